This design comes from an exercise in tuning for small area, a short achievable clock period and few clock cycles on the open sky130 flow, not from production work.
At most, simulation tests tie the RTL to the original design; equivalence was not proved.
Order is by start time. A run may have started before the one above it ended, and the first run may already hold edits.
Not every run is shown, and edits may drop behaviour that the tests do not exercise.
For runs 2 to 10, 16, 17, 25 to 29, 32 to 37, 40, 44, 45, 47, 50, 51, 56 and 65, only the layout was checked, not whether the RTL still works.
Power and IR drop assume default switching activity.

[design/flow/config.mk]
export PLATFORM = sky130hd
export DESIGN_NAME = lab9
export DESIGN_NICKNAME = lab9
export VERILOG_FILES = /design/flow/design.v
export SDC_FILE = /design/flow/constraint.sdc
export NUM_CORES = 4
export LEC_CHECK = 0
export CAP_MARGIN = 20
export CORE_MARGIN = 2
export CORE_UTILIZATION = 40
export SLEW_MARGIN = 20
[design/flow/constraint.sdc]
create_clock -name core_clock -period 5.0 [get_ports {clk}]
set_input_delay 1.0000 -clock core_clock [delete_from_list [all_inputs] [get_ports {clk}]]
set_output_delay 1.0000 -clock core_clock [all_outputs]
set_load 0.01 [all_outputs]
[design/flow/design.v]
module lab9(x,y,z,clk,reset,start,done);
input [7:0]x,y;
input clk,reset;
input start;
output reg [7:0]z;
output reg done;
reg [7:0]xr,yr,tmp;
reg busy;
always@(posedge clk)
begin
	if(reset)
	begin
		busy<=0;
		done<=0;
		z<=0; 
	end
	else if(start && !busy)
	begin
		xr<=x;
		yr<=y;
		busy<=1;
		done<=0;
	end
	else if(!busy)
	begin
		done<=0;
	end
	else 
	begin
		if(xr>0)
		begin
			if(yr==0)
			begin
				yr=xr;
				xr=0;
			end
			else
			begin
			if(xr<=yr)
			begin
				tmp=xr;
				xr = yr;
				yr=tmp;
			end
			xr = xr - yr;
			end
		end
		else
		begin
			z=yr;
			busy<=0;
			done<=1;
		end
	end
end
endmodule
[design/flow/run.sh]
#!/bin/bash
# synth_recipe.tcl (not shown) runs the flow's synth.tcl, then flattens the netlist and writes it again
# the make line also repeats each setting of config.mk as NAME=value (left out here)
make -C /OpenROAD-flow-scripts/flow DESIGN_CONFIG=/design/flow/config.mk WORK_HOME=/design/flow/orfs CLKGATE_MAP_FILE= SYNTH_SCRIPT=/design/flow/synth_recipe.tcl finish
==> reports/metrics.yaml, run 1 <==
status: "finished clean"
topRoutingLayerUsed: "met4"
power_density_nw_per_um2: 374
max_freq_mhz: 267
yosysSeqAreaShare_pct: 39.0
grt_overflow: 0
antennaDiodeCount: 0
area_delta_synth_final_pct: 20.1
worstMarginPinSlew_ps: 758
slowest_delay_ps: 460
rsz0062_at_grt: "no"
synthAdderAreaFrac_pct: 6.45
dieArea_um2: 4910
routed_via_density: 5.62
gp_congestion: 0.812
drive_gt1_share_pct: 3.98
post_synth_num_cell_types: 47
worstPathRequired_ps: 5050
grt_start_max_net_pins: 22
path_max_fanout: 7
maxSlewHeadroom_pct: 48.1
die_height_um: 70.1
switching_share_pct: 38.8
synth_edf_count: 16
muxShareOfSynthArea_pct: 2.29
cp_common_cell: "ha_1"
worst-path-buf-inv: 1
wl_per_cell_um: 15.2
pwr-share-comb_pct: 46.2
core_area_um2: 4290
cts.htree.levels: 1
cts_buffer_depth: 2
ctsHoldBuffers: 0
clk_pin_slew_ps: 90
grt_pass1_wl_mm: 7.32
synth_flop_cell: "edfxtp_1"
post-route-min-period_ps: 3750
power_leakage_nw: 0.838
crit_chain: "inv_1, ha_1, nand4_1, nor2_4, nor2_1, a2111o_1, nor3b_1, ha_1, or3_1, a211o_1, xor2_1, a22o_1"
hold_path_class: "reg -> reg"
tns_ps: 0
synth_top_family_by_area: "compound AO/OA/AOI/OAI gates"
routed_wl_mm: 4.24
synth_seq_cells: 26
rows: 24
via_count: 1562
synthArstFlopShare_pct: 0
clock_skew_ps: 7.88
ys_top_cells_by_count: "26 x nand2_1, 24 x nor2_1, 21 x a21oi_1, 16 x edfxtp_1, 12 x inv_1"
grt.total_usage_pct: 18.4
die_x_um: 70.1
finish.cell_count_without_fillers: 278
crit_slowest_cell: "ha_1"
postCtsResizedCells: 0
cp_top_family: "simple AND/OR/NAND/NOR gates"
antenna_found_initial: 0
remaining_drc_errors: 0
internal-power_mw: 0.480
cts.sinks: 26
cap_violations: 0
cts_tree: "yes"
cp-end-kind: "flip-flop"
io_pins: 28
startpoint_type: "flip-flop"
synthSimpleGateAreaFrac_pct: 21.8
p_seq_share_pct: 38.0
dp_cells: 275
route.met3.wl_um: 125
synth_top_area_share_pct: 27.5
ir_drop_mv: 0.177
netlist_top_cells_area: "edfxtp_1 28%, dfxtp_1 11%, ha_1 6.4%"
io_buffers: 27
p_switching_mw: 0.304
synth.avg_cell_area_um2: 8.60
finalCritPeriodShare_pct: 75.0
pwr-share-clk_pct: 15.8
ys_warn_count: 1
wl_met1_mm: 2.04
worstSetupPathType: "reg -> reg"
dr.pass1.iters: 4
synth_compound_area_share_pct: 24.4
initial_core_util_pct: 40.7
syn_inst: 203
synthXorXnorAreaFrac_pct: 1.50
grt_pass1_vias: 1546
cts_root_buf: "clkbuf_8"
synth_most_common_cell: "nand2_1"
cts_setup_buffers: 0
post-dp-hpwl_mm: 3.30
cts_buffers: 3
drtIter0Drc: 69
synth_area_leader_cell: "edfxtp_1"
ant_nets: 0
met2_wirelength_mm: 1.98
syn_nets: 231
crit_arrival_ps: 3800
nets: 256
fillCellCount: 452
clk_latency_ps: 280
hold_viol: 0
netlist_area_um2: 1750
finalSetupViolations: 0
drv_slew: 0
-- worst reg2reg max path: cells and delay by family, from the launching register on --
family | cells | cell delay, ps
and+or+nand+nor | 5 | 1150
AOI/OAI and AO/OA | 3 | 970
adders and majority gates | 2 | 670
DFF | 1 | 440
xor gates and xnor gates | 1 | 160
buffers and inverters | 1 | 150
-- worst paths after layout --
| check | startpoint | endpoint | slack (ps) | cells past startpoint |
|---|---|---|---|---|
| max reg2reg | yr[3] | xr[4] | 1250 | 12 |
| max | yr[3] | xr[4] | 1250 | 12 |
| min | z[4] | z[4] | 490 | 2 |
| min reg2reg | z[4] | z[4] | 490 | 2 |
-- flip-flops by register name, indices dropped and copies added, names as in the netlist, named ones only --
signal	flops
z	8
done	1
yr	7
busy	1
xr	8
-- logic make-up (layout without fill, tap and decap cells) --
group,Yosys count,in the layout
xor+xnor,3,3
simple gates,79,79
flops,26,26
compound gates,62,62
mux,4,4
fa+ha+maj,9,9
buf+inv,20,43
-- placed cells by master, fill, tap and decap left out, types with 3 or more instances in the layout --
cell             instances
nor2_1                  24
a22o_1                   3
a21oi_1                 21
edfxtp_1                16
dfxtp_1                 10
o211a_1                  3
nor3_1                   4
nand2b_1                 3
ha_1                     9
nor4_1                   5
clkbuf_8                 3
inv_1                   12
and2_1                   3
clkdlybuf4s50_1         27
o21ai_0                 11
nand2_1                 26
mux2i_1                  4
o21a_1                   4
a2111oi_0                5
or3_1                    3
-- final cells by class --
| type | count | area, um^2 | area share (%) |
|---|---|---|---|
| Clock buffer | 3 | 41.3 | 1.97 |
| Inverter | 12 | 45.0 | 2.15 |
| Sequential cell | 26 | 681 | 32.4 |
| Multi-Input combinational cell | 157 | 988 | 47.1 |
| Tap cell | 52 | 65.1 | 3.10 |
| Timing Repair Buffer | 28 | 278 | 13.2 |
-- through the flow --
step | instance area, um^2 | setup WS, ps | util (%) | hold slack (ps) | total power [mW]
3_5_place_dp | 2060 | 1310 | 47.9 | 482 | 0.660
4_1_cts | 2100 | 1300 | 48.9 | 501 | 0.781
5_1_grt | 2100 | 1070 | 48.9 | 531 | 0.838
6_report | 2100 | 1250 | 48.9 | 494 | 0.784
2_1_floorplan | 1750 | 1680 | - | 468 | 0.574
3_3_place_gp | 2060 | 1300 | 47.9 | 472 | 0.663
-- power by group through the flow --
stage	Sequential (mW)	Clock, mW	Combinational [mW]
5_1_grt	0.302	0.131	0.405
4_1_cts	0.297	0.124	0.359
6_report	0.298	0.124	0.362
3_3_place_gp	0.302	0	0.361
2_1_floorplan	0.291	0	0.283
3_5_place_dp	0.302	0	0.358
-- layer usage --
| metal | global-route usage, % | up-vias |
|---|---|---|
| li1 | - | 794 |
| met1 | 25.2 | 726 |
| met4 | 6.62 | 0 |
| met2 | 29.8 | 33 |
| met3 | 2.45 | 9 |
| met5 | 0 | - |
Testbench counts, summed over its fixed seeds: cycles 70,623.
==> run 2, diff against run 1 <==
==> design/flow/design.v (replaced) <==
module lab9(x,y,z,clk,reset,start,done);
input [7:0]x,y;
input clk,reset;
input start;
output [7:0]z;
output done;
reg [7:0] a, b;
reg busy;
wire [7:0] o = a | b;
wire [7:0] m = o & ~(o - 8'd1);           
wire a_even = ~|(a & m);
wire b_even = ~|(b & m);
wire fin = (a == b) | ~|a | ~|b;
wire [8:0] dab = {1'b0, a} - {1'b0, b};
wire [7:0] dba = b - a;
wire a_ge = ~dab[8];
assign done = busy & fin;
assign z = a | b;
always @(posedge clk) begin
	if (reset) begin
		busy <= 1'b0;
	end else if (start && (!busy || fin)) begin
		a <= x;
		b <= y;
		busy <= 1'b1;
	end else if (busy) begin
		if (fin) begin
			busy <= 1'b0;
		end else if (a_even) begin
			a <= a >> 1;
		end else if (b_even) begin
			b <= b >> 1;
		end else if (a_ge) begin
			a <= dab[7:1];
		end else begin
			a <= dba[7:1];
			b <= a;
		end
	end
end
endmodule
==> reports/metrics.yaml, run 2 <==
ant_nets: 0  # unchanged
cts.htree.levels: 1  # unchanged
initial_core_util_pct: 42.1  # was 40.7%
power_mw: 0.613  # was 0.784 mW
pwr-share-comb_pct: 50.6  # was 46.2%
clk_pin_slew_ps: 60  # was 90 ps
grt.total_usage_pct: 19.7  # was 18.4%
cts.sinks: 17  # was 26
cts_buffers: 3  # unchanged
dr.pass1.iters: 4  # unchanged
yosysSeqAreaShare_pct: 26.9  # was 39.0%
die_height_um: 72.2  # was 70.1 um
cts_buffer_depth: 2  # unchanged
routed_via_density: 5.53  # was 5.62
post-route-min-period_ps: 3590  # was 3750 ps
fin_ws_ps: 1410  # was 1250 ps
final_common_cell: "inv_1"  # was clkdlybuf4s50_1
synth_most_common_cell: "inv_1"  # was nand2_1
pwr-share-clk_pct: 16.4  # was 15.8%
synth_seq_cells: 17  # was 26
dieArea_um2: 5210  # was 4910 um^2
cts_tree: "yes"  # unchanged
grt_pass1_vias: 1635  # was 1546
synth_top_area_share_pct: 25.8  # was 27.5%
placed_cell_area_um2: 2170  # was 2060 um^2
drive_gt1_share_pct: 2.79  # was 3.98%
crit_slowest_cell: "clkdlybuf4s50_1"  # was ha_1
netlist_area_um2: 1860  # was 1750 um^2
cts_setup_buffers: 0  # unchanged
crit_arrival_ps: 2590  # was 3800 ps
die_x_um: 72.2  # was 70.1 um
hold_viol: 0  # unchanged
p_switching_mw: 0.245  # was 0.304 mW
status: "finished clean"  # unchanged
syn_inst: 224  # was 203
synth_flop_cell: "edfxtp_1"  # unchanged
finalCritPeriodShare_pct: 71.8  # was 75.0%
hold_path_class: "reg -> reg"  # unchanged
via_count: 1676  # was 1562
antennaDiodeCount: 0  # unchanged
nets: 296  # was 256
final_design_area_no_fill_um2: 2220  # was 2100 um^2
ys_warn_count: 1  # unchanged
cts_root_buf: "clkbuf_8"  # unchanged
antenna_found_initial: 0  # unchanged
ys_top_cells_by_count: "30 x inv_1, 23 x ha_1, 22 x nand2_1, 18 x a21oi_1, 17 x nor2_1"  # was 26 x nand2_1, 24 x nor2_1, 21 x a21oi_1, 16 x edfxtp_1, 12 x inv_1
core_area_um2: 4410  # was 4290 um^2
cp-end-kind: "output port"  # was flip-flop
drtIter0Drc: 100  # was 69
-- run 2: cell types whose count changed in the layout (fill, tap and decap cells not counted), moves of 5 or more --
| cell | delta |
|---|---|
| o21ai_0 | -6 |
| mux2i_1 | +6 |
| o21ai_1 | +5 |
| ha_1 | +14 |
| a2111oi_0 | -5 |
| inv_1 | +18 |
| dfxtp_1 | -9 |
| nor2_1 | -7 |
-- run 2: cells by family after synthesis --
family          share of synthesized area, %
mux                                     5.38
xor+xnor                                2.83
fa+ha+maj                               17.6
simple gates                            18.2
flops                                   26.9
buf+inv                                 7.94
compound gates                          21.1
-- run 2: path summary, 6_finish.rpt --
| check | from | to | slack (ps) | cells past startpoint |
|---|---|---|---|---|
| max | a[1] | done | 1410 | 6 |
| max reg2reg | a[1] | b[3] | 1620 | 9 |
| min reg2reg | busy | busy | 580 | 2 |
| min | busy | busy | 580 | 2 |
-- run 2: tightest hold or removal path, stage by stage (launching register included) --
cell and delay, ps:
dfxtp_1 340, a21oi_1 130, nor2_1 60
-- run 2: area by class of cell --
cell class / count / area [um^2] / share of cell area (%)
Tap cell: 52 / 65.1 / 2.93
Inverter: 30 / 113 / 5.07
Clock buffer: 4 / 45.0 / 2.03
Timing Repair Buffer: 29 / 285 / 12.9
Multi-Input combinational cell: 171 / 1210 / 54.6
Sequential cell: 17 / 500 / 22.5
-- run 2: metal layers --
| layer | wire length, um | vias up | track usage, % |
|---|---|---|---|
| met1 | 2340 | 776 | 27.8 |
| li1 | - | 853 | - |
| met3 | 177 | 4 | 0.833 |
| met5 | 0 | - | 0 |
| met4 | 26 | 0 | 3.77 |
| met2 | 2320 | 43 | 33.6 |
==> run 3, diff against run 2 <==
--- a/design/flow/config.mk
+++ b/design/flow/config.mk
@@ -8,4 +8,5 @@
 export CAP_MARGIN = 20
 export CORE_MARGIN = 2
 export CORE_UTILIZATION = 40
+export SETUP_SLACK_MARGIN = 1.5
 export SLEW_MARGIN = 20
==> reports/metrics.yaml, run 3 <==
status: "finished clean"  # unchanged
synth_area_leader_cell: "edfxtp_1"  # unchanged
tns_ps: 0  # unchanged
post_synth_num_cell_types: 45  # unchanged
area_delta_synth_final_pct: 23.1  # was 19.4%
rsz0062_at_grt: "no"  # unchanged
grt_pass1_wl_mm: 8.07  # was 7.99 mm
slowest_delay_ps: 540  # about the same
post-route-min-period_ps: 3370  # was 3590 ps
whs_path_depth: 2  # unchanged
die_x_um: 72.2  # unchanged
ir_drop_mv: 0.171  # was 0.170 mV
utilization_pct: 51.8  # was 50.3%
r2r-start: "a[0]"  # was a[1]
final_cell_mix: "30 x inv_1, 27 x clkdlybuf4s50_1, 22 x nand2_1, 22 x ha_1, 17 x a21oi_1"  # was 30 x inv_1, 27 x clkdlybuf4s50_1, 23 x ha_1, 22 x nand2_1, 18 x a21oi_1
r2r_slack_ps: 1940  # was 1620 ps
synth_edf_count: 16  # unchanged
clk_pin_slew_ps: 60  # about the same
netlist_area_um2: 1860  # unchanged
synth_flop_cell: "edfxtp_1"  # unchanged
core_area_um2: 4410  # unchanged
nets: 301  # was 296
power_mw: 0.625  # was 0.613 mW
p_seq_mw: 0.199  # was 0.203 mW
synth.avg_cell_area_um2: 8.30  # unchanged
clock_skew_ps: 1.44  # was 1.27 ps
routed_wl_mm: 5.00  # was 4.87 mm
dr.pass1.iters: 4  # unchanged
clk_latency_ps: 250  # about the same
dp_cells: 299  # unchanged
ys_top_cells_by_count: "30 x inv_1, 23 x ha_1, 22 x nand2_1, 18 x a21oi_1, 17 x nor2_1"  # unchanged
syn_inst: 224  # unchanged
pwr-share-comb_pct: 51.9  # was 50.6%
switching_share_pct: 40.1  # was 39.9%
crit_arrival_ps: 2370  # was 2590 ps
post-dp-hpwl_mm: 4.02  # unchanged
grt.total_usage_pct: 19.9  # was 19.7%
gp_congestion: 0.868  # unchanged
cts_root_buf: "clkbuf_8"  # unchanged
placed_cell_area_um2: 2170  # unchanged
r2r_end: "b[3]"  # unchanged
synth_seq_cells: 17  # unchanged
initial_core_util_pct: 42.1  # unchanged
place_ws_ps: 1590  # unchanged
remaining_drc_errors: 0  # unchanged
routed_via_density: 5.52  # was 5.53
pg_clk_mw: 0.102  # was 0.100 mW
worstMarginPinSlew_ps: 639  # was 871 ps
finalCritPeriodShare_pct: 67.3  # was 71.8%
finalSetupViolations: 0  # unchanged
netlist_top_cells_area: "edfxtp_1 26%, ha_1 15%, inv_1 6.1%"  # unchanged
cts_buffer_depth: 2  # unchanged
maxSlewHeadroom_pct: 57.4  # was 41.2%
fillCellCount: 414  # was 420
power_density_nw_per_um2: 273  # was 276 nW/um^2
synth_top_area_share_pct: 25.8  # unchanged
p_switching_mw: 0.251  # was 0.245 mW
max_freq_mhz: 297  # was 279 MHz
p_seq_share_pct: 31.9  # was 33.1%
grt_start_max_net_pins: 24  # unchanged
rows: 24  # unchanged
cts.sinks: 17  # unchanged
ant_nets: 0  # unchanged
ff2ff_path_depth: 9  # unchanged
cts_tree: "yes"  # unchanged
dieArea_um2: 5210  # unchanged
power_leader: "combinational cells"  # unchanged
cp-end-kind: "output port"  # unchanged
startpoint_type: "flip-flop"  # unchanged
hold_viol: 0  # unchanged
ys_warn_count: 1  # unchanged
==> run 3: cell counts after synthesis <==
No cell type changed its count.
==> run 3: layout make-up <==
| type | count | area (um^2) | area share (%) |
|---|---|---|---|
| Sequential cell | 17 | 500 | 21.9 |
| Inverter | 30 | 113 | 4.92 |
| Clock buffer | 4 | 45.0 | 1.97 |
| Multi-Input combinational cell | 171 | 1240 | 54.3 |
| Tap cell | 52 | 65.1 | 2.84 |
| Timing Repair Buffer | 34 | 323 | 14.1 |
==> run 3: routing by layer <==
metal  part of all wire [%]  vias up  GRT usage, %  wire length (um)
met5                      0        -             0                 0
met4                   0.68        0          3.77                34
met3                    4.2        5         0.833               209
met2                     48       40          34.1              2400
met1                     47      789          28.1              2350
li1                       -      865             -                 -
==> run 3: cells by family after synthesis <==
logic type / after synthesis / share of synthesized area [%]
and+or+nand+nor: 71 / 18.2
AOI/OAI and AO/OA: 59 / 21.1
buffers and inverters: 36 / 7.94
adders and majority gates: 25 / 17.6
DFF: 17 / 26.9
muxes: 10 / 5.38
xor gates and xnor gates: 6 / 2.83
==> run 3: repair_timing <==
action / CTS / global route
setup buffers: 2 / 3
resized for setup: 2 / 5
setup endpoints to repair: 1 / 9
pin swaps: 0 / 2
hold buffers: 0 / 0
==> run 3: critical path: cells and delay by family (launching register included) <==
family | cells | cell delay [ps]
adders and majority gates | 1 | 290
buffers and inverters | 2 | 710
AOI/OAI and AO/OA | 1 | 190
DFF | 1 | 490
and+or+nand+nor | 2 | 440
==> run 4, diff against run 3 <==
--- a/design/flow/config.mk
+++ b/design/flow/config.mk
@@ -8,5 +8,5 @@
 export CAP_MARGIN = 20
 export CORE_MARGIN = 2
 export CORE_UTILIZATION = 40
-export SETUP_SLACK_MARGIN = 1.5
+export SETUP_SLACK_MARGIN = 2.5
 export SLEW_MARGIN = 20
==> reports/metrics.yaml, run 4 <==
ys_top_cells_by_count: "30 x inv_1, 23 x ha_1, 22 x nand2_1, 18 x a21oi_1, 17 x nor2_1"  # unchanged
tns_ps: 0  # unchanged
power_mw: 0.708  # was 0.625 mW
finalCritPeriodShare_pct: 54.7  # was 67.3%
grt_overflow: 0  # unchanged
dp_cells: 299  # unchanged
antenna_found_initial: 0  # unchanged
ctsHoldBuffers: 0  # unchanged
synth_most_common_cell: "inv_1"  # unchanged
cp_top_family: "flip-flops"  # was buffers and inverters
p_seq_share_pct: 27.1  # was 31.9%
dieArea_um2: 5210  # unchanged
hold_path_class: "reg -> reg"  # unchanged
drtIter0Drc: 146  # was 124
ir_drop_mv: 0.187  # was 0.171 mV
routed_wl_mm: 5.73  # was 5.00 mm
area_delta_synth_final_pct: 40.8  # was 23.1%
cts.htree.levels: 1  # unchanged
worstMarginPinSlew_ps: 486  # was 639 ps
synth_flop_cell: "edfxtp_1"  # unchanged
cts_buffers: 3  # unchanged
ys_warn_count: 1  # unchanged
synth_area_leader_cell: "edfxtp_1"  # unchanged
post-route-min-period_ps: 2740  # was 3370 ps
final_common_cell: "buf_4"  # was inv_1
die_x_um: 72.2  # unchanged
seq_area_um2: 500  # unchanged
synth_edf_count: 16  # unchanged
netlist_area_um2: 1860  # unchanged
finish.cell_count_without_fillers: 330  # was 308
die_height_um: 72.2  # unchanged
hold_viol: 0  # unchanged
worst-path-buf-inv: 2  # unchanged
synth.avg_cell_area_um2: 8.30  # unchanged
clk_latency_ps: 240  # was 250 ps
ant_nets: 0  # unchanged
fillCellCount: 396  # was 414
cts.sinks: 17  # unchanged
cts_buffer_depth: 2  # unchanged
syn_inst: 224  # unchanged
place_ws_ps: 1800  # was 1590 ps
multi_input_comb_area_um2: 1400  # was 1240 um^2
rows: 24  # unchanged
post_synth_num_cell_types: 45  # unchanged
nets: 323  # was 301
final_cell_mix: "27 x buf_4, 22 x nand2_1, 21 x inv_1, 18 x clkdlybuf4s50_1"  # was 30 x inv_1, 27 x clkdlybuf4s50_1, 22 x nand2_1, 22 x ha_1, 17 x a21oi_1
status: "finished clean"  # unchanged
hold_ws_ps: 570  # was 578 ps
max_freq_mhz: 366  # was 297 MHz
placed_cell_area_um2: 2210  # was 2170 um^2
io_buffers: 27  # unchanged
synth_top_area_share_pct: 25.8  # unchanged
clock_skew_ps: 0.759  # was 1.44 ps
core_area_um2: 4410  # unchanged
synth_compound_area_share_pct: 21.1  # unchanged
p_switching_mw: 0.286  # was 0.251 mW
crit_slowest_cell: "edfxtp_1"  # was clkdlybuf4s50_1
pwr-share-comb_pct: 58.8  # was 51.9%
gp_congestion: 0.859  # was 0.868
cts_root_buf: "clkbuf_8"  # unchanged
drive_gt1_share_pct: 24.5  # was 7.42%
initial_core_util_pct: 42.1  # unchanged
finalSetupViolations: 0  # unchanged
netlist_top_cells_area: "edfxtp_1 26%, ha_1 15%, inv_1 6.1%"  # unchanged
worstSetupPathType: "reg -> out"  # unchanged
utilization_pct: 59.3  # was 51.8%
cts_tree: "yes"  # unchanged
muxShareOfSynthArea_pct: 5.38  # unchanged
cap_violations: 0  # unchanged
syn_nets: 268  # unchanged
io_pins: 28  # unchanged
## run 4: cell counts after synthesis
No cell type changed its count.
## run 4: routing by layer
metal	share of wire, %	GRT usage, %	vias up
met5	0	0	-
li1	-	-	910
met1	48	32.0	866
met4	1.4	7.34	0
met2	46	36.2	50
met3	4.6	3.33	6
## run 4: what timing repair did
action | CTS | global route
gates resized for setup | 42 | 8
hold endpoints to repair | 0 | 0
buffers inserted | 25 | 2
endpoints found under the setup margin | 36 | 24
pin swaps | 15 | 5
## run 4: worst paths after layout
path,start,to,slack (ps),cells past startpoint
worst max register to register,a[3],a[2],2310,10
worst min register to register,busy,busy,570,2
worst max-delay path,a[3],done,2260,6
worst min-delay path,busy,busy,570,2
## run 4: power by group through the flow
| stage | sequential [mW] | combinational [mW] | clock, mW |
|---|---|---|---|
| final | 0.192 | 0.417 | 0.0998 |
| after global routing | 0.194 | 0.452 | 0.105 |
| after CTS | 0.191 | 0.392 | 0.101 |
| after detailed placement | 0.206 | 0.313 | 0 |
| after global placement | 0.206 | 0.315 | 0 |
| after floorplan | 0.197 | 0.229 | 0 |
## run 4: worst min-delay path: stages (launching register included)
cell and delay, ps:
dfxtp_1 340, a21oi_1 130, nor2_1 60
## run 4: logic make-up after synthesis
| kind of cell | count (synthesis) |
|---|---|
| and+or+nand+nor | 71 |
| buffers and inverters | 36 |
| adders and majority gates | 25 |
| AOI/OAI and AO/OA | 59 |
| muxes | 10 |
| xor gates and xnor gates | 6 |
| DFF | 17 |
## run 4: layout make-up
cell class | count | area share, %
inverters | 30 | 4.40
well taps | 52 | 2.48
multi-input cells | 171 | 53.6
clock buffers | 4 | 1.72
flip-flops and latches | 17 | 19.1
repair buffers | 56 | 18.7
==> run 5, diff against run 4 <==
==> design/flow/design.v (replaced) <==
module lab9(x,y,z,clk,reset,start,done);
input [7:0]x,y;
input clk,reset;
input start;
output [7:0]z;
output done;
reg [7:0] a, b;
reg busy;
wire [7:0] o = a | b;
wire [7:0] lo = {|o[6:0], |o[5:0], |o[4:0], |o[3:0], |o[2:0], |o[1:0], o[0], 1'b0};
wire a_odd = |(a & ~lo);
wire b_odd = |(b & ~lo);
wire fin = (a == b) | ~|a | ~|b;
wire [7:0] pr = ~(a ^ b);                 
wire [7:0] gn = a & ~b;                   
wire [8:0] c;                             
wire [8:0] c1;                            
assign c[0] = 1'b0;
assign c1[0] = 1'b1;
genvar i;
generate for (i = 0; i < 8; i = i + 1) begin : add
	assign c[i+1] = gn[i] | (pr[i] & c[i]);
	assign c1[i+1] = c[i+1] | (&pr[i:0]);
end endgenerate
wire [7:0] s = pr ^ c[7:0];
wire [7:0] dab = pr ^ c1[7:0];            
wire [7:0] dba = ~s;                      
wire a_ge = c1[8];
assign done = busy & fin;
assign z = o;
always @(posedge clk) begin
	if (reset)
		busy <= 1'b0;
	else if (start)
		busy <= 1'b1;
	else if (fin)
		busy <= 1'b0;
end
always @(posedge clk) begin
	if (start) begin
		a <= x;
		b <= y;
	end else if (!a_odd) begin
		a <= a >> 1;
	end else if (!b_odd) begin
		b <= b >> 1;
	end else if (a_ge) begin
		a <= dab[7:1];
	end else begin
		a <= dba[7:1];
		b <= a;
	end
end
endmodule
==> reports/metrics.yaml, run 5 <==
status: "finished clean"  # unchanged
multi_input_comb_area_um2: 1160  # was 1400 um^2
clock_buffers: 3  # was 4
rsz0062_at_grt: "yes"  # unchanged
hold_ws_ps: 548  # was 570 ps
min-delay-start: "busy"  # unchanged
dp_cells: 247  # was 299
nMultiInputCombCells: 126  # was 171
initial_core_util_pct: 41.2  # was 42.1%
synthSimpleGateAreaFrac_pct: 14.5  # was 18.2%
yosysSeqAreaShare_pct: 30.8  # was 26.9%
dr.pass1.iters: 4  # unchanged
synth_flop_cell: "edfxtp_1"  # unchanged
utilization_pct: 60.2  # was 59.3%
tns_ps: 0  # unchanged
seq_area_um2: 500  # unchanged
whs_path_depth: 2  # unchanged
final_common_cell: "buf_4"  # unchanged
crit_arrival_ps: 4030  # was 1740 ps
cts.sinks: 17  # unchanged
via_count: 1593  # was 1832
fillCellCount: 319  # was 396
maxSlewHeadroom_pct: 37.9  # was 67.6%
synth_seq_cells: 17  # unchanged
final_cell_mix: "27 x buf_4, 22 x inv_1, 18 x clkdlybuf4s50_1, 16 x a21oi_1, 16 x edfxtp_1"  # was 27 x buf_4, 22 x nand2_1, 21 x inv_1, 18 x clkdlybuf4s50_1
cts_buffer_depth: 2  # unchanged
buffers: 56  # unchanged
post-route-min-period_ps: 4040  # was 2740 ps
taps: 50  # was 52
hold_path_class: "reg -> reg"  # unchanged
path_max_fanout: 6  # was 3
ctsHoldBuffers: 0  # unchanged
grt_pass1_wl_mm: 7.65  # was 9.04 mm
ff2ff_path_depth: 13  # was 10
synth_area_leader_cell: "edfxtp_1"  # unchanged
muxShareOfSynthArea_pct: 5.93  # was 5.38%
nonClkBufAreaFrac_pct: 20.8  # was 18.7%
grt_overflow: 0  # unchanged
cap_violations: 0  # unchanged
netlist_area_um2: 1630  # was 1860 um^2
syn_nets: 210  # was 268
startpoint_type: "flip-flop"  # unchanged
ys_warn_count: 1  # unchanged
max_freq_mhz: 248  # was 366 MHz
multi_input_area_share_pct: 48.9  # was 53.6%
cp-end-kind: "flip-flop"  # was output port
whs_endpoint: "busy"  # unchanged
top_regs: "a x8, b x8, busy x1"  # unchanged
synthArstFlopShare_pct: 0  # unchanged
antenna_found_initial: 0  # unchanged
worstPathRequired_ps: 5000  # was 4000 ps
dominant_cells: "multi-input gates"  # unchanged
post-dp-hpwl_mm: 3.41  # was 4.11 mm
gp_congestion: 0.873  # was 0.859
r2r-start: "b[0]"  # was a[3]
syn_inst: 174  # was 224
antennaDiodeCount: 0  # unchanged
ys_top_cells_by_count: "28 x inv_1, 17 x a21oi_1, 16 x edfxtp_1, 13 x nand2_1, 10 x ha_1"  # was 30 x inv_1, 23 x ha_1, 22 x nand2_1, 18 x a21oi_1, 17 x nor2_1
core_area_um2: 3940  # was 4410 um^2
post_synth_num_cell_types: 41  # was 45
grt_pass1_vias: 1616  # was 1786
finalCritPeriodShare_pct: 80.7  # was 54.7%
synth_top_family_by_area: "compound AO/OA/AOI/OAI gates"  # unchanged
drv_slew: 0  # unchanged
drtIter0Drc: 87  # was 146
io_buffers: 27  # unchanged
dieArea_um2: 4590  # was 5210 um^2
synth_edf_count: 16  # unchanged
cts.htree.levels: 1  # unchanged
cts_buffers: 3  # unchanged
r2r_slack_ps: 960  # was 2310 ps
## run 5: changes by cell type after synthesis, moves of 3 or more
cell,delta
ha_1,-13
nand2_1,-9
nor2_1,-8
mux2i_1,-6
o211ai_1,+6
o21ai_1,-6
fa_1,+5
mux2_2,+5
nor3_1,-4
o31ai_1,-3
xnor2_1,-3
## run 5: routing by layer
metal / up-vias / share of wire [%] / track usage, %
met1: 764 / 43 / 28.3
met2: 64 / 49 / 39.6
li1: 747 / - / -
met4: 0 / 2.9 / 10.5
met5: - / 0 / 0
met3: 18 / 5.2 / 4.17
## run 5: worst max path at each step
stage,to,depth (start not counted),start
floorplan,b[0],12,b[0]
global placement,b[4],12,b[0]
detailed placement,b[6],12,b[0]
CTS,a[0],12,a[0]
global route,a[0],13,b[0]
finish,a[0],13,b[0]
## run 5: timing repair
item | 4_1_cts | 5_1_grt
pin swaps | 10 | 12
setup endpoints to repair | 34 | 36
hold endpoints to repair | 0 | 0
gates cloned | 1 | 1
buffers inserted | 17 | 11
gates resized for setup | 31 | 19
## run 5: worst max-delay path: stages, from the launching register on
cell,delay [ps]
edfxtp_1,390
inv_2,70
ha_2,170
fa_2,350
fa_2,360
fa_2,360
fa_2,360
fa_2,370
fa_2,380
fa_2,440
a21oi_4,220
nand2_1,80
o211ai_1,90
o221ai_1,120
## run 5: cell families (layout without fill, tap and decap cells)
logic type	after synthesis	after routing
compound gates	46	48
flops	17	17
fa+ha+maj	17	17
xor+xnor	5	5
simple gates	47	47
mux	9	9
buf+inv	33	88
## run 5: through the flow
step	worst slack [ps]	instance area [um^2]
after detailed placement	537	1990
after floorplan	844	1690
after CTS	1000	2220
after global placement	651	1990
final	963	2370
after global routing	822	2370
Power of run 5 is not shown: the default activity estimate is doubtful for this run.
==> run 6, diff against run 5 <==
--- a/design/flow/config.mk
+++ b/design/flow/config.mk
@@ -8,5 +8,5 @@
 export CAP_MARGIN = 20
 export CORE_MARGIN = 2
 export CORE_UTILIZATION = 40
-export SETUP_SLACK_MARGIN = 2.5
+export SETUP_SLACK_MARGIN = 3.0
 export SLEW_MARGIN = 20
==> reports/metrics.yaml, run 6 <==
status: "finished clean"  # unchanged
finalSetupViolations: 0  # unchanged
core_area_um2: 3940  # unchanged
ys_top_cells_by_count: "28 x inv_1, 17 x a21oi_1, 16 x edfxtp_1, 13 x nand2_1, 10 x ha_1"  # unchanged
worstSetupPathType: "reg -> reg"  # unchanged
io_pins: 28  # unchanged
crit_start: "b[0]"  # unchanged
post_synth_num_cell_types: 41  # unchanged
synth_compound_area_share_pct: 20.6  # unchanged
crit_chain: "inv_2, ha_2, fa_2, fa_2, fa_2, fa_2, fa_2, fa_2, fa_2, buf_4, buf_4, a2111oi_2, a211o_1"  # was inv_2, ha_2, fa_2, fa_2, fa_2, fa_2, fa_2, fa_2, fa_2, a21oi_4, nand2_1, o211ai_1, o221ai_1
yosysSeqAreaShare_pct: 30.8  # unchanged
finish.cell_count_without_fillers: 307  # was 281
grt_overflow: 0  # unchanged
drv_slew: 0  # unchanged
via_count: 1733  # was 1593
wl_per_cell_um: 19.2  # was 18.5 um
grt_pass1_wl_mm: 8.63  # was 7.65 mm
ys_warn_count: 1  # unchanged
r2r_slack_ps: 860  # was 960 ps
antenna_found_initial: 0  # unchanged
cts_root_buf: "clkbuf_8"  # unchanged
worstMarginPinSlew_ps: 699  # was 921 ps
clk_pin_slew_ps: 70  # was 80 ps
io_buffers: 27  # unchanged
netlist_area_um2: 1630  # unchanged
gp_congestion: 0.947  # was 0.873
netlist_top_cells_area: "edfxtp_1 30%, fa_1 8.6%, ha_1 7.7%"  # unchanged
nets: 294  # was 268
final_cell_mix: "43 x buf_4, 18 x clkdlybuf4s50_1, 16 x edfxtp_1, 14 x a21oi_1"  # was 27 x buf_4, 22 x inv_1, 18 x clkdlybuf4s50_1, 16 x a21oi_1, 16 x edfxtp_1
finalCritPeriodShare_pct: 82.8  # was 80.7%
syn_nets: 210  # unchanged
ctsHoldBuffers: 0  # unchanged
cts_buffer_depth: 2  # unchanged
top_regs: "a x8, b x8, busy x1"  # unchanged
synth_edf_count: 16  # unchanged
post-dp-hpwl_mm: 3.44  # was 3.41 mm
cp-end-kind: "flip-flop"  # unchanged
rows: 23  # unchanged
cts_tree: "yes"  # unchanged
remaining_drc_errors: 0  # unchanged
synth_seq_cells: 17  # unchanged
synth_top_family_by_area: "compound AO/OA/AOI/OAI gates"  # unchanged
synthArstFlopShare_pct: 0  # unchanged
slowest_delay_ps: 420  # was 440 ps
max_freq_mhz: 241  # was 248 MHz
drtIter0Drc: 99  # was 87
dp_cells: 248  # was 247
clk_latency_ps: 260  # about the same
synthXorXnorAreaFrac_pct: 2.69  # unchanged
routed_via_density: 5.64  # was 5.67
grt_start_max_net_pins: 29  # was 21
routed_wl_mm: 5.88  # was 5.20 mm
cp_common_cell: "fa_2"  # unchanged
synth_flop_cell: "edfxtp_1"  # unchanged
cts_buffers: 3  # unchanged
cap_violations: 0  # unchanged
crit_arrival_ps: 4280  # was 4030 ps
r2r_end: "a[5]"  # was a[0]
tns_ps: 0  # unchanged
ff2ff_path_depth: 13  # unchanged
post-route-min-period_ps: 4140  # was 4040 ps
cp_top_family: "adder cells"  # unchanged
maxSlewHeadroom_pct: 53.1  # was 37.9%
synth_top_area_share_pct: 29.6  # unchanged
utilization_pct: 70.2  # was 60.2%
synthAdderAreaFrac_pct: 16.3  # unchanged
hold_viol: 0  # unchanged
initial_core_util_pct: 41.2  # unchanged
synthSimpleGateAreaFrac_pct: 14.5  # unchanged
worstPathRequired_ps: 5130  # was 5000 ps
ant_nets: 0  # unchanged
## run 6: changes by cell type in the layout (fill, tap and decap cells not counted), sizes merged
cell,delta
clkbuf,+1
a221o,+1
buf,+29
dlygate4sd2,-1
dlymetal6s2s,-3
a21oi,-1
## run 6: cell type report
class / instances / area (um^2)
Fill cell: 270 / 1170
Inverter: 28 / 120
Sequential cell: 17 / 500
Tap cell: 50 / 62.6
Timing Repair Buffer: 82 / 734
Multi-Input combinational cell: 126 / 1300
Clock buffer: 3 / 41.3
Clock inverter: 1 / 5.00
## run 6: stage by stage
step	setup slack [ps]	area, um^2
after detailed placement	531	2010
final	858	2770
after CTS	982	2550
after floorplan	844	1710
after global routing	740	2770
after global placement	638	2010
## run 6: what timing repair did
item                       CTS  global route
setup buffers               35            18
resized for setup           70            39
cloned                       2             0
setup endpoints to repair   41            41
pin swaps                   20             6
## run 6: worst min-delay path: stages, from the launching register on
cell and delay (ps):
dfxtp_1 320, a41oi_2 120, nor2_1 40
## run 6: worst min-delay path by stage
stage               depth (start not counted)  startpoint    to
finish                                      2        busy  busy
global route                                2        busy  busy
CTS                                         2        busy  busy
detailed placement                          2        busy  busy
global placement                            2        busy  busy
floorplan                                   2        busy  busy
## run 6: routing by layer
layer	wire length [um]	global-route usage (%)	vias to the layer above
met2	3190	44.5	64
met5	0	0	-
li1	-	-	808
met4	126	10.2	0
met3	247	3.50	11
met1	2320	33.4	850
## run 6: cells by family after synthesis
group | count (synthesis)
AND/OR/NAND/NOR | 47
AO/OA/AOI/OAI | 46
buffers and inverters | 33
adder cells (fa/ha/maj) | 17
flip-flops | 17
multiplexers | 9
XOR/XNOR | 5
Power of run 6 is not shown: the default activity estimate is doubtful for this run.
==> run 7, diff against run 6 <==
==> design/flow/design.v (replaced) <==
module lab9(x,y,z,clk,reset,start,done);
input [7:0]x,y;
input clk,reset;
input start;
output [7:0]z;
output done;
reg [7:0] a, b;
reg busy;
wire [7:0] o = a | b;
wire [7:0] lo = {|o[6:0], |o[5:0], |o[4:0], |o[3:0], |o[2:0], |o[1:0], o[0], 1'b0};
wire a_odd = |(a & ~lo);
wire b_odd = |(b & ~lo);
wire [7:0] pr = ~(a ^ b);                 
wire [7:0] g = a & ~b;
wire [7:0] t = a | ~b;
wire [7:0] G, T;
wire g10 = g[1] | (t[1] & g[0]),  t10 = t[1] & t[0];
wire g32 = g[3] | (t[3] & g[2]),  t32 = t[3] & t[2];
wire g54 = g[5] | (t[5] & g[4]),  t54 = t[5] & t[4];
wire g76 = g[7] | (t[7] & g[6]),  t76 = t[7] & t[6];
wire g20 = g[2] | (t[2] & g10),   t20 = t[2] & t10;
wire g30 = g32 | (t32 & g10),     t30 = t32 & t10;
wire g64 = g[6] | (t[6] & g54),   t64 = t[6] & t54;
wire g74 = g76 | (t76 & g54),     t74 = t76 & t54;
assign G[0] = g[0];              assign T[0] = t[0];
assign G[1] = g10;               assign T[1] = t10;
assign G[2] = g20;               assign T[2] = t20;
assign G[3] = g30;               assign T[3] = t30;
assign G[4] = g[4] | (t[4] & g30); assign T[4] = t[4] & t30;
assign G[5] = g54 | (t54 & g30);   assign T[5] = t54 & t30;
assign G[6] = g64 | (t64 & g30);   assign T[6] = t64 & t30;
assign G[7] = g74 | (t74 & g30);   assign T[7] = t74 & t30;
wire [7:0] c  = {G[6:0], 1'b0};           
wire [7:0] c1 = {G[6:0] | T[6:0], 1'b1};  
wire [7:0] dab = pr ^ c1;                 
wire [7:0] dba = ~(pr ^ c);               
wire a_ge = G[7] | T[7];                  
wire fin = &pr | ~|a | ~|b;
assign done = busy & fin;
assign z = o;
always @(posedge clk) begin
	if (reset)
		busy <= 1'b0;
	else if (start)
		busy <= 1'b1;
	else if (fin)
		busy <= 1'b0;
end
always @(posedge clk) begin
	if (start) begin
		a <= x;
		b <= y;
	end else if (!a_odd) begin
		a <= a >> 1;
	end else if (!b_odd) begin
		b <= b >> 1;
	end else if (a_ge) begin
		a <= dab[7:1];
	end else begin
		a <= dba[7:1];
		b <= a;
	end
end
endmodule
--- a/design/flow/config.mk
+++ b/design/flow/config.mk
@@ -8,5 +8,5 @@
 export CAP_MARGIN = 20
 export CORE_MARGIN = 2
 export CORE_UTILIZATION = 40
-export SETUP_SLACK_MARGIN = 3.0
+export SETUP_SLACK_MARGIN = 2.5
 export SLEW_MARGIN = 20
==> reports/metrics.yaml, run 7 <==
status: "finished clean"  # unchanged
cts.sinks: 17  # unchanged
remaining_drc_errors: 0  # unchanged
drtIter0Drc: 165  # was 99
netlist_area_um2: 1860  # was 1630 um^2
grt_pass1_wl_mm: 9.22  # was 8.63 mm
initial_core_util_pct: 42.1  # was 41.2%
worstPathRequired_ps: 4000  # was 5130 ps
crit_slowest_cell: "edfxtp_1"  # was fa_2
netlist_top_cells_area: "edfxtp_1 26%, ha_1 16%, inv_1 5.7%"  # was edfxtp_1 30%, fa_1 8.6%, ha_1 7.7%
top_regs: "a x8, b x8, busy x1"  # unchanged
cap_violations: 0  # unchanged
antennaDiodeCount: 0  # unchanged
fin_ws_ps: 2260  # was 858 ps
ant_nets: 0  # unchanged
grt_overflow: 0  # unchanged
io_buffers: 27  # unchanged
dieArea_um2: 5210  # was 4590 um^2
min-delay-start: "busy"  # unchanged
grt_start_max_net_pins: 25  # was 29
cts.htree.levels: 1  # unchanged
post-route-min-period_ps: 2740  # was 4140 ps
ff2ff_path_depth: 16  # was 13
synth_edf_count: 16  # unchanged
worstMarginPinSlew_ps: 663  # was 699 ps
syn_inst: 212  # was 174
area_delta_synth_final_pct: 54.1  # was 70.3%
drv_slew: 0  # unchanged
utilization_pct: 64.9  # was 70.2%
syn_nets: 258  # was 210
via_count: 1914  # was 1733
place_ws_ps: 1910  # was 531 ps
post-dp-hpwl_mm: 3.81  # was 3.44 mm
post_synth_num_cell_types: 44  # was 41
wl_per_cell_um: 17.8  # was 19.2 um
worstSetupPathType: "reg -> out"  # was reg -> reg
nets: 332  # was 294
slowest_delay_ps: 460  # was 420 ps
tns_ps: 0  # unchanged
die_height_um: 72.2  # was 67.7 um
rows: 24  # was 23
rsz0062_at_grt: "yes"  # unchanged
finalSetupViolations: 0  # unchanged
drive_gt1_share_pct: 36.1  # was 51.4%
path_max_fanout: 2  # was 5
path_depth: 6  # was 13
routed_via_density: 5.68  # was 5.64
core_area_um2: 4410  # was 3940 um^2
cts_tree: "yes"  # unchanged
grt.total_usage_pct: 22.9  # was 26.1%
worst-path-buf-inv: 2  # was 3
grt_pass1_vias: 1898  # was 1672
cts_buffers: 3  # unchanged
finalCritPeriodShare_pct: 54.8  # was 82.8%
final_common_cell: "buf_4"  # unchanged
final_cell_mix: "42 x buf_4, 18 x clkdlybuf4s50_1, 17 x ha_1, 16 x edfxtp_1, 15 x inv_1"  # was 43 x buf_4, 18 x clkdlybuf4s50_1, 16 x edfxtp_1, 14 x a21oi_1
ys_top_cells_by_count: "28 x inv_1, 24 x ha_1, 16 x a21oi_1, 16 x edfxtp_1, 14 x nand2_1"  # was 28 x inv_1, 17 x a21oi_1, 16 x edfxtp_1, 13 x nand2_1, 10 x ha_1
cp-end-kind: "output port"  # was flip-flop
routed_wl_mm: 6.00  # was 5.88 mm
synthArstFlopShare_pct: 0  # unchanged
crit_start: "a[2]"  # was b[0]
ctsHoldBuffers: 0  # unchanged
r2r_slack_ps: 2270  # was 860 ps
io_pins: 28  # unchanged
startpoint_type: "flip-flop"  # unchanged
synth_most_common_cell: "inv_1"  # unchanged
synth_flop_cell: "edfxtp_1"  # unchanged
clock_skew_ps: 4.82  # was 3.46 ps
hold_path_class: "reg -> reg"  # unchanged
r2r_end: "busy"  # was a[5]
gp_congestion: 0.885  # was 0.947
[run 7: changes by cell type in the layout (fill, tap and decap cells not counted), sizes merged, moves of 4 or more]
cell,previous run,this run
fa,7,3
nor3b,0,4
mux2,5,0
nor3,4,8
buf,60,48
ha,10,24
dlymetal6s2s,0,5
nand3,3,9
o21ai,5,12
[run 7: through the flow]
stage	area (um^2)	cells
after detailed placement	2190	287
after floorplan	1870	212
after global routing	2870	337
final	2870	337
after global placement	2190	287
after CTS	2690	330
[run 7: cell type report]
type,instances,area (um^2)
Timing Repair Buffer,74,654
Fill cell,351,1550
Clock buffer,3,41.3
Tap cell,52,65.1
Clock inverter,1,5.00
Inverter,28,105
Multi-Input combinational cell,162,1490
Sequential cell,17,500
[run 7: logic make-up (layout without fill, tap and decap cells)]
| group | Yosys count | in the layout | share of synthesized area, % |
|---|---|---|---|
| AND/OR/NAND/NOR | 73 | 73 | 21.3 |
| AO/OA/AOI/OAI | 52 | 52 | 20.5 |
| buffers and inverters | 33 | 106 | 6.73 |
| adder cells (fa/ha/maj) | 27 | 27 | 19.4 |
| flip-flops | 17 | 17 | 26.9 |
| multiplexers | 7 | 7 | 3.77 |
| XOR/XNOR | 3 | 3 | 1.41 |
[run 7: routing by layer]
layer / share of wire [%] / track usage [%]
met3: 6.0 / 1.53
met1: 44 / 32.0
met5: 0 / 0
met2: 49 / 38.4
met4: 1.1 / 6.29
[run 7: repair_timing]
| action | CTS | global route |
|---|---|---|
| gates resized for setup | 43 | 25 |
| endpoints found under the setup margin | 38 | 32 |
| buffers inserted | 39 | 7 |
| pin swaps | 19 | 16 |
| endpoints found under the hold margin | 0 | 0 |
Power of run 7 is not shown: the default activity estimate is doubtful for this run.
==> run 8, diff against run 7 <==
==> design/flow/flow/run.sh (new file) <==
#!/bin/bash
# The standard layout, with the smallest buffer on every input and output port
# instead of the one buffer_ports picks by default.
set -euo pipefail
bash standard.sh "BUFFER_PORTS_ARGS=-buffer_cell sky130_fd_sc_hd__buf_1" finish > standard.log 2>&1
==> design/flow/standard.sh (new file) <==
#!/bin/bash
# synth_recipe.tcl (not shown) runs the flow's synth.tcl, then flattens the netlist and writes it again
# the make line also repeats each setting of config.mk as NAME=value (left out here)
make -C /OpenROAD-flow-scripts/flow DESIGN_CONFIG=/design/flow/config.mk WORK_HOME=/design/flow/orfs CLKGATE_MAP_FILE= SYNTH_SCRIPT=/design/flow/synth_recipe.tcl "${@:-finish}"
removed: design/flow/run.sh
==> reports/metrics.yaml, run 8 <==
cts_root_buf: "clkbuf_8"  # unchanged
cts_tree: "yes"  # unchanged
grt_pass1_wl_mm: 9.63  # was 9.22 mm
finalCritPeriodShare_pct: 55.7  # was 54.8%
ant_nets: 0  # unchanged
whs_path_depth: 2  # unchanged
post-dp-hpwl_mm: 3.91  # was 3.81 mm
synth_area_leader_cell: "edfxtp_1"  # unchanged
routed_via_density: 5.78  # was 5.68
netlist_top_cells_area: "edfxtp_1 26%, ha_1 16%, inv_1 5.7%"  # unchanged
via_count: 1891  # was 1914
crit_arrival_ps: 1780  # was 1740 ps
synthAdderAreaFrac_pct: 19.4  # unchanged
max_freq_mhz: 359  # was 365 MHz
status: "finished clean"  # unchanged
drive_gt1_share_pct: 32.7  # was 36.1%
multi_input_area_share_pct: 56.7  # was 52.1%
dominant_cells: "multi-input gates"  # unchanged
hold_viol: 0  # unchanged
nets: 322  # was 332
drv_slew: 0  # unchanged
cts.htree.levels: 1  # unchanged
tns_ps: 0  # unchanged
ys_top_cells_by_count: "28 x inv_1, 24 x ha_1, 16 x a21oi_1, 16 x edfxtp_1, 14 x nand2_1"  # unchanged
io_buffers: 27  # unchanged
antennaDiodeCount: 0  # unchanged
r2r_end: "a[5]"  # was busy
synth_seq_cells: 17  # unchanged
final_cell_mix: "32 x buf_4, 26 x buf_1, 18 x inv_1, 18 x ha_1, 16 x edfxtp_1"  # was 42 x buf_4, 18 x clkdlybuf4s50_1, 17 x ha_1, 16 x edfxtp_1, 15 x inv_1
clk_latency_ps: 250  # about the same
n_all_inverters: 28  # unchanged
synthArstFlopShare_pct: 0  # unchanged
grt_overflow: 0  # unchanged
worstPathRequired_ps: 4000  # about the same
slowest_delay_ps: 450  # was 460 ps
taps: 52  # unchanged
grt_start_max_net_pins: 43  # was 25
synth.avg_cell_area_um2: 8.77  # unchanged
clock_area_share_pct: 1.77  # was 1.62%
min-delay-start: "busy"  # unchanged
yosysSeqAreaShare_pct: 26.9  # unchanged
die_x_um: 72.2  # unchanged
seq_area_um2: 500  # unchanged
ctsHoldBuffers: 0  # unchanged
synth_compound_area_share_pct: 20.5  # unchanged
nMultiInputCombCells: 162  # unchanged
final_common_cell: "buf_4"  # unchanged
r2r-start: "a[0]"  # was a[2]
dieArea_um2: 5210  # unchanged
ff2ff_path_depth: 12  # was 16
seq_cell_count: 17  # unchanged
area_delta_synth_final_pct: 40.8  # was 54.1%
top_regs: "a x8, b x8, busy x1"  # unchanged
initial_core_util_pct: 42.1  # unchanged
clock_buffers: 3  # unchanged
rows: 24  # unchanged
syn_inst: 212  # unchanged
buffers: 64  # was 74
gp_congestion: 0.836  # was 0.885
routed_wl_mm: 6.23  # was 6.00 mm
synthSimpleGateAreaFrac_pct: 21.3  # unchanged
ys_warn_count: 1  # unchanged
nonClkBufAreaFrac_pct: 15.9  # was 22.8%
cts.sinks: 17  # unchanged
clock_skew_ps: 2.65  # was 4.82 ps
synth_most_common_cell: "inv_1"  # unchanged
hold_path_class: "reg -> reg"  # unchanged
synth_top_area_share_pct: 25.8  # unchanged
r2r_slack_ps: 2220  # was 2270 ps
cap_violations: 0  # unchanged
synthXorXnorAreaFrac_pct: 1.41  # unchanged
[run 8: cell count changes in the layout (fill, tap and decap cells not counted), moves of 2 or more]
cell / delta
buf_1: +26
clkdlybuf4s50_1: -18
buf_4: -10
dlymetal6s2s_1: -5
dlygate4sd2_1: -3
inv_1: +3
inv_2: -3
nor4_1: +2
[run 8: how the worst max path moves through the flow]
stage	from	endpoint	slack, ps
after floorplan	a[0]	a[4]	2440
after global placement	b[0]	b[0]	2170
after detailed placement	b[0]	b[0]	2140
after CTS	b[3]	done	2270
after global routing	a[0]	a[5]	2100
final	b[2]	done	2220
[run 8: logic make-up after synthesis]
group,Yosys count
AOI/OAI and AO/OA,52
xor gates and xnor gates,3
adders and majority gates,27
buffers and inverters,33
DFF,17
muxes,7
and+or+nand+nor,73
[run 8: repair_timing]
action | 4_1_cts | 5_1_grt
setup endpoints to repair | 30 | 31
cloned | 0 | 0
pin swaps | 14 | 20
buffers inserted | 23 | 13
resized for setup | 29 | 26
[run 8: critical path: cells and delay by family (launching register included)]
family          cells  cell delay, ps
buf+inv             2             260
fa+ha+maj           1             280
simple gates        2             350
flops               1             450
compound gates      1             180
[run 8: metal layers]
| layer | global-route usage (%) | wire length [um] |
|---|---|---|
| met5 | 0 | 0 |
| met4 | 7.97 | 230 |
| met3 | 2.64 | 381 |
| met2 | 40.8 | 2940 |
| met1 | 31.9 | 2680 |
[run 8: through the flow]
step           std cells  hold slack (ps)  util, %  cell area, um^2  setup slack [ps]
6_report             327              600     59.3             2620              2220
4_1_cts              314              591     53.2             2350              2270
2_1_floorplan        212              501        -             1870              2440
3_5_place_dp         287              573     45.8             2020              2140
3_3_place_gp         287              549     45.8             2020              2170
5_1_grt              327              641     59.3             2620              2100
Power of run 8 is not shown: the default activity estimate is doubtful for this run.
==> run 9, diff against run 8 <==
--- a/design/flow/design.v
+++ b/design/flow/design.v
@@ -8,8 +8,11 @@
 reg busy;
 wire [7:0] o = a | b;
 wire [7:0] lo = {|o[6:0], |o[5:0], |o[4:0], |o[3:0], |o[2:0], |o[1:0], o[0], 1'b0};
-wire a_odd = |(a & ~lo);
-wire b_odd = |(b & ~lo);
+wire [7:0] m0 = ~lo;                      
+wire [7:0] m1 = lo & ~{lo[6:0], 1'b0};       
+wire a_odd = |(a & m0);
+wire b_odd = |(b & m0);
+wire d_2 = ~|((a ^ b) & m1);              
 wire [7:0] pr = ~(a ^ b);                 
 wire [7:0] g = a & ~b;
 wire [7:0] t = a | ~b;
@@ -54,11 +57,13 @@
 		a <= a >> 1;
 	end else if (!b_odd) begin
 		b <= b >> 1;
-	end else if (a_ge) begin
-		a <= dab[7:1];
 	end else begin
-		a <= dba[7:1];
-		b <= a;
+		if (a_ge)
+			a <= d_2 ? dab[7:2] : dab[7:1];
+		else
+			a <= d_2 ? dba[7:2] : dba[7:1];
+		if (!a_ge)
+			b <= a;
 	end
 end
 endmodule
--- a/design/flow/config.mk
+++ b/design/flow/config.mk
@@ -8,5 +8,5 @@
 export CAP_MARGIN = 20
 export CORE_MARGIN = 2
 export CORE_UTILIZATION = 40
-export SETUP_SLACK_MARGIN = 2.5
+export SETUP_SLACK_MARGIN = 2.0
 export SLEW_MARGIN = 20
==> reports/metrics.yaml, run 9 <==
cap_violations: 0  # unchanged
synth_area_leader_cell: "edfxtp_1"  # unchanged
grt_pass1_vias: 1705  # was 1921
drive_gt1_share_pct: 14.9  # was 32.7%
synthArstFlopShare_pct: 0  # unchanged
grt_overflow: 0  # unchanged
via_count: 1722  # was 1891
netlist_area_um2: 1860  # about the same
die_x_um: 72.2  # about the same
dr.pass1.iters: 4  # unchanged
gp_congestion: 0.889  # was 0.836
drtIter0Drc: 109  # was 169
top_regs: "a x8, b x8, busy x1"  # unchanged
post-route-min-period_ps: 2900  # was 2780 ps
grt_start_max_net_pins: 21  # was 43
synth.avg_cell_area_um2: 8.98  # was 8.77 um^2
cts_buffers: 3  # unchanged
multi_input_comb_area_um2: 1250  # was 1490 um^2
cts_root_buf: "clkbuf_8"  # unchanged
rsz0062_at_grt: "yes"  # unchanged
initial_core_util_pct: 42.1  # about the same
ys_top_cells_by_count: "28 x inv_1, 24 x ha_1, 16 x edfxtp_1, 16 x nor2_1, 12 x a21oi_1"  # was 28 x inv_1, 24 x ha_1, 16 x a21oi_1, 16 x edfxtp_1, 14 x nand2_1
ys_warn_count: 1  # unchanged
startpoint_type: "flip-flop"  # unchanged
rows: 24  # unchanged
tns_ps: 0  # unchanged
hold_viol: 0  # unchanged
path_max_fanout: 6  # was 3
io_pins: 28  # unchanged
drv_slew: 0  # unchanged
clock_skew_ps: 7.67  # was 2.65 ps
cts_tree: "yes"  # unchanged
post-dp-hpwl_mm: 4.07  # was 3.91 mm
maxSlewHeadroom_pct: 63.8  # was 56.3%
syn_nets: 253  # was 258
dieArea_um2: 5210  # about the same
clk_pin_slew_ps: 70  # about the same
antennaDiodeCount: 0  # unchanged
grt.total_usage_pct: 21.6  # was 24.0%
finalCritPeriodShare_pct: 58.0  # was 55.7%
cts_buffer_depth: 2  # unchanged
nets: 296  # was 322
final_cell_mix: "26 x inv_1, 26 x buf_1, 24 x ha_1, 18 x buf_4"  # was 32 x buf_4, 26 x buf_1, 18 x inv_1, 18 x ha_1, 16 x edfxtp_1
routed_via_density: 5.72  # was 5.78
grt_pass1_wl_mm: 8.65  # was 9.63 mm
worstMarginPinSlew_ps: 541  # was 650 ps
io_buffers: 27  # unchanged
cts.sinks: 17  # unchanged
synth_top_area_share_pct: 25.9  # was 25.8%
crit_arrival_ps: 1900  # was 1780 ps
yosysSeqAreaShare_pct: 26.9  # about the same
max_freq_mhz: 345  # was 359 MHz
area_delta_synth_final_pct: 18.7  # was 40.8%
seq_area_um2: 500  # unchanged
core_area_um2: 4410  # unchanged
post_synth_num_cell_types: 45  # was 44
synth_most_common_cell: "inv_1"  # unchanged
ant_nets: 0  # unchanged
cts.htree.levels: 1  # unchanged
worstPathRequired_ps: 4000  # about the same
synth_seq_cells: 17  # unchanged
syn_inst: 207  # was 212
hold_path_class: "reg -> reg"  # unchanged
netlist_top_cells_area: "edfxtp_1 26%, ha_1 16%, inv_1 5.7%"  # unchanged
synth_flop_cell: "edfxtp_1"  # unchanged
remaining_drc_errors: 0  # unchanged
cp-end-kind: "output port"  # unchanged
status: "finished clean"  # unchanged
worstSetupPathType: "reg -> out"  # unchanged
fillCellCount: 426  # was 371
routed_wl_mm: 5.42  # was 6.23 mm
[run 9: final timing paths]
| path | slack (ps) | cells after the start | endpoint | start |
|---|---|---|---|---|
| max | 2100 | 6 | done | a[4] |
| min | 560 | 2 | busy | busy |
| max reg2reg | 2120 | 10 | a[4] | b[0] |
| min reg2reg | 560 | 2 | busy | busy |
[run 9: kinds of logic after synthesis]
logic type	synth area share, %
flip-flops	26.9
AND/OR/NAND/NOR	15.2
adder cells (fa/ha/maj)	19.4
buffers and inverters	7.54
XOR/XNOR	3.30
multiplexers	6.73
AO/OA/AOI/OAI	20.9
[run 9: repair_timing]
item / in CTS / in global routing
pin swaps: 0 / 2
gates resized for setup: 2 / 8
setup buffers: 2 / 14
setup endpoints to repair: 12 / 6
[run 9: cell type report]
cell class,instances,area share [%]
clock inverters,1,0.227
flip-flops and latches,17,22.7
multi-input cells,155,56.7
inverters,28,4.76
clock buffers,3,1.87
repair buffers,45,10.8
well taps,52,2.95
[run 9: per-stage QoR]
step | setup WS, ps | std cells | hold slack (ps) | utilization (%) | instance area (um^2)
after floorplan | 2310 | 207 | 501 | - | 1860
after global placement | 1930 | 281 | 524 | 45.4 | 2000
after detailed placement | 1850 | 281 | 544 | 45.4 | 2000
after CTS | 2010 | 287 | 555 | 47.1 | 2080
after global routing | 1970 | 301 | 603 | 50.0 | 2210
final | 2100 | 301 | 555 | 50.0 | 2210
[run 9: critical path, stage by stage, from the launching register on]
cell and delay [ps]:
edfxtp_1 460, inv_1 100, ha_1 360, nor4_1 280, nand2_1 140, a31oi_1 150
clkbuf_2 150
[run 9: layer usage]
layer	vias to the layer above	track usage [%]	wire [um]
met5	-	0	0
met4	0	10.1	136
met3	12	2.92	252
met2	58	34.4	2580
met1	812	29.2	2450
li1	840	-	-
Power of run 9 is not shown: the default activity estimate is doubtful for this run.
==> run 10, diff against run 9 <==
--- a/design/flow/config.mk
+++ b/design/flow/config.mk
@@ -8,5 +8,5 @@
 export CAP_MARGIN = 20
 export CORE_MARGIN = 2
 export CORE_UTILIZATION = 40
-export SETUP_SLACK_MARGIN = 2.0
+export SETUP_SLACK_MARGIN = 2.5
 export SLEW_MARGIN = 20
==> reports/metrics.yaml, run 10 <==
status: "finished clean"  # unchanged
die_height_um: 72.2  # unchanged
ys_warn_count: 1  # unchanged
placed_cell_area_um2: 2020  # was 2000 um^2
cp_common_cell: "or3_4"
synth_seq_cells: 17  # unchanged
crit_slowest_cell: "edfxtp_1"  # unchanged
max_freq_mhz: 343  # was 345 MHz
fin_ws_ps: 2090  # was 2100 ps
multi_input_comb_area_um2: 1530  # was 1250 um^2
remaining_drc_errors: 0  # unchanged
via_count: 1938  # was 1722
cts_buffers: 3  # unchanged
clk_pin_slew_ps: 70  # about the same
io_pins: 28  # unchanged
place_ws_ps: 1850  # about the same
dieArea_um2: 5210  # unchanged
routed_wl_mm: 6.47  # was 5.42 mm
syn_inst: 207  # unchanged
syn_nets: 253  # unchanged
startpoint_type: "flip-flop"  # unchanged
final_common_cell: "buf_4"
cts.htree.levels: 1  # unchanged
cp_top_family: "compound AO/OA/AOI/OAI gates"  # was flip-flops
antenna_found_initial: 0  # unchanged
finalSetupViolations: 0  # unchanged
synthArstFlopShare_pct: 0  # unchanged
initial_core_util_pct: 42.1  # unchanged
antennaDiodeCount: 0  # unchanged
utilization_pct: 60.9  # was 50.0%
rows: 24  # unchanged
worstMarginPinSlew_ps: 541  # about the same
core_area_um2: 4410  # unchanged
cp-end-kind: "flip-flop"  # was output port
nets: 320  # was 296
area_delta_synth_final_pct: 44.7  # was 18.7%
routed_via_density: 5.96  # was 5.72
maxSlewHeadroom_pct: 63.8  # about the same
synth.avg_cell_area_um2: 8.98  # unchanged
dr.pass1.iters: 5  # was 4
io_buffers: 27  # unchanged
cts_root_buf: "clkbuf_8"  # unchanged
worstSetupPathType: "reg -> reg"  # was reg -> out
yosysSeqAreaShare_pct: 26.9  # unchanged
netlist_top_cells_area: "edfxtp_1 26%, ha_1 16%, inv_1 5.7%"  # unchanged
synth_top_area_share_pct: 25.9  # unchanged
path_max_fanout: 6  # unchanged
netlist_area_um2: 1860  # unchanged
ys_top_cells_by_count: "28 x inv_1, 24 x ha_1, 16 x edfxtp_1, 16 x nor2_1, 12 x a21oi_1"  # unchanged
grt_start_max_net_pins: 21  # unchanged
grt.total_usage_pct: 25.2  # was 21.6%
post-route-min-period_ps: 2910  # was 2900 ps
grt_pass1_vias: 1912  # was 1705
seq_area_um2: 500  # unchanged
worstPathRequired_ps: 5010  # was 4000 ps
drv_slew: 0  # unchanged
final_cell_mix: "35 x buf_4, 25 x buf_1, 16 x edfxtp_1, 15 x inv_1"  # was 26 x inv_1, 26 x buf_1, 24 x ha_1, 18 x buf_4
ant_nets: 0  # unchanged
hold_viol: 0  # unchanged
cts_buffer_depth: 2  # unchanged
slowest_delay_ps: 520  # was 460 ps
die_x_um: 72.2  # unchanged
synth_area_leader_cell: "edfxtp_1"  # unchanged
synth_most_common_cell: "inv_1"  # unchanged
worst-path-buf-inv: 2  # unchanged
cts_tree: "yes"  # unchanged
cap_violations: 0  # unchanged
tns_ps: 0  # unchanged
rsz0062_at_grt: "yes"  # unchanged
fillCellCount: 362  # was 426
post_synth_num_cell_types: 45  # unchanged
==> run 10: cell count changes in the layout (fill, tap and decap cells not counted), moves of 4 or more <==
cell	change
buf_4	+17
inv_1	-11
inv_2	+11
ha_1	-10
ha_4	+9
buf_6	+7
nor4_1	-4
==> run 10: logic make-up after synthesis <==
group / count (synthesis) / share of synthesized area (%)
adder cells (fa/ha/maj): 27 / 19.4
buffers and inverters: 35 / 7.54
flip-flops: 17 / 26.9
AO/OA/AOI/OAI: 53 / 20.9
multiplexers: 12 / 6.73
AND/OR/NAND/NOR: 56 / 15.2
XOR/XNOR: 7 / 3.30
==> run 10: per-layer routing <==
| metal | part of all wire [%] | track usage (%) | wire [um] |
|---|---|---|---|
| met5 | 0 | 0 | 0 |
| met3 | 7.5 | 5.00 | 486 |
| met2 | 49 | 42.3 | 3180 |
| met1 | 38 | 31.2 | 2490 |
| met4 | 4.9 | 11.3 | 319 |
==> run 10: area by class of cell <==
cell class	count	share of cell area (%)
Tap cell	52	2.42
Clock inverter	1	0.186
Sequential cell	17	18.6
Timing Repair Buffer	69	16.6
Inverter	28	3.91
Multi-Input combinational cell	155	56.8
Clock buffer	3	1.54
==> run 10: repair_timing <==
action                                  in CTS  in global routing
gates resized for setup                     43                 24
pin swaps                                   15                 22
gates cloned                                 0                  0
endpoints found under the setup margin      32                 29
setup buffers                               28                 13
hold buffers                                 0                  0
==> run 10: path summary, 6_finish.rpt <==
check,start,to,slack [ps],cells after the start
setup / recovery,a[0],a[1],2090,9
hold / removal,busy,busy,540,2
setup reg to reg,a[0],a[1],2090,9
hold reg to reg,busy,busy,540,2
Power of run 10 is not shown: default switching activity piles up to over one toggle a cycle in this logic, so the estimate is an artifact.
==> run 11, diff against run 10 <==
--- a/design/flow/design.v
+++ b/design/flow/design.v
@@ -49,21 +49,15 @@
 	else if (fin)
 		busy <= 1'b0;
 end
+wire sh_a  = ~start & ~a_odd;             
+wire sh_b  = ~start & a_odd & ~b_odd;     
+wire sub   = ~start & a_odd & b_odd;      
+wire [7:0] dsel = a_ge ? (d_2 ? dab[7:2] : dab[7:1]) : (d_2 ? dba[7:2] : dba[7:1]);
+wire [7:0] a_nx = ({8{start}} & x) | ({8{sh_a}} & (a >> 1)) | ({8{sub}} & dsel) | ({8{sh_b}} & a);
+wire [7:0] b_nx = ({8{start}} & y) | ({8{sh_b}} & (b >> 1)) | ({8{sub & ~a_ge}} & a)
+                | ({8{sh_a | (sub & a_ge)}} & b);
 always @(posedge clk) begin
-	if (start) begin
-		a <= x;
-		b <= y;
-	end else if (!a_odd) begin
-		a <= a >> 1;
-	end else if (!b_odd) begin
-		b <= b >> 1;
-	end else begin
-		if (a_ge)
-			a <= d_2 ? dab[7:2] : dab[7:1];
-		else
-			a <= d_2 ? dba[7:2] : dba[7:1];
-		if (!a_ge)
-			b <= a;
-	end
+	a <= a_nx;
+	b <= b_nx;
 end
 endmodule
--- a/design/flow/config.mk
+++ b/design/flow/config.mk
@@ -8,5 +8,5 @@
 export CAP_MARGIN = 20
 export CORE_MARGIN = 2
 export CORE_UTILIZATION = 40
-export SETUP_SLACK_MARGIN = 2.5
+export SETUP_SLACK_MARGIN = 1.5
 export SLEW_MARGIN = 20
==> reports/metrics.yaml, run 11 <==
synth_flop_cell: "dfxtp_1"  # was edfxtp_1
startpoint_type: "flip-flop"  # unchanged
routed_via_density: 5.85  # was 5.96
cap_violations: 0  # unchanged
worstSetupPathType: "reg -> reg"  # unchanged
grt_use_met3_pct: 1.93  # was 5.00%
clk_latency_ps: 250  # was 260 ps
route.met3.wl_um: 327  # was 486 um
busiest_layer: "met2"  # unchanged
post_synth_num_cell_types: 50  # was 45
ys_warn_count: 1  # unchanged
drv_slew: 0  # unchanged
grt_overflow: 0  # unchanged
synth_most_common_cell: "inv_1"  # unchanged
cts_buffers: 3  # unchanged
fillCellCount: 466  # was 362
topRoutingLayerUsed: "met4"  # unchanged
wl_per_cell_um: 17.0  # was 19.9 um
synth_area_leader_cell: "dfxtp_1"  # was edfxtp_1
yosysSeqAreaShare_pct: 17.9  # was 26.9%
area_delta_synth_final_pct: 10.5  # was 44.7%
antennaDiodeCount: 0  # unchanged
crit_start: "a[0]"  # unchanged
dieArea_um2: 5330  # was 5210 um^2
ant_nets: 0  # unchanged
post-dp-hpwl_mm: 4.25  # was 4.07 mm
cts.htree.levels: 1  # unchanged
hold_viol: 0  # unchanged
grt_start_max_net_pins: 38  # was 21
hold_path_class: "reg -> reg"  # unchanged
status: "finished clean"  # unchanged
grt_use_met1_pct: 30.9  # was 31.2%
cts_setup_buffers: 0  # was 28
worstPathRequired_ps: 5170  # was 5010 ps
dr.pass1.iters: 4  # was 5
synth.avg_cell_area_um2: 8.00  # was 8.98 um^2
die_x_um: 73.0  # was 72.2 um
min-delay-start: "busy"  # unchanged
netlist_top_cells_area: "dfxtp_1 18%, ha_1 15%, inv_1 6.5%"  # was edfxtp_1 26%, ha_1 16%, inv_1 5.7%
synth_top_area_share_pct: 17.9  # was 25.9%
cts.sinks: 17  # unchanged
syn_inst: 238  # was 207
syn_nets: 283  # was 253
cts_buffer_depth: 2  # unchanged
synth_edf_count: 0  # was 16
netlist_area_um2: 1900  # was 1860 um^2
post-route-min-period_ps: 3120  # was 2910 ps
antenna_found_initial: 0  # unchanged
r2r_slack_ps: 1880  # was 2090 ps
r2r_end: "a[2]"  # was a[1]
nets: 309  # was 320
ys_top_cells_by_count: "33 x inv_1, 23 x ha_1, 18 x nand2_1, 17 x dfxtp_1, 13 x a21oi_1"  # was 28 x inv_1, 24 x ha_1, 16 x edfxtp_1, 16 x nor2_1, 12 x a21oi_1
rsz0062_at_grt: "no"  # was yes
wl_met1_mm: 2.51  # was 2.49 mm
synthArstFlopShare_pct: 0  # unchanged
final_common_cell: "inv_1"  # was buf_4
maxSlewHeadroom_pct: 49.9  # was 63.8%
whs_path_depth: 2  # unchanged
via_count: 1855  # was 1938
clock_skew_ps: 5.08  # was 4.11 ps
max_freq_mhz: 321  # was 343 MHz
path_max_fanout: 6  # unchanged
grt.total_usage_pct: 20.9  # was 25.2%
rows: 25  # was 24
worstMarginPinSlew_ps: 746  # was 541 ps
grt_pass1_wl_mm: 8.67  # was 9.80 mm
grt_pass1_vias: 1680  # was 1912
r2r-start: "a[0]"  # unchanged
drive_gt1_share_pct: 4.18  # was 37.7%
whs_endpoint: "busy"  # unchanged
core_area_um2: 4660  # was 4410 um^2
==> run 11: cell count changes after synthesis, moves of 4 or more <==
cell | before | now
dfxtp_1 | 1 | 17
edfxtp_1 | 16 | 0
o31ai_1 | 2 | 10
nand2_1 | 11 | 18
nor2_1 | 16 | 10
a22o_1 | 7 | 2
a22oi_1 | 1 | 6
inv_1 | 28 | 33
o221ai_1 | 0 | 4
xnor2_1 | 6 | 10
==> run 11: cell type report <==
cell class                 instances  share of cell area (%)
timing repair buffer              30                    5.89
sequential                        17                    16.2
inverter                          33                    5.89
clock buffer                       4                    2.14
tap                               54                    3.21
multi-input combinational        179                    66.7
==> run 11: kinds of logic (layout without fill, tap and decap cells) <==
kind of cell / Yosys count / after routing / share of synthesized area [%]
AOI/OAI and AO/OA: 69 / 69 / 27.0
and+or+nand+nor: 62 / 62 / 17.4
buffers and inverters: 42 / 67 / 8.48
adders and majority gates: 26 / 26 / 18.3
DFF: 17 / 17 / 17.9
xor gates and xnor gates: 12 / 12 / 5.52
muxes: 10 / 10 / 5.39
==> run 11: stage by stage <==
stage	worst slack (ps)	hold slack (ps)	utilization (%)	instances	instance area (um^2)
floorplan	2440	501	-	238	1900
global placement	1880	525	44.1	313	2060
detailed placement	1960	524	44.1	313	2060
CTS	1920	539	45.1	317	2100
global route	1760	565	45.1	317	2100
finish	1880	537	45.1	317	2100
==> run 11: critical path, cell delays in order, from the launching register on <==
cell and delay, ps:
dfxtp_1 460, ha_1 190, inv_1 50, fa_1 440, or2_2 300, a32oi_1 430, a221o_1 350, nand4b_1 330
o22a_1 350, o211ai_1 110
Testbench counts for the RTL of run 11, summed over its fixed seeds: cycles 24,549.
Power of run 11 is not shown: the default activity estimate is doubtful for this run.
==> run 12, diff against run 11 <==
--- a/design/flow/config.mk
+++ b/design/flow/config.mk
@@ -8,5 +8,5 @@
 export CAP_MARGIN = 20
 export CORE_MARGIN = 2
 export CORE_UTILIZATION = 40
-export SETUP_SLACK_MARGIN = 1.5
+export SETUP_SLACK_MARGIN = 2.0
 export SLEW_MARGIN = 20
==> reports/metrics.yaml, run 12 <==
synth_edf_count: 0  # unchanged
synth_seq_cells: 17  # unchanged
die_x_um: 73.0  # unchanged
grt_pass1_wl_mm: 8.68  # was 8.67 mm
synth_most_common_cell: "inv_1"  # unchanged
drv_slew: 0  # unchanged
synth_flop_cell: "dfxtp_1"  # unchanged
ff2ff_path_depth: 10  # was 9
final_cell_mix: "33 x inv_1, 27 x buf_1, 23 x ha_1, 18 x nand2_1"  # was 33 x inv_1, 27 x buf_1, 23 x ha_1, 18 x nand2_1, 17 x dfxtp_1
antenna_found_initial: 0  # unchanged
clk_pin_slew_ps: 60  # about the same
cap_violations: 0  # unchanged
die_height_um: 73.0  # unchanged
core_area_um2: 4660  # unchanged
grt_overflow: 0  # unchanged
final_common_cell: "inv_1"  # unchanged
hold_viol: 0  # unchanged
cts_buffer_depth: 2  # unchanged
antennaDiodeCount: 0  # unchanged
worstSetupPathType: "reg -> out"  # was reg -> reg
r2r_slack_ps: 2140  # was 1880 ps
netlist_top_cells_area: "dfxtp_1 18%, ha_1 15%, inv_1 6.5%"  # unchanged
cts_root_buf: "clkbuf_8"  # unchanged
clk_latency_ps: 250  # about the same
dieArea_um2: 5330  # unchanged
cts_buffers: 3  # unchanged
rsz0062_at_grt: "yes"  # was no
synth.avg_cell_area_um2: 8.00  # unchanged
drtIter0Drc: 115  # was 138
startpoint_type: "flip-flop"  # unchanged
netlist_area_um2: 1900  # unchanged
area_delta_synth_final_pct: 12.4  # was 10.5%
grt_start_max_net_pins: 38  # unchanged
routed_via_density: 5.79  # was 5.85
post-dp-hpwl_mm: 4.25  # unchanged
wl_per_cell_um: 17.0  # about the same
via_count: 1840  # was 1855
maxSlewHeadroom_pct: 48.8  # was 49.9%
dr.pass1.iters: 4  # unchanged
cts.htree.levels: 1  # unchanged
worstMarginPinSlew_ps: 761  # was 746 ps
rows: 25  # unchanged
grt_pass1_vias: 1685  # was 1680
nets: 310  # was 309
synth_top_area_share_pct: 17.9  # unchanged
status: "finished clean"  # unchanged
ys_top_cells_by_count: "33 x inv_1, 23 x ha_1, 18 x nand2_1, 17 x dfxtp_1, 13 x a21oi_1"  # unchanged
finalCritPeriodShare_pct: 58.9  # was 62.3%
clock_skew_ps: 3.21  # was 5.08 ps
drive_gt1_share_pct: 10.6  # was 4.18%
io_buffers: 27  # unchanged
fillCellCount: 457  # was 466
crit_arrival_ps: 1950  # was 3280 ps
worstPathRequired_ps: 4000  # was 5170 ps
path_max_fanout: 6  # unchanged
syn_nets: 283  # unchanged
post-route-min-period_ps: 2950  # was 3120 ps
routed_wl_mm: 5.39  # was 5.40 mm
top_regs: "a x8, b x8, busy x1"  # unchanged
finalSetupViolations: 0  # unchanged
syn_inst: 238  # unchanged
whs_path_depth: 2  # unchanged
cts.sinks: 17  # unchanged
gp_congestion: 0.851  # unchanged
synthArstFlopShare_pct: 0  # unchanged
hold_path_class: "reg -> reg"  # unchanged
post_synth_num_cell_types: 50  # unchanged
tns_ps: 0  # unchanged
io_pins: 28  # unchanged
ys_warn_count: 1  # unchanged
remaining_drc_errors: 0  # unchanged
initial_core_util_pct: 40.8  # unchanged
yosysSeqAreaShare_pct: 17.9  # unchanged
cts_tree: "yes"  # unchanged
synth_area_leader_cell: "dfxtp_1"  # unchanged
cp-end-kind: "output port"  # was flip-flop
grt.total_usage_pct: 20.9  # about the same
ant_nets: 0  # unchanged
max_freq_mhz: 339  # was 321 MHz
## run 12: critical path, cell delays in order (launching register included)
cell,delay [ps]
dfxtp_2,430
inv_1,140
ha_1,340
nor4_1,270
nand2_1,140
a31oi_1,200
buf_1,170
## run 12: cell type report
class | count | area [um^2] | share of cell area (%)
Sequential cell | 17 | 357 | 16.7
Timing Repair Buffer | 31 | 131 | 6.14
Clock buffer | 4 | 45.0 | 2.11
Tap cell | 54 | 67.6 | 3.16
Multi-Input combinational cell | 179 | 1420 | 66.1
Inverter | 33 | 124 | 5.79
## run 12: through the flow
step                      cell area (um^2)  hold WS, ps  std cells  utilization [%]  worst slack (ps)
after floorplan                       1900          501        238                -              2440
after global placement                2060          525        313             44.1              1880
after detailed placement              2060          524        313             44.1              1960
after CTS                             2110          539        317             45.4              2000
after global routing                  2140          565        318             45.9              1930
final                                 2140          536        318             45.9              2050
## run 12: worst paths after layout
path / start / to
max: b[4] / done
min: busy / busy
max reg2reg: a[0] / a[2]
min reg2reg: busy / busy
## run 12: timing repair
item                       in CTS  in global routing
setup endpoints to repair      12                 12
pin swaps                       0                  1
hold buffers                    0                  0
buffers inserted                0                  1
resized for setup               5                 11
## run 12: kinds of logic after synthesis
| family | share of synthesized area (%) |
|---|---|
| flip-flops | 17.9 |
| adder cells (fa/ha/maj) | 18.3 |
| AO/OA/AOI/OAI | 27.0 |
| XOR/XNOR | 5.52 |
| AND/OR/NAND/NOR | 17.4 |
| multiplexers | 5.39 |
| buffers and inverters | 8.48 |
## run 12: routing by layer
layer	up-vias	part of all wire [%]	global-route usage [%]
met5	-	0	0
li1	919	-	-
met3	8	4.5	1.93
met1	862	48	30.9
met2	51	46	32.3
met4	0	1.6	5.97
Power of run 12 is not shown: the default activity estimate is doubtful for this run.
==> run 13, diff against run 12 <==
==> design/flow/design.v (replaced) <==
module lab9(x,y,z,clk,reset,start,done);
input [7:0]x,y;
input clk,reset;
input start;
output [7:0]z;
output done;
reg [7:0] a, b;
reg busy;
wire [7:0] o = a | b;
wire [7:0] lo = {|o[6:0], |o[5:0], |o[4:0], |o[3:0], |o[2:0], |o[1:0], o[0], 1'b0};
wire [7:0] m0 = ~lo;                      
wire [7:0] m1 = lo & ~{lo[6:0], 1'b0};       
wire a_odd = |(a & m0);
wire b_odd = |(b & m0);
wire d_2 = ~|((a ^ b) & m1);              
wire [6:0] u = a[7:1], v = b[7:1];
wire [6:0] pr = ~(u ^ v);                 
wire [6:0] g = u & ~v;
wire [6:0] t = u | ~v;
wire [6:0] G, T;
wire g10 = g[1] | (t[1] & g[0]),  t10 = t[1] & t[0];
wire g32 = g[3] | (t[3] & g[2]),  t32 = t[3] & t[2];
wire g54 = g[5] | (t[5] & g[4]),  t54 = t[5] & t[4];
wire g20 = g[2] | (t[2] & g10),   t20 = t[2] & t10;
wire g30 = g32 | (t32 & g10),     t30 = t32 & t10;
wire g64 = g[6] | (t[6] & g54),   t64 = t[6] & t54;
assign G[0] = g[0];              assign T[0] = t[0];
assign G[1] = g10;               assign T[1] = t10;
assign G[2] = g20;               assign T[2] = t20;
assign G[3] = g30;               assign T[3] = t30;
assign G[4] = g[4] | (t[4] & g30); assign T[4] = t[4] & t30;
assign G[5] = g54 | (t54 & g30);   assign T[5] = t54 & t30;
assign G[6] = g64 | (t64 & g30);   assign T[6] = t64 & t30;
wire [6:0] c  = {G[5:0], 1'b0};           
wire [6:0] c1 = {G[5:0] | T[5:0], 1'b1};  
wire [6:0] dab = pr ^ c1;                 
wire [6:0] dba = ~(pr ^ c);               
wire a_ge = G[6] | T[6];                  
wire fin = (a == b) | ~|a | ~|b;
assign done = busy & fin;
assign z = o;
always @(posedge clk) begin
	if (reset)
		busy <= 1'b0;
	else if (start)
		busy <= 1'b1;
	else if (fin)
		busy <= 1'b0;
end
wire sh_a  = ~start & ~a_odd;             
wire sh_b  = ~start & a_odd & ~b_odd;     
wire sub   = ~start & a_odd & b_odd;      
wire [7:0] dsel = a_ge ? (d_2 ? dab[6:1] : dab) : (d_2 ? dba[6:1] : dba);
wire [7:0] a_nx = ({8{start}} & x) | ({8{sh_a}} & (a >> 1)) | ({8{sub}} & dsel) | ({8{sh_b}} & a);
wire [7:0] b_nx = ({8{start}} & y) | ({8{sh_b}} & (b >> 1)) | ({8{sub & ~a_ge}} & a)
                | ({8{sh_a | (sub & a_ge)}} & b);
always @(posedge clk) begin
	a <= a_nx;
	b <= b_nx;
end
endmodule
==> reports/metrics.yaml, run 13 <==
hold_viol: 0  # unchanged
synth.avg_cell_area_um2: 8.25  # was 8.00 um^2
ctsHoldBuffers: 0  # unchanged
met2_wirelength_mm: 2.75  # was 2.49 mm
synth_top_area_share_pct: 18.9  # was 17.9%
cts.htree.levels: 1  # unchanged
ys_top_cells_by_count: "31 x inv_1, 22 x ha_1, 17 x dfxtp_1, 13 x nor2_1"  # was 33 x inv_1, 23 x ha_1, 18 x nand2_1, 17 x dfxtp_1, 13 x a21oi_1
clk_pin_slew_ps: 80  # was 60 ps
dieArea_um2: 5050  # was 5330 um^2
grt_pass1_vias: 1661  # was 1685
die_x_um: 71.1  # was 73.0 um
post_synth_num_cell_types: 41  # was 50
hold_path_class: "reg -> reg"  # unchanged
synth_compound_area_share_pct: 28.4  # was 27.0%
routed_via_density: 6.09  # was 5.79
gp_congestion: 0.974  # was 0.851
synth_flop_cell: "dfxtp_1"  # unchanged
antennaDiodeCount: 0  # unchanged
grt_overflow: 0  # unchanged
path_max_fanout: 6  # unchanged
drtIter0Drc: 147  # was 115
finish.cell_count_without_fillers: 296  # was 318
final_common_cell: "inv_1"  # unchanged
wl_met1_mm: 2.52  # was 2.57 mm
syn_inst: 218  # was 238
max_freq_mhz: 342  # was 339 MHz
crit_arrival_ps: 1920  # was 1950 ps
core_area_um2: 4350  # was 4660 um^2
final_cell_mix: "31 x inv_1, 27 x buf_1, 20 x ha_1, 13 x nor2_1"  # was 33 x inv_1, 27 x buf_1, 23 x ha_1, 18 x nand2_1
utilization_pct: 46.4  # was 45.9%
worstPathRequired_ps: 4000  # about the same
finalCritPeriodShare_pct: 58.4  # was 58.9%
wl_per_cell_um: 19.1  # was 17.0 um
cts_buffer_depth: 2  # unchanged
io_buffers: 27  # unchanged
die_height_um: 71.1  # was 73.0 um
worstSetupPathType: "reg -> out"  # unchanged
status: "finished clean"  # unchanged
cts_buffers: 3  # unchanged
rows: 24  # was 25
dp_cells: 292  # was 313
hold_ws_ps: 470  # was 536 ps
synthSimpleGateAreaFrac_pct: 15.1  # was 17.4%
yosysSeqAreaShare_pct: 18.9  # was 17.9%
grt_start_max_net_pins: 16  # was 38
drv_slew: 0  # unchanged
io_pins: 28  # unchanged
grt.total_usage_pct: 23.1  # was 20.9%
area_delta_synth_final_pct: 12.4  # about the same
synthXorXnorAreaFrac_pct: 4.38  # was 5.52%
clk_latency_ps: 260  # was 250 ps
synth_top_family_by_area: "compound AO/OA/AOI/OAI gates"  # unchanged
synth_edf_count: 0  # unchanged
drive_gt1_share_pct: 11.9  # was 10.6%
rsz0062_at_grt: "no"  # was yes
clock_skew_ps: 5.64  # was 3.21 ps
finalSetupViolations: 0  # unchanged
synthAdderAreaFrac_pct: 18.6  # was 18.3%
cp-end-kind: "output port"  # unchanged
routed_wl_mm: 5.65  # was 5.39 mm
antenna_found_initial: 0  # unchanged
cts_tree: "yes"  # unchanged
maxSlewHeadroom_pct: 50.8  # was 48.8%
via_count: 1804  # was 1840
dr.pass1.iters: 4  # unchanged
topRoutingLayerUsed: "met4"  # unchanged
top_regs: "a x8, b x8, busy x1"  # unchanged
synth_most_common_cell: "inv_1"  # unchanged
muxShareOfSynthArea_pct: 6.12  # was 5.39%
ys_warn_count: 1  # unchanged
route.met3.wl_um: 274  # was 241 um
==> run 13: final timing paths <==
kind                            from    to  slack (ps)  depth (start not counted)
worst max-delay path            b[2]  done        2080                          6
worst min-delay path            busy  busy         470                          2
worst max register to register  b[1]  b[7]        2240                         10
worst min register to register  busy  busy         470                          2
==> run 13: critical path: stages, from the launching register on <==
cell and delay (ps):
dfxtp_1 470, inv_1 110, ha_1 360, nor4_2 290, nand2_1 130, a31oi_1 140
buf_1 160
==> run 13: cell families after synthesis <==
family                   Yosys count
buffers and inverters             38
multiplexers                      11
AO/OA/AOI/OAI                     67
AND/OR/NAND/NOR                   51
flip-flops                        17
adder cells (fa/ha/maj)           25
XOR/XNOR                           9
==> run 13: stage by stage <==
stage / cell area [um^2] / setup slack, ps
global route: 2020 / 2000
floorplan: 1800 / 2550
detailed placement: 1950 / 2140
finish: 2020 / 2080
CTS: 2000 / 2010
global placement: 1950 / 2110
==> run 13: area by class of cell <==
cell class	instances	area (um^2)	area share, %
repair buffers	29	116	5.75
multi-input cells	163	1320	65.3
clock inverters	1	5.00	0.248
flip-flops and latches	17	357	17.6
clock buffers	3	41.3	2.04
well taps	52	65.1	3.22
inverters	31	116	5.75
==> run 13: what timing repair did <==
item | 4_1_cts | 5_1_grt
endpoints found under the setup margin | 1 | 10
buffers inserted | 0 | 0
pin swaps | 0 | 0
gates resized for setup | 3 | 13
==> run 13: metal layers <==
layer | track usage (%) | vias to the layer above
met1 | 31.9 | 874
met2 | 37.7 | 66
met4 | 6.29 | 0
li1 | - | 854
met3 | 3.42 | 10
met5 | 0 | -
Testbench counts for the RTL of run 13, summed over its fixed seeds: cycles 24,549.
Power of run 13 is not shown: the default activity estimate is doubtful for this run.
==> run 14, diff against run 13 <==
--- a/design/flow/config.mk
+++ b/design/flow/config.mk
@@ -8,5 +8,5 @@
 export CAP_MARGIN = 20
 export CORE_MARGIN = 2
 export CORE_UTILIZATION = 40
-export SETUP_SLACK_MARGIN = 2.0
+export SETUP_SLACK_MARGIN = 2.5
 export SLEW_MARGIN = 20
==> reports/metrics.yaml, run 14 <==
status: "finished clean"  # unchanged
drive_gt1_share_pct: 37.0  # was 11.9%
final_design_area_no_fill_um2: 2600  # was 2020 um^2
worstPathRequired_ps: 4000  # about the same
io_pins: 28  # unchanged
routed_wl_mm: 6.92  # was 5.65 mm
multi_input_comb_area_um2: 1520  # was 1320 um^2
post_synth_num_cell_types: 41  # unchanged
syn_nets: 262  # unchanged
antenna_found_initial: 0  # unchanged
finish.cell_count_without_fillers: 336  # was 296
worstSetupPathType: "reg -> out"  # unchanged
rsz0062_at_grt: "yes"  # was no
remaining_drc_errors: 0  # unchanged
rows: 24  # unchanged
top_regs: "a x8, b x8, busy x1"  # unchanged
yosysSeqAreaShare_pct: 18.9  # unchanged
routed_via_density: 6.11  # was 6.09
synth.avg_cell_area_um2: 8.25  # unchanged
ctsHoldBuffers: 0  # unchanged
die_height_um: 71.1  # unchanged
postCtsResizedCells: 65  # was 3
via_count: 2054  # was 1804
grt.total_usage_pct: 26.2  # was 23.1%
antennaDiodeCount: 0  # unchanged
max_freq_mhz: 356  # was 342 MHz
io_buffers: 27  # unchanged
syn_inst: 218  # unchanged
cp-end-kind: "output port"  # unchanged
startpoint_type: "flip-flop"  # unchanged
drtIter0Drc: 202  # was 147
netlist_top_cells_area: "dfxtp_1 19%, ha_1 15%, inv_1 6.5%"  # unchanged
hold_path_class: "reg -> reg"  # unchanged
hold_ws_ps: 478  # was 470 ps
synth_most_common_cell: "inv_1"  # unchanged
maxSlewHeadroom_pct: 50.4  # was 50.8%
synth_seq_cells: 17  # unchanged
fillCellCount: 380  # was 452
cts.htree.levels: 1  # unchanged
ys_top_cells_by_count: "31 x inv_1, 22 x ha_1, 17 x dfxtp_1, 13 x nor2_1"  # unchanged
area_delta_synth_final_pct: 44.3  # was 12.4%
cts_buffer_depth: 2  # unchanged
clk_latency_ps: 270  # was 260 ps
cts.sinks: 17  # unchanged
clock_skew_ps: 8.35  # was 5.64 ps
dieArea_um2: 5050  # unchanged
synthArstFlopShare_pct: 0  # unchanged
drv_slew: 0  # unchanged
ys_warn_count: 1  # unchanged
gp_congestion: 0.974  # unchanged
dp_cells: 292  # unchanged
core_area_um2: 4350  # unchanged
hold_viol: 0  # unchanged
finalSetupViolations: 0  # unchanged
final_cell_mix: "38 x buf_4, 25 x buf_1, 18 x inv_1, 14 x ha_1, 13 x dfxtp_4"  # was 31 x inv_1, 27 x buf_1, 20 x ha_1, 13 x nor2_1
cts_root_buf: "clkbuf_8"  # unchanged
worstMarginPinSlew_ps: 742  # was 736 ps
grt_pass1_vias: 1914  # was 1661
crit_arrival_ps: 1810  # was 1920 ps
cts_tree: "yes"  # unchanged
synth_top_area_share_pct: 18.9  # unchanged
grt_pass1_wl_mm: 10.1  # was 9.02 mm
cts_setup_buffers: 29  # was 0
ff2ff_path_depth: 17  # was 10
post-route-min-period_ps: 2810  # was 2920 ps
nets: 329  # was 289
tns_ps: 0  # unchanged
initial_core_util_pct: 41.3  # unchanged
cts_buffers: 3  # unchanged
seq_area_um2: 393  # was 357 um^2
final_common_cell: "buf_4"  # was inv_1
-- run 14: cell counts after synthesis --
No cell type changed its count.
-- run 14: per-stage QoR --
stage	utilization, %	worst slack [ps]
finish	59.6	2190
global route	59.6	2150
CTS	55.3	2380
detailed placement	44.7	2140
global placement	44.7	2110
floorplan	-	2550
-- run 14: critical path: stages (launching register included) --
cell	delay [ps]
dfxtp_4	370
clkinvlp_4	130
ha_4	280
nor4_4	260
nand2_1	120
a31oi_1	200
buf_2	180
-- run 14: metal layers --
metal | vias to the layer above | global-route usage, % | wire, um
li1 | 934 | - | -
met1 | 965 | 32.8 | 2630
met2 | 123 | 43.5 | 3510
met3 | 32 | 4.56 | 529
met4 | 0 | 12.6 | 249
met5 | - | 0 | 0
-- run 14: final cells by class --
type                            count  share of cell area, %
Clock buffer                        3                   1.59
Clock inverter                      1                  0.193
Inverter                           31                   5.35
Multi-Input combinational cell    163                   58.5
Sequential cell                    17                   15.1
Tap cell                           52                   2.51
Timing Repair Buffer               69                   16.7
-- run 14: final timing paths --
kind / start / slack (ps) / endpoint
max: b[5] / 2190 / done
min: busy / 480 / busy
max reg2reg: b[5] / 2290 / busy
min reg2reg: busy / 480 / busy
-- run 14: logic make-up (layout without fill, tap and decap cells) --
logic type	Yosys count	in the layout	synth area share, %
AO/OA/AOI/OAI	67	67	28.4
XOR/XNOR	9	9	4.38
adder cells (fa/ha/maj)	25	25	18.6
buffers and inverters	38	104	8.41
flip-flops	17	17	18.9
multiplexers	11	11	6.12
AND/OR/NAND/NOR	51	51	15.1
Power of run 14 is not shown: the default activity estimate is doubtful for this run.
==> run 15, diff against run 14 <==
--- a/design/flow/config.mk
+++ b/design/flow/config.mk
@@ -8,5 +8,5 @@
 export CAP_MARGIN = 20
 export CORE_MARGIN = 2
 export CORE_UTILIZATION = 40
-export SETUP_SLACK_MARGIN = 2.5
+export SETUP_SLACK_MARGIN = 2.25
 export SLEW_MARGIN = 20
==> reports/metrics.yaml, run 15 <==
dieArea_um2: 5050  # unchanged
grt_overflow: 0  # unchanged
crit_start: "b[5]"  # unchanged
syn_nets: 262  # unchanged
routed_wl_mm: 5.86  # was 6.92 mm
via_count: 1813  # was 2054
fin_ws_ps: 2310  # was 2190 ps
synthArstFlopShare_pct: 0  # unchanged
syn_inst: 218  # unchanged
crit_chain: "clkinvlp_4, ha_4, nor4_2, nand2_1, a31oi_1, buf_2"  # was clkinvlp_4, ha_4, nor4_4, nand2_1, a31oi_1, buf_2
status: "finished clean"  # unchanged
finalSetupViolations: 0  # unchanged
maxSlewHeadroom_pct: 50.7  # was 50.4%
crit_end: "done"  # unchanged
worstSetupPathType: "reg -> out"  # unchanged
cts_tree: "yes"  # unchanged
top_regs: "a x8, b x8, busy x1"  # unchanged
drtIter0Drc: 169  # was 202
nets: 299  # was 329
synth_flop_cell: "dfxtp_1"  # unchanged
rows: 24  # unchanged
remaining_drc_errors: 0  # unchanged
netlist_top_cells_area: "dfxtp_1 19%, ha_1 15%, inv_1 6.5%"  # unchanged
worst-path-buf-inv: 2  # unchanged
die_x_um: 71.1  # unchanged
fillCellCount: 434  # was 380
rsz0062_at_grt: "no"  # was yes
worstMarginPinSlew_ps: 737  # was 742 ps
hold_viol: 0  # unchanged
worstPathRequired_ps: 4000  # about the same
dp_cells: 292  # unchanged
path_max_fanout: 5  # was 4
crit_slowest_cell: "dfxtp_4"  # unchanged
utilization_pct: 51.6  # was 59.6%
final_common_cell: "buf_1"  # was buf_4
io_pins: 28  # unchanged
post-dp-hpwl_mm: 4.34  # unchanged
synth_top_area_share_pct: 18.9  # unchanged
ys_top_cells_by_count: "31 x inv_1, 22 x ha_1, 17 x dfxtp_1, 13 x nor2_1"  # unchanged
muxShareOfSynthArea_pct: 6.12  # unchanged
synthSimpleGateAreaFrac_pct: 15.1  # unchanged
routed_via_density: 5.92  # was 6.11
ant_nets: 0  # unchanged
path_depth: 6  # unchanged
r2r-start: "a[1]"  # was b[5]
cts.htree.levels: 1  # unchanged
cts_buffers: 3  # unchanged
place_ws_ps: 2140  # unchanged
clock_skew_ps: 6.65  # was 8.35 ps
finalCritPeriodShare_pct: 53.7  # was 56.1%
netlist_area_um2: 1800  # unchanged
synth_edf_count: 0  # unchanged
ff2ff_path_depth: 9  # was 17
core_area_um2: 4350  # unchanged
synth_top_family_by_area: "compound AO/OA/AOI/OAI gates"  # unchanged
cp_top_family: "flip-flops"  # was simple AND/OR/NAND/NOR gates
post-route-min-period_ps: 2690  # was 2810 ps
cp-end-kind: "output port"  # unchanged
initial_core_util_pct: 41.3  # unchanged
gp_congestion: 0.974  # unchanged
ctsHoldBuffers: 0  # unchanged
crit_arrival_ps: 1690  # was 1810 ps
dr.pass1.iters: 5  # unchanged
synth_compound_area_share_pct: 28.4  # unchanged
grt_pass1_wl_mm: 9.03  # was 10.1 mm
final_cell_mix: "26 x buf_1, 23 x inv_1, 15 x ha_1, 13 x nor2_1, 12 x buf_4"  # was 38 x buf_4, 25 x buf_1, 18 x inv_1, 14 x ha_1, 13 x dfxtp_4
cap_violations: 0  # unchanged
tns_ps: 0  # unchanged
synth.avg_cell_area_um2: 8.25  # unchanged
cts.sinks: 17  # unchanged
grt_start_max_net_pins: 16  # unchanged
==> run 15: changes by cell type in the layout (fill, tap and decap cells not counted), moves of 3 or more <==
cell     change
buf_4       -26
dfxtp_4      -3
inv_4        -3
buf_6        -4
inv_1        +5
==> run 15: per-layer routing <==
| metal | part of all wire [%] | vias to the layer above | wire length [um] | global-route usage, % |
|---|---|---|---|---|
| met1 | 43 | 850 | 2530 | 32.1 |
| li1 | - | 878 | - | - |
| met4 | 1.7 | 0 | 99 | 6.08 |
| met2 | 50 | 76 | 2900 | 37.8 |
| met5 | 0 | - | 0 | 0 |
| met3 | 5.5 | 9 | 325 | 3.42 |
==> run 15: stage by stage <==
| stage | hold WS (ps) | instance area (um^2) |
|---|---|---|
| 2_1_floorplan | 445 | 1800 |
| 3_3_place_gp | 460 | 1950 |
| 3_5_place_dp | 460 | 1950 |
| 4_1_cts | 469 | 2070 |
| 5_1_grt | 519 | 2240 |
| 6_report | 476 | 2240 |
==> run 15: cell type report <==
type                            count  area [um^2]  area share [%]
Clock buffer                        3         41.3            1.84
Clock inverter                      1         5.00           0.223
Inverter                           31          123            5.46
Multi-Input combinational cell    163         1440            63.9
Sequential cell                    17          383            17.1
Tap cell                           52         65.1            2.90
Timing Repair Buffer               39          193            8.58
==> run 15: worst min path at each step <==
stage / cells after the start / end / slack, ps / startpoint
after detailed placement: 2 / busy / 460 / busy
after global routing: 2 / busy / 520 / busy
after floorplan: 2 / busy / 440 / busy
after global placement: 2 / busy / 460 / busy
final: 2 / busy / 480 / busy
after CTS: 2 / busy / 470 / busy
==> run 15: what timing repair did <==
action                     in CTS  in global routing
setup buffers                   0                 10
setup endpoints to repair      12                 14
resized for setup              27                 26
pin swaps                       1                  3
Power of run 15 is not shown: the default activity estimate is doubtful for this run.
==> run 16, diff against run 15 <==
--- a/design/flow/design.v
+++ b/design/flow/design.v
@@ -3,7 +3,7 @@
 input clk,reset;
 input start;
 output [7:0]z;
-output done;
+output reg done;
 reg [7:0] a, b;
 reg busy;
 wire [7:0] o = a | b;
@@ -37,15 +37,18 @@
 wire [6:0] dba = ~(pr ^ c);               
 wire a_ge = G[6] | T[6];                  
 wire fin = (a == b) | ~|a | ~|b;
-assign done = busy & fin;
 assign z = o;
 always @(posedge clk) begin
-	if (reset)
+	if (reset) begin
 		busy <= 1'b0;
-	else if (start)
-		busy <= 1'b1;
-	else if (fin)
-		busy <= 1'b0;
+		done <= 1'b0;
+	end else begin
+		done <= busy & fin & ~start;
+		if (start)
+			busy <= 1'b1;
+		else if (fin)
+			busy <= 1'b0;
+	end
 end
 wire sh_a  = ~start & ~a_odd;             
 wire sh_b  = ~start & a_odd & ~b_odd;     
--- a/design/flow/config.mk
+++ b/design/flow/config.mk
@@ -8,5 +8,5 @@
 export CAP_MARGIN = 20
 export CORE_MARGIN = 2
 export CORE_UTILIZATION = 40
-export SETUP_SLACK_MARGIN = 2.25
+export SETUP_SLACK_MARGIN = 3.0
 export SLEW_MARGIN = 20
==> reports/metrics.yaml, run 16 <==
tns_ps: 0  # unchanged
slowest_delay_ps: 390  # was 410 ps
cts_root_buf: "clkbuf_8"  # unchanged
ctsHoldBuffers: 0  # unchanged
worstPathRequired_ps: 5140  # was 4000 ps
ff2ff_path_depth: 11  # was 9
netlist_top_cells_area: "dfxtp_1 19%, ha_1 14%, inv_1 5.9%"  # was dfxtp_1 19%, ha_1 15%, inv_1 6.5%
antennaDiodeCount: 0  # unchanged
dr.pass1.iters: 4  # was 5
cts_buffer_depth: 2  # unchanged
clk_latency_ps: 260  # was 270 ps
synth_area_leader_cell: "dfxtp_1"  # unchanged
cap_violations: 0  # unchanged
synth_seq_cells: 18  # was 17
finish.cell_count_without_fillers: 363  # was 306
post-route-min-period_ps: 2500  # was 2690 ps
drv_slew: 0  # unchanged
whs_path_depth: 1  # was 2
grt_pass1_vias: 1879  # was 1651
clk_pin_slew_ps: 60  # was 70 ps
die_x_um: 73  # was 71.1 um
synth_top_area_share_pct: 18.9  # about the same
yosysSeqAreaShare_pct: 18.9  # about the same
routed_via_density: 5.79  # was 5.92
cp_top_family: "compound AO/OA/AOI/OAI gates"  # was flip-flops
syn_nets: 273  # was 262
die_height_um: 73  # was 71.1 um
path_max_fanout: 7  # was 5
synthArstFlopShare_pct: 0  # unchanged
cp-end-kind: "flip-flop"  # was output port
syn_inst: 229  # was 218
status: "finished clean"  # unchanged
hold_path_class: "reg -> reg"  # unchanged
final_common_cell: "buf_4"  # was buf_1
fin_ws_ps: 2500  # was 2310 ps
area_delta_synth_final_pct: 55.5  # was 24.8%
rsz0062_at_grt: "yes"  # was no
grt_overflow: 0  # unchanged
drive_gt1_share_pct: 48.5  # was 23.6%
ant_nets: 0  # unchanged
post-dp-hpwl_mm: 3.95  # was 4.34 mm
wl_per_cell_um: 18.0  # was 19.1 um
synth_edf_count: 0  # unchanged
dieArea_um2: 5330  # was 5050 um^2
rows: 25  # was 24
ys_warn_count: 1  # unchanged
io_pins: 28  # unchanged
top_regs: "a x8, b x8"  # was a x8, b x8, busy x1
grt_pass1_wl_mm: 9.54  # was 9.03 mm
final_cell_mix: "44 x buf_4, 21 x buf_1, 15 x nand2_1, 14 x buf_6, 13 x dfxtp_4"  # was 26 x buf_1, 23 x inv_1, 15 x ha_1, 13 x nor2_1, 12 x buf_4
synth_flop_cell: "dfxtp_1"  # unchanged
crit_slowest_cell: "a221o_1"  # was dfxtp_4
crit_chain: "inv_4, buf_4, buf_6, ha_4, and3_4, a221o_1, a22oi_2, buf_4, nor4_4, buf_6, a221o_1"  # was clkinvlp_4, ha_4, nor4_2, nand2_1, a31oi_1, buf_2
clock_skew_ps: 10.1  # was 6.65 ps
placed_cell_area_um2: 2060  # was 1950 um^2
place_ws_ps: 2270  # was 2140 ps
initial_core_util_pct: 40.9  # was 41.3%
cts_buffers: 3  # unchanged
synth_most_common_cell: "inv_1"  # unchanged
antenna_found_initial: 0  # unchanged
final_design_area_no_fill_um2: 2960  # was 2240 um^2
cts_tree: "yes"  # unchanged
grt.total_usage_pct: 23.3  # was 23.2%
worstMarginPinSlew_ps: 501  # was 737 ps
worstSetupPathType: "reg -> reg"  # was reg -> out
remaining_drc_errors: 0  # unchanged
netlist_area_um2: 1900  # was 1800 um^2
finalSetupViolations: 0  # unchanged
crit_arrival_ps: 2630  # was 1690 ps
core_area_um2: 4660  # was 4350 um^2
via_count: 2101  # was 1813
[run 16: final cells by class]
type                            count  area, um^2
Multi-Input combinational cell    173        1640
Fill cell                         373        1700
Inverter                           30         145
Tap cell                           54        67.6
Sequential cell                    18         413
Timing Repair Buffer               84         642
Clock buffer                        4        55.1
[run 16: final timing paths]
kind | from | endpoint | slack, ps
setup reg to reg | b[1] | b[1] | 2500
hold reg to reg | busy | done | 490
hold / removal | busy | done | 490
setup / recovery | b[1] | b[1] | 2500
[run 16: per-stage QoR]
step	utilization, %	hold slack (ps)
2_1_floorplan	-	448
3_3_place_gp	44.1	475
3_5_place_dp	44.3	472
4_1_cts	57.6	485
5_1_grt	63.5	493
6_report	63.5	486
[run 16: per-layer routing]
layer / share of wire (%) / wire, um / global-route usage (%)
met5: 0 / 0 / 0
met4: 2.4 / 156 / 7.00
met3: 5.3 / 348 / 1.52
met2: 47 / 3090 / 36.9
met1: 45 / 2960 / 33.6
[run 16: repair_timing]
| action | in CTS | in global routing |
|---|---|---|
| setup buffers | 39 | 15 |
| pin swaps | 22 | 21 |
| gates resized for setup | 85 | 34 |
| setup endpoints to repair | 24 | 24 |
| cloned | 1 | 1 |
| endpoints found under the hold margin | 0 | 0 |
[run 16: kinds of logic (layout without fill, tap and decap cells)]
group                    count (synthesis)  after routing  synth area share (%)
AO/OA/AOI/OAI                           64             65                  26.6
XOR/XNOR                                 9              9                  4.14
adder cells (fa/ha/maj)                 25             25                  17.6
buffers and inverters                   39            118                  9.00
flip-flops                              18             18                  18.9
multiplexers                            11             11                  5.98
AND/OR/NAND/NOR                         63             63                  17.7
Power of run 16 is not shown: the default activity estimate is doubtful for this run.
==> run 17, diff against run 16 <==
--- a/design/flow/config.mk
+++ b/design/flow/config.mk
@@ -8,5 +8,5 @@
 export CAP_MARGIN = 20
 export CORE_MARGIN = 2
 export CORE_UTILIZATION = 40
-export SETUP_SLACK_MARGIN = 3.0
+export SETUP_SLACK_MARGIN = 2.5
 export SLEW_MARGIN = 20
==> reports/metrics.yaml, run 17 <==
status: "finished clean"  # unchanged
initial_core_util_pct: 40.9  # unchanged
crit_slowest_cell: "dfxtp_2"  # was a221o_1
wl_per_cell_um: 16.5  # was 18.0 um
maxSlewHeadroom_pct: 70.0  # was 66.6%
drv_slew: 0  # unchanged
yosysSeqAreaShare_pct: 18.9  # unchanged
synth_most_common_cell: "inv_1"  # unchanged
netlist_top_cells_area: "dfxtp_1 19%, ha_1 14%, inv_1 5.9%"  # unchanged
drtIter0Drc: 167  # was 191
dr.pass1.iters: 4  # unchanged
post-route-min-period_ps: 2440  # was 2500 ps
crit_arrival_ps: 2580  # was 2630 ps
synth_flop_cell: "dfxtp_1"  # unchanged
cts_buffers: 3  # unchanged
cp_common_cell: "buf_4"
dieArea_um2: 5330  # unchanged
io_pins: 28  # unchanged
synth_top_area_share_pct: 18.9  # unchanged
cts.sinks: 18  # unchanged
worstSetupPathType: "reg -> reg"  # unchanged
cp-end-kind: "flip-flop"  # unchanged
hold_viol: 0  # unchanged
worstPathRequired_ps: 5140  # about the same
syn_inst: 229  # unchanged
grt_pass1_vias: 1839  # was 1879
top_regs: "a x8, b x8"  # unchanged
worstMarginPinSlew_ps: 451  # was 501 ps
final_cell_mix: "27 x inv_1, 27 x buf_1, 20 x ha_1, 19 x nand2_1, 16 x buf_4"  # was 44 x buf_4, 21 x buf_1, 15 x nand2_1, 14 x buf_6, 13 x dfxtp_4
startpoint_type: "flip-flop"  # unchanged
clk_latency_ps: 250  # was 260 ps
final_design_area_no_fill_um2: 2310  # was 2960 um^2
synthArstFlopShare_pct: 0  # unchanged
ys_top_cells_by_count: "30 x inv_1, 22 x ha_1, 19 x nand2_1, 18 x dfxtp_1, 13 x o21ai_0"  # unchanged
grt_overflow: 0  # unchanged
grt_start_max_net_pins: 32  # unchanged
post_synth_num_cell_types: 47  # unchanged
cts_root_buf: "clkbuf_8"  # unchanged
path_max_fanout: 7  # unchanged
synth_area_leader_cell: "dfxtp_1"  # unchanged
synth.avg_cell_area_um2: 8.32  # unchanged
ant_nets: 0  # unchanged
cts.htree.levels: 1  # unchanged
die_height_um: 73  # unchanged
synth_edf_count: 0  # unchanged
antenna_found_initial: 0  # unchanged
finalCritPeriodShare_pct: 48.7  # was 49.9%
cts_tree: "yes"  # unchanged
cts_buffer_depth: 2  # unchanged
slowest_delay_ps: 370  # was 390 ps
netlist_area_um2: 1900  # unchanged
crit_chain: "inv_1, ha_1, o21bai_4, a21oi_4, buf_4, a221oi_2, buf_4, or2_2, and2_4, a221o_1"  # was inv_4, buf_4, buf_6, ha_4, and3_4, a221o_1, a22oi_2, buf_4, nor4_4, buf_6, a221o_1
post-dp-hpwl_mm: 4.06  # was 3.95 mm
nets: 314  # was 354
via_count: 1831  # was 2101
core_area_um2: 4660  # unchanged
fillCellCount: 472  # was 373
routed_via_density: 5.67  # was 5.79
io_buffers: 27  # unchanged
routed_wl_mm: 5.33  # was 6.55 mm
syn_nets: 273  # unchanged
remaining_drc_errors: 0  # unchanged
finalSetupViolations: 0  # unchanged
clock_skew_ps: 1.92  # was 10.1 ps
gp_congestion: 0.824  # was 0.815
clk_pin_slew_ps: 70  # was 60 ps
drive_gt1_share_pct: 23.4  # was 48.5%
synth_seq_cells: 18  # unchanged
ctsHoldBuffers: 0  # unchanged
area_delta_synth_final_pct: 21.6  # was 55.5%
cap_violations: 0  # unchanged
run 17: worst paths after layout:
path,from,end,slack [ps],cells after the start
max reg2reg,a[3],a[5],2560,10
min,busy,done,480,1
max,a[3],a[5],2560,10
min reg2reg,busy,done,480,1
run 17: per-layer routing:
layer	up-vias	part of all wire (%)	GRT usage, %
met3	12	5.3	2.21
li1	912	-	-
met1	855	48	30.3
met4	0	2.0	7.00
met2	52	45	33.6
met5	-	0	0
run 17: layout make-up:
class	instances	area (um^2)	area share [%]
Tap cell	54	67.6	2.92
Clock buffer	4	55.1	2.38
Sequential cell	18	384	16.6
Inverter	30	115	4.97
Multi-Input combinational cell	172	1450	62.6
Timing Repair Buffer	45	244	10.5
run 17: stage by stage:
stage	hold slack, ps	instances	worst slack, ps	utilization, %
detailed placement	475	303	2200	43.8
CTS	486	318	2410	47.4
global placement	469	303	1970	43.6
global route	513	323	2440	49.7
floorplan	448	229	2530	-
finish	484	323	2560	49.7
run 17: worst max-delay path, delay by kind of cell (launching register included):
kind                     cells  cell delay, ps
flip-flops                   1             370
AO/OA/AOI/OAI                4             660
buffers and inverters        3             450
AND/OR/NAND/NOR              2             520
adder cells (fa/ha/maj)      1             310
run 17: repair_timing:
action | in CTS | in global routing
resized for setup | 12 | 22
pin swaps | 7 | 9
setup endpoints to repair | 16 | 15
setup buffers | 11 | 5
run 17: logic make-up (layout without fill, tap and decap cells):
family,Yosys count,after routing,share of synthesized area (%)
AO/OA/AOI/OAI,64,64,26.6
AND/OR/NAND/NOR,63,63,17.7
buffers and inverters,39,79,9.00
adder cells (fa/ha/maj),25,25,17.6
flip-flops,18,18,18.9
multiplexers,11,11,5.98
XOR/XNOR,9,9,4.14
Power of run 17 is not shown: the default activity estimate is doubtful for this run.
==> run 18, diff against run 17 <==
--- a/design/flow/design.v
+++ b/design/flow/design.v
@@ -3,7 +3,7 @@
 input clk,reset;
 input start;
 output [7:0]z;
-output reg done;
+output done;
 reg [7:0] a, b;
 reg busy;
 wire [7:0] o = a | b;
@@ -37,23 +37,21 @@
 wire [6:0] dba = ~(pr ^ c);               
 wire a_ge = G[6] | T[6];                  
 wire fin = (a == b) | ~|a | ~|b;
+assign done = busy & fin;
 assign z = o;
 always @(posedge clk) begin
-	if (reset) begin
+	if (reset)
 		busy <= 1'b0;
-		done <= 1'b0;
-	end else begin
-		done <= busy & fin & ~start;
-		if (start)
-			busy <= 1'b1;
-		else if (fin)
-			busy <= 1'b0;
-	end
+	else if (start)
+		busy <= 1'b1;
+	else if (fin)
+		busy <= 1'b0;
 end
 wire sh_a  = ~start & ~a_odd;             
 wire sh_b  = ~start & a_odd & ~b_odd;     
 wire sub   = ~start & a_odd & b_odd;      
-wire [7:0] dsel = a_ge ? (d_2 ? dab[6:1] : dab) : (d_2 ? dba[6:1] : dba);
+wire [6:0] dd = pr ^ (a_ge ? c1 : ~c);    
+wire [7:0] dsel = d_2 ? dd[6:1] : dd;
 wire [7:0] a_nx = ({8{start}} & x) | ({8{sh_a}} & (a >> 1)) | ({8{sub}} & dsel) | ({8{sh_b}} & a);
 wire [7:0] b_nx = ({8{start}} & y) | ({8{sh_b}} & (b >> 1)) | ({8{sub & ~a_ge}} & a)
                 | ({8{sh_a | (sub & a_ge)}} & b);
--- a/design/flow/config.mk
+++ b/design/flow/config.mk
@@ -8,5 +8,5 @@
 export CAP_MARGIN = 20
 export CORE_MARGIN = 2
 export CORE_UTILIZATION = 40
-export SETUP_SLACK_MARGIN = 2.5
+export SETUP_SLACK_MARGIN = 2.25
 export SLEW_MARGIN = 20
==> reports/metrics.yaml, run 18 <==
cts_root_buf: "clkbuf_8"  # unchanged
synth_flop_cell: "dfxtp_1"  # unchanged
postCtsResizedCells: 27  # was 12
max_freq_mhz: 360  # was 411 MHz
yosysSeqAreaShare_pct: 19.9  # was 18.9%
grt.total_usage_pct: 19.7  # was 21.4%
startpoint_type: "flip-flop"  # unchanged
final_common_cell: "inv_1"
crit_start: "a[6]"  # was a[3]
synth_area_leader_cell: "dfxtp_1"  # unchanged
synth_seq_cells: 17  # was 18
io_buffers: 27  # unchanged
topRoutingLayerUsed: "met4"  # unchanged
clock_skew_ps: 1.27  # was 1.92 ps
min-delay-start: "a[7]"  # was busy
via_count: 1704  # was 1831
netlist_area_um2: 1710  # was 1900 um^2
drive_gt1_share_pct: 15.7  # was 23.4%
synthArstFlopShare_pct: 0  # unchanged
dr.pass1.iters: 4  # unchanged
final_cell_mix: "33 x inv_1, 26 x buf_1, 21 x nand2_1, 19 x ha_1, 15 x a221o_1"  # was 27 x inv_1, 27 x buf_1, 20 x ha_1, 19 x nand2_1, 16 x buf_4
antenna_found_initial: 0  # unchanged
routed_via_density: 5.70  # was 5.67
routed_wl_mm: 4.83  # was 5.33 mm
hold_viol: 0  # unchanged
crit_arrival_ps: 1780  # was 2580 ps
worstSetupPathType: "reg -> out"  # was reg -> reg
finalCritPeriodShare_pct: 55.5  # was 48.7%
antennaDiodeCount: 0  # unchanged
tns_ps: 0  # unchanged
crit_slowest_cell: "dfxtp_4"  # was dfxtp_2
clk_latency_ps: 260  # was 250 ps
top_regs: "a x8, b x8, busy x1"  # was a x8, b x8
post-route-min-period_ps: 2780  # was 2440 ps
fillCellCount: 400  # was 472
hold_ws_ps: 517  # was 484 ps
finish.cell_count_without_fillers: 299  # was 323
netlist_top_cells_area: "dfxtp_1 20%, ha_1 17%, a221o_1 8.8%"  # was dfxtp_1 19%, ha_1 14%, inv_1 5.9%
cp-end-kind: "output port"  # was flip-flop
drtIter0Drc: 78  # was 167
area_delta_synth_final_pct: 20.4  # was 21.6%
path_max_fanout: 7  # unchanged
cts_setup_buffers: 3  # was 11
seq_area_um2: 385  # was 384 um^2
drv_slew: 0  # unchanged
post-dp-hpwl_mm: 3.69  # was 4.06 mm
cts_buffers: 3  # unchanged
finalSetupViolations: 0  # unchanged
initial_core_util_pct: 42.2  # was 40.9%
syn_inst: 220  # was 229
cts_tree: "yes"  # unchanged
worstMarginPinSlew_ps: 658  # was 451 ps
slowest_delay_ps: 390  # was 370 ps
wl_per_cell_um: 16.2  # was 16.5 um
cp_top_family: "flip-flops"  # was compound AO/OA/AOI/OAI gates
die_height_um: 69.5  # was 73 um
worst-path-buf-inv: 2  # was 3
status: "finished clean"  # unchanged
clk_pin_slew_ps: 70  # about the same
grt_pass1_vias: 1623  # was 1839
grt_overflow: 0  # unchanged
synth_most_common_cell: "inv_1"  # unchanged
cts.sinks: 17  # was 18
dp_cells: 292  # was 303
cts.htree.levels: 1  # unchanged
ys_top_cells_by_count: "34 x inv_1, 23 x ha_1, 21 x nand2_1, 17 x dfxtp_1, 15 x a221o_1"  # was 30 x inv_1, 22 x ha_1, 19 x nand2_1, 18 x dfxtp_1, 13 x o21ai_0
worstPathRequired_ps: 4000  # was 5140 ps
synth.avg_cell_area_um2: 7.79  # was 8.32 um^2
rsz0062_at_grt: "yes"  # unchanged
ys_warn_count: 1  # unchanged
ant_nets: 0  # unchanged
-- run 18: cell types whose count changed in the layout (fill, tap and decap cells not counted), sizes merged, moves of 4 or more --
cell     before  now
mux2i         8    4
a221o        10   15
inv          30   34
nand2b        1    5
a21boi        1    6
o2111ai       5    0
buf          45   31
-- run 18: kinds of logic (layout without fill, tap and decap cells) --
group | Yosys count | after routing | share of synthesized area, %
compound gates | 73 | 73 | 32.8
simple gates | 56 | 56 | 15.8
buf+inv | 41 | 70 | 9.34
fa+ha+maj | 23 | 23 | 16.8
flops | 17 | 17 | 19.9
xor+xnor | 6 | 6 | 3.07
mux | 4 | 4 | 2.34
-- run 18: area by class of cell --
| type | instances | share of cell area (%) |
|---|---|---|
| Clock inverter | 1 | 0.243 |
| Tap cell | 50 | 3.03 |
| Multi-Input combinational cell | 162 | 62.6 |
| Inverter | 35 | 6.37 |
| Timing Repair Buffer | 31 | 7.03 |
| Clock buffer | 3 | 2.00 |
| Sequential cell | 17 | 18.7 |
-- run 18: path summary, 6_finish.rpt --
kind	to	slack (ps)	cells past startpoint
worst max-delay path	done	2220	6
worst min-delay path	a[7]	520	2
worst max register to register	a[5]	2460	8
worst min register to register	a[7]	520	2
-- run 18: per-stage QoR --
stage	setup slack [ps]	area [um^2]	utilization (%)
after CTS	2250	2020	49.7
after global routing	2140	2060	50.8
after floorplan	2610	1710	-
after global placement	2020	1860	45.8
after detailed placement	2070	1860	45.8
final	2220	2060	50.8
-- run 18: per-layer routing --
layer / global-route usage [%] / up-vias
met1: 27.7 / 796
met2: 32.7 / 40
met4: 4.36 / 0
met3: 1.60 / 9
li1: - / 859
met5: 0 / -
Testbench counts for the RTL of run 18, summed over its fixed seeds: cycles 24,549.
Power of run 18 is not shown: the default activity estimate is doubtful for this run.
==> run 19, diff against run 18 <==
--- a/design/flow/config.mk
+++ b/design/flow/config.mk
@@ -8,5 +8,5 @@
 export CAP_MARGIN = 20
 export CORE_MARGIN = 2
 export CORE_UTILIZATION = 40
-export SETUP_SLACK_MARGIN = 2.25
+export SETUP_SLACK_MARGIN = 2.0
 export SLEW_MARGIN = 20
==> reports/metrics.yaml, run 19 <==
status: "finished clean"  # unchanged
seq_area_um2: 353  # was 385 um^2
die_x_um: 69.5  # unchanged
initial_core_util_pct: 42.2  # unchanged
finalCritPeriodShare_pct: 57.6  # was 55.5%
clk_latency_ps: 260  # about the same
grt_start_max_net_pins: 32  # unchanged
routed_wl_mm: 4.68  # was 4.83 mm
worstMarginPinSlew_ps: 944  # was 658 ps
path_max_fanout: 17  # was 7
netlist_top_cells_area: "dfxtp_1 20%, ha_1 17%, a221o_1 8.8%"  # unchanged
io_buffers: 27  # unchanged
drtIter0Drc: 76  # was 78
gp_congestion: 0.905  # unchanged
grt.total_usage_pct: 19.4  # was 19.7%
cts_root_buf: "clkbuf_8"  # unchanged
ant_nets: 0  # unchanged
utilization_pct: 47.5  # was 50.8%
max_freq_mhz: 347  # was 360 MHz
die_height_um: 69.5  # unchanged
via_count: 1661  # was 1704
final_cell_mix: "34 x inv_1, 27 x buf_1, 23 x ha_1, 21 x nand2_1, 15 x a221o_1"  # was 33 x inv_1, 26 x buf_1, 21 x nand2_1, 19 x ha_1, 15 x a221o_1
cts.htree.levels: 1  # unchanged
post-route-min-period_ps: 2880  # was 2780 ps
routed_via_density: 5.61  # was 5.70
nets: 289  # was 292
rsz0062_at_grt: "no"  # was yes
grt_pass1_wl_mm: 7.71  # was 7.83 mm
core_area_um2: 4060  # unchanged
ys_top_cells_by_count: "34 x inv_1, 23 x ha_1, 21 x nand2_1, 17 x dfxtp_1, 15 x a221o_1"  # unchanged
antennaDiodeCount: 0  # unchanged
hold_path_class: "reg -> reg"  # unchanged
post_synth_num_cell_types: 40  # unchanged
crit_arrival_ps: 3030  # was 1780 ps
syn_inst: 220  # unchanged
tns_ps: 0  # unchanged
dieArea_um2: 4820  # unchanged
synth_edf_count: 0  # unchanged
synth_most_common_cell: "inv_1"  # unchanged
fillCellCount: 414  # was 400
drv_slew: 0  # unchanged
hold_viol: 0  # unchanged
synth_flop_cell: "dfxtp_1"  # unchanged
wl_per_cell_um: 15.8  # was 16.2 um
clock_skew_ps: 3.21  # was 1.27 ps
cts_buffers: 3  # unchanged
rows: 23  # unchanged
ys_warn_count: 1  # unchanged
clk_pin_slew_ps: 70  # about the same
worstSetupPathType: "reg -> reg"  # was reg -> out
final_common_cell: "inv_1"  # unchanged
cts_buffer_depth: 2  # unchanged
finalSetupViolations: 0  # unchanged
synth.avg_cell_area_um2: 7.79  # unchanged
cap_violations: 0  # unchanged
syn_nets: 262  # unchanged
top_regs: "a x8, b x8, busy x1"  # unchanged
cp-end-kind: "flip-flop"  # was output port
area_delta_synth_final_pct: 12.3  # was 20.4%
r2r-start: "b[1]"  # was a[4]
drive_gt1_share_pct: 8.94  # was 15.7%
antenna_found_initial: 0  # unchanged
cts_tree: "yes"  # unchanged
dr.pass1.iters: 4  # unchanged
maxSlewHeadroom_pct: 37.1  # was 56.2%
grt_overflow: 0  # unchanged
netlist_area_um2: 1710  # unchanged
multi_input_comb_area_um2: 1220  # was 1290 um^2
synth_area_leader_cell: "dfxtp_1"  # unchanged
io_pins: 28  # unchanged
post-dp-hpwl_mm: 3.69  # unchanged
run 19: layer usage:
metal  vias up  global-route usage, %  wire, um
met5         -                      0         0
met4         0                   5.88        82
met3         9                   1.89       155
met2        37                   30.9      2130
met1       760                   27.6      2300
li1        855                      -         -
run 19: repair_timing:
item	in CTS	in global routing
setup endpoints to repair	0	8
gates resized for setup	0	12
hold buffers	0	0
run 19: cells by family after synthesis:
| logic type | synth area share [%] |
|---|---|
| muxes | 2.34 |
| buffers and inverters | 9.34 |
| xor gates and xnor gates | 3.07 |
| DFF | 19.9 |
| and+or+nand+nor | 15.8 |
| AOI/OAI and AO/OA | 32.8 |
| adders and majority gates | 16.8 |
run 19: cell type report:
| class | count | share of cell area (%) |
|---|---|---|
| clock buffer | 3 | 2.14 |
| clock inverter | 1 | 0.260 |
| inverter | 35 | 6.82 |
| multi-input combinational | 162 | 63.5 |
| sequential | 17 | 18.3 |
| tap | 50 | 3.25 |
| timing repair buffer | 28 | 5.65 |
run 19: path summary, 6_finish.rpt:
path | endpoint | slack [ps] | depth (start not counted)
hold reg to reg | a[7] | 520 | 2
hold / removal | a[7] | 520 | 2
setup / recovery | a[2] | 2120 | 9
setup reg to reg | a[2] | 2120 | 9
run 19: per-stage QoR:
stage          setup WS [ps]  area, um^2  instances
2_1_floorplan           2610        1710        220
3_3_place_gp            2020        1860        292
3_5_place_dp            2070        1860        292
4_1_cts                 2020        1900        296
5_1_grt                 2000        1930        296
6_report                2120        1930        296
run 19: critical path, cell delays in order, from the launching register on:
cell	delay, ps
dfxtp_2	400
inv_1	90
ha_1	210
nand2b_1	150
a21o_1	250
a311oi_4	840
o211ai_1	180
o21ai_1	160
xnor2_1	140
a221o_1	360
Power of run 19 is not shown: the default activity estimate is doubtful for this run.
==> run 20, diff against run 19 <==
--- a/design/flow/config.mk
+++ b/design/flow/config.mk
@@ -8,5 +8,7 @@
 export CAP_MARGIN = 20
 export CORE_MARGIN = 2
 export CORE_UTILIZATION = 40
+export CTS_CLUSTER_DIAMETER = 200
+export CTS_CLUSTER_SIZE = 30
 export SETUP_SLACK_MARGIN = 2.0
 export SLEW_MARGIN = 20
==> reports/metrics.yaml, run 20 <==
status: "finished clean"  # unchanged
netlist_area_um2: 1710  # unchanged
slowest_delay_ps: 840  # about the same
synthArstFlopShare_pct: 0  # unchanged
r2r-start: "b[1]"  # unchanged
cts_setup_buffers: 0  # unchanged
nets: 289  # unchanged
maxSlewHeadroom_pct: 37.1  # unchanged
place_ws_ps: 2070  # unchanged
final_common_cell: "inv_1"  # unchanged
postCtsResizedCells: 0  # unchanged
grt_overflow: 0  # unchanged
ys_warn_count: 1  # unchanged
cts_buffers: 3  # unchanged
yosysSeqAreaShare_pct: 19.9  # unchanged
drive_gt1_share_pct: 8.94  # unchanged
rsz0062_at_grt: "no"  # unchanged
cap_violations: 0  # unchanged
io_pins: 28  # unchanged
worstPathRequired_ps: 5150  # about the same
worstMarginPinSlew_ps: 944  # unchanged
synth.avg_cell_area_um2: 7.79  # unchanged
syn_nets: 262  # unchanged
whs_endpoint: "a[7]"  # unchanged
min-delay-start: "a[7]"  # unchanged
whs_path_depth: 2  # unchanged
drv_slew: 0  # unchanged
finish.cell_count_without_fillers: 296  # unchanged
crit_chain: "inv_1, ha_1, nand2b_1, a21o_1, a311oi_4, o211ai_1, o21ai_1, xnor2_1, a221o_1"  # unchanged
synth_seq_cells: 17  # unchanged
ys_top_cells_by_count: "34 x inv_1, 23 x ha_1, 21 x nand2_1, 17 x dfxtp_1, 15 x a221o_1"  # unchanged
grt_pass1_vias: 1605  # unchanged
cp-end-kind: "flip-flop"  # unchanged
routed_wl_mm: 4.68  # unchanged
cts.sinks: 17  # unchanged
final_design_area_no_fill_um2: 1930  # unchanged
path_max_fanout: 17  # unchanged
initial_core_util_pct: 42.2  # unchanged
dieArea_um2: 4820  # unchanged
synth_area_leader_cell: "dfxtp_1"  # unchanged
synth_most_common_cell: "inv_1"  # unchanged
grt_start_max_net_pins: 32  # unchanged
remaining_drc_errors: 0  # unchanged
drtIter0Drc: 76  # unchanged
fin_ws_ps: 2120  # unchanged
placed_cell_area_um2: 1860  # unchanged
tns_ps: 0  # unchanged
syn_inst: 220  # unchanged
startpoint_type: "flip-flop"  # unchanged
ctsHoldBuffers: 0  # unchanged
post-dp-hpwl_mm: 3.69  # unchanged
final_cell_mix: "34 x inv_1, 27 x buf_1, 23 x ha_1, 21 x nand2_1, 15 x a221o_1"  # unchanged
synth_edf_count: 0  # unchanged
clk_pin_slew_ps: 70  # about the same
die_x_um: 69.5  # unchanged
synth_flop_cell: "dfxtp_1"  # unchanged
utilization_pct: 47.5  # unchanged
worstSetupPathType: "reg -> reg"  # unchanged
routed_via_density: 5.61  # unchanged
ant_nets: 0  # unchanged
clk_latency_ps: 260  # about the same
ff2ff_path_depth: 9  # unchanged
grt_pass1_wl_mm: 7.71  # unchanged
synth_top_area_share_pct: 19.9  # unchanged
post-route-min-period_ps: 2880  # unchanged
top_regs: "a x8, b x8, busy x1"  # unchanged
wl_per_cell_um: 15.8  # unchanged
crit_arrival_ps: 3030  # about the same
dr.pass1.iters: 4  # unchanged
crit_slowest_cell: "a311oi_4"  # unchanged
cts_tree: "yes"  # unchanged
==> run 20: metal layers <==
layer | share of wire [%] | wire, um | GRT usage [%]
met1 | 49 | 2300 | 27.6
met5 | 0 | 0 | 0
met2 | 46 | 2130 | 30.9
met3 | 3.3 | 155 | 1.89
met4 | 1.8 | 82 | 5.88
==> run 20: cell families after synthesis <==
family / share of synthesized area [%]
DFF: 19.9
muxes: 2.34
and+or+nand+nor: 15.8
xor gates and xnor gates: 3.07
adders and majority gates: 16.8
AOI/OAI and AO/OA: 32.8
buffers and inverters: 9.34
==> run 20: layout make-up <==
type,instances,area (um^2)
clock inverters,1,5.00
inverters,35,131
repair buffers,28,109
flip-flops and latches,17,353
fillers,414,2130
clock buffers,3,41.3
well taps,50,62.6
multi-input cells,162,1220
==> run 20: worst max-delay path: cells and delay by family, from the launching register on <==
| kind | cells | cell delay (ps) |
|---|---|---|
| XOR/XNOR | 1 | 140 |
| AO/OA/AOI/OAI | 5 | 1790 |
| adder cells (fa/ha/maj) | 1 | 210 |
| flip-flops | 1 | 400 |
| buffers and inverters | 1 | 90 |
| AND/OR/NAND/NOR | 1 | 150 |
==> run 20: worst max-delay path by stage <==
| stage | startpoint | to | slack [ps] | cells after the start |
|---|---|---|---|---|
| final | b[1] | a[2] | 2120 | 9 |
| after global routing | a[1] | done | 2000 | 6 |
| after CTS | a[1] | done | 2020 | 6 |
| after detailed placement | a[1] | a[5] | 2070 | 9 |
| after global placement | a[1] | a[5] | 2020 | 9 |
| after floorplan | a[1] | done | 2610 | 5 |
Power of run 20 is not shown: the default activity estimate is doubtful for this run.
==> run 21, diff against run 20 <==
--- a/design/flow/config.mk
+++ b/design/flow/config.mk
@@ -8,7 +8,5 @@
 export CAP_MARGIN = 20
 export CORE_MARGIN = 2
 export CORE_UTILIZATION = 40
-export CTS_CLUSTER_DIAMETER = 200
-export CTS_CLUSTER_SIZE = 30
-export SETUP_SLACK_MARGIN = 2.0
+export SETUP_SLACK_MARGIN = 1.75
 export SLEW_MARGIN = 20
==> reports/metrics.yaml, run 21 <==
muxShareOfSynthArea_pct: 2.34  # unchanged
antenna_found_initial: 0  # unchanged
clock_skew_ps: 3.98  # was 3.21 ps
finalCritPeriodShare_pct: 60.0  # was 57.6%
die_x_um: 69.5  # unchanged
worstPathRequired_ps: 5150  # about the same
io_buffers: 27  # unchanged
finish.cell_count_without_fillers: 296  # unchanged
ys_warn_count: 1  # unchanged
ff2ff_path_depth: 9  # unchanged
wl_met1_mm: 2.24  # was 2.30 mm
syn_inst: 220  # unchanged
ys_top_cells_by_count: "34 x inv_1, 23 x ha_1, 21 x nand2_1, 17 x dfxtp_1, 15 x a221o_1"  # unchanged
antennaDiodeCount: 0  # unchanged
whs_path_depth: 2  # unchanged
synthXorXnorAreaFrac_pct: 3.07  # unchanged
dieArea_um2: 4820  # unchanged
nets: 289  # unchanged
yosysSeqAreaShare_pct: 19.9  # unchanged
netlist_area_um2: 1710  # unchanged
finalSetupViolations: 0  # unchanged
synth_top_family_by_area: "compound AO/OA/AOI/OAI gates"  # unchanged
max_freq_mhz: 333  # was 347 MHz
grt_overflow: 0  # unchanged
hold_viol: 0  # unchanged
topRoutingLayerUsed: "met4"  # unchanged
syn_nets: 262  # unchanged
whs_endpoint: "a[7]"  # unchanged
min-delay-start: "a[7]"  # unchanged
synth.avg_cell_area_um2: 7.79  # unchanged
synth_seq_cells: 17  # unchanged
worstMarginPinSlew_ps: 952  # was 944 ps
path_max_fanout: 17  # unchanged
io_pins: 28  # unchanged
grt_start_max_net_pins: 32  # unchanged
top_regs: "a x8, b x8, busy x1"  # unchanged
r2r-start: "b[1]"  # unchanged
r2r_end: "a[2]"  # unchanged
startpoint_type: "flip-flop"  # unchanged
cap_violations: 0  # unchanged
hold_path_class: "reg -> reg"  # unchanged
drive_gt1_share_pct: 4.47  # was 8.94%
dp_cells: 292  # unchanged
synthAdderAreaFrac_pct: 16.8  # unchanged
initial_core_util_pct: 42.2  # unchanged
cts_root_buf: "clkbuf_8"  # unchanged
area_delta_synth_final_pct: 11.2  # was 12.3%
synth_area_leader_cell: "dfxtp_1"  # unchanged
ant_nets: 0  # unchanged
die_height_um: 69.5  # unchanged
dr.pass1.iters: 4  # unchanged
drtIter0Drc: 72  # was 76
final_cell_mix: "34 x inv_1, 27 x buf_1, 23 x ha_1, 21 x nand2_1, 17 x dfxtp_1"  # was 34 x inv_1, 27 x buf_1, 23 x ha_1, 21 x nand2_1, 15 x a221o_1
cts_buffers: 3  # unchanged
grt_pass1_wl_mm: 7.71  # unchanged
status: "finished clean"  # unchanged
cts_tree: "yes"  # unchanged
clk_pin_slew_ps: 70  # about the same
cts_buffer_depth: 2  # unchanged
routed_wl_mm: 4.66  # was 4.68 mm
wl_per_cell_um: 15.8  # about the same
netlist_top_cells_area: "dfxtp_1 20%, ha_1 17%, a221o_1 8.8%"  # unchanged
maxSlewHeadroom_pct: 36.5  # was 37.1%
remaining_drc_errors: 0  # unchanged
cp-end-kind: "flip-flop"  # unchanged
utilization_pct: 47.0  # was 47.5%
tns_ps: 0  # unchanged
gp_congestion: 0.905  # unchanged
routed_via_density: 5.59  # was 5.61
grt.total_usage_pct: 19.4  # unchanged
synth_flop_cell: "dfxtp_1"  # unchanged
==> run 21: area by class of cell <==
cell class,count,area [um^2]
fill,420,2150
multi-input combinational,162,1220
sequential,17,340
inverter,35,131
timing repair buffer,28,109
tap,50,62.6
clock buffer,3,41.3
clock inverter,1,5.00
==> run 21: per-layer routing <==
layer	GRT usage, %	up-vias
met1	27.6	746
met4	5.88	0
met2	30.9	46
met5	0	-
li1	-	854
met3	1.89	9
==> run 21: worst max-delay path, cell delays in order, from the launching register on <==
cell	delay, ps
dfxtp_1	470
inv_1	120
ha_1	220
nand2b_1	150
a21o_1	250
a311oi_4	840
o211ai_1	180
o21ai_1	160
xnor2_1	140
a221o_1	360
==> run 21: repair_timing <==
item | in CTS | in global routing
resized for setup | 0 | 1
hold endpoints to repair | 0 | 0
hold buffers | 0 | 0
endpoints found under the setup margin | 0 | 3
==> run 21: how the worst max path moves through the flow <==
stage | start | endpoint | slack, ps | cells past startpoint
floorplan | a[1] | done | 2610 | 5
global placement | a[1] | a[5] | 2020 | 9
detailed placement | a[1] | a[5] | 2070 | 9
CTS | a[1] | done | 2020 | 6
global route | a[1] | done | 1840 | 6
finish | b[1] | a[2] | 2000 | 9
==> run 21: cells by family after synthesis <==
| group | Yosys count |
|---|---|
| AO/OA/AOI/OAI | 73 |
| AND/OR/NAND/NOR | 56 |
| buffers and inverters | 41 |
| adder cells (fa/ha/maj) | 23 |
| flip-flops | 17 |
| XOR/XNOR | 6 |
| multiplexers | 4 |
==> run 21: through the flow <==
step | hold slack (ps) | setup slack (ps) | cell area [um^2]
floorplan | 501 | 2610 | 1710
global placement | 535 | 2020 | 1860
detailed placement | 556 | 2070 | 1860
CTS | 563 | 2020 | 1900
global route | 614 | 1840 | 1910
finish | 565 | 2000 | 1910
Power of run 21 is not shown: the default activity estimate is doubtful for this run.
==> run 22, diff against run 21 <==
--- a/design/flow/config.mk
+++ b/design/flow/config.mk
@@ -8,5 +8,5 @@
 export CAP_MARGIN = 20
 export CORE_MARGIN = 2
 export CORE_UTILIZATION = 40
-export SETUP_SLACK_MARGIN = 1.75
+export SETUP_SLACK_MARGIN = 2.1
 export SLEW_MARGIN = 20
==> reports/metrics.yaml, run 22 <==
hold_viol: 0  # unchanged
core_area_um2: 4060  # unchanged
wl_per_cell_um: 15.6  # was 15.8 um
ys_warn_count: 1  # unchanged
synth_edf_count: 0  # unchanged
fillCellCount: 414  # was 420
gp_congestion: 0.905  # unchanged
netlist_top_cells_area: "dfxtp_1 20%, ha_1 17%, a221o_1 8.8%"  # unchanged
routed_wl_mm: 4.68  # was 4.66 mm
remaining_drc_errors: 0  # unchanged
ctsHoldBuffers: 0  # unchanged
top_regs: "a x8, b x8, busy x1"  # unchanged
io_pins: 28  # unchanged
status: "finished clean"  # unchanged
antennaDiodeCount: 0  # unchanged
nets: 293  # was 289
clk_latency_ps: 260  # about the same
grt.total_usage_pct: 19.4  # unchanged
synth_area_leader_cell: "dfxtp_1"  # unchanged
cts.htree.levels: 1  # unchanged
cap_violations: 0  # unchanged
worstMarginPinSlew_ps: 724  # was 952 ps
synthArstFlopShare_pct: 0  # unchanged
met2_usage_pct: 30.9  # unchanged
cts_root_buf: "clkbuf_8"  # unchanged
synth_top_area_share_pct: 19.9  # unchanged
synth.avg_cell_area_um2: 7.79  # unchanged
post-route-min-period_ps: 2860  # was 3000 ps
whs_path_depth: 2  # unchanged
startpoint_type: "flip-flop"  # unchanged
worstSetupPathType: "reg -> out"  # was reg -> reg
grt_pass1_wl_mm: 7.71  # unchanged
netlist_area_um2: 1710  # unchanged
dr.pass1.iters: 4  # unchanged
clock_skew_ps: 3.16  # was 3.98 ps
path_max_fanout: 7  # was 17
crit_arrival_ps: 1860  # was 3150 ps
rows: 23  # unchanged
worstPathRequired_ps: 4000  # was 5150 ps
max_freq_mhz: 350  # was 333 MHz
final_common_cell: "inv_1"  # unchanged
hold_path_class: "reg -> reg"  # unchanged
grt_use_met3_pct: 1.89  # unchanged
die_x_um: 69.5  # unchanged
routed_via_density: 5.61  # was 5.59
grt_use_met1_pct: 27.6  # unchanged
cts.sinks: 17  # unchanged
ant_nets: 0  # unchanged
yosysSeqAreaShare_pct: 19.9  # unchanged
cts_tree: "yes"  # unchanged
clk_pin_slew_ps: 70  # about the same
drtIter0Drc: 74  # was 72
via_count: 1683  # was 1655
rsz0062_at_grt: "yes"  # was no
synth_flop_cell: "dfxtp_1"  # unchanged
grt_pass1_vias: 1606  # was 1605
die_height_um: 69.5  # unchanged
final_cell_mix: "34 x inv_1, 26 x buf_1, 23 x ha_1, 21 x nand2_1, 15 x a221o_1"  # was 34 x inv_1, 27 x buf_1, 23 x ha_1, 21 x nand2_1, 17 x dfxtp_1
tns_ps: 0  # unchanged
r2r-start: "a[4]"  # was b[1]
io_buffers: 27  # unchanged
ff2ff_path_depth: 8  # was 9
grt_start_max_net_pins: 32  # unchanged
post-dp-hpwl_mm: 3.69  # unchanged
cts_buffer_depth: 2  # unchanged
finalCritPeriodShare_pct: 57.2  # was 60.0%
synth_seq_cells: 17  # unchanged
cp-end-kind: "output port"  # was flip-flop
grt_overflow: 0  # unchanged
r2r_slack_ps: 2300  # was 2000 ps
synth_most_common_cell: "inv_1"  # unchanged
run 22: cells by family after synthesis:
| family | share of synthesized area [%] |
|---|---|
| flops | 19.9 |
| simple gates | 15.8 |
| buf+inv | 9.34 |
| mux | 2.34 |
| xor+xnor | 3.07 |
| fa+ha+maj | 16.8 |
| compound gates | 32.8 |
run 22: worst paths after layout:
path                            endpoint
worst max-delay path                done
worst min-delay path                a[7]
worst max register to register      a[2]
worst min register to register      a[7]
run 22: repair_timing:
item                       in CTS  in global routing
cloned                          0                  0
pin swaps                       0                  1
setup endpoints to repair       3                  6
hold endpoints to repair        0                  0
setup buffers                   0                  4
gates resized for setup         8                  6
run 22: layer usage:
metal  vias to the layer above  routed length [um]
li1                        862                   -
met1                       769                2310
met2                        43                2130
met3                         9                 164
met4                         0                  82
met5                         -                   0
run 22: layout make-up:
type                    instances  area (um^2)  area share (%)
clock buffers                   3         41.3            2.11
clock inverters                 1         5.00           0.256
inverters                      35          131            6.71
multi-input cells             162         1220            62.5
flip-flops and latches         17          354            18.1
well taps                      50         62.6            3.19
repair buffers                 32          140            7.16
run 22: worst max-delay path, stage by stage (launching register included):
cell and delay [ps]:
dfxtp_2 400, inv_1 100, ha_1 370, nor4_2 300, nand2_1 110, a31oi_1 160, clkbuf_2 160
run 22: through the flow:
step / cell area, um^2 / worst slack, ps / hold WS, ps / std cells / utilization (%)
floorplan: 1710 / 2610 / 501 / 220 / -
global placement: 1860 / 2020 / 535 / 292 / 45.8
detailed placement: 1860 / 2070 / 556 / 292 / 45.8
CTS: 1920 / 2120 / 515 / 296 / 47.2
global route: 1960 / 2020 / 553 / 300 / 48.3
finish: 1960 / 2140 / 522 / 300 / 48.3
Power of run 22 is not shown: the default activity estimate is doubtful for this run.
==> run 23, diff against run 22 <==
--- a/design/flow/config.mk
+++ b/design/flow/config.mk
@@ -7,6 +7,6 @@
 export LEC_CHECK = 0
 export CAP_MARGIN = 20
 export CORE_MARGIN = 2
-export CORE_UTILIZATION = 40
-export SETUP_SLACK_MARGIN = 2.1
+export CORE_UTILIZATION = 65
+export SETUP_SLACK_MARGIN = 2.0
 export SLEW_MARGIN = 20
==> reports/metrics.yaml, run 23 <==
synth_most_common_cell: "inv_1"  # unchanged
io_buffers: 27  # unchanged
grt_overflow: 0  # unchanged
r2r_slack_ps: 2230  # was 2300 ps
cp-end-kind: "output port"  # unchanged
die_height_um: 55.4  # was 69.5 um
final_common_cell: "inv_1"  # unchanged
ant_nets: 0  # unchanged
multi_input_comb_area_um2: 1240  # was 1220 um^2
netlist_top_cells_area: "dfxtp_1 20%, ha_1 17%, a221o_1 8.8%"  # unchanged
synth_area_leader_cell: "dfxtp_1"  # unchanged
cts.sinks: 17  # unchanged
synth_top_area_share_pct: 19.9  # unchanged
routed_via_density: 6.42  # was 5.61
clk_latency_ps: 310  # was 260 ps
hold_path_class: "reg -> reg"  # unchanged
initial_core_util_pct: 69.2  # was 42.2%
io_pins: 28  # unchanged
die_x_um: 55.4  # was 69.5 um
status: "finished clean"  # unchanged
startpoint_type: "flip-flop"  # unchanged
finalCritPeriodShare_pct: 58.5  # was 57.2%
post-dp-hpwl_mm: 3.45  # was 3.69 mm
postCtsResizedCells: 3  # was 8
synth_seq_cells: 17  # unchanged
antennaDiodeCount: 0  # unchanged
dr.pass1.iters: 5  # was 4
gp_congestion: 0.998  # was 0.905
yosysSeqAreaShare_pct: 19.9  # unchanged
drive_gt1_share_pct: 10.6  # was 11.2%
ctsHoldBuffers: 0  # unchanged
wl_per_cell_um: 17.1  # was 15.6 um
grt_pass1_wl_mm: 7.71  # unchanged
finalSetupViolations: 0  # unchanged
cts_buffer_depth: 2  # unchanged
post-route-min-period_ps: 2930  # was 2860 ps
area_delta_synth_final_pct: 11.8  # was 14.2%
hold_viol: 0  # unchanged
clk_pin_slew_ps: 100  # was 70 ps
tns_ps: 0  # unchanged
worstSetupPathType: "reg -> out"  # unchanged
hold_ws_ps: 545  # was 522 ps
netlist_area_um2: 1710  # unchanged
ys_warn_count: 1  # unchanged
syn_nets: 262  # unchanged
grt_pass1_vias: 1630  # was 1606
seq_area_um2: 369  # was 354 um^2
top_regs: "a x8, b x8, busy x1"  # unchanged
ys_top_cells_by_count: "34 x inv_1, 23 x ha_1, 21 x nand2_1, 17 x dfxtp_1, 15 x a221o_1"  # unchanged
drv_slew: 0  # unchanged
rows: 18  # was 23
maxSlewHeadroom_pct: 44.7  # was 51.4%
syn_inst: 220  # unchanged
remaining_drc_errors: 0  # unchanged
cap_violations: 0  # unchanged
synthArstFlopShare_pct: 0  # unchanged
cts_buffers: 3  # unchanged
final_cell_mix: "34 x inv_1, 27 x buf_1, 22 x ha_1, 21 x nand2_1, 15 x a221o_1"  # was 34 x inv_1, 26 x buf_1, 23 x ha_1, 21 x nand2_1, 15 x a221o_1
worstMarginPinSlew_ps: 829  # was 724 ps
routed_wl_mm: 4.73  # was 4.68 mm
antenna_found_initial: 0  # unchanged
path_max_fanout: 6  # was 7
cts_setup_buffers: 0  # unchanged
synth_edf_count: 0  # unchanged
cts_root_buf: "clkbuf_4"  # was clkbuf_8
cts.htree.levels: 1  # unchanged
max_freq_mhz: 342  # was 350 MHz
grt.total_usage_pct: 31.1  # was 19.4%
core_area_um2: 2480  # was 4060 um^2
cts_tree: "yes"  # unchanged
rsz0062_at_grt: "no"  # was yes
-- run 23: cell counts after synthesis --
No cell type changed its count.
-- run 23: area by class of cell --
type | count | area share [%]
Clock buffer | 4 | 1.37
Inverter | 35 | 6.86
Multi-Input combinational cell | 162 | 64.9
Sequential cell | 17 | 19.3
Tap cell | 30 | 1.96
Timing Repair Buffer | 28 | 5.68
-- run 23: final timing paths --
check,depth (start not counted),start,to
setup / recovery,6,b[5],done
hold / removal,2,a[7],a[7]
setup reg to reg,9,a[4],a[2]
hold reg to reg,2,a[7],a[7]
-- run 23: through the flow --
stage | instance area [um^2] | util [%] | setup slack [ps] | instances
after floorplan | 1710 | - | 2610 | 220
after global placement | 1830 | 73.9 | 2120 | 272
after detailed placement | 1830 | 73.9 | 2080 | 272
after CTS | 1860 | 75.2 | 2010 | 276
after global routing | 1920 | 77.3 | 1980 | 276
final | 1920 | 77.3 | 2070 | 276
-- run 23: cell families (layout without fill, tap and decap cells) --
group                    Yosys count  after routing  synth area share (%)
multiplexers                       4              4                  2.34
AO/OA/AOI/OAI                     73             73                  32.8
AND/OR/NAND/NOR                   56             56                  15.8
XOR/XNOR                           6              6                  3.07
buffers and inverters             41             67                  9.34
flip-flops                        17             17                  19.9
adder cells (fa/ha/maj)           23             23                  16.8
-- run 23: critical path, stage by stage, from the launching register on --
cell,delay [ps]
dfxtp_2,420
inv_1,90
ha_1,350
nor4_2,300
nand2_1,130
a31oi_1,150
buf_1,170
-- run 23: routing by layer --
| metal | GRT usage [%] | vias up | routed length (um) |
|---|---|---|---|
| li1 | - | 857 | - |
| met1 | 42.7 | 805 | 1950 |
| met2 | 49.3 | 100 | 2280 |
| met3 | 3.75 | 10 | 403 |
| met4 | 12.9 | 0 | 95 |
| met5 | 0 | - | 0 |
Power of run 23 is not shown: the default activity estimate is doubtful for this run.
==> run 24, diff against run 23 <==
--- a/design/flow/config.mk
+++ b/design/flow/config.mk
@@ -7,6 +7,7 @@
 export LEC_CHECK = 0
 export CAP_MARGIN = 20
 export CORE_MARGIN = 2
-export CORE_UTILIZATION = 65
+export CORE_UTILIZATION = 40
+export PLACE_DENSITY = 0.85
 export SETUP_SLACK_MARGIN = 2.0
 export SLEW_MARGIN = 20
==> reports/metrics.yaml, run 24 <==
fillCellCount: 400  # was 188
final_cell_mix: "34 x inv_1, 27 x buf_1, 23 x ha_1, 21 x nand2_1, 15 x a221o_1"  # was 34 x inv_1, 27 x buf_1, 22 x ha_1, 21 x nand2_1, 15 x a221o_1
topRoutingLayerUsed: "met4"  # unchanged
crit_chain: "inv_1, ha_1, nor4_2, nand2_1, a31oi_1, buf_1"  # unchanged
clock_skew_ps: 1.89  # was 5.72 ps
antenna_found_initial: 0  # unchanged
multi_input_area_share_pct: 63.4  # was 64.9%
muxShareOfSynthArea_pct: 2.34  # unchanged
hold_path_class: "reg -> reg"  # unchanged
grt_use_met3_pct: 5.09  # was 3.75%
drv_slew: 0  # unchanged
initial_core_util_pct: 42.2  # was 69.2%
post-dp-hpwl_mm: 3.66  # was 3.45 mm
post_synth_num_cell_types: 40  # unchanged
whs_path_depth: 2  # unchanged
grt_start_max_net_pins: 32  # unchanged
finalCritPeriodShare_pct: 59.2  # was 58.5%
seq_area_um2: 362  # was 369 um^2
dominant_cells: "multi-input gates"  # unchanged
ys_top_cells_by_count: "34 x inv_1, 23 x ha_1, 21 x nand2_1, 17 x dfxtp_1, 15 x a221o_1"  # unchanged
cts_buffer_depth: 2  # unchanged
syn_nets: 262  # unchanged
route.met3.wl_um: 575  # was 403 um
dr.pass1.iters: 4  # was 5
worstSetupPathType: "reg -> out"  # unchanged
tns_ps: 0  # unchanged
startpoint_type: "flip-flop"  # unchanged
synth_flop_cell: "dfxtp_1"  # unchanged
syn_inst: 220  # unchanged
synthArstFlopShare_pct: 0  # unchanged
cp_top_family: "simple AND/OR/NAND/NOR gates"  # unchanged
met2_usage_pct: 30.1  # was 49.3%
die_x_um: 69.5  # was 55.4 um
dieArea_um2: 4820  # was 3060 um^2
max_freq_mhz: 338  # was 342 MHz
cp-end-kind: "output port"  # unchanged
rsz0062_at_grt: "no"  # unchanged
nonClkBufAreaFrac_pct: 5.61  # was 5.68%
synth_compound_area_share_pct: 32.8  # unchanged
drtIter0Drc: 148  # was 130
netlist_top_cells_area: "dfxtp_1 20%, ha_1 17%, a221o_1 8.8%"  # unchanged
wl_per_cell_um: 16.2  # was 17.1 um
drive_gt1_share_pct: 10.6  # unchanged
final_common_cell: "inv_1"  # unchanged
grt.total_usage_pct: 20.5  # was 31.1%
grt_pass1_wl_mm: 8.21  # was 7.71 mm
ctsHoldBuffers: 0  # unchanged
ff2ff_path_depth: 8  # was 9
crit_slowest_cell: "dfxtp_2"  # unchanged
ant_nets: 0  # unchanged
maxSlewHeadroom_pct: 43.2  # was 44.7%
status: "finished clean"  # unchanged
antennaDiodeCount: 0  # unchanged
worst-path-buf-inv: 2  # unchanged
wl_met1_mm: 1.97  # was 1.95 mm
seq_area_share_pct: 18.6  # was 19.3%
synthXorXnorAreaFrac_pct: 3.07  # unchanged
worstPathRequired_ps: 4000  # about the same
cts.htree.levels: 1  # unchanged
cts_root_buf: "clkbuf_8"  # was clkbuf_4
synth_top_area_share_pct: 19.9  # unchanged
multi_input_comb_area_um2: 1230  # was 1240 um^2
area_delta_synth_final_pct: 13.2  # was 11.8%
via_count: 1763  # was 1772
io_pins: 28  # unchanged
r2r_slack_ps: 2190  # was 2230 ps
slowest_delay_ps: 410  # was 420 ps
gp_congestion: 0.916  # was 0.998
finalSetupViolations: 0  # unchanged
top_regs: "a x8, b x8, busy x1"  # unchanged
die_height_um: 69.5  # was 55.4 um
[run 24: changes by cell type in the layout (fill, tap and decap cells not counted)]
cell      delta
clkbuf_1     -1
clkbuf_4     -3
clkbuf_8     +3
clkinv_2     +1
dfxtp_2      +3
dfxtp_4      -3
ha_1         +1
ha_4         -1
[run 24: cells by family (layout without fill, tap and decap cells)]
logic type | after synthesis | in the layout
muxes | 4 | 4
adders and majority gates | 23 | 23
DFF | 17 | 17
buffers and inverters | 41 | 67
and+or+nand+nor | 56 | 56
xor gates and xnor gates | 6 | 6
AOI/OAI and AO/OA | 73 | 73
[run 24: timing repair]
| item | CTS | global route |
|---|---|---|
| pin swaps | 0 | 1 |
| setup buffers | 0 | 0 |
| gates resized for setup | 3 | 15 |
| setup endpoints to repair | 1 | 8 |
[run 24: stage by stage]
| stage | setup WS, ps | utilization [%] | std cells | hold slack [ps] | area, um^2 |
|---|---|---|---|---|---|
| after floorplan | 2610 | - | 220 | 501 | 1710 |
| after global placement | 2100 | 45.8 | 292 | 522 | 1860 |
| after detailed placement | 2070 | 45.8 | 292 | 543 | 1860 |
| after CTS | 2010 | 47.0 | 296 | 547 | 1910 |
| after global routing | 2000 | 47.8 | 296 | 577 | 1940 |
| final | 2040 | 47.8 | 296 | 532 | 1940 |
[run 24: worst register-to-register path, delay by kind of cell, from the launching register on]
kind	cells	cell delay, ps
DFF	1	360
adders and majority gates	1	190
AOI/OAI and AO/OA	3	1230
buffers and inverters	2	230
and+or+nand+nor	2	740
[run 24: worst paths after layout]
check             startpoint    to
setup / recovery        b[7]  done
hold / removal          a[7]  a[7]
setup reg to reg        a[4]  a[3]
hold reg to reg         a[7]  a[7]
Power of run 24 is not shown: the default activity estimate is doubtful for this run.
==> run 25, diff against run 24 <==
--- a/design/flow/design.v
+++ b/design/flow/design.v
@@ -13,6 +13,7 @@
 wire a_odd = |(a & m0);
 wire b_odd = |(b & m0);
 wire d_2 = ~|((a ^ b) & m1);              
+wire d_3 = d_2 & ~|((a ^ b) & {m1[6:0], 1'b0});  
 wire [6:0] u = a[7:1], v = b[7:1];
 wire [6:0] pr = ~(u ^ v);                 
 wire [6:0] g = u & ~v;
@@ -51,7 +52,7 @@
 wire sh_b  = ~start & a_odd & ~b_odd;     
 wire sub   = ~start & a_odd & b_odd;      
 wire [6:0] dd = pr ^ (a_ge ? c1 : ~c);    
-wire [7:0] dsel = d_2 ? dd[6:1] : dd;
+wire [7:0] dsel = ({8{~d_2}} & dd) | ({8{d_2 & ~d_3}} & dd[6:1]) | ({8{d_3}} & dd[6:2]);
 wire [7:0] a_nx = ({8{start}} & x) | ({8{sh_a}} & (a >> 1)) | ({8{sub}} & dsel) | ({8{sh_b}} & a);
 wire [7:0] b_nx = ({8{start}} & y) | ({8{sh_b}} & (b >> 1)) | ({8{sub & ~a_ge}} & a)
                 | ({8{sh_a | (sub & a_ge)}} & b);
--- a/design/flow/config.mk
+++ b/design/flow/config.mk
@@ -8,6 +8,5 @@
 export CAP_MARGIN = 20
 export CORE_MARGIN = 2
 export CORE_UTILIZATION = 40
-export PLACE_DENSITY = 0.85
 export SETUP_SLACK_MARGIN = 2.0
 export SLEW_MARGIN = 20
==> reports/metrics.yaml, run 25 <==
status: "finished clean"  # unchanged
netlist_top_cells_area: "dfxtp_1 18%, ha_1 14%, inv_1 5.6%"  # was dfxtp_1 20%, ha_1 17%, a221o_1 8.8%
busiest_layer: "met2"  # unchanged
cap_violations: 0  # unchanged
ant_nets: 0  # unchanged
synthArstFlopShare_pct: 0  # unchanged
grt_use_met3_pct: 4.12  # was 5.09%
r2r_slack_ps: 2210  # was 2190 ps
grt_overflow: 0  # unchanged
finalCritPeriodShare_pct: 57.7  # was 59.2%
finalSetupViolations: 0  # unchanged
ys_warn_count: 1  # unchanged
via_count: 1925  # was 1763
cts_root_buf: "clkbuf_8"  # unchanged
cts_tree: "yes"  # unchanged
worstSetupPathType: "reg -> out"  # unchanged
worstMarginPinSlew_ps: 1020  # was 852 ps
clk_pin_slew_ps: 80  # was 60 ps
path_max_fanout: 7  # was 6
cts_buffers: 3  # unchanged
cp_top_family: "simple AND/OR/NAND/NOR gates"  # unchanged
synth_area_leader_cell: "dfxtp_1"  # unchanged
synth_top_area_share_pct: 17.6  # was 19.9%
routed_wl_mm: 5.36  # was 4.80 mm
gp_congestion: 0.923  # was 0.916
yosysSeqAreaShare_pct: 17.6  # was 19.9%
whs_path_depth: 2  # unchanged
post_synth_num_cell_types: 63  # was 40
rows: 25  # was 23
worstPathRequired_ps: 4000  # about the same
grt_pass1_vias: 1805  # was 1724
netlist_area_um2: 1940  # was 1710 um^2
hold_viol: 0  # unchanged
dr.pass1.iters: 6  # was 4
grt_start_max_net_pins: 21  # was 32
top_regs: "a x8, b x8, busy x1"  # unchanged
hold_path_class: "reg -> reg"  # unchanged
grt_use_met1_pct: 30.6  # was 27.8%
io_buffers: 27  # unchanged
ys_top_cells_by_count: "29 x inv_1, 22 x ha_1, 22 x nand2_1, 17 x dfxtp_1"  # was 34 x inv_1, 23 x ha_1, 21 x nand2_1, 17 x dfxtp_1, 15 x a221o_1
r2r-start: "b[1]"  # was a[4]
crit_slowest_cell: "dfxtp_2"  # unchanged
startpoint_type: "flip-flop"  # unchanged
wl_per_cell_um: 16.8  # was 16.2 um
antennaDiodeCount: 0  # unchanged
io_pins: 28  # unchanged
cts.sinks: 17  # unchanged
synth_most_common_cell: "inv_1"  # unchanged
antenna_found_initial: 0  # unchanged
drive_gt1_share_pct: 12.5  # was 10.6%
drv_slew: 0  # unchanged
r2r_end: "a[1]"  # was a[3]
tns_ps: 0  # unchanged
area_delta_synth_final_pct: 11.2  # was 13.2%
syn_inst: 239  # was 220
crit_arrival_ps: 1890  # was 1960 ps
post-route-min-period_ps: 2890  # was 2960 ps
ctsHoldBuffers: 0  # unchanged
maxSlewHeadroom_pct: 31.7  # was 43.2%
initial_core_util_pct: 41.3  # was 42.2%
syn_nets: 280  # was 262
met2_usage_pct: 32.6  # was 30.1%
min-delay-start: "busy"  # was a[7]
core_area_um2: 4690  # was 4060 um^2
ff2ff_path_depth: 9  # was 8
synth_edf_count: 0  # unchanged
die_x_um: 73.6  # was 69.5 um
post-dp-hpwl_mm: 4.19  # was 3.66 mm
rsz0062_at_grt: "no"  # unchanged
fillCellCount: 479  # was 400
clk_latency_ps: 270  # was 260 ps
run 25: final cells by class:
| type | count | area (um^2) | area share (%) |
|---|---|---|---|
| multi-input cells | 187 | 1460 | 67.9 |
| inverters | 30 | 113 | 5.23 |
| flip-flops and latches | 17 | 362 | 16.8 |
| well taps | 54 | 67.6 | 3.14 |
| repair buffers | 27 | 101 | 4.70 |
| clock buffers | 3 | 41.3 | 1.92 |
| clock inverters | 1 | 7.51 | 0.348 |
run 25: cell families (layout without fill, tap and decap cells):
logic type / Yosys count / after routing / synth area share (%)
XOR/XNOR: 6 / 6 / 2.71
adder cells (fa/ha/maj): 22 / 22 / 14.2
AND/OR/NAND/NOR: 85 / 85 / 25.1
flip-flops: 17 / 17 / 17.6
AO/OA/AOI/OAI: 71 / 71 / 31.2
multiplexers: 3 / 3 / 1.55
buffers and inverters: 35 / 61 / 7.62
run 25: metrics by stage:
stage	cell area [um^2]	setup slack [ps]	utilization, %	hold WS, ps	instances
finish	2150	2110	45.9	492	319
CTS	2130	2000	45.3	487	319
floorplan	1940	2550	-	445	239
global placement	2070	2150	44.2	477	315
detailed placement	2070	2070	44.2	475	315
global route	2150	2000	45.9	518	319
run 25: how the worst max path moves through the flow:
stage	from	endpoint	slack, ps	depth (start not counted)
3_3_place_gp	start	a[2]	2150	7
2_1_floorplan	start	a[2]	2550	8
6_report	a[2]	done	2110	6
4_1_cts	a[5]	done	2000	6
3_5_place_dp	start	a[0]	2070	7
5_1_grt	a[7]	done	2000	6
run 25: metal layers:
layer  up-vias  wire, um
li1        940         -
met1       913      2560
met2        65      2390
met3         7       343
met4         0        59
met5         -         0
Power of run 25 is not shown: the default activity estimate is doubtful for this run.
==> run 26, diff against run 25 <==
--- a/design/flow/design.v
+++ b/design/flow/design.v
@@ -52,7 +52,7 @@
 wire sh_b  = ~start & a_odd & ~b_odd;     
 wire sub   = ~start & a_odd & b_odd;      
 wire [6:0] dd = pr ^ (a_ge ? c1 : ~c);    
-wire [7:0] dsel = ({8{~d_2}} & dd) | ({8{d_2 & ~d_3}} & dd[6:1]) | ({8{d_3}} & dd[6:2]);
+wire [7:0] dsel = d_3 ? dd[6:2] : d_2 ? dd[6:1] : dd;
 wire [7:0] a_nx = ({8{start}} & x) | ({8{sh_a}} & (a >> 1)) | ({8{sub}} & dsel) | ({8{sh_b}} & a);
 wire [7:0] b_nx = ({8{start}} & y) | ({8{sh_b}} & (b >> 1)) | ({8{sub & ~a_ge}} & a)
                 | ({8{sh_a | (sub & a_ge)}} & b);
==> reports/metrics.yaml, run 26 <==
yosysSeqAreaShare_pct: 17.5  # was 17.6%
maxSlewHeadroom_pct: 61.6  # was 31.7%
dieArea_um2: 5450  # was 5420 um^2
synth_flop_cell: "dfxtp_1"  # unchanged
ant_nets: 0  # unchanged
top_regs: "a x8, b x8, busy x1"  # unchanged
area_delta_synth_final_pct: 11.6  # was 11.2%
startpoint_type: "flip-flop"  # unchanged
synthAdderAreaFrac_pct: 14.8  # was 14.2%
grt_overflow: 0  # unchanged
synth_edf_count: 0  # unchanged
hold_ws_ps: 521  # was 492 ps
worstMarginPinSlew_ps: 572  # was 1020 ps
place_ws_ps: 2150  # was 2070 ps
post_synth_num_cell_types: 58  # was 63
finalSetupViolations: 0  # unchanged
synth_seq_cells: 17  # unchanged
max_freq_mhz: 345  # was 346 MHz
clk_pin_slew_ps: 70  # was 80 ps
grt_start_max_net_pins: 38  # was 21
synth.avg_cell_area_um2: 7.86  # was 8.11 um^2
remaining_drc_errors: 0  # unchanged
rsz0062_at_grt: "yes"  # was no
cts.sinks: 17  # unchanged
status: "finished clean"  # unchanged
cts_tree: "yes"  # unchanged
wl_per_cell_um: 15.3  # was 16.8 um
cts_root_buf: "clkbuf_8"  # unchanged
finish.cell_count_without_fillers: 341  # was 319
die_height_um: 73.8  # was 73.6 um
cts.htree.levels: 1  # unchanged
synthSimpleGateAreaFrac_pct: 21.8  # was 25.1%
path_max_fanout: 7  # unchanged
rows: 25  # unchanged
drive_gt1_share_pct: 9.12  # was 12.5%
synth_area_leader_cell: "dfxtp_1"  # unchanged
cp-end-kind: "output port"  # unchanged
drv_slew: 0  # unchanged
io_buffers: 27  # unchanged
finalCritPeriodShare_pct: 58.0  # was 57.7%
ctsHoldBuffers: 0  # unchanged
grt_pass1_vias: 1884  # was 1805
drtIter0Drc: 139  # was 134
synth_most_common_cell: "inv_1"  # unchanged
seq_area_um2: 348  # was 362 um^2
clk_latency_ps: 250  # was 270 ps
netlist_area_um2: 1950  # was 1940 um^2
gp_congestion: 0.859  # was 0.923
multi_input_comb_area_um2: 1470  # was 1460 um^2
cts_buffer_depth: 2  # unchanged
post-route-min-period_ps: 2900  # was 2890 ps
routed_via_density: 5.58  # was 6.03
utilization_pct: 46.0  # was 45.9%
ys_warn_count: 1  # unchanged
via_count: 1903  # was 1925
dp_cells: 336  # was 315
hold_path_class: "reg -> reg"  # unchanged
synthXorXnorAreaFrac_pct: 2.70  # was 2.71%
hold_viol: 0  # unchanged
die_x_um: 73.8  # was 73.6 um
ys_top_cells_by_count: "30 x inv_1, 23 x ha_1, 23 x nand2_1, 18 x o21ai_0, 17 x dfxtp_1"  # was 29 x inv_1, 22 x ha_1, 22 x nand2_1, 17 x dfxtp_1
worstPathRequired_ps: 4000  # about the same
nets: 317  # was 307
netlist_top_cells_area: "dfxtp_1 17%, ha_1 15%, inv_1 5.8%"  # was dfxtp_1 18%, ha_1 14%, inv_1 5.6%
dr.pass1.iters: 4  # was 6
synth_top_family_by_area: "compound AO/OA/AOI/OAI gates"  # unchanged
tns_ps: 0  # unchanged
clock_skew_ps: 4.08  # was 9.61 ps
worstSetupPathType: "reg -> out"  # unchanged
post-dp-hpwl_mm: 4.16  # was 4.19 mm
core_area_um2: 4720  # was 4690 um^2
==> run 26: changes by cell type after synthesis, moves of 3 or more <==
cell      before  now
a21boi_0       7    2
a21oi_1        9   12
a222oi_1       6    1
a22oi_1        3   11
clkbuf_1       2    5
nand3_1       11    3
nand3b_1       4    1
o21ai_0        3   18
o221ai_1       0    3
o31ai_1        5    2
==> run 26: area by class of cell <==
type / count / share of cell area [%]
inverter: 31 / 5.35
tap: 67 / 3.85
timing repair buffer: 29 / 5.35
clock buffer: 4 / 2.07
sequential: 17 / 16.0
multi-input combinational: 193 / 67.4
==> run 26: final timing paths <==
path / to / startpoint / cells past startpoint / slack, ps
worst min-delay path: a[7] / a[7] / 2 / 520
worst max register to register: a[4] / a[5] / 10 / 2180
worst max-delay path: done / a[1] / 6 / 2100
worst min register to register: a[7] / a[7] / 2 / 520
==> run 26: routing by layer <==
metal  global-route usage, %  share of wire [%]  vias to the layer above
met5                       0                  0                        -
met1                    29.0                 47                      876
li1                        -                  -                      971
met4                    4.24               0.59                        0
met3                    1.78                5.3                        4
met2                    34.7                 47                       52
==> run 26: what timing repair did <==
item | in CTS | in global routing
resized for setup | 0 | 6
buffers inserted | 0 | 1
endpoints found under the setup margin | 0 | 2
==> run 26: critical path, stage by stage, from the launching register on <==
cell and delay (ps):
dfxtp_1 450, inv_1 120, ha_1 360, nor4_1 300, nand2_1 120, a31oi_1 140, buf_1 160
Power of run 26 is not shown: the default activity estimate is doubtful for this run.
==> run 27, diff against run 26 <==
--- a/design/flow/design.v
+++ b/design/flow/design.v
@@ -13,7 +13,6 @@
 wire a_odd = |(a & m0);
 wire b_odd = |(b & m0);
 wire d_2 = ~|((a ^ b) & m1);              
-wire d_3 = d_2 & ~|((a ^ b) & {m1[6:0], 1'b0});  
 wire [6:0] u = a[7:1], v = b[7:1];
 wire [6:0] pr = ~(u ^ v);                 
 wire [6:0] g = u & ~v;
@@ -52,8 +51,10 @@
 wire sh_b  = ~start & a_odd & ~b_odd;     
 wire sub   = ~start & a_odd & b_odd;      
 wire [6:0] dd = pr ^ (a_ge ? c1 : ~c);    
-wire [7:0] dsel = d_3 ? dd[6:2] : d_2 ? dd[6:1] : dd;
-wire [7:0] a_nx = ({8{start}} & x) | ({8{sh_a}} & (a >> 1)) | ({8{sub}} & dsel) | ({8{sh_b}} & a);
+wire [7:0] base = sh_a ? a[7:1] : dd;
+wire two = sh_a ? ~|(a & m1) : d_2;
+wire [7:0] dsel = two ? base[7:1] : base;
+wire [7:0] a_nx = ({8{start}} & x) | ({8{sh_a | sub}} & dsel) | ({8{sh_b}} & a);
 wire [7:0] b_nx = ({8{start}} & y) | ({8{sh_b}} & (b >> 1)) | ({8{sub & ~a_ge}} & a)
                 | ({8{sh_a | (sub & a_ge)}} & b);
 always @(posedge clk) begin
==> reports/metrics.yaml, run 27 <==
dr.pass1.iters: 4  # unchanged
worstMarginPinSlew_ps: 907  # was 572 ps
path_max_fanout: 8  # was 7
cts.htree.levels: 1  # unchanged
finish.cell_count_without_fillers: 318  # was 341
dieArea_um2: 5240  # was 5450 um^2
die_height_um: 72.4  # was 73.8 um
grt_overflow: 0  # unchanged
startpoint_type: "flip-flop"  # unchanged
final_common_cell: "inv_1"  # unchanged
cts_buffers: 3  # unchanged
cts_tree: "yes"  # unchanged
synth_area_leader_cell: "dfxtp_1"  # unchanged
gp_congestion: 0.968  # was 0.859
core_area_um2: 4440  # was 4720 um^2
drtIter0Drc: 134  # was 139
finalSetupViolations: 0  # unchanged
synth_most_common_cell: "inv_1"  # unchanged
ys_top_cells_by_count: "30 x inv_1, 23 x ha_1, 21 x nand2_1, 17 x a21oi_1, 17 x dfxtp_1"  # was 30 x inv_1, 23 x ha_1, 23 x nand2_1, 18 x o21ai_0, 17 x dfxtp_1
remaining_drc_errors: 0  # unchanged
post-route-min-period_ps: 2910  # was 2900 ps
crit_chain: "inv_1, ha_1, nor4_1, nand2_1, a31oi_1, buf_1"  # unchanged
io_buffers: 27  # unchanged
die_x_um: 72.4  # was 73.8 um
r2r-start: "a[3]"  # was a[5]
antennaDiodeCount: 0  # unchanged
synth_edf_count: 0  # unchanged
whs_path_depth: 2  # unchanged
rows: 24  # was 25
status: "finished clean"  # unchanged
finalCritPeriodShare_pct: 58.2  # was 58.0%
tns_ps: 0  # unchanged
grt_pass1_wl_mm: 8.60  # was 8.97 mm
max_freq_mhz: 344  # was 345 MHz
worstSetupPathType: "reg -> out"  # unchanged
synth_top_area_share_pct: 18.2  # was 17.5%
grt_start_max_net_pins: 22  # was 38
synthArstFlopShare_pct: 0  # unchanged
routed_via_density: 5.94  # was 5.58
utilization_pct: 46.5  # was 46.0%
rsz0062_at_grt: "yes"  # unchanged
wl_per_cell_um: 16.5  # was 15.3 um
hold_ws_ps: 541  # was 521 ps
yosysSeqAreaShare_pct: 18.2  # was 17.5%
synth.avg_cell_area_um2: 7.73  # was 7.86 um^2
grt_pass1_vias: 1725  # was 1884
cts.sinks: 17  # unchanged
cts_root_buf: "clkbuf_8"  # unchanged
r2r_end: "a[0]"  # was a[4]
drive_gt1_share_pct: 9.40  # was 9.12%
cts_buffer_depth: 2  # unchanged
netlist_area_um2: 1870  # was 1950 um^2
ctsHoldBuffers: 0  # unchanged
dp_cells: 314  # was 336
synth_seq_cells: 17  # unchanged
cp-end-kind: "output port"  # unchanged
routed_wl_mm: 5.24  # was 5.22 mm
ff2ff_path_depth: 9  # was 10
cp_top_family: "flip-flops"  # unchanged
hold_viol: 0  # unchanged
antenna_found_initial: 0  # unchanged
clock_skew_ps: 3.55  # was 4.08 ps
ys_warn_count: 1  # unchanged
top_regs: "a x8, b x8, busy x1"  # unchanged
final_design_area_no_fill_um2: 2070  # was 2170 um^2
hold_path_class: "reg -> reg"  # unchanged
min-delay-start: "busy"  # was a[7]
initial_core_util_pct: 42.1  # was 41.3%
whs_endpoint: "busy"  # was a[7]
via_count: 1889  # was 1903
final_cell_mix: "30 x inv_1, 27 x buf_1, 23 x ha_1, 21 x nand2_1, 17 x a21oi_1"  # was 30 x inv_1, 27 x buf_1, 23 x nand2_1, 23 x ha_1, 18 x o21ai_0
## run 27: cell types whose count changed after synthesis, sizes merged, moves of 3 or more
cell	delta
o21a	+3
o21ai	-5
nor2	+6
a21oi	+4
a221o	-3
o21bai	+3
nand3	+6
a22oi	-7
nor4	-3
## run 27: cells by family after synthesis
logic type                 after synthesis  share of synthesized area [%]
adders and majority gates               23                           15.4
buffers and inverters                   37                           8.09
xor gates and xnor gates                 6                           2.81
DFF                                     17                           18.2
muxes                                    4                           2.14
and+or+nand+nor                         72                           19.4
AOI/OAI and AO/OA                       83                           34.0
## run 27: area by class of cell
cell class,instances,area [um^2]
Fill cell,470,2380
Multi-Input combinational cell,188,1390
Sequential cell,17,353
Inverter,30,113
Timing Repair Buffer,27,101
Tap cell,52,65.1
Clock buffer,3,41.3
Clock inverter,1,7.51
## run 27: worst max path at each step
| stage | slack (ps) | endpoint | startpoint | cells past startpoint |
|---|---|---|---|---|
| finish | 2090 | done | a[5] | 6 |
| global route | 1940 | done | a[1] | 6 |
| CTS | 2010 | done | a[2] | 6 |
| detailed placement | 1980 | a[0] | start | 6 |
| global placement | 2070 | a[1] | start | 5 |
| floorplan | 2470 | done | a[4] | 6 |
## run 27: worst min-delay path, stage by stage (launching register included)
cell	delay, ps
dfxtp_1	310
a41oi_1	140
nor2_1	50
## run 27: what timing repair did
action	4_1_cts	5_1_grt
endpoints found under the setup margin	1	6
cloned	0	0
setup buffers	0	0
resized for setup	4	6
## run 27: routing by layer
layer | vias up | global-route usage [%] | part of all wire (%)
li1 | 941 | - | -
met4 | 0 | 2.47 | 0.40
met1 | 882 | 29.7 | 48
met5 | - | 0 | 0
met2 | 64 | 34.6 | 45
met3 | 2 | 3.19 | 5.8
Power of run 27 is not shown: the default activity estimate is doubtful for this run.
==> run 28, diff against run 27 <==
--- a/design/flow/design.v
+++ b/design/flow/design.v
@@ -52,8 +52,10 @@
 wire sub   = ~start & a_odd & b_odd;      
 wire [6:0] dd = pr ^ (a_ge ? c1 : ~c);    
 wire [7:0] base = sh_a ? a[7:1] : dd;
+wire [7:0] m2 = {m1[6:0], 1'b0};          
 wire two = sh_a ? ~|(a & m1) : d_2;
-wire [7:0] dsel = two ? base[7:1] : base;
+wire three = two & (sh_a ? ~|(a & m2) : ~|((a ^ b) & m2));
+wire [7:0] dsel = three ? base[7:2] : two ? base[7:1] : base;
 wire [7:0] a_nx = ({8{start}} & x) | ({8{sh_a | sub}} & dsel) | ({8{sh_b}} & a);
 wire [7:0] b_nx = ({8{start}} & y) | ({8{sh_b}} & (b >> 1)) | ({8{sub & ~a_ge}} & a)
                 | ({8{sh_a | (sub & a_ge)}} & b);
==> reports/metrics.yaml, run 28 <==
ant_nets: 0  # unchanged
via_count: 2286  # was 1889
worstPathRequired_ps: 4000  # about the same
cts_buffers: 3  # unchanged
dieArea_um2: 6000  # was 5240 um^2
initial_core_util_pct: 42.0  # was 42.1%
post-route-min-period_ps: 2990  # was 2910 ps
drv_slew: 0  # unchanged
final_cell_mix: "31 x inv_1, 28 x nand2_1, 26 x buf_1, 22 x ha_1, 14 x nor2_1"  # was 30 x inv_1, 27 x buf_1, 23 x ha_1, 21 x nand2_1, 17 x a21oi_1
post-dp-hpwl_mm: 5.11  # was 4.20 mm
r2r_end: "a[2]"  # was a[0]
grt_pass1_wl_mm: 10.8  # was 8.60 mm
clk_pin_slew_ps: 70  # about the same
synth_top_area_share_pct: 15.8  # was 18.2%
finalCritPeriodShare_pct: 59.8  # was 58.2%
synth_most_common_cell: "inv_1"  # unchanged
netlist_area_um2: 2160  # was 1870 um^2
final_design_area_no_fill_um2: 2470  # was 2070 um^2
finish.cell_count_without_fillers: 374  # was 318
yosysSeqAreaShare_pct: 15.8  # was 18.2%
grt_pass1_vias: 2162  # was 1725
die_height_um: 77.4  # was 72.4 um
ff2ff_path_depth: 9  # unchanged
routed_wl_mm: 6.78  # was 5.24 mm
cts.sinks: 17  # unchanged
grt_overflow: 0  # unchanged
slowest_delay_ps: 440  # about the same
final_common_cell: "inv_1"  # unchanged
gp_congestion: 0.895  # was 0.968
syn_nets: 319  # was 284
crit_slowest_cell: "dfxtp_2"  # unchanged
cap_violations: 0  # unchanged
clock_skew_ps: 6.70  # was 3.55 ps
maxSlewHeadroom_pct: 59.2  # was 39.5%
hold_viol: 0  # unchanged
antenna_found_initial: 0  # unchanged
cts.htree.levels: 1  # unchanged
core_area_um2: 5140  # was 4440 um^2
crit_arrival_ps: 1990  # was 1910 ps
finalSetupViolations: 0  # unchanged
rsz0062_at_grt: "yes"  # unchanged
worstSetupPathType: "reg -> out"  # unchanged
path_depth: 6  # unchanged
synth_edf_count: 0  # unchanged
die_x_um: 77.4  # was 72.4 um
synth_seq_cells: 17  # unchanged
wl_per_cell_um: 18.1  # was 16.5 um
dr.pass1.iters: 6  # was 4
synth_flop_cell: "dfxtp_1"  # unchanged
postCtsResizedCells: 17  # was 4
antennaDiodeCount: 0  # unchanged
dp_cells: 362  # was 314
clk_latency_ps: 250  # about the same
crit_chain: "inv_1, ha_1, nor4_2, nand2_1, a31oi_1, buf_1"  # was inv_1, ha_1, nor4_1, nand2_1, a31oi_1, buf_1
cp_top_family: "simple AND/OR/NAND/NOR gates"  # was flip-flops
synth_area_leader_cell: "dfxtp_1"  # unchanged
synthArstFlopShare_pct: 0  # unchanged
io_buffers: 27  # unchanged
cp-end-kind: "output port"  # unchanged
worst-path-buf-inv: 2  # unchanged
cts_tree: "yes"  # unchanged
post_synth_num_cell_types: 69  # was 56
r2r_slack_ps: 2100  # was 2200 ps
status: "finished clean"  # unchanged
drtIter0Drc: 281  # was 134
rows: 26  # was 24
startpoint_type: "flip-flop"  # unchanged
placed_cell_area_um2: 2280  # was 2000 um^2
crit_start: "a[5]"  # unchanged
synth.avg_cell_area_um2: 7.79  # was 7.73 um^2
ys_top_cells_by_count: "31 x inv_1, 28 x nand2_1, 23 x ha_1, 17 x dfxtp_1, 14 x nor2_1"  # was 30 x inv_1, 23 x ha_1, 21 x nand2_1, 17 x a21oi_1, 17 x dfxtp_1
[run 28: through the flow]
step / util [%] / hold slack (ps) / worst slack (ps)
floorplan: - / 448 / 2420
global placement: 44.4 / 504 / 1660
detailed placement: 44.4 / 495 / 1570
CTS: 46.6 / 508 / 2030
global route: 48.0 / 533 / 1880
finish: 48.0 / 507 / 2010
[run 28: worst min-delay path by stage]
stage / startpoint / endpoint / slack (ps) / cells after the start
2_1_floorplan: b[0] / b[0] / 450 / 2
4_1_cts: b[0] / b[0] / 510 / 2
6_report: b[0] / b[0] / 510 / 2
5_1_grt: b[0] / b[0] / 530 / 2
3_3_place_gp: b[0] / b[0] / 500 / 2
3_5_place_dp: b[0] / b[0] / 500 / 2
[run 28: logic make-up after synthesis]
kind of cell	after synthesis	synth area share [%]
buf+inv	44	8.53
flops	17	15.8
compound gates	88	33.0
xor+xnor	4	1.62
mux	6	3.07
simple gates	95	24.7
fa+ha+maj	23	13.3
[run 28: layer usage]
| layer | GRT usage (%) | wire length [um] | part of all wire, % | vias up |
|---|---|---|---|---|
| met5 | 0 | 0 | 0 | - |
| met4 | 5.18 | 100 | 1.5 | 0 |
| met3 | 3.60 | 489 | 7.2 | 8 |
| met2 | 37.2 | 3120 | 46 | 101 |
| met1 | 30.1 | 3060 | 45 | 1075 |
| li1 | - | - | - | 1102 |
[run 28: final cells by class]
| type | count | area, um^2 |
|---|---|---|
| tap | 70 | 87.6 |
| clock buffer | 3 | 41.3 |
| inverter | 32 | 120 |
| timing repair buffer | 35 | 181 |
| fill | 552 | 2670 |
| clock inverter | 1 | 5.00 |
| sequential | 17 | 360 |
| multi-input combinational | 216 | 1670 |
Power of run 28 is not shown: the default activity estimate is doubtful for this run.
==> run 29, diff against run 28 <==
--- a/design/flow/design.v
+++ b/design/flow/design.v
@@ -47,18 +47,14 @@
 	else if (fin)
 		busy <= 1'b0;
 end
-wire sh_a  = ~start & ~a_odd;             
-wire sh_b  = ~start & a_odd & ~b_odd;     
-wire sub   = ~start & a_odd & b_odd;      
+wire ev_a = ~a_odd;                       
+wire ev_b = a_odd & ~b_odd;               
 wire [6:0] dd = pr ^ (a_ge ? c1 : ~c);    
-wire [7:0] base = sh_a ? a[7:1] : dd;
-wire [7:0] m2 = {m1[6:0], 1'b0};          
-wire two = sh_a ? ~|(a & m1) : d_2;
-wire three = two & (sh_a ? ~|(a & m2) : ~|((a ^ b) & m2));
-wire [7:0] dsel = three ? base[7:2] : two ? base[7:1] : base;
-wire [7:0] a_nx = ({8{start}} & x) | ({8{sh_a | sub}} & dsel) | ({8{sh_b}} & a);
-wire [7:0] b_nx = ({8{start}} & y) | ({8{sh_b}} & (b >> 1)) | ({8{sub & ~a_ge}} & a)
-                | ({8{sh_a | (sub & a_ge)}} & b);
+wire [7:0] base = ev_a ? a[7:1] : ev_b ? b[7:1] : {1'b0, dd};
+wire two = ev_a ? ~|(a & m1) : ev_b ? ~|(b & m1) : d_2;
+wire swap = ~start & (ev_b | (~ev_a & ~a_ge));
+wire [7:0] a_nx = ({8{start}} & x) | ({8{~start & two}} & base[7:1]) | ({8{~start & ~two}} & base);
+wire [7:0] b_nx = ({8{start}} & y) | ({8{swap}} & a) | ({8{~start & ~swap}} & b);
 always @(posedge clk) begin
 	a <= a_nx;
 	b <= b_nx;
==> reports/metrics.yaml, run 29 <==
final_common_cell: "inv_1"  # unchanged
clk_latency_ps: 250  # about the same
placed_cell_area_um2: 2140  # was 2280 um^2
drive_gt1_share_pct: 11.8  # was 14.8%
synth_edf_count: 0  # unchanged
worstMarginPinSlew_ps: 958  # was 596 ps
io_pins: 28  # unchanged
syn_inst: 265  # was 277
grt_start_max_net_pins: 28  # was 25
cts_setup_buffers: 0  # was 3
initial_core_util_pct: 42.2  # was 42.0%
ys_top_cells_by_count: "30 x inv_1, 23 x ha_1, 23 x o21ai_0, 20 x nand2_1, 19 x a21oi_1"  # was 31 x inv_1, 28 x nand2_1, 23 x ha_1, 17 x dfxtp_1, 14 x nor2_1
dieArea_um2: 5640  # was 6000 um^2
drtIter0Drc: 91  # was 281
rsz0062_at_grt: "yes"  # unchanged
netlist_area_um2: 2020  # was 2160 um^2
path_depth: 6  # unchanged
antenna_found_initial: 0  # unchanged
via_count: 1970  # was 2286
tns_ps: 0  # unchanged
drv_slew: 0  # unchanged
antennaDiodeCount: 0  # unchanged
worstSetupPathType: "reg -> out"  # unchanged
ctsHoldBuffers: 0  # unchanged
cts_buffer_depth: 2  # unchanged
grt.total_usage_pct: 21.5  # was 22.3%
clk_pin_slew_ps: 60  # was 70 ps
crit_slowest_cell: "dfxtp_1"  # was dfxtp_2
whs_path_depth: 2  # unchanged
slowest_delay_ps: 440  # about the same
die_x_um: 75.1  # was 77.4 um
top_regs: "a x8, b x8, busy x1"  # unchanged
grt_pass1_wl_mm: 9.23  # was 10.8 mm
cap_violations: 0  # unchanged
crit_chain: "inv_1, ha_1, nor4_2, nand2_1, a31oi_1, buf_1"  # unchanged
post-route-min-period_ps: 2920  # was 2990 ps
rows: 25  # was 26
clock_skew_ps: 1.95  # was 6.70 ps
synth_area_leader_cell: "dfxtp_1"  # unchanged
remaining_drc_errors: 0  # unchanged
worst-path-buf-inv: 2  # unchanged
ys_warn_count: 1  # unchanged
path_max_fanout: 6  # was 9
ant_nets: 0  # unchanged
synthArstFlopShare_pct: 0  # unchanged
synth_seq_cells: 17  # unchanged
wl_per_cell_um: 16.3  # was 18.1 um
core_area_um2: 4790  # was 5140 um^2
crit_arrival_ps: 1920  # was 1990 ps
max_freq_mhz: 342  # was 335 MHz
cts_root_buf: "clkbuf_8"  # unchanged
dr.pass1.iters: 4  # was 6
grt_overflow: 0  # unchanged
final_cell_mix: "30 x inv_1, 27 x buf_1, 23 x o21ai_0, 21 x ha_1, 20 x nand2_1"  # was 31 x inv_1, 28 x nand2_1, 26 x buf_1, 22 x ha_1, 14 x nor2_1
synth_most_common_cell: "inv_1"  # unchanged
finalCritPeriodShare_pct: 58.5  # was 59.8%
hold_viol: 0  # unchanged
status: "finished clean"  # unchanged
routed_via_density: 5.56  # was 6.11
synth_flop_cell: "dfxtp_1"  # unchanged
cp-end-kind: "output port"  # unchanged
startpoint_type: "flip-flop"  # unchanged
yosysSeqAreaShare_pct: 16.8  # was 15.8%
ff2ff_path_depth: 10  # was 9
io_buffers: 27  # unchanged
hold_path_class: "reg -> reg"  # unchanged
cts.sinks: 17  # unchanged
gp_congestion: 1.00  # was 0.895
finalSetupViolations: 0  # unchanged
nets: 330  # was 347
cts_buffers: 3  # unchanged
## run 29: cell types whose count changed in the layout (fill, tap and decap cells not counted), moves of 4 or more
cell	delta
o21ai_0	+17
a222oi_1	-8
mux2i_1	+11
a31oi_1	-4
buf_4	-7
o21a_1	+4
a21oi_1	+8
nand2_1	-8
## run 29: cells by family (layout without fill, tap and decap cells)
kind of cell / count (synthesis) / after routing / share of synthesized area (%)
compound gates: 91 / 91 / 32.1
xor+xnor: 2 / 2 / 0.866
fa+ha+maj: 23 / 23 / 14.2
buf+inv: 41 / 63 / 9.03
flops: 17 / 17 / 16.8
mux: 15 / 15 / 7.49
simple gates: 76 / 76 / 19.5
## run 29: timing repair
action | in CTS | in global routing
gates resized for setup | 3 | 14
endpoints found under the setup margin | 2 | 13
hold endpoints to repair | 0 | 0
## run 29: metal layers
layer	track usage, %	routed length [um]
met2	36.5	2650
met5	0	0
met1	28.8	2690
met4	7.94	149
met3	0.803	291
## run 29: final timing paths
kind	startpoint	to	slack, ps
worst max register to register	b[1]	a[1]	2190
worst max-delay path	b[6]	done	2080
worst min-delay path	busy	busy	480
worst min register to register	busy	busy	480
## run 29: area by class of cell
type                    count  area, um^2
repair buffers             27         101
flip-flops and latches     17         354
inverters                  32         120
fillers                   495        2540
multi-input cells         207        1540
clock buffers               4        45.0
well taps                  67        83.8
## run 29: through the flow
stage	worst slack, ps	instances	hold slack (ps)
6_report	2080	354	478
5_1_grt	1950	354	507
4_1_cts	1940	354	486
3_5_place_dp	1970	350	475
3_3_place_gp	1930	350	466
2_1_floorplan	2450	265	445
Power of run 29 is not shown: the default activity estimate is doubtful for this run.
==> run 30, diff against run 29 <==
--- a/design/flow/design.v
+++ b/design/flow/design.v
@@ -47,14 +47,14 @@
 	else if (fin)
 		busy <= 1'b0;
 end
-wire ev_a = ~a_odd;                       
-wire ev_b = a_odd & ~b_odd;               
+wire sh_a  = ~start & ~a_odd;             
+wire sh_b  = ~start & a_odd & ~b_odd;     
+wire sub   = ~start & a_odd & b_odd;      
 wire [6:0] dd = pr ^ (a_ge ? c1 : ~c);    
-wire [7:0] base = ev_a ? a[7:1] : ev_b ? b[7:1] : {1'b0, dd};
-wire two = ev_a ? ~|(a & m1) : ev_b ? ~|(b & m1) : d_2;
-wire swap = ~start & (ev_b | (~ev_a & ~a_ge));
-wire [7:0] a_nx = ({8{start}} & x) | ({8{~start & two}} & base[7:1]) | ({8{~start & ~two}} & base);
-wire [7:0] b_nx = ({8{start}} & y) | ({8{swap}} & a) | ({8{~start & ~swap}} & b);
+wire [7:0] dsel = d_2 ? dd[6:1] : dd;
+wire [7:0] a_nx = ({8{start}} & x) | ({8{sh_a}} & (a >> 1)) | ({8{sub}} & dsel) | ({8{sh_b}} & a);
+wire [7:0] b_nx = ({8{start}} & y) | ({8{sh_b}} & (b >> 1)) | ({8{sub & ~a_ge}} & a)
+                | ({8{sh_a | (sub & a_ge)}} & b);
 always @(posedge clk) begin
 	a <= a_nx;
 	b <= b_nx;
--- a/design/flow/config.mk
+++ b/design/flow/config.mk
@@ -5,6 +5,7 @@
 export SDC_FILE = /design/flow/constraint.sdc
 export NUM_CORES = 4
 export LEC_CHECK = 0
+export ABC_AREA = 1
 export CAP_MARGIN = 20
 export CORE_MARGIN = 2
 export CORE_UTILIZATION = 40
==> reports/metrics.yaml, run 30 <==
remaining_drc_errors: 0  # unchanged
worstPathRequired_ps: 4000  # about the same
post-dp-hpwl_mm: 4.18  # was 4.61 mm
synth_top_family_by_area: "simple AND/OR/NAND/NOR gates"  # was compound AO/OA/AOI/OAI gates
rows: 24  # was 25
finalSetupViolations: 0  # unchanged
cts_setup_buffers: 0  # unchanged
synth_flop_cell: "dfxtp_1"  # unchanged
status: "finished clean"  # unchanged
top_regs: "a x8, b x8, busy x1"  # unchanged
path_max_fanout: 5  # was 6
cts_tree: "yes"  # unchanged
drv_slew: 0  # unchanged
yosysSeqAreaShare_pct: 18.3  # was 16.8%
synthArstFlopShare_pct: 0  # unchanged
synthSimpleGateAreaFrac_pct: 42.6  # was 19.5%
io_pins: 28  # unchanged
worstSetupPathType: "reg -> out"  # unchanged
place_ws_ps: 2290  # was 1970 ps
cts_buffer_depth: 2  # unchanged
synth_seq_cells: 17  # unchanged
grt_pass1_wl_mm: 8.61  # was 9.23 mm
fin_ws_ps: 2090  # was 2080 ps
tns_ps: 0  # unchanged
finalCritPeriodShare_pct: 58.2  # was 58.5%
muxShareOfSynthArea_pct: 0  # was 7.49%
cts_root_buf: "clkbuf_8"  # unchanged
initial_core_util_pct: 42.2  # about the same
final_common_cell: "nand2_1"  # was inv_1
wl_per_cell_um: 13.7  # was 16.3 um
netlist_top_cells_area: "dfxtp_1 18%, nand2_1 17%, ha_1 15%"  # was dfxtp_1 17%, ha_1 14%, mux2i_1 6.9%
r2r_slack_ps: 2720  # was 2190 ps
grt_start_max_net_pins: 19  # was 28
core_area_um2: 4410  # was 4790 um^2
synth_area_leader_cell: "dfxtp_1"  # unchanged
synth_top_area_share_pct: 18.3  # was 16.8%
grt_pass1_vias: 1803  # was 1842
gp_congestion: 0.892  # was 1.00
cts.htree.levels: 1  # unchanged
die_x_um: 72.2  # was 75.1 um
worstMarginPinSlew_ps: 864  # was 958 ps
ys_warn_count: 1  # unchanged
grt.total_usage_pct: 20.7  # was 21.5%
clk_pin_slew_ps: 70  # was 60 ps
via_count: 1997  # was 1970
hold_path_class: "reg -> reg"  # unchanged
antenna_found_initial: 0  # unchanged
die_height_um: 72.2  # was 75.1 um
cts.sinks: 17  # unchanged
ant_nets: 0  # unchanged
synthAdderAreaFrac_pct: 15.5  # was 14.2%
synth_compound_area_share_pct: 13.0  # was 32.1%
antennaDiodeCount: 0  # unchanged
cts_buffers: 3  # unchanged
post_synth_num_cell_types: 26  # was 55
area_delta_synth_final_pct: 14.0  # was 10.8%
dr.pass1.iters: 5  # was 4
startpoint_type: "flip-flop"  # unchanged
max_freq_mhz: 343  # was 342 MHz
grt_overflow: 0  # unchanged
hold_viol: 0  # unchanged
netlist_area_um2: 1860  # was 2020 um^2
clock_skew_ps: 3.41  # was 1.95 ps
hold_ws_ps: 464  # was 478 ps
final_cell_mix: "85 x nand2_1, 44 x inv_1, 35 x nand3_1, 26 x buf_1, 25 x nor2_1"  # was 30 x inv_1, 27 x buf_1, 23 x o21ai_0, 21 x ha_1, 20 x nand2_1
ys_top_cells_by_count: "85 x nand2_1, 49 x inv_1, 35 x nand3_1, 25 x nor2_1, 23 x ha_1"  # was 30 x inv_1, 23 x ha_1, 23 x o21ai_0, 20 x nand2_1, 19 x a21oi_1
syn_inst: 305  # was 265
synth.avg_cell_area_um2: 6.10  # was 7.63 um^2
syn_nets: 347  # was 307
cp-end-kind: "output port"  # unchanged
synth_edf_count: 0  # unchanged
==> run 30: repair_timing <==
| action | 4_1_cts | 5_1_grt |
|---|---|---|
| endpoints found under the hold margin | 0 | 0 |
| setup endpoints to repair | 0 | 1 |
| hold buffers | 0 | 0 |
| gates resized for setup | 0 | 21 |
==> run 30: cell type report <==
class	count	area, um^2	share of cell area, %
repair buffers	27	103	4.83
clock buffers	4	45.0	2.12
multi-input cells	236	1370	64.4
inverters	50	188	8.84
flip-flops and latches	17	355	16.7
well taps	52	65.1	3.07
==> run 30: worst max-delay path, cell delays in order (launching register included) <==
cell	delay, ps
dfxtp_1	330
inv_1	180
ha_4	240
inv_1	100
nand4_1	140
nor4_2	280
nor3_1	110
inv_1	60
nand2_1	40
inv_1	40
clkbuf_2	120
==> run 30: worst paths after layout <==
path / end / cells after the start / startpoint
setup reg to reg: a[0] / 13 / a[4]
setup / recovery: done / 10 / b[7]
hold / removal: busy / 2 / busy
hold reg to reg: busy / 2 / busy
==> run 30: per-layer routing <==
metal | vias up | share of wire (%) | track usage (%)
met4 | 0 | 1.0 | 3.35
met1 | 903 | 50 | 31.2
li1 | 1038 | - | -
met5 | - | 0 | 0
met2 | 50 | 44 | 32.4
met3 | 6 | 4.7 | 2.08
==> run 30: stage by stage <==
step | util, % | instance area [um^2] | std cells
finish | 48.1 | 2120 | 386
global route | 48.1 | 2120 | 386
CTS | 46.7 | 2060 | 386
detailed placement | 45.7 | 2020 | 382
global placement | 45.7 | 2020 | 382
floorplan | - | 1860 | 305
Testbench counts for the RTL of run 30, summed over its fixed seeds: cycles 24,549.
Power of run 30 is not shown: the default activity estimate is doubtful for this run.
==> run 31, diff against run 30 <==
--- a/design/flow/config.mk
+++ b/design/flow/config.mk
@@ -9,5 +9,5 @@
 export CAP_MARGIN = 20
 export CORE_MARGIN = 2
 export CORE_UTILIZATION = 40
-export SETUP_SLACK_MARGIN = 2.0
+export SETUP_SLACK_MARGIN = 2.3
 export SLEW_MARGIN = 20
==> reports/metrics.yaml, run 31 <==
synth_edf_count: 0  # unchanged
status: "finished clean"  # unchanged
synthArstFlopShare_pct: 0  # unchanged
antennaDiodeCount: 0  # unchanged
grt_pass1_wl_mm: 9.33  # was 8.61 mm
clk_pin_slew_ps: 80  # was 70 ps
yosysSeqAreaShare_pct: 18.3  # unchanged
utilization_pct: 52.3  # was 48.1%
placed_cell_area_um2: 2020  # unchanged
rows: 24  # unchanged
seq_area_um2: 360  # was 355 um^2
finalSetupViolations: 0  # unchanged
worstMarginPinSlew_ps: 829  # was 864 ps
gp_congestion: 0.892  # unchanged
synth_top_area_share_pct: 18.3  # unchanged
netlist_area_um2: 1860  # unchanged
cts_buffers: 3  # unchanged
clock_skew_ps: 3.57  # was 3.41 ps
finalCritPeriodShare_pct: 54.3  # was 58.2%
place_ws_ps: 2290  # unchanged
tns_ps: 0  # unchanged
clk_latency_ps: 260  # was 250 ps
cts_tree: "yes"  # unchanged
synth_most_common_cell: "nand2_1"  # unchanged
via_count: 2059  # was 1997
drive_gt1_share_pct: 21.8  # was 12.6%
die_x_um: 72.2  # unchanged
grt_pass1_vias: 1952  # was 1803
cp-end-kind: "output port"  # unchanged
maxSlewHeadroom_pct: 44.8  # was 42.4%
dieArea_um2: 5220  # unchanged
slowest_delay_ps: 370  # was 330 ps
nets: 391  # was 377
ant_nets: 0  # unchanged
core_area_um2: 4410  # unchanged
post_synth_num_cell_types: 26  # unchanged
final_cell_mix: "85 x nand2_1, 35 x nand3_1, 33 x inv_1, 26 x buf_1, 25 x nor2_1"  # was 85 x nand2_1, 44 x inv_1, 35 x nand3_1, 26 x buf_1, 25 x nor2_1
hold_path_class: "reg -> reg"  # unchanged
synth.avg_cell_area_um2: 6.10  # unchanged
path_max_fanout: 3  # was 5
grt.total_usage_pct: 22.4  # was 20.7%
area_delta_synth_final_pct: 23.9  # was 14.0%
ys_warn_count: 1  # unchanged
ctsHoldBuffers: 0  # unchanged
initial_core_util_pct: 42.2  # unchanged
startpoint_type: "flip-flop"  # unchanged
crit_slowest_cell: "dfxtp_2"  # was dfxtp_1
synth_seq_cells: 17  # unchanged
final_design_area_no_fill_um2: 2310  # was 2120 um^2
wl_per_cell_um: 14.0  # was 13.7 um
cp_common_cell: "inv_1"  # unchanged
worstSetupPathType: "reg -> out"  # unchanged
grt_start_max_net_pins: 19  # unchanged
syn_inst: 305  # unchanged
post-route-min-period_ps: 2710  # was 2910 ps
die_height_um: 72.2  # unchanged
cts.sinks: 17  # unchanged
synth_flop_cell: "dfxtp_1"  # unchanged
grt_overflow: 0  # unchanged
crit_arrival_ps: 1710  # was 1910 ps
synth_area_leader_cell: "dfxtp_1"  # unchanged
multi_input_comb_area_um2: 1420  # was 1370 um^2
routed_via_density: 5.15  # was 5.17
cts_root_buf: "clkbuf_8"  # unchanged
top_regs: "a x8, b x8, busy x1"  # unchanged
remaining_drc_errors: 0  # unchanged
drv_slew: 0  # unchanged
syn_nets: 347  # unchanged
drtIter0Drc: 209  # was 154
final_common_cell: "nand2_1"  # unchanged
cts_buffer_depth: 2  # unchanged
## run 31: per-layer routing
| metal | part of all wire, % | vias to the layer above | global-route usage, % |
|---|---|---|---|
| met3 | 4.7 | 4 | 2.36 |
| met4 | 0.82 | 0 | 4.40 |
| li1 | - | 1065 | - |
| met2 | 45 | 56 | 35.7 |
| met1 | 49 | 934 | 32.8 |
| met5 | 0 | - | 0 |
## run 31: kinds of logic after synthesis
group                    after synthesis  synth area share (%)
AO/OA/AOI/OAI                         42                  13.0
adder cells (fa/ha/maj)               23                  15.5
buffers and inverters                 52                  10.7
flip-flops                            17                  18.3
AND/OR/NAND/NOR                      171                  42.6
## run 31: what timing repair did
| action | CTS | global route |
|---|---|---|
| gates resized for setup | 49 | 0 |
| gates cloned | 0 | 0 |
| pin swaps | 4 | 0 |
| setup endpoints to repair | 1 | 1 |
| setup buffers | 14 | 0 |
## run 31: critical path: cells and delay by family (launching register included)
family	cells	cell delay [ps]
fa+ha+maj	1	240
simple gates	4	540
buf+inv	5	310
flops	1	370
## run 31: final cells by class
class,instances,area share [%]
multi-input cells,236,61.6
flip-flops and latches,17,15.6
repair buffers,41,9.00
inverters,50,9.00
well taps,52,2.82
clock buffers,4,1.95
## run 31: final timing paths
| path | start | end | slack [ps] | cells after the start |
|---|---|---|---|---|
| setup / recovery | a[2] | done | 2290 | 10 |
| hold / removal | busy | busy | 460 | 2 |
| setup reg to reg | a[2] | a[0] | 2620 | 15 |
| hold reg to reg | busy | busy | 460 | 2 |
## run 31: through the flow
| step | instances | hold slack, ps |
|---|---|---|
| after floorplan | 305 | 433 |
| after global placement | 382 | 449 |
| after detailed placement | 382 | 455 |
| after CTS | 400 | 466 |
| after global routing | 400 | 494 |
| final | 400 | 464 |
Power of run 31 is not shown: the default activity estimate is doubtful for this run.
==> run 32, diff against run 31 <==
--- a/design/flow/design.v
+++ b/design/flow/design.v
@@ -3,7 +3,7 @@
 input clk,reset;
 input start;
 output [7:0]z;
-output done;
+output reg done;
 reg [7:0] a, b;
 reg busy;
 wire [7:0] o = a | b;
@@ -37,15 +37,18 @@
 wire [6:0] dba = ~(pr ^ c);               
 wire a_ge = G[6] | T[6];                  
 wire fin = (a == b) | ~|a | ~|b;
-assign done = busy & fin;
 assign z = o;
 always @(posedge clk) begin
-	if (reset)
+	if (reset) begin
 		busy <= 1'b0;
-	else if (start)
-		busy <= 1'b1;
-	else if (fin)
-		busy <= 1'b0;
+		done <= 1'b0;
+	end else begin
+		done <= busy & fin & ~start;
+		if (start)
+			busy <= 1'b1;
+		else if (fin)
+			busy <= 1'b0;
+	end
 end
 wire sh_a  = ~start & ~a_odd;             
 wire sh_b  = ~start & a_odd & ~b_odd;     
--- a/design/flow/config.mk
+++ b/design/flow/config.mk
@@ -9,5 +9,5 @@
 export CAP_MARGIN = 20
 export CORE_MARGIN = 2
 export CORE_UTILIZATION = 40
-export SETUP_SLACK_MARGIN = 2.3
+export SETUP_SLACK_MARGIN = 2.6
 export SLEW_MARGIN = 20
==> reports/metrics.yaml, run 32 <==
routed_via_density: 5.11  # was 5.15
synth.avg_cell_area_um2: 6.25  # was 6.10 um^2
ys_top_cells_by_count: "93 x nand2_1, 41 x inv_1, 40 x nand3_1, 23 x ha_1, 20 x a21oi_1"  # was 85 x nand2_1, 49 x inv_1, 35 x nand3_1, 25 x nor2_1, 23 x ha_1
hold_path_class: "reg -> reg"  # unchanged
cp_top_family: "flip-flops"  # was simple AND/OR/NAND/NOR gates
drtIter0Drc: 134  # was 209
syn_inst: 301  # was 305
dr.pass1.iters: 4  # unchanged
area_delta_synth_final_pct: 11.4  # was 23.9%
grt_pass1_vias: 1842  # was 1952
finalCritPeriodShare_pct: 46.9  # was 54.3%
via_count: 1947  # was 2059
slowest_delay_ps: 460  # was 370 ps
crit_slowest_cell: "dfxtp_1"  # was dfxtp_2
antenna_found_initial: 0  # unchanged
place_ws_ps: 2270  # was 2290 ps
netlist_top_cells_area: "dfxtp_1 19%, nand2_1 19%, ha_1 15%"  # was dfxtp_1 18%, nand2_1 17%, ha_1 15%
cts_buffer_depth: 2  # unchanged
netlist_area_um2: 1880  # was 1860 um^2
clock_skew_ps: 2.21  # was 3.57 ps
dieArea_um2: 5270  # was 5220 um^2
crit_chain: "inv_1, ha_1, inv_1, buf_1"  # was inv_4, ha_4, inv_2, nand4_1, nor4_2, nor3_2, inv_1, nand2_1, inv_1, buf_2
remaining_drc_errors: 0  # unchanged
drv_slew: 0  # unchanged
fin_ws_ps: 2650  # was 2290 ps
finalSetupViolations: 0  # unchanged
synth_edf_count: 0  # unchanged
antennaDiodeCount: 0  # unchanged
status: "finished clean"  # unchanged
crit_arrival_ps: 1350  # was 1710 ps
drive_gt1_share_pct: 10.0  # was 21.8%
fillCellCount: 474  # was 450
cts_tree: "yes"  # unchanged
synth_top_area_share_pct: 19.1  # was 18.3%
die_x_um: 72.6  # was 72.2 um
initial_core_util_pct: 42.3  # was 42.2%
gp_congestion: 0.907  # was 0.892
grt_overflow: 0  # unchanged
nets: 372  # was 391
io_pins: 28  # unchanged
clk_latency_ps: 250  # was 260 ps
cts_buffers: 3  # unchanged
maxSlewHeadroom_pct: 71.0  # was 44.8%
ant_nets: 0  # unchanged
clk_pin_slew_ps: 70  # was 80 ps
routed_wl_mm: 5.26  # was 5.62 mm
ctsHoldBuffers: 0  # unchanged
worstSetupPathType: "reg -> out"  # unchanged
worst-path-buf-inv: 3  # was 5
syn_nets: 343  # was 347
synthArstFlopShare_pct: 0  # unchanged
top_regs: "a x8, b x8"  # was a x8, b x8, busy x1
yosysSeqAreaShare_pct: 19.1  # was 18.3%
post-dp-hpwl_mm: 4.21  # was 4.18 mm
die_height_um: 72.6  # was 72.2 um
synth_seq_cells: 18  # was 17
synth_area_leader_cell: "dfxtp_1"  # unchanged
max_freq_mhz: 426  # was 368 MHz
cts_root_buf: "clkbuf_8"  # unchanged
grt_start_max_net_pins: 19  # unchanged
post-route-min-period_ps: 2350  # was 2710 ps
ys_warn_count: 1  # unchanged
path_max_fanout: 5  # was 3
grt.total_usage_pct: 21.3  # was 22.4%
worstMarginPinSlew_ps: 435  # was 829 ps
synth_most_common_cell: "nand2_1"  # unchanged
rsz0062_at_grt: "no"  # was yes
cp_common_cell: "inv_1"  # unchanged
cts.sinks: 18  # was 17
startpoint_type: "flip-flop"  # unchanged
tns_ps: 0  # unchanged
## run 32: metrics by stage
step / hold WS [ps] / instance area (um^2) / std cells / util [%]
global route: 491 / 2100 / 381 / 47.2
finish: 455 / 2100 / 381 / 47.2
floorplan: 429 / 1880 / 301 / -
CTS: 456 / 2080 / 381 / 46.8
global placement: 448 / 2030 / 377 / 45.6
detailed placement: 445 / 2030 / 377 / 45.6
## run 32: per-layer routing
metal | vias to the layer above | global-route usage, % | share of wire, %
met5 | - | 0 | 0
met4 | 0 | 5.14 | 0.69
met3 | 4 | 2.07 | 4.7
met2 | 48 | 34.6 | 46
met1 | 867 | 30.2 | 49
li1 | 1028 | - | -
## run 32: final timing paths
path	from	to	slack, ps	depth (start not counted)
setup / recovery	b[4]	z[4]	2650	4
hold / removal	busy	done	460	2
setup reg to reg	b[1]	a[1]	2910	12
hold reg to reg	busy	done	460	2
## run 32: timing repair
action	4_1_cts	5_1_grt
endpoints found under the setup margin	14	19
buffers inserted	0	0
cloned	0	0
resized for setup	2	7
## run 32: logic make-up (layout without fill, tap and decap cells)
kind of cell             count (synthesis)  in the layout  synth area share [%]
AND/OR/NAND/NOR                        184            184                  47.4
buffers and inverters                   45             73                  9.57
AO/OA/AOI/OAI                           31             31                  8.58
flip-flops                              18             18                  19.1
adder cells (fa/ha/maj)                 23             23                  15.3
## run 32: layout make-up
cell class                 instances  area (um^2)  share of cell area, %
multi-input combinational        238         1350                   64.4
sequential                        18          367                   17.5
inverter                          42          158                   7.52
timing repair buffer              27          103                   4.90
tap                               52         65.1                   3.10
clock buffer                       4         55.1                   2.63
Power of run 32 is not shown: the default activity estimate is doubtful for this run.
==> run 33, diff against run 32 <==
--- a/design/flow/config.mk
+++ b/design/flow/config.mk
@@ -9,5 +9,5 @@
 export CAP_MARGIN = 20
 export CORE_MARGIN = 2
 export CORE_UTILIZATION = 40
-export SETUP_SLACK_MARGIN = 2.6
+export SETUP_SLACK_MARGIN = 2.8
 export SLEW_MARGIN = 20
==> reports/metrics.yaml, run 33 <==
netlist_top_cells_area: "dfxtp_1 19%, nand2_1 19%, ha_1 15%"  # unchanged
routed_via_density: 5.23  # was 5.11
synth.avg_cell_area_um2: 6.25  # unchanged
synth_seq_cells: 18  # unchanged
nets: 376  # was 372
rsz0062_at_grt: "yes"  # was no
dr.pass1.iters: 5  # was 4
finalCritPeriodShare_pct: 43.5  # was 46.9%
area_delta_synth_final_pct: 16.6  # was 11.4%
ys_warn_count: 1  # unchanged
ant_nets: 0  # unchanged
tns_ps: 0  # unchanged
synthSimpleGateAreaFrac_pct: 47.4  # unchanged
final_cell_mix: "92 x nand2_1, 39 x nand3_1, 34 x inv_1, 20 x a21oi_1, 19 x buf_1"  # was 92 x nand2_1, 40 x inv_1, 40 x nand3_1, 26 x buf_1, 23 x ha_1
grt_start_max_net_pins: 19  # unchanged
cap_violations: 0  # unchanged
finalSetupViolations: 0  # unchanged
synth_compound_area_share_pct: 8.58  # unchanged
drtIter0Drc: 174  # was 134
synth_area_leader_cell: "dfxtp_1"  # unchanged
cts_tree: "yes"  # unchanged
syn_inst: 301  # unchanged
path_max_fanout: 6  # was 5
yosysSeqAreaShare_pct: 19.1  # unchanged
die_x_um: 72.6  # unchanged
fillCellCount: 457  # was 474
final_common_cell: "nand2_1"  # unchanged
status: "finished clean"  # unchanged
syn_nets: 343  # unchanged
crit_arrival_ps: 1180  # was 1350 ps
grt_pass1_vias: 1876  # was 1842
ys_top_cells_by_count: "93 x nand2_1, 41 x inv_1, 40 x nand3_1, 23 x ha_1, 20 x a21oi_1"  # unchanged
antenna_found_initial: 0  # unchanged
cts.htree.levels: 1  # unchanged
cts_root_buf: "clkbuf_8"  # unchanged
max_freq_mhz: 460  # was 426 MHz
synthXorXnorAreaFrac_pct: 0  # unchanged
netlist_area_um2: 1880  # unchanged
initial_core_util_pct: 42.3  # unchanged
io_pins: 28  # unchanged
synthArstFlopShare_pct: 0  # unchanged
drive_gt1_share_pct: 20.1  # was 10.0%
worstSetupPathType: "reg -> out"  # unchanged
cts_buffer_depth: 2  # unchanged
rows: 24  # unchanged
post-dp-hpwl_mm: 4.21  # unchanged
synth_top_area_share_pct: 19.1  # unchanged
cp-end-kind: "output port"  # unchanged
synth_most_common_cell: "nand2_1"  # unchanged
maxSlewHeadroom_pct: 70.1  # was 71.0%
synth_top_family_by_area: "simple AND/OR/NAND/NOR gates"  # unchanged
antennaDiodeCount: 0  # unchanged
top_regs: "a x8, b x8"  # unchanged
muxShareOfSynthArea_pct: 0  # unchanged
synth_edf_count: 0  # unchanged
cts_buffers: 3  # unchanged
ctsHoldBuffers: 0  # unchanged
grt_overflow: 0  # unchanged
drv_slew: 0  # unchanged
wl_per_cell_um: 14.3  # was 13.8 um
worstMarginPinSlew_ps: 448  # was 435 ps
post-route-min-period_ps: 2180  # was 2350 ps
die_height_um: 72.6  # unchanged
clk_pin_slew_ps: 70  # about the same
via_count: 2014  # was 1947
clock_skew_ps: 0.824  # was 2.21 ps
routed_wl_mm: 5.49  # was 5.26 mm
gp_congestion: 0.907  # unchanged
worstPathRequired_ps: 4000  # about the same
dieArea_um2: 5270  # unchanged
startpoint_type: "flip-flop"  # unchanged
==> run 33: layer usage <==
metal  GRT usage [%]  share of wire (%)
met3            2.49                5.6
met4            5.97                1.1
met1            29.9                 47
met2            35.3                 47
met5               0                  0
==> run 33: logic make-up (layout without fill, tap and decap cells) <==
family,count (synthesis),count (layout)
AND/OR/NAND/NOR,184,184
flip-flops,18,18
adder cells (fa/ha/maj),23,23
AO/OA/AOI/OAI,31,31
buffers and inverters,45,77
==> run 33: layout make-up <==
type / count / area, um^2 / area share (%)
repair buffers: 31 / 141 / 6.44
inverters: 42 / 158 / 7.18
well taps: 52 / 65.1 / 2.96
flip-flops and latches: 18 / 392 / 17.8
multi-input cells: 238 / 1380 / 63.1
clock buffers: 4 / 55.1 / 2.51
==> run 33: stage by stage <==
step	hold slack, ps	cell area (um^2)	utilization (%)	std cells	setup WS, ps
floorplan	429	1880	-	301	2960
global route	491	2190	49.4	385	2760
CTS	456	2120	47.8	381	2750
detailed placement	445	2030	45.6	377	2270
finish	455	2190	49.4	385	2820
global placement	448	2030	45.6	377	2370
==> run 33: repair_timing <==
item / 4_1_cts / 5_1_grt
setup buffers: 0 / 4
pin swaps: 0 / 1
resized for setup: 29 / 17
endpoints found under the setup margin: 22 / 23
==> run 33: worst paths after layout <==
kind	start	end	cells after the start	slack [ps]
setup / recovery	b[2]	z[2]	4	2820
hold / removal	busy	done	2	460
setup reg to reg	b[5]	a[0]	10	2930
hold reg to reg	busy	done	2	460
==> run 33: critical path, stage by stage, from the launching register on <==
cell     delay [ps]
dfxtp_2         410
inv_1            80
ha_1            190
inv_2           110
buf_2           150
Power of run 33 is not shown: the default activity estimate is doubtful for this run.
==> run 34, diff against run 33 <==
--- a/design/flow/config.mk
+++ b/design/flow/config.mk
@@ -9,5 +9,5 @@
 export CAP_MARGIN = 20
 export CORE_MARGIN = 2
 export CORE_UTILIZATION = 40
-export SETUP_SLACK_MARGIN = 2.8
+export SETUP_SLACK_MARGIN = 3.0
 export SLEW_MARGIN = 20
==> reports/metrics.yaml, run 34 <==
status: "finished clean"  # unchanged
rsz0062_at_grt: "yes"  # unchanged
post-dp-hpwl_mm: 4.24  # was 4.21 mm
hold_ws_ps: 454  # was 455 ps
dieArea_um2: 5270  # unchanged
cts_buffers: 3  # unchanged
synth_area_leader_cell: "dfxtp_1"  # unchanged
synth_edf_count: 0  # unchanged
grt_overflow: 0  # unchanged
cts.sinks: 18  # unchanged
synth_top_area_share_pct: 19.1  # unchanged
maxSlewHeadroom_pct: 76.8  # was 70.1%
finalSetupViolations: 0  # unchanged
synth_most_common_cell: "nand2_1"  # unchanged
rows: 24  # unchanged
netlist_area_um2: 1880  # unchanged
cap_violations: 0  # unchanged
r2r_slack_ps: 3070  # was 2930 ps
core_area_um2: 4440  # unchanged
antenna_found_initial: 0  # unchanged
grt.total_usage_pct: 23.5  # was 21.5%
tns_ps: 0  # unchanged
worstSetupPathType: "reg -> out"  # unchanged
final_common_cell: "nand2_1"  # unchanged
startpoint_type: "flip-flop"  # unchanged
cp-end-kind: "output port"  # unchanged
min-delay-start: "busy"  # unchanged
dp_cells: 377  # unchanged
yosysSeqAreaShare_pct: 19.1  # unchanged
via_count: 2151  # was 2014
hold_path_class: "reg -> reg"  # unchanged
clk_latency_ps: 250  # about the same
nets: 399  # was 376
drv_slew: 0  # unchanged
whs_endpoint: "done"  # unchanged
clk_pin_slew_ps: 70  # about the same
initial_core_util_pct: 42.3  # unchanged
dr.pass1.iters: 5  # unchanged
routed_wl_mm: 6.09  # was 5.49 mm
drive_gt1_share_pct: 32.6  # was 20.1%
netlist_top_cells_area: "dfxtp_1 19%, nand2_1 19%, ha_1 15%"  # unchanged
wl_per_cell_um: 14.9  # was 14.3 um
finalCritPeriodShare_pct: 40.1  # was 43.5%
remaining_drc_errors: 0  # unchanged
synth_seq_cells: 18  # unchanged
cts_tree: "yes"  # unchanged
r2r_end: "a[3]"  # was a[0]
crit_arrival_ps: 1010  # was 1180 ps
worstPathRequired_ps: 4000  # about the same
grt_pass1_vias: 1961  # was 1876
io_pins: 28  # unchanged
gp_congestion: 0.878  # was 0.907
r2r-start: "b[4]"  # was b[5]
whs_path_depth: 2  # unchanged
max_freq_mhz: 498  # was 460 MHz
area_delta_synth_final_pct: 37.6  # was 16.6%
top_regs: "a x8, b x8"  # unchanged
cts_root_buf: "clkbuf_8"  # unchanged
grt_pass1_wl_mm: 9.63  # was 8.83 mm
routed_via_density: 5.27  # was 5.23
ys_top_cells_by_count: "93 x nand2_1, 41 x inv_1, 40 x nand3_1, 23 x ha_1, 20 x a21oi_1"  # unchanged
post-route-min-period_ps: 2010  # was 2180 ps
die_height_um: 72.6  # unchanged
synth_flop_cell: "dfxtp_1"  # unchanged
die_x_um: 72.6  # unchanged
synth.avg_cell_area_um2: 6.25  # unchanged
ys_warn_count: 1  # unchanged
path_max_fanout: 4  # was 6
ff2ff_path_depth: 11  # was 10
worstMarginPinSlew_ps: 348  # was 448 ps
post_synth_num_cell_types: 25  # unchanged
[run 34: cell counts after synthesis]
Identical to the previous run, type by type.
[run 34: metrics by stage]
step           util, %  setup slack (ps)  instance area, um^2
2_1_floorplan        -              3020                 1880
3_3_place_gp      45.6              2500                 2030
3_5_place_dp      45.6              2440                 2030
4_1_cts           54.7              2980                 2430
5_1_grt           58.3              2920                 2590
6_report          58.3              2990                 2590
[run 34: timing repair]
action | CTS | global route
endpoints found under the setup margin | 24 | 23
resized for setup | 82 | 29
pin swaps | 4 | 8
setup buffers | 21 | 6
[run 34: kinds of logic after synthesis]
kind of cell | count (synthesis) | synth area share (%)
flops | 18 | 19.1
compound gates | 31 | 8.58
simple gates | 184 | 47.4
buf+inv | 45 | 9.57
fa+ha+maj | 23 | 15.3
[run 34: metal layers]
metal	part of all wire [%]	global-route usage (%)	vias to the layer above	wire, um
met5	0	0	-	0
met4	1.5	7.20	0	94
met3	6.7	2.35	8	411
met2	47	37.5	82	2870
met1	45	33.3	974	2720
li1	-	-	1087	-
[run 34: worst max path at each step]
stage           from   end  slack (ps)  depth (start not counted)
2_1_floorplan  start  b[6]        3020                          9
3_3_place_gp   start  a[2]        2500                          6
3_5_place_dp   start  a[2]        2440                          6
4_1_cts         a[2]  z[2]        2980                          4
5_1_grt         a[0]  a[1]        2920                         13
6_report        a[1]  z[1]        2990                          4
[run 34: area by class of cell]
cell class / instances / area [um^2]
fillers: 429 / 1850
multi-input cells: 238 / 1510
flip-flops and latches: 18 / 413
repair buffers: 54 / 353
inverters: 42 / 195
well taps: 52 / 65.1
clock buffers: 4 / 55.1
[run 34: critical path: stages, from the launching register on]
cell and delay [ps]:
dfxtp_4 380, inv_4 50, ha_4 170, inv_2 60, buf_6 90
Power of run 34 is not shown: the default activity estimate is doubtful for this run.
==> run 35, diff against run 34 <==
--- a/design/flow/config.mk
+++ b/design/flow/config.mk
@@ -9,5 +9,5 @@
 export CAP_MARGIN = 20
 export CORE_MARGIN = 2
 export CORE_UTILIZATION = 40
-export SETUP_SLACK_MARGIN = 3.0
+export SETUP_SLACK_MARGIN = 3.2
 export SLEW_MARGIN = 20
==> reports/metrics.yaml, run 35 <==
status: "finished clean"  # unchanged
drv_slew: 0  # unchanged
via_count: 2434  # was 2151
fin_ws_ps: 3020  # was 2990 ps
cp_common_cell: "inv_4"
synth_top_family_by_area: "simple AND/OR/NAND/NOR gates"  # unchanged
cap_violations: 0  # unchanged
cts.htree.levels: 1  # unchanged
synth_compound_area_share_pct: 8.58  # unchanged
rows: 24  # unchanged
post_synth_num_cell_types: 25  # unchanged
antenna_found_initial: 0  # unchanged
post-dp-hpwl_mm: 4.23  # was 4.24 mm
die_x_um: 72.6  # unchanged
grt_pass1_wl_mm: 11.6  # was 9.63 mm
final_cell_mix: "80 x nand2_1, 50 x buf_4, 26 x nand3_1, 18 x buf_1"  # was 92 x nand2_1, 34 x nand3_1, 27 x buf_4, 19 x inv_1, 19 x a21oi_1
grt_pass1_vias: 2368  # was 1961
crit_slowest_cell: "dfxtp_4"  # unchanged
dp_cells: 377  # unchanged
syn_inst: 301  # unchanged
synth_top_area_share_pct: 19.1  # unchanged
ant_nets: 0  # unchanged
slowest_delay_ps: 370  # was 380 ps
finish.cell_count_without_fillers: 440  # was 408
wl_per_cell_um: 16.7  # was 14.9 um
die_height_um: 72.6  # unchanged
grt.total_usage_pct: 28.2  # was 23.5%
drtIter0Drc: 210  # was 137
worstSetupPathType: "reg -> out"  # unchanged
hold_path_class: "reg -> reg"  # unchanged
path_max_fanout: 3  # was 4
syn_nets: 343  # unchanged
synthAdderAreaFrac_pct: 15.3  # unchanged
crit_chain: "inv_4, ha_4, inv_4, buf_6"  # was inv_4, ha_4, inv_2, buf_6
met2_usage_pct: 47.0  # was 37.5%
max_freq_mhz: 504  # was 498 MHz
clk_pin_slew_ps: 70  # about the same
clk_latency_ps: 250  # about the same
clock_skew_ps: 2.16  # was 1.54 ps
dr.pass1.iters: 5  # unchanged
finalCritPeriodShare_pct: 39.7  # was 40.1%
grt_use_met1_pct: 36.7  # was 33.3%
cts_buffers: 3  # unchanged
synth.avg_cell_area_um2: 6.25  # unchanged
drive_gt1_share_pct: 47.2  # was 32.6%
gp_congestion: 0.879  # was 0.878
antennaDiodeCount: 0  # unchanged
synthArstFlopShare_pct: 0  # unchanged
routed_wl_mm: 7.35  # was 6.09 mm
cts.sinks: 18  # unchanged
synth_area_leader_cell: "dfxtp_1"  # unchanged
synthXorXnorAreaFrac_pct: 0  # unchanged
yosysSeqAreaShare_pct: 19.1  # unchanged
post-route-min-period_ps: 1980  # was 2010 ps
ctsHoldBuffers: 0  # unchanged
finalSetupViolations: 0  # unchanged
initial_core_util_pct: 42.3  # unchanged
cts_buffer_depth: 2  # unchanged
startpoint_type: "flip-flop"  # unchanged
synth_seq_cells: 18  # unchanged
maxSlewHeadroom_pct: 75.7  # was 76.8%
synth_edf_count: 0  # unchanged
ys_top_cells_by_count: "93 x nand2_1, 41 x inv_1, 40 x nand3_1, 23 x ha_1, 20 x a21oi_1"  # unchanged
grt_start_max_net_pins: 19  # unchanged
grt_overflow: 0  # unchanged
io_pins: 28  # unchanged
nets: 432  # was 399
ys_warn_count: 1  # unchanged
top_regs: "a x8, b x8"  # unchanged
synth_flop_cell: "dfxtp_1"  # unchanged
crit_arrival_ps: 980  # was 1010 ps
-- run 35: logic make-up after synthesis --
family | Yosys count
compound gates | 31
simple gates | 184
buf+inv | 45
flops | 18
fa+ha+maj | 23
-- run 35: layout make-up --
class / instances / area [um^2]
fill: 340 / 1340
sequential: 18 / 415
clock buffer: 3 / 41.3
timing repair buffer: 85 / 637
tap: 52 / 65.1
inverter: 42 / 208
multi-input combinational: 240 / 1740
-- run 35: worst paths after layout --
kind	startpoint	to	slack, ps	cells past startpoint
hold / removal	busy	done	450	2
setup reg to reg	a[0]	a[6]	3050	12
hold reg to reg	busy	done	450	2
setup / recovery	a[4]	z[4]	3020	4
-- run 35: timing repair --
item                                    in CTS  in global routing
pin swaps                                   41                 20
resized for setup                          149                 22
gates cloned                                 2                  0
endpoints found under the setup margin      25                 24
buffers inserted                            45                 13
-- run 35: worst max-delay path, delay by kind of cell (launching register included) --
kind | cells | cell delay [ps]
buffers and inverters | 3 | 200
DFF | 1 | 370
adders and majority gates | 1 | 160
-- run 35: layer usage --
metal,wire length [um],up-vias
met5,0,-
met4,237,0
met3,606,36
met2,3510,141
met1,3000,1095
li1,-,1162
-- run 35: through the flow --
step | util [%] | hold slack (ps) | cell area, um^2
6_report | 69.8 | 454 | 3100
4_1_cts | 65.5 | 462 | 2910
3_5_place_dp | 45.7 | 448 | 2030
5_1_grt | 69.8 | 489 | 3100
3_3_place_gp | 45.7 | 449 | 2030
2_1_floorplan | - | 429 | 1900
Power of run 35 is not shown: the default activity estimate is doubtful for this run.
==> run 36, diff against run 35 <==
--- a/design/flow/design.v
+++ b/design/flow/design.v
@@ -13,6 +13,7 @@
 wire a_odd = |(a & m0);
 wire b_odd = |(b & m0);
 wire d_2 = ~|((a ^ b) & m1);              
+wire d_3 = d_2 & ~|((a ^ b) & {m1[6:0], 1'b0});  
 wire [6:0] u = a[7:1], v = b[7:1];
 wire [6:0] pr = ~(u ^ v);                 
 wire [6:0] g = u & ~v;
@@ -54,7 +55,7 @@
 wire sh_b  = ~start & a_odd & ~b_odd;     
 wire sub   = ~start & a_odd & b_odd;      
 wire [6:0] dd = pr ^ (a_ge ? c1 : ~c);    
-wire [7:0] dsel = d_2 ? dd[6:1] : dd;
+wire [7:0] dsel = ({8{~d_2}} & dd) | ({8{d_2 & ~d_3}} & dd[6:1]) | ({8{d_3}} & dd[6:2]);
 wire [7:0] a_nx = ({8{start}} & x) | ({8{sh_a}} & (a >> 1)) | ({8{sub}} & dsel) | ({8{sh_b}} & a);
 wire [7:0] b_nx = ({8{start}} & y) | ({8{sh_b}} & (b >> 1)) | ({8{sub & ~a_ge}} & a)
                 | ({8{sh_a | (sub & a_ge)}} & b);
--- a/design/flow/config.mk
+++ b/design/flow/config.mk
@@ -9,5 +9,5 @@
 export CAP_MARGIN = 20
 export CORE_MARGIN = 2
 export CORE_UTILIZATION = 40
-export SETUP_SLACK_MARGIN = 3.2
+export SETUP_SLACK_MARGIN = 2.6
 export SLEW_MARGIN = 20
==> reports/metrics.yaml, run 36 <==
status: "finished clean"  # unchanged
dr.pass1.iters: 4  # was 5
cts_tree: "yes"  # unchanged
cts_buffers: 3  # unchanged
synth_edf_count: 0  # unchanged
fin_ws_ps: 2690  # was 3020 ps
remaining_drc_errors: 0  # unchanged
die_x_um: 73.5  # was 72.6 um
synth_most_common_cell: "nand2_1"  # unchanged
startpoint_type: "flip-flop"  # unchanged
fillCellCount: 522  # was 340
grt_pass1_wl_mm: 8.93  # was 11.6 mm
clk_pin_slew_ps: 70  # about the same
routed_wl_mm: 5.33  # was 7.35 mm
synth_flop_cell: "dfxtp_1"  # unchanged
cap_violations: 0  # unchanged
placed_cell_area_um2: 2090  # was 2030 um^2
worst-path-buf-inv: 3  # unchanged
top_regs: "a x8, b x8"  # unchanged
rows: 25  # was 24
cp-end-kind: "output port"  # unchanged
antenna_found_initial: 0  # unchanged
hold_viol: 0  # unchanged
synth_top_area_share_pct: 18.6  # was 19.1%
synth_seq_cells: 18  # unchanged
place_ws_ps: 2770  # was 2520 ps
ctsHoldBuffers: 0  # unchanged
io_pins: 28  # unchanged
tns_ps: 0  # unchanged
crit_chain: "inv_1, ha_1, inv_1, buf_1"  # was inv_4, ha_4, inv_4, buf_6
crit_arrival_ps: 1310  # was 980 ps
netlist_area_um2: 1930  # was 1880 um^2
worstPathRequired_ps: 4000  # about the same
finalCritPeriodShare_pct: 46.1  # was 39.7%
initial_core_util_pct: 41.2  # was 42.3%
drv_slew: 0  # unchanged
cts_root_buf: "clkbuf_8"  # unchanged
clock_skew_ps: 2.15  # was 2.16 ps
path_max_fanout: 5  # was 3
drive_gt1_share_pct: 9.30  # was 47.2%
grt_overflow: 0  # unchanged
cts_setup_buffers: 0  # was 45
core_area_um2: 4690  # was 4440 um^2
cts.sinks: 18  # unchanged
ys_warn_count: 1  # unchanged
grt_start_max_net_pins: 20  # was 19
r2r-start: "b[5]"  # was a[0]
ant_nets: 0  # unchanged
cp_common_cell: "inv_1"  # was inv_4
finalSetupViolations: 0  # unchanged
area_delta_synth_final_pct: 11.9  # was 65.0%
final_cell_mix: "91 x nand2_1, 49 x inv_1, 49 x nand3_1, 27 x buf_1, 22 x ha_1"  # was 80 x nand2_1, 50 x buf_4, 26 x nand3_1, 18 x buf_1
syn_nets: 357  # was 343
die_height_um: 73.5  # was 72.6 um
crit_slowest_cell: "dfxtp_1"  # was dfxtp_4
synthArstFlopShare_pct: 0  # unchanged
ys_top_cells_by_count: "92 x nand2_1, 50 x inv_1, 49 x nand3_1, 22 x ha_1, 18 x dfxtp_1"  # was 93 x nand2_1, 41 x inv_1, 40 x nand3_1, 23 x ha_1, 20 x a21oi_1
rsz0062_at_grt: "no"  # was yes
worstMarginPinSlew_ps: 487  # was 361 ps
slowest_delay_ps: 440  # was 370 ps
cts_buffer_depth: 2  # unchanged
drtIter0Drc: 173  # was 210
synth_area_leader_cell: "dfxtp_1"  # unchanged
post-route-min-period_ps: 2310  # was 1980 ps
grt_pass1_vias: 1938  # was 2368
synth.avg_cell_area_um2: 6.12  # was 6.25 um^2
yosysSeqAreaShare_pct: 18.6  # was 19.1%
hold_path_class: "reg -> reg"  # unchanged
gp_congestion: 0.954  # was 0.879
nets: 387  # was 432
final_common_cell: "nand2_1"  # unchanged
## run 36: cell count changes after synthesis, sizes merged, moves of 2 or more
cell    before  now
nor2        24   22
nand2      103   99
a21oi       20   11
nand3b       3    1
a22oi        0    7
o21ai        9   17
inv         42   51
nand3       41   49
nor4         4    2
## run 36: final timing paths
kind / to / slack (ps) / depth (start not counted)
worst max-delay path: z[5] / 2690 / 4
worst min-delay path: done / 450 / 2
worst max register to register: a[1] / 2800 / 12
worst min register to register: done / 450 / 2
## run 36: cell type report
cell class,instances,area (um^2),area share [%]
inverter,52,199,9.20
tap,54,67.6,3.12
multi-input combinational,243,1380,63.9
clock buffer,3,41.3,1.91
timing repair buffer,28,109,5.03
sequential,18,365,16.9
## run 36: kinds of logic (layout without fill, tap and decap cells)
group / Yosys count / in the layout / share of synthesized area [%]
adder cells (fa/ha/maj): 22 / 22 / 14.2
flip-flops: 18 / 18 / 18.6
AND/OR/NAND/NOR: 183 / 183 / 44.0
buffers and inverters: 55 / 83 / 11.1
AO/OA/AOI/OAI: 38 / 38 / 12.0
## run 36: metal layers
layer / global-route usage [%] / up-vias / routed length, um
li1: - / 1086 / -
met1: 28.7 / 904 / 2510
met2: 33.9 / 66 / 2500
met3: 4.25 / 6 / 275
met4: 4.44 / 0 / 41
met5: 0 / - / 0
## run 36: worst min-delay path, cell delays in order, from the launching register on
cell and delay [ps]:
dfxtp_1 310, nand3_1 70, inv_1 30
## run 36: per-stage QoR
| stage | std cells | utilization [%] |
|---|---|---|
| finish | 398 | 46.1 |
| global route | 398 | 46.1 |
| CTS | 398 | 45.4 |
| detailed placement | 395 | 44.6 |
| global placement | 395 | 44.6 |
| floorplan | 316 | - |
Power of run 36 is not shown: the default activity estimate is doubtful for this run.
==> run 37, diff against run 36 <==
--- a/design/flow/config.mk
+++ b/design/flow/config.mk
@@ -9,5 +9,5 @@
 export CAP_MARGIN = 20
 export CORE_MARGIN = 2
 export CORE_UTILIZATION = 40
-export SETUP_SLACK_MARGIN = 2.6
+export SETUP_SLACK_MARGIN = 2.8
 export SLEW_MARGIN = 20
==> reports/metrics.yaml, run 37 <==
status: "finished clean"  # unchanged
initial_core_util_pct: 41.2  # unchanged
grt_start_max_net_pins: 20  # unchanged
synthXorXnorAreaFrac_pct: 0  # unchanged
synthArstFlopShare_pct: 0  # unchanged
yosysSeqAreaShare_pct: 18.6  # unchanged
grt.total_usage_pct: 21.0  # about the same
tns_ps: 0  # unchanged
hold_viol: 0  # unchanged
post-route-min-period_ps: 2150  # was 2310 ps
via_count: 2097  # was 2062
finalSetupViolations: 0  # unchanged
netlist_top_cells_area: "dfxtp_1 19%, nand2_1 18%, ha_1 14%"  # unchanged
r2r-start: "a[0]"  # was b[5]
grt_pass1_vias: 1931  # was 1938
clk_latency_ps: 250  # about the same
crit_arrival_ps: 1150  # was 1310 ps
ff2ff_path_depth: 14  # was 12
drtIter0Drc: 168  # was 173
utilization_pct: 48.8  # was 46.1%
nets: 390  # was 387
min-delay-start: "busy"  # unchanged
post_synth_num_cell_types: 27  # unchanged
synth_compound_area_share_pct: 12.0  # unchanged
die_height_um: 73.5  # unchanged
post-dp-hpwl_mm: 4.42  # unchanged
ys_top_cells_by_count: "92 x nand2_1, 50 x inv_1, 49 x nand3_1, 22 x ha_1, 18 x dfxtp_1"  # unchanged
final_cell_mix: "91 x nand2_1, 48 x nand3_1, 40 x inv_1, 21 x buf_1"  # was 91 x nand2_1, 49 x inv_1, 49 x nand3_1, 27 x buf_1, 22 x ha_1
worstMarginPinSlew_ps: 317  # was 487 ps
synthSimpleGateAreaFrac_pct: 44.0  # unchanged
cap_violations: 0  # unchanged
whs_endpoint: "done"  # unchanged
clk_pin_slew_ps: 70  # about the same
route.met3.wl_um: 243  # was 275 um
finalCritPeriodShare_pct: 43.0  # was 46.1%
topRoutingLayerUsed: "met4"  # unchanged
dieArea_um2: 5410  # unchanged
worstPathRequired_ps: 4000  # about the same
synth_edf_count: 0  # unchanged
die_x_um: 73.5  # unchanged
r2r_slack_ps: 3000  # was 2800 ps
io_pins: 28  # unchanged
io_buffers: 27  # unchanged
cts_root_buf: "clkbuf_8"  # unchanged
cts_tree: "yes"  # unchanged
syn_nets: 357  # unchanged
ant_nets: 0  # unchanged
max_freq_mhz: 466  # was 433 MHz
drive_gt1_share_pct: 19.9  # was 9.30%
cts.htree.levels: 1  # unchanged
routed_wl_mm: 5.39  # was 5.33 mm
path_max_fanout: 6  # was 5
dr.pass1.iters: 4  # unchanged
clock_skew_ps: 2.99  # was 2.15 ps
synthAdderAreaFrac_pct: 14.2  # unchanged
area_delta_synth_final_pct: 18.4  # was 11.9%
wl_per_cell_um: 13.4  # about the same
grt_overflow: 0  # unchanged
cp-end-kind: "output port"  # unchanged
whs_path_depth: 2  # unchanged
finish.cell_count_without_fillers: 401  # was 398
cts_buffer_depth: 2  # unchanged
startpoint_type: "flip-flop"  # unchanged
hold_path_class: "reg -> reg"  # unchanged
ys_warn_count: 1  # unchanged
muxShareOfSynthArea_pct: 0  # unchanged
rsz0062_at_grt: "yes"  # was no
drv_slew: 0  # unchanged
final_common_cell: "nand2_1"  # unchanged
synth_top_family_by_area: "simple AND/OR/NAND/NOR gates"  # unchanged
remaining_drc_errors: 0  # unchanged
-- run 37: cell counts after synthesis --
No cell type changed its count.
-- run 37: worst max-delay path: stages, from the launching register on --
cell and delay (ps):
dfxtp_4 380, inv_1 80, ha_2 210, inv_1 100, buf_2 140
-- run 37: worst max path at each step --
stage | slack [ps] | to
2_1_floorplan | 3000 | a[6]
3_3_place_gp | 2740 | a[2]
3_5_place_dp | 2770 | a[2]
4_1_cts | 2770 | z[4]
5_1_grt | 2790 | b[5]
6_report | 2850 | z[5]
-- run 37: kinds of logic after synthesis --
logic type,count (synthesis)
buffers and inverters,55
AND/OR/NAND/NOR,183
flip-flops,18
AO/OA/AOI/OAI,38
adder cells (fa/ha/maj),22
-- run 37: layout make-up --
type                       instances  area, um^2  area share [%]
multi-input combinational        243        1440            62.7
inverter                          52         199            8.69
clock buffer                       3        41.3            1.80
tap                               54        67.6            2.95
timing repair buffer              31         151            6.61
sequential                        18         395            17.3
-- run 37: stage by stage --
stage / hold slack (ps) / cell area (um^2) / setup slack (ps)
after floorplan: 429 / 1930 / 3000
after global placement: 440 / 2090 / 2740
after detailed placement: 443 / 2090 / 2770
after CTS: 452 / 2160 / 2770
after global routing: 493 / 2290 / 2790
final: 447 / 2290 / 2850
-- run 37: repair_timing --
| item | 4_1_cts | 5_1_grt |
|---|---|---|
| setup buffers | 0 | 3 |
| resized for setup | 24 | 32 |
| pin swaps | 0 | 5 |
| cloned | 0 | 0 |
| endpoints found under the setup margin | 14 | 24 |
-- run 37: metal layers --
metal | vias to the layer above | track usage [%]
li1 | 1094 | -
met1 | 937 | 28.8
met2 | 60 | 33.9
met3 | 6 | 4.25
met4 | 0 | 4.44
met5 | - | 0
Power of run 37 is not shown: the default activity estimate is doubtful for this run.
==> run 38, diff against run 37 <==
--- a/design/flow/design.v
+++ b/design/flow/design.v
@@ -37,8 +37,8 @@
 wire [6:0] dab = pr ^ c1;                 
 wire [6:0] dba = ~(pr ^ c);               
 wire a_ge = G[6] | T[6];                  
-wire fin = (a == b) | ~|a | ~|b;
-assign z = o;
+wire fin = (a == b) | ~|a;
+assign z = b;
 always @(posedge clk) begin
 	if (reset) begin
 		busy <= 1'b0;
@@ -57,7 +57,7 @@
 wire [6:0] dd = pr ^ (a_ge ? c1 : ~c);    
 wire [7:0] dsel = ({8{~d_2}} & dd) | ({8{d_2 & ~d_3}} & dd[6:1]) | ({8{d_3}} & dd[6:2]);
 wire [7:0] a_nx = ({8{start}} & x) | ({8{sh_a}} & (a >> 1)) | ({8{sub}} & dsel) | ({8{sh_b}} & a);
-wire [7:0] b_nx = ({8{start}} & y) | ({8{sh_b}} & (b >> 1)) | ({8{sub & ~a_ge}} & a)
+wire [7:0] b_nx = ({8{start}} & (|y ? y : x)) | ({8{sh_b}} & (b >> 1)) | ({8{sub & ~a_ge}} & a)
                 | ({8{sh_a | (sub & a_ge)}} & b);
 always @(posedge clk) begin
 	a <= a_nx;
--- a/design/flow/config.mk
+++ b/design/flow/config.mk
@@ -9,5 +9,5 @@
 export CAP_MARGIN = 20
 export CORE_MARGIN = 2
 export CORE_UTILIZATION = 40
-export SETUP_SLACK_MARGIN = 2.8
+export SETUP_SLACK_MARGIN = 3.0
 export SLEW_MARGIN = 20
==> reports/metrics.yaml, run 38 <==
status: "finished clean"  # unchanged
rsz0062_at_grt: "yes"  # unchanged
die_height_um: 73.4  # was 73.5 um
placed_cell_area_um2: 2080  # was 2090 um^2
synth_seq_cells: 18  # unchanged
post-route-min-period_ps: 1980  # was 2150 ps
fin_ws_ps: 3020  # was 2850 ps
remaining_drc_errors: 0  # unchanged
post_synth_num_cell_types: 30  # was 27
cts_root_buf: "clkbuf_8"  # unchanged
syn_nets: 361  # was 357
min-delay-start: "busy"  # unchanged
worstPathRequired_ps: 5160  # was 4000 ps
dieArea_um2: 5390  # was 5410 um^2
hold_ws_ps: 463  # was 447 ps
antenna_found_initial: 0  # unchanged
synth_edf_count: 0  # unchanged
gp_congestion: 0.909  # was 0.954
grt_overflow: 0  # unchanged
via_count: 2366  # was 2097
worstMarginPinSlew_ps: 416  # was 317 ps
crit_arrival_ps: 2140  # was 1150 ps
startpoint_type: "flip-flop"  # unchanged
area_delta_synth_final_pct: 44.2  # was 18.4%
tns_ps: 0  # unchanged
finalCritPeriodShare_pct: 39.5  # was 43.0%
cts_buffer_depth: 2  # unchanged
cap_violations: 0  # unchanged
routed_via_density: 5.53  # was 5.23
dr.pass1.iters: 5  # was 4
rows: 25  # unchanged
final_cell_mix: "76 x nand2_1, 34 x inv_1, 27 x nand3_1, 26 x buf_1, 20 x o21ai_0"  # was 91 x nand2_1, 48 x nand3_1, 40 x inv_1, 21 x buf_1
synth_most_common_cell: "nand2_1"  # unchanged
synth.avg_cell_area_um2: 6.00  # was 6.12 um^2
cts.sinks: 18  # unchanged
synthArstFlopShare_pct: 0  # unchanged
cts_tree: "yes"  # unchanged
io_buffers: 27  # unchanged
hold_viol: 0  # unchanged
netlist_top_cells_area: "dfxtp_1 19%, nand2_1 18%, ha_1 14%"  # unchanged
core_area_um2: 4690  # unchanged
drive_gt1_share_pct: 36.4  # was 19.9%
max_freq_mhz: 506  # was 466 MHz
multi_input_comb_area_um2: 1720  # was 1440 um^2
drtIter0Drc: 139  # was 168
ctsHoldBuffers: 0  # unchanged
worstSetupPathType: "reg -> reg"  # was reg -> out
grt_pass1_wl_mm: 9.80  # was 8.93 mm
hold_path_class: "reg -> reg"  # unchanged
routed_wl_mm: 6.67  # was 5.39 mm
clock_skew_ps: 7.66  # was 2.99 ps
yosysSeqAreaShare_pct: 18.7  # was 18.6%
r2r_slack_ps: 3020  # was 3000 ps
grt_start_max_net_pins: 17  # was 20
r2r-start: "a[2]"  # was a[0]
top_regs: "a x8, b x8"  # unchanged
clk_latency_ps: 260  # was 250 ps
drv_slew: 0  # unchanged
grt_pass1_vias: 2104  # was 1931
fillCellCount: 456  # was 497
whs_path_depth: 2  # unchanged
cp-end-kind: "flip-flop"  # was output port
final_design_area_no_fill_um2: 2780  # was 2290 um^2
post-dp-hpwl_mm: 4.54  # was 4.42 mm
clk_pin_slew_ps: 80  # was 70 ps
cts_buffers: 3  # unchanged
place_ws_ps: 2480  # was 2770 ps
initial_core_util_pct: 41.1  # was 41.2%
ys_top_cells_by_count: "90 x nand2_1, 47 x inv_1, 45 x nand3_1, 21 x ha_1, 20 x o21ai_0"  # was 92 x nand2_1, 50 x inv_1, 49 x nand3_1, 22 x ha_1, 18 x dfxtp_1
finalSetupViolations: 0  # unchanged
path_max_fanout: 8  # was 6
## run 38: per-layer routing
metal | wire (um) | vias up | track usage (%)
met5 | 0 | - | 0
met1 | 2950 | 1089 | 30.9
met4 | 121 | 0 | 6.87
li1 | - | 1170 | -
met2 | 3280 | 91 | 38.9
met3 | 317 | 16 | 2.74
## run 38: area by class of cell
type | instances | area share (%)
flip-flops and latches | 18 | 14.7
multi-input cells | 252 | 62.0
well taps | 54 | 2.43
repair buffers | 51 | 12.0
inverters | 49 | 6.93
clock buffers | 4 | 1.98
## run 38: cells by family after synthesis
family	count (synthesis)	share of synthesized area [%]
compound gates	51	14.8
fa+ha+maj	21	13.6
buf+inv	52	10.5
flops	18	18.7
simple gates	179	42.3
## run 38: worst max path at each step
stage	slack [ps]	to	cells past startpoint
after floorplan	3040	b[4]	7
after global placement	2440	b[2]	6
after detailed placement	2480	b[3]	6
after CTS	3010	a[4]	14
after global routing	2920	a[4]	15
final	3020	a[0]	15
## run 38: timing repair
action | 4_1_cts | 5_1_grt
cloned | 1 | 1
pin swaps | 9 | 31
endpoints found under the setup margin | 16 | 16
resized for setup | 40 | 87
setup buffers | 6 | 17
hold endpoints to repair | 0 | 0
## run 38: critical path, stage by stage, from the launching register on
cell	delay, ps
dfxtp_2	350
inv_2	100
ha_2	220
inv_1	50
nand2_1	50
nand2_1	80
nand2_2	90
nand3_4	130
nand2_8	140
nand3b_1	170
nand2_1	130
nand2_2	80
nand3_2	80
nand3_2	90
nand2_2	80
nand2_1	40
## run 38: per-stage QoR
step / util [%] / cells
3_5_place_dp: 44.3 / 399
3_3_place_gp: 44.3 / 399
5_1_grt: 59.2 / 428
6_report: 59.2 / 428
4_1_cts: 49.2 / 410
2_1_floorplan: - / 321
Testbench counts for the RTL of run 38, summed over its fixed seeds: cycles 25,276.
Power of run 38 is not shown: default switching activity piles up to over one toggle a cycle in this logic, so the estimate is an artifact.
==> run 39, diff against run 38 <==
--- a/design/flow/config.mk
+++ b/design/flow/config.mk
@@ -9,5 +9,5 @@
 export CAP_MARGIN = 20
 export CORE_MARGIN = 2
 export CORE_UTILIZATION = 40
-export SETUP_SLACK_MARGIN = 3.0
+export SETUP_SLACK_MARGIN = 2.8
 export SLEW_MARGIN = 20
==> reports/metrics.yaml, run 39 <==
status: "finished clean"  # unchanged
crit_chain: "inv_1, ha_1, nand3_1, o21ai_0, nor2_1, nand2_2, nor2_4, nand3_1, nand2_1, nand2_1, nand2_1"  # was inv_2, ha_2, inv_1, nand2_1, nand2_1, nand2_2, nand3_4, nand2_8, nand3b_1, nand2_1, nand2_2, nand3_2, nand3_2, nand2_2, nand2_1
post-dp-hpwl_mm: 4.54  # unchanged
seq_area_um2: 375  # was 409 um^2
cts_buffers: 3  # unchanged
ctsHoldBuffers: 0  # unchanged
grt.total_usage_pct: 22.1  # was 23.1%
crit_start: "a[5]"  # was a[2]
syn_nets: 361  # unchanged
final_common_cell: "nand2_1"  # unchanged
drive_gt1_share_pct: 16.3  # was 36.4%
r2r-start: "a[5]"  # was a[2]
netlist_area_um2: 1930  # unchanged
remaining_drc_errors: 0  # unchanged
drv_slew: 0  # unchanged
startpoint_type: "flip-flop"  # unchanged
ff2ff_path_depth: 11  # was 15
initial_core_util_pct: 41.1  # unchanged
synth_area_leader_cell: "dfxtp_1"  # unchanged
netlist_top_cells_area: "dfxtp_1 19%, nand2_1 18%, ha_1 14%"  # unchanged
cap_violations: 0  # unchanged
r2r_slack_ps: 2920  # was 3020 ps
io_pins: 28  # unchanged
nets: 396  # was 415
wl_per_cell_um: 14.4  # was 15.6 um
min-delay-start: "busy"  # unchanged
crit_slowest_cell: "ha_1"  # was dfxtp_2
die_x_um: 73.4  # unchanged
post-route-min-period_ps: 2080  # was 1980 ps
synth_flop_cell: "dfxtp_1"  # unchanged
drtIter0Drc: 114  # was 139
core_area_um2: 4690  # unchanged
cts.htree.levels: 1  # unchanged
slowest_delay_ps: 400  # was 350 ps
grt_pass1_vias: 2034  # was 2104
multi_input_comb_area_um2: 1470  # was 1720 um^2
max_freq_mhz: 482  # was 506 MHz
worst-path-buf-inv: 1  # was 2
worstMarginPinSlew_ps: 387  # was 416 ps
path_max_fanout: 6  # was 8
whs_endpoint: "busy"  # unchanged
clk_latency_ps: 260  # about the same
synth_edf_count: 0  # unchanged
hold_viol: 0  # unchanged
dr.pass1.iters: 4  # was 5
worstPathRequired_ps: 5200  # was 5160 ps
finalSetupViolations: 0  # unchanged
post_synth_num_cell_types: 30  # unchanged
cp_common_cell: "nand2_1"  # unchanged
tns_ps: 0  # unchanged
r2r_end: "a[5]"  # was a[0]
synth_seq_cells: 18  # unchanged
cts_tree: "yes"  # unchanged
die_height_um: 73.4  # unchanged
routed_wl_mm: 5.89  # was 6.67 mm
cts_root_buf: "clkbuf_8"  # unchanged
ant_nets: 0  # unchanged
synth_top_area_share_pct: 18.7  # unchanged
clk_pin_slew_ps: 80  # about the same
top_regs: "a x8, b x8"  # unchanged
routed_via_density: 5.41  # was 5.53
synth_most_common_cell: "nand2_1"  # unchanged
final_cell_mix: "90 x nand2_1, 44 x nand3_1, 43 x inv_1, 26 x buf_1, 20 x o21ai_0"  # was 76 x nand2_1, 34 x inv_1, 27 x nand3_1, 26 x buf_1, 20 x o21ai_0
yosysSeqAreaShare_pct: 18.7  # unchanged
path_depth: 11  # was 15
antenna_found_initial: 0  # unchanged
whs_path_depth: 2  # unchanged
worstSetupPathType: "reg -> reg"  # unchanged
ys_warn_count: 1  # unchanged
maxSlewHeadroom_pct: 74.0  # was 72.0%
grt_pass1_wl_mm: 9.37  # was 9.80 mm
## run 39: worst max-delay path by stage
stage,to,slack (ps)
after global placement,b[2],2440
after floorplan,b[4],3040
after CTS,a[4],2790
after global routing,b[2],2800
final,a[5],2920
after detailed placement,b[3],2480
## run 39: metal layers
metal	track usage, %	vias up	wire [um]	part of all wire, %
li1	-	1126	-	-
met1	30.1	1001	2810	48
met2	35.2	75	2610	44
met3	3.16	12	330	5.6
met4	8.69	0	135	2.3
met5	0	-	0	0
## run 39: stage by stage
| stage | utilization [%] | area [um^2] | hold slack (ps) | worst slack [ps] | std cells |
|---|---|---|---|---|---|
| finish | 49.0 | 2300 | 462 | 2920 | 409 |
| global route | 49.0 | 2300 | 509 | 2800 | 409 |
| CTS | 46.0 | 2160 | 465 | 2790 | 403 |
| detailed placement | 44.3 | 2080 | 454 | 2480 | 399 |
| global placement | 44.3 | 2080 | 445 | 2440 | 399 |
| floorplan | - | 1930 | 430 | 3040 | 321 |
## run 39: cell type report
| class | instances | share of cell area, % |
|---|---|---|
| well taps | 54 | 2.94 |
| inverters | 49 | 8.16 |
| clock buffers | 4 | 2.39 |
| repair buffers | 31 | 6.31 |
| multi-input cells | 253 | 63.9 |
| flip-flops and latches | 18 | 16.3 |
## run 39: what timing repair did
item	CTS	global route
resized for setup	9	30
setup endpoints to repair	16	16
pin swaps	1	5
cloned	0	2
setup buffers	0	4
hold endpoints to repair	0	0
## run 39: cells by family (layout without fill, tap and decap cells)
logic type | after synthesis | in the layout | share of synthesized area [%]
simple gates | 179 | 181 | 42.3
buf+inv | 52 | 84 | 10.5
compound gates | 51 | 51 | 14.8
fa+ha+maj | 21 | 21 | 13.6
flops | 18 | 18 | 18.7
Power of run 39 is not shown: the default activity estimate is doubtful for this run.
==> run 40, diff against run 39 <==
--- a/design/flow/design.v
+++ b/design/flow/design.v
@@ -3,7 +3,7 @@
 input clk,reset;
 input start;
 output [7:0]z;
-output reg done;
+output done;
 reg [7:0] a, b;
 reg busy;
 wire [7:0] o = a | b;
@@ -37,26 +37,23 @@
 wire [6:0] dab = pr ^ c1;                 
 wire [6:0] dba = ~(pr ^ c);               
 wire a_ge = G[6] | T[6];                  
-wire fin = (a == b) | ~|a;
+wire fin = (a == b);
+assign done = busy & fin;
 assign z = b;
 always @(posedge clk) begin
-	if (reset) begin
+	if (reset)
 		busy <= 1'b0;
-		done <= 1'b0;
-	end else begin
-		done <= busy & fin & ~start;
-		if (start)
-			busy <= 1'b1;
-		else if (fin)
-			busy <= 1'b0;
-	end
+	else if (start)
+		busy <= 1'b1;
+	else if (fin)
+		busy <= 1'b0;
 end
 wire sh_a  = ~start & ~a_odd;             
 wire sh_b  = ~start & a_odd & ~b_odd;     
 wire sub   = ~start & a_odd & b_odd;      
 wire [6:0] dd = pr ^ (a_ge ? c1 : ~c);    
 wire [7:0] dsel = ({8{~d_2}} & dd) | ({8{d_2 & ~d_3}} & dd[6:1]) | ({8{d_3}} & dd[6:2]);
-wire [7:0] a_nx = ({8{start}} & x) | ({8{sh_a}} & (a >> 1)) | ({8{sub}} & dsel) | ({8{sh_b}} & a);
+wire [7:0] a_nx = ({8{start}} & (|x ? x : y)) | ({8{sh_a}} & (a >> 1)) | ({8{sub}} & dsel) | ({8{sh_b}} & a);
 wire [7:0] b_nx = ({8{start}} & (|y ? y : x)) | ({8{sh_b}} & (b >> 1)) | ({8{sub & ~a_ge}} & a)
                 | ({8{sh_a | (sub & a_ge)}} & b);
 always @(posedge clk) begin
--- a/design/flow/config.mk
+++ b/design/flow/config.mk
@@ -9,5 +9,5 @@
 export CAP_MARGIN = 20
 export CORE_MARGIN = 2
 export CORE_UTILIZATION = 40
-export SETUP_SLACK_MARGIN = 2.8
+export SETUP_SLACK_MARGIN = 2.6
 export SLEW_MARGIN = 20
==> reports/metrics.yaml, run 40 <==
status: "finished clean"  # unchanged
final_common_cell: "nand2_1"  # unchanged
seq_area_um2: 388  # was 375 um^2
tns_ps: 0  # unchanged
yosysSeqAreaShare_pct: 16.1  # was 18.7%
path_max_fanout: 5  # was 6
drtIter0Drc: 102  # was 114
synth_flop_cell: "dfxtp_1"  # unchanged
remaining_drc_errors: 0  # unchanged
synthArstFlopShare_pct: 0  # unchanged
synth_seq_cells: 17  # was 18
synth_most_common_cell: "nand2_1"  # unchanged
cap_violations: 0  # unchanged
io_buffers: 27  # unchanged
cts_tree: "yes"  # unchanged
crit_arrival_ps: 1570  # was 2280 ps
ctsHoldBuffers: 0  # unchanged
hold_viol: 0  # unchanged
clock_buffers: 3  # was 4
cts_buffers: 3  # unchanged
final_cell_mix: "91 x nand2_1, 42 x inv_1, 38 x nand3_1, 38 x a21oi_1, 26 x buf_1"  # was 90 x nand2_1, 44 x nand3_1, 43 x inv_1, 26 x buf_1, 20 x o21ai_0
cts_buffer_depth: 2  # unchanged
n_all_inverters: 54  # was 49
rows: 26  # was 25
antenna_found_initial: 0  # unchanged
nets: 434  # was 396
cts_root_buf: "clkbuf_8"  # unchanged
ys_warn_count: 1  # unchanged
routed_via_density: 5.05  # was 5.41
maxSlewHeadroom_pct: 65.1  # was 74.0%
syn_inst: 349  # was 321
routed_wl_mm: 6.02  # was 5.89 mm
grt.total_usage_pct: 20.3  # was 22.1%
clock_skew_ps: 6.33  # was 4.51 ps
r2r_slack_ps: 2840  # was 2920 ps
slowest_delay_ps: 370  # was 400 ps
hold_path_class: "reg -> reg"  # unchanged
buffers: 45  # was 31
cts.htree.levels: 1  # unchanged
post-dp-hpwl_mm: 4.67  # was 4.54 mm
grt_pass1_vias: 2087  # was 2034
io_pins: 28  # unchanged
multi_input_area_share_pct: 63.1  # was 63.9%
max_freq_mhz: 389  # was 482 MHz
syn_nets: 389  # was 361
ys_top_cells_by_count: "91 x nand2_1, 52 x inv_1, 38 x a21oi_1, 38 x nand3_1, 25 x o21ai_0"  # was 90 x nand2_1, 47 x inv_1, 45 x nand3_1, 21 x ha_1, 20 x o21ai_0
fillCellCount: 519  # was 503
worstSetupPathType: "reg -> out"  # was reg -> reg
finalCritPeriodShare_pct: 51.4  # was 41.5%
core_area_um2: 5110  # was 4690 um^2
whs_path_depth: 2  # unchanged
multi_input_comb_area_um2: 1670  # was 1470 um^2
startpoint_type: "flip-flop"  # unchanged
crit_chain: "inv_1, ha_4, nor4_4, nand2_1, nor2_1, buf_2"  # was inv_1, ha_1, nand3_1, o21ai_0, nor2_1, nand2_2, nor2_4, nand3_1, nand2_1, nand2_1, nand2_1
crit_end: "done"  # was a[5]
die_x_um: 76.7  # was 73.4 um
area_delta_synth_final_pct: 24.8  # was 19.4%
clk_latency_ps: 260  # about the same
initial_core_util_pct: 41.4  # was 41.1%
postCtsResizedCells: 40  # was 9
min-delay-start: "busy"  # unchanged
top_regs: "a x8, b x8, busy x1"  # was a x8, b x8
grt_start_max_net_pins: 17  # unchanged
dominant_cells: "multi-input gates"  # unchanged
synth_top_area_share_pct: 16.2  # was 18.7%
drive_gt1_share_pct: 21.6  # was 16.3%
clock_area_share_pct: 1.75  # was 2.39%
netlist_area_um2: 2110  # was 1930 um^2
cts.sinks: 17  # was 18
nMultiInputCombCells: 273  # was 253
clk_pin_slew_ps: 80  # about the same
[run 40: changes by cell type in the layout (fill, tap and decap cells not counted), sizes merged, moves of 2 or more]
| cell | change |
|---|---|
| a21oi | +16 |
| buf | +14 |
| nand3 | -7 |
| o21ai | +6 |
| inv | +5 |
| nand2 | +5 |
| nand4 | +3 |
| clkinv | +2 |
| nor4 | -2 |
| o21bai | +2 |
[run 40: metal layers]
metal / part of all wire [%] / up-vias / track usage [%] / wire, um
met5: 0 / - / 0 / 0
met4: 0.83 / 0 / 5.27 / 50
met3: 3.3 / 5 / 2.00 / 199
met2: 48 / 42 / 36.1 / 2870
met1: 48 / 1057 / 26.0 / 2900
li1: - / 1235 / - / -
[run 40: critical path, delay by kind of cell, from the launching register on]
kind                       cells  cell delay, ps
and+or+nand+nor                3             480
adders and majority gates      1             230
buffers and inverters          2             240
DFF                            1             370
[run 40: logic make-up (layout without fill, tap and decap cells)]
family / count (synthesis) / in the layout / share of synthesized area (%)
and+or+nand+nor: 179 / 179 / 41.5
AOI/OAI and AO/OA: 73 / 73 / 18.6
buffers and inverters: 59 / 103 / 11.4
adders and majority gates: 21 / 21 / 12.4
DFF: 17 / 17 / 16.1
[run 40: per-stage QoR]
step / util [%] / hold slack (ps) / cells / cell area, um^2 / setup WS, ps
2_1_floorplan: - / 434 / 349 / 2110 / 2660
3_3_place_gp: 44.4 / 474 / 441 / 2270 / 2410
3_5_place_dp: 44.4 / 457 / 441 / 2270 / 2400
4_1_cts: 48.7 / 467 / 450 / 2490 / 2380
5_1_grt: 51.7 / 508 / 463 / 2640 / 2360
6_report: 51.7 / 469 / 463 / 2640 / 2430
Power of run 40 is not shown: the default activity estimate is doubtful for this run.
==> run 41, diff against run 40 <==
--- a/design/flow/design.v
+++ b/design/flow/design.v
@@ -3,17 +3,16 @@
 input clk,reset;
 input start;
 output [7:0]z;
-output done;
+output reg done;
 reg [7:0] a, b;
 reg busy;
 wire [7:0] o = a | b;
 wire [7:0] lo = {|o[6:0], |o[5:0], |o[4:0], |o[3:0], |o[2:0], |o[1:0], o[0], 1'b0};
 wire [7:0] m0 = ~lo;                      
-wire [7:0] m1 = lo & ~{lo[6:0], 1'b0};       
 wire a_odd = |(a & m0);
 wire b_odd = |(b & m0);
-wire d_2 = ~|((a ^ b) & m1);              
-wire d_3 = d_2 & ~|((a ^ b) & {m1[6:0], 1'b0});  
+wire d_2 = ~|((a ^ b) & ~{lo[6:0], 1'b0});
+wire d_3 = ~|((a ^ b) & ~{lo[5:0], 2'b0});
 wire [6:0] u = a[7:1], v = b[7:1];
 wire [6:0] pr = ~(u ^ v);                 
 wire [6:0] g = u & ~v;
@@ -37,23 +36,26 @@
 wire [6:0] dab = pr ^ c1;                 
 wire [6:0] dba = ~(pr ^ c);               
 wire a_ge = G[6] | T[6];                  
-wire fin = (a == b);
-assign done = busy & fin;
+wire fin = (a == b) | ~|a;
 assign z = b;
 always @(posedge clk) begin
-	if (reset)
+	if (reset) begin
 		busy <= 1'b0;
-	else if (start)
-		busy <= 1'b1;
-	else if (fin)
-		busy <= 1'b0;
+		done <= 1'b0;
+	end else begin
+		done <= busy & fin & ~start;
+		if (start)
+			busy <= 1'b1;
+		else if (fin)
+			busy <= 1'b0;
+	end
 end
 wire sh_a  = ~start & ~a_odd;             
 wire sh_b  = ~start & a_odd & ~b_odd;     
 wire sub   = ~start & a_odd & b_odd;      
 wire [6:0] dd = pr ^ (a_ge ? c1 : ~c);    
 wire [7:0] dsel = ({8{~d_2}} & dd) | ({8{d_2 & ~d_3}} & dd[6:1]) | ({8{d_3}} & dd[6:2]);
-wire [7:0] a_nx = ({8{start}} & (|x ? x : y)) | ({8{sh_a}} & (a >> 1)) | ({8{sub}} & dsel) | ({8{sh_b}} & a);
+wire [7:0] a_nx = ({8{start}} & x) | ({8{sh_a}} & (a >> 1)) | ({8{sub}} & dsel) | ({8{sh_b}} & a);
 wire [7:0] b_nx = ({8{start}} & (|y ? y : x)) | ({8{sh_b}} & (b >> 1)) | ({8{sub & ~a_ge}} & a)
                 | ({8{sh_a | (sub & a_ge)}} & b);
 always @(posedge clk) begin
--- a/design/flow/config.mk
+++ b/design/flow/config.mk
@@ -9,5 +9,5 @@
 export CAP_MARGIN = 20
 export CORE_MARGIN = 2
 export CORE_UTILIZATION = 40
-export SETUP_SLACK_MARGIN = 2.6
+export SETUP_SLACK_MARGIN = 2.8
 export SLEW_MARGIN = 20
==> reports/metrics.yaml, run 41 <==
antenna_found_initial: 0  # unchanged
tns_ps: 0  # unchanged
grt_start_max_net_pins: 16  # was 17
synth_area_leader_cell: "dfxtp_1"  # was nand2_1
worstSetupPathType: "in -> reg"  # was reg -> out
routed_wl_mm: 5.39  # was 6.02 mm
worstMarginPinSlew_ps: 546  # was 523 ps
clk_latency_ps: 260  # about the same
maxSlewHeadroom_pct: 63.5  # was 65.1%
post_synth_num_cell_types: 30  # was 32
via_count: 2117  # was 2339
cts_tree: "yes"  # unchanged
remaining_drc_errors: 0  # unchanged
fillCellCount: 532  # was 519
wl_met1_mm: 2.70  # was 2.90 mm
synth_flop_cell: "dfxtp_1"  # unchanged
cts_root_buf: "clkbuf_8"  # unchanged
worstPathRequired_ps: 5190  # was 4000 ps
clock_skew_ps: 5.52  # was 6.33 ps
rsz0062_at_grt: "yes"  # unchanged
dr.pass1.iters: 4  # was 5
cp-end-kind: "flip-flop"  # was output port
hold_viol: 0  # unchanged
final_cell_mix: "83 x nand2_1, 46 x nand3_1, 43 x inv_1, 30 x a21oi_1, 26 x buf_1"  # was 91 x nand2_1, 42 x inv_1, 38 x nand3_1, 38 x a21oi_1, 26 x buf_1
top_regs: "a x8, b x8"  # was a x8, b x8, busy x1
post-dp-hpwl_mm: 4.35  # was 4.67 mm
routed_via_density: 5.09  # was 5.05
io_pins: 28  # unchanged
initial_core_util_pct: 41.6  # was 41.4%
cts_buffer_depth: 2  # unchanged
drive_gt1_share_pct: 14.6  # was 21.6%
drtIter0Drc: 141  # was 102
area_delta_synth_final_pct: 15.8  # was 24.8%
grt_overflow: 0  # unchanged
ant_nets: 0  # unchanged
grt_pass1_vias: 1895  # was 2087
post-route-min-period_ps: 2050  # was 2570 ps
finalSetupViolations: 0  # unchanged
netlist_top_cells_area: "dfxtp_1 18%, nand2_1 16%, ha_1 13%"  # was nand2_1 16%, dfxtp_1 16%, ha_1 12%
synth_top_area_share_pct: 18.2  # was 16.2%
synth.avg_cell_area_um2: 6.24  # was 6.06 um^2
cap_violations: 0  # unchanged
grt.total_usage_pct: 20.7  # was 20.3%
nets: 390  # was 434
synthArstFlopShare_pct: 0  # unchanged
ys_top_cells_by_count: "85 x nand2_1, 46 x nand3_1, 44 x inv_1, 30 x a21oi_1, 21 x ha_1"  # was 91 x nand2_1, 52 x inv_1, 38 x a21oi_1, 38 x nand3_1, 25 x o21ai_0
syn_inst: 317  # was 349
die_x_um: 74.3  # was 76.7 um
seq_area_um2: 372  # was 388 um^2
ys_warn_count: 1  # unchanged
die_height_um: 74.3  # was 76.7 um
rows: 25  # was 26
cts.sinks: 18  # was 17
gp_congestion: 0.838  # was 0.847
multi_input_comb_area_um2: 1470  # was 1670 um^2
hold_path_class: "reg -> reg"  # unchanged
clk_pin_slew_ps: 70  # was 80 ps
utilization_pct: 48.2  # was 51.7%
core_area_um2: 4750  # was 5110 um^2
synth_most_common_cell: "nand2_1"  # unchanged
status: "finished clean"  # unchanged
grt_pass1_wl_mm: 8.96  # was 9.77 mm
drv_slew: 0  # unchanged
io_buffers: 27  # unchanged
netlist_area_um2: 1980  # was 2110 um^2
wl_per_cell_um: 13.0  # about the same
crit_arrival_ps: 2250  # was 1570 ps
dieArea_um2: 5520  # was 5880 um^2
cts.htree.levels: 1  # unchanged
place_ws_ps: 2530  # was 2400 ps
hold_ws_ps: 451  # was 469 ps
[run 41: layout make-up]
type / instances / share of cell area, %
flip-flops and latches: 18 / 16.2
clock buffers: 4 / 2.40
inverters: 46 / 7.54
multi-input cells: 250 / 64.2
well taps: 67 / 3.66
repair buffers: 31 / 5.96
[run 41: routing by layer]
| layer | vias up | global-route usage (%) |
|---|---|---|
| met2 | 50 | 32.1 |
| met5 | - | 0 |
| met4 | 0 | 2.18 |
| met1 | 959 | 31.0 |
| met3 | 4 | 3.52 |
| li1 | 1104 | - |
[run 41: through the flow]
step                area (um^2)  std cells
floorplan                  1980        317
CTS                        2200        412
global route               2290        416
finish                     2290        416
global placement           2140        408
detailed placement         2140        408
[run 41: what timing repair did]
action | CTS | global route
setup buffers | 0 | 4
pin swaps | 0 | 4
hold buffers | 0 | 0
gates resized for setup | 1 | 21
gates cloned | 0 | 0
endpoints found under the setup margin | 1 | 15
[run 41: logic make-up (layout without fill, tap and decap cells)]
family                     count (synthesis)  count (layout)  share of synthesized area [%]
DFF                                       18              18                           18.2
buffers and inverters                     49              81                           9.81
and+or+nand+nor                          179             179                           44.8
AOI/OAI and AO/OA                         50              50                           13.9
adders and majority gates                 21              21                           13.3
[run 41: worst paths after layout]
path,depth (start not counted),slack (ps),end,from
max,6,2950,b[3],start
min reg2reg,2,450,done,busy
max reg2reg,11,2950,a[1],a[1]
min,2,450,done,busy
[run 41: worst max-delay path, cell delays in order]
cell,delay (ps)
buf_2,170
inv_1,310
nand3_1,330
nand2_2,270
nand2_1,70
nand3_1,90
Testbench counts for the RTL of run 41, summed over its fixed seeds: cycles 25,276.
Power of run 41 is not shown: the default activity estimate is doubtful for this run.
==> run 42, diff against run 41 <==
--- a/design/flow/config.mk
+++ b/design/flow/config.mk
@@ -9,5 +9,5 @@
 export CAP_MARGIN = 20
 export CORE_MARGIN = 2
 export CORE_UTILIZATION = 40
-export SETUP_SLACK_MARGIN = 2.8
+export SETUP_SLACK_MARGIN = 2.9
 export SLEW_MARGIN = 20
==> reports/metrics.yaml, run 42 <==
r2r_slack_ps: 3050  # was 2950 ps
drive_gt1_share_pct: 21.7  # was 14.6%
finalSetupViolations: 0  # unchanged
core_area_um2: 4750  # unchanged
hold_viol: 0  # unchanged
io_buffers: 27  # unchanged
dr.pass1.iters: 4  # unchanged
io_pins: 28  # unchanged
via_count: 2148  # was 2117
ff2ff_path_depth: 10  # was 11
cts.htree.levels: 1  # unchanged
nets: 396  # was 390
worstPathRequired_ps: 5200  # was 5190 ps
whs_path_depth: 2  # unchanged
maxSlewHeadroom_pct: 74.9  # was 63.5%
antenna_found_initial: 0  # unchanged
rsz0062_at_grt: "yes"  # unchanged
synth_edf_count: 0  # unchanged
finish.cell_count_without_fillers: 422  # was 416
routed_via_density: 5.09  # about the same
met2_wirelength_mm: 2.56  # was 2.42 mm
rows: 25  # unchanged
ys_top_cells_by_count: "85 x nand2_1, 46 x nand3_1, 44 x inv_1, 30 x a21oi_1, 21 x ha_1"  # unchanged
r2r_end: "a[4]"  # was a[1]
cts_tree: "yes"  # unchanged
routed_wl_mm: 5.59  # was 5.39 mm
multi_input_comb_area_um2: 1540  # was 1470 um^2
synth_most_common_cell: "nand2_1"  # unchanged
post-dp-hpwl_mm: 4.35  # unchanged
synth.avg_cell_area_um2: 6.24  # unchanged
clock_skew_ps: 1.24  # was 5.52 ps
top_regs: "a x8, b x8"  # unchanged
worstMarginPinSlew_ps: 373  # was 546 ps
finalCritPeriodShare_pct: 39.0  # was 41.1%
seq_area_um2: 384  # was 372 um^2
max_freq_mhz: 512  # was 487 MHz
post-route-min-period_ps: 1950  # was 2050 ps
ys_warn_count: 1  # unchanged
fillCellCount: 502  # was 532
post_synth_num_cell_types: 30  # unchanged
drv_slew: 0  # unchanged
synth_area_leader_cell: "dfxtp_1"  # unchanged
clk_pin_slew_ps: 70  # about the same
grt_pass1_wl_mm: 9.00  # was 8.96 mm
whs_endpoint: "done"  # unchanged
initial_core_util_pct: 41.6  # unchanged
r2r-start: "a[3]"  # was a[1]
grt_start_max_net_pins: 16  # unchanged
gp_congestion: 0.838  # unchanged
cts_root_buf: "clkbuf_8"  # unchanged
grt_overflow: 0  # unchanged
syn_nets: 357  # unchanged
placed_cell_area_um2: 2140  # unchanged
synth_seq_cells: 18  # unchanged
dp_cells: 408  # unchanged
place_ws_ps: 2530  # unchanged
grt.total_usage_pct: 20.7  # about the same
path_max_fanout: 6  # was 11
die_x_um: 74.3  # unchanged
netlist_area_um2: 1980  # unchanged
final_cell_mix: "83 x nand2_1, 45 x nand3_1, 41 x inv_1, 30 x a21oi_1, 26 x buf_1"  # was 83 x nand2_1, 46 x nand3_1, 43 x inv_1, 30 x a21oi_1, 26 x buf_1
hold_path_class: "reg -> reg"  # unchanged
ctsHoldBuffers: 0  # unchanged
die_height_um: 74.3  # unchanged
cap_violations: 0  # unchanged
final_design_area_no_fill_um2: 2450  # was 2290 um^2
dieArea_um2: 5520  # unchanged
clk_latency_ps: 260  # about the same
route.met3.wl_um: 197  # was 230 um
status: "finished clean"  # unchanged
area_delta_synth_final_pct: 23.8  # was 15.8%
-- run 42: cell counts after synthesis --
Identical to the previous run, type by type.
-- run 42: worst max path at each step --
stage | to | startpoint | cells past startpoint
2_1_floorplan | a[6] | start | 7
3_3_place_gp | b[3] | start | 6
3_5_place_dp | b[3] | start | 6
4_1_cts | a[1] | b[1] | 14
5_1_grt | a[0] | b[3] | 14
6_report | a[4] | a[3] | 10
-- run 42: cells by family after synthesis --
| kind of cell | synth area share, % |
|---|---|
| AO/OA/AOI/OAI | 13.9 |
| adder cells (fa/ha/maj) | 13.3 |
| buffers and inverters | 9.81 |
| flip-flops | 18.2 |
| AND/OR/NAND/NOR | 44.8 |
-- run 42: per-layer routing --
| metal | vias to the layer above | global-route usage (%) |
|---|---|---|
| met5 | - | 0 |
| met4 | 0 | 2.18 |
| met3 | 4 | 3.52 |
| met2 | 37 | 32.4 |
| li1 | 1120 | - |
| met1 | 987 | 31.0 |
-- run 42: critical path: stages, from the launching register on --
cell     delay (ps)
dfxtp_2         370
inv_1           120
ha_4            270
a21oi_1         160
nand4_1         160
nor3_4          360
buf_4           170
nand3_1          70
nand3_1         110
nand2_1          50
nand2_1          50
-- run 42: area by class of cell --
class / count / area share, %
clock buffers: 4 / 2.25
inverters: 46 / 7.31
repair buffers: 37 / 8.28
well taps: 67 / 3.43
multi-input cells: 250 / 63.0
flip-flops and latches: 18 / 15.7
-- run 42: what timing repair did --
item                                    CTS  global route
endpoints found under the hold margin     0             0
resized for setup                         3            43
pin swaps                                 2             9
endpoints found under the setup margin   15            16
setup buffers                             2             8
Power of run 42 is not shown: the default activity estimate is doubtful for this run.
==> run 43, diff against run 42 <==
--- a/design/flow/config.mk
+++ b/design/flow/config.mk
@@ -9,5 +9,5 @@
 export CAP_MARGIN = 20
 export CORE_MARGIN = 2
 export CORE_UTILIZATION = 40
-export SETUP_SLACK_MARGIN = 2.9
+export SETUP_SLACK_MARGIN = 2.85
 export SLEW_MARGIN = 20
==> reports/metrics.yaml, run 43 <==
netlist_top_cells_area: "dfxtp_1 18%, nand2_1 16%, ha_1 13%"  # unchanged
cts_buffers: 3  # unchanged
finalSetupViolations: 0  # unchanged
cts_buffer_depth: 2  # unchanged
multi_input_comb_area_um2: 1530  # was 1540 um^2
post-dp-hpwl_mm: 4.35  # unchanged
top_regs: "a x8, b x8"  # unchanged
antenna_found_initial: 0  # unchanged
status: "finished clean"  # unchanged
cts_root_buf: "clkbuf_8"  # unchanged
die_x_um: 74.3  # unchanged
synth_seq_cells: 18  # unchanged
finish.cell_count_without_fillers: 418  # was 422
seq_area_um2: 380  # was 384 um^2
fillCellCount: 518  # was 502
cp_common_cell: "nand3_1"
grt_overflow: 0  # unchanged
io_buffers: 27  # unchanged
post_synth_num_cell_types: 30  # unchanged
worstPathRequired_ps: 5150  # was 5200 ps
cts_tree: "yes"  # unchanged
finalCritPeriodShare_pct: 40.1  # was 39.0%
clock_skew_ps: 5.26  # was 1.24 ps
max_freq_mhz: 499  # was 512 MHz
grt.total_usage_pct: 20.7  # about the same
nets: 392  # was 396
grt_start_max_net_pins: 16  # unchanged
ys_top_cells_by_count: "85 x nand2_1, 46 x nand3_1, 44 x inv_1, 30 x a21oi_1, 21 x ha_1"  # unchanged
tns_ps: 0  # unchanged
ant_nets: 0  # unchanged
r2r-start: "a[5]"  # was a[3]
remaining_drc_errors: 0  # unchanged
routed_wl_mm: 5.48  # was 5.59 mm
hold_path_class: "reg -> reg"  # unchanged
io_pins: 28  # unchanged
initial_core_util_pct: 41.6  # unchanged
synth_area_leader_cell: "dfxtp_1"  # unchanged
path_max_fanout: 6  # unchanged
gp_congestion: 0.838  # unchanged
synthArstFlopShare_pct: 0  # unchanged
synth_top_area_share_pct: 18.2  # unchanged
hold_viol: 0  # unchanged
maxSlewHeadroom_pct: 64.5  # was 74.9%
final_cell_mix: "83 x nand2_1, 45 x nand3_1, 41 x inv_1, 30 x a21oi_1, 26 x buf_1"  # unchanged
crit_chain: "inv_1, ha_2, nand3_1, nand4_1, nor3_4, nor2_4, nand3_1, nand3_1, nand2_1, nand2_1"  # was inv_1, ha_4, a21oi_1, nand4_1, nor3_4, buf_4, nand3_1, nand3_1, nand2_1, nand2_1
synth.avg_cell_area_um2: 6.24  # unchanged
synth_flop_cell: "dfxtp_1"  # unchanged
cts.sinks: 18  # unchanged
slowest_delay_ps: 410  # was 370 ps
yosysSeqAreaShare_pct: 18.2  # unchanged
syn_inst: 317  # unchanged
rows: 25  # unchanged
cts.htree.levels: 1  # unchanged
drv_slew: 0  # unchanged
dr.pass1.iters: 4  # unchanged
crit_arrival_ps: 2150  # about the same
synth_most_common_cell: "nand2_1"  # unchanged
die_height_um: 74.3  # unchanged
crit_start: "a[5]"  # was a[3]
ys_warn_count: 1  # unchanged
syn_nets: 357  # unchanged
wl_per_cell_um: 13.1  # was 13.2 um
worstMarginPinSlew_ps: 530  # was 373 ps
startpoint_type: "flip-flop"  # unchanged
synth_edf_count: 0  # unchanged
netlist_area_um2: 1980  # unchanged
via_count: 2136  # was 2148
drive_gt1_share_pct: 19.1  # was 21.7%
dp_cells: 408  # unchanged
cp-end-kind: "flip-flop"  # unchanged
crit_slowest_cell: "dfxtp_1"  # was dfxtp_2
run 43: final timing paths:
check | to | slack [ps] | depth (start not counted)
worst max-delay path | a[2] | 3000 | 10
worst min-delay path | done | 450 | 2
worst min register to register | done | 450 | 2
worst max register to register | a[2] | 3000 | 10
run 43: layer usage:
metal | part of all wire (%) | global-route usage (%) | vias to the layer above
met2 | 45 | 32.1 | 47
met1 | 50 | 31.0 | 974
met5 | 0 | 0 | -
li1 | - | - | 1111
met4 | 0.58 | 2.18 | 0
met3 | 4.3 | 3.52 | 4
run 43: kinds of logic after synthesis:
logic type | Yosys count | share of synthesized area, %
AO/OA/AOI/OAI | 50 | 13.9
adder cells (fa/ha/maj) | 21 | 13.3
buffers and inverters | 49 | 9.81
flip-flops | 18 | 18.2
AND/OR/NAND/NOR | 179 | 44.8
run 43: critical path: cells and delay by family, from the launching register on:
kind / cells / cell delay, ps
adders and majority gates: 1 / 350
DFF: 1 / 410
buffers and inverters: 1 / 120
and+or+nand+nor: 8 / 1020
run 43: layout make-up:
cell class | count | area share, %
Multi-Input combinational cell | 250 | 64.3
Clock buffer | 4 | 2.32
Inverter | 46 | 7.44
Tap cell | 67 | 3.53
Sequential cell | 18 | 16.0
Timing Repair Buffer | 33 | 6.38
run 43: stage by stage:
stage	hold WS, ps	cell area [um^2]	util (%)	worst slack, ps
after floorplan	424	1980	-	3050
after detailed placement	441	2140	45.0	2530
after global placement	437	2140	45.0	2600
final	451	2370	49.9	3000
after global routing	500	2370	49.9	2840
after CTS	452	2200	46.2	2850
run 43: repair_timing:
item	in CTS	in global routing
resized for setup	1	39
setup endpoints to repair	8	15
setup buffers	0	6
pin swaps	0	8
Power of run 43 is not shown: the default activity estimate is doubtful for this run.
==> run 44, diff against run 43 <==
--- a/design/flow/design.v
+++ b/design/flow/design.v
@@ -3,7 +3,7 @@
 input clk,reset;
 input start;
 output [7:0]z;
-output reg done;
+output done;
 reg [7:0] a, b;
 reg busy;
 wire [7:0] o = a | b;
@@ -36,19 +36,16 @@
 wire [6:0] dab = pr ^ c1;                 
 wire [6:0] dba = ~(pr ^ c);               
 wire a_ge = G[6] | T[6];                  
-wire fin = (a == b) | ~|a;
+wire fin = ~|a;
 assign z = b;
+assign done = busy & fin;
 always @(posedge clk) begin
-	if (reset) begin
+	if (reset)
 		busy <= 1'b0;
-		done <= 1'b0;
-	end else begin
-		done <= busy & fin & ~start;
-		if (start)
-			busy <= 1'b1;
-		else if (fin)
-			busy <= 1'b0;
-	end
+	else if (start)
+		busy <= 1'b1;
+	else if (fin)
+		busy <= 1'b0;
 end
 wire sh_a  = ~start & ~a_odd;             
 wire sh_b  = ~start & a_odd & ~b_odd;     
--- a/design/flow/config.mk
+++ b/design/flow/config.mk
@@ -9,5 +9,6 @@
 export CAP_MARGIN = 20
 export CORE_MARGIN = 2
 export CORE_UTILIZATION = 40
-export SETUP_SLACK_MARGIN = 2.85
+export CTS_BUF_LIST = sky130_fd_sc_hd__clkbuf_4 sky130_fd_sc_hd__clkbuf_8
+export SETUP_SLACK_MARGIN = 2.8
 export SLEW_MARGIN = 20
==> reports/metrics.yaml, run 44 <==
synth_edf_count: 0  # unchanged
post-route-min-period_ps: 2290  # was 2000 ps
wl_per_cell_um: 13.3  # was 13.1 um
status: "finished clean"  # unchanged
finish.cell_count_without_fillers: 411  # was 418
die_height_um: 72.3  # was 74.3 um
clk_latency_ps: 260  # about the same
rsz0062_at_grt: "yes"  # was no
top_regs: "a x8, b x8, busy x1"  # was a x8, b x8
worstSetupPathType: "reg -> out"  # was reg -> reg
ys_warn_count: 1  # unchanged
utilization_pct: 52.6  # was 49.9%
hold_viol: 0  # unchanged
antennaDiodeCount: 0  # unchanged
drive_gt1_share_pct: 22.0  # was 19.1%
grt_pass1_vias: 1981  # was 1895
grt.total_usage_pct: 21.5  # was 20.7%
rows: 24  # was 25
syn_inst: 310  # was 317
io_pins: 28  # unchanged
nets: 400  # was 392
tns_ps: 0  # unchanged
max_freq_mhz: 437  # was 499 MHz
io_buffers: 27  # unchanged
cts_buffer_depth: 2  # unchanged
maxSlewHeadroom_pct: 75.1  # was 64.5%
grt_start_max_net_pins: 14  # was 16
worstPathRequired_ps: 4000  # was 5150 ps
placed_cell_area_um2: 2020  # was 2140 um^2
post_synth_num_cell_types: 29  # was 30
cts.htree.levels: 1  # unchanged
grt_pass1_wl_mm: 9.05  # was 8.96 mm
dr.pass1.iters: 4  # unchanged
synth_seq_cells: 17  # was 18
ctsHoldBuffers: 0  # unchanged
cp-end-kind: "output port"  # was flip-flop
initial_core_util_pct: 42.3  # was 41.6%
min-delay-start: "busy"  # unchanged
via_count: 2124  # was 2136
dp_cells: 386  # was 408
core_area_um2: 4410  # was 4750 um^2
path_max_fanout: 3  # was 6
antenna_found_initial: 0  # unchanged
crit_start: "a[7]"  # was a[5]
synth_top_area_share_pct: 18.2  # about the same
final_design_area_no_fill_um2: 2320  # was 2370 um^2
cap_violations: 0  # unchanged
hold_path_class: "reg -> reg"  # unchanged
remaining_drc_errors: 0  # unchanged
cts_tree: "yes"  # unchanged
routed_wl_mm: 5.46  # was 5.48 mm
synth.avg_cell_area_um2: 6.03  # was 6.24 um^2
r2r_slack_ps: 2850  # was 3000 ps
cts_setup_buffers: 8  # was 0
yosysSeqAreaShare_pct: 18.2  # about the same
synth_area_leader_cell: "dfxtp_1"  # unchanged
drv_slew: 0  # unchanged
clock_skew_ps: 5.18  # was 5.26 ps
routed_via_density: 5.17  # was 5.11
synth_flop_cell: "dfxtp_1"  # unchanged
drtIter0Drc: 86  # was 175
synthArstFlopShare_pct: 0  # unchanged
gp_congestion: 0.844  # was 0.838
finalSetupViolations: 0  # unchanged
finalCritPeriodShare_pct: 45.7  # was 40.1%
netlist_area_um2: 1870  # was 1980 um^2
netlist_top_cells_area: "dfxtp_1 18%, nand2_1 17%, ha_1 14%"  # was dfxtp_1 18%, nand2_1 16%, ha_1 13%
grt_overflow: 0  # unchanged
area_delta_synth_final_pct: 24.3  # was 20.0%
final_cell_mix: "84 x nand2_1, 36 x nand3_1, 30 x inv_1, 27 x nor2_1, 25 x buf_1"  # was 83 x nand2_1, 45 x nand3_1, 41 x inv_1, 30 x a21oi_1, 26 x buf_1
dieArea_um2: 5230  # was 5520 um^2
-- run 44: cell types whose count changed after synthesis, moves of 3 or more --
cell,before,now
inv_1,44,37
o22ai_1,0,3
a21oi_1,30,25
nand2_2,10,7
nand3_1,46,37
o21ai_0,12,15
nor2_4,6,2
nor2_1,14,30
-- run 44: worst paths after layout --
kind	endpoint	cells after the start
min	busy	2
max reg2reg	b[1]	16
max	done	6
min reg2reg	busy	2
-- run 44: critical path: stages (launching register included) --
cell and delay [ps]:
dfxtp_4 350, inv_2 60, nand4_1 110, nor3_1 140, nand3_1 140, nor2_1 100
buf_2 130
-- run 44: cell type report --
type,count,area [um^2]
Sequential cell,17,359
Tap cell,52,65.1
Timing Repair Buffer,47,267
Multi-Input combinational cell,250,1420
Fill cell,467,2090
Inverter,41,160
Clock buffer,4,48.8
-- run 44: metal layers --
metal / wire [um] / track usage [%] / vias to the layer above
li1: - / - / 1108
met1: 2620 / 29.7 / 950
met2: 2560 / 37.0 / 58
met4: 78 / 5.66 / 0
met5: 0 / 0 / -
met3: 195 / 0.417 / 8
-- run 44: metrics by stage --
step | hold WS (ps) | worst slack (ps)
2_1_floorplan | 434 | 3010
3_3_place_gp | 455 | 2510
3_5_place_dp | 458 | 2520
4_1_cts | 467 | 2710
5_1_grt | 494 | 2630
6_report | 460 | 2710
-- run 44: logic make-up (layout without fill, tap and decap cells) --
family | after synthesis | after routing | synth area share [%]
buffers and inverters | 44 | 92 | 9.58
adder cells (fa/ha/maj) | 21 | 21 | 14.1
AO/OA/AOI/OAI | 50 | 50 | 15.4
AND/OR/NAND/NOR | 178 | 179 | 42.7
flip-flops | 17 | 17 | 18.2
Power of run 44 is not shown: the default activity estimate is doubtful for this run.
==> run 45, diff against run 44 <==
--- a/design/flow/config.mk
+++ b/design/flow/config.mk
@@ -9,6 +9,5 @@
 export CAP_MARGIN = 20
 export CORE_MARGIN = 2
 export CORE_UTILIZATION = 40
-export CTS_BUF_LIST = sky130_fd_sc_hd__clkbuf_4 sky130_fd_sc_hd__clkbuf_8
 export SETUP_SLACK_MARGIN = 2.8
 export SLEW_MARGIN = 20
==> reports/metrics.yaml, run 45 <==
placed_cell_area_um2: 2020  # unchanged
area_delta_synth_final_pct: 24.4  # was 24.3%
dr.pass1.iters: 4  # unchanged
crit_end: "done"  # unchanged
fin_ws_ps: 2710  # about the same
cts.sinks: 17  # unchanged
synth_seq_cells: 17  # unchanged
remaining_drc_errors: 0  # unchanged
path_max_fanout: 3  # unchanged
cp-end-kind: "output port"  # unchanged
grt_overflow: 0  # unchanged
cap_violations: 0  # unchanged
post_synth_num_cell_types: 29  # unchanged
met2_usage_pct: 37.0  # unchanged
grt_start_max_net_pins: 14  # unchanged
busiest_layer: "met2"  # unchanged
nets: 400  # unchanged
startpoint_type: "flip-flop"  # unchanged
clock_skew_ps: 4.10  # was 5.18 ps
netlist_top_cells_area: "dfxtp_1 18%, nand2_1 17%, ha_1 14%"  # unchanged
crit_arrival_ps: 1290  # about the same
synth.avg_cell_area_um2: 6.03  # unchanged
status: "finished clean"  # unchanged
worstMarginPinSlew_ps: 368  # was 373 ps
synth_flop_cell: "dfxtp_1"  # unchanged
final_design_area_no_fill_um2: 2320  # about the same
hold_path_class: "reg -> reg"  # unchanged
netlist_area_um2: 1870  # unchanged
cts_buffers: 3  # unchanged
rows: 24  # unchanged
place_ws_ps: 2520  # unchanged
clk_latency_ps: 260  # about the same
drtIter0Drc: 104  # was 86
gp_congestion: 0.844  # unchanged
dp_cells: 386  # unchanged
seq_area_um2: 359  # unchanged
via_count: 2102  # was 2124
synth_edf_count: 0  # unchanged
wl_per_cell_um: 13.3  # about the same
io_buffers: 27  # unchanged
worstSetupPathType: "reg -> out"  # unchanged
hold_ws_ps: 460  # about the same
io_pins: 28  # unchanged
top_regs: "a x8, b x8, busy x1"  # unchanged
finalCritPeriodShare_pct: 45.7  # about the same
post-route-min-period_ps: 2290  # about the same
fillCellCount: 465  # was 467
r2r-start: "a[3]"  # unchanged
grt.total_usage_pct: 21.5  # unchanged
grt_pass1_vias: 1985  # was 1981
synth_most_common_cell: "nand2_1"  # unchanged
r2r_end: "b[1]"  # unchanged
ys_warn_count: 1  # unchanged
grt_use_met3_pct: 0.417  # unchanged
grt_pass1_wl_mm: 9.05  # about the same
initial_core_util_pct: 42.3  # unchanged
finalSetupViolations: 0  # unchanged
antennaDiodeCount: 0  # unchanged
maxSlewHeadroom_pct: 75.4  # was 75.1%
routed_via_density: 5.11  # was 5.17
grt_use_met1_pct: 29.7  # unchanged
syn_inst: 310  # unchanged
synth_top_area_share_pct: 18.2  # unchanged
rsz0062_at_grt: "yes"  # unchanged
ff2ff_path_depth: 16  # unchanged
cts_buffer_depth: 2  # unchanged
finish.cell_count_without_fillers: 411  # unchanged
crit_start: "a[7]"  # unchanged
drive_gt1_share_pct: 22.3  # was 22.0%
multi_input_comb_area_um2: 1430  # was 1420 um^2
final_common_cell: "nand2_1"  # unchanged
-- run 45: area by class of cell --
| type | count | share of cell area [%] |
|---|---|---|
| Clock buffer | 4 | 1.94 |
| Inverter | 41 | 6.89 |
| Sequential cell | 17 | 15.5 |
| Tap cell | 52 | 2.80 |
| Timing Repair Buffer | 47 | 11.5 |
| Multi-Input combinational cell | 250 | 61.4 |
-- run 45: what timing repair did --
item,in CTS,in global routing
resized for setup,16,28
gates cloned,0,1
setup buffers,8,12
setup endpoints to repair,16,16
pin swaps,2,7
-- run 45: routing by layer --
layer	wire length, um	up-vias	part of all wire (%)
li1	-	1105	-
met2	2570	63	47
met3	270	7	4.9
met1	2550	927	47
met5	0	-	0
met4	70	0	1.3
-- run 45: cells by family after synthesis --
| kind of cell | Yosys count | synth area share (%) |
|---|---|---|
| and+or+nand+nor | 178 | 42.7 |
| AOI/OAI and AO/OA | 50 | 15.4 |
| buffers and inverters | 44 | 9.58 |
| adders and majority gates | 21 | 14.1 |
| DFF | 17 | 18.2 |
-- run 45: how the worst min path moves through the flow --
stage | startpoint | end | cells past startpoint
after detailed placement | busy | busy | 2
after CTS | busy | busy | 2
after global routing | busy | busy | 2
final | busy | busy | 2
after global placement | busy | busy | 2
after floorplan | busy | busy | 2
-- run 45: worst max-delay path, cell delays in order (launching register included) --
cell,delay (ps)
dfxtp_4,350
inv_2,60
nand4_1,110
nor3_1,140
nand3_1,140
nor2_1,100
buf_2,130
Power of run 45 is not shown: the default activity estimate is doubtful for this run.
==> run 46, diff against run 45 <==
--- a/design/flow/design.v
+++ b/design/flow/design.v
@@ -3,7 +3,7 @@
 input clk,reset;
 input start;
 output [7:0]z;
-output done;
+output reg done;
 reg [7:0] a, b;
 reg busy;
 wire [7:0] o = a | b;
@@ -36,16 +36,19 @@
 wire [6:0] dab = pr ^ c1;                 
 wire [6:0] dba = ~(pr ^ c);               
 wire a_ge = G[6] | T[6];                  
-wire fin = ~|a;
+wire fin = (a == b) | ~|a;
 assign z = b;
-assign done = busy & fin;
 always @(posedge clk) begin
-	if (reset)
+	if (reset) begin
 		busy <= 1'b0;
-	else if (start)
-		busy <= 1'b1;
-	else if (fin)
-		busy <= 1'b0;
+		done <= 1'b0;
+	end else begin
+		done <= busy & fin & ~start;
+		if (start)
+			busy <= 1'b1;
+		else if (fin)
+			busy <= 1'b0;
+	end
 end
 wire sh_a  = ~start & ~a_odd;             
 wire sh_b  = ~start & a_odd & ~b_odd;     
--- a/design/flow/config.mk
+++ b/design/flow/config.mk
@@ -9,5 +9,6 @@
 export CAP_MARGIN = 20
 export CORE_MARGIN = 2
 export CORE_UTILIZATION = 40
+export CTS_BUF_LIST = sky130_fd_sc_hd__clkbuf_4
 export SETUP_SLACK_MARGIN = 2.8
 export SLEW_MARGIN = 20
==> reports/metrics.yaml, run 46 <==
startpoint_type: "flip-flop"  # unchanged
muxShareOfSynthArea_pct: 0  # unchanged
cap_violations: 0  # unchanged
post-dp-hpwl_mm: 4.35  # was 4.17 mm
met2_wirelength_mm: 2.43  # was 2.57 mm
cts.sinks: 18  # was 17
path_max_fanout: 7  # was 3
routed_wl_mm: 5.43  # was 5.47 mm
final_common_cell: "nand2_1"  # unchanged
cts_root_buf: "clkbuf_4"  # was clkbuf_8
synth_flop_cell: "dfxtp_1"  # unchanged
syn_nets: 357  # was 350
fillCellCount: 534  # was 465
netlist_area_um2: 1980  # was 1870 um^2
nets: 389  # was 400
crit_chain: "inv_1, ha_1, nor2_1, o211ai_1, nor2_2, nand4_4, nor2_4, nand3_1, nand3_1, nand2_1, nand2_1"  # was inv_2, nand4_1, nor3_1, nand3_1, nor2_1, buf_2
min-delay-start: "busy"  # unchanged
synthXorXnorAreaFrac_pct: 0  # unchanged
top_regs: "a x8, b x8"  # was a x8, b x8, busy x1
clk_latency_ps: 310  # was 260 ps
synth_compound_area_share_pct: 13.9  # was 15.4%
yosysSeqAreaShare_pct: 18.2  # about the same
io_pins: 28  # unchanged
hold_path_class: "reg -> reg"  # unchanged
io_buffers: 27  # unchanged
clock_skew_ps: 13.2  # was 4.10 ps
crit_arrival_ps: 2300  # was 1290 ps
crit_start: "a[1]"  # was a[7]
synthArstFlopShare_pct: 0  # unchanged
routed_via_density: 5.04  # was 5.11
synth_edf_count: 0  # unchanged
rows: 25  # was 24
synthSimpleGateAreaFrac_pct: 44.8  # was 42.7%
drv_slew: 0  # unchanged
status: "finished clean"  # unchanged
worst-path-buf-inv: 1  # was 2
max_freq_mhz: 485  # was 438 MHz
finalSetupViolations: 0  # unchanged
worstPathRequired_ps: 5240  # was 4000 ps
ant_nets: 0  # unchanged
synth_area_leader_cell: "dfxtp_1"  # unchanged
worstMarginPinSlew_ps: 520  # was 368 ps
area_delta_synth_final_pct: 13.6  # was 24.4%
route.met3.wl_um: 250  # was 270 um
synth_top_family_by_area: "simple AND/OR/NAND/NOR gates"  # unchanged
clk_pin_slew_ps: 120  # was 70 ps
post_synth_num_cell_types: 30  # was 29
cts_buffer_depth: 2  # unchanged
antennaDiodeCount: 0  # unchanged
drtIter0Drc: 145  # was 104
dieArea_um2: 5520  # was 5230 um^2
ys_warn_count: 1  # unchanged
remaining_drc_errors: 0  # unchanged
post-route-min-period_ps: 2060  # was 2290 ps
syn_inst: 317  # was 310
cp_top_family: "simple AND/OR/NAND/NOR gates"  # unchanged
topRoutingLayerUsed: "met4"  # unchanged
antenna_found_initial: 0  # unchanged
synth.avg_cell_area_um2: 6.24  # was 6.03 um^2
cts_tree: "yes"  # unchanged
core_area_um2: 4750  # was 4410 um^2
grt_use_met1_pct: 31.0  # was 29.7%
via_count: 2093  # was 2102
tns_ps: 0  # unchanged
wl_met1_mm: 2.72  # was 2.55 mm
dr.pass1.iters: 4  # unchanged
grt_pass1_vias: 1891  # was 1985
synthAdderAreaFrac_pct: 13.3  # was 14.1%
cp-end-kind: "flip-flop"  # was output port
hold_viol: 0  # unchanged
die_height_um: 74.3  # was 72.3 um
run 46: cell types whose count changed after synthesis, moves of 3 or more:
cell / previous run / this run
nor2_1: 30 / 14
nand3_1: 37 / 46
inv_1: 37 / 44
a21oi_1: 25 / 30
nor2_4: 2 / 6
nand2_2: 7 / 10
o21ai_0: 15 / 12
o22ai_1: 3 / 0
run 46: layout make-up:
class / instances / area (um^2) / area share [%]
inverters: 46 / 173 / 7.69
flip-flops and latches: 18 / 373 / 16.6
clock inverters: 1 / 3.75 / 0.167
clock buffers: 3 / 22.5 / 1.00
repair buffers: 30 / 125 / 5.57
well taps: 67 / 83.8 / 3.73
multi-input cells: 250 / 1470 / 65.2
run 46: path summary, 6_finish.rpt:
| kind | endpoint | slack (ps) | depth (start not counted) |
|---|---|---|---|
| max reg2reg | a[1] | 2940 | 11 |
| max | a[1] | 2940 | 11 |
| min | done | 460 | 2 |
| min reg2reg | done | 460 | 2 |
run 46: worst reg2reg max path: cells and delay by family (launching register included):
| family | cells | cell delay [ps] |
|---|---|---|
| compound gates | 1 | 140 |
| buf+inv | 1 | 110 |
| fa+ha+maj | 1 | 310 |
| flops | 1 | 400 |
| simple gates | 8 | 1050 |
run 46: timing repair:
item	4_1_cts	5_1_grt
gates resized for setup	0	19
endpoints found under the setup margin	0	15
setup buffers	0	3
hold endpoints to repair	0	0
run 46: metrics by stage:
step           worst slack (ps)  std cells  area [um^2]  hold WS, ps  util (%)
3_3_place_gp               2600        408         2140          437      45.0
4_1_cts                    2840        412         2170          457      45.6
6_report                   2940        415         2250          456      47.2
3_5_place_dp               2530        408         2140          441      45.0
2_1_floorplan              3050        317         1980          424         -
5_1_grt                    2790        415         2250          507      47.2
Testbench counts for the RTL of run 46, summed over its fixed seeds: cycles 25,276.
Power of run 46 is not shown: the default activity estimate is doubtful for this run.
==> run 47, diff against run 46 <==
--- a/design/flow/design.v
+++ b/design/flow/design.v
@@ -55,8 +55,9 @@
 wire sub   = ~start & a_odd & b_odd;      
 wire [6:0] dd = pr ^ (a_ge ? c1 : ~c);    
 wire [7:0] dsel = ({8{~d_2}} & dd) | ({8{d_2 & ~d_3}} & dd[6:1]) | ({8{d_3}} & dd[6:2]);
-wire [7:0] a_nx = ({8{start}} & x) | ({8{sh_a}} & (a >> 1)) | ({8{sub}} & dsel) | ({8{sh_b}} & a);
-wire [7:0] b_nx = ({8{start}} & (|y ? y : x)) | ({8{sh_b}} & (b >> 1)) | ({8{sub & ~a_ge}} & a)
+wire [7:0] a_nx = ({8{start}} & x) | ({8{sh_a}} & (a >> 1)) | ({8{sub}} & dsel) | ({8{sh_b & ~bz}} & a);
+wire bz = ~|b & a_odd;                    
+wire [7:0] b_nx = ({8{start}} & y) | ({8{sh_b & ~bz}} & (b >> 1)) | ({8{(sub & ~a_ge) | (~start & bz)}} & a)
                 | ({8{sh_a | (sub & a_ge)}} & b);
 always @(posedge clk) begin
 	a <= a_nx;
==> reports/metrics.yaml, run 47 <==
r2r-start: "b[3]"  # was a[1]
remaining_drc_errors: 0  # unchanged
fillCellCount: 495  # was 534
netlist_area_um2: 1890  # was 1980 um^2
wl_per_cell_um: 13.8  # was 13.1 um
ant_nets: 0  # unchanged
tns_ps: 0  # unchanged
crit_arrival_ps: 2270  # was 2300 ps
ys_warn_count: 1  # unchanged
rows: 25  # unchanged
dieArea_um2: 5290  # was 5520 um^2
ys_top_cells_by_count: "89 x nand2_1, 44 x nand3_1, 39 x inv_1, 39 x nor2_1, 21 x ha_1"  # was 85 x nand2_1, 46 x nand3_1, 44 x inv_1, 30 x a21oi_1, 21 x ha_1
gp_congestion: 0.937  # was 0.838
netlist_top_cells_area: "dfxtp_1 19%, nand2_1 18%, ha_1 14%"  # was dfxtp_1 18%, nand2_1 16%, ha_1 13%
worstSetupPathType: "reg -> reg"  # unchanged
path_max_fanout: 9  # was 7
utilization_pct: 48.5  # was 47.2%
nets: 390  # was 389
synth_flop_cell: "dfxtp_1"  # unchanged
maxSlewHeadroom_pct: 71.0  # was 65.2%
io_pins: 28  # unchanged
cts_tree: "yes"  # unchanged
routed_via_density: 5.22  # was 5.04
synth_top_area_share_pct: 19.1  # was 18.2%
area_delta_synth_final_pct: 18.8  # was 13.6%
fin_ws_ps: 2940  # about the same
post_synth_num_cell_types: 27  # was 30
synth_edf_count: 0  # unchanged
die_x_um: 72.7  # was 74.3 um
dr.pass1.iters: 4  # unchanged
worstPathRequired_ps: 5210  # was 5240 ps
cts_root_buf: "clkbuf_4"  # unchanged
final_common_cell: "nand2_1"  # unchanged
worstMarginPinSlew_ps: 435  # was 520 ps
clk_pin_slew_ps: 120  # about the same
finalCritPeriodShare_pct: 41.2  # about the same
synth.avg_cell_area_um2: 5.98  # was 6.24 um^2
drtIter0Drc: 132  # was 145
finish.cell_count_without_fillers: 403  # was 415
grt.total_usage_pct: 22.5  # was 20.5%
final_cell_mix: "86 x nand2_1, 43 x nand3_1, 34 x nor2_1, 33 x inv_1, 26 x buf_1"  # was 85 x nand2_1, 46 x nand3_1, 42 x inv_1, 30 x a21oi_1, 26 x buf_1
post-route-min-period_ps: 2060  # about the same
cts.sinks: 18  # unchanged
via_count: 2102  # was 2093
yosysSeqAreaShare_pct: 19.1  # was 18.2%
top_regs: "a x8, b x8"  # unchanged
grt_start_max_net_pins: 21  # was 16
drive_gt1_share_pct: 14.9  # was 12.9%
final_design_area_no_fill_um2: 2240  # was 2250 um^2
placed_cell_area_um2: 2040  # was 2140 um^2
synth_seq_cells: 18  # unchanged
cp-end-kind: "flip-flop"  # unchanged
rsz0062_at_grt: "no"  # was yes
cap_violations: 0  # unchanged
hold_viol: 0  # unchanged
status: "finished clean"  # unchanged
routed_wl_mm: 5.57  # was 5.43 mm
synth_most_common_cell: "nand2_1"  # unchanged
antennaDiodeCount: 0  # unchanged
syn_inst: 316  # was 317
hold_ws_ps: 480  # was 456 ps
crit_start: "b[3]"  # was a[1]
startpoint_type: "flip-flop"  # unchanged
min-delay-start: "busy"  # unchanged
grt_overflow: 0  # unchanged
drv_slew: 0  # unchanged
finalSetupViolations: 0  # unchanged
cts_buffer_depth: 2  # unchanged
io_buffers: 27  # unchanged
synth_area_leader_cell: "dfxtp_1"  # unchanged
initial_core_util_pct: 40.8  # was 41.6%
-- run 47: per-layer routing --
layer / vias to the layer above / share of wire, % / track usage (%)
li1: 1098 / - / -
met1: 948 / 47 / 30.9
met2: 50 / 48 / 38.1
met3: 6 / 3.2 / 1.66
met4: 0 / 1.3 / 5.56
met5: - / 0 / 0
-- run 47: cell families after synthesis --
family | share of synthesized area, %
compound gates | 10.6
flops | 19.1
buf+inv | 8.74
simple gates | 47.7
fa+ha+maj | 13.9
-- run 47: worst max-delay path, cell delays in order, from the launching register on --
cell,delay (ps)
dfxtp_2,390
inv_1,100
ha_1,250
a21oi_2,240
nand3_4,150
nand2_4,170
nand2_8,100
nand2_1,80
nand3_1,140
nand3_1,110
nand3_1,90
nand2_1,90
nand2_1,50
-- run 47: cell type report --
cell class | count | area [um^2] | share of cell area, %
clock buffer | 3 | 22.5 | 1.00
clock inverter | 1 | 3.75 | 0.167
inverter | 39 | 146 | 6.52
multi-input combinational | 256 | 1480 | 66.1
sequential | 18 | 374 | 16.7
tap | 54 | 67.6 | 3.01
timing repair buffer | 32 | 146 | 6.52
-- run 47: final timing paths --
kind | to | slack, ps | depth (start not counted)
worst max-delay path | a[4] | 2940 | 12
worst min-delay path | done | 480 | 1
worst max register to register | a[4] | 2940 | 12
worst min register to register | done | 480 | 1
-- run 47: repair_timing --
action | in CTS | in global routing
pin swaps | 1 | 4
gates resized for setup | 10 | 36
setup endpoints to repair | 15 | 15
buffers inserted | 1 | 4
Power of run 47 is not shown: the default activity estimate is doubtful for this run.
==> run 48, diff against run 47 <==
--- a/design/flow/design.v
+++ b/design/flow/design.v
@@ -55,9 +55,8 @@
 wire sub   = ~start & a_odd & b_odd;      
 wire [6:0] dd = pr ^ (a_ge ? c1 : ~c);    
 wire [7:0] dsel = ({8{~d_2}} & dd) | ({8{d_2 & ~d_3}} & dd[6:1]) | ({8{d_3}} & dd[6:2]);
-wire [7:0] a_nx = ({8{start}} & x) | ({8{sh_a}} & (a >> 1)) | ({8{sub}} & dsel) | ({8{sh_b & ~bz}} & a);
-wire bz = ~|b & a_odd;                    
-wire [7:0] b_nx = ({8{start}} & y) | ({8{sh_b & ~bz}} & (b >> 1)) | ({8{(sub & ~a_ge) | (~start & bz)}} & a)
+wire [7:0] a_nx = ({8{start}} & x) | ({8{sh_a}} & (a >> 1)) | ({8{sub}} & dsel) | ({8{sh_b}} & a);
+wire [7:0] b_nx = ({8{start}} & (|y ? y : x)) | ({8{sh_b}} & (b >> 1)) | ({8{sub & ~a_ge}} & a)
                 | ({8{sh_a | (sub & a_ge)}} & b);
 always @(posedge clk) begin
 	a <= a_nx;
--- a/design/flow/config.mk
+++ b/design/flow/config.mk
@@ -8,7 +8,7 @@
 export ABC_AREA = 1
 export CAP_MARGIN = 20
 export CORE_MARGIN = 2
-export CORE_UTILIZATION = 40
+export CORE_UTILIZATION = 60
 export CTS_BUF_LIST = sky130_fd_sc_hd__clkbuf_4
 export SETUP_SLACK_MARGIN = 2.8
 export SLEW_MARGIN = 20
==> reports/metrics.yaml, run 48 <==
nets: 391  # was 390
ys_warn_count: 1  # unchanged
cts_root_buf: "clkbuf_4"  # unchanged
ant_nets: 0  # unchanged
maxSlewHeadroom_pct: 64.2  # was 71.0%
synthArstFlopShare_pct: 0  # unchanged
cts_tree: "yes"  # unchanged
r2r_slack_ps: 2960  # was 2940 ps
drive_gt1_share_pct: 14.3  # was 14.9%
drv_slew: 0  # unchanged
final_common_cell: "nand2_1"  # unchanged
tns_ps: 0  # unchanged
io_pins: 28  # unchanged
synth_top_area_share_pct: 18.2  # was 19.1%
rsz0062_at_grt: "yes"  # was no
worstPathRequired_ps: 5180  # was 5210 ps
via_count: 2177  # was 2102
clock_skew_ps: 1.23  # was 4.39 ps
synth_flop_cell: "dfxtp_1"  # unchanged
netlist_area_um2: 1980  # was 1890 um^2
finalCritPeriodShare_pct: 41.1  # was 41.2%
finalSetupViolations: 0  # unchanged
rows: 20  # was 25
crit_chain: "buf_1, inv_1, nand2_2, inv_2, nand3_1, nand2_2, nand2_1, nand3_1"  # was inv_1, ha_1, a21oi_2, nand3_4, nand2_4, nand2_8, nand2_1, nand3_1, nand3_1, nand3_1, nand2_1, nand2_1
dieArea_um2: 3770  # was 5290 um^2
hold_viol: 0  # unchanged
gp_congestion: 0.866  # was 0.937
final_design_area_no_fill_um2: 2230  # was 2240 um^2
antenna_found_initial: 0  # unchanged
top_regs: "a x8, b x8"  # unchanged
final_cell_mix: "84 x nand2_1, 45 x nand3_1, 44 x inv_1, 30 x a21oi_1, 27 x buf_1"  # was 86 x nand2_1, 43 x nand3_1, 34 x nor2_1, 33 x inv_1, 26 x buf_1
cp-end-kind: "flip-flop"  # unchanged
antennaDiodeCount: 0  # unchanged
crit_slowest_cell: "buf_1"  # was dfxtp_2
syn_nets: 357  # was 356
placed_cell_area_um2: 2110  # was 2040 um^2
synth_edf_count: 0  # unchanged
worst-path-buf-inv: 3  # was 1
die_height_um: 61.4  # was 72.7 um
place_ws_ps: 2630  # was 2390 ps
grt_pass1_wl_mm: 7.94  # was 9.51 mm
cts_buffer_depth: 2  # unchanged
wl_per_cell_um: 12.9  # was 13.8 um
grt_overflow: 0  # unchanged
slowest_delay_ps: 320  # was 390 ps
whs_path_depth: 2  # was 1
status: "finished clean"  # unchanged
met2_usage_pct: 45.3  # was 38.1%
cp_top_family: "buffers and inverters"  # was simple AND/OR/NAND/NOR gates
max_freq_mhz: 487  # was 485 MHz
fin_ws_ps: 2950  # was 2940 ps
post_synth_num_cell_types: 30  # was 27
post-route-min-period_ps: 2050  # was 2060 ps
ff2ff_path_depth: 14  # was 12
crit_arrival_ps: 2240  # was 2270 ps
startpoint_type: "input port"  # was flip-flop
area_delta_synth_final_pct: 13.0  # was 18.8%
core_area_um2: 3100  # was 4630 um^2
synth_seq_cells: 18  # unchanged
die_x_um: 61.4  # was 72.7 um
worstMarginPinSlew_ps: 534  # was 435 ps
utilization_pct: 72.0  # was 48.5%
synth_most_common_cell: "nand2_1"  # unchanged
path_depth: 8  # was 12
cts.htree.levels: 1  # unchanged
grt_use_met3_pct: 4.62  # was 1.66%
cts.sinks: 18  # unchanged
syn_inst: 317  # was 316
ys_top_cells_by_count: "85 x nand2_1, 46 x nand3_1, 44 x inv_1, 30 x a21oi_1, 21 x ha_1"  # was 89 x nand2_1, 44 x nand3_1, 39 x inv_1, 39 x nor2_1, 21 x ha_1
grt_start_max_net_pins: 16  # was 21
ctsHoldBuffers: 0  # unchanged
run 48: cell types whose count changed in the layout (fill, tap and decap cells not counted), sizes merged, moves of 3 or more:
cell,before,now
a21oi,11,31
inv,39,46
nand3,44,47
nor2,43,21
o21ai,20,13
run 48: what timing repair did:
| item | CTS | global route |
|---|---|---|
| resized for setup | 0 | 21 |
| endpoints found under the setup margin | 0 | 15 |
| buffers inserted | 0 | 5 |
run 48: worst min-delay path, cell delays in order (launching register included):
cell,delay (ps)
dfxtp_1,330
nand2_1,70
a211oi_1,40
run 48: cell families after synthesis:
logic type | after synthesis | share of synthesized area, %
AOI/OAI and AO/OA | 50 | 13.9
and+or+nand+nor | 179 | 44.8
buffers and inverters | 49 | 9.81
adders and majority gates | 21 | 13.3
DFF | 18 | 18.2
run 48: metrics by stage:
step | hold slack, ps | instances
after floorplan | 424 | 317
after global placement | 440 | 385
after detailed placement | 441 | 385
after CTS | 475 | 389
after global routing | 499 | 394
final | 479 | 394
run 48: final cells by class:
type	count	area, um^2
Multi-Input combinational cell	250	1460
Fill cell	283	868
Sequential cell	18	378
Inverter	46	173
Timing Repair Buffer	32	139
Tap cell	44	55.1
Clock buffer	3	22.5
Clock inverter	1	3.75
run 48: path summary, 6_finish.rpt:
check,start,endpoint
hold reg to reg,busy,done
hold / removal,busy,done
setup / recovery,start,b[5]
setup reg to reg,a[6],a[2]
run 48: per-layer routing:
| metal | wire length [um] | up-vias | part of all wire [%] |
|---|---|---|---|
| li1 | - | 1112 | - |
| met1 | 2310 | 983 | 45 |
| met2 | 2430 | 76 | 48 |
| met3 | 285 | 6 | 5.6 |
| met4 | 55 | 0 | 1.1 |
| met5 | 0 | - | 0 |
Testbench counts for the RTL of run 48, summed over its fixed seeds: cycles 25,276.
Power of run 48 is not shown: the default activity estimate is doubtful for this run.
==> run 49, diff against run 48 <==
--- a/design/flow/config.mk
+++ b/design/flow/config.mk
@@ -8,7 +8,8 @@
 export ABC_AREA = 1
 export CAP_MARGIN = 20
 export CORE_MARGIN = 2
-export CORE_UTILIZATION = 60
+export CORE_UTILIZATION = 40
 export CTS_BUF_LIST = sky130_fd_sc_hd__clkbuf_4
+export GPL_TIMING_DRIVEN = 1
 export SETUP_SLACK_MARGIN = 2.8
 export SLEW_MARGIN = 20
==> reports/metrics.yaml, run 49 <==
worstMarginPinSlew_ps: 520  # was 534 ps
io_pins: 28  # unchanged
grt.total_usage_pct: 20.5  # was 27.7%
rows: 25  # was 20
seq_area_um2: 373  # was 378 um^2
area_delta_synth_final_pct: 13.6  # was 13.0%
r2r_slack_ps: 2940  # was 2960 ps
min-delay-start: "busy"  # unchanged
synth_top_area_share_pct: 18.2  # unchanged
syn_nets: 357  # unchanged
cts.sinks: 18  # unchanged
finalCritPeriodShare_pct: 41.2  # was 41.1%
whs_path_depth: 2  # unchanged
fillCellCount: 534  # was 283
r2r-start: "a[1]"  # was a[6]
multi_input_comb_area_um2: 1470  # was 1460 um^2
whs_endpoint: "done"  # unchanged
ys_warn_count: 1  # unchanged
worstPathRequired_ps: 5240  # was 5180 ps
io_buffers: 27  # unchanged
final_cell_mix: "85 x nand2_1, 46 x nand3_1, 42 x inv_1, 30 x a21oi_1, 26 x buf_1"  # was 84 x nand2_1, 45 x nand3_1, 44 x inv_1, 30 x a21oi_1, 27 x buf_1
die_height_um: 74.3  # was 61.4 um
cts_tree: "yes"  # unchanged
busiest_layer: "met2"  # unchanged
cts.htree.levels: 1  # unchanged
grt_use_met3_pct: 3.52  # was 4.62%
met2_usage_pct: 32.0  # was 45.3%
wl_met1_mm: 2.72  # was 2.31 mm
path_max_fanout: 7  # was 11
netlist_area_um2: 1980  # unchanged
clk_pin_slew_ps: 120  # was 100 ps
maxSlewHeadroom_pct: 65.2  # was 64.2%
syn_inst: 317  # unchanged
wl_per_cell_um: 13.1  # was 12.9 um
ff2ff_path_depth: 11  # was 14
cp-end-kind: "flip-flop"  # unchanged
grt_start_max_net_pins: 16  # unchanged
synth_edf_count: 0  # unchanged
yosysSeqAreaShare_pct: 18.2  # unchanged
r2r_end: "a[1]"  # was a[2]
grt_overflow: 0  # unchanged
clock_skew_ps: 13.2  # was 1.23 ps
synth_seq_cells: 18  # unchanged
antenna_found_initial: 0  # unchanged
routed_wl_mm: 5.43  # was 5.09 mm
remaining_drc_errors: 0  # unchanged
max_freq_mhz: 485  # was 487 MHz
post-route-min-period_ps: 2060  # was 2050 ps
drtIter0Drc: 145  # was 172
via_count: 2093  # was 2177
worstSetupPathType: "reg -> reg"  # was in -> reg
startpoint_type: "flip-flop"  # was input port
status: "finished clean"  # unchanged
cts_root_buf: "clkbuf_4"  # unchanged
synth_most_common_cell: "nand2_1"  # unchanged
grt_use_met1_pct: 31.0  # was 39.2%
hold_viol: 0  # unchanged
synthArstFlopShare_pct: 0  # unchanged
drive_gt1_share_pct: 12.9  # was 14.3%
cts_buffer_depth: 2  # unchanged
tns_ps: 0  # unchanged
antennaDiodeCount: 0  # unchanged
route.met3.wl_um: 250  # was 285 um
synth_flop_cell: "dfxtp_1"  # unchanged
hold_path_class: "reg -> reg"  # unchanged
met2_wirelength_mm: 2.43  # unchanged
top_regs: "a x8, b x8"  # unchanged
ant_nets: 0  # unchanged
drv_slew: 0  # unchanged
dr.pass1.iters: 4  # was 5
grt_pass1_wl_mm: 8.92  # was 7.94 mm
## run 49: worst max path at each step
stage,slack [ps],from,end,depth (start not counted)
3_5_place_dp,2530,start,b[3],6
4_1_cts,2840,start,b[3],6
6_report,2940,a[1],a[1],11
5_1_grt,2790,b[5],a[0],13
2_1_floorplan,3050,start,a[6],7
3_3_place_gp,2600,start,b[3],6
## run 49: logic make-up after synthesis
family	count (synthesis)	share of synthesized area, %
buffers and inverters	49	9.81
DFF	18	18.2
AOI/OAI and AO/OA	50	13.9
adders and majority gates	21	13.3
and+or+nand+nor	179	44.8
## run 49: layout make-up
| type | instances | area share [%] |
|---|---|---|
| clock inverters | 1 | 0.167 |
| clock buffers | 3 | 1.00 |
| multi-input cells | 250 | 65.2 |
| flip-flops and latches | 18 | 16.6 |
| inverters | 46 | 7.69 |
| repair buffers | 30 | 5.57 |
| well taps | 67 | 3.73 |
## run 49: worst max-delay path, cell delays in order (launching register included)
cell      delay (ps)
dfxtp_2          400
inv_1            100
ha_1             310
nor2_1           200
o211ai_1         140
nor2_2           160
nand4_4          170
nor2_4           200
nand3_1           90
nand3_1          100
nand2_1           50
nand2_1           60
## run 49: repair_timing
action | CTS | global route
endpoints found under the setup margin | 0 | 15
buffers inserted | 0 | 3
gates resized for setup | 0 | 19
## run 49: per-stage QoR
step | cells | cell area [um^2] | worst slack, ps | util [%] | hold slack (ps)
3_3_place_gp | 408 | 2140 | 2600 | 45.0 | 437
5_1_grt | 415 | 2250 | 2790 | 47.2 | 507
6_report | 415 | 2250 | 2940 | 47.2 | 456
2_1_floorplan | 317 | 1980 | 3050 | - | 424
4_1_cts | 412 | 2170 | 2840 | 45.6 | 457
3_5_place_dp | 408 | 2140 | 2530 | 45.0 | 441
Power of run 49 is not shown: the default activity estimate is doubtful for this run.
==> run 50, diff against run 49 <==
--- a/design/flow/design.v
+++ b/design/flow/design.v
@@ -55,8 +55,9 @@
 wire sub   = ~start & a_odd & b_odd;      
 wire [6:0] dd = pr ^ (a_ge ? c1 : ~c);    
 wire [7:0] dsel = ({8{~d_2}} & dd) | ({8{d_2 & ~d_3}} & dd[6:1]) | ({8{d_3}} & dd[6:2]);
-wire [7:0] a_nx = ({8{start}} & x) | ({8{sh_a}} & (a >> 1)) | ({8{sub}} & dsel) | ({8{sh_b}} & a);
-wire [7:0] b_nx = ({8{start}} & (|y ? y : x)) | ({8{sh_b}} & (b >> 1)) | ({8{sub & ~a_ge}} & a)
+wire [7:0] a_nx = ({8{start}} & x) | ({8{sh_a & |(a & ~{lo[6:0], 1'b0})}} & (a >> 1)) | ({8{sh_a & ~|(a & ~{lo[6:0], 1'b0})}} & (a >> 2)) | ({8{sub}} & dsel) | ({8{sh_b & ~bz}} & a);
+wire bz = ~|b & a_odd;                    
+wire [7:0] b_nx = ({8{start}} & y) | ({8{sh_b & ~bz}} & (b >> 1)) | ({8{(sub & ~a_ge) | (~start & bz)}} & a)
                 | ({8{sh_a | (sub & a_ge)}} & b);
 always @(posedge clk) begin
 	a <= a_nx;
--- a/design/flow/config.mk
+++ b/design/flow/config.mk
@@ -10,6 +10,5 @@
 export CORE_MARGIN = 2
 export CORE_UTILIZATION = 40
 export CTS_BUF_LIST = sky130_fd_sc_hd__clkbuf_4
-export GPL_TIMING_DRIVEN = 1
 export SETUP_SLACK_MARGIN = 2.8
 export SLEW_MARGIN = 20
==> reports/metrics.yaml, run 50 <==
fillCellCount: 495  # was 534
cts_buffer_depth: 2  # unchanged
area_delta_synth_final_pct: 24.6  # was 13.6%
path_max_fanout: 6  # was 7
dr.pass1.iters: 6  # was 4
cts.htree.levels: 1  # unchanged
die_x_um: 74.0  # was 74.3 um
seq_area_um2: 392  # was 373 um^2
wl_per_cell_um: 13.6  # was 13.1 um
topRoutingLayerUsed: "met4"  # unchanged
worstPathRequired_ps: 5200  # was 5240 ps
grt_overflow: 0  # unchanged
rsz0062_at_grt: "yes"  # unchanged
multi_input_comb_area_um2: 1540  # was 1470 um^2
synth_seq_cells: 18  # unchanged
ff2ff_path_depth: 15  # was 11
crit_chain: "inv_1, ha_2, inv_2, nor2_1, nor2_2, nor2_2, nor2_4, buf_6, nand4_1, nand3_1, nand2_1, nand2_1, nand3_1, nand2_1, nand2_1"  # was inv_1, ha_1, nor2_1, o211ai_1, nor2_2, nand4_4, nor2_4, nand3_1, nand3_1, nand2_1, nand2_1
die_height_um: 74.0  # was 74.3 um
post_synth_num_cell_types: 33  # was 30
syn_nets: 371  # was 357
rows: 25  # unchanged
startpoint_type: "flip-flop"  # unchanged
met2_wirelength_mm: 2.84  # was 2.43 mm
utilization_pct: 51.8  # was 47.2%
route.met3.wl_um: 169  # was 250 um
slowest_delay_ps: 390  # was 400 ps
tns_ps: 0  # unchanged
cap_violations: 0  # unchanged
post-route-min-period_ps: 2060  # about the same
syn_inst: 331  # was 317
ys_warn_count: 1  # unchanged
whs_path_depth: 2  # unchanged
clock_skew_ps: 4.11  # was 13.2 ps
synth_edf_count: 0  # unchanged
synth_top_area_share_pct: 19.7  # was 18.2%
max_freq_mhz: 484  # was 485 MHz
routed_via_density: 5.12  # was 5.04
netlist_area_um2: 1960  # was 1980 um^2
gp_congestion: 0.929  # was 0.838
yosysSeqAreaShare_pct: 18.4  # was 18.2%
synth_area_leader_cell: "nand2_1"  # was dfxtp_1
grt_pass1_vias: 1994  # was 1891
grt_pass1_wl_mm: 9.47  # was 8.92 mm
cts_root_buf: "clkbuf_4"  # unchanged
routed_wl_mm: 6.02  # was 5.43 mm
cts_buffers: 3  # unchanged
dieArea_um2: 5480  # was 5520 um^2
crit_slowest_cell: "dfxtp_4"  # was dfxtp_2
wl_met1_mm: 2.97  # was 2.72 mm
io_buffers: 27  # unchanged
synth.avg_cell_area_um2: 5.93  # was 6.24 um^2
cp_common_cell: "nand2_1"
nets: 417  # was 389
maxSlewHeadroom_pct: 72.7  # was 65.2%
worstSetupPathType: "reg -> reg"  # unchanged
clk_pin_slew_ps: 100  # was 120 ps
cts.sinks: 18  # unchanged
remaining_drc_errors: 0  # unchanged
initial_core_util_pct: 41.5  # was 41.6%
synthArstFlopShare_pct: 0  # unchanged
post-dp-hpwl_mm: 4.66  # was 4.35 mm
hold_path_class: "reg -> reg"  # unchanged
top_regs: "a x8, b x8"  # unchanged
status: "finished clean"  # unchanged
synth_flop_cell: "dfxtp_1"  # unchanged
synth_most_common_cell: "nand2_1"  # unchanged
final_cell_mix: "99 x nand2_1, 56 x nand3_1, 36 x inv_1, 26 x buf_1, 23 x nor2_1"  # was 85 x nand2_1, 46 x nand3_1, 42 x inv_1, 30 x a21oi_1, 26 x buf_1
worstMarginPinSlew_ps: 408  # was 520 ps
ys_top_cells_by_count: "103 x nand2_1, 57 x nand3_1, 43 x inv_1, 30 x nor2_1, 21 x ha_1"  # was 85 x nand2_1, 46 x nand3_1, 44 x inv_1, 30 x a21oi_1, 21 x ha_1
antennaDiodeCount: 0  # unchanged
hold_viol: 0  # unchanged
## run 50: what timing repair did
item                                    CTS  global route
gates cloned                              0             0
buffers inserted                          7            10
endpoints found under the setup margin   15            16
gates resized for setup                  22            38
pin swaps                                 3            10
endpoints found under the hold margin     0             0
## run 50: final timing paths
path / from / endpoint / slack (ps)
worst min register to register: busy / done / 450
worst max register to register: b[5] / a[3] / 2940
worst max-delay path: b[5] / a[3] / 2940
worst min-delay path: busy / done / 450
## run 50: final cells by class
type	instances	area share, %
timing repair buffer	44	9.57
inverter	46	7.22
tap	67	3.43
sequential	18	16.0
multi-input combinational	264	62.8
clock buffer	3	0.921
## run 50: per-stage QoR
stage | instance area [um^2] | hold WS, ps | cells
after floorplan | 1960 | 413 | 331
after global placement | 2130 | 426 | 422
after detailed placement | 2130 | 422 | 422
after CTS | 2270 | 433 | 432
after global routing | 2440 | 470 | 442
final | 2440 | 445 | 442
## run 50: per-layer routing
| layer | vias up | track usage, % |
|---|---|---|
| met5 | - | 0 |
| met4 | 0 | 2.83 |
| met3 | 4 | 3.25 |
| met2 | 42 | 37.4 |
| met1 | 1044 | 31.8 |
| li1 | 1175 | - |
## run 50: logic make-up after synthesis
kind of cell / share of synthesized area, %
adder cells (fa/ha/maj): 13.4
buffers and inverters: 9.76
AND/OR/NAND/NOR: 51.1
AO/OA/AOI/OAI: 7.33
flip-flops: 18.4
## run 50: critical path, delay by kind of cell (launching register included)
family                     cells  cell delay [ps]
and+or+nand+nor               11             1100
DFF                            1              390
buffers and inverters          3              300
adders and majority gates      1              190
Power of run 50 is not shown: the default activity estimate is doubtful for this run.
==> run 51, diff against run 50 <==
--- a/design/flow/design.v
+++ b/design/flow/design.v
@@ -51,14 +51,12 @@
 	end
 end
 wire sh_a  = ~start & ~a_odd;             
-wire sh_b  = ~start & a_odd & ~b_odd;     
+wire swp   = ~start & a_odd & ~b_odd;     
 wire sub   = ~start & a_odd & b_odd;      
 wire [6:0] dd = pr ^ (a_ge ? c1 : ~c);    
 wire [7:0] dsel = ({8{~d_2}} & dd) | ({8{d_2 & ~d_3}} & dd[6:1]) | ({8{d_3}} & dd[6:2]);
-wire [7:0] a_nx = ({8{start}} & x) | ({8{sh_a & |(a & ~{lo[6:0], 1'b0})}} & (a >> 1)) | ({8{sh_a & ~|(a & ~{lo[6:0], 1'b0})}} & (a >> 2)) | ({8{sub}} & dsel) | ({8{sh_b & ~bz}} & a);
-wire bz = ~|b & a_odd;                    
-wire [7:0] b_nx = ({8{start}} & y) | ({8{sh_b & ~bz}} & (b >> 1)) | ({8{(sub & ~a_ge) | (~start & bz)}} & a)
-                | ({8{sh_a | (sub & a_ge)}} & b);
+wire [7:0] a_nx = ({8{start}} & x) | ({8{sh_a}} & (a >> 1)) | ({8{sub}} & dsel) | ({8{swp}} & (b >> 1));
+wire [7:0] b_nx = ({8{start}} & y) | ({8{(sub & ~a_ge) | swp}} & a) | ({8{sh_a | (sub & a_ge)}} & b);
 always @(posedge clk) begin
 	a <= a_nx;
 	b <= b_nx;
==> reports/metrics.yaml, run 51 <==
dp_cells: 378  # was 422
routed_wl_mm: 5.34  # was 6.02 mm
path_depth: 12  # was 15
cap_violations: 0  # unchanged
crit_arrival_ps: 2340  # was 2270 ps
core_area_um2: 4660  # was 4720 um^2
finish.cell_count_without_fillers: 395  # was 442
grt_pass1_wl_mm: 8.81  # was 9.47 mm
synth_seq_cells: 18  # unchanged
ctsHoldBuffers: 0  # unchanged
antennaDiodeCount: 0  # unchanged
antenna_found_initial: 0  # unchanged
worst-path-buf-inv: 2  # was 3
syn_inst: 299  # was 331
postCtsResizedCells: 11  # was 22
slowest_delay_ps: 360  # was 390 ps
ys_top_cells_by_count: "94 x nand2_1, 41 x nand3_1, 36 x inv_1, 22 x ha_1"  # was 103 x nand2_1, 57 x nand3_1, 43 x inv_1, 30 x nor2_1, 21 x ha_1
tns_ps: 0  # unchanged
initial_core_util_pct: 40.9  # was 41.5%
hold_viol: 0  # unchanged
final_common_cell: "nand2_1"  # unchanged
met2_usage_pct: 35.7  # was 37.4%
synth_edf_count: 0  # unchanged
fin_ws_ps: 2920  # was 2940 ps
synth_area_leader_cell: "dfxtp_1"  # was nand2_1
crit_chain: "inv_1, ha_2, nand2_1, nand2_1, a21oi_1, nand3_1, nor3_4, buf_4, nand3_1, nand3_1, nand2_1, nand2_1"  # was inv_1, ha_2, inv_2, nor2_1, nor2_2, nor2_2, nor2_4, buf_6, nand4_1, nand3_1, nand2_1, nand2_1, nand3_1, nand2_1, nand2_1
clk_latency_ps: 300  # about the same
status: "finished clean"  # unchanged
busiest_layer: "met2"  # unchanged
grt_start_max_net_pins: 24  # was 20
io_buffers: 27  # unchanged
fillCellCount: 462  # was 495
r2r-start: "b[3]"  # was b[5]
remaining_drc_errors: 0  # unchanged
crit_end: "a[2]"  # was a[3]
final_design_area_no_fill_um2: 2330  # was 2440 um^2
synth_top_area_share_pct: 18.9  # was 19.7%
post-route-min-period_ps: 2080  # was 2060 ps
worstSetupPathType: "reg -> reg"  # unchanged
drive_gt1_share_pct: 21.7  # was 20.5%
post_synth_num_cell_types: 33  # unchanged
maxSlewHeadroom_pct: 70.5  # was 72.7%
yosysSeqAreaShare_pct: 18.9  # was 18.4%
wl_per_cell_um: 13.5  # was 13.6 um
max_freq_mhz: 480  # was 484 MHz
grt_use_met3_pct: 0.829  # was 3.25%
path_max_fanout: 6  # unchanged
synthArstFlopShare_pct: 0  # unchanged
grt_use_met1_pct: 28.8  # was 31.8%
grt_overflow: 0  # unchanged
post-dp-hpwl_mm: 4.13  # was 4.66 mm
cts_buffer_depth: 2  # unchanged
area_delta_synth_final_pct: 22.4  # was 24.6%
rsz0062_at_grt: "yes"  # unchanged
netlist_area_um2: 1910  # was 1960 um^2
startpoint_type: "flip-flop"  # unchanged
ys_warn_count: 1  # unchanged
worstMarginPinSlew_ps: 443  # was 408 ps
clock_skew_ps: 3.04  # was 4.11 ps
r2r_slack_ps: 2920  # was 2940 ps
cts.sinks: 18  # unchanged
dieArea_um2: 5340  # was 5480 um^2
gp_congestion: 0.823  # was 0.929
utilization_pct: 50.1  # was 51.8%
clk_pin_slew_ps: 110  # was 100 ps
worstPathRequired_ps: 5250  # was 5200 ps
io_pins: 28  # unchanged
hold_path_class: "reg -> reg"  # unchanged
netlist_top_cells_area: "dfxtp_1 19%, nand2_1 19%, ha_1 14%"  # was nand2_1 20%, dfxtp_1 18%, nand3_1 15%
routed_via_density: 5.18  # was 5.12
cts_buffers: 3  # unchanged
-- run 51: cell count changes in the layout (fill, tap and decap cells not counted), sizes merged, moves of 6 or more --
| cell | previous run | this run |
|---|---|---|
| nand3 | 59 | 42 |
| nor2 | 33 | 23 |
| nand2 | 108 | 102 |
| inv | 45 | 38 |
| o21bai | 0 | 8 |
-- run 51: worst min-delay path by stage --
| stage | start | depth (start not counted) | slack [ps] | end |
|---|---|---|---|---|
| 4_1_cts | busy | 1 | 480 | done |
| 3_3_place_gp | busy | 1 | 470 | done |
| 3_5_place_dp | busy | 1 | 470 | done |
| 5_1_grt | busy | 1 | 500 | done |
| 6_report | busy | 1 | 480 | done |
| 2_1_floorplan | busy | 1 | 450 | done |
-- run 51: area by class of cell --
class	count	area (um^2)	share of cell area [%]
multi-input cells	239	1490	63.7
flip-flops and latches	18	379	16.2
repair buffers	40	219	9.38
inverters	40	155	6.65
well taps	54	67.6	2.90
clock buffers	3	22.5	0.965
clock inverters	1	3.75	0.161
-- run 51: layer usage --
| metal | part of all wire [%] | vias to the layer above | wire, um |
|---|---|---|---|
| met5 | 0 | - | 0 |
| met4 | 0.43 | 0 | 23 |
| met3 | 3.7 | 3 | 195 |
| met2 | 49 | 37 | 2640 |
| met1 | 46 | 948 | 2480 |
| li1 | - | 1059 | - |
-- run 51: cells by family (layout without fill, tap and decap cells) --
| group | after synthesis | in the layout | synth area share [%] |
|---|---|---|---|
| compound gates | 27 | 27 | 9.12 |
| fa+ha+maj | 22 | 22 | 14.4 |
| buf+inv | 42 | 84 | 8.79 |
| flops | 18 | 18 | 18.9 |
| simple gates | 190 | 190 | 48.8 |
Power of run 51 is not shown: the default activity estimate is doubtful for this run.
==> run 52, diff against run 51 <==
--- a/design/flow/design.v
+++ b/design/flow/design.v
@@ -51,12 +51,13 @@
 	end
 end
 wire sh_a  = ~start & ~a_odd;             
-wire swp   = ~start & a_odd & ~b_odd;     
+wire sh_b  = ~start & a_odd & ~b_odd;     
 wire sub   = ~start & a_odd & b_odd;      
 wire [6:0] dd = pr ^ (a_ge ? c1 : ~c);    
 wire [7:0] dsel = ({8{~d_2}} & dd) | ({8{d_2 & ~d_3}} & dd[6:1]) | ({8{d_3}} & dd[6:2]);
-wire [7:0] a_nx = ({8{start}} & x) | ({8{sh_a}} & (a >> 1)) | ({8{sub}} & dsel) | ({8{swp}} & (b >> 1));
-wire [7:0] b_nx = ({8{start}} & y) | ({8{(sub & ~a_ge) | swp}} & a) | ({8{sh_a | (sub & a_ge)}} & b);
+wire [7:0] a_nx = ({8{start}} & x) | ({8{sh_a}} & (a >> 1)) | ({8{sub}} & dsel) | ({8{sh_b}} & a);
+wire [7:0] b_nx = ({8{start}} & (|y ? y : x)) | ({8{sh_b}} & (b >> 1)) | ({8{sub & ~a_ge}} & a)
+                | ({8{sh_a | (sub & a_ge)}} & b);
 always @(posedge clk) begin
 	a <= a_nx;
 	b <= b_nx;
--- a/design/flow/config.mk
+++ b/design/flow/config.mk
@@ -10,5 +10,5 @@
 export CORE_MARGIN = 2
 export CORE_UTILIZATION = 40
 export CTS_BUF_LIST = sky130_fd_sc_hd__clkbuf_4
-export SETUP_SLACK_MARGIN = 2.8
+export SETUP_SLACK_MARGIN = 2.7
 export SLEW_MARGIN = 20
==> reports/metrics.yaml, run 52 <==
worstPathRequired_ps: 5190  # was 5250 ps
grt_overflow: 0  # unchanged
cp-end-kind: "flip-flop"  # unchanged
synthArstFlopShare_pct: 0  # unchanged
drtIter0Drc: 151  # was 129
final_common_cell: "nand2_1"  # unchanged
core_area_um2: 4750  # was 4660 um^2
synth_most_common_cell: "nand2_1"  # unchanged
drive_gt1_share_pct: 11.2  # was 21.7%
cts_tree: "yes"  # unchanged
grt_pass1_vias: 1891  # was 1872
busiest_layer: "met2"  # unchanged
via_count: 2095  # was 2047
grt.total_usage_pct: 20.5  # was 20.8%
finish.cell_count_without_fillers: 415  # was 395
dr.pass1.iters: 4  # unchanged
routed_via_density: 5.05  # was 5.18
synth_area_leader_cell: "dfxtp_1"  # unchanged
grt_use_met1_pct: 31.0  # was 28.8%
seq_area_um2: 367  # was 379 um^2
synth_top_area_share_pct: 18.2  # was 18.9%
routed_wl_mm: 5.36  # was 5.34 mm
io_buffers: 27  # unchanged
cp_top_family: "simple AND/OR/NAND/NOR gates"  # unchanged
rows: 25  # unchanged
cts.sinks: 18  # unchanged
utilization_pct: 46.4  # was 50.1%
startpoint_type: "flip-flop"  # unchanged
dp_cells: 408  # was 378
met2_usage_pct: 32.0  # was 35.7%
ff2ff_path_depth: 13  # was 12
rsz0062_at_grt: "yes"  # unchanged
wl_met1_mm: 2.71  # was 2.48 mm
io_pins: 28  # unchanged
slowest_delay_ps: 390  # was 360 ps
grt_use_met3_pct: 3.52  # was 0.829%
top_regs: "a x8, b x8"  # unchanged
syn_nets: 357  # was 340
multi_input_comb_area_um2: 1430  # was 1490 um^2
path_max_fanout: 6  # unchanged
synth_seq_cells: 18  # unchanged
fillCellCount: 537  # was 462
route.met3.wl_um: 202  # was 195 um
cts_root_buf: "clkbuf_4"  # unchanged
area_delta_synth_final_pct: 11.7  # was 22.4%
cap_violations: 0  # unchanged
topRoutingLayerUsed: "met4"  # unchanged
post-dp-hpwl_mm: 4.35  # was 4.13 mm
wl_per_cell_um: 12.9  # was 13.5 um
clk_latency_ps: 300  # about the same
r2r_end: "a[1]"  # was a[2]
netlist_top_cells_area: "dfxtp_1 18%, nand2_1 16%, ha_1 13%"  # was dfxtp_1 19%, nand2_1 19%, ha_1 14%
synth_flop_cell: "dfxtp_1"  # unchanged
grt_pass1_wl_mm: 8.92  # was 8.81 mm
cts.htree.levels: 1  # unchanged
die_height_um: 74.3  # was 73.0 um
drv_slew: 0  # unchanged
crit_arrival_ps: 2300  # was 2340 ps
clock_skew_ps: 7.56  # was 3.04 ps
ant_nets: 0  # unchanged
ys_top_cells_by_count: "85 x nand2_1, 46 x nand3_1, 44 x inv_1, 30 x a21oi_1, 21 x ha_1"  # was 94 x nand2_1, 41 x nand3_1, 36 x inv_1, 22 x ha_1
worst-path-buf-inv: 2  # unchanged
min-delay-start: "busy"  # unchanged
worstSetupPathType: "reg -> reg"  # unchanged
die_x_um: 74.3  # was 73.0 um
whs_path_depth: 2  # was 1
met2_wirelength_mm: 2.43  # was 2.64 mm
dieArea_um2: 5520  # was 5340 um^2
hold_path_class: "reg -> reg"  # unchanged
synth.avg_cell_area_um2: 6.24  # was 6.38 um^2
status: "finished clean"  # unchanged
run 52: how the worst max path moves through the flow:
stage / from / end / slack, ps / cells after the start
after CTS: start / b[3] / 2840 / 6
after global routing: a[6] / a[0] / 2690 / 14
after detailed placement: start / b[3] / 2530 / 6
final: b[5] / a[1] / 2890 / 13
after floorplan: start / a[6] / 3050 / 7
after global placement: start / b[3] / 2600 / 6
run 52: worst register-to-register path: stages (launching register included):
cell     delay (ps)
dfxtp_2         390
inv_1            80
ha_1            240
a21oi_2         250
nor2_1          100
nor2_4          240
buf_4           180
nand3_1          90
nand2_1          90
nand2_2          60
nand3_1          70
nand3_1          90
nand2_1          70
nand2_1          50
run 52: metrics by stage:
stage	worst slack [ps]	hold slack, ps	instance area (um^2)
6_report	2890	455	2210
5_1_grt	2690	507	2210
4_1_cts	2840	457	2170
3_5_place_dp	2530	441	2140
3_3_place_gp	2600	437	2140
2_1_floorplan	3050	424	1980
run 52: kinds of logic (layout without fill, tap and decap cells):
logic type	count (synthesis)	after routing	synth area share, %
flip-flops	18	18	18.2
AND/OR/NAND/NOR	179	179	44.8
adder cells (fa/ha/maj)	21	21	13.3
buffers and inverters	49	80	9.81
AO/OA/AOI/OAI	50	50	13.9
run 52: repair_timing:
| action | 4_1_cts | 5_1_grt |
|---|---|---|
| setup endpoints to repair | 0 | 11 |
| hold buffers | 0 | 0 |
| buffers inserted | 0 | 3 |
| resized for setup | 0 | 8 |
run 52: area by class of cell:
class	count	share of cell area (%)
flip-flops and latches	18	16.6
repair buffers	30	5.67
inverters	46	7.82
multi-input cells	250	64.9
well taps	67	3.80
clock inverters	1	0.170
clock buffers	3	1.02
Testbench counts for the RTL of run 52, summed over its fixed seeds: cycles 25,276.
Power of run 52 is not shown: the default activity estimate is doubtful for this run.
==> run 53, diff against run 52 <==
--- a/design/flow/config.mk
+++ b/design/flow/config.mk
@@ -10,5 +10,5 @@
 export CORE_MARGIN = 2
 export CORE_UTILIZATION = 40
 export CTS_BUF_LIST = sky130_fd_sc_hd__clkbuf_4
-export SETUP_SLACK_MARGIN = 2.7
+export SETUP_SLACK_MARGIN = 2.9
 export SLEW_MARGIN = 20
==> reports/metrics.yaml, run 53 <==
netlist_area_um2: 1980  # unchanged
remaining_drc_errors: 0  # unchanged
max_freq_mhz: 500  # was 474 MHz
dieArea_um2: 5520  # unchanged
placed_cell_area_um2: 2140  # unchanged
grt_pass1_wl_mm: 8.96  # was 8.92 mm
routed_via_density: 5.12  # was 5.05
clk_latency_ps: 300  # about the same
rows: 25  # unchanged
die_height_um: 74.3  # unchanged
grt_overflow: 0  # unchanged
muxShareOfSynthArea_pct: 0  # unchanged
post-route-min-period_ps: 2000  # was 2110 ps
rsz0062_at_grt: "no"  # was yes
gp_congestion: 0.838  # unchanged
dp_cells: 408  # unchanged
worstMarginPinSlew_ps: 500  # was 519 ps
cts_root_buf: "clkbuf_4"  # unchanged
cap_violations: 0  # unchanged
synthArstFlopShare_pct: 0  # unchanged
maxSlewHeadroom_pct: 66.6  # was 65.3%
hold_ws_ps: 455  # about the same
cts_tree: "yes"  # unchanged
final_common_cell: "nand2_1"  # unchanged
finalCritPeriodShare_pct: 40.0  # was 42.2%
grt.total_usage_pct: 20.6  # was 20.5%
path_max_fanout: 11  # was 6
nets: 396  # was 389
ys_top_cells_by_count: "85 x nand2_1, 46 x nand3_1, 44 x inv_1, 30 x a21oi_1, 21 x ha_1"  # unchanged
finish.cell_count_without_fillers: 422  # was 415
fin_ws_ps: 3000  # was 2890 ps
synth.avg_cell_area_um2: 6.24  # unchanged
routed_wl_mm: 5.57  # was 5.36 mm
drive_gt1_share_pct: 21.7  # was 11.2%
hold_path_class: "reg -> reg"  # unchanged
synthAdderAreaFrac_pct: 13.3  # unchanged
hold_viol: 0  # unchanged
die_x_um: 74.3  # unchanged
synth_top_family_by_area: "simple AND/OR/NAND/NOR gates"  # unchanged
antenna_found_initial: 0  # unchanged
synthSimpleGateAreaFrac_pct: 44.8  # unchanged
tns_ps: 0  # unchanged
synth_most_common_cell: "nand2_1"  # unchanged
netlist_top_cells_area: "dfxtp_1 18%, nand2_1 16%, ha_1 13%"  # unchanged
worstSetupPathType: "in -> reg"  # was reg -> reg
finalSetupViolations: 0  # unchanged
status: "finished clean"  # unchanged
place_ws_ps: 2530  # unchanged
io_pins: 28  # unchanged
wl_per_cell_um: 13.2  # was 12.9 um
utilization_pct: 51.0  # was 46.4%
drtIter0Drc: 192  # was 151
syn_inst: 317  # unchanged
final_cell_mix: "83 x nand2_1, 46 x nand3_1, 40 x inv_1, 30 x a21oi_1, 26 x buf_1"  # was 85 x nand2_1, 46 x nand3_1, 44 x inv_1, 30 x a21oi_1, 26 x buf_1
grt_pass1_vias: 1899  # was 1891
ant_nets: 0  # unchanged
synth_flop_cell: "dfxtp_1"  # unchanged
grt_start_max_net_pins: 16  # unchanged
synth_top_area_share_pct: 18.2  # unchanged
post_synth_num_cell_types: 30  # unchanged
startpoint_type: "input port"  # was flip-flop
via_count: 2161  # was 2095
synth_area_leader_cell: "dfxtp_1"  # unchanged
io_buffers: 27  # unchanged
syn_nets: 357  # unchanged
synth_edf_count: 0  # unchanged
cts_buffer_depth: 2  # unchanged
cts.htree.levels: 1  # unchanged
synth_seq_cells: 18  # unchanged
area_delta_synth_final_pct: 22.7  # was 11.7%
antennaDiodeCount: 0  # unchanged
run 53: cell counts after synthesis:
Identical to the previous run, type by type.
run 53: path summary, 6_finish.rpt:
path          from    to  slack, ps  cells past startpoint
max          start  b[3]       3000                      6
min reg2reg   busy  done        460                      2
min           busy  done        460                      2
max reg2reg   b[5]  a[1]       3040                     13
run 53: cells by family (layout without fill, tap and decap cells):
kind of cell,Yosys count,after routing
buffers and inverters,49,87
AOI/OAI and AO/OA,50,50
adders and majority gates,21,21
DFF,18,18
and+or+nand+nor,179,179
run 53: timing repair:
item                       in CTS  in global routing
setup endpoints to repair      14                 15
gates cloned                    0                  0
setup buffers                   1                  9
gates resized for setup         6                 47
pin swaps                       1                 11
run 53: per-layer routing:
| layer | up-vias | GRT usage, % | part of all wire (%) | wire length (um) |
|---|---|---|---|---|
| met5 | - | 0 | 0 | 0 |
| met4 | 0 | 1.59 | 0.41 | 23 |
| met3 | 2 | 3.52 | 2.9 | 164 |
| met2 | 40 | 32.3 | 46 | 2580 |
| met1 | 998 | 30.8 | 50 | 2800 |
| li1 | 1121 | - | - | - |
run 53: worst max-delay path: stages:
cell	delay, ps
buf_2	160
inv_1	300
nand3_1	320
nand2_2	280
nand2_1	70
nand3_1	90
run 53: cell type report:
| type | count | area, um^2 |
|---|---|---|
| Fill cell | 509 | 2330 |
| Multi-Input combinational cell | 250 | 1560 |
| Sequential cell | 18 | 395 |
| Timing Repair Buffer | 37 | 190 |
| Inverter | 46 | 175 |
| Tap cell | 67 | 83.8 |
| Clock buffer | 3 | 22.5 |
| Clock inverter | 1 | 3.75 |
Power of run 53 is not shown: the default activity estimate is doubtful for this run.
==> run 54, diff against run 53 <==
==> design/flow/flow/run.sh (replaced) <==
#!/bin/bash
# The standard layout with two changes:
# - synthesis maps with the ABC script flow/abc_area.script (ABC_AREA is 1),
#   from a copy of ORFS's scripts folder, and without Yosys's extract_fa
#   (ADDER_MAP_FILE empty), so ABC maps the adder logic too;
# - the smallest buffer on every input and output port.
set -euo pipefail
rm -rf scripts
cp -r "$FLOW_HOME/scripts" scripts
cp flow/abc_area.script scripts/abc_area.script
bash standard.sh "SCRIPTS_DIR=$PWD/scripts" "ADDER_MAP_FILE=" \
  "BUFFER_PORTS_ARGS=-buffer_cell sky130_fd_sc_hd__buf_1" finish > standard.log 2>&1
==> design/flow/flow/abc_area.script (new file) <==
strash
dch -f
map -D 1600
topo
stime -c
--- a/design/flow/config.mk
+++ b/design/flow/config.mk
@@ -10,5 +10,5 @@
 export CORE_MARGIN = 2
 export CORE_UTILIZATION = 40
 export CTS_BUF_LIST = sky130_fd_sc_hd__clkbuf_4
-export SETUP_SLACK_MARGIN = 2.9
+export SETUP_SLACK_MARGIN = 2.8
 export SLEW_MARGIN = 20
==> reports/metrics.yaml, run 54 <==
io_buffers: 27  # unchanged
clk_latency_ps: 280  # was 300 ps
post-route-min-period_ps: 2350  # was 2000 ps
hold_path_class: "reg -> reg"  # unchanged
crit_end: "b[1]"  # was b[3]
maxSlewHeadroom_pct: 65.6  # was 66.6%
drtIter0Drc: 140  # was 192
synth_top_area_share_pct: 25.2  # was 18.2%
status: "finished clean"  # unchanged
rows: 21  # was 25
post_synth_num_cell_types: 24  # was 30
core_area_um2: 3390  # was 4750 um^2
synth_top_family_by_area: "compound AO/OA/AOI/OAI gates"  # was simple AND/OR/NAND/NOR gates
synth_area_leader_cell: "dfxtp_1"  # unchanged
grt_overflow: 0  # unchanged
startpoint_type: "flip-flop"  # was input port
wl_per_cell_um: 16.2  # was 13.2 um
die_height_um: 63.8  # was 74.3 um
syn_inst: 233  # was 317
ys_warn_count: 1  # unchanged
synth_flop_cell: "dfxtp_1"  # unchanged
antenna_found_initial: 0  # unchanged
routed_wl_mm: 5.50  # was 5.57 mm
synth.avg_cell_area_um2: 6.13  # was 6.24 um^2
final_cell_mix: "48 x nand2_1, 27 x buf_1, 26 x buf_4, 20 x a21oi_1, 19 x nor2_1"  # was 83 x nand2_1, 46 x nand3_1, 40 x inv_1, 30 x a21oi_1, 26 x buf_1
synthAdderAreaFrac_pct: 0  # was 13.3%
multi_input_comb_area_um2: 1280  # was 1560 um^2
die_x_um: 63.8  # was 74.3 um
r2r_end: "b[1]"  # was a[1]
muxShareOfSynthArea_pct: 0  # unchanged
fillCellCount: 293  # was 509
antennaDiodeCount: 0  # unchanged
cts_buffer_depth: 2  # unchanged
crit_start: "b[0]"  # was start
path_max_fanout: 8  # was 11
utilization_pct: 65.4  # was 51.0%
netlist_top_cells_area: "dfxtp_1 25%, nand2_1 15%, nor2_1 8.1%"  # was dfxtp_1 18%, nand2_1 16%, ha_1 13%
fin_ws_ps: 2650  # was 3000 ps
worstPathRequired_ps: 5200  # was 5230 ps
netlist_area_um2: 1430  # was 1980 um^2
ys_top_cells_by_count: "58 x nand2_1, 31 x nor2_1, 29 x clkinv_1, 22 x a21oi_1, 18 x dfxtp_1"  # was 85 x nand2_1, 46 x nand3_1, 44 x inv_1, 30 x a21oi_1, 21 x ha_1
ant_nets: 0  # unchanged
grt.total_usage_pct: 26.6  # was 20.6%
worstMarginPinSlew_ps: 515  # was 500 ps
grt_pass1_vias: 1857  # was 1899
synthXorXnorAreaFrac_pct: 3.06  # was 0%
cp-end-kind: "flip-flop"  # unchanged
synth_seq_cells: 18  # unchanged
synthSimpleGateAreaFrac_pct: 29.9  # was 44.8%
cts_root_buf: "clkbuf_4"  # unchanged
place_ws_ps: 2210  # was 2530 ps
placed_cell_area_um2: 1670  # was 2140 um^2
dr.pass1.iters: 5  # unchanged
yosysSeqAreaShare_pct: 25.2  # was 18.2%
io_pins: 28  # unchanged
cts.htree.levels: 1  # unchanged
via_count: 2001  # was 2161
initial_core_util_pct: 42.2  # was 41.6%
seq_area_um2: 394  # was 395 um^2
gp_congestion: 0.912  # was 0.838
ff2ff_path_depth: 14  # was 13
rsz0062_at_grt: "yes"  # was no
dieArea_um2: 4070  # was 5520 um^2
finalSetupViolations: 0  # unchanged
max_freq_mhz: 426  # was 500 MHz
syn_nets: 252  # was 357
r2r_slack_ps: 2650  # was 3040 ps
final_common_cell: "nand2_1"  # unchanged
remaining_drc_errors: 0  # unchanged
clock_skew_ps: 4.31  # was 13.7 ps
crit_arrival_ps: 2540  # was 2230 ps
run 54: cell count changes in the layout (fill, tap and decap cells not counted), sizes merged, moves of 4 or more:
cell and delta:
nor3 +5, nor2 +10, clkinv +22, ha -21, nand3 -39, inv -40, xor2 +5, nand4 -4
buf +19, a22oi +12, nand2 -39, o2111ai +8, a21oi -9
run 54: critical path, stage by stage (launching register included):
cell and delay, ps:
dfxtp_2 380, clkinv_1 110, nand3_2 120, clkinv_2 70, nand4_1 140, buf_4 140, clkinv_1 130, a21oi_2 220
o311ai_4 140, buf_4 170, nor2_2 210, inv_2 110, o21ai_4 140, nand2_2 90, o2111ai_2 80
run 54: per-layer routing:
layer	global-route usage [%]	routed length, um
met5	0	0
met4	11.4	138
met3	2.64	378
met2	44.9	2750
met1	34.5	2230
run 54: stage by stage:
| step | std cells | hold slack [ps] |
|---|---|---|
| detailed placement | 306 | 447 |
| CTS | 333 | 460 |
| global placement | 306 | 445 |
| floorplan | 233 | 430 |
| finish | 340 | 456 |
| global route | 340 | 474 |
run 54: layout make-up:
class / count / area share, %
clock buffers: 4 / 1.36
inverters: 29 / 5.65
multi-input cells: 187 / 57.7
flip-flops and latches: 18 / 17.8
well taps: 46 / 2.60
repair buffers: 56 / 14.9
run 54: timing repair:
action                                  4_1_cts  5_1_grt
pin swaps                                    22       19
cloned                                        2        0
endpoints found under the setup margin       16       16
resized for setup                            60       30
endpoints found under the hold margin         0        0
buffers inserted                             21        7
run 54: worst min path at each step:
stage,startpoint,endpoint,slack [ps],cells past startpoint
after global placement,busy,done,440,2
after CTS,busy,done,460,2
final,busy,done,460,2
after floorplan,busy,done,430,2
after detailed placement,busy,done,450,2
after global routing,busy,done,470,2
Power of run 54 is not shown: the default activity estimate is doubtful for this run.
==> run 55, diff against run 54 <==
==> design/flow/flow/abc_area.script (replaced) <==
strash
dch -f
map -D 1600
topo
stime -c
buffer -c
upsize -c
dnsize -c
==> reports/metrics.yaml, run 55 <==
maxSlewHeadroom_pct: 65.1  # was 65.6%
synth_area_leader_cell: "dfxtp_1"  # unchanged
antenna_found_initial: 0  # unchanged
synth_edf_count: 0  # unchanged
nets: 314  # unchanged
slowest_delay_ps: 380  # about the same
synth_seq_cells: 18  # unchanged
core_area_um2: 3630  # was 3390 um^2
drtIter0Drc: 163  # was 140
final_common_cell: "nand2_1"  # unchanged
post-route-min-period_ps: 2300  # was 2350 ps
clock_skew_ps: 4.39  # was 4.31 ps
clk_pin_slew_ps: 100  # about the same
worstMarginPinSlew_ps: 522  # was 515 ps
initial_core_util_pct: 41.4  # was 42.2%
r2r_slack_ps: 2700  # was 2650 ps
syn_inst: 238  # was 233
hold_viol: 0  # unchanged
ant_nets: 0  # unchanged
drv_slew: 0  # unchanged
rsz0062_at_grt: "yes"  # unchanged
crit_start: "a[4]"  # was b[0]
ff2ff_path_depth: 13  # was 14
routed_via_density: 5.55  # was 5.89
worstSetupPathType: "reg -> reg"  # unchanged
crit_end: "a[2]"  # was b[1]
area_delta_synth_final_pct: 48.9  # was 55.1%
crit_slowest_cell: "dfxtp_4"  # was dfxtp_2
startpoint_type: "flip-flop"  # unchanged
grt_start_max_net_pins: 13  # unchanged
synth.avg_cell_area_um2: 6.32  # was 6.13 um^2
synth_flop_cell: "dfxtp_1"  # unchanged
worstPathRequired_ps: 5190  # was 5200 ps
cts_buffers: 3  # unchanged
crit_arrival_ps: 2490  # was 2540 ps
io_buffers: 27  # unchanged
synth_most_common_cell: "nand2_1"  # unchanged
cts.htree.levels: 1  # unchanged
synth_top_area_share_pct: 23.9  # was 25.2%
gp_congestion: 0.852  # was 0.912
rows: 22  # was 21
io_pins: 28  # unchanged
r2r-start: "a[4]"  # was b[0]
drive_gt1_share_pct: 37.5  # was 37.4%
tns_ps: 0  # unchanged
post-dp-hpwl_mm: 3.46  # was 3.56 mm
grt_pass1_vias: 1778  # was 1857
yosysSeqAreaShare_pct: 23.9  # was 25.2%
status: "finished clean"  # unchanged
-- run 55: changes by cell type after synthesis, sizes merged --
cell,delta
clkinv,-29
inv,+29
buf,+3
clkbuf,+2
-- run 55: cell type report --
| cell class | count | area (um^2) |
|---|---|---|
| fill | 357 | 1390 |
| multi-input combinational | 186 | 1310 |
| sequential | 18 | 403 |
| timing repair buffer | 57 | 330 |
| inverter | 29 | 120 |
| tap | 48 | 60.1 |
| clock buffer | 3 | 22.5 |
-- run 55: repair_timing --
action	CTS	global route
resized for setup	59	36
pin swaps	12	25
setup endpoints to repair	16	16
gates cloned	0	0
buffers inserted	12	18
-- run 55: worst min-delay path: cells and delay by family (launching register included) --
family / cells / cell delay (ps)
and+or+nand+nor: 2 / 100
DFF: 1 / 320
-- run 55: kinds of logic after synthesis --
logic type / Yosys count
XOR/XNOR: 5
AO/OA/AOI/OAI: 74
AND/OR/NAND/NOR: 107
flip-flops: 18
buffers and inverters: 34
-- run 55: through the flow --
step                setup WS, ps  hold WS [ps]  instance area [um^2]  std cells  utilization, %
floorplan                   2810           430                  1520        238               -
global placement            2320           450                  1640        308            45.2
detailed placement          2280           445                  1640        308            45.2
CTS                         2800           461                  1970        323            54.3
global route                2610           476                  2240        341            61.7
finish                      2700           454                  2240        341            61.7
-- run 55: worst min path at each step --
stage / to / start / cells past startpoint
after global placement: done / busy / 2
after CTS: done / busy / 2
final: done / busy / 2
after global routing: done / busy / 2
after floorplan: done / busy / 2
after detailed placement: done / busy / 2
-- run 55: per-layer routing --
layer  GRT usage (%)  vias to the layer above  wire length (um)
met5               0                        -                 0
met1            32.3                      871              2230
met4            8.59                        0               136
met2            40.3                       59              2570
met3            2.74                       15               250
li1                -                      947                 -
Power of run 55 is not shown: the default activity estimate is doubtful for this run.
==> run 56, diff against run 55 <==
--- a/design/flow/design.v
+++ b/design/flow/design.v
@@ -55,8 +55,9 @@
 wire sub   = ~start & a_odd & b_odd;      
 wire [6:0] dd = pr ^ (a_ge ? c1 : ~c);    
 wire [7:0] dsel = ({8{~d_2}} & dd) | ({8{d_2 & ~d_3}} & dd[6:1]) | ({8{d_3}} & dd[6:2]);
-wire [7:0] a_nx = ({8{start}} & x) | ({8{sh_a}} & (a >> 1)) | ({8{sub}} & dsel) | ({8{sh_b}} & a);
-wire [7:0] b_nx = ({8{start}} & (|y ? y : x)) | ({8{sh_b}} & (b >> 1)) | ({8{sub & ~a_ge}} & a)
+wire [7:0] a_nx = ({8{start}} & x) | ({8{sh_a}} & (a >> 1)) | ({8{sub}} & dsel) | ({8{sh_b & ~bz}} & a);
+wire bz = ~|b & a_odd;                    
+wire [7:0] b_nx = ({8{start}} & y) | ({8{sh_b & ~bz}} & (b >> 1)) | ({8{(sub & ~a_ge) | (~start & bz)}} & a)
                 | ({8{sh_a | (sub & a_ge)}} & b);
 always @(posedge clk) begin
 	a <= a_nx;
==> design/flow/flow/run.sh (replaced) <==
#!/bin/bash
# The standard layout with two changes: synthesis leaves the adder logic to
# ABC (ADDER_MAP_FILE empty skips Yosys's extract_fa and the adder cell map),
# and every input and output port gets the smallest buffer.
set -euo pipefail
bash standard.sh "ADDER_MAP_FILE=" \
  "BUFFER_PORTS_ARGS=-buffer_cell sky130_fd_sc_hd__buf_1" finish > standard.log 2>&1
removed: design/flow/flow/abc_area.script
==> reports/metrics.yaml, run 56 <==
status: "finished clean"  # unchanged
post-dp-hpwl_mm: 4.05  # was 3.46 mm
path_max_fanout: 15  # was 8
cap_violations: 0  # unchanged
worstMarginPinSlew_ps: 367  # was 522 ps
grt.total_usage_pct: 21.0  # was 24.2%
slowest_delay_ps: 400  # was 380 ps
crit_start: "b[1]"  # was a[4]
finalCritPeriodShare_pct: 40.4  # was 46.0%
cts_buffers: 3  # unchanged
synth_area_leader_cell: "dfxtp_1"  # unchanged
hold_path_class: "reg -> reg"  # unchanged
yosysSeqAreaShare_pct: 19.4  # was 23.9%
hold_viol: 0  # unchanged
grt_pass1_wl_mm: 8.75  # was 8.10 mm
clock_skew_ps: 1.93  # was 4.39 ps
drive_gt1_share_pct: 14.4  # was 37.5%
netlist_top_cells_area: "dfxtp_1 19%, nand2_1 19%, nand3_1 15%"  # was dfxtp_1 24%, nand2_1 14%, a21oi_1 7.3%
gp_congestion: 0.865  # was 0.852
cp-end-kind: "flip-flop"  # unchanged
busiest_layer: "met2"  # unchanged
post-route-min-period_ps: 2020  # was 2300 ps
startpoint_type: "flip-flop"  # unchanged
grt_pass1_vias: 1856  # was 1778
rows: 24  # was 22
grt_start_max_net_pins: 19  # was 13
syn_nets: 328  # was 257
worstPathRequired_ps: 5220  # was 5190 ps
maxSlewHeadroom_pct: 75.5  # was 65.1%
cts.sinks: 18  # unchanged
die_x_um: 72.2  # was 65.3 um
drtIter0Drc: 109  # was 163
crit_slowest_cell: "dfxtp_1"  # was dfxtp_4
ys_top_cells_by_count: "95 x nand2_1, 54 x nand3_1, 40 x inv_1, 18 x dfxtp_1, 18 x nor2_1"  # was 57 x nand2_1, 29 x nor2_1, 24 x inv_1, 22 x a21oi_1, 18 x dfxtp_1
area_delta_synth_final_pct: 9.08  # was 48.9%
cts_tree: "yes"  # unchanged
synth_flop_cell: "dfxtp_1"  # unchanged
clk_latency_ps: 300  # was 290 ps
remaining_drc_errors: 0  # unchanged
worstSetupPathType: "reg -> reg"  # unchanged
clk_pin_slew_ps: 100  # about the same
finalSetupViolations: 0  # unchanged
final_common_cell: "nand2_1"  # unchanged
cts.htree.levels: 1  # unchanged
synth_seq_cells: 18  # unchanged
grt_use_met1_pct: 30.6  # was 32.3%
tns_ps: 0  # unchanged
post_synth_num_cell_types: 37  # was 36
grt_overflow: 0  # unchanged
r2r_end: "a[6]"  # was a[2]
synth_most_common_cell: "nand2_1"  # unchanged
ant_nets: 0  # unchanged
fillCellCount: 488  # was 357
r2r-start: "b[1]"  # was a[4]
wl_per_cell_um: 13.0  # was 15.2 um
antennaDiodeCount: 0  # unchanged
die_height_um: 72.2  # was 65.3 um
synth_edf_count: 0  # unchanged
io_buffers: 27  # unchanged
drv_slew: 0  # unchanged
crit_arrival_ps: 2240  # was 2490 ps
synth.avg_cell_area_um2: 6.02  # was 6.32 um^2
synthArstFlopShare_pct: 0  # unchanged
ys_warn_count: 1  # unchanged
routed_wl_mm: 5.03  # was 5.19 mm
cts_root_buf: "clkbuf_4"  # unchanged
dr.pass1.iters: 4  # was 5
antenna_found_initial: 0  # unchanged
syn_inst: 309  # was 238
synth_top_area_share_pct: 19.4  # was 23.9%
initial_core_util_pct: 42.1  # was 41.4%
## run 56: what timing repair did
| item | 4_1_cts | 5_1_grt |
|---|---|---|
| cloned | 0 | 0 |
| hold buffers | 0 | 0 |
| gates resized for setup | 1 | 4 |
| pin swaps | 0 | 0 |
| setup buffers | 0 | 0 |
| setup endpoints to repair | 15 | 15 |
## run 56: layout make-up
type	count	area (um^2)	area share (%)
flip-flops and latches	18	362	17.8
clock buffers	3	22.5	1.11
inverters	43	161	7.95
well taps	52	65.1	3.21
repair buffers	27	103	5.06
multi-input cells	243	1320	64.9
## run 56: kinds of logic after synthesis
group | share of synthesized area [%]
AOI/OAI and AO/OA | 15.3
buffers and inverters | 10.6
DFF | 19.4
and+or+nand+nor | 54.7
## run 56: through the flow
| step | cell area (um^2) | utilization, % | setup slack (ps) | cells | hold WS (ps) |
|---|---|---|---|---|---|
| after floorplan | 1860 | - | 3000 | 309 | 429 |
| after global routing | 2030 | 46.0 | 2800 | 386 | 503 |
| after CTS | 2010 | 45.6 | 2880 | 386 | 470 |
| after global placement | 1990 | 45.1 | 2390 | 383 | 464 |
| final | 2030 | 46.0 | 2980 | 386 | 468 |
| after detailed placement | 1990 | 45.1 | 2310 | 383 | 454 |
## run 56: worst max-delay path: cells and delay by family, from the launching register on
kind            cells  cell delay (ps)
simple gates        9             1270
compound gates      2              270
flops               1              400
## run 56: routing by layer
layer	part of all wire, %	routed length, um
met5	0	0
met4	2.0	100
met3	4.4	222
met2	46	2300
met1	48	2410
## run 56: worst min-delay path by stage
stage,end,cells past startpoint,slack (ps),start
after detailed placement,busy,2,450,busy
after global placement,busy,2,460,busy
after CTS,busy,2,470,busy
after floorplan,busy,2,430,busy
final,busy,2,470,busy
after global routing,busy,2,500,busy
Power of run 56 is not shown: the default activity estimate is doubtful for this run.
==> run 57, diff against run 56 <==
--- a/design/flow/design.v
+++ b/design/flow/design.v
@@ -55,9 +55,8 @@
 wire sub   = ~start & a_odd & b_odd;      
 wire [6:0] dd = pr ^ (a_ge ? c1 : ~c);    
 wire [7:0] dsel = ({8{~d_2}} & dd) | ({8{d_2 & ~d_3}} & dd[6:1]) | ({8{d_3}} & dd[6:2]);
-wire [7:0] a_nx = ({8{start}} & x) | ({8{sh_a}} & (a >> 1)) | ({8{sub}} & dsel) | ({8{sh_b & ~bz}} & a);
-wire bz = ~|b & a_odd;                    
-wire [7:0] b_nx = ({8{start}} & y) | ({8{sh_b & ~bz}} & (b >> 1)) | ({8{(sub & ~a_ge) | (~start & bz)}} & a)
+wire [7:0] a_nx = ({8{start}} & x) | ({8{sh_a}} & (a >> 1)) | ({8{sub}} & dsel) | ({8{sh_b}} & a);
+wire [7:0] b_nx = ({8{start}} & (|y ? y : x)) | ({8{sh_b}} & (b >> 1)) | ({8{sub & ~a_ge}} & a)
                 | ({8{sh_a | (sub & a_ge)}} & b);
 always @(posedge clk) begin
 	a <= a_nx;
--- a/design/flow/config.mk
+++ b/design/flow/config.mk
@@ -10,5 +10,5 @@
 export CORE_MARGIN = 2
 export CORE_UTILIZATION = 40
 export CTS_BUF_LIST = sky130_fd_sc_hd__clkbuf_4
-export SETUP_SLACK_MARGIN = 2.8
+export SETUP_SLACK_MARGIN = 3.15
 export SLEW_MARGIN = 20
==> reports/metrics.yaml, run 57 <==
post-route-min-period_ps: 1850  # was 2020 ps
cp_top_family: "flip-flops"  # was simple AND/OR/NAND/NOR gates
cp-end-kind: "output port"  # was flip-flop
clk_latency_ps: 300  # about the same
final_cell_mix: "75 x nand2_1, 32 x inv_1, 23 x nor2_1, 21 x nand3_1, 19 x nand3_2"  # was 94 x nand2_1, 54 x nand3_1, 40 x inv_1, 26 x buf_1, 18 x nor2_1
max_freq_mhz: 539  # was 495 MHz
rows: 24  # unchanged
ant_nets: 0  # unchanged
io_buffers: 27  # unchanged
top_regs: "a x8, b x8"  # unchanged
grt.total_usage_pct: 22.6  # was 21.0%
grt_pass1_vias: 2005  # was 1856
grt_pass1_wl_mm: 9.30  # was 8.75 mm
synth_edf_count: 0  # unchanged
cts.sinks: 18  # unchanged
placed_cell_area_um2: 2000  # was 1990 um^2
synth_area_leader_cell: "dfxtp_1"  # unchanged
rsz0062_at_grt: "yes"  # was no
place_ws_ps: 2630  # was 2310 ps
synthArstFlopShare_pct: 0  # unchanged
synthAdderAreaFrac_pct: 0  # unchanged
io_pins: 28  # unchanged
cap_violations: 0  # unchanged
remaining_drc_errors: 0  # unchanged
antennaDiodeCount: 0  # unchanged
fin_ws_ps: 3150  # was 2980 ps
die_height_um: 71.7  # was 72.2 um
clk_pin_slew_ps: 100  # about the same
cts_tree: "yes"  # unchanged
synth_seq_cells: 18  # unchanged
yosysSeqAreaShare_pct: 19.7  # was 19.4%
maxSlewHeadroom_pct: 80.8  # was 75.5%
worstMarginPinSlew_ps: 286  # was 367 ps
tns_ps: 0  # unchanged
worstPathRequired_ps: 4000  # was 5220 ps
post_synth_num_cell_types: 31  # was 37
via_count: 2251  # was 2050
ys_warn_count: 1  # unchanged
drv_slew: 0  # unchanged
status: "finished clean"  # unchanged
finalSetupViolations: 0  # unchanged
synth_top_area_share_pct: 19.7  # was 19.4%
hold_viol: 0  # unchanged
core_area_um2: 4380  # was 4410 um^2
finish.cell_count_without_fillers: 419  # was 386
netlist_area_um2: 1830  # was 1860 um^2
routed_wl_mm: 6.05  # was 5.03 mm
cts_buffers: 3  # unchanged
grt_overflow: 0  # unchanged
initial_core_util_pct: 41.8  # was 42.1%
cts_buffer_depth: 2  # unchanged
worst-path-buf-inv: 1  # was 0
wl_per_cell_um: 14.4  # was 13.0 um
syn_inst: 317  # was 309
netlist_top_cells_area: "dfxtp_1 20%, nand2_1 18%, nand3_1 11%"  # was dfxtp_1 19%, nand2_1 19%, nand3_1 15%
final_design_area_no_fill_um2: 2590  # was 2030 um^2
synthSimpleGateAreaFrac_pct: 55.2  # was 54.7%
gp_congestion: 0.851  # was 0.865
syn_nets: 336  # was 328
finalCritPeriodShare_pct: 37.1  # was 40.4%
hold_path_class: "reg -> reg"  # unchanged
startpoint_type: "flip-flop"  # unchanged
synth_flop_cell: "dfxtp_1"  # unchanged
crit_chain: "buf_6"  # was nor2_2, nand3_2, nor2_4, nand2_2, nor2_4, nand2_2, nand2_2, nand2_4, nor2_8, a21boi_0, o211ai_1
path_max_fanout: 7  # was 15
crit_slowest_cell: "dfxtp_4"  # was dfxtp_1
dp_cells: 395  # was 383
muxShareOfSynthArea_pct: 0  # unchanged
synthXorXnorAreaFrac_pct: 0  # unchanged
dr.pass1.iters: 4  # unchanged
fillCellCount: 455  # was 488
==> run 57: path summary, 6_finish.rpt <==
check / to / startpoint / cells after the start / slack (ps)
worst max-delay path: z[2] / b[2] / 1 / 3150
worst min-delay path: done / busy / 1 / 500
worst max register to register: a[2] / a[2] / 15 / 3190
worst min register to register: done / busy / 1 / 500
==> run 57: final cells by class <==
cell class | instances | area, um^2 | share of cell area (%)
multi-input cells | 248 | 1560 | 60.4
flip-flops and latches | 18 | 408 | 15.8
well taps | 52 | 65.1 | 2.51
clock buffers | 3 | 22.5 | 0.870
inverters | 50 | 208 | 8.02
repair buffers | 48 | 322 | 12.4
==> run 57: timing repair <==
action | CTS | global route
resized for setup | 23 | 109
pin swaps | 5 | 30
endpoints found under the setup margin | 24 | 23
hold buffers | 0 | 0
setup buffers | 5 | 16
==> run 57: per-stage QoR <==
stage | utilization, % | hold WS [ps]
after CTS | 47.9 | 504
after global placement | 45.5 | 470
after floorplan | - | 455
final | 59.0 | 500
after detailed placement | 45.5 | 490
after global routing | 59.0 | 514
==> run 57: logic make-up after synthesis <==
group / count (synthesis)
and+or+nand+nor: 203
DFF: 18
buffers and inverters: 51
AOI/OAI and AO/OA: 45
==> run 57: layer usage <==
metal  vias up  track usage (%)  part of all wire [%]
met5         -                0                     0
met3         6            0.844                   4.7
met4         0             6.71                  0.89
li1       1142                -                     -
met2        68             36.7                    50
met1      1035             32.4                    45
Testbench counts for the RTL of run 57, summed over its fixed seeds: cycles 25,276.
Power of run 57 is not shown: the default activity estimate is doubtful for this run.
==> run 58, diff against run 57 <==
--- a/design/flow/config.mk
+++ b/design/flow/config.mk
@@ -10,5 +10,5 @@
 export CORE_MARGIN = 2
 export CORE_UTILIZATION = 40
 export CTS_BUF_LIST = sky130_fd_sc_hd__clkbuf_4
-export SETUP_SLACK_MARGIN = 3.15
+export SETUP_SLACK_MARGIN = 3.0
 export SLEW_MARGIN = 20
==> reports/metrics.yaml, run 58 <==
r2r-start: "a[4]"  # was a[2]
ant_nets: 0  # unchanged
synth_area_leader_cell: "dfxtp_1"  # unchanged
gp_congestion: 0.847  # was 0.851
r2r_end: "a[3]"  # was a[2]
wl_per_cell_um: 13.7  # was 14.4 um
io_buffers: 27  # unchanged
grt_overflow: 0  # unchanged
status: "finished clean"  # unchanged
synth_top_area_share_pct: 19.7  # unchanged
grt.total_usage_pct: 21.6  # was 22.6%
cp_top_family: "flip-flops"  # unchanged
worstSetupPathType: "reg -> out"  # unchanged
io_pins: 28  # unchanged
slowest_delay_ps: 450  # was 440 ps
worstMarginPinSlew_ps: 339  # was 286 ps
synth_seq_cells: 18  # unchanged
drive_gt1_share_pct: 19.3  # was 37.6%
cp-end-kind: "output port"  # unchanged
crit_chain: "buf_1"  # was buf_6
cts_tree: "yes"  # unchanged
dr.pass1.iters: 5  # was 4
antenna_found_initial: 0  # unchanged
initial_core_util_pct: 41.8  # unchanged
syn_nets: 336  # unchanged
maxSlewHeadroom_pct: 77.2  # was 80.8%
fillCellCount: 506  # was 455
clk_latency_ps: 320  # was 300 ps
post-dp-hpwl_mm: 4.45  # was 4.47 mm
via_count: 2119  # was 2251
crit_slowest_cell: "dfxtp_1"  # was dfxtp_4
top_regs: "a x8, b x8"  # unchanged
crit_arrival_ps: 940  # was 850 ps
area_delta_synth_final_pct: 17.2  # was 41.2%
synthArstFlopShare_pct: 0  # unchanged
dieArea_um2: 5140  # unchanged
path_max_fanout: 7  # unchanged
max_freq_mhz: 515  # was 539 MHz
final_common_cell: "nand2_1"  # unchanged
hold_viol: 0  # unchanged
whs_endpoint: "done"  # unchanged
yosysSeqAreaShare_pct: 19.7  # unchanged
ff2ff_path_depth: 12  # was 15
post-route-min-period_ps: 1940  # was 1850 ps
remaining_drc_errors: 0  # unchanged
min-delay-start: "busy"  # unchanged
cts_buffer_depth: 2  # unchanged
hold_path_class: "reg -> reg"  # unchanged
synth_most_common_cell: "nand2_1"  # unchanged
clock_skew_ps: 3.22  # was 1.37 ps
tns_ps: 0  # unchanged
core_area_um2: 4380  # unchanged
worst-path-buf-inv: 1  # unchanged
whs_path_depth: 1  # unchanged
die_height_um: 71.7  # unchanged
routed_wl_mm: 5.53  # was 6.05 mm
startpoint_type: "flip-flop"  # unchanged
cap_violations: 0  # unchanged
cts.sinks: 18  # unchanged
synth_edf_count: 0  # unchanged
final_cell_mix: "86 x nand2_1, 40 x nand3_1, 36 x inv_1, 28 x nor2_1, 26 x buf_1"  # was 75 x nand2_1, 32 x inv_1, 23 x nor2_1, 21 x nand3_1, 19 x nand3_2
post_synth_num_cell_types: 31  # unchanged
grt_pass1_wl_mm: 8.89  # was 9.30 mm
cts.htree.levels: 1  # unchanged
grt_start_max_net_pins: 13  # unchanged
syn_inst: 317  # unchanged
netlist_area_um2: 1830  # unchanged
rsz0062_at_grt: "no"  # was yes
netlist_top_cells_area: "dfxtp_1 20%, nand2_1 18%, nand3_1 11%"  # unchanged
ys_warn_count: 1  # unchanged
dp_cells: 395  # unchanged
run 58: per-layer routing:
metal  vias to the layer above  share of wire, %  global-route usage (%)  routed length, um
met4                         0              0.96                    5.03                 53
met3                         5               3.8                   0.844                209
met2                        48                46                    34.9               2550
li1                       1104                 -                       -                  -
met1                       962                49                    31.8               2710
met5                         -                 0                       0                  0
run 58: how the worst max path moves through the flow:
| stage | startpoint | end | slack, ps | cells after the start |
|---|---|---|---|---|
| after floorplan | start | a[0] | 3130 | 7 |
| after detailed placement | start | a[3] | 2440 | 8 |
| after global routing | a[4] | a[1] | 3000 | 12 |
| after global placement | start | a[0] | 2530 | 8 |
| final | b[0] | z[0] | 3060 | 1 |
| after CTS | b[3] | z[3] | 3020 | 1 |
run 58: layout make-up:
type                    count  area (um^2)  share of cell area, %
multi-input cells         248         1350                   62.7
flip-flops and latches     18          372                   17.3
inverters                  50          191                   8.91
repair buffers             33          148                   6.87
well taps                  52         65.1                   3.03
clock buffers               3         22.5                   1.05
clock inverters             1         3.75                  0.175
run 58: repair_timing:
item	CTS	global route
buffers inserted	0	6
hold buffers	0	0
pin swaps	0	5
endpoints found under the setup margin	16	18
gates resized for setup	2	27
run 58: cell families (layout without fill, tap and decap cells):
kind of cell / count (synthesis) / in the layout / synth area share, %
and+or+nand+nor: 203 / 203 / 55.2
buffers and inverters: 51 / 87 / 10.4
AOI/OAI and AO/OA: 45 / 45 / 14.7
DFF: 18 / 18 / 19.7
run 58: metrics by stage:
stage                     cell area (um^2)  hold slack (ps)  util [%]  worst slack, ps
after floorplan                       1830              455         -             3130
after global placement                2000              469      45.5             2530
after detailed placement              2000              469      45.5             2440
after CTS                             2020              488      46.2             3020
after global routing                  2150              518      49.0             3000
final                                 2150              484      49.0             3060
Power of run 58 is not shown: the default activity estimate is doubtful for this run.
==> run 59, diff against run 58 <==
--- a/design/flow/config.mk
+++ b/design/flow/config.mk
@@ -10,5 +10,5 @@
 export CORE_MARGIN = 2
 export CORE_UTILIZATION = 40
 export CTS_BUF_LIST = sky130_fd_sc_hd__clkbuf_4
-export SETUP_SLACK_MARGIN = 3.0
+export SETUP_SLACK_MARGIN = 2.8
 export SLEW_MARGIN = 20
==> reports/metrics.yaml, run 59 <==
status: "finished clean"  # unchanged
dominant_cells: "multi-input gates"  # unchanged
synthSimpleGateAreaFrac_pct: 55.2  # unchanged
rsz0062_at_grt: "no"  # unchanged
finalCritPeriodShare_pct: 40.0  # was 38.9%
crit_arrival_ps: 2260  # was 940 ps
cts.sinks: 18  # unchanged
syn_inst: 317  # unchanged
initial_core_util_pct: 41.8  # unchanged
buffers: 27  # was 33
ant_nets: 0  # unchanged
seq_area_um2: 360  # was 372 um^2
hold_viol: 0  # unchanged
antennaDiodeCount: 0  # unchanged
cts_tree: "yes"  # unchanged
die_x_um: 71.7  # unchanged
multi_input_area_share_pct: 63.3  # was 62.7%
yosysSeqAreaShare_pct: 19.7  # unchanged
netlist_top_cells_area: "dfxtp_1 20%, nand2_1 18%, nand3_1 11%"  # unchanged
core_area_um2: 4380  # unchanged
die_height_um: 71.7  # unchanged
maxSlewHeadroom_pct: 75.7  # was 77.2%
finalSetupViolations: 0  # unchanged
io_pins: 28  # unchanged
synthArstFlopShare_pct: 0  # unchanged
seq_area_share_pct: 17.8  # was 17.3%
fillCellCount: 515  # was 506
synthXorXnorAreaFrac_pct: 0  # unchanged
synth_edf_count: 0  # unchanged
synth_top_family_by_area: "simple AND/OR/NAND/NOR gates"  # unchanged
dr.pass1.iters: 4  # was 5
nonClkBufAreaFrac_pct: 5.07  # was 6.87%
max_freq_mhz: 500  # was 515 MHz
cts_root_buf: "clkbuf_4"  # unchanged
drv_slew: 0  # unchanged
clk_pin_slew_ps: 110  # about the same
rows: 24  # unchanged
remaining_drc_errors: 0  # unchanged
worstMarginPinSlew_ps: 364  # was 339 ps
post-dp-hpwl_mm: 4.45  # unchanged
grt_pass1_wl_mm: 8.89  # unchanged
worstSetupPathType: "reg -> reg"  # was reg -> out
synthAdderAreaFrac_pct: 0  # unchanged
nets: 367  # was 373
nMultiInputCombCells: 248  # unchanged
synth_most_common_cell: "nand2_1"  # unchanged
seq_cell_count: 18  # unchanged
routed_wl_mm: 5.43  # was 5.53 mm
syn_nets: 336  # unchanged
synth_flop_cell: "dfxtp_1"  # unchanged
cts_buffers: 3  # unchanged
path_max_fanout: 7  # unchanged
synth_area_leader_cell: "dfxtp_1"  # unchanged
grt_pass1_vias: 1881  # unchanged
multi_input_comb_area_um2: 1280  # was 1350 um^2
routed_via_density: 5.25  # was 5.23
n_all_inverters: 50  # unchanged
final_cell_mix: "89 x nand2_1, 40 x nand3_1, 37 x inv_1, 33 x nor2_1, 26 x buf_1"  # was 86 x nand2_1, 40 x nand3_1, 36 x inv_1, 28 x nor2_1, 26 x buf_1
via_count: 2096  # was 2119
cts.htree.levels: 1  # unchanged
grt_start_max_net_pins: 13  # unchanged
dieArea_um2: 5140  # unchanged
synth_compound_area_share_pct: 14.7  # unchanged
post-route-min-period_ps: 2000  # was 1940 ps
grt.total_usage_pct: 21.6  # unchanged
synth_seq_cells: 18  # unchanged
cp-end-kind: "flip-flop"  # was output port
ys_warn_count: 1  # unchanged
taps: 52  # unchanged
synth_top_area_share_pct: 19.7  # unchanged
drive_gt1_share_pct: 12.4  # was 19.3%
[run 59: cell counts after synthesis]
No cell type changed its count.
[run 59: kinds of logic after synthesis]
logic type	count (synthesis)
buffers and inverters	51
AO/OA/AOI/OAI	45
AND/OR/NAND/NOR	203
flip-flops	18
[run 59: timing repair]
item / CTS / global route
hold endpoints to repair: 0 / 0
hold buffers: 0 / 0
gates cloned: 0 / 0
endpoints found under the setup margin: 5 / 6
gates resized for setup: 1 / 1
buffers inserted: 0 / 0
[run 59: through the flow]
| stage | utilization [%] | setup WS [ps] | instance area, um^2 | hold slack [ps] | std cells |
|---|---|---|---|---|---|
| floorplan | - | 3130 | 1830 | 455 | 317 |
| global placement | 45.5 | 2530 | 2000 | 469 | 395 |
| detailed placement | 45.5 | 2440 | 2000 | 469 | 395 |
| CTS | 46.1 | 2940 | 2020 | 488 | 399 |
| global route | 46.2 | 2830 | 2020 | 522 | 399 |
| finish | 46.2 | 3000 | 2020 | 488 | 399 |
[run 59: worst paths after layout]
path | start | cells after the start | to | slack (ps)
worst min-delay path | busy | 1 | done | 490
worst min register to register | busy | 1 | done | 490
worst max register to register | b[4] | 12 | a[1] | 3000
worst max-delay path | b[4] | 12 | a[1] | 3000
[run 59: layer usage]
metal  vias to the layer above  wire length (um)  track usage [%]
met5                         -                 0                0
met4                         0                47             5.03
met3                         4               255            0.844
met2                        57              2480             34.9
met1                       942              2650             31.8
li1                       1093                 -                -
[run 59: critical path: stages (launching register included)]
cell	delay, ps
dfxtp_1	470
nor2_1	130
nor2_1	310
inv_1	130
nand2_1	80
nand3_1	60
nor2_1	120
nand2_2	130
nor2_4	190
nand3_1	100
nand3_1	100
nand2_1	80
nand2_1	60
Power of run 59 is not shown: the default activity estimate is doubtful for this run.
==> run 60, diff against run 59 <==
--- a/design/flow/design.v
+++ b/design/flow/design.v
@@ -51,13 +51,12 @@
 	end
 end
 wire sh_a  = ~start & ~a_odd;             
-wire sh_b  = ~start & a_odd & ~b_odd;     
+wire swp   = ~start & a_odd & ~b_odd;     
 wire sub   = ~start & a_odd & b_odd;      
 wire [6:0] dd = pr ^ (a_ge ? c1 : ~c);    
 wire [7:0] dsel = ({8{~d_2}} & dd) | ({8{d_2 & ~d_3}} & dd[6:1]) | ({8{d_3}} & dd[6:2]);
-wire [7:0] a_nx = ({8{start}} & x) | ({8{sh_a}} & (a >> 1)) | ({8{sub}} & dsel) | ({8{sh_b}} & a);
-wire [7:0] b_nx = ({8{start}} & (|y ? y : x)) | ({8{sh_b}} & (b >> 1)) | ({8{sub & ~a_ge}} & a)
-                | ({8{sh_a | (sub & a_ge)}} & b);
+wire [7:0] a_nx = ({8{start}} & x) | ({8{sh_a & |(a & ~{lo[6:0], 1'b0})}} & (a >> 1)) | ({8{sh_a & ~|(a & ~{lo[6:0], 1'b0})}} & (a >> 2)) | ({8{sub}} & dsel) | ({8{swp}} & (b >> 1));
+wire [7:0] b_nx = ({8{start}} & y) | ({8{(sub & ~a_ge) | swp}} & a) | ({8{sh_a | (sub & a_ge)}} & b);
 always @(posedge clk) begin
 	a <= a_nx;
 	b <= b_nx;
--- a/design/flow/config.mk
+++ b/design/flow/config.mk
@@ -10,5 +10,5 @@
 export CORE_MARGIN = 2
 export CORE_UTILIZATION = 40
 export CTS_BUF_LIST = sky130_fd_sc_hd__clkbuf_4
-export SETUP_SLACK_MARGIN = 2.8
+export SETUP_SLACK_MARGIN = 3.0
 export SLEW_MARGIN = 20
==> reports/metrics.yaml, run 60 <==
status: "finished clean"  # unchanged
cp_top_family: "flip-flops"  # was simple AND/OR/NAND/NOR gates
io_buffers: 27  # unchanged
worst-path-buf-inv: 1  # unchanged
cap_violations: 0  # unchanged
cts_tree: "yes"  # unchanged
clk_latency_ps: 300  # was 310 ps
drtIter0Drc: 135  # was 69
rows: 24  # unchanged
final_common_cell: "nand2_1"  # unchanged
hold_viol: 0  # unchanged
drive_gt1_share_pct: 20.7  # was 12.4%
finalCritPeriodShare_pct: 38.6  # was 40.0%
final_design_area_no_fill_um2: 2160  # was 2020 um^2
path_max_fanout: 5  # was 7
ant_nets: 0  # unchanged
via_count: 2166  # was 2096
remaining_drc_errors: 0  # unchanged
grt_start_max_net_pins: 20  # was 13
synthArstFlopShare_pct: 0  # unchanged
synth_most_common_cell: "nand2_1"  # unchanged
routed_via_density: 5.30  # was 5.25
cp-end-kind: "output port"  # was flip-flop
crit_arrival_ps: 930  # was 2260 ps
grt_overflow: 0  # unchanged
min-delay-start: "busy"  # unchanged
max_freq_mhz: 519  # was 500 MHz
antennaDiodeCount: 0  # unchanged
initial_core_util_pct: 41.6  # was 41.8%
finish.cell_count_without_fillers: 409  # was 399
utilization_pct: 49.6  # was 46.2%
synth_seq_cells: 18  # unchanged
slowest_delay_ps: 460  # was 470 ps
ctsHoldBuffers: 0  # unchanged
cts_buffers: 3  # unchanged
cts_root_buf: "clkbuf_4"  # unchanged
r2r-start: "a[1]"  # was b[4]
rsz0062_at_grt: "yes"  # was no
worstMarginPinSlew_ps: 355  # was 364 ps
syn_inst: 320  # was 317
gp_congestion: 0.948  # was 0.847
finalSetupViolations: 0  # unchanged
dieArea_um2: 5090  # was 5140 um^2
final_cell_mix: "99 x nand2_1, 53 x nand3_1, 31 x inv_1, 26 x buf_1, 23 x nor2_1"  # was 89 x nand2_1, 40 x nand3_1, 37 x inv_1, 33 x nor2_1, 26 x buf_1
placed_cell_area_um2: 1970  # was 2000 um^2
cts.htree.levels: 1  # unchanged
netlist_area_um2: 1810  # was 1830 um^2
ys_warn_count: 1  # unchanged
synth_edf_count: 0  # unchanged
run 60: cell types whose count changed in the layout (fill, tap and decap cells not counted), moves of 5 or more:
| cell | change |
|---|---|
| dfxtp_2 | +7 |
| dfxtp_1 | -12 |
| nand3_1 | +13 |
| a21oi_1 | -9 |
| inv_1 | -6 |
| o22ai_1 | -7 |
| dfxtp_4 | +5 |
| nand2_1 | +10 |
| nand3b_1 | -7 |
| buf_4 | +8 |
| o21bai_1 | +8 |
| nor2_1 | -10 |
run 60: metrics by stage:
stage                     hold slack [ps]  setup WS [ps]
after floorplan                       413           3070
after global placement                427           2490
after detailed placement              426           2390
after CTS                             442           3000
after global routing                  465           2970
final                                 440           3070
run 60: cells by family after synthesis:
| group | share of synthesized area, % |
|---|---|
| simple gates | 55.9 |
| flops | 19.9 |
| buf+inv | 10.1 |
| compound gates | 14.1 |
run 60: metal layers:
layer  up-vias  GRT usage, %  routed length, um  share of wire [%]
li1       1130             -                  -                  -
met1       978          30.9               2580                 48
met2        51          34.3               2470                 46
met3         7          1.69                309                5.7
met4         0          5.03                 58                1.1
met5         -             0                  0                  0
run 60: final timing paths:
check | depth (start not counted) | to | slack, ps
max | 1 | z[7] | 3070
min | 2 | done | 440
max reg2reg | 10 | a[5] | 3070
min reg2reg | 2 | done | 440
run 60: final cells by class:
cell class                 instances  area [um^2]
sequential                        18          388
multi-input combinational        254         1330
timing repair buffer              35          165
clock buffer                       3         22.5
clock inverter                     1         3.75
inverter                          46          180
tap                               52         65.1
fill                             495         2200
run 60: what timing repair did:
action	4_1_cts	5_1_grt
cloned	0	0
endpoints found under the setup margin	15	16
setup buffers	0	8
resized for setup	5	37
endpoints found under the hold margin	0	0
pin swaps	0	8
Testbench counts for the RTL of run 60, summed over its fixed seeds: cycles 23,913.
Power of run 60 is not shown: the default activity estimate is doubtful for this run.
==> run 61, diff against run 60 <==
--- a/design/flow/config.mk
+++ b/design/flow/config.mk
@@ -10,5 +10,5 @@
 export CORE_MARGIN = 2
 export CORE_UTILIZATION = 40
 export CTS_BUF_LIST = sky130_fd_sc_hd__clkbuf_4
-export SETUP_SLACK_MARGIN = 3.0
+export SETUP_SLACK_MARGIN = 2.9
 export SLEW_MARGIN = 20
==> reports/metrics.yaml, run 61 <==
synth.avg_cell_area_um2: 5.67  # unchanged
final_cell_mix: "99 x nand2_1, 54 x nand3_1, 32 x inv_1, 26 x buf_1, 23 x nor2_1"  # was 99 x nand2_1, 53 x nand3_1, 31 x inv_1, 26 x buf_1, 23 x nor2_1
crit_start: "a[1]"  # was b[7]
syn_nets: 339  # unchanged
antenna_found_initial: 0  # unchanged
grt_pass1_vias: 1924  # was 1886
drv_slew: 0  # unchanged
cap_violations: 0  # unchanged
top_regs: "a x8, b x8"  # unchanged
cp_common_cell: "nand2_1"
cp_top_family: "simple AND/OR/NAND/NOR gates"  # was flip-flops
finalCritPeriodShare_pct: 39.0  # was 38.6%
nets: 376  # was 377
initial_core_util_pct: 41.6  # unchanged
netlist_top_cells_area: "nand2_1 21%, dfxtp_1 20%, nand3_1 15%"  # unchanged
dieArea_um2: 5090  # unchanged
die_height_um: 71.3  # unchanged
gp_congestion: 0.942  # was 0.948
routed_via_density: 5.35  # was 5.30
r2r-start: "a[1]"  # unchanged
routed_wl_mm: 5.45  # was 5.42 mm
worstPathRequired_ps: 5200  # was 4000 ps
cp-end-kind: "flip-flop"  # was output port
rows: 24  # unchanged
cts_tree: "yes"  # unchanged
crit_chain: "inv_2, nand2_1, inv_1, nor2_1, and2_1, o211ai_1, nor2_2, nor2_4, nand3_1, nand3_1, nand2_1, nand2_1"  # was buf_1
post_synth_num_cell_types: 30  # unchanged
die_x_um: 71.3  # unchanged
final_common_cell: "nand2_1"  # unchanged
area_delta_synth_final_pct: 15.9  # was 19.0%
grt_start_max_net_pins: 20  # unchanged
max_freq_mhz: 512  # was 519 MHz
wl_per_cell_um: 13.4  # was 13.2 um
synthArstFlopShare_pct: 0  # unchanged
cts.htree.levels: 1  # unchanged
hold_viol: 0  # unchanged
cts.sinks: 18  # unchanged
grt_overflow: 0  # unchanged
ys_top_cells_by_count: "103 x nand2_1, 54 x nand3_1, 34 x inv_1, 24 x nor2_1, 18 x dfxtp_1"  # unchanged
place_ws_ps: 2430  # was 2390 ps
clk_latency_ps: 300  # about the same
via_count: 2183  # was 2166
synth_seq_cells: 18  # unchanged
cts_buffer_depth: 2  # unchanged
ant_nets: 0  # unchanged
dr.pass1.iters: 5  # was 4
netlist_area_um2: 1810  # unchanged
grt_pass1_wl_mm: 9.27  # was 8.74 mm
min-delay-start: "busy"  # unchanged
path_max_fanout: 6  # was 5
cts_buffers: 3  # unchanged
synth_area_leader_cell: "nand2_1"  # unchanged
maxSlewHeadroom_pct: 77.0  # was 76.3%
tns_ps: 0  # unchanged
antennaDiodeCount: 0  # unchanged
slowest_delay_ps: 420  # was 460 ps
synth_most_common_cell: "nand2_1"  # unchanged
crit_arrival_ps: 2160  # was 930 ps
worstSetupPathType: "reg -> reg"  # was reg -> out
clk_pin_slew_ps: 110  # was 100 ps
ys_warn_count: 1  # unchanged
synth_top_area_share_pct: 21.3  # unchanged
ctsHoldBuffers: 0  # unchanged
grt.total_usage_pct: 22.6  # was 21.3%
post-route-min-period_ps: 1950  # was 1930 ps
yosysSeqAreaShare_pct: 19.9  # unchanged
post-dp-hpwl_mm: 4.38  # was 4.36 mm
synth_flop_cell: "dfxtp_1"  # unchanged
hold_path_class: "reg -> reg"  # unchanged
clock_skew_ps: 7.64  # was 7.35 ps
status: "finished clean"  # unchanged
==> run 61: cell count changes in the layout (fill, tap and decap cells not counted), sizes merged <==
cell    before  now
clkbuf       4    3
==> run 61: final cells by class <==
type                            instances  area (um^2)
Clock inverter                          1         3.75
Clock buffer                            3         22.5
Fill cell                             503         2250
Tap cell                               52         65.1
Multi-Input combinational cell        254         1310
Inverter                               46          175
Sequential cell                        18          369
Timing Repair Buffer                   34          155
==> run 61: path summary, 6_finish.rpt <==
check / endpoint / slack (ps) / cells past startpoint
setup / recovery: a[2] / 3050 / 12
hold / removal: done / 440 / 2
hold reg to reg: done / 440 / 2
setup reg to reg: a[2] / 3050 / 12
==> run 61: timing repair <==
item,4_1_cts,5_1_grt
resized for setup,1,19
pin swaps,0,2
endpoints found under the hold margin,0,0
gates cloned,0,0
buffers inserted,0,7
endpoints found under the setup margin,15,15
==> run 61: worst min-delay path, stage by stage, from the launching register on <==
cell and delay (ps):
dfxtp_1 320, inv_1 50, nor4_1 40
==> run 61: metrics by stage <==
| step | area, um^2 | cells | util (%) | hold WS, ps |
|---|---|---|---|---|
| 2_1_floorplan | 1810 | 320 | - | 413 |
| 3_3_place_gp | 1970 | 397 | 45.3 | 428 |
| 3_5_place_dp | 1970 | 397 | 45.3 | 438 |
| 4_1_cts | 2000 | 401 | 45.9 | 449 |
| 5_1_grt | 2100 | 408 | 48.2 | 482 |
| 6_report | 2100 | 408 | 48.2 | 444 |
==> run 61: cell families after synthesis <==
logic type | synth area share, %
simple gates | 55.9
compound gates | 14.1
flops | 19.9
buf+inv | 10.1
==> run 61: routing by layer <==
metal  GRT usage [%]  up-vias  routed length, um
met5               0        -                  0
li1                -     1121                  -
met4            6.29        0                118
met1            34.6      989               2610
met2            34.2       61               2440
met3            1.27       12                292
Power of run 61 is not shown: the default activity estimate is doubtful for this run.
==> run 62, diff against run 61 <==
==> design/flow/flow/run.sh (replaced) <==
#!/bin/bash
# The standard layout with three changes:
# - synthesis maps with the ABC script flow/abc_area.script (ABC_AREA is 1):
#   ORFS's area script with a dc2 pass before dch, taken from a copy of
#   ORFS's scripts folder;
# - synthesis leaves the adder logic to ABC (ADDER_MAP_FILE empty skips
#   Yosys's extract_fa and the adder cell map);
# - every input and output port gets the smallest buffer.
set -euo pipefail
rm -rf scripts
cp -r "$FLOW_HOME/scripts" scripts
cp flow/abc_area.script scripts/abc_area.script
bash standard.sh "SCRIPTS_DIR=$PWD/scripts" "ADDER_MAP_FILE=" \
  "BUFFER_PORTS_ARGS=-buffer_cell sky130_fd_sc_hd__buf_1" finish > standard.log 2>&1
==> design/flow/flow/abc_area.script (new file) <==
strash
dc2
dch
map -B 0.9
topo
stime -c
buffer -c
upsize -c
dnsize -c
==> reports/metrics.yaml, run 62 <==
synth_seq_cells: 18  # unchanged
worstMarginPinSlew_ps: 437  # was 345 ps
worstPathRequired_ps: 5230  # was 5200 ps
io_buffers: 27  # unchanged
grt_start_max_net_pins: 21  # was 20
grt_pass1_vias: 1812  # was 1924
dieArea_um2: 4750  # was 5090 um^2
fillCellCount: 435  # was 503
clock_skew_ps: 1.22  # was 7.64 ps
utilization_pct: 52.9  # was 48.2%
nets: 352  # was 376
synth_area_leader_cell: "dfxtp_1"  # was nand2_1
antennaDiodeCount: 0  # unchanged
dr.pass1.iters: 5  # unchanged
hold_path_class: "reg -> reg"  # unchanged
finalSetupViolations: 0  # unchanged
netlist_top_cells_area: "dfxtp_1 21%, nand2_1 21%, nand3_1 15%"  # was nand2_1 21%, dfxtp_1 20%, nand3_1 15%
rsz0062_at_grt: "yes"  # unchanged
r2r_slack_ps: 2950  # was 3050 ps
cts_root_buf: "clkbuf_4"  # unchanged
cts.sinks: 18  # unchanged
drive_gt1_share_pct: 24.4  # was 17.7%
cts_buffers: 3  # unchanged
hold_viol: 0  # unchanged
ys_top_cells_by_count: "96 x nand2_1, 52 x nand3_1, 28 x inv_1, 26 x nor2_1, 18 x dfxtp_1"  # was 103 x nand2_1, 54 x nand3_1, 34 x inv_1, 24 x nor2_1, 18 x dfxtp_1
synthArstFlopShare_pct: 0  # unchanged
dp_cells: 367  # was 397
post-route-min-period_ps: 2050  # was 1950 ps
antenna_found_initial: 0  # unchanged
core_area_um2: 4030  # was 4350 um^2
ff2ff_path_depth: 13  # was 12
place_ws_ps: 2340  # was 2430 ps
synth.avg_cell_area_um2: 5.77  # was 5.67 um^2
final_design_area_no_fill_um2: 2130  # was 2100 um^2
clk_latency_ps: 290  # was 300 ps
clk_pin_slew_ps: 100  # was 110 ps
gp_congestion: 0.876  # was 0.942
io_pins: 28  # unchanged
max_freq_mhz: 488  # was 512 MHz
finalCritPeriodShare_pct: 40.9  # was 39.0%
synth_most_common_cell: "nand2_1"  # unchanged
yosysSeqAreaShare_pct: 21.4  # was 19.9%
grt_overflow: 0  # unchanged
die_x_um: 68.9  # was 71.3 um
fin_ws_ps: 2950  # was 3050 ps
routed_via_density: 5.42  # was 5.35
path_max_fanout: 5  # was 6
placed_cell_area_um2: 1840  # was 1970 um^2
synth_top_area_share_pct: 21.4  # was 21.3%
cp-end-kind: "flip-flop"  # unchanged
maxSlewHeadroom_pct: 70.9  # was 77.0%
syn_nets: 311  # was 339
cap_violations: 0  # unchanged
cts_buffer_depth: 2  # unchanged
syn_inst: 292  # was 320
final_cell_mix: "86 x nand2_1, 49 x nand3_1, 26 x inv_1, 26 x buf_1, 17 x nor2_1"  # was 99 x nand2_1, 54 x nand3_1, 32 x inv_1, 26 x buf_1, 23 x nor2_1
netlist_area_um2: 1690  # was 1810 um^2
drtIter0Drc: 142  # was 141
post_synth_num_cell_types: 33  # was 30
routed_wl_mm: 5.37  # was 5.45 mm
crit_arrival_ps: 2280  # was 2160 ps
finish.cell_count_without_fillers: 382  # was 408
final_common_cell: "nand2_1"  # unchanged
grt_pass1_wl_mm: 8.34  # was 9.27 mm
ctsHoldBuffers: 0  # unchanged
status: "finished clean"  # unchanged
tns_ps: 0  # unchanged
top_regs: "a x8, b x8"  # unchanged
cts.htree.levels: 1  # unchanged
via_count: 2069  # was 2183
startpoint_type: "flip-flop"  # unchanged
==> run 62: changes by cell type after synthesis, sizes merged, moves of 2 or more <==
cell	before	now
a211oi	0	4
inv	46	37
nand2	110	101
nand3	57	53
nand4	3	6
nor3b	1	3
nor4	3	0
o2111ai	0	2
o21ai	21	12
o21bai	8	0
o22ai	0	3
==> run 62: worst max-delay path, stage by stage, from the launching register on <==
cell and delay [ps]:
dfxtp_4 380, nor2_4 140, nand2_2 110, nor2_4 160
nand2_4 90, nor3_1 180, nor2_1 90, nand2_2 100
inv_2 60, nor2_8 120, inv_4 80, nor3b_4 230
nand3_1 140, nand3_1 110
==> run 62: area by class of cell <==
type                    instances  area, um^2  area share (%)
repair buffers                 38         223            10.4
inverters                      37         141            6.63
clock inverters                 1        3.75           0.176
clock buffers                   3        22.5            1.06
well taps                      50        62.6            2.93
multi-input cells             235        1290            60.5
flip-flops and latches         18         389            18.3
==> run 62: logic make-up (layout without fill, tap and decap cells) <==
family                 Yosys count  after routing  synth area share [%]
and+or+nand+nor                204            204                  57.1
buffers and inverters           39             79                  8.91
AOI/OAI and AO/OA               31             31                  12.6
DFF                             18             18                  21.4
==> run 62: final timing paths <==
kind,startpoint,endpoint
setup / recovery,a[1],a[3]
hold / removal,busy,done
setup reg to reg,a[1],a[3]
hold reg to reg,busy,done
==> run 62: metal layers <==
layer | global-route usage (%) | part of all wire (%) | up-vias
met4 | 5.39 | 1.0 | 0
met3 | 1.95 | 5.4 | 5
met5 | 0 | 0 | -
met2 | 37.0 | 45 | 70
met1 | 33.4 | 49 | 943
li1 | - | - | 1051
==> run 62: repair_timing <==
action / in CTS / in global routing
buffers inserted: 2 / 9
pin swaps: 1 / 13
setup endpoints to repair: 15 / 15
cloned: 0 / 0
resized for setup: 6 / 49
Power of run 62 is not shown: the default activity estimate is doubtful for this run.
==> run 63, diff against run 62 <==
==> design/flow/flow/run.sh (replaced) <==
#!/bin/bash
# The standard layout with two changes: synthesis leaves the adder logic to
# ABC (ADDER_MAP_FILE empty skips Yosys's extract_fa and the adder cell map),
# and every input and output port gets the smallest buffer.
set -euo pipefail
bash standard.sh "ADDER_MAP_FILE=" \
  "BUFFER_PORTS_ARGS=-buffer_cell sky130_fd_sc_hd__buf_1" finish > standard.log 2>&1
--- a/design/flow/config.mk
+++ b/design/flow/config.mk
@@ -10,5 +10,5 @@
 export CORE_MARGIN = 2
 export CORE_UTILIZATION = 40
 export CTS_BUF_LIST = sky130_fd_sc_hd__clkbuf_4
-export SETUP_SLACK_MARGIN = 2.9
+export SETUP_SLACK_MARGIN = 2.95
 export SLEW_MARGIN = 20
removed: design/flow/flow/abc_area.script
==> reports/metrics.yaml, run 63 <==
rsz0062_at_grt: "yes"  # unchanged
topRoutingLayerUsed: "met4"  # unchanged
final_common_cell: "nand2_1"  # unchanged
yosysSeqAreaShare_pct: 19.9  # was 21.4%
cts_buffer_depth: 2  # unchanged
crit_slowest_cell: "dfxtp_1"  # was dfxtp_4
grt_pass1_vias: 1886  # was 1812
route.met3.wl_um: 388  # was 289 um
ctsHoldBuffers: 0  # unchanged
synth_area_leader_cell: "nand2_1"  # was dfxtp_1
cts.htree.levels: 1  # unchanged
syn_nets: 339  # was 311
via_count: 2168  # was 2069
wl_met1_mm: 2.47  # was 2.62 mm
clk_pin_slew_ps: 100  # about the same
final_cell_mix: "99 x nand2_1, 53 x nand3_1, 31 x inv_1, 26 x buf_1, 23 x nor2_1"  # was 86 x nand2_1, 49 x nand3_1, 26 x inv_1, 26 x buf_1, 17 x nor2_1
wl_per_cell_um: 13.1  # was 14.1 um
crit_chain: "buf_1"  # was nor2_4, nand2_2, nor2_4, nand2_4, nor3_1, nor2_1, nand2_2, inv_2, nor2_8, inv_4, nor3b_4, nand3_1, nand3_1
routed_wl_mm: 5.34  # was 5.37 mm
met2_wirelength_mm: 2.43  # was 2.41 mm
ant_nets: 0  # unchanged
cp-end-kind: "output port"  # was flip-flop
cap_violations: 0  # unchanged
dieArea_um2: 5090  # was 4750 um^2
cts.sinks: 18  # unchanged
finalCritPeriodShare_pct: 38.7  # was 40.9%
synthArstFlopShare_pct: 0  # unchanged
worstPathRequired_ps: 4000  # was 5230 ps
cts_tree: "yes"  # unchanged
worstSetupPathType: "reg -> out"  # was reg -> reg
ys_top_cells_by_count: "103 x nand2_1, 54 x nand3_1, 34 x inv_1, 24 x nor2_1, 18 x dfxtp_1"  # was 96 x nand2_1, 52 x nand3_1, 28 x inv_1, 26 x nor2_1, 18 x dfxtp_1
netlist_area_um2: 1810  # was 1690 um^2
max_freq_mhz: 517  # was 488 MHz
cp_top_family: "flip-flops"  # was simple AND/OR/NAND/NOR gates
drv_slew: 0  # unchanged
io_buffers: 27  # unchanged
slowest_delay_ps: 460  # was 380 ps
gp_congestion: 0.948  # was 0.876
drtIter0Drc: 132  # was 142
die_height_um: 71.3  # was 68.9 um
top_regs: "a x8, b x8"  # unchanged
synth_seq_cells: 18  # unchanged
io_pins: 28  # unchanged
finalSetupViolations: 0  # unchanged
ys_warn_count: 1  # unchanged
grt_overflow: 0  # unchanged
syn_inst: 320  # was 292
hold_viol: 0  # unchanged
nets: 374  # was 352
tns_ps: 0  # unchanged
startpoint_type: "flip-flop"  # unchanged
die_x_um: 71.3  # was 68.9 um
routed_via_density: 5.34  # was 5.42
maxSlewHeadroom_pct: 71.1  # was 70.9%
cts_root_buf: "clkbuf_4"  # unchanged
post-dp-hpwl_mm: 4.36  # was 4.02 mm
crit_arrival_ps: 930  # was 2280 ps
status: "finished clean"  # unchanged
synth_most_common_cell: "nand2_1"  # unchanged
remaining_drc_errors: 0  # unchanged
grt_pass1_wl_mm: 8.74  # was 8.34 mm
cts_buffers: 3  # unchanged
grt_start_max_net_pins: 20  # was 21
clock_skew_ps: 1.49  # was 1.22 ps
post-route-min-period_ps: 1930  # was 2050 ps
worst-path-buf-inv: 1  # was 2
rows: 24  # was 23
netlist_top_cells_area: "nand2_1 21%, dfxtp_1 20%, nand3_1 15%"  # was dfxtp_1 21%, nand2_1 21%, nand3_1 15%
initial_core_util_pct: 41.6  # was 41.8%
worstMarginPinSlew_ps: 431  # was 437 ps
path_max_fanout: 5  # unchanged
[run 63: final timing paths]
kind,start,endpoint,slack (ps),cells after the start
max,b[7],z[7],3070,1
min,busy,done,440,2
max reg2reg,a[1],a[5],3070,10
min reg2reg,busy,done,440,2
[run 63: layout make-up]
class / instances / area (um^2)
Multi-Input combinational cell: 254 / 1320
Clock buffer: 3 / 22.5
Clock inverter: 1 / 3.75
Inverter: 46 / 180
Fill cell: 497 / 2240
Timing Repair Buffer: 32 / 140
Sequential cell: 18 / 379
Tap cell: 52 / 65.1
[run 63: cell families after synthesis]
family / Yosys count / synth area share (%)
AO/OA/AOI/OAI: 41 / 14.1
AND/OR/NAND/NOR: 213 / 55.9
flip-flops: 18 / 19.9
buffers and inverters: 48 / 10.1
[run 63: stage by stage]
step                      hold WS (ps)  instance area [um^2]  util [%]  instances  setup slack, ps
after floorplan                    413                  1810         -        320             3070
after global placement             427                  1970      45.3        397             2490
after detailed placement           426                  1970      45.3        397             2390
after CTS                          442                  2010      46.2        401             2970
after global routing               465                  2110      48.6        406             2930
final                              440                  2110      48.6        406             3070
[run 63: timing repair]
item	CTS	global route
resized for setup	3	32
cloned	0	0
pin swaps	0	5
setup endpoints to repair	15	15
setup buffers	0	5
[run 63: per-layer routing]
metal  vias up  global-route usage, %
met1       978                   30.9
li1       1121                      -
met3         5                   1.69
met2        64                   34.3
met5         -                      0
met4         0                   5.03
Power of run 63 is not shown: the default activity estimate is doubtful for this run.
==> run 64, diff against run 63 <==
--- a/design/flow/config.mk
+++ b/design/flow/config.mk
@@ -8,7 +8,7 @@
 export ABC_AREA = 1
 export CAP_MARGIN = 20
 export CORE_MARGIN = 2
-export CORE_UTILIZATION = 40
+export CORE_UTILIZATION = 65
 export CTS_BUF_LIST = sky130_fd_sc_hd__clkbuf_4
-export SETUP_SLACK_MARGIN = 2.95
+export SETUP_SLACK_MARGIN = 2.9
 export SLEW_MARGIN = 20
==> reports/metrics.yaml, run 64 <==
worstMarginPinSlew_ps: 341  # was 431 ps
post_synth_num_cell_types: 30  # unchanged
cts.htree.levels: 1  # unchanged
grt_use_met3_pct: 1.61  # was 1.69%
rsz0062_at_grt: "no"  # was yes
syn_nets: 339  # unchanged
worstPathRequired_ps: 5200  # was 4000 ps
path_max_fanout: 9  # was 5
post-dp-hpwl_mm: 3.95  # was 4.36 mm
synth_flop_cell: "dfxtp_1"  # unchanged
grt_pass1_vias: 1893  # was 1886
synth_area_leader_cell: "nand2_1"  # unchanged
grt_use_met1_pct: 44.4  # was 30.9%
met2_usage_pct: 56.0  # was 34.3%
cts_tree: "yes"  # unchanged
drive_gt1_share_pct: 14.4  # was 19.2%
io_pins: 28  # unchanged
ys_warn_count: 1  # unchanged
die_height_um: 56.8  # was 71.3 um
maxSlewHeadroom_pct: 77.2  # was 71.1%
cts_buffers: 3  # unchanged
cap_violations: 0  # unchanged
dieArea_um2: 3230  # was 5090 um^2
netlist_area_um2: 1810  # unchanged
grt_overflow: 0  # unchanged
area_delta_synth_final_pct: 10.1  # was 16.6%
crit_arrival_ps: 2150  # was 930 ps
remaining_drc_errors: 0  # unchanged
nets: 369  # was 374
clock_skew_ps: 4.48  # was 1.49 ps
initial_core_util_pct: 66.9  # was 41.6%
drv_slew: 0  # unchanged
clk_latency_ps: 300  # about the same
final_cell_mix: "103 x nand2_1, 54 x nand3_1, 32 x inv_1, 26 x buf_1, 24 x nor2_1"  # was 99 x nand2_1, 53 x nand3_1, 31 x inv_1, 26 x buf_1, 23 x nor2_1
netlist_top_cells_area: "nand2_1 21%, dfxtp_1 20%, nand3_1 15%"  # unchanged
synth.avg_cell_area_um2: 5.67  # unchanged
cts.sinks: 18  # unchanged
routed_via_density: 5.63  # was 5.34
ctsHoldBuffers: 0  # unchanged
cts_root_buf: "clkbuf_4"  # unchanged
hold_viol: 0  # unchanged
core_area_um2: 2710  # was 4350 um^2
busiest_layer: "met2"  # unchanged
synth_top_area_share_pct: 21.3  # unchanged
finalSetupViolations: 0  # unchanged
top_regs: "a x8, b x8"  # unchanged
hold_path_class: "reg -> reg"  # unchanged
ant_nets: 0  # unchanged
cts_setup_buffers: 0  # unchanged
antenna_found_initial: 0  # unchanged
synthArstFlopShare_pct: 0  # unchanged
synth_most_common_cell: "nand2_1"  # unchanged
status: "finished clean"  # unchanged
gp_congestion: 0.941  # was 0.948
synth_edf_count: 0  # unchanged
io_buffers: 27  # unchanged
finalCritPeriodShare_pct: 39.0  # was 38.7%
wl_per_cell_um: 13.0  # was 13.1 um
antennaDiodeCount: 0  # unchanged
grt.total_usage_pct: 32.5  # was 21.3%
ys_top_cells_by_count: "103 x nand2_1, 54 x nand3_1, 34 x inv_1, 24 x nor2_1, 18 x dfxtp_1"  # unchanged
clk_pin_slew_ps: 100  # about the same
synth_seq_cells: 18  # unchanged
drtIter0Drc: 202  # was 132
cts_buffer_depth: 2  # unchanged
worstSetupPathType: "reg -> reg"  # was reg -> out
syn_inst: 320  # unchanged
dr.pass1.iters: 5  # unchanged
routed_wl_mm: 4.94  # was 5.34 mm
die_x_um: 56.8  # was 71.3 um
tns_ps: 0  # unchanged
-- run 64: per-stage QoR --
step / utilization (%) / instance area [um^2] / hold slack (ps) / setup WS [ps] / cells
final: 73.6 / 2000 / 437 / 3050 / 379
after global routing: 73.6 / 2000 / 481 / 2900 / 379
after CTS: 72.7 / 1970 / 438 / 2990 / 379
after detailed placement: 71.8 / 1950 / 428 / 2460 / 376
after global placement: 71.8 / 1950 / 426 / 2550 / 376
after floorplan: - / 1810 / 413 / 2920 / 320
-- run 64: kinds of logic (layout without fill, tap and decap cells) --
family	after synthesis	count (layout)	share of synthesized area, %
and+or+nand+nor	213	213	55.9
buffers and inverters	48	76	10.1
AOI/OAI and AO/OA	41	41	14.1
DFF	18	18	19.9
-- run 64: layer usage --
metal | part of all wire (%) | wire, um | vias up
li1 | - | - | 1107
met1 | 45 | 2210 | 924
met2 | 46 | 2290 | 97
met3 | 7.7 | 381 | 6
met4 | 1.3 | 64 | 0
met5 | 0 | 0 | -
-- run 64: final cells by class --
class	count	area (um^2)
flip-flops and latches	18	368
repair buffers	27	103
clock buffers	3	22.5
multi-input cells	254	1290
well taps	31	38.8
inverters	46	175
fillers	256	714
-- run 64: final timing paths --
check,endpoint,cells past startpoint,slack (ps),start
worst max-delay path,a[2],13,3050,a[6]
worst min-delay path,done,2,440,busy
worst max register to register,a[2],13,3050,a[6]
worst min register to register,done,2,440,busy
-- run 64: critical path, cell delays in order (launching register included) --
cell and delay [ps]:
dfxtp_1 470, inv_1 130, nand2_1 120, nand2_1 110
a21oi_2 180, inv_2 120, nand2_4 180, nand2_1 100
nand2_1 70, nand2_1 80, nand3_1 90, nand3_1 90
nand2_1 70, nand2_1 50
Power of run 64 is not shown: the default activity estimate is doubtful for this run.
==> run 65, diff against run 64 <==
--- a/design/flow/design.v
+++ b/design/flow/design.v
@@ -55,7 +55,10 @@
 wire sub   = ~start & a_odd & b_odd;      
 wire [6:0] dd = pr ^ (a_ge ? c1 : ~c);    
 wire [7:0] dsel = ({8{~d_2}} & dd) | ({8{d_2 & ~d_3}} & dd[6:1]) | ({8{d_3}} & dd[6:2]);
-wire [7:0] a_nx = ({8{start}} & x) | ({8{sh_a & |(a & ~{lo[6:0], 1'b0})}} & (a >> 1)) | ({8{sh_a & ~|(a & ~{lo[6:0], 1'b0})}} & (a >> 2)) | ({8{sub}} & dsel) | ({8{swp}} & (b >> 1));
+wire [7:0] ev = a_odd ? b : a;
+wire ev2 = ~|(ev & ~{lo[6:0], 1'b0});
+wire [7:0] a_nx = ({8{start}} & x) | ({8{(sh_a | swp) & ~ev2}} & (ev >> 1)) | ({8{(sh_a | swp) & ev2}} & (ev >> 2))
+                | ({8{sub}} & dsel);
 wire [7:0] b_nx = ({8{start}} & y) | ({8{(sub & ~a_ge) | swp}} & a) | ({8{sh_a | (sub & a_ge)}} & b);
 always @(posedge clk) begin
 	a <= a_nx;
--- a/design/flow/config.mk
+++ b/design/flow/config.mk
@@ -8,7 +8,7 @@
 export ABC_AREA = 1
 export CAP_MARGIN = 20
 export CORE_MARGIN = 2
-export CORE_UTILIZATION = 65
+export CORE_UTILIZATION = 55
 export CTS_BUF_LIST = sky130_fd_sc_hd__clkbuf_4
 export SETUP_SLACK_MARGIN = 2.9
 export SLEW_MARGIN = 20
==> reports/metrics.yaml, run 65 <==
drive_gt1_share_pct: 28.9  # was 14.4%
post_synth_num_cell_types: 30  # unchanged
min-delay-start: "busy"  # unchanged
syn_nets: 351  # was 339
r2r-start: "a[0]"  # was a[6]
cts_buffer_depth: 2  # unchanged
post-route-min-period_ps: 2070  # was 1950 ps
grt.total_usage_pct: 28.4  # was 32.5%
routed_via_density: 5.70  # was 5.63
cp-end-kind: "flip-flop"  # unchanged
yosysSeqAreaShare_pct: 18.8  # was 19.9%
cts_tree: "yes"  # unchanged
remaining_drc_errors: 0  # unchanged
place_ws_ps: 2630  # was 2460 ps
drv_slew: 0  # unchanged
finish.cell_count_without_fillers: 423  # was 379
rsz0062_at_grt: "yes"  # was no
synth_area_leader_cell: "nand2_1"  # unchanged
cp_common_cell: "nor2_4"  # was nand2_1
hold_viol: 0  # unchanged
synth_flop_cell: "dfxtp_1"  # unchanged
fillCellCount: 272  # was 256
routed_wl_mm: 6.08  # was 4.94 mm
antennaDiodeCount: 0  # unchanged
dieArea_um2: 3980  # was 3230 um^2
dp_cells: 401  # was 376
clk_latency_ps: 290  # was 300 ps
top_regs: "a x8, b x8"  # unchanged
cap_violations: 0  # unchanged
dr.pass1.iters: 5  # unchanged
whs_endpoint: "done"  # unchanged
synth_top_area_share_pct: 22.1  # was 21.3%
cts_buffers: 3  # unchanged
clk_pin_slew_ps: 100  # about the same
synth.avg_cell_area_um2: 5.78  # was 5.67 um^2
syn_inst: 332  # was 320
cts.htree.levels: 1  # unchanged
status: "finished clean"  # unchanged
synth_edf_count: 0  # unchanged
die_height_um: 63.1  # was 56.8 um
nets: 397  # was 369
finalCritPeriodShare_pct: 41.5  # was 39.0%
netlist_top_cells_area: "nand2_1 22%, dfxtp_1 19%, nand3_1 13%"  # was nand2_1 21%, dfxtp_1 20%, nand3_1 15%
initial_core_util_pct: 57.5  # was 66.9%
cts.sinks: 18  # unchanged
r2r_end: "a[3]"  # was a[2]
synth_compound_area_share_pct: 10.4  # was 14.1%
ys_top_cells_by_count: "113 x nand2_1, 48 x nand3_1, 37 x inv_1, 23 x nand4_1, 22 x nor2_1"  # was 103 x nand2_1, 54 x nand3_1, 34 x inv_1, 24 x nor2_1, 18 x dfxtp_1
ant_nets: 0  # unchanged
-- run 65: stage by stage --
step           utilization [%]  hold slack, ps  cell area, um^2
3_3_place_gp              61.6             466             2050
4_1_cts                   64.6             488             2160
3_5_place_dp              61.6             474             2050
2_1_floorplan                -             446             1920
5_1_grt                   74.8             510             2500
6_report                  74.8             497             2500
-- run 65: worst max path at each step --
stage / from / to / depth (start not counted)
floorplan: b[0] / a[0] / 13
global placement: start / a[5] / 6
detailed placement: start / a[5] / 5
CTS: b[3] / a[3] / 12
global route: a[0] / a[3] / 13
finish: a[0] / a[3] / 13
-- run 65: final cells by class --
class	instances	area, um^2	share of cell area, %
sequential	18	394	15.8
multi-input combinational	272	1620	65.0
timing repair buffer	43	233	9.32
tap	46	57.6	2.31
clock inverter	1	3.75	0.150
inverter	40	163	6.52
clock buffer	3	22.5	0.902
-- run 65: metal layers --
| layer | routed length (um) | vias to the layer above | global-route usage (%) |
|---|---|---|---|
| met5 | 0 | - | 0 |
| met4 | 248 | 0 | 12.2 |
| met3 | 398 | 20 | 1.79 |
| met2 | 2800 | 114 | 45.7 |
| met1 | 2630 | 1066 | 39.0 |
| li1 | - | 1213 | - |
-- run 65: critical path, delay by kind of cell (launching register included) --
kind                   cells  cell delay, ps
AND/OR/NAND/NOR           12            1420
flip-flops                 1             430
buffers and inverters      1              70
-- run 65: repair_timing --
action | CTS | global route
setup buffers | 2 | 14
gates resized for setup | 22 | 72
pin swaps | 3 | 19
gates cloned | 0 | 2
setup endpoints to repair | 15 | 15
-- run 65: cells by family (layout without fill, tap and decap cells) --
family	count (synthesis)	after routing
AOI/OAI and AO/OA	30	30
and+or+nand+nor	240	242
buffers and inverters	44	87
DFF	18	18
Power of run 65 is not shown: the default activity estimate is doubtful for this run.
==> run 66, diff against run 65 <==
--- a/design/flow/design.v
+++ b/design/flow/design.v
@@ -55,10 +55,7 @@
 wire sub   = ~start & a_odd & b_odd;      
 wire [6:0] dd = pr ^ (a_ge ? c1 : ~c);    
 wire [7:0] dsel = ({8{~d_2}} & dd) | ({8{d_2 & ~d_3}} & dd[6:1]) | ({8{d_3}} & dd[6:2]);
-wire [7:0] ev = a_odd ? b : a;
-wire ev2 = ~|(ev & ~{lo[6:0], 1'b0});
-wire [7:0] a_nx = ({8{start}} & x) | ({8{(sh_a | swp) & ~ev2}} & (ev >> 1)) | ({8{(sh_a | swp) & ev2}} & (ev >> 2))
-                | ({8{sub}} & dsel);
+wire [7:0] a_nx = ({8{start}} & x) | ({8{sh_a & |(a & ~{lo[6:0], 1'b0})}} & (a >> 1)) | ({8{sh_a & ~|(a & ~{lo[6:0], 1'b0})}} & (a >> 2)) | ({8{sub}} & dsel) | ({8{swp}} & (b >> 1));
 wire [7:0] b_nx = ({8{start}} & y) | ({8{(sub & ~a_ge) | swp}} & a) | ({8{sh_a | (sub & a_ge)}} & b);
 always @(posedge clk) begin
 	a <= a_nx;
==> reports/metrics.yaml, run 66 <==
worstSetupPathType: "reg -> reg"  # unchanged
routed_wl_mm: 4.98  # was 6.08 mm
area_delta_synth_final_pct: 12.3  # was 30.1%
utilization_pct: 65.6  # was 74.8%
hold_path_class: "reg -> reg"  # unchanged
finalSetupViolations: 0  # unchanged
startpoint_type: "flip-flop"  # unchanged
final_design_area_no_fill_um2: 2040  # was 2500 um^2
syn_inst: 320  # was 332
synth_area_leader_cell: "nand2_1"  # unchanged
ys_warn_count: 1  # unchanged
slowest_delay_ps: 440  # was 430 ps
final_cell_mix: "103 x nand2_1, 54 x nand3_1, 32 x inv_1, 26 x buf_1, 24 x nor2_1"  # was 98 x nand2_1, 42 x nand3_1, 27 x inv_1, 26 x buf_1, 23 x nand4_1
max_freq_mhz: 521  # was 482 MHz
synth.avg_cell_area_um2: 5.67  # was 5.78 um^2
finalCritPeriodShare_pct: 38.4  # was 41.5%
grt_pass1_wl_mm: 7.90  # was 9.11 mm
drive_gt1_share_pct: 14.9  # was 28.9%
worstMarginPinSlew_ps: 411  # was 465 ps
rows: 20  # was 21
antenna_found_initial: 0  # unchanged
io_pins: 28  # unchanged
gp_congestion: 0.960  # was 0.981
cts.htree.levels: 1  # unchanged
multi_input_comb_area_um2: 1280  # was 1620 um^2
min-delay-start: "busy"  # unchanged
final_common_cell: "nand2_1"  # unchanged
placed_cell_area_um2: 1960  # was 2050 um^2
dp_cells: 389  # was 401
hold_viol: 0  # unchanged
crit_chain: "nor2_2, nand2_4, inv_2, a21oi_1, o21ai_1, nor3_4, nor2_4, a21oi_4, o21bai_1"  # was inv_2, nand2_4, nor2_4, nand2_1, nand2_2, nor2_4, nand4_1, nand3_2, nand2_2, nor2_4, nand2_4, nand3_1, nand4_1
seq_area_um2: 369  # was 394 um^2
wl_met1_mm: 2.36  # was 2.63 mm
initial_core_util_pct: 58.4  # was 57.5%
grt_start_max_net_pins: 20  # was 22
crit_start: "a[0]"  # unchanged
netlist_area_um2: 1810  # was 1920 um^2
rsz0062_at_grt: "no"  # was yes
routed_via_density: 5.37  # was 5.70
cts_buffer_depth: 2  # unchanged
grt_overflow: 0  # unchanged
grt.total_usage_pct: 28.2  # was 28.4%
remaining_drc_errors: 0  # unchanged
met2_wirelength_mm: 2.26  # was 2.80 mm
antennaDiodeCount: 0  # unchanged
wl_per_cell_um: 12.6  # was 14.4 um
r2r-start: "a[0]"  # unchanged
post-route-min-period_ps: 1920  # was 2070 ps
post-dp-hpwl_mm: 4.07  # was 4.37 mm
crit_arrival_ps: 2110  # was 2240 ps
tns_ps: 0  # unchanged
ctsHoldBuffers: 0  # unchanged
yosysSeqAreaShare_pct: 19.9  # was 18.8%
status: "finished clean"  # unchanged
dr.pass1.iters: 4  # was 5
topRoutingLayerUsed: "met4"  # unchanged
path_max_fanout: 8  # was 6
syn_nets: 339  # was 351
dieArea_um2: 3770  # was 3980 um^2
clock_skew_ps: 1.26  # was 1.30 ps
cts_buffers: 3  # unchanged
cts_root_buf: "clkbuf_4"  # unchanged
maxSlewHeadroom_pct: 72.4  # was 68.6%
via_count: 2117  # was 2413
synthArstFlopShare_pct: 0  # unchanged
synth_top_area_share_pct: 21.3  # was 22.1%
core_area_um2: 3100  # was 3340 um^2
ys_top_cells_by_count: "103 x nand2_1, 54 x nand3_1, 34 x inv_1, 24 x nor2_1, 18 x dfxtp_1"  # was 113 x nand2_1, 48 x nand3_1, 37 x inv_1, 23 x nand4_1, 22 x nor2_1
drv_slew: 0  # unchanged
worstPathRequired_ps: 5190  # was 5160 ps
cp-end-kind: "flip-flop"  # unchanged
-- run 66: cells by family after synthesis --
family / after synthesis / share of synthesized area, %
buffers and inverters: 48 / 10.1
AOI/OAI and AO/OA: 41 / 14.1
and+or+nand+nor: 213 / 55.9
DFF: 18 / 19.9
-- run 66: per-stage QoR --
| step | hold WS, ps | worst slack (ps) |
|---|---|---|
| CTS | 456 | 3010 |
| finish | 450 | 3080 |
| global placement | 426 | 2550 |
| detailed placement | 441 | 2440 |
| global route | 477 | 2900 |
| floorplan | 413 | 2920 |
-- run 66: timing repair --
item                       in CTS  in global routing
setup endpoints to repair      15                 14
setup buffers                   0                  2
gates resized for setup         1                 12
pin swaps                       0                  2
-- run 66: final timing paths --
| check | slack, ps | cells after the start | endpoint |
|---|---|---|---|
| setup reg to reg | 3080 | 9 | b[6] |
| hold reg to reg | 450 | 2 | done |
| hold / removal | 450 | 2 | done |
| setup / recovery | 3080 | 9 | b[6] |
-- run 66: metal layers --
layer,global-route usage [%],up-vias
met4,10.0,0
met3,1.68,9
met1,39.8,926
li1,-,1110
met2,45.6,72
met5,0,-
-- run 66: critical path: cells and delay by family (launching register included) --
family	cells	cell delay, ps
simple gates	4	610
flops	1	440
buf+inv	1	50
compound gates	4	690
-- run 66: layout make-up --
cell class / instances / area share (%)
Clock buffer: 3 / 1.11
Inverter: 46 / 8.60
Multi-Input combinational cell: 254 / 63.1
Sequential cell: 18 / 18.1
Tap cell: 44 / 2.70
Timing Repair Buffer: 29 / 6.39
Testbench counts for the RTL of run 66, summed over its fixed seeds: cycles 23,913.
Power of run 66 is not shown: the default activity estimate is doubtful for this run.
==> run 67, diff against run 66 <==
--- a/design/flow/config.mk
+++ b/design/flow/config.mk
@@ -10,5 +10,5 @@
 export CORE_MARGIN = 2
 export CORE_UTILIZATION = 55
 export CTS_BUF_LIST = sky130_fd_sc_hd__clkbuf_4
-export SETUP_SLACK_MARGIN = 2.9
+export SETUP_SLACK_MARGIN = 2.95
 export SLEW_MARGIN = 20
==> reports/metrics.yaml, run 67 <==
startpoint_type: "flip-flop"  # unchanged
cp_top_family: "simple AND/OR/NAND/NOR gates"  # was compound AO/OA/AOI/OAI gates
synth_top_area_share_pct: 21.3  # unchanged
synth_seq_cells: 18  # unchanged
hold_viol: 0  # unchanged
syn_inst: 320  # unchanged
nets: 372  # was 371
rows: 20  # unchanged
ant_nets: 0  # unchanged
grt.total_usage_pct: 28.8  # was 28.2%
grt_pass1_wl_mm: 7.99  # was 7.90 mm
post-dp-hpwl_mm: 4.15  # was 4.07 mm
routed_wl_mm: 5.12  # was 4.98 mm
post_synth_num_cell_types: 30  # unchanged
hold_path_class: "reg -> reg"  # unchanged
remaining_drc_errors: 0  # unchanged
path_max_fanout: 9  # was 8
gp_congestion: 0.962  # was 0.960
initial_core_util_pct: 58.4  # unchanged
crit_chain: "inv_2, nand2_1, nand2_1, nand2_1, nand2_2, nand3_2, nand2_4, nand2_8, nand2_1, nand2_1, nand2_1, nand3_1, nand3_1, nand2_1, nand2_1"  # was nor2_2, nand2_4, inv_2, a21oi_1, o21ai_1, nor3_4, nor2_4, a21oi_4, o21bai_1
crit_arrival_ps: 2180  # was 2110 ps
cts.sinks: 18  # unchanged
postCtsResizedCells: 2  # was 1
cp_common_cell: "nand2_1"
synth_area_leader_cell: "nand2_1"  # unchanged
grt_start_max_net_pins: 20  # unchanged
ctsHoldBuffers: 0  # unchanged
cp-end-kind: "flip-flop"  # unchanged
io_buffers: 27  # unchanged
ys_top_cells_by_count: "103 x nand2_1, 54 x nand3_1, 34 x inv_1, 24 x nor2_1, 18 x dfxtp_1"  # unchanged
synth_edf_count: 0  # unchanged
cts_buffer_depth: 2  # unchanged
antennaDiodeCount: 0  # unchanged
wl_per_cell_um: 13.0  # was 12.6 um
cts_setup_buffers: 0  # unchanged
seq_area_um2: 372  # was 369 um^2
synth_flop_cell: "dfxtp_1"  # unchanged
clk_pin_slew_ps: 100  # about the same
status: "finished clean"  # unchanged
final_cell_mix: "101 x nand2_1, 53 x nand3_1, 32 x inv_1, 26 x buf_1, 24 x nor2_1"  # was 103 x nand2_1, 54 x nand3_1, 32 x inv_1, 26 x buf_1, 24 x nor2_1
tns_ps: 0  # unchanged
worstMarginPinSlew_ps: 422  # was 411 ps
routed_via_density: 5.48  # was 5.37
fillCellCount: 324  # was 344
netlist_top_cells_area: "nand2_1 21%, dfxtp_1 20%, nand3_1 15%"  # unchanged
drive_gt1_share_pct: 16.5  # was 14.9%
rsz0062_at_grt: "yes"  # was no
worst-path-buf-inv: 1  # unchanged
synth.avg_cell_area_um2: 5.67  # unchanged
syn_nets: 339  # unchanged
multi_input_comb_area_um2: 1310  # was 1280 um^2
via_count: 2165  # was 2117
finalCritPeriodShare_pct: 38.7  # was 38.4%
dieArea_um2: 3770  # unchanged
core_area_um2: 3100  # unchanged
yosysSeqAreaShare_pct: 19.9  # unchanged
finalSetupViolations: 0  # unchanged
grt_pass1_vias: 1805  # was 1802
synthArstFlopShare_pct: 0  # unchanged
cap_violations: 0  # unchanged
grt_overflow: 0  # unchanged
worstPathRequired_ps: 5240  # was 5190 ps
cts_tree: "yes"  # unchanged
slowest_delay_ps: 360  # was 440 ps
worstSetupPathType: "reg -> reg"  # unchanged
maxSlewHeadroom_pct: 71.6  # was 72.4%
area_delta_synth_final_pct: 13.5  # was 12.3%
max_freq_mhz: 516  # was 521 MHz
antenna_found_initial: 0  # unchanged
cts_root_buf: "clkbuf_4"  # unchanged
clock_skew_ps: 5.27  # was 1.26 ps
==> run 67: worst min-delay path, cell delays in order, from the launching register on <==
cell     delay, ps
dfxtp_1        320
inv_1           40
nor4_1          40
==> run 67: path summary, 6_finish.rpt <==
check	cells past startpoint	startpoint	endpoint	slack, ps
worst max register to register	15	a[2]	a[3]	3060
worst min-delay path	2	busy	done	440
worst min register to register	2	busy	done	440
worst max-delay path	15	a[2]	a[3]	3060
==> run 67: metal layers <==
metal	vias to the layer above	routed length (um)	track usage [%]
met5	-	0	0
met2	84	2410	46.2
met3	5	371	3.15
li1	1101	-	-
met4	0	44	7.90
met1	975	2290	41.1
==> run 67: area by class of cell <==
type | instances | share of cell area, %
Clock buffer | 3 | 1.09
Inverter | 46 | 8.52
Multi-Input combinational cell | 254 | 63.6
Sequential cell | 18 | 18.1
Tap cell | 44 | 2.68
Timing Repair Buffer | 30 | 6.08
==> run 67: cell families (layout without fill, tap and decap cells) <==
| group | count (synthesis) | after routing | share of synthesized area, % |
|---|---|---|---|
| compound gates | 41 | 41 | 14.1 |
| buf+inv | 48 | 79 | 10.1 |
| flops | 18 | 18 | 19.9 |
| simple gates | 213 | 213 | 55.9 |
==> run 67: per-stage QoR <==
stage | instances | hold slack [ps] | utilization [%] | worst slack, ps | cell area, um^2
after floorplan | 320 | 413 | - | 3070 | 1810
after global placement | 389 | 431 | 63.2 | 2570 | 1960
after detailed placement | 389 | 432 | 63.2 | 2450 | 1960
after CTS | 392 | 447 | 64.0 | 2980 | 1990
after global routing | 395 | 478 | 66.3 | 2920 | 2060
final | 395 | 442 | 66.3 | 3060 | 2060
Power of run 67 is not shown: the default activity estimate is doubtful for this run.
==> run 68, diff against run 67 <==
--- a/design/flow/config.mk
+++ b/design/flow/config.mk
@@ -8,7 +8,7 @@
 export ABC_AREA = 1
 export CAP_MARGIN = 20
 export CORE_MARGIN = 2
-export CORE_UTILIZATION = 55
+export CORE_UTILIZATION = 50
 export CTS_BUF_LIST = sky130_fd_sc_hd__clkbuf_4
-export SETUP_SLACK_MARGIN = 2.95
+export SETUP_SLACK_MARGIN = 2.9
 export SLEW_MARGIN = 20
==> reports/metrics.yaml, run 68 <==
clk_latency_ps: 300  # about the same
cts.htree.levels: 1  # unchanged
synth_flop_cell: "dfxtp_1"  # unchanged
antenna_found_initial: 0  # unchanged
drtIter0Drc: 138  # was 165
min-delay-start: "busy"  # unchanged
synth_seq_cells: 18  # unchanged
cts_tree: "yes"  # unchanged
tns_ps: 0  # unchanged
via_count: 2107  # was 2165
syn_inst: 320  # unchanged
initial_core_util_pct: 53.1  # was 58.4%
remaining_drc_errors: 0  # unchanged
drive_gt1_share_pct: 14.7  # was 16.5%
netlist_area_um2: 1810  # unchanged
core_area_um2: 3420  # was 3100 um^2
cts_buffer_depth: 2  # unchanged
synth_area_leader_cell: "nand2_1"  # unchanged
rsz0062_at_grt: "no"  # was yes
maxSlewHeadroom_pct: 73.9  # was 71.6%
netlist_top_cells_area: "nand2_1 21%, dfxtp_1 20%, nand3_1 15%"  # unchanged
finalSetupViolations: 0  # unchanged
synth_top_area_share_pct: 21.3  # unchanged
cts.sinks: 18  # unchanged
wl_per_cell_um: 13.0  # about the same
whs_path_depth: 2  # unchanged
routed_wl_mm: 5.14  # was 5.12 mm
ant_nets: 0  # unchanged
ys_top_cells_by_count: "103 x nand2_1, 54 x nand3_1, 34 x inv_1, 24 x nor2_1, 18 x dfxtp_1"  # unchanged
final_cell_mix: "102 x nand2_1, 54 x nand3_1, 32 x inv_1, 26 x buf_1, 23 x nor2_1"  # was 101 x nand2_1, 53 x nand3_1, 32 x inv_1, 26 x buf_1, 24 x nor2_1
grt_overflow: 0  # unchanged
startpoint_type: "flip-flop"  # unchanged
fin_ws_ps: 3060  # about the same
cts_buffers: 3  # unchanged
whs_endpoint: "done"  # unchanged
finalCritPeriodShare_pct: 38.9  # was 38.7%
yosysSeqAreaShare_pct: 19.9  # unchanged
dr.pass1.iters: 5  # unchanged
ys_warn_count: 1  # unchanged
grt_pass1_vias: 1872  # was 1805
cap_violations: 0  # unchanged
ff2ff_path_depth: 11  # was 15
cts_root_buf: "clkbuf_4"  # unchanged
post-dp-hpwl_mm: 4.13  # was 4.15 mm
grt_start_max_net_pins: 20  # unchanged
worstSetupPathType: "reg -> reg"  # unchanged
ctsHoldBuffers: 0  # unchanged
area_delta_synth_final_pct: 11.9  # was 13.5%
postCtsResizedCells: 1  # was 2
top_regs: "a x8, b x8"  # unchanged
drv_slew: 0  # unchanged
hold_path_class: "reg -> reg"  # unchanged
r2r_slack_ps: 3060  # about the same
clk_pin_slew_ps: 100  # about the same
post_synth_num_cell_types: 30  # unchanged
place_ws_ps: 2450  # about the same
post-route-min-period_ps: 1940  # about the same
r2r_end: "a[5]"  # was a[3]
path_max_fanout: 6  # was 9
hold_viol: 0  # unchanged
gp_congestion: 0.969  # was 0.962
die_height_um: 64.2  # was 61.4 um
synth.avg_cell_area_um2: 5.67  # unchanged
status: "finished clean"  # unchanged
worstPathRequired_ps: 5240  # about the same
hold_ws_ps: 448  # was 442 ps
routed_via_density: 5.35  # was 5.48
antennaDiodeCount: 0  # unchanged
io_buffers: 27  # unchanged
max_freq_mhz: 515  # was 516 MHz
cp-end-kind: "flip-flop"  # unchanged
-- run 68: cell counts after synthesis --
Identical to the previous run, type by type.
-- run 68: per-stage QoR --
stage | cell area (um^2) | utilization, %
final | 2030 | 59.4
after global routing | 2030 | 59.4
after CTS | 1990 | 58.2
after detailed placement | 1960 | 57.5
after global placement | 1960 | 57.5
after floorplan | 1810 | -
-- run 68: cell families (layout without fill, tap and decap cells) --
logic type	count (synthesis)	count (layout)	synth area share, %
compound gates	41	41	14.1
flops	18	18	19.9
simple gates	213	213	55.9
buf+inv	48	76	10.1
-- run 68: metal layers --
layer  global-route usage, %  vias to the layer above  routed length, um
met1                    37.2                      917               2470
met5                       0                        -                  0
met4                    8.24                        0                 62
met2                    43.2                       79               2330
met3                    1.41                        5                271
li1                        -                     1106                  -
-- run 68: layout make-up --
| type | count | area, um^2 |
|---|---|---|
| Clock buffer | 3 | 22.5 |
| Fill cell | 373 | 1390 |
| Inverter | 46 | 175 |
| Multi-Input combinational cell | 254 | 1300 |
| Sequential cell | 18 | 368 |
| Tap cell | 46 | 57.6 |
| Timing Repair Buffer | 27 | 103 |
-- run 68: worst max-delay path by stage --
stage / start / to / slack (ps) / cells after the start
after global routing: a[3] / a[5] / 2890 / 11
after detailed placement: start / a[0] / 2450 / 10
after global placement: start / a[0] / 2520 / 10
final: a[3] / a[5] / 3060 / 11
after floorplan: start / a[0] / 2920 / 10
after CTS: a[3] / a[5] / 2920 / 11
-- run 68: critical path: stages (launching register included) --
cell and delay [ps]:
dfxtp_1 430, inv_2 100, nor2_2 150, inv_1 60, nand2_1 90, inv_1 80
o21ai_0 180, nor2_1 70, nand2_2 170, nor3b_4 290, nand3_1 140, nand3_1 110
Power of run 68 is not shown: the default activity estimate is doubtful for this run.
==> run 69, diff against run 68 <==
--- a/design/flow/config.mk
+++ b/design/flow/config.mk
@@ -8,7 +8,7 @@
 export ABC_AREA = 1
 export CAP_MARGIN = 20
 export CORE_MARGIN = 2
-export CORE_UTILIZATION = 50
+export CORE_UTILIZATION = 55
 export CTS_BUF_LIST = sky130_fd_sc_hd__clkbuf_4
-export SETUP_SLACK_MARGIN = 2.9
+export SETUP_SLACK_MARGIN = 2.85
 export SLEW_MARGIN = 20
==> reports/metrics.yaml, run 69 <==
tns_ps: 0  # unchanged
path_max_fanout: 9  # was 6
synth_flop_cell: "dfxtp_1"  # unchanged
clk_pin_slew_ps: 100  # about the same
r2r_slack_ps: 3060  # about the same
clk_latency_ps: 300  # about the same
antennaDiodeCount: 0  # unchanged
crit_arrival_ps: 2140  # was 2190 ps
synth_seq_cells: 18  # unchanged
antenna_found_initial: 0  # unchanged
synth_top_area_share_pct: 21.3  # unchanged
dp_cells: 389  # was 391
ys_top_cells_by_count: "103 x nand2_1, 54 x nand3_1, 34 x inv_1, 24 x nor2_1, 18 x dfxtp_1"  # unchanged
die_height_um: 61.4  # was 64.2 um
cts_tree: "yes"  # unchanged
synth_area_leader_cell: "nand2_1"  # unchanged
final_common_cell: "nand2_1"  # unchanged
finish.cell_count_without_fillers: 392  # was 394
grt_overflow: 0  # unchanged
status: "finished clean"  # unchanged
rows: 20  # was 21
clock_skew_ps: 3.02  # was 4.87 ps
synthArstFlopShare_pct: 0  # unchanged
grt.total_usage_pct: 28.2  # was 26.4%
die_x_um: 61.4  # was 64.2 um
nets: 369  # unchanged
maxSlewHeadroom_pct: 72.6  # was 73.9%
cts_root_buf: "clkbuf_4"  # unchanged
max_freq_mhz: 515  # about the same
io_buffers: 27  # unchanged
synth_most_common_cell: "nand2_1"  # unchanged
cts_buffer_depth: 2  # unchanged
initial_core_util_pct: 58.4  # was 53.1%
hold_viol: 0  # unchanged
io_pins: 28  # unchanged
synth.avg_cell_area_um2: 5.67  # unchanged
gp_congestion: 0.960  # was 0.969
startpoint_type: "flip-flop"  # unchanged
post-dp-hpwl_mm: 4.07  # was 4.13 mm
cap_violations: 0  # unchanged
routed_via_density: 5.41  # was 5.35
drv_slew: 0  # unchanged
cts.sinks: 18  # unchanged
top_regs: "a x8, b x8"  # unchanged
routed_wl_mm: 5.02  # was 5.14 mm
placed_cell_area_um2: 1960  # about the same
remaining_drc_errors: 0  # unchanged
core_area_um2: 3100  # was 3420 um^2
ys_warn_count: 1  # unchanged
worstMarginPinSlew_ps: 407  # was 388 ps
drtIter0Drc: 320  # was 138
ant_nets: 0  # unchanged
synth_edf_count: 0  # unchanged
wl_per_cell_um: 12.8  # was 13.0 um
drive_gt1_share_pct: 13.8  # was 14.7%
netlist_top_cells_area: "nand2_1 21%, dfxtp_1 20%, nand3_1 15%"  # unchanged
hold_path_class: "reg -> reg"  # unchanged
yosysSeqAreaShare_pct: 19.9  # unchanged
worstSetupPathType: "reg -> reg"  # unchanged
worstPathRequired_ps: 5200  # was 5240 ps
netlist_area_um2: 1810  # unchanged
hold_ws_ps: 450  # was 448 ps
post_synth_num_cell_types: 30  # unchanged
grt_pass1_vias: 1802  # was 1872
finalSetupViolations: 0  # unchanged
via_count: 2120  # was 2107
met2_wirelength_mm: 2.25  # was 2.33 mm
final_cell_mix: "103 x nand2_1, 54 x nand3_1, 32 x inv_1, 26 x buf_1, 24 x nor2_1"  # was 102 x nand2_1, 54 x nand3_1, 32 x inv_1, 26 x buf_1, 23 x nor2_1
grt_pass1_wl_mm: 7.90  # was 8.58 mm
dieArea_um2: 3770  # was 4120 um^2
wl_met1_mm: 2.28  # was 2.47 mm
-- run 69: cell counts after synthesis --
No cell type changed its count.
-- run 69: repair_timing --
action	CTS	global route
buffers inserted	0	0
hold buffers	0	0
setup endpoints to repair	11	6
resized for setup	1	10
-- run 69: critical path, cell delays in order (launching register included) --
cell and delay [ps]:
dfxtp_1 410, inv_2 90, nor2_4 120, nand2_1 60, nand2_1 120, nand2_1 130, nand3_2 120, nand2_4 100
nand2_4 170, nand2_1 90, nand2_1 60, nand2_1 80, nand3_1 80, nand3_1 100, nand2_1 80, nand2_1 40
-- run 69: path summary, 6_finish.rpt --
path,startpoint,to,cells after the start
setup / recovery,a[1],a[4],15
hold / removal,busy,done,2
setup reg to reg,a[1],a[4],15
hold reg to reg,busy,done,2
-- run 69: cell type report --
cell class	count	area (um^2)
Timing Repair Buffer	27	103
Inverter	46	175
Fill cell	344	1100
Sequential cell	18	368
Clock buffer	3	22.5
Multi-Input combinational cell	254	1280
Tap cell	44	55.1
-- run 69: logic make-up after synthesis --
group / share of synthesized area [%]
AO/OA/AOI/OAI: 14.1
buffers and inverters: 10.1
AND/OR/NAND/NOR: 55.9
flip-flops: 19.9
-- run 69: stage by stage --
step,util [%],setup slack [ps]
5_1_grt,64.6,2860
4_1_cts,64.0,3010
2_1_floorplan,-,2920
6_report,64.6,3060
3_5_place_dp,63.2,2440
3_3_place_gp,63.2,2550
-- run 69: metal layers --
| metal | GRT usage, % | vias to the layer above |
|---|---|---|
| met2 | 45.6 | 98 |
| met3 | 1.68 | 13 |
| met5 | 0 | - |
| li1 | - | 1101 |
| met1 | 39.8 | 908 |
| met4 | 10.0 | 0 |
Power of run 69 is not shown: the default activity estimate is doubtful for this run.

-- re-timing with driven ports --
The flow's constraints put no driver on any port. The routed layouts listed below were extracted and timed again, unchanged, in two steps. Step 1, drivers: a clkbuf_16 drives clk and a buf_2 each remaining input, both assumed. Step 2 moves the port delays by t, midway between the first and last clock arrival at a register: inputs arrive t later, outputs are due t later. That takes back most of the time a late clock gives input paths. Three values: no drivers, after step 1, after step 2; two values: the first two.
run | shift t [ns] | setup WS [ns] | slew at the worst register clock pin (ns)
run 1 | 0.301 | 1.251 / 1.251 / 1.251 | 0.09 / 0.09
run 2 | 0.268 | 1.411 / 1.391 / 1.618 | 0.06 / 0.06
run 3 | 0.271 | 1.633 / 1.613 / 1.883 | 0.06 / 0.06
run 4 | 0.267 | 2.264 / 2.241 / 2.313 | 0.06 / 0.06
run 5 | 0.281 | 0.963 / 0.963 / 0.963 | 0.08 / 0.08
run 6 | 0.279 | 0.858 / 0.858 / 0.858 | 0.07 / 0.07
run 7 | 0.267 | 2.261 / 2.241 / 2.270 | 0.07 / 0.07
run 8 | 0.268 | 2.216 / 2.194 / 2.219 | 0.07 / 0.07
run 9 | 0.279 | 2.098 / 2.071 / 2.119 | 0.07 / 0.07
run 10 | 0.285 | 2.088 / 2.088 / 2.088 | 0.08 / 0.08
run 11 | 0.275 | 1.884 / 1.879 / 1.884 | 0.06 / 0.06
run 12 | 0.275 | 2.054 / 2.028 / 2.137 | 0.06 / 0.06
run 13 | 0.291 | 2.079 / 2.050 / 2.181 | 0.08 / 0.08
run 14 | 0.293 | 2.194 / 2.164 / 2.290 | 0.08 / 0.08
run 15 | 0.291 | 2.313 / 2.284 / 2.188 | 0.08 / 0.08
run 16 | 0.276 | 2.503 / 2.503 / 2.287 | 0.08 / 0.08
run 17 | 0.275 | 2.564 / 2.564 / 2.334 | 0.07 / 0.07
run 18 | 0.280 | 2.223 / 2.199 / 2.459 | 0.07 / 0.07
run 19 | 0.281 | 2.122 / 2.099 / 2.122 | 0.07 / 0.07
run 20 | 0.281 | 2.122 / 2.099 / 2.122 | 0.07 / 0.07
run 21 | 0.281 | 2.001 / 1.981 / 2.001 | 0.07 / 0.07
run 22 | 0.281 | 2.139 / 2.113 / 2.303 | 0.07 / 0.07
run 23 | 0.330 | 2.073 / 2.053 / 2.234 | 0.11 / 0.11
run 24 | 0.282 | 2.038 / 2.016 / 2.190 | 0.07 / 0.07
run 25 | 0.294 | 2.114 / 2.086 / 2.016 | 0.08 / 0.08
run 26 | 0.273 | 2.099 / 2.076 / 2.181 | 0.07 / 0.07
run 27 | 0.278 | 2.092 / 2.067 / 1.962 | 0.07 / 0.07
run 28 | 0.275 | 2.012 / 1.987 / 1.936 | 0.07 / 0.07
run 29 | 0.270 | 2.075 / 2.052 / 2.193 | 0.06 / 0.06
run 30 | 0.278 | 2.088 / 2.063 / 2.288 | 0.08 / 0.08
run 31 | 0.279 | 2.286 / 2.261 / 2.320 | 0.08 / 0.08
run 32 | 0.273 | 2.654 / 2.632 / 2.710 | 0.07 / 0.07
run 33 | 0.273 | 2.824 / 2.802 / 2.693 | 0.07 / 0.07
run 34 | 0.276 | 2.994 / 2.968 / 2.900 | 0.07 / 0.07
run 35 | 0.275 | 3.017 / 2.993 / 2.898 | 0.07 / 0.07
run 36 | 0.271 | 2.693 / 2.669 / 2.802 | 0.07 / 0.07
run 37 | 0.271 | 2.852 / 2.828 / 2.820 | 0.07 / 0.07
run 38 | 0.281 | 3.024 / 3.024 / 2.875 | 0.08 / 0.08
run 39 | 0.281 | 2.923 / 2.923 / 2.766 | 0.08 / 0.08
run 40 | 0.284 | 2.428 / 2.401 / 2.492 | 0.08 / 0.08
run 41 | 0.280 | 2.945 / 2.948 / 2.671 | 0.07 / 0.07
run 42 | 0.280 | 3.048 / 3.048 / 2.776 | 0.07 / 0.07
run 43 | 0.281 | 2.997 / 2.997 / 2.772 | 0.07 / 0.07
run 44 | 0.280 | 2.714 / 2.691 / 2.697 | 0.07 / 0.07
run 45 | 0.280 | 2.715 / 2.692 / 2.705 | 0.07 / 0.07
run 46 | 0.323 | 2.939 / 2.939 / 2.657 | 0.12 / 0.12
run 47 | 0.333 | 2.940 / 2.940 / 2.780 | 0.12 / 0.12
run 48 | 0.309 | 2.946 / 2.932 / 2.623 | 0.10 / 0.10
run 49 | 0.323 | 2.939 / 2.939 / 2.657 | 0.12 / 0.12
run 50 | 0.322 | 2.935 / 2.935 / 2.797 | 0.10 / 0.10
run 51 | 0.323 | 2.916 / 2.916 / 2.619 | 0.11 / 0.11
run 52 | 0.315 | 2.888 / 2.888 / 2.658 | 0.11 / 0.11
run 53 | 0.312 | 2.999 / 3.001 / 2.689 | 0.11 / 0.11
run 54 | 0.301 | 2.654 / 2.654 / 2.628 | 0.10 / 0.10
run 55 | 0.310 | 2.702 / 2.702 / 2.510 | 0.10 / 0.10
run 56 | 0.320 | 2.978 / 2.978 / 2.702 | 0.10 / 0.10
run 57 | 0.317 | 3.146 / 3.124 / 2.920 | 0.10 / 0.10
run 58 | 0.335 | 3.057 / 3.036 / 2.825 | 0.11 / 0.11
run 59 | 0.329 | 3.002 / 2.987 / 2.803 | 0.11 / 0.11
run 60 | 0.319 | 3.072 / 3.050 / 2.862 | 0.10 / 0.10
run 61 | 0.319 | 3.049 / 3.043 / 2.789 | 0.11 / 0.11
run 62 | 0.307 | 2.953 / 2.953 / 2.821 | 0.10 / 0.10
run 63 | 0.321 | 3.066 / 3.044 / 2.774 | 0.10 / 0.10
run 64 | 0.315 | 3.050 / 3.050 / 2.809 | 0.10 / 0.10
run 65 | 0.315 | 2.926 / 2.926 / 2.795 | 0.10 / 0.10
run 66 | 0.320 | 3.080 / 3.064 / 2.803 | 0.10 / 0.10
run 67 | 0.317 | 3.063 / 3.063 / 2.797 | 0.10 / 0.10
run 68 | 0.322 | 3.057 / 3.057 / 2.773 | 0.10 / 0.10
run 69 | 0.315 | 3.059 / 3.059 / 2.808 | 0.10 / 0.10
After both steps every run listed still meets setup and hold. For run 48, which loses most, drivers alone change the setup slack by -0.014 ns; drivers and shift together by -0.323 ns.
